Context: an optimization exercise on an open-source flow, tuned for small area, a short achievable clock period and few clock cycles per item. The choices shown serve that exercise and are no tape-out recipe.
Where RTL was checked, it was by simulation tests only, not by an equivalence proof against the original.
The runs stand in the order in which they began. Some may have run side by side, so a run need not build on the results above it, and the first need not be the original design.
The series may have gaps, and a smaller design here may also do less where the tests do not look.
Function not checked in runs 9, 10, 13 to 18, 24, 25, 31, 33 to 35, 40 to 43, 45, 48, 56 and 57: the RTL went through the layout flow alone.

`design/flow/design.v`:
```
module Convolution_without_pipeline(
    clk, rst_n, in_valid,
    In_IFM_1, In_IFM_2, In_IFM_3, In_IFM_4, In_IFM_5, In_IFM_6, In_IFM_7, In_IFM_8, In_IFM_9,
    In_Weight_1, In_Weight_2, In_Weight_3, In_Weight_4, In_Weight_5, In_Weight_6, In_Weight_7, In_Weight_8, In_Weight_9,
    out_valid, Out_OFM
    );
input clk, rst_n;
input in_valid;
input [7:0] In_IFM_1, In_IFM_2, In_IFM_3, In_IFM_4, In_IFM_5, In_IFM_6, In_IFM_7, In_IFM_8, In_IFM_9;
input [7:0] In_Weight_1, In_Weight_2, In_Weight_3, In_Weight_4, In_Weight_5, In_Weight_6, In_Weight_7, In_Weight_8, In_Weight_9;
output reg out_valid;
output reg [20:0] Out_OFM;
wire [20:0] dot = In_IFM_1*In_Weight_1 + In_IFM_2*In_Weight_2 + In_IFM_3*In_Weight_3
                + In_IFM_4*In_Weight_4 + In_IFM_5*In_Weight_5 + In_IFM_6*In_Weight_6
                + In_IFM_7*In_Weight_7 + In_IFM_8*In_Weight_8 + In_IFM_9*In_Weight_9;
always @(posedge clk or negedge rst_n)
    if (!rst_n) out_valid <= 1'b0;
    else        out_valid <= in_valid;
always @(posedge clk)
    Out_OFM <= dot;
endmodule
```
`design/flow/config.mk`:
```
export PLATFORM = sky130hd
export DESIGN_NAME = Convolution_without_pipeline
export DESIGN_NICKNAME = Convolution_without_pipeline
export VERILOG_FILES = /design/flow/design.v
export SDC_FILE = /design/flow/constraint.sdc
export NUM_CORES = 4
export LEC_CHECK = 0
export CAP_MARGIN = 20
export CORE_MARGIN = 2
export CORE_UTILIZATION = 40
export SLEW_MARGIN = 20
```
`design/flow/run.sh`:
```
#!/bin/bash
# synth_recipe.tcl (not shown) runs the flow's synth.tcl, then flattens the netlist and writes it again
# the make line also repeats each setting of config.mk as NAME=value (left out here)
make -C /OpenROAD-flow-scripts/flow DESIGN_CONFIG=/design/flow/config.mk WORK_HOME=/design/flow/orfs CLKGATE_MAP_FILE= SYNTH_SCRIPT=/design/flow/synth_recipe.tcl finish
```
`design/flow/constraint.sdc`:
```
create_clock -name core_clock -period 10.0 [get_ports {clk}]
set_input_delay 2.0000 -clock core_clock [delete_from_list [all_inputs] [get_ports {clk}]]
set_output_delay 2.0000 -clock core_clock [all_outputs]
set_load 0.01 [all_outputs]
```
==> results of run 1 <==
layer usage:
layer  GRT usage (%)  routed length (um)
met1            29.9               25000
met2            37.4               27200
met3            1.51                2030
met4            2.94                 693
met5               0                   0
cell usage after synthesis (3+ instances only):
master    instances  area, um^2
inv_1           702        2640
fa_1            543       10900
and2_1          361        2260
ha_1            258        3230
nand2_1         222         833
dfxtp_1          21         420
a21o_1           12        90.1
a21oi_1          11        55.1
xnor2_1           8        70.1
nor2b_1           5        31.3
nor2_1            4        15.0
nor3_1            4        20.0
o21ai_1           4        20.0
xor2_1            4        35.0
a211oi_1          3        22.5
nand4_1           3        18.8
cell type report:
type | count | area (um^2) | area share (%)
tap | 680 | 851 | 3.57
timing repair buffer | 214 | 2040 | 8.55
antenna | 1 | 2.50 | 0.0105
inverter | 702 | 2640 | 11.1
sequential | 22 | 445 | 1.87
multi-input combinational | 1465 | 17800 | 74.6
clock buffer | 4 | 88.8 | 0.373
through the flow:
step / hold WS (ns) / instance area (um^2) / TNS (ns)
finish: 1.88 / 23800 / 0
global route: 1.89 / 23800 / 0
CTS: 1.88 / 23800 / 0
detailed placement: 2.15 / 23700 / -0.0212
global placement: 2.15 / 23700 / 0
floorplan: 1.70 / 20900 / 0
registers in the layout, summed over array words and instances (netlist names):
| signal | flops |
|---|---|
| out_valid | 1 |
| Out_OFM | 21 |
worst max-delay path, cell delays in order:
cell and delay (ns):
clkdlybuf4s50_1 0.69, nand2_1 0.14, fa_1 0.55, inv_1 0.05
fa_1 0.48, fa_1 0.57, inv_1 0.07, fa_1 0.53
inv_1 0.08, fa_1 0.49, fa_1 0.51, fa_1 0.54
inv_1 0.07, fa_1 0.48, inv_1 0.05, fa_1 0.50
fa_1 0.42, ha_1 0.37, and3_2 0.23, a221oi_4 0.28
nor2b_1 0.10, nand4_1 0.14, o21bai_2 0.10, a311o_1 0.34
what timing repair did:
| action | 4_1_cts | 5_1_grt |
|---|---|---|
| setup endpoints to repair | 0 | 1 |
| buffers inserted | 0 | 0 |
| gates resized for setup | 0 | 5 |
logic make-up after synthesis:
kind of cell               after synthesis  synth area share, %
AOI/OAI and AO/OA                       44                 1.46
xor gates and xnor gates                12                0.504
adders and majority gates              801                 67.6
buffers and inverters                  706                 12.8
DFF                                     22                 2.14
muxes                                    1               0.0480
and+or+nand+nor                        607                 15.5
worst paths after layout:
path                        startpoint           to  slack [ns]  depth (start not counted)
max                        In_IFM_6[3]  Out_OFM[20]        0.37                         24
min in group core_clock       in_valid    out_valid        2.19                          1
max in group asynchronous        rst_n    out_valid        8.02                          1
min                              rst_n    out_valid        1.88                          1
==> summary.txt, run 1 <==
Floorplanning
  • Row count: 83
  • Horiz. Die Dim: roughly 230 um
  • Die area: around 54000 um^2
  • Die Height: ~230 um
  • Starting Density: about two fifths
  • Total core area: a little over 50000 um^2
  • Io pins: 169

Timing
  • Period utilization: ~96%
  • Least-Margin Pin Slew: 0.388 ns
  • Slew headroom: approximately 74%
  • Maximum clock rate: between 100 and 150 MHz
  • Min cycle time layout: 9.63 ns
  • Final Setup Violations: 0
  • Final WS setup: 0.369 ns
  • Hold Fails Final Rpt: 0
  • Unrepaired setup endpoints after global routing: no
  • Slew Viols, Final: 0

Clocking
  • Clock root cell: clkbuf_16
  • CTS tree: built
  • Total CTS buffers: 3
  • Hold buffers post-CTS: 0
  • Clock Sinks: 22
  • Max clock buf depth: 2
  • H-tree depth: 1
  • CTS clk-pin slew, worst paths: roughly 0.06 ns

Detailed routing
  • # DRC: 0
  • Total Routed Length: 54900 um
  • WL/cell: 17.8 um
  • Vias: 14300
  • 1st-iter DRT viols: around 650
  • Routed Antenna Nets: 0
  • Via density: about 4.6
  • Total iterations of the first detailed-routing run: 5

Synthesis
  • Cell count after synthesis: about 2200
  • Synth cell types: 37
  • Sequential share of the synthesized area: about 2.1%
  • Flops & latches, synth: 22
  • Cell area after synthesis: roughly 21000 um^2
  • Syn_nets: between 3000 and 4000
  • Avg Synthesized Cell Area: about 9.5 um^2
  • Number of enable flip-flop cells after synthesis: 0
  • Synth Flop Type: dfxtp_1
  • Post-synth ARST share: under 10%
  • Synth warn: 1

Global route
  • GR Util All Layers: 21.4%
  • Initial antenna violation count: 1
  • Number of global-route vias before repair: about 16000
  • Pin count of the biggest net entering global routing: 13
  • First-pass GRT wire length: roughly 90000 um
  • Total global routing overflow: 0

Setup path
  • Setup CP Type: in -> reg
  • CP startpoint kind: primary input
  • WP data required: approximately 10 ns
  • Crit path DAT: between 9 and 10 ns
  • Crit end category: flip-flop
  • Worst-path fanout max: 8

Place
  • DP Worst Slack: -0.0212 ns
  • Gpl congestion: approximately 0.9
  • IO buf count: 168
  • Cells after DPL: 3083
  • HPWL after DPL: a little over 50000 um

Final layout
  • Post-Layout Cell Count: ~3100
  • Commonest non-fill, non-tap cell in the layout: inv_1
  • Layout Area Growth over Synthesis: 14.2%
  • Most frequent cells in the layout: inv_1, fa_1, and2_1, ha_1, nand2_1
  • Layout cells sized above 1: 2.29%
  • Filler instances: roughly 5000
  • Finished Core Util: a little under half
  • # nets final: ~3400

Hold path
  • Worst min path class: in -> async

Run
  • Max-Cap Viols: 0

Status
  • Status: no timing/DRC/antenna violations
Testbench counts, summed over its fixed seeds: cycles 3,208, items 3,200.
Power of run 1 is left out: the tool's default activity adds up to more than one toggle a clock period on the data nets, which glitch-free logic cannot reach.
--- run 2: outline of the changes from run 1 ---
design/flow/design.v: 21 -> 1217 lines; modules unchanged: 0
  Convolution_without_pipeline: edited, 21 -> 1213 lines, shown in part
  fa3: new, 4 lines
==> module Convolution_without_pipeline as of run 2, first 14 of 1213 lines <==
module Convolution_without_pipeline(
    clk, rst_n, in_valid,
    In_IFM_1, In_IFM_2, In_IFM_3, In_IFM_4, In_IFM_5, In_IFM_6, In_IFM_7, In_IFM_8, In_IFM_9,
    In_Weight_1, In_Weight_2, In_Weight_3, In_Weight_4, In_Weight_5, In_Weight_6, In_Weight_7, In_Weight_8, In_Weight_9,
    out_valid, Out_OFM
    );
input clk, rst_n;
input in_valid;
input [7:0] In_IFM_1, In_IFM_2, In_IFM_3, In_IFM_4, In_IFM_5, In_IFM_6, In_IFM_7, In_IFM_8, In_IFM_9;
input [7:0] In_Weight_1, In_Weight_2, In_Weight_3, In_Weight_4, In_Weight_5, In_Weight_6, In_Weight_7, In_Weight_8, In_Weight_9;
output reg out_valid;
output [20:0] Out_OFM;
always @(posedge clk or negedge rst_n)
    if (!rst_n) out_valid <= 1'b0;
==> module fa3 as of run 2 <==
module fa3(input a, input b, input c, output s, output co);
assign s = a ^ b ^ c;
assign co = (a & b) | (a & c) | (b & c);
endmodule
--- a/design/flow/config.mk
+++ b/design/flow/config.mk
@@ -9,3 +9,5 @@
 export CORE_MARGIN = 2
 export CORE_UTILIZATION = 40
 export SLEW_MARGIN = 20
+export SYNTH_HIERARCHICAL = 1
+export SYNTH_MINIMUM_KEEP_SIZE = 0
==> summary.txt, run 2 <==
Setup path
  • Biggest cell delay along the critical path: ~0.55 ns
  • Crit path DAT: roughly 4.3 ns
  • WP data required: around 8 ns
  • CP max stage cell: clkdlybuf4s50_1
  • Bufs and invs on worst path: 2
  • CP startpoint kind: flip-flop
  • Worst-path fanout max: 4
  • Most used cell, CP: fa_1
  • CP Cell Sequence: fa_1 > fa_1 > fa_1 > fa_1 > inv_1 > ha_1 > nor2b_1 > a31o_1 > o31ai_2 > a21oi_2 > xnor2_1 > clkdlybuf4s50_1
  • Crit end category: output port
  • CP delay by family, top: adder cells
  • Setup CP Type: reg -> out

Global route
  • GR Util All Layers: about a quarter
  • Pin count of the biggest net entering global routing: 12
  • Number of global-route vias before repair: 12000
  • First-pass GRT wire length: between 70000 and 80000 um
  • Initial antenna violation count: 0
  • Total global routing overflow: 0

Timing
  • Slew headroom: about 63%
  • Maximum clock rate: 158 MHz
  • Final Setup Violations: 0
  • Setup TNS: 0 ns
  • Min cycle time layout: around 6.3 ns
  • Least-Margin Pin Slew: approximately 0.55 ns
  • Final WS setup: 3.66 ns
  • Hold Fails Final Rpt: 0
  • Slew Viols, Final: 0
  • Hold Slack: 1.79 ns
  • Period utilization: between 60% and 70%
  • Unrepaired setup endpoints after global routing: no

Synthesis
  • Sequential share of the synthesized area: under 10%
  • Cell area after synthesis: 15700 um^2
  • Synth warn: 7
  • Flops & latches, synth: between 60 and 70
  • Synth Flop Type: dfxtp_1
  • Post-synth ARST share: 1.54%
  • Synth cell types: 37
  • Avg Synthesized Cell Area: about 11 um^2
  • Synth area leader: fa_1
  • Syn_nets: 2135
  • Area fraction of the dominant cell type after synthesis: ~70%
  • Cell count after synthesis: between 1000 and 1500
  • Number of enable flip-flop cells after synthesis: 0
  • Area contributors post-synth: fa_1, nand2_1, dfxtp_1
  • Synth top cells by count: nand2_1, fa_1, clkbuf_1
  • Most numerous cell in the Yosys netlist: nand2_1

Final layout
  • Most frequent cells in the layout: nand2_1, fa_1, clkdlybuf4s50_1, dfxtp_1, inv_1
  • Layout cells sized above 1: 1.43%
  • Multi-input gate area: between 10000 and 15000 um^2
  • Commonest non-fill, non-tap cell in the layout: nand2_1
  • Sequential cell area: approximately 1300 um^2
  • # diodes: 0
  • Final instance area: between 15000 and 20000 um^2
  • Filler instances: about 3600
  • # nets final: 2168
  • Layout Area Growth over Synthesis: 13.3%

Run
  • Max-Cap Viols: 0

Detailed routing
  • Total Routed Length: approximately 51000 um
  • Routed Antenna Nets: 0
  • 1st-iter DRT viols: ~1000
  • Via density: about 5.4
  • WL/cell: 25.9 um
  • # DRC: 0
  • Total iterations of the first detailed-routing run: 5
  • Vias: around 11000

Clocking
  • Max clock buf depth: 2
  • Clock root cell: clkbuf_16
  • CTS resizes: 0
  • Total CTS buffers: 9
  • CTS tree: built
  • H-tree depth: 3
  • CTS clk-pin slew, worst paths: around 0.06 ns
  • Clock Sinks: 65
  • Hold buffers post-CTS: 0
  • Post-CTS Setup Bufs: 0

Floorplanning
  • Starting Density: just over 40%
  • Horiz. Die Dim: approximately 200 um
  • Total core area: approximately 39000 um^2
  • Die area: 40700 um^2
  • Row count: slightly above 70
  • Io pins: 169
  • Die Height: 202 um

Place
  • DP Worst Slack: ~3.8 ns
  • Gpl congestion: around 0.94
  • HPWL after DPL: approximately 47000 um
  • IO buf count: 167
  • DP Area: approximately 17000 um^2

Hold path
  • Worst min path class: in -> async

Status
  • Status: no timing/DRC/antenna violations
==> run 2: changes by cell type in the layout (fill, tap and decap cells not counted), moves of 6 or more <==
cell and change:
a21o_1 -10, and2_1 -361, buf_4 -45, clkbuf_16 +6, dfxtp_1 +43, fa_1 +6
ha_1 -249, inv_1 -682, nand2_1 +358
==> run 2: cell families (layout without fill, tap and decap cells) <==
group           after synthesis  after routing  share of synthesized area, %
compound gates               19             19                         0.879
buf+inv                     166            203                          4.00
fa+ha+maj                   558            558                          70.9
other cells                   1              1                        0.0240
simple gates                606            606                          15.0
xor+xnor                     15             15                         0.839
flops                        65             65                          8.34
==> run 2: modules after synthesis, one instance, submodules excluded <==
module / cells / flip-flops and latches / cell area [um^2] / times used
fa3: 1 / 0 / 20.0 / 549
Convolution_without_pipeline: 881 / 65 / 4670 / 1
==> run 2: layer usage <==
metal  share of wire [%]  track usage, %  routed length [um]
met2                  47            41.4               24100
met4                 4.9            10.8                2530
met5                   0               0                   0
met3                 8.5            4.05                4390
met1                  40            37.5               20400
==> run 2: final timing paths <==
kind	start	endpoint	cells after the start
max in group asynchronous	rst_n	out_valid	1
min in group core_clock	in_valid	out_valid	1
setup / recovery	r_c414	Out_OFM[17]	12
hold / removal	rst_n	out_valid	1
==> run 2: metrics by stage <==
stage / util (%) / cells
CTS: 45.9 / 1985
global placement: 45.1 / 1970
global route: 45.9 / 1985
detailed placement: 45.1 / 1970
floorplan: - / 1430
finish: 45.9 / 1985
==> run 2: final cells by class <==
cell class | instances | area share (%)
Clock buffer | 10 | 1.29
Sequential cell | 65 | 7.36
Multi-Input combinational cell | 1199 | 77.3
Tap cell | 518 | 3.65
Inverter | 20 | 0.423
Timing Repair Buffer | 168 | 9.46
Clock inverter | 5 | 0.458
Testbench counts for the RTL of run 2, summed over its fixed seeds: cycles 3,208, items 3,200.
Power of run 2 is not shown: the default activity estimate is doubtful for this run.
==> run 3: too many edits to list; what changed since run 2 <==
design/flow/design.v: 1217 -> 1206 lines; modules unchanged: 1
  Convolution_without_pipeline: edited, 1213 -> 1202 lines, not shown
==> summary.txt, run 3 <==
Floorplanning
  • Total core area: a little under 40000 um^2
  • Die area: ~40000 um^2
  • Die Height: ~200 um
  • Starting Density: about two fifths
  • Row count: a little over 70
  • Io pins: 169
  • Horiz. Die Dim: between 200 and 250 um

Setup path
  • Crit end category: output port
  • CP delay by family, top: adder cells
  • CP Cell Sequence: fa_1 > fa_1 > fa_1 > inv_1 > ha_1 > and4bb_1 > o211ai_1 > and4_1 > a2111oi_0 > clkdlybuf4s50_1
  • Crit path from: r_c309
  • Worst-path fanout max: 6
  • Bufs and invs on worst path: 2
  • Crit path DAT: 4.24 ns
  • CP max stage cell: clkdlybuf4s50_1
  • Biggest cell delay along the critical path: 0.61 ns
  • Most used cell, CP: fa_1
  • WP data required: about 8.0 ns
  • CP startpoint kind: flip-flop
  • Setup CP Type: reg -> out

Global route
  • First-pass GRT wire length: about 77000 um
  • Pin count of the biggest net entering global routing: 16
  • Number of global-route vias before repair: roughly 12000
  • Total global routing overflow: 0
  • Initial antenna violation count: 0
  • GR Util All Layers: roughly a quarter

Clocking
  • Max clock buf depth: 2
  • CTS resizes: 0
  • Clock Sinks: 54
  • CTS clk-pin slew, worst paths: around 0.070 ns
  • H-tree depth: 2
  • Post-CTS Setup Bufs: 0
  • Total CTS buffers: 5
  • Clock root cell: clkbuf_16
  • CTS tree: built
  • Hold buffers post-CTS: 0

Timing
  • Hold Fails Final Rpt: 0
  • Slew Viols, Final: 0
  • Maximum clock rate: approximately 160 MHz
  • Setup TNS: 0 ns
  • Slew headroom: 33.4%
  • Unrepaired setup endpoints after global routing: no
  • Min cycle time layout: between 6 and 7 ns
  • Final Setup Violations: 0
  • Least-Margin Pin Slew: around 1.0 ns
  • Period utilization: a little over three fifths

Final layout
  • Most frequent cells in the layout: nand2_1, fa_1, clkdlybuf4s50_1, dfxtp_1, inv_1
  • # diodes: 0
  • Commonest non-fill, non-tap cell in the layout: nand2_1
  • Layout cells sized above 1: less than 1%
  • Filler instances: between 3000 and 4000
  • # nets final: about 2200
  • Layout Area Growth over Synthesis: 12.2%
  • Post-Layout Cell Count: around 2000
  • Finished Core Util: a little under half

Place
  • HPWL after DPL: ~46000 um
  • Gpl congestion: a little under 1
  • IO buf count: ~170
  • Cells after DPL: a little under 2000

Detailed routing
  • Via density: roughly 5.4
  • Routed Antenna Nets: 0
  • 1st-iter DRT viols: slightly below 900
  • # DRC: 0
  • WL/cell: between 20 and 25 um
  • Total iterations of the first detailed-routing run: 5
  • Vias: around 11000
  • Total Routed Length: 49500 um

Synthesis
  • Flops & latches, synth: 54
  • Number of enable flip-flop cells after synthesis: 0
  • Area contributors post-synth: fa_1, nand2_1, dfxtp_1
  • Area fraction of the dominant cell type after synthesis: a little over two thirds
  • Post-synth ARST share: 1.85%
  • Most numerous cell in the Yosys netlist: nand2_1
  • Synth warn: 7
  • Cell count after synthesis: around 1400
  • Synth top cells by count: nand2_1, fa_1, clkbuf_1
  • Sequential share of the synthesized area: under 10%
  • Syn_nets: 2141
  • Synth Flop Type: dfxtp_1
  • Avg Synthesized Cell Area: about 11 um^2
  • Synth cell types: 48
  • Cell area after synthesis: approximately 16000 um^2
  • Synth area leader: fa_1

Run
  • Max-Cap Viols: 0

Hold path
  • Worst min path class: in -> async

Status
  • Status: no timing/DRC/antenna violations
[run 3: changes by cell type after synthesis, sizes merged, moves of 3 or more]
cell	change
dfxtp	-11
inv	+3
nand2	+3
o221ai	+3
xor2	-3
[run 3: cell type report]
class / instances / area (um^2) / share of cell area [%]
timing repair buffer: 167 / 1670 / 9.58
inverter: 23 / 86.3 / 0.495
clock buffer: 7 / 143 / 0.818
sequential: 54 / 1090 / 6.22
multi-input combinational: 1212 / 13800 / 79.2
tap: 518 / 648 / 3.71
[run 3: per-layer routing]
layer	GRT usage [%]	part of all wire [%]	vias up
met5	0	0	-
met4	5.05	2.3	0
met3	4.39	9.2	52
met2	43.0	49	622
met1	36.4	40	5789
li1	-	-	4282
[run 3: logic make-up after synthesis]
logic type,Yosys count,synth area share (%)
other cells,1,0.0241
flops,54,6.98
fa+ha+maj,558,71.4
compound gates,25,1.15
xor+xnor,12,0.676
simple gates,616,15.6
buf+inv,170,4.18
[run 3: worst paths after layout]
kind / endpoint / slack [ns] / depth (start not counted)
worst min-delay path: out_valid / 1.83 / 1
min in group core_clock: out_valid / 2.14 / 1
max in group asynchronous: out_valid / 8.08 / 1
worst max-delay path: Out_OFM[12] / 3.76 / 10
[run 3: modules after synthesis, one instance, submodules excluded]
module                        area, um^2  cells  flip-flops and latches  times used
Convolution_without_pipeline        4560    887                      54           1
fa3                                 20.0      1                       0         549
[run 3: metrics by stage]
stage	area, um^2	worst slack [ns]	hold WS (ns)
floorplan	15500	4.24	1.70
global placement	17300	3.46	2.15
detailed placement	17300	3.46	2.15
CTS	17400	3.68	1.82
global route	17400	3.49	1.83
finish	17400	3.76	1.83
Testbench counts for the RTL of run 3, summed over its fixed seeds: cycles 3,208, items 3,200.
Power of run 3 is not shown: the default activity estimate is doubtful for this run.
==> run 4: changes to the inputs <==
--- a/design/flow/config.mk
+++ b/design/flow/config.mk
@@ -8,6 +8,7 @@
 export CAP_MARGIN = 20
 export CORE_MARGIN = 2
 export CORE_UTILIZATION = 40
+export SETUP_SLACK_MARGIN = 4.5
 export SLEW_MARGIN = 20
 export SYNTH_HIERARCHICAL = 1
 export SYNTH_MINIMUM_KEEP_SIZE = 0
==> summary.txt, run 4 <==
Timing
  • Period utilization: 54.8%
  • Hold Fails Final Rpt: 0
  • Slew headroom: 32.6%
  • Final WS setup: roughly 4.5 ns
  • Min cycle time layout: approximately 5.5 ns
  • Least-Margin Pin Slew: between 1 and 1.5 ns
  • Unrepaired setup endpoints after global routing: yes
  • Setup TNS: 0 ns
  • Slew Viols, Final: 0
  • Final Setup Violations: 0
  • Maximum clock rate: ~180 MHz

Final layout
  • Post-Layout Cell Count: about 2000
  • Commonest non-fill, non-tap cell in the layout: nand2_1
  • Filler instances: around 3700
  • Layout cells sized above 1: 19.8%
  • Most frequent cells in the layout: nand2_1, fa_1, fa_2, clkbuf_4, buf_2
  • # diodes: 0
  • # nets final: 2181
  • Layout Area Growth over Synthesis: 12.2%

Place
  • DP Worst Slack: roughly 3.6 ns
  • IO buf count: approximately 170
  • Cells after DPL: 1974
  • HPWL after DPL: around 46000 um
  • Gpl congestion: around 0.97

Detailed routing
  • Total iterations of the first detailed-routing run: 5
  • 1st-iter DRT viols: ~1000
  • Total Routed Length: between 50000 and 60000 um
  • Routed Antenna Nets: 0
  • Via density: approximately 5.5
  • WL/cell: 25.2 um
  • # DRC: 0
  • Vias: roughly 11000

Synthesis
  • Simple logic cell fraction of the synthesized area: ~16%
  • Synth Area in XOR/XNOR: less than 1%
  • Avg Synthesized Cell Area: approximately 11 um^2
  • Largest family of logic cells by synthesized area: adder cells
  • Post-synth ARST share: 1.85%
  • Synth cell types: 48
  • Mux cell area share after synthesis: 0%
  • Synth warn: 7
  • Synth area leader: fa_1
  • Adder-cell share of the synthesized area: 71.4%
  • Most numerous cell in the Yosys netlist: nand2_1
  • Area contributors post-synth: fa_1, nand2_1, dfxtp_1
  • Cell area after synthesis: between 15000 and 20000 um^2
  • Syn_nets: 2141
  • Flops & latches, synth: 54
  • Area fraction of the dominant cell type after synthesis: a little over two thirds
  • Cell count after synthesis: approximately 1400
  • Number of enable flip-flop cells after synthesis: 0
  • Synth top cells by count: nand2_1, fa_1, clkbuf_1
  • Synth Area in Compound Gates: about 1.2%
  • Synth Flop Type: dfxtp_1
  • Sequential share of the synthesized area: 6.98%

Floorplanning
  • Io pins: roughly 170
  • Horiz. Die Dim: a little over 200 um
  • Row count: about 70
  • Total core area: around 38000 um^2
  • Die Height: slightly above 200 um
  • Starting Density: between 40 and 50%
  • Die area: a little over 40000 um^2

Hold path
  • Worst min path class: in -> async

Clocking
  • H-tree depth: 2
  • Clock Sinks: 54
  • Max clock buf depth: 2
  • CTS clk-pin slew, worst paths: 0.08 ns
  • Clock root cell: clkbuf_16
  • CTS tree: built
  • Total CTS buffers: 5

Run
  • Max-Cap Viols: 0

Setup path
  • WP data required: between 10 and 15 ns
  • Crit end category: flip-flop
  • Crit path DAT: 5.66 ns
  • CP startpoint kind: primary input
  • Worst-path fanout max: 8
  • Setup CP Type: in -> reg

Global route
  • Pin count of the biggest net entering global routing: 17
  • Number of global-route vias before repair: around 12000
  • GR Util All Layers: 25.9%
  • Initial antenna violation count: 0
  • Total global routing overflow: 0
  • First-pass GRT wire length: ~76000 um

Status
  • Status: no timing/DRC/antenna violations
[run 4: changes by cell type in the layout (fill, tap and decap cells not counted), sizes merged]
cell	previous run	this run
buf	0	74
clkbuf	7	97
dlygate4sd2	0	2
clkinv	0	1
clkdlybuf4s18	0	1
clkdlybuf4s50	167	13
[run 4: modules after synthesis (local to each module, per instance)]
| module | cells | cell area [um^2] |
|---|---|---|
| Convolution_without_pipeline | 887 | 4560 |
| fa3 | 1 | 20.0 |
[run 4: logic make-up after synthesis]
logic type | after synthesis
XOR/XNOR | 12
AND/OR/NAND/NOR | 616
buffers and inverters | 170
other | 1
flip-flops | 54
adder cells (fa/ha/maj) | 558
AO/OA/AOI/OAI | 25
[run 4: layout make-up]
cell class	instances	area, um^2	area share, %
multi-input cells	1212	14200	81.4
clock inverters	1	8.76	0.0502
repair buffers	180	1250	7.17
well taps	518	648	3.71
clock buffers	7	153	0.875
flip-flops and latches	54	1090	6.25
inverters	23	86.3	0.495
[run 4: timing repair]
item	CTS	global route
buffers inserted	11	2
hold buffers	0	0
endpoints found under the setup margin	56	27
pin swaps	19	16
resized for setup	783	147
[run 4: critical path, stage by stage]
cell     delay (ns)
buf_2          0.21
nand2_1        0.11
fa_1           0.45
fa_1           0.49
fa_2           0.44
fa_1           0.47
fa_1           0.54
fa_1           0.44
fa_1           0.50
[run 4: path summary, 6_finish.rpt]
check / slack [ns] / startpoint / cells after the start / to
setup / recovery: 4.52 / In_IFM_5[6] / 9 / r_s493
hold / removal: 1.83 / rst_n / 1 / out_valid
max in group asynchronous: 8.08 / rst_n / 1 / out_valid
min in group core_clock: 2.13 / in_valid / 1 / out_valid
[run 4: stage by stage]
stage	hold WS [ns]	area [um^2]	utilization [%]
floorplan	1.70	15800	-
global placement	2.15	17400	45.3
detailed placement	2.15	17400	45.3
CTS	1.82	17200	44.7
global route	1.83	17500	45.4
finish	1.83	17500	45.4
[run 4: layer usage]
metal / global-route usage (%) / part of all wire, % / vias to the layer above
li1: - / - / 4307
met1: 36.5 / 40 / 5850
met2: 43.0 / 49 / 659
met3: 3.73 / 8.5 / 65
met4: 5.58 / 2.7 / 0
met5: 0 / 0 / -
Power of run 4 is not shown: the default activity estimate is doubtful for this run.
==> run 5: changes to the inputs <==
--- a/design/flow/config.mk
+++ b/design/flow/config.mk
@@ -7,8 +7,8 @@
 export LEC_CHECK = 0
 export CAP_MARGIN = 20
 export CORE_MARGIN = 2
-export CORE_UTILIZATION = 40
-export SETUP_SLACK_MARGIN = 4.5
+export CORE_UTILIZATION = 60
+export SETUP_SLACK_MARGIN = 5
 export SLEW_MARGIN = 20
 export SYNTH_HIERARCHICAL = 1
 export SYNTH_MINIMUM_KEEP_SIZE = 0
==> summary.txt, run 5 <==
Floorplanning
  • Die area: between 20000 and 30000 um^2
  • Io pins: approximately 170
  • Die Height: around 160 um
  • Starting Density: 61.4%
  • Horiz. Die Dim: between 150 and 200 um
  • Total core area: ~25000 um^2
  • Row count: between 50 and 60

Detailed routing
  • WL/cell: approximately 27 um
  • Total Routed Length: 50000 um
  • # DRC: 0
  • 1st-iter DRT viols: approximately 1000
  • Total iterations of the first detailed-routing run: 5
  • Via density: between 6 and 7
  • Vias: about 11000
  • Routed Antenna Nets: 0

Timing
  • Slew Viols, Final: 0
  • Hold Fails Final Rpt: 0
  • Least-Margin Pin Slew: between 0.8 and 0.9 ns
  • Slew headroom: 43.7%
  • Maximum clock rate: between 150 and 200 MHz
  • Hold Slack: 1.82 ns
  • Min cycle time layout: roughly 5.6 ns
  • Period utilization: around 56%
  • Final Setup Violations: 0
  • Setup TNS: 0 ns
  • Unrepaired setup endpoints after global routing: yes

Clocking
  • Clock Sinks: 54
  • CTS tree: built
  • CTS clk-pin slew, worst paths: ~0.080 ns
  • H-tree depth: 2
  • Max clock buf depth: 2
  • Clock root cell: clkbuf_16
  • Hold buffers post-CTS: 0
  • Total CTS buffers: 5

Final layout
  • Filler instances: approximately 1500
  • Final instance area: 20100 um^2
  • # nets final: around 2200
  • Commonest non-fill, non-tap cell in the layout: fa_2
  • Post-Layout Cell Count: between 1500 and 2000
  • Multi-input gate area: 15700 um^2
  • Layout Area Growth over Synthesis: 29.2%
  • Most frequent cells in the layout: fa_2, nand2_1, nand2_2, fa_1, buf_6
  • # diodes: 0
  • Sequential cell area: 1090 um^2
  • Layout cells sized above 1: ~56%

Synthesis
  • Flops & latches, synth: 54
  • Avg Synthesized Cell Area: approximately 11 um^2
  • Synth Flop Type: dfxtp_1
  • Cell count after synthesis: about 1400
  • Area fraction of the dominant cell type after synthesis: between 70 and 80%
  • Synth warn: 7
  • Number of enable flip-flop cells after synthesis: 0
  • Syn_nets: ~2100
  • Area contributors post-synth: fa_1, nand2_1, dfxtp_1
  • Synth area leader: fa_1
  • Most numerous cell in the Yosys netlist: nand2_1
  • Synth cell types: 48
  • Post-synth ARST share: 1.85%
  • Sequential share of the synthesized area: 6.98%
  • Synth top cells by count: nand2_1, fa_1, clkbuf_1
  • Cell area after synthesis: approximately 16000 um^2

Setup path
  • Crit path DAT: roughly 3.6 ns
  • CP startpoint kind: flip-flop
  • Worst-path fanout max: 4
  • WP data required: roughly 8.0 ns
  • Crit end category: output port
  • Setup CP Type: reg -> out

Global route
  • Total global routing overflow: 0
  • GR Util All Layers: between 30% and 40%
  • Initial antenna violation count: 1
  • First-pass GRT wire length: 74100 um
  • Number of global-route vias before repair: ~13000
  • Pin count of the biggest net entering global routing: 19

Place
  • HPWL after DPL: 42900 um
  • DP Area: around 18000 um^2
  • IO buf count: between 150 and 200
  • Gpl congestion: 0.983
  • Cells after DPL: ~1800

Run
  • Max-Cap Viols: 0

Hold path
  • Worst min path class: in -> async

Status
  • Status: no timing/DRC/antenna violations
-- run 5: kinds of logic (layout without fill, tap and decap cells) --
group,count (synthesis),in the layout,share of synthesized area (%)
and+or+nand+nor,616,616,15.6
AOI/OAI and AO/OA,25,25,1.15
other,1,1,0.0241
xor gates and xnor gates,12,12,0.676
buffers and inverters,170,229,4.18
adders and majority gates,558,558,71.4
DFF,54,54,6.98
-- run 5: Yosys stat by module, one instance, submodules excluded --
module / times used / flip-flops and latches / area, um^2 / cells
Convolution_without_pipeline: 1 / 54 / 4560 / 887
fa3: 549 / 0 / 20.0 / 1
-- run 5: how the worst max path moves through the flow --
stage	from	end	slack, ns	cells past startpoint
2_1_floorplan	In_Weight_2[1]	r_s188	4.58	9
3_3_place_gp	In_IFM_1[0]	r_s188	3.73	9
3_5_place_dp	In_Weight_2[1]	r_s188	3.71	9
4_1_cts	r_c366	Out_OFM[17]	4.53	12
5_1_grt	r_c309	Out_OFM[11]	4.28	11
6_report	r_c309	Out_OFM[11]	4.43	11
-- run 5: final cells by class --
cell class | count | area share, %
multi-input combinational | 1212 | 78.4
timing repair buffer | 198 | 12.8
sequential | 54 | 5.43
tap | 330 | 2.06
clock buffer | 5 | 0.623
inverter | 23 | 0.430
clock inverter | 3 | 0.237
-- run 5: metrics by stage --
stage                     utilization (%)  setup WS, ns
after global placement               71.9          3.73
after CTS                            76.6          4.53
after detailed placement             71.9          3.71
after floorplan                         -          4.58
final                                79.3          4.43
after global routing                 79.3          4.28
-- run 5: metal layers --
layer | part of all wire (%) | wire length, um | track usage [%]
met4 | 8.1 | 4060 | 24.8
met2 | 49 | 24700 | 63.2
met5 | 0.042 | 21 | 0
met1 | 33 | 16700 | 49.7
met3 | 9.1 | 4540 | 6.05
-- run 5: worst max-delay path, stage by stage (launching register included) --
cell and delay (ns):
dfxtp_2 0.33, fa_2 0.38, fa_2 0.42, fa_1 0.51, inv_2 0.05, ha_4 0.29, nand4bb_1 0.18, buf_4 0.19
buf_4 0.12, o31ai_1 0.31, xor2_1 0.18, dlygate4sd2_1 0.28
-- run 5: what timing repair did --
action,in CTS,in global routing
endpoints found under the setup margin,61,34
pin swaps,173,150
buffers inserted,22,9
gates resized for setup,1269,176
Power of run 5 is not shown: the default activity estimate is doubtful for this run.
==> run 6: changes to the inputs <==
--- a/design/flow/config.mk
+++ b/design/flow/config.mk
@@ -7,7 +7,7 @@
 export LEC_CHECK = 0
 export CAP_MARGIN = 20
 export CORE_MARGIN = 2
-export CORE_UTILIZATION = 60
+export CORE_UTILIZATION = 40
 export SETUP_SLACK_MARGIN = 5
 export SLEW_MARGIN = 20
 export SYNTH_HIERARCHICAL = 1
==> summary.txt, run 6 <==
Timing
  • Min cycle time layout: 5.41 ns
  • Setup TNS: 0 ns
  • Hold Fails Final Rpt: 0
  • Unrepaired setup endpoints after global routing: yes
  • Slew headroom: approximately 57%
  • Least-Margin Pin Slew: between 0.6 and 0.7 ns
  • Final Setup Violations: 0
  • Period utilization: a little over half
  • Maximum clock rate: around 180 MHz
  • Slew Viols, Final: 0

Setup path
  • Crit end category: output port
  • Setup CP Type: reg -> out
  • Crit path DAT: around 3.4 ns
  • Worst-path fanout max: 7
  • WP data required: around 8 ns
  • CP startpoint kind: flip-flop

Floorplanning
  • Io pins: about 170
  • Die area: between 40000 and 50000 um^2
  • Starting Density: around two fifths
  • Die Height: between 200 and 250 um
  • Horiz. Die Dim: roughly 200 um
  • Row count: 72
  • Total core area: between 30000 and 40000 um^2

Clocking
  • H-tree depth: 2
  • CTS clk-pin slew, worst paths: around 0.080 ns
  • Clock Sinks: 54
  • Total CTS buffers: 5
  • Clock root cell: clkbuf_16
  • CTS tree: built
  • Max clock buf depth: 2

Detailed routing
  • WL/cell: between 20 and 30 um
  • Vias: around 11000
  • Total iterations of the first detailed-routing run: 5
  • Via density: around 5.4
  • 1st-iter DRT viols: 681
  • Total Routed Length: 51300 um
  • # DRC: 0
  • Routed Antenna Nets: 0

Global route
  • GR Util All Layers: between 20% and 30%
  • Total global routing overflow: 0
  • Initial antenna violation count: 0
  • First-pass GRT wire length: a little under 80000 um
  • Number of global-route vias before repair: roughly 12000
  • Pin count of the biggest net entering global routing: 20

Synthesis
  • Cell count after synthesis: around 1400
  • Avg Synthesized Cell Area: ~11 um^2
  • Synth warn: 7
  • Synth area leader: fa_1
  • Sequential share of the synthesized area: about 7%
  • Area fraction of the dominant cell type after synthesis: approximately 71%
  • Number of enable flip-flop cells after synthesis: 0
  • Cell area after synthesis: approximately 16000 um^2
  • Most numerous cell in the Yosys netlist: nand2_1
  • Post-synth ARST share: between 1.5 and 2%
  • Synth cell types: 48
  • Synth Flop Type: dfxtp_1
  • Syn_nets: around 2100
  • Synth top cells by count: nand2_1, fa_1, clkbuf_1
  • Flops & latches, synth: 54
  • Area contributors post-synth: fa_1, nand2_1, dfxtp_1

Place
  • DP Area: 18400 um^2
  • Gpl congestion: approximately 0.89
  • HPWL after DPL: between 40000 and 50000 um
  • IO buf count: between 150 and 200

Final layout
  • Most frequent cells in the layout: fa_2, nand2_1, nand2_2, fa_1, buf_12
  • # diodes: 0
  • # nets final: roughly 2200
  • Layout cells sized above 1: a little under three fifths
  • Layout Area Growth over Synthesis: 32.0%
  • Final instance area: roughly 20000 um^2
  • Commonest non-fill, non-tap cell in the layout: fa_2

Status
  • Status: no timing/DRC/antenna violations

Run
  • Max-Cap Viols: 0

Hold path
  • Worst min path class: in -> async
==> run 6: logic make-up (layout without fill, tap and decap cells) <==
logic type	Yosys count	after routing	share of synthesized area [%]
AND/OR/NAND/NOR	616	616	15.6
other	1	1	0.0241
adder cells (fa/ha/maj)	558	558	71.4
XOR/XNOR	12	12	0.676
flip-flops	54	54	6.98
AO/OA/AOI/OAI	25	25	1.15
buffers and inverters	170	223	4.18
==> run 6: final timing paths <==
path                               end  slack [ns]  cells past startpoint      from
max                        Out_OFM[17]        4.59                     11    r_c366
min                          out_valid        1.82                      1     rst_n
max in group asynchronous    out_valid        8.09                      1     rst_n
min in group core_clock      out_valid        2.12                      1  in_valid
==> run 6: cell type report <==
cell class,instances,area [um^2]
clock buffers,5,125
flip-flops and latches,54,1090
fillers,3287,17900
repair buffers,192,2720
well taps,518,648
inverters,23,86.3
clock inverters,3,28.8
multi-input cells,1212,15800
==> run 6: routing by layer <==
layer	track usage [%]	part of all wire [%]
met1	35.7	39
met2	44.5	51
met3	3.60	6.8
met4	7.83	3.4
met5	0	0
==> run 6: worst max-delay path, stage by stage, from the launching register on <==
cell	delay, ns
dfxtp_2	0.33
fa_2	0.38
fa_1	0.46
fa_2	0.54
inv_1	0.06
ha_4	0.33
nand4b_1	0.21
nor4_4	0.23
buf_4	0.17
o211ai_1	0.08
nor3b_2	0.17
buf_2	0.14
==> run 6: per-stage QoR <==
stage | setup slack, ns | std cells | util, % | hold WS (ns)
after CTS | 4.52 | 1995 | 51.7 | 1.80
final | 4.59 | 2007 | 53.4 | 1.82
after detailed placement | 3.67 | 1974 | 47.9 | 2.15
after global placement | 3.67 | 1974 | 47.9 | 2.15
after floorplan | 4.58 | 1436 | - | 1.70
after global routing | 4.41 | 2007 | 53.4 | 1.80
==> run 6: what timing repair did <==
action / 4_1_cts / 5_1_grt
pin swaps: 188 / 156
gates resized for setup: 1347 / 166
buffers inserted: 13 / 12
setup endpoints to repair: 63 / 33
gates cloned: 0 / 0
hold buffers: 0 / 0
==> run 6: modules after synthesis, one instance, submodules excluded <==
module,cells inside,cell area [um^2],flip-flops and latches
fa3,1,20.0,0
Convolution_without_pipeline,887,4560,54
Power of run 6 is not shown: the default activity estimate is doubtful for this run.
==> run 7: changes to the inputs <==
--- a/design/flow/config.mk
+++ b/design/flow/config.mk
@@ -7,8 +7,8 @@
 export LEC_CHECK = 0
 export CAP_MARGIN = 20
 export CORE_MARGIN = 2
-export CORE_UTILIZATION = 40
-export SETUP_SLACK_MARGIN = 5
+export CORE_UTILIZATION = 60
+export SETUP_SLACK_MARGIN = 4.5
 export SLEW_MARGIN = 20
 export SYNTH_HIERARCHICAL = 1
 export SYNTH_MINIMUM_KEEP_SIZE = 0
==> summary.txt, run 7 <==
Detailed routing
  • 1st-iter DRT viols: between 1000 and 1500
  • # DRC: 0
  • Total Routed Length: roughly 48000 um
  • WL/cell: about 26 um
  • Vias: between 10000 and 15000
  • Routed Antenna Nets: 0
  • Via density: ~6.1
  • Total iterations of the first detailed-routing run: 7

Synthesis
  • Synth cell types: 48
  • Synth top cells by count: nand2_1, fa_1, clkbuf_1
  • Avg Synthesized Cell Area: roughly 11 um^2
  • Synth area leader: fa_1
  • Flops & latches, synth: 54
  • Cell area after synthesis: about 16000 um^2
  • Area fraction of the dominant cell type after synthesis: approximately 71%
  • Sequential share of the synthesized area: between 6 and 7%
  • Number of enable flip-flop cells after synthesis: 0
  • Post-synth ARST share: around 1.9%
  • Synth Flop Type: dfxtp_1
  • Syn_nets: between 2000 and 2500
  • Synth warn: 7
  • Area contributors post-synth: fa_1, nand2_1, dfxtp_1
  • Cell count after synthesis: around 1400
  • Most numerous cell in the Yosys netlist: nand2_1

Timing
  • Period utilization: a little under three fifths
  • Slew headroom: a little under half
  • Least-Margin Pin Slew: around 0.79 ns
  • Setup TNS: 0 ns
  • Hold Fails Final Rpt: 0
  • Final Setup Violations: 0
  • Slew Viols, Final: 0
  • Min cycle time layout: between 5 and 6 ns
  • Maximum clock rate: 180 MHz
  • Unrepaired setup endpoints after global routing: yes

Clocking
  • Hold buffers post-CTS: 0
  • CTS tree: built
  • Clock root cell: clkbuf_16
  • Clock Sinks: 54
  • Total CTS buffers: 5
  • Max clock buf depth: 2
  • CTS clk-pin slew, worst paths: approximately 0.08 ns
  • H-tree depth: 2

Place
  • Gpl congestion: 0.960
  • HPWL after DPL: between 40000 and 50000 um
  • IO buf count: about 170

Setup path
  • Crit end category: output port
  • Most used cell, CP: fa_2
  • Crit path DAT: between 3 and 4 ns
  • CP startpoint kind: flip-flop
  • Setup CP Type: reg -> out
  • Worst-path fanout max: 4
  • CP max stage cell: fa_2
  • Bufs and invs on worst path: 3
  • CP delay by family, top: adder cells
  • CP Cell Sequence: fa_1 > fa_2 > fa_2 > inv_2 > ha_4 > nand4b_1 > nor4_4 > buf_4 > o211ai_1 > nor3b_2 > buf_2
  • WP data required: approximately 8 ns
  • Biggest cell delay along the critical path: approximately 0.6 ns

Global route
  • First-pass GRT wire length: between 70000 and 80000 um
  • Initial antenna violation count: 0
  • Total global routing overflow: 0
  • Pin count of the biggest net entering global routing: 18
  • Number of global-route vias before repair: between 10000 and 15000
  • GR Util All Layers: about 38%

Final layout
  • Multi-input gate area: between 10000 and 15000 um^2
  • Filler instances: approximately 2000
  • # diodes: 0
  • Most frequent cells in the layout: nand2_1, fa_1, fa_2, buf_2, clkbuf_4
  • Layout cells sized above 1: roughly 21%
  • Commonest non-fill, non-tap cell in the layout: nand2_1
  • Layout Area Growth over Synthesis: 10.4%
  • Sequential cell area: roughly 1100 um^2
  • # nets final: 2184

Floorplanning
  • Die area: 27200 um^2
  • Io pins: 169
  • Total core area: 25300 um^2
  • Row count: 58
  • Starting Density: a little over 60%
  • Die Height: approximately 160 um
  • Horiz. Die Dim: 165 um

Hold path
  • Worst min path class: in -> async

Run
  • Max-Cap Viols: 0

Status
  • Status: no timing/DRC/antenna violations
-- run 7: cell counts after synthesis --
Identical to the previous run, type by type.
-- run 7: worst paths after layout --
| kind | slack [ns] | depth (start not counted) | endpoint | startpoint |
|---|---|---|---|---|
| max | 4.43 | 11 | Out_OFM[17] | r_c458 |
| min | 1.83 | 1 | out_valid | rst_n |
| max in group asynchronous | 8.08 | 1 | out_valid | rst_n |
| min in group core_clock | 2.13 | 1 | out_valid | in_valid |
-- run 7: logic make-up (layout without fill, tap and decap cells) --
group           count (synthesis)  count (layout)  synth area share (%)
buf+inv                       170             214                  4.18
flops                          54              54                  6.98
fa+ha+maj                     558             558                  71.4
xor+xnor                       12              12                 0.676
other cells                     1               1                0.0241
simple gates                  616             616                  15.6
compound gates                 25              25                  1.15
-- run 7: layout make-up --
type                       instances  area share (%)
multi-input combinational       1212            82.8
sequential                        54            6.36
timing repair buffer             183            7.00
clock buffer                       6           0.809
inverter                          23           0.503
tap                              330            2.41
clock inverter                     2          0.0948
-- run 7: modules after synthesis, one instance, submodules excluded --
module | flip-flops and latches | times used | area (um^2)
Convolution_without_pipeline | 54 | 1 | 4560
fa3 | 0 | 549 | 20.0
-- run 7: timing repair --
| item | in CTS | in global routing |
|---|---|---|
| endpoints found under the setup margin | 57 | 27 |
| hold endpoints to repair | 0 | 0 |
| pin swaps | 23 | 25 |
| gates resized for setup | 718 | 168 |
| setup buffers | 9 | 7 |
-- run 7: per-layer routing --
layer  vias up  global-route usage [%]  share of wire [%]
met5         -                       0                  0
met4         0                    20.2                6.6
met3       125                    6.38                9.6
met2       757                    59.1                 48
met1      5819                    51.0                 36
li1       4317                       -                  -
-- run 7: per-stage QoR --
stage          worst slack (ns)  util, %  cells  hold WS (ns)  area (um^2)
3_3_place_gp               3.61     67.8   1786          2.15        17200
6_report                   4.43     67.8   1810          1.83        17200
2_1_floorplan              4.46        -   1436          1.70        15800
3_5_place_dp               3.59     67.8   1786          2.16        17200
4_1_cts                    4.37     67.9   1803          1.83        17200
5_1_grt                    4.33     67.8   1810          1.83        17200
Power of run 7 is not shown: the default activity estimate is doubtful for this run.
==> run 8: changes to the inputs <==
--- a/design/flow/config.mk
+++ b/design/flow/config.mk
@@ -7,8 +7,8 @@
 export LEC_CHECK = 0
 export CAP_MARGIN = 20
 export CORE_MARGIN = 2
-export CORE_UTILIZATION = 60
-export SETUP_SLACK_MARGIN = 4.5
+export CORE_UTILIZATION = 40
+export SETUP_SLACK_MARGIN = 4.7
 export SLEW_MARGIN = 20
 export SYNTH_HIERARCHICAL = 1
 export SYNTH_MINIMUM_KEEP_SIZE = 0
==> summary.txt, run 8 <==
Clocking
  • Max clock buf depth: 2
  • Hold buffers post-CTS: 0
  • H-tree depth: 2
  • Total CTS buffers: 5
  • Clock Sinks: 54
  • Clock root cell: clkbuf_16
  • CTS tree: built
  • CTS clk-pin slew, worst paths: roughly 0.08 ns

Place
  • DP Area: 17900 um^2
  • IO buf count: 167
  • HPWL after DPL: between 40000 and 50000 um
  • Gpl congestion: around 0.95

Floorplanning
  • Io pins: ~170
  • Die area: 40500 um^2
  • Starting Density: approximately two fifths
  • Die Height: 201 um
  • Horiz. Die Dim: 201 um
  • Total core area: ~38000 um^2
  • Row count: slightly above 70

Final layout
  • Finished Core Util: 47.8%
  • Layout Area Growth over Synthesis: 18.2%
  • Filler instances: about 3600
  • Final instance area: 18400 um^2
  • # nets final: approximately 2200
  • Most frequent cells in the layout: nand2_1, fa_2, fa_1, buf_4, buf_6
  • Commonest non-fill, non-tap cell in the layout: nand2_1
  • Layout cells sized above 1: approximately 36%

Setup path
  • CP startpoint kind: flip-flop
  • Crit path from: r_c366
  • Setup crit end: Out_OFM[17]
  • Worst-path fanout max: 4
  • WP data required: 8.00 ns
  • Crit end category: output port
  • Crit path DAT: about 3.5 ns
  • Setup CP Type: reg -> out

Timing
  • Period utilization: between 50% and 60%
  • Maximum clock rate: roughly 180 MHz
  • Min cycle time layout: between 5 and 6 ns
  • Final Setup Violations: 0
  • Slew headroom: between 20 and 30%
  • Unrepaired setup endpoints after global routing: yes
  • Hold Fails Final Rpt: 0
  • Hold Slack: ~1.8 ns
  • Setup TNS: 0 ns
  • Slew Viols, Final: 0
  • Least-Margin Pin Slew: between 1 and 1.5 ns

Synthesis
  • Most numerous cell in the Yosys netlist: nand2_1
  • Cell area after synthesis: roughly 16000 um^2
  • Sequential share of the synthesized area: roughly 7.0%
  • Syn_nets: 2141
  • Flops & latches, synth: 54
  • Synth area leader: fa_1
  • Synth Flop Type: dfxtp_1
  • Area contributors post-synth: fa_1, nand2_1, dfxtp_1
  • Cell count after synthesis: approximately 1400
  • Area fraction of the dominant cell type after synthesis: 70.7%
  • Synth cell types: 48
  • Synth warn: 7
  • Synth top cells by count: nand2_1, fa_1, clkbuf_1
  • Number of enable flip-flop cells after synthesis: 0
  • Avg Synthesized Cell Area: approximately 11 um^2
  • Post-synth ARST share: roughly 1.9%

Global route
  • Total global routing overflow: 0
  • Number of global-route vias before repair: about 12000
  • First-pass GRT wire length: about 77000 um
  • Pin count of the biggest net entering global routing: 20
  • Initial antenna violation count: 0
  • GR Util All Layers: 26.3%

Detailed routing
  • Total Routed Length: approximately 51000 um
  • WL/cell: 25.5 um
  • 1st-iter DRT viols: 934
  • Routed Antenna Nets: 0
  • Total iterations of the first detailed-routing run: 5
  • Vias: 10800
  • Via density: approximately 5.4
  • # DRC: 0

Hold path
  • Worst min path class: in -> async

Status
  • Status: no timing/DRC/antenna violations

Run
  • Max-Cap Viols: 0
-- run 8: cell counts after synthesis --
No cell type changed its count.
-- run 8: metal layers --
metal	up-vias	GRT usage, %	part of all wire (%)
met2	700	43.1	49
li1	4307	-	-
met5	-	0	0
met1	5751	35.1	37
met4	0	8.41	3.9
met3	74	5.86	10
-- run 8: kinds of logic after synthesis --
group                    share of synthesized area, %
AND/OR/NAND/NOR                                  15.6
adder cells (fa/ha/maj)                          71.4
buffers and inverters                            4.18
flip-flops                                       6.98
AO/OA/AOI/OAI                                    1.15
XOR/XNOR                                        0.676
other                                          0.0241
-- run 8: worst min-delay path by stage --
stage,endpoint,slack [ns],cells after the start,from
CTS,out_valid,1.80,1,rst_n
global route,out_valid,1.81,1,rst_n
floorplan,out_valid,1.70,0,rst_n
finish,out_valid,1.82,1,rst_n
detailed placement,out_valid,2.15,1,rst_n
global placement,out_valid,2.15,1,rst_n
-- run 8: final cells by class --
type,count,area [um^2],share of cell area [%]
antenna,1,2.50,0.0136
clock buffer,5,125,0.681
clock inverter,3,28.8,0.157
inverter,23,86.3,0.470
multi-input combinational,1212,14900,80.9
sequential,54,1090,5.94
tap,518,648,3.53
timing repair buffer,176,1530,8.33
-- run 8: modules after synthesis, one instance, submodules excluded --
module | copies in the design | area (um^2)
Convolution_without_pipeline | 1 | 4560
fa3 | 549 | 20.0
-- run 8: worst max-delay path, cell delays in order (launching register included) --
cell,delay [ns]
dfxtp_2,0.33
fa_2,0.39
fa_1,0.46
fa_2,0.36
fa_2,0.37
inv_2,0.09
ha_4,0.16
nand4b_1,0.20
nor4_4,0.25
buf_4,0.18
o211ai_1,0.08
nor3b_2,0.16
buf_2,0.14
-- run 8: metrics by stage --
stage	cells	setup slack, ns
detailed placement	1974	3.63
global route	1991	4.36
CTS	1991	4.52
floorplan	1436	4.58
finish	1992	4.52
global placement	1974	3.72
-- run 8: timing repair --
item                       4_1_cts  5_1_grt
hold endpoints to repair         0        0
setup endpoints to repair       57       24
pin swaps                       24       64
setup buffers                    9        0
resized for setup              901      201
Power of run 8 is not shown: the default activity estimate is doubtful for this run.
## Run 9: large edit since run 8, in outline
design/flow/design.v: 1206 -> 1213 lines; modules unchanged: 1
  Convolution_without_pipeline: edited, 1202 -> 1209 lines, not shown
--- a/design/flow/config.mk
+++ b/design/flow/config.mk
@@ -8,7 +8,7 @@
 export CAP_MARGIN = 20
 export CORE_MARGIN = 2
 export CORE_UTILIZATION = 40
-export SETUP_SLACK_MARGIN = 4.7
+export SETUP_SLACK_MARGIN = 4.5
 export SLEW_MARGIN = 20
 export SYNTH_HIERARCHICAL = 1
 export SYNTH_MINIMUM_KEEP_SIZE = 0
==> summary.txt, run 9 <==
Status
  • Status: no timing/DRC/antenna violations

Synthesis
  • Post-synth ARST share: around 1.6%
  • Cell area after synthesis: 15700 um^2
  • Avg Synthesized Cell Area: around 11 um^2
  • Syn_nets: 2148
  • Synth top cells by count: nand2_1, fa_1, clkbuf_1
  • Synth warn: 7
  • Cell count after synthesis: roughly 1400
  • Most numerous cell in the Yosys netlist: nand2_1
  • Synth area leader: fa_1
  • Number of enable flip-flop cells after synthesis: 0
  • Area contributors post-synth: fa_1, nand2_1, dfxtp_1
  • Synth Flop Type: dfxtp_1
  • Area fraction of the dominant cell type after synthesis: 70.1%
  • Flops & latches, synth: 61
  • Synth cell types: 48
  • Sequential share of the synthesized area: between 7 and 8%

Final layout
  • Layout cells sized above 1: between 10% and 20%
  • Layout Area Growth over Synthesis: 11.3%
  • # diodes: 0
  • Finished Core Util: around 45%
  • Most frequent cells in the layout: nand2_1, fa_1, buf_2, dfxtp_1, clkbuf_2
  • Post-Layout Cell Count: 2005
  • # nets final: 2187
  • Commonest non-fill, non-tap cell in the layout: nand2_1

Timing
  • Period utilization: approximately 60%
  • Min cycle time layout: 5.97 ns
  • Maximum clock rate: approximately 170 MHz
  • Slew headroom: between 40 and 50%
  • Final Setup Violations: 0
  • Setup TNS: 0 ns
  • Unrepaired setup endpoints after global routing: yes
  • Final WS setup: 4.03 ns
  • Slew Viols, Final: 0
  • Hold Fails Final Rpt: 0
  • Least-Margin Pin Slew: a little over 0.8 ns

Floorplanning
  • Horiz. Die Dim: 202 um
  • Io pins: between 150 and 200
  • Row count: 72
  • Total core area: just under 40000 um^2
  • Die area: around 41000 um^2
  • Starting Density: 40.6%
  • Die Height: 202 um

Hold path
  • Worst min path class: in -> async

Global route
  • Total global routing overflow: 0
  • Pin count of the biggest net entering global routing: 12
  • Initial antenna violation count: 1
  • Number of global-route vias before repair: around 12000
  • GR Util All Layers: 26.2%
  • First-pass GRT wire length: 77300 um

Detailed routing
  • 1st-iter DRT viols: 972
  • Total Routed Length: just over 50000 um
  • Total iterations of the first detailed-routing run: 5
  • Vias: 10900
  • Via density: ~5.4
  • # DRC: 0
  • WL/cell: 25.2 um
  • Routed Antenna Nets: 0

Place
  • DP Worst Slack: ~3.6 ns
  • Cells after DPL: around 2000
  • HPWL after DPL: 46300 um
  • IO buf count: ~170
  • Gpl congestion: 0.938

Setup path
  • Worst-path fanout max: 4
  • CP startpoint kind: flip-flop
  • Setup CP Type: reg -> out
  • WP data required: around 8 ns
  • Crit end category: output port
  • Crit path DAT: 3.97 ns

Run
  • Max-Cap Viols: 0

Clocking
  • H-tree depth: 3
  • Clock root cell: clkbuf_16
  • CTS tree: built
  • Max clock buf depth: 2
  • Total CTS buffers: 9
  • Clock Sinks: 61
  • CTS clk-pin slew, worst paths: about 0.060 ns
-- run 9: cell count changes after synthesis, sizes merged --
| cell | change |
|---|---|
| dfxtp | +7 |
-- run 9: repair_timing --
item	4_1_cts	5_1_grt
buffers inserted	5	3
setup endpoints to repair	56	22
resized for setup	449	214
pin swaps	23	17
hold buffers	0	0
-- run 9: through the flow --
step / area [um^2] / hold slack (ns)
floorplan: 15800 / 1.70
global placement: 17400 / 2.15
detailed placement: 17400 / 2.15
CTS: 18000 / 1.79
global route: 17500 / 1.79
finish: 17500 / 1.80
-- run 9: kinds of logic (layout without fill, tap and decap cells) --
kind of cell / after synthesis / count (layout) / share of synthesized area, %
compound gates: 25 / 25 / 1.14
xor+xnor: 12 / 12 / 0.670
fa+ha+maj: 558 / 558 / 70.8
buf+inv: 170 / 214 / 4.15
flops: 61 / 61 / 7.82
other cells: 1 / 1 / 0.0239
simple gates: 616 / 616 / 15.4
-- run 9: area by class of cell --
cell class              instances  area (um^2)
repair buffers                175         1210
inverters                      23         86.3
flip-flops and latches         61         1230
fillers                      3640        21200
clock buffers                  10          229
well taps                     518          648
clock inverters                 6         63.8
multi-input cells            1212        14000
-- run 9: critical path: stages (launching register included) --
cell,delay (ns)
dfxtp_2,0.32
fa_2,0.39
fa_1,0.46
fa_2,0.35
fa_2,0.54
inv_2,0.06
ha_4,0.29
nand4b_1,0.20
nor4_4,0.44
buf_4,0.18
o211ai_1,0.07
nor3b_2,0.17
buf_2,0.14
-- run 9: worst max-delay path by stage --
stage	startpoint	to	slack (ns)	depth (start not counted)
detailed placement	In_IFM_1[0]	r_s367	3.65	9
global placement	In_IFM_1[0]	r_s367	3.67	9
finish	r_c415	Out_OFM[17]	4.03	12
CTS	r_c415	Out_OFM[17]	4.05	12
global route	r_c415	Out_OFM[17]	3.90	12
floorplan	In_Weight_7[2]	r_s367	4.49	9
-- run 9: Yosys stat by module (local to each module, per instance) --
module,times used,cells inside,flops+latches
Convolution_without_pipeline,1,894,61
fa3,549,1,0
-- run 9: layer usage --
layer | share of wire, % | track usage [%]
met5 | 0 | 0
met4 | 4.1 | 9.22
met3 | 8.0 | 3.31
met2 | 47 | 40.9
met1 | 41 | 38.0
Power of run 9 is not shown: the default activity estimate is doubtful for this run.
--- run 10: outline of the changes from run 9 ---
design/flow/design.v: 1213 -> 1201 lines; modules unchanged: 1
  Convolution_without_pipeline: edited, 1209 -> 1197 lines, not shown
==> summary.txt, run 10 <==
Detailed routing
  • Met2 Routed Length: ~24000 um
  • 1st-iter DRT viols: 1133
  • Met1 WL: slightly below 20000 um
  • Met3 WL: 4410 um
  • Vias: about 11000
  • WL/cell: 25.3 um
  • Total iterations of the first detailed-routing run: 7
  • # DRC: 0
  • Via density: ~5.5
  • Routed Antenna Nets: 0
  • Total Routed Length: 50100 um
  • Top Layer Used: met4

Setup path
  • Crit end category: output port
  • WP data required: about 8.0 ns
  • Biggest cell delay along the critical path: 0.51 ns
  • CP startpoint kind: flip-flop
  • CP max stage cell: fa_1
  • CP Cell Sequence: fa_1 > fa_2 > fa_1 > inv_1 > ha_4 > nand4b_1 > buf_4 > nor4_4 > buf_4 > o211ai_1 > nor3b_2 > dlygate4sd2_1
  • Bufs and invs on worst path: 4
  • CP delay by family, top: adder cells
  • Setup CP Type: reg -> out
  • Crit path DAT: 3.50 ns
  • Worst-path fanout max: 4

Clocking
  • Clock Sinks: 49
  • H-tree depth: 2
  • CTS clk-pin slew, worst paths: 0.07 ns
  • Max clock buf depth: 2
  • Total CTS buffers: 5
  • CTS tree: built
  • Clock root cell: clkbuf_16

Final layout
  • Commonest non-fill, non-tap cell in the layout: nand2_1
  • Layout cells sized above 1: roughly 24%
  • Layout Area Growth over Synthesis: 14.1%
  • Finished Core Util: between 40 and 50%
  • Final instance area: between 15000 and 20000 um^2
  • Most frequent cells in the layout: nand2_1, fa_1, fa_2, buf_4, clkbuf_4
  • # nets final: roughly 2200
  • Post-Layout Cell Count: 1978

Floorplanning
  • Horiz. Die Dim: 201 um
  • Total core area: ~38000 um^2
  • Starting Density: 40.8%
  • Die Height: 201 um
  • Io pins: between 150 and 200
  • Row count: 71
  • Die area: ~40000 um^2

Place
  • HPWL after DPL: around 46000 um
  • Gpl congestion: between 0.9 and 1
  • IO buf count: ~170
  • DP Worst Slack: ~3.5 ns
  • Cells after DPL: around 2000
  • DP Area: between 15000 and 20000 um^2

Global route
  • First-pass GRT wire length: between 70000 and 80000 um
  • Pin count of the biggest net entering global routing: 16
  • Number of global-route vias before repair: approximately 12000
  • GR Util All Layers: about a quarter
  • Initial antenna violation count: 0
  • Total global routing overflow: 0

Synthesis
  • Synth top cells by count: nand2_1, fa_1, clkbuf_1
  • Cell count after synthesis: 1431
  • Synth area leader: fa_1
  • Synth cell types: 47
  • Number of enable flip-flop cells after synthesis: 0
  • Area contributors post-synth: fa_1, nand2_1, dfxtp_1
  • Cell area after synthesis: about 15000 um^2
  • Sequential share of the synthesized area: ~6.4%
  • Syn_nets: approximately 2100
  • Avg Synthesized Cell Area: around 11 um^2
  • Flops & latches, synth: just under 50
  • Area fraction of the dominant cell type after synthesis: a little under three quarters
  • Synth Flop Type: dfxtp_1
  • Most numerous cell in the Yosys netlist: nand2_1
  • Synth warn: 7
  • Post-synth ARST share: around 2.0%

Timing
  • Hold Fails Final Rpt: 0
  • Setup TNS: 0 ns
  • Period utilization: a little under three fifths
  • Min cycle time layout: roughly 5.5 ns
  • Maximum clock rate: 182 MHz
  • Slew Viols, Final: 0
  • Final WS setup: ~4.5 ns
  • Unrepaired setup endpoints after global routing: yes
  • Final Setup Violations: 0
  • Hold Slack: ~1.8 ns

Run
  • Max-Cap Viols: 0

Hold path
  • Worst min path class: in -> async

Status
  • Status: no timing/DRC/antenna violations
## run 10: changes by cell type after synthesis, sizes merged
cell,previous run,this run
dfxtp,60,48
## run 10: cell type report
class | instances | area [um^2]
Sequential cell | 49 | 986
Timing Repair Buffer | 174 | 1360
Tap cell | 511 | 639
Clock buffer | 6 | 129
Multi-Input combinational cell | 1212 | 14400
Inverter | 23 | 86.3
Antenna cell | 1 | 2.50
Fill cell | 3617 | 20200
Clock inverter | 2 | 38.8
## run 10: layer usage
metal / GRT usage [%] / vias up
li1: - / 4284
met1: 36.3 / 5800
met2: 41.6 / 679
met3: 4.12 / 90
met4: 8.68 / 0
met5: 0 / -
## run 10: cell families after synthesis
| group | after synthesis | share of synthesized area [%] |
|---|---|---|
| AND/OR/NAND/NOR | 616 | 15.7 |
| buffers and inverters | 170 | 4.21 |
| XOR/XNOR | 12 | 0.680 |
| other | 1 | 0.0243 |
| AO/OA/AOI/OAI | 25 | 1.16 |
| adder cells (fa/ha/maj) | 558 | 71.9 |
| flip-flops | 49 | 6.38 |
## run 10: timing repair
| action | in CTS | in global routing |
|---|---|---|
| buffers inserted | 5 | 1 |
| cloned | 0 | 0 |
| hold endpoints to repair | 0 | 0 |
| endpoints found under the setup margin | 49 | 25 |
| hold buffers | 0 | 0 |
| gates resized for setup | 840 | 121 |
| pin swaps | 11 | 38 |
## run 10: worst max path at each step
stage / to / depth (start not counted) / slack (ns) / start
6_report: Out_OFM[17] / 12 / 4.50 / r_c458
5_1_grt: Out_OFM[17] / 12 / 4.38 / r_c458
4_1_cts: Out_OFM[17] / 11 / 4.44 / r_c458
3_5_place_dp: r_s418 / 9 / 3.50 / In_Weight_1[2]
3_3_place_gp: r_s311 / 9 / 3.51 / In_IFM_1[0]
2_1_floorplan: r_s311 / 9 / 4.44 / In_IFM_5[6]
## run 10: modules after synthesis, one instance, submodules excluded
module,flip-flops and latches,times used,cells,area (um^2)
Convolution_without_pipeline,49,1,882,4460
fa3,0,549,1,20.0
Power of run 10 is not shown: the default activity estimate is doubtful for this run.
==> run 11: changes to the inputs <==
==> design/flow/design.v: back to that of run 3 <==
==> design/flow/flow/run.sh (new file) <==
#!/bin/bash
# Own flow: the standard ORFS flow, with the port buffers made from buf_2
# cells (instead of the slow clkdlybuf4s50_1 that buffer_ports picks by default).
set -euo pipefail
bash standard.sh synth > synth.log 2>&1
bash standard.sh "BUFFER_PORTS_ARGS=-buffer_cell sky130_fd_sc_hd__buf_2" finish > layout.log 2>&1
==> design/flow/standard.sh (new file) <==
#!/bin/bash
# synth_recipe.tcl (not shown) runs the flow's synth.tcl, then flattens the netlist and writes it again
# the make line also repeats each setting of config.mk as NAME=value (left out here)
make -C /OpenROAD-flow-scripts/flow DESIGN_CONFIG=/design/flow/config.mk WORK_HOME=/design/flow/orfs CLKGATE_MAP_FILE= SYNTH_SCRIPT=/design/flow/synth_recipe.tcl "${@:-finish}"
removed: design/flow/run.sh
==> summary.txt, run 11 <==
Synthesis
  • Cell area after synthesis: 15500 um^2
  • Cell count after synthesis: roughly 1400
  • Most numerous cell in the Yosys netlist: nand2_1
  • Syn_nets: between 2000 and 2500
  • Area contributors post-synth: fa_1, nand2_1, dfxtp_1
  • Synth top cells by count: nand2_1, fa_1, clkbuf_1
  • Synth warn: 7
  • Avg Synthesized Cell Area: approximately 11 um^2
  • Synth cell types: 48
  • Synth area leader: fa_1
  • Area fraction of the dominant cell type after synthesis: about 71%
  • Number of enable flip-flop cells after synthesis: 0
  • Synth Flop Type: dfxtp_1
  • Flops & latches, synth: 54
  • Sequential share of the synthesized area: 6.98%
  • Post-synth ARST share: under 10%

Detailed routing
  • Vias: approximately 11000
  • WL/cell: approximately 25 um
  • # DRC: 0
  • Total iterations of the first detailed-routing run: 5
  • Routed Antenna Nets: 0
  • Via density: roughly 5.4
  • 1st-iter DRT viols: 964
  • Total Routed Length: 49600 um

Setup path
  • Most used cell, CP: fa_2
  • Critical path depth: 12
  • CP max stage cell: fa_1
  • Worst-path fanout max: 4
  • Biggest cell delay along the critical path: 0.46 ns
  • CP delay by family, top: adder cells
  • CP Cell Sequence: fa_2 > fa_1 > fa_2 > fa_2 > inv_2 > ha_4 > nand4b_1 > nor4_4 > buf_4 > o211ai_1 > nor3b_2 > buf_2
  • Crit path DAT: roughly 3.5 ns
  • Crit end category: output port
  • Setup CP Type: reg -> out
  • CP startpoint kind: flip-flop
  • Bufs and invs on worst path: 3
  • WP data required: 8.00 ns

Timing
  • Unrepaired setup endpoints after global routing: yes
  • Hold Fails Final Rpt: 0
  • Least-Margin Pin Slew: between 1 and 1.5 ns
  • Slew Viols, Final: 0
  • Final Setup Violations: 0
  • Setup TNS: 0 ns
  • Maximum clock rate: 182 MHz
  • Min cycle time layout: 5.49 ns
  • Hold Slack: roughly 1.5 ns
  • Period utilization: between 50 and 60%
  • Slew headroom: 31.5%

Clocking
  • Max clock buf depth: 2
  • Clock root cell: clkbuf_16
  • CTS clk-pin slew, worst paths: about 0.070 ns
  • Hold buffers post-CTS: 0
  • H-tree depth: 2
  • Total CTS buffers: 5
  • CTS tree: built
  • Clock Sinks: between 50 and 60

Place
  • IO buf count: 167
  • HPWL after DPL: roughly 46000 um
  • Gpl congestion: between 0.9 and 1

Global route
  • Total global routing overflow: 0
  • GR Util All Layers: 25.7%
  • Number of global-route vias before repair: approximately 12000
  • First-pass GRT wire length: about 76000 um
  • Pin count of the biggest net entering global routing: 16
  • Initial antenna violation count: 0

Floorplanning
  • Row count: a little over 70
  • Io pins: 169
  • Die Height: 201 um
  • Horiz. Die Dim: between 200 and 250 um
  • Die area: 40500 um^2
  • Starting Density: between 40% and 50%
  • Total core area: between 30000 and 40000 um^2

Final layout
  • Finished Core Util: a little under half
  • # diodes: 0
  • Commonest non-fill, non-tap cell in the layout: nand2_1
  • Layout cells sized above 1: 21.0%
  • Layout Area Growth over Synthesis: 11.8%
  • Most frequent cells in the layout: nand2_1, fa_1, fa_2, clkbuf_4, buf_2
  • # nets final: 2177

Hold path
  • Worst min path class: in -> async

Run
  • Max-Cap Viols: 0

Status
  • Status: no timing/DRC/antenna violations
## run 11: stage by stage
stage / cells / cell area (um^2) / worst slack, ns
6_report: 1990 / 17400 / 4.51
3_3_place_gp: 1974 / 16600 / 4.08
2_1_floorplan: 1436 / 15800 / 4.46
4_1_cts: 1987 / 17000 / 4.45
5_1_grt: 1990 / 17400 / 4.40
3_5_place_dp: 1974 / 16600 / 4.11
## run 11: worst paths after layout
check / end / from / slack [ns]
worst max-delay path: Out_OFM[17] / r_c366 / 4.51
worst min-delay path: out_valid / rst_n / 1.46
max in group asynchronous: out_valid / rst_n / 8.46
min in group core_clock: out_valid / in_valid / 1.81
## run 11: Yosys stat by module (local to each module, per instance)
module | cells | flip-flops and latches | cell area (um^2)
Convolution_without_pipeline | 887 | 54 | 4560
fa3 | 1 | 0 | 20.0
## run 11: cell type report
| class | instances | area, um^2 |
|---|---|---|
| flip-flops and latches | 54 | 1090 |
| fillers | 3651 | 21100 |
| clock buffers | 6 | 129 |
| repair buffers | 176 | 1180 |
| multi-input cells | 1212 | 14200 |
| inverters | 23 | 86.3 |
| clock inverters | 1 | 7.51 |
| well taps | 518 | 648 |
## run 11: routing by layer
metal / share of wire (%) / track usage [%] / routed length [um] / vias up
met5: 0 / 0 / 0 / -
met4: 4.3 / 9.02 / 2120 / 0
met1: 40 / 36.5 / 20000 / 5731
met3: 8.4 / 3.61 / 4180 / 88
met2: 47 / 41.0 / 23300 / 659
li1: - / - / - / 4302
## run 11: repair_timing
| item | 4_1_cts | 5_1_grt |
|---|---|---|
| endpoints found under the setup margin | 15 | 21 |
| gates resized for setup | 54 | 144 |
| buffers inserted | 6 | 3 |
| pin swaps | 18 | 30 |
## run 11: logic make-up after synthesis
logic type      synth area share (%)
fa+ha+maj                       71.4
simple gates                    15.6
compound gates                  1.15
buf+inv                         4.18
xor+xnor                       0.676
other cells                   0.0241
flops                           6.98
Testbench counts for the RTL of run 11, summed over its fixed seeds: cycles 3,208, items 3,200.
Power of run 11 is not shown: the default activity estimate is doubtful for this run.
==> run 12: changes to the inputs <==
==> design/flow/run.sh (new file) <==
#!/bin/bash
# synth_recipe.tcl (not shown) runs the flow's synth.tcl, then flattens the netlist and writes it again
# the make line also repeats each setting of config.mk as NAME=value (left out here)
make -C /OpenROAD-flow-scripts/flow DESIGN_CONFIG=/design/flow/config.mk WORK_HOME=/design/flow/orfs CLKGATE_MAP_FILE= SYNTH_SCRIPT=/design/flow/synth_recipe.tcl finish
--- a/design/flow/config.mk
+++ b/design/flow/config.mk
@@ -8,7 +8,7 @@
 export CAP_MARGIN = 20
 export CORE_MARGIN = 2
 export CORE_UTILIZATION = 40
-export SETUP_SLACK_MARGIN = 4.5
+export SETUP_SLACK_MARGIN = 4.4
 export SLEW_MARGIN = 20
 export SYNTH_HIERARCHICAL = 1
 export SYNTH_MINIMUM_KEEP_SIZE = 0
removed: design/flow/flow/run.sh
removed: design/flow/standard.sh
==> summary.txt, run 12 <==
Place
  • Gpl congestion: 0.932
  • HPWL after DPL: around 47000 um
  • IO buf count: 167

Timing
  • Setup TNS: 0 ns
  • Hold Fails Final Rpt: 0
  • Maximum clock rate: 180 MHz
  • Period utilization: 55.5%
  • Final Setup Violations: 0
  • Min cycle time layout: about 5.5 ns
  • Unrepaired setup endpoints after global routing: yes
  • Slew Viols, Final: 0
  • Slew headroom: a little under a third
  • Least-Margin Pin Slew: 1.03 ns

Detailed routing
  • Met1 WL: 20000 um
  • WL/cell: about 26 um
  • 1st-iter DRT viols: approximately 1000
  • Met2 Routed Length: roughly 25000 um
  • Total Routed Length: slightly above 50000 um
  • Via density: 5.50
  • Total iterations of the first detailed-routing run: 6
  • Top Layer Used: met4
  • Routed Antenna Nets: 0
  • # DRC: 0
  • Met3 WL: 4410 um
  • Vias: between 10000 and 15000

Synthesis
  • Simple logic cell fraction of the synthesized area: between 15 and 20%
  • Cell area after synthesis: roughly 16000 um^2
  • Avg Synthesized Cell Area: 10.8 um^2
  • Synth warn: 7
  • Number of enable flip-flop cells after synthesis: 0
  • Area contributors post-synth: fa_1, nand2_1, dfxtp_1
  • Syn_nets: ~2100
  • Area fraction of the dominant cell type after synthesis: between 70 and 80%
  • Synth Flop Type: dfxtp_1
  • Synth top cells by count: nand2_1, fa_1, clkbuf_1
  • Largest family of logic cells by synthesized area: adder cells
  • Synth area leader: fa_1
  • Synth Area in XOR/XNOR: less than 1%
  • Adder-cell share of the synthesized area: 71.4%
  • Mux cell area share after synthesis: 0%
  • Post-synth ARST share: under 10%
  • Flops & latches, synth: 54
  • Most numerous cell in the Yosys netlist: nand2_1
  • Sequential share of the synthesized area: ~7%
  • Cell count after synthesis: 1436
  • Synth cell types: 48
  • Synth Area in Compound Gates: 1.15%

Final layout
  • # nets final: 2174
  • Most frequent cells in the layout: nand2_1, fa_1, buf_2, dfxtp_1, fa_2
  • Layout Area Growth over Synthesis: 10.5%
  • Filler instances: ~3700
  • Layout cells sized above 1: roughly 16%
  • # diodes: 0
  • Commonest non-fill, non-tap cell in the layout: nand2_1

Setup path
  • WP data required: ~8 ns
  • CP startpoint kind: flip-flop
  • Crit end category: output port
  • Worst-path fanout max: 4
  • Crit path DAT: about 3.6 ns
  • Setup CP Type: reg -> out
  • Crit path from: r_s309

Floorplanning
  • Total core area: just under 40000 um^2
  • Die Height: approximately 200 um
  • Die area: ~40000 um^2
  • Io pins: 169
  • Row count: 72
  • Starting Density: around 40%
  • Horiz. Die Dim: between 200 and 250 um

Status
  • Status: no timing/DRC/antenna violations

Clocking
  • Max clock buf depth: 2
  • CTS tree: built
  • Clock root cell: clkbuf_16
  • CTS clk-pin slew, worst paths: 0.08 ns
  • Total CTS buffers: 5
  • Clock Sinks: between 50 and 60
  • Hold buffers post-CTS: 0
  • H-tree depth: 2

Global route
  • First-pass GRT wire length: between 70000 and 80000 um
  • GR Util All Layers: between 20% and 30%
  • Number of global-route vias before repair: between 10000 and 15000
  • Pin count of the biggest net entering global routing: 19
  • Total global routing overflow: 0
  • Initial antenna violation count: 0

Run
  • Max-Cap Viols: 0

Hold path
  • Worst min path class: in -> async
==> run 12: cell count changes in the layout (fill, tap and decap cells not counted), sizes merged, moves of 3 or more <==
cell           change
clkdlybuf4s50     +13
clkdlybuf4s18      +6
clkbuf            -74
buf               +39
dlygate4sd2        +3
clkdlybuf4s15      +9
==> run 12: cells by family after synthesis <==
family | Yosys count
flip-flops | 54
XOR/XNOR | 12
AND/OR/NAND/NOR | 616
adder cells (fa/ha/maj) | 558
buffers and inverters | 170
other | 1
AO/OA/AOI/OAI | 25
==> run 12: cell type report <==
cell class | instances | area [um^2] | share of cell area [%]
clock buffers | 5 | 125 | 0.728
clock inverters | 3 | 48.8 | 0.284
inverters | 23 | 86.3 | 0.502
multi-input cells | 1212 | 14100 | 82.0
flip-flops and latches | 54 | 1090 | 6.34
well taps | 518 | 648 | 3.77
repair buffers | 173 | 1100 | 6.39
==> run 12: worst max-delay path: stages (launching register included) <==
cell,delay (ns)
dfxtp_2,0.33
fa_2,0.47
fa_2,0.35
fa_1,0.56
inv_2,0.06
ha_4,0.30
and4bb_1,0.19
o211ai_1,0.22
and4_1,0.26
a2111oi_2,0.32
buf_2,0.18
==> run 12: Yosys stat by module (local to each module, per instance) <==
module	flops+latches	cells
Convolution_without_pipeline	54	887
fa3	0	1
==> run 12: path summary, 6_finish.rpt <==
kind,to,slack [ns],depth (start not counted)
setup / recovery,Out_OFM[12],4.45,10
hold / removal,out_valid,1.82,1
max in group asynchronous,out_valid,8.09,1
min in group core_clock,out_valid,2.12,1
==> run 12: through the flow <==
stage,hold WS [ns],area (um^2),setup WS (ns),utilization (%),instances
floorplan,1.70,15700,4.39,-,1436
global placement,2.15,17300,3.55,45.0,1974
detailed placement,2.15,17300,3.51,45.0,1974
CTS,1.81,17600,4.29,45.7,1986
global route,1.81,17200,4.33,44.7,1988
finish,1.82,17200,4.45,44.7,1988
==> run 12: layer usage <==
layer / vias up / global-route usage, %
met5: - / 0
met4: 0 / 8.94
met3: 78 / 3.94
met2: 672 / 42.4
met1: 5892 / 37.0
li1: 4294 / -
==> run 12: timing repair <==
item                       4_1_cts  5_1_grt
buffers inserted                 4        2
resized for setup              590      216
pin swaps                       14        8
setup endpoints to repair       55       22
Power of run 12 is not shown: the default activity estimate is doubtful for this run.
## Run 13: large edit since run 12, in outline
design/flow/design.v: 1206 -> 1348 lines; modules unchanged: 1
  Convolution_without_pipeline: edited, 1202 -> 1340 lines, shown in part
  ha2n: new, 4 lines
==> module Convolution_without_pipeline as of run 13, first 12 of 1340 lines <==
module Convolution_without_pipeline(
    clk, rst_n, in_valid,
    In_IFM_1, In_IFM_2, In_IFM_3, In_IFM_4, In_IFM_5, In_IFM_6, In_IFM_7, In_IFM_8, In_IFM_9,
    In_Weight_1, In_Weight_2, In_Weight_3, In_Weight_4, In_Weight_5, In_Weight_6, In_Weight_7, In_Weight_8, In_Weight_9,
    out_valid, Out_OFM
    );
input clk, rst_n;
input in_valid;
input [7:0] In_IFM_1, In_IFM_2, In_IFM_3, In_IFM_4, In_IFM_5, In_IFM_6, In_IFM_7, In_IFM_8, In_IFM_9;
input [7:0] In_Weight_1, In_Weight_2, In_Weight_3, In_Weight_4, In_Weight_5, In_Weight_6, In_Weight_7, In_Weight_8, In_Weight_9;
output reg out_valid;
output [20:0] Out_OFM;
==> module ha2n as of run 13 <==
module ha2n(input a, input b, output s, output co);
assign s = ~(a ^ b);
assign co = a | b;
endmodule
--- a/design/flow/config.mk
+++ b/design/flow/config.mk
@@ -8,7 +8,7 @@
 export CAP_MARGIN = 20
 export CORE_MARGIN = 2
 export CORE_UTILIZATION = 40
-export SETUP_SLACK_MARGIN = 4.4
+export SETUP_SLACK_MARGIN = 4.5
 export SLEW_MARGIN = 20
 export SYNTH_HIERARCHICAL = 1
 export SYNTH_MINIMUM_KEEP_SIZE = 0
==> summary.txt, run 13 <==
Timing
  • Slew Viols, Final: 0
  • Setup TNS: 0 ns
  • Hold Slack: between 1.5 and 2 ns
  • Maximum clock rate: between 150 and 200 MHz
  • Unrepaired setup endpoints after global routing: yes
  • Final WS setup: about 4.4 ns
  • Period utilization: between 50% and 60%
  • Hold Fails Final Rpt: 0
  • Final Setup Violations: 0
  • Min cycle time layout: roughly 5.6 ns

Floorplanning
  • Die Height: between 200 and 250 um
  • Row count: 74
  • Total core area: a little over 40000 um^2
  • Horiz. Die Dim: approximately 210 um
  • Io pins: between 150 and 200
  • Die area: ~43000 um^2
  • Starting Density: between 40% and 50%

Final layout
  • Layout Area Growth over Synthesis: 11.4%
  • # nets final: roughly 2400
  • Most frequent cells in the layout: nand2_1, fa_1, inv_1, buf_2, dfxtp_1
  • Finished Core Util: between 40% and 50%
  • Layout cells sized above 1: between 10% and 20%
  • Commonest non-fill, non-tap cell in the layout: nand2_1
  • # diodes: 0

Clocking
  • H-tree depth: 3
  • Clock root cell: clkbuf_16
  • Clock Sinks: 68
  • CTS tree: built
  • Total CTS buffers: 9
  • CTS clk-pin slew, worst paths: 0.06 ns
  • Hold buffers post-CTS: 0
  • Max clock buf depth: 2

Detailed routing
  • Met1 WL: between 20000 and 25000 um
  • # DRC: 0
  • WL/cell: about 25 um
  • 1st-iter DRT viols: between 1000 and 1500
  • Met2 Routed Length: about 26000 um
  • Total iterations of the first detailed-routing run: 5
  • Routed Antenna Nets: 0
  • Via density: between 5 and 6
  • Vias: 11800
  • Top Layer Used: met4
  • Met3 WL: about 4300 um
  • Total Routed Length: around 55000 um

Synthesis
  • Post-synth ARST share: under 10%
  • Mux cell area share after synthesis: 0%
  • Flops & latches, synth: 68
  • Synth Flop Type: dfxtp_1
  • Synth Area in Compound Gates: under 10%
  • Syn_nets: approximately 2300
  • Largest family of logic cells by synthesized area: adder cells
  • Synth Area in XOR/XNOR: less than 1%
  • Area fraction of the dominant cell type after synthesis: 65.2%
  • Number of enable flip-flop cells after synthesis: 0
  • Adder-cell share of the synthesized area: between 60% and 70%
  • Cell area after synthesis: roughly 17000 um^2
  • Synth top cells by count: nand2_1, fa_1, clkbuf_1
  • Synth warn: 7
  • Cell count after synthesis: 1620
  • Simple logic cell fraction of the synthesized area: around 14%
  • Most numerous cell in the Yosys netlist: nand2_1
  • Avg Synthesized Cell Area: 10.2 um^2
  • Sequential share of the synthesized area: about 8%
  • Synth area leader: fa_1
  • Area contributors post-synth: fa_1, nand2_1, dfxtp_1
  • Synth cell types: 37

Place
  • HPWL after DPL: between 40000 and 50000 um
  • Gpl congestion: between 0.9 and 1
  • DP Worst Slack: around 3.6 ns
  • IO buf count: approximately 170

Status
  • Status: no timing/DRC/antenna violations

Global route
  • Number of global-route vias before repair: 13300
  • Pin count of the biggest net entering global routing: 15
  • Total global routing overflow: 0
  • Initial antenna violation count: 0
  • GR Util All Layers: 27.0%
  • First-pass GRT wire length: around 84000 um

Setup path
  • Crit path DAT: about 3.6 ns
  • Worst-path fanout max: 6
  • CP startpoint kind: flip-flop
  • WP data required: roughly 8 ns
  • Setup CP Type: reg -> out
  • Crit end category: output port

Run
  • Max-Cap Viols: 0

Hold path
  • Worst min path class: in -> async
==> run 13: repair_timing <==
action                     4_1_cts  5_1_grt
setup endpoints to repair       61       26
pin swaps                       19        7
gates resized for setup        474      186
buffers inserted                 6        3
==> run 13: Yosys stat by module (local to each module, per instance) <==
module	cells inside	flip-flops and latches	times used	area, um^2
Convolution_without_pipeline	966	68	1	5160
ha2n	5	0	23	27.5
fa3	1	0	539	20.0
==> run 13: worst max path at each step <==
stage | from | end | slack (ns) | depth (start not counted)
final | r_s470 | Out_OFM[16] | 4.45 | 12
after global routing | r_s472 | Out_OFM[16] | 4.30 | 12
after CTS | r_s470 | Out_OFM[16] | 4.41 | 12
after detailed placement | In_Weight_2[4] | r_s514 | 3.60 | 9
after global placement | In_Weight_3[5] | r_s514 | 3.65 | 9
after floorplan | In_Weight_2[0] | r_s518 | 4.48 | 9
==> run 13: area by class of cell <==
| class | instances | area, um^2 |
|---|---|---|
| well taps | 532 | 666 |
| multi-input cells | 1271 | 14400 |
| fillers | 3947 | 22400 |
| clock inverters | 7 | 57.6 |
| flip-flops and latches | 68 | 1370 |
| inverters | 132 | 495 |
| repair buffers | 176 | 1310 |
| clock buffers | 9 | 225 |
==> run 13: critical path: stages (launching register included) <==
cell      delay (ns)
dfxtp_2         0.32
fa_2            0.38
fa_2            0.46
fa_1            0.54
inv_2           0.05
ha_4            0.17
a21o_1          0.18
a21o_1          0.22
a21oi_4         0.22
a21oi_4         0.08
or2_4           0.24
o211ai_1        0.16
buf_2           0.17
==> run 13: cell families (layout without fill, tap and decap cells) <==
logic type | Yosys count | after routing
other cells | 1 | 1
fa+ha+maj | 581 | 581
xor+xnor | 13 | 13
compound gates | 53 | 53
flops | 68 | 68
buf+inv | 281 | 324
simple gates | 623 | 623
==> run 13: stage by stage <==
step	area (um^2)	std cells
4_1_cts	18900	2192
3_5_place_dp	18400	2170
5_1_grt	18500	2195
2_1_floorplan	16700	1620
3_3_place_gp	18400	2170
6_report	18500	2195
==> run 13: per-layer routing <==
metal	GRT usage, %	vias to the layer above
li1	-	4793
met1	35.5	6275
met2	43.5	624
met3	4.81	101
met4	13.2	0
met5	0	-
Power of run 13 is not shown: the default activity estimate is doubtful for this run.
==> run 14: changes to the inputs <==
--- a/design/flow/design.v
+++ b/design/flow/design.v
@@ -1223,15 +1223,19 @@
 fa3 u_fa548 (.a(c530), .b(s503), .c(s531), .s(s548), .co(c548));
 fa3 u_fa512 (.a(c471), .b(c472), .c(s474), .s(s512), .co(c512));
 fa3 u_fa514 (.a(c474), .b(s477), .c(c475), .s(s514), .co(c514));
+fa3 u_fa516 (.a(c477), .b(s480), .c(c478), .s(s516), .co(c516));
 fa3 u_fa518 (.a(s483), .b(c480), .c(c481), .s(s518), .co(c518));
 fa3 u_fa525 (.a(c490), .b(s494), .c(c491), .s(s525), .co(c525));
+fa3 u_fa519 (.a(s484), .b(c482), .c(s485), .s(s519), .co(c519));
+fa3 u_fa521 (.a(c484), .b(c485), .c(s488), .s(s521), .co(c521));
 fa3 u_fa523 (.a(c487), .b(s491), .c(c488), .s(s523), .co(c523));
-reg r_s448, r_c467, r_s469, r_s470, r_c470, r_s472, r_s473, r_c473, r_s475, r_s476, r_c476, r_c477;
-reg r_s478, r_c478, r_s479, r_c479, r_s480, r_s481, r_s482, r_c482, r_s484, r_c484, r_s485, r_c485;
-reg r_s488, r_s495, r_c504, r_s505, r_c505, r_s506, r_c506, r_s507, r_c507, r_s508, r_c508, r_s510;
-reg r_c510, r_s512, r_c512, r_s514, r_c514, r_s518, r_c518, r_s520, r_c520, r_s522, r_c522, r_s523;
-reg r_c523, r_s524, r_s525, r_c525, r_c526, r_s527, r_c531, r_s532, r_c532, r_s543, r_c543, r_s545;
-reg r_c545, r_s546, r_c546, r_s547, r_c547, r_s548, r_c548;
+fa3 u_fa542 (.a(s524), .b(c522), .c(s525), .s(s542), .co(c542));
+reg r_s448, r_c467, r_s469, r_s470, r_c470, r_s472, r_s473, r_c473, r_s475, r_s476, r_c476, r_s478;
+reg r_s479, r_c479, r_s481, r_s482, r_s495, r_c504, r_s505, r_c505, r_s506, r_c506, r_s507, r_c507;
+reg r_s508, r_c508, r_s510, r_c510, r_s512, r_c512, r_s514, r_c514, r_s516, r_c516, r_s518, r_c518;
+reg r_s519, r_c519, r_s520, r_c520, r_s521, r_c521, r_s522, r_s523, r_c523, r_c525, r_c526, r_s527;
+reg r_c531, r_s532, r_c532, r_s542, r_c542, r_s543, r_c543, r_s545, r_c545, r_s546, r_c546, r_s547;
+reg r_c547, r_s548, r_c548;
 always @(posedge clk) begin
     r_s448 <= s448;
     r_c467 <= c467;
@@ -1244,20 +1248,11 @@
     r_s475 <= s475;
     r_s476 <= s476;
     r_c476 <= c476;
-    r_c477 <= c477;
     r_s478 <= s478;
-    r_c478 <= c478;
     r_s479 <= s479;
     r_c479 <= c479;
-    r_s480 <= s480;
     r_s481 <= s481;
     r_s482 <= s482;
-    r_c482 <= c482;
-    r_s484 <= s484;
-    r_c484 <= c484;
-    r_s485 <= s485;
-    r_c485 <= c485;
-    r_s488 <= s488;
     r_s495 <= s495;
     r_c504 <= c504;
     r_s505 <= s505;
@@ -1274,22 +1269,27 @@
     r_c512 <= c512;
     r_s514 <= s514;
     r_c514 <= c514;
+    r_s516 <= s516;
+    r_c516 <= c516;
     r_s518 <= s518;
     r_c518 <= c518;
+    r_s519 <= s519;
+    r_c519 <= c519;
     r_s520 <= s520;
     r_c520 <= c520;
+    r_s521 <= s521;
+    r_c521 <= c521;
     r_s522 <= s522;
-    r_c522 <= c522;
     r_s523 <= s523;
     r_c523 <= c523;
-    r_s524 <= s524;
-    r_s525 <= s525;
     r_c525 <= c525;
     r_c526 <= c526;
     r_s527 <= s527;
     r_c531 <= c531;
     r_s532 <= s532;
     r_c532 <= c532;
+    r_s542 <= s542;
+    r_c542 <= c542;
     r_s543 <= s543;
     r_c543 <= c543;
     r_s545 <= s545;
@@ -1308,31 +1308,27 @@
 fa3 u_fa549 (.a(r_c531), .b(r_s532), .c(r_s505), .s(s549), .co(c549));
 fa3 u_fa534 (.a(r_c506), .b(r_s508), .c(r_c507), .s(s534), .co(c534));
 fa3 u_fa513 (.a(r_s475), .b(r_c473), .c(r_s476), .s(s513), .co(c513));
-fa3 u_fa516 (.a(r_c477), .b(r_s480), .c(r_c478), .s(s516), .co(c516));
 fa3 u_fa515 (.a(r_s478), .b(r_c476), .c(r_s479), .s(s515), .co(c515));
 fa3 u_fa517 (.a(r_s481), .b(r_c479), .c(r_s482), .s(s517), .co(c517));
-fa3 u_fa519 (.a(r_s484), .b(r_c482), .c(r_s485), .s(s519), .co(c519));
-fa3 u_fa521 (.a(r_c484), .b(r_c485), .c(r_s488), .s(s521), .co(c521));
 fa3 u_fa550 (.a(r_c532), .b(r_s507), .c(s533), .s(s550), .co(c550));
 ha2n u_ha561 (.a(r_c526), .b(r_c543), .s(s561), .co(c561));
 fa3 u_fa535 (.a(r_c508), .b(r_s510), .c(c509), .s(s535), .co(c535));
 fa3 u_fa536 (.a(r_c510), .b(r_s512), .c(c511), .s(s536), .co(c536));
 fa3 u_fa551 (.a(c533), .b(s509), .c(s534), .s(s551), .co(c551));
 fa3 u_fa537 (.a(r_c512), .b(r_s514), .c(c513), .s(s537), .co(c537));
-fa3 u_fa542 (.a(r_s524), .b(r_c522), .c(r_s525), .s(s542), .co(c542));
-fa3 u_fa538 (.a(r_c514), .b(s516), .c(c515), .s(s538), .co(c538));
-fa3 u_fa539 (.a(c516), .b(r_s518), .c(c517), .s(s539), .co(c539));
-fa3 u_fa540 (.a(r_s520), .b(r_c518), .c(c519), .s(s540), .co(c540));
+fa3 u_fa538 (.a(r_c514), .b(r_s516), .c(c515), .s(s538), .co(c538));
+fa3 u_fa539 (.a(r_c516), .b(r_s518), .c(c517), .s(s539), .co(c539));
+fa3 u_fa540 (.a(r_s520), .b(r_c518), .c(r_c519), .s(s540), .co(c540));
 fa3 u_fa541 (.a(r_s522), .b(r_c520), .c(r_s523), .s(s541), .co(c541));
 fa3 u_fa552 (.a(c534), .b(s511), .c(s535), .s(s552), .co(c552));
 fa3 u_fa553 (.a(s513), .b(c535), .c(s536), .s(s553), .co(c553));
 fa3 u_fa554 (.a(s515), .b(c536), .c(s537), .s(s554), .co(c554));
-fa3 u_fa560 (.a(r_s543), .b(r_c525), .c(c542), .s(s560), .co(c560));
+fa3 u_fa560 (.a(r_s543), .b(r_c525), .c(r_c542), .s(s560), .co(c560));
 fa3 u_fa555 (.a(s517), .b(c537), .c(s538), .s(s555), .co(c555));
-fa3 u_fa556 (.a(s519), .b(c538), .c(s539), .s(s556), .co(c556));
-fa3 u_fa557 (.a(s521), .b(c539), .c(s540), .s(s557), .co(c557));
-fa3 u_fa558 (.a(c521), .b(s541), .c(c540), .s(s558), .co(c558));
-fa3 u_fa559 (.a(r_c523), .b(s542), .c(c541), .s(s559), .co(c559));
+fa3 u_fa556 (.a(r_s519), .b(c538), .c(s539), .s(s556), .co(c556));
+fa3 u_fa557 (.a(r_s521), .b(c539), .c(s540), .s(s557), .co(c557));
+fa3 u_fa558 (.a(r_c521), .b(s541), .c(c540), .s(s558), .co(c558));
+fa3 u_fa559 (.a(r_c523), .b(r_s542), .c(c541), .s(s559), .co(c559));
 wire [19:0] row_a_n = {1'b1, c561, s561, s560, s559, c557, c556, c555, c554, c553, c552, c551, c550, c549, r_c548, r_c547, r_c546, r_c545, c544, r_s448};
 wire [19:0] row_b_n = {1'b1, 1'b1, c560, c559, c558, s558, s557, s556, s555, s554, s553, s552, s551, s550, s549, r_s548, r_s547, r_s546, r_s545, s544};
 wire [19:0] sum = ~row_a_n + ~row_b_n;
==> summary.txt, run 14 <==
Timing
  • Unrepaired setup endpoints after global routing: yes
  • Setup TNS: 0 ns
  • Period utilization: 55.6%
  • Min cycle time layout: approximately 5.6 ns
  • Hold Fails Final Rpt: 0
  • Final Setup Violations: 0
  • Maximum clock rate: around 180 MHz
  • Slew Viols, Final: 0

Detailed routing
  • Met1 WL: about 22000 um
  • Met3 WL: between 4000 and 5000 um
  • # DRC: 0
  • 1st-iter DRT viols: ~1000
  • Met2 Routed Length: ~27000 um
  • Top Layer Used: met4
  • Total iterations of the first detailed-routing run: 5
  • Total Routed Length: roughly 56000 um
  • Via density: around 5.4
  • Routed Antenna Nets: 0
  • WL/cell: roughly 26 um
  • Vias: roughly 12000

Global route
  • M3 GR Usage: under 10%
  • GR Layer Usage met2: ~44%
  • Total global routing overflow: 0
  • Busiest grt layer: met2
  • Pin count of the biggest net entering global routing: 12
  • GR Util All Layers: around 28%
  • First-pass GRT wire length: roughly 86000 um
  • Initial antenna violation count: 0
  • Number of global-route vias before repair: between 10000 and 15000
  • Routing usage on met1: a little under two fifths

Synthesis
  • Synth warn: 7
  • Synth top cells by count: nand2_1, fa_1, clkbuf_1
  • Synth cell types: 37
  • Syn_nets: 2344
  • Number of enable flip-flop cells after synthesis: 0
  • Synth Flop Type: dfxtp_1
  • Most numerous cell in the Yosys netlist: nand2_1
  • Cell count after synthesis: 1616
  • Avg Synthesized Cell Area: 10.2 um^2
  • Cell area after synthesis: 16500 um^2
  • Post-synth ARST share: under 10%
  • Synth area leader: fa_1
  • Sequential share of the synthesized area: a little under 8%
  • Area contributors post-synth: fa_1, nand2_1, dfxtp_1
  • Area fraction of the dominant cell type after synthesis: 65.5%
  • Flops & latches, synth: 64

Setup path
  • CP startpoint kind: flip-flop
  • WP data required: roughly 8 ns
  • Crit path DAT: between 3 and 4 ns
  • Crit path from: r_s473
  • Setup CP Type: reg -> out
  • Worst-path fanout max: 5
  • Crit end category: output port

Status
  • Status: no timing/DRC/antenna violations

Clocking
  • Max clock buf depth: 2
  • H-tree depth: 3
  • Clock root cell: clkbuf_16
  • Clock Sinks: between 60 and 70
  • CTS tree: built
  • CTS clk-pin slew, worst paths: approximately 0.06 ns
  • Total CTS buffers: 9

Place
  • Gpl congestion: between 0.9 and 1
  • IO buf count: about 170
  • HPWL after DPL: roughly 51000 um

Final layout
  • Most frequent cells in the layout: nand2_1, fa_1, inv_1, buf_2, fa_2
  • Layout cells sized above 1: between 10% and 20%
  • Commonest non-fill, non-tap cell in the layout: nand2_1
  • # diodes: 0
  • Finished Core Util: between 40% and 50%
  • # nets final: around 2400
  • Layout Area Growth over Synthesis: 11.3%

Floorplanning
  • Io pins: between 150 and 200
  • Horiz. Die Dim: a little over 200 um
  • Die Height: about 210 um
  • Total core area: just over 40000 um^2
  • Starting Density: 40.5%
  • Die area: between 40000 and 50000 um^2
  • Row count: between 70 and 80

Run
  • Max-Cap Viols: 0

Hold path
  • Worst min path class: in -> async
==> run 14: final timing paths <==
path / to / slack, ns / depth (start not counted)
max in group asynchronous: out_valid / 8.12 / 1
min in group core_clock: out_valid / 2.09 / 1
setup / recovery: Out_OFM[16] / 4.44 / 12
hold / removal: out_valid / 1.78 / 1
==> run 14: critical path, stage by stage, from the launching register on <==
cell and delay (ns):
dfxtp_2 0.32, fa_2 0.38, fa_1 0.47, fa_1 0.52
inv_2 0.05, ha_4 0.25, a21o_1 0.16, a21o_1 0.18
a21oi_4 0.20, a21oi_2 0.09, or2_4 0.24, o211ai_1 0.18
buf_2 0.18
==> run 14: through the flow <==
| stage | cell area, um^2 | hold WS, ns | cells | setup WS (ns) |
|---|---|---|---|---|
| 6_report | 18400 | 1.78 | 2195 | 4.44 |
| 5_1_grt | 18400 | 1.77 | 2195 | 4.32 |
| 4_1_cts | 18800 | 1.77 | 2191 | 4.34 |
| 3_5_place_dp | 18400 | 2.15 | 2166 | 3.48 |
| 3_3_place_gp | 18400 | 2.15 | 2166 | 3.47 |
| 2_1_floorplan | 16900 | 1.70 | 1616 | 4.48 |
==> run 14: kinds of logic (layout without fill, tap and decap cells) <==
logic type               count (synthesis)  after routing  synth area share [%]
AND/OR/NAND/NOR                        623            623                  14.5
adder cells (fa/ha/maj)                581            581                  68.6
buffers and inverters                  281            328                  6.41
flip-flops                              64             64                  7.79
AO/OA/AOI/OAI                           53             53                  1.96
XOR/XNOR                                13             13                 0.690
other                                    1              1                0.0227
==> run 14: repair_timing <==
action                                  in CTS  in global routing
resized for setup                          586                214
endpoints found under the setup margin      57                 28
setup buffers                                9                  4
endpoints found under the hold margin        0                  0
pin swaps                                   15                 11
hold buffers                                 0                  0
==> run 14: final cells by class <==
class / count / area [um^2]
Sequential cell: 64 / 1290
Tap cell: 532 / 666
Inverter: 132 / 495
Multi-Input combinational cell: 1271 / 14500
Clock buffer: 11 / 243
Clock inverter: 5 / 78.8
Timing Repair Buffer: 180 / 1140
Fill cell: 3982 / 22400
==> run 14: per-module statistics from Yosys (local to each module, per instance) <==
| module | flip-flops and latches | cells inside |
|---|---|---|
| Convolution_without_pipeline | 64 | 962 |
| fa3 | 0 | 1 |
| ha2n | 0 | 5 |
Power of run 14 is not shown: the default activity estimate is doubtful for this run.
--- run 15: outline of the changes from run 14 ---
design/flow/design.v: 1344 -> 1570 lines; modules unchanged: 1
  Convolution_without_pipeline: edited, 1336 -> 1542 lines, shown in part
  xnor2m: new, 3 lines
  xor2m: new, 3 lines
  or2m: new, 3 lines
  nor2m: new, 3 lines
  nand2m: new, 3 lines, not shown
  invm: new, 3 lines
  a21oim: new, 3 lines, not shown
  o21aim: new, 3 lines, not shown
  removed: ha2n
==> module Convolution_without_pipeline, changes in run 15, first 6 of 1687 lines <==
@@ -13,113 +13,124 @@
 always @(posedge clk or negedge rst_n)
     if (!rst_n) out_valid <= 1'b0;
     else        out_valid <= in_valid;
-wire c0, c1, c10, c100, c101, c102, c103, c104, c105, c106, c107, c108, c109, c11, c110, c111;
-wire c112, c113, c114, c115, c116, c117, c118, c119, c12, c120, c121, c122, c123, c124, c125, c126;
==> module xnor2m as of run 15 <==
module xnor2m(input a, input b, output y);
assign y = ~(a ^ b);
endmodule
==> module xor2m as of run 15 <==
module xor2m(input a, input b, output y);
assign y = a ^ b;
endmodule
==> module or2m as of run 15 <==
module or2m(input a, input b, output y);
assign y = a | b;
endmodule
==> module nor2m as of run 15 <==
module nor2m(input a, input b, output y);
assign y = ~(a | b);
endmodule
==> module invm as of run 15 <==
module invm(input a, output y);
assign y = ~a;
endmodule
==> summary.txt, run 15 <==
Synthesis
  • Sequential share of the synthesized area: under 10%
  • Largest family of logic cells by synthesized area: adder cells
  • Cell count after synthesis: approximately 1600
  • Syn_nets: 2252
  • Cell area after synthesis: around 17000 um^2
  • Synth Area in XOR/XNOR: 2.96%
  • Mux cell area share after synthesis: 0%
  • Synth warn: 7
  • Synth Flop Type: dfxtp_1
  • Adder-cell share of the synthesized area: about 60%
  • Flops & latches, synth: between 60 and 70
  • Area fraction of the dominant cell type after synthesis: between 60 and 70%
  • Post-synth ARST share: under 10%
  • Most numerous cell in the Yosys netlist: nand2_1
  • Synth cell types: 15
  • Area contributors post-synth: fa_1, nand2_1, buf_6
  • Simple logic cell fraction of the synthesized area: 14.7%
  • Avg Synthesized Cell Area: roughly 11 um^2
  • Synth area leader: fa_1
  • Synth top cells by count: nand2_1, fa_1, buf_6
  • Synth Area in Compound Gates: between 2 and 3%
  • Number of enable flip-flop cells after synthesis: 0

Final layout
  • Layout Area Growth over Synthesis: 4.74%
  • Most frequent cells in the layout: nand2_1, fa_1, buf_2, dfxtp_1, clkbuf_4
  • Layout cells sized above 1: a little under a fifth
  • # diodes: 0
  • # nets final: around 2300
  • Commonest non-fill, non-tap cell in the layout: nand2_1
  • Final instance area: about 18000 um^2
  • Finished Core Util: around 42%

Clocking
  • Clock root cell: clkbuf_16
  • CTS clk-pin slew, worst paths: 0.06 ns
  • Hold buffers post-CTS: 0
  • Clock Sinks: 66
  • H-tree depth: 3
  • Max clock buf depth: 2
  • CTS tree: built
  • Total CTS buffers: 9

Timing
  • Final Setup Violations: 0
  • Slew headroom: approximately 52%
  • Maximum clock rate: approximately 180 MHz
  • Setup TNS: 0 ns
  • Period utilization: 55.6%
  • Hold Fails Final Rpt: 0
  • Min cycle time layout: roughly 5.6 ns
  • Least-Margin Pin Slew: around 0.72 ns
  • Unrepaired setup endpoints after global routing: yes
  • Slew Viols, Final: 0

Floorplanning
  • Starting Density: between 40% and 50%
  • Row count: 76
  • Die Height: 213 um
  • Horiz. Die Dim: between 200 and 250 um
  • Io pins: between 150 and 200
  • Total core area: around 43000 um^2
  • Die area: ~45000 um^2

Hold path
  • Worst min path class: in -> async

Global route
  • Total global routing overflow: 0
  • First-pass GRT wire length: 83000 um
  • Initial antenna violation count: 0
  • Number of global-route vias before repair: 12900
  • GR Util All Layers: around a quarter
  • Pin count of the biggest net entering global routing: 15

Setup path
  • Crit path from: r_s503
  • WP data required: ~8.0 ns
  • Worst-path fanout max: 2
  • Crit end category: output port
  • CP startpoint kind: flip-flop
  • Crit path DAT: roughly 3.6 ns
  • Setup CP Type: reg -> out

Detailed routing
  • # DRC: 0
  • Total iterations of the first detailed-routing run: 5
  • 1st-iter DRT viols: 1053
  • WL/cell: about 26 um
  • Vias: between 10000 and 15000
  • Routed Antenna Nets: 0
  • Total Routed Length: between 50000 and 60000 um
  • Via density: roughly 5.3

Status
  • Status: no timing/DRC/antenna violations

Place
  • Gpl congestion: ~0.96
  • IO buf count: around 170
  • HPWL after DPL: 51200 um
  • DP Area: around 18000 um^2

Run
  • Max-Cap Viols: 0
run 15: changes by cell type in the layout (fill, tap and decap cells not counted), moves of 12 or more:
cell      previous run  this run
buf_2              117        99
fa_1               476       516
ha_1                33         0
xor2_1               5        19
nand2_2              2        14
o21ai_1              2        18
inv_1              128         9
clkbuf_4            13        37
fa_2                64        23
or2_1                0        23
a21oi_2              8        32
xnor2_1              8        26
nor2_1              13        26
a21oi_1             13         0
run 15: cells by family (layout without fill, tap and decap cells):
group | Yosys count | count (layout)
xor+xnor | 59 | 59
fa+ha+maj | 539 | 539
compound gates | 63 | 63
simple gates | 664 | 664
flops | 66 | 66
buf+inv | 174 | 207
other cells | 1 | 1
run 15: final cells by class:
class	instances	area, um^2
Clock inverter	7	105
Inverter	9	33.8
Tap cell	585	732
Sequential cell	66	1330
Timing Repair Buffer	182	1160
Multi-Input combinational cell	1326	14700
Fill cell	4186	24800
Clock buffer	9	225
run 15: timing repair:
item,in CTS,in global routing
setup buffers,11,4
gates resized for setup,585,264
pin swaps,12,14
setup endpoints to repair,60,24
run 15: worst paths after layout:
kind,endpoint,cells after the start
max,Out_OFM[17],11
min,out_valid,1
max in group asynchronous,out_valid,1
min in group core_clock,r_n548_0,3
run 15: worst max-delay path, cell delays in order, from the launching register on:
cell and delay (ns):
dfxtp_1 0.32, fa_2 0.39, fa_1 0.57, fa_2 0.51
nor2_1 0.34, a21oi_2 0.14, o21ai_1 0.25, a21oi_2 0.05
o21ai_1 0.10, a21oi_2 0.06, xnor2_2 0.16, dlygate4sd2_1 0.31
run 15: through the flow:
stage | cells | setup slack [ns] | hold WS [ns]
final | 2184 | 4.44 | 1.79
after global routing | 2184 | 4.31 | 1.78
after CTS | 2180 | 4.28 | 1.77
after detailed placement | 2153 | 3.52 | 2.15
after global placement | 2153 | 3.56 | 2.15
after floorplan | 1566 | 4.51 | 1.70
run 15: routing by layer:
metal,track usage (%),up-vias,share of wire (%)
li1,-,4656,-
met1,36.3,6131,39
met2,40.8,719,46
met3,4.91,97,9.8
met4,10.3,0,4.3
met5,0,-,0
Power of run 15 is not shown: default switching activity piles up to over one toggle a cycle in this logic, so the estimate is an artifact.
==> run 16: changes to the inputs <==
--- a/design/flow/config.mk
+++ b/design/flow/config.mk
@@ -8,7 +8,7 @@
 export CAP_MARGIN = 20
 export CORE_MARGIN = 2
 export CORE_UTILIZATION = 40
-export SETUP_SLACK_MARGIN = 4.5
+export SETUP_SLACK_MARGIN = 4.7
 export SLEW_MARGIN = 20
 export SYNTH_HIERARCHICAL = 1
 export SYNTH_MINIMUM_KEEP_SIZE = 0
==> summary.txt, run 16 <==
Detailed routing
  • Vias: approximately 12000
  • Routed Antenna Nets: 0
  • 1st-iter DRT viols: ~940
  • Total Routed Length: about 56000 um
  • # DRC: 0
  • WL/cell: about 25 um
  • Total iterations of the first detailed-routing run: 5
  • Via density: roughly 5.2

Clocking
  • Max clock buf depth: 2
  • CTS tree: built
  • Clock root cell: clkbuf_16
  • Hold buffers post-CTS: 0
  • H-tree depth: 3
  • Total CTS buffers: 9
  • CTS clk-pin slew, worst paths: about 0.06 ns
  • Clock Sinks: 66

Final layout
  • Layout Area Growth over Synthesis: 9.03%
  • Most frequent cells in the layout: nand2_1, fa_1, fa_2, buf_4, clkbuf_4
  • Commonest non-fill, non-tap cell in the layout: nand2_1
  • Layout cells sized above 1: 27.6%
  • Final instance area: between 15000 and 20000 um^2
  • # diodes: 0
  • # nets final: around 2300

Setup path
  • CP Cell Sequence: fa_2 > fa_1 > fa_2 > xor2_2 > buf_6 > a21oi_4 > o21ai_4 > buf_6 > a21oi_2 > o21ai_2 > xor2_1 > buf_2
  • Setup CP Type: reg -> out
  • Crit end category: output port
  • CP delay by family, top: adder cells
  • Crit path DAT: 3.37 ns
  • WP data required: 8.00 ns
  • Worst-path fanout max: 3
  • Bufs and invs on worst path: 3
  • CP max stage cell: fa_1
  • CP startpoint kind: flip-flop
  • Biggest cell delay along the critical path: roughly 0.57 ns

Place
  • HPWL after DPL: 50700 um
  • DP Area: 18300 um^2
  • DP Worst Slack: 3.65 ns
  • Gpl congestion: ~0.93
  • IO buf count: about 170

Synthesis
  • Sequential share of the synthesized area: between 7 and 8%
  • Synth cell types: 15
  • Syn_nets: 2252
  • Area contributors post-synth: fa_1, nand2_1, buf_6
  • Avg Synthesized Cell Area: between 10 and 15 um^2
  • Synth Flop Type: dfxtp_1
  • Cell count after synthesis: 1566
  • Most numerous cell in the Yosys netlist: nand2_1
  • Flops & latches, synth: 66
  • Post-synth ARST share: between 1.5 and 2%
  • Number of enable flip-flop cells after synthesis: 0
  • Synth area leader: fa_1
  • Synth warn: 7
  • Area fraction of the dominant cell type after synthesis: 61.8%
  • Synth top cells by count: nand2_1, fa_1, buf_6
  • Cell area after synthesis: approximately 17000 um^2

Global route
  • Pin count of the biggest net entering global routing: 13
  • Total global routing overflow: 0
  • Initial antenna violation count: 0
  • Number of global-route vias before repair: around 13000
  • First-pass GRT wire length: approximately 85000 um
  • GR Util All Layers: approximately a quarter

Timing
  • Maximum clock rate: 186 MHz
  • Slew headroom: between 60% and 70%
  • Min cycle time layout: 5.37 ns
  • Least-Margin Pin Slew: 0.575 ns
  • Setup TNS: 0 ns
  • Slew Viols, Final: 0
  • Final Setup Violations: 0
  • Unrepaired setup endpoints after global routing: yes
  • Period utilization: a little over half
  • Hold Fails Final Rpt: 0
  • Final WS setup: 4.63 ns

Floorplanning
  • Die Height: between 200 and 250 um
  • Horiz. Die Dim: 213 um
  • Starting Density: between 40% and 50%
  • Total core area: about 43000 um^2
  • Row count: 76
  • Io pins: 169
  • Die area: approximately 45000 um^2

Run
  • Max-Cap Viols: 0

Hold path
  • Worst min path class: in -> async

Status
  • Status: no timing/DRC/antenna violations
run 16: cell counts after synthesis:
Identical to the previous run, type by type.
run 16: worst paths after layout:
kind | startpoint | endpoint | slack, ns | cells after the start
max in group asynchronous | rst_n | out_valid | 8.09 | 1
worst max-delay path | r_s495 | Out_OFM[15] | 4.63 | 12
worst min-delay path | rst_n | out_valid | 1.81 | 1
min in group core_clock | In_IFM_9[0] | r_n548_0 | 2.08 | 3
run 16: cell families (layout without fill, tap and decap cells):
logic type               count (synthesis)  in the layout  share of synthesized area [%]
adder cells (fa/ha/maj)                539            539                           61.8
AO/OA/AOI/OAI                           63             63                           2.56
flip-flops                              66             66                           7.59
buffers and inverters                  174            228                           10.4
other                                    1              1                         0.0215
AND/OR/NAND/NOR                        664            664                           14.7
XOR/XNOR                                59             59                           2.96
run 16: stage by stage:
| step | instances | hold WS, ns | utilization [%] |
|---|---|---|---|
| after floorplan | 1566 | 1.70 | - |
| after global placement | 2153 | 2.15 | 42.5 |
| after detailed placement | 2153 | 2.16 | 42.5 |
| after CTS | 2198 | 1.80 | 43.3 |
| after global routing | 2205 | 1.80 | 44.2 |
| final | 2205 | 1.81 | 44.2 |
run 16: per-layer routing:
metal	global-route usage, %	up-vias	part of all wire (%)	wire [um]
li1	-	4692	-	-
met1	36.8	6195	40	22700
met2	42.1	591	47	26500
met3	3.96	91	7.6	4260
met4	10.9	0	4.8	2700
met5	0	-	0	0
run 16: area by class of cell:
type                    instances  area, um^2
inverters                       9        33.8
multi-input cells            1326       15100
clock buffers                  10         229
clock inverters                 6         115
repair buffers                203        1500
well taps                     585         732
flip-flops and latches         66        1330
fillers                      4120       24000
run 16: timing repair:
item,in CTS,in global routing
setup buffers,29,7
pin swaps,44,53
hold endpoints to repair,0,0
setup endpoints to repair,67,23
resized for setup,898,140
run 16: per-module statistics from Yosys (local to each module, per instance):
module,area (um^2),times used,cells
Convolution_without_pipeline,5290,1,808
a21oim,8.76,35,1
fa3,20.0,539,1
invm,3.75,9,1
nand2m,3.75,29,1
nor2m,3.75,36,1
o21aim,5.00,28,1
or2m,6.26,23,1
xnor2m,8.76,29,1
xor2m,8.76,30,1
Power of run 16 is left out for the same reason.
==> run 17: changes to the inputs <==
==> design/flow/flow/run.sh (new file) <==
#!/bin/bash
# Own flow: the standard flow (standard.sh) with its synthesis unchanged.
# The layout steps only differ in two ways:
#  * the delay cells (clkdlybuf4s*, dlygate*, dlymetal*) are not used, so the
#    port buffers and the resizer use ordinary buffers instead;
#  * buffer_ports uses buf_2 for the port buffers.
set -euo pipefail
bash standard.sh synth > synth.log 2>&1
PLATFORM_DONT_USE="sky130_fd_sc_hd__probe_p_8 sky130_fd_sc_hd__probec_p_8 sky130_fd_sc_hd__lpflow_bleeder_1 sky130_fd_sc_hd__lpflow_clkbufkapwr_1 sky130_fd_sc_hd__lpflow_clkbufkapwr_16 sky130_fd_sc_hd__lpflow_clkbufkapwr_2 sky130_fd_sc_hd__lpflow_clkbufkapwr_4 sky130_fd_sc_hd__lpflow_clkbufkapwr_8 sky130_fd_sc_hd__lpflow_clkinvkapwr_1 sky130_fd_sc_hd__lpflow_clkinvkapwr_16 sky130_fd_sc_hd__lpflow_clkinvkapwr_2 sky130_fd_sc_hd__lpflow_clkinvkapwr_4 sky130_fd_sc_hd__lpflow_clkinvkapwr_8 sky130_fd_sc_hd__lpflow_decapkapwr_12 sky130_fd_sc_hd__lpflow_decapkapwr_3 sky130_fd_sc_hd__lpflow_decapkapwr_4 sky130_fd_sc_hd__lpflow_decapkapwr_6 sky130_fd_sc_hd__lpflow_decapkapwr_8 sky130_fd_sc_hd__lpflow_inputiso0n_1 sky130_fd_sc_hd__lpflow_inputiso0p_1 sky130_fd_sc_hd__lpflow_inputiso1n_1 sky130_fd_sc_hd__lpflow_inputiso1p_1 sky130_fd_sc_hd__lpflow_inputisolatch_1 sky130_fd_sc_hd__lpflow_isobufsrc_1 sky130_fd_sc_hd__lpflow_isobufsrc_16 sky130_fd_sc_hd__lpflow_isobufsrc_2 sky130_fd_sc_hd__lpflow_isobufsrc_4 sky130_fd_sc_hd__lpflow_isobufsrc_8 sky130_fd_sc_hd__lpflow_isobufsrckapwr_16 sky130_fd_sc_hd__lpflow_lsbuf_lh_hl_isowell_tap_1 sky130_fd_sc_hd__lpflow_lsbuf_lh_hl_isowell_tap_2 sky130_fd_sc_hd__lpflow_lsbuf_lh_hl_isowell_tap_4 sky130_fd_sc_hd__lpflow_lsbuf_lh_isowell_4 sky130_fd_sc_hd__lpflow_lsbuf_lh_isowell_tap_1 sky130_fd_sc_hd__lpflow_lsbuf_lh_isowell_tap_2 sky130_fd_sc_hd__lpflow_lsbuf_lh_isowell_tap_4"
DELAY_CELLS="sky130_fd_sc_hd__clkdlybuf4s15_1 sky130_fd_sc_hd__clkdlybuf4s15_2 sky130_fd_sc_hd__clkdlybuf4s18_1 sky130_fd_sc_hd__clkdlybuf4s18_2 sky130_fd_sc_hd__clkdlybuf4s25_1 sky130_fd_sc_hd__clkdlybuf4s25_2 sky130_fd_sc_hd__clkdlybuf4s50_1 sky130_fd_sc_hd__clkdlybuf4s50_2 sky130_fd_sc_hd__dlygate4sd1_1 sky130_fd_sc_hd__dlygate4sd2_1 sky130_fd_sc_hd__dlygate4sd3_1 sky130_fd_sc_hd__dlymetal6s2s_1 sky130_fd_sc_hd__dlymetal6s4s_1 sky130_fd_sc_hd__dlymetal6s6s_1"
bash standard.sh "DONT_USE_CELLS=$PLATFORM_DONT_USE $DELAY_CELLS" \
  "BUFFER_PORTS_ARGS=-buffer_cell sky130_fd_sc_hd__buf_2" finish > layout.log 2>&1
==> design/flow/standard.sh (new file) <==
#!/bin/bash
# synth_recipe.tcl (not shown) runs the flow's synth.tcl, then flattens the netlist and writes it again
# the make line also repeats each setting of config.mk as NAME=value (left out here)
make -C /OpenROAD-flow-scripts/flow DESIGN_CONFIG=/design/flow/config.mk WORK_HOME=/design/flow/orfs CLKGATE_MAP_FILE= SYNTH_SCRIPT=/design/flow/synth_recipe.tcl "${@:-finish}"
--- a/design/flow/config.mk
+++ b/design/flow/config.mk
@@ -8,7 +8,7 @@
 export CAP_MARGIN = 20
 export CORE_MARGIN = 2
 export CORE_UTILIZATION = 40
-export SETUP_SLACK_MARGIN = 4.7
+export SETUP_SLACK_MARGIN = 4.5
 export SLEW_MARGIN = 20
 export SYNTH_HIERARCHICAL = 1
 export SYNTH_MINIMUM_KEEP_SIZE = 0
removed: design/flow/run.sh
==> summary.txt, run 17 <==
Synthesis
  • Synth warn: 7
  • Synth cell types: 15
  • Cell area after synthesis: 17500 um^2
  • Most numerous cell in the Yosys netlist: nand2_1
  • Syn_nets: 2252
  • Area contributors post-synth: fa_1, nand2_1, buf_6
  • Sequential share of the synthesized area: under 10%
  • Number of enable flip-flop cells after synthesis: 0
  • Avg Synthesized Cell Area: between 10 and 15 um^2
  • Cell count after synthesis: 1566
  • Synth top cells by count: nand2_1, fa_1, buf_6
  • Flops & latches, synth: 66
  • Synth area leader: fa_1
  • Synth Flop Type: dfxtp_1
  • Post-synth ARST share: between 1.5 and 2%
  • Area fraction of the dominant cell type after synthesis: roughly three fifths

Clocking
  • CTS tree: built
  • Clock root cell: clkbuf_16
  • Total CTS buffers: 9
  • H-tree depth: 3
  • CTS clk-pin slew, worst paths: approximately 0.060 ns
  • Hold buffers post-CTS: 0
  • Max clock buf depth: 2
  • Clock Sinks: 66

Floorplanning
  • Starting Density: roughly 41%
  • Horiz. Die Dim: between 200 and 250 um
  • Io pins: 169
  • Row count: 76
  • Die area: 45400 um^2
  • Total core area: roughly 43000 um^2
  • Die Height: 213 um

Timing
  • Hold Fails Final Rpt: 0
  • Period utilization: 54.5%
  • Unrepaired setup endpoints after global routing: yes
  • Final WS setup: approximately 4.5 ns
  • Least-Margin Pin Slew: 0.702 ns
  • Slew Viols, Final: 0
  • Slew headroom: a little over half
  • Final Setup Violations: 0
  • Min cycle time layout: 5.45 ns
  • Maximum clock rate: roughly 180 MHz
  • Setup TNS: 0 ns

Place
  • DP Worst Slack: approximately 4 ns
  • HPWL after DPL: between 50000 and 60000 um
  • IO buf count: around 170
  • Gpl congestion: between 0.9 and 1

Setup path
  • Crit end category: flip-flop
  • CP max stage cell: fa_1
  • Worst-path fanout max: 8
  • Bufs and invs on worst path: 1
  • WP data required: just over 10 ns
  • Crit path DAT: approximately 5.7 ns
  • Most used cell, CP: fa_1
  • CP delay by family, top: adder cells
  • Biggest cell delay along the critical path: roughly 0.55 ns
  • CP Cell Sequence: buf_2 > nand2_1 > fa_1 > fa_1 > fa_1 > fa_1 > fa_1 > fa_1 > fa_1
  • Setup CP Type: in -> reg
  • CP startpoint kind: primary input

Global route
  • Pin count of the biggest net entering global routing: 13
  • GR Util All Layers: between 20% and 30%
  • Initial antenna violation count: 0
  • Number of global-route vias before repair: ~13000
  • First-pass GRT wire length: between 80000 and 90000 um
  • Total global routing overflow: 0

Detailed routing
  • WL/cell: between 20 and 30 um
  • 1st-iter DRT viols: approximately 960
  • Via density: around 5.3
  • Routed Antenna Nets: 0
  • Vias: 11700
  • Total Routed Length: 55500 um
  • # DRC: 0
  • Total iterations of the first detailed-routing run: 5

Final layout
  • # diodes: 0
  • # nets final: between 2000 and 2500
  • Layout Area Growth over Synthesis: 4.00%
  • Commonest non-fill, non-tap cell in the layout: nand2_1
  • Most frequent cells in the layout: nand2_1, fa_1, buf_2, clkbuf_4, dfxtp_1
  • Layout cells sized above 1: about 18%
  • Finished Core Util: 42.2%

Run
  • Max-Cap Viols: 0

Status
  • Status: no timing/DRC/antenna violations

Hold path
  • Worst min path class: in -> async
[run 17: worst max-delay path by stage]
stage                 from           to  slack (ns)  depth (start not counted)
6_report       In_IFM_8[3]       r_s538        4.55                          9
5_1_grt             r_s491  Out_OFM[10]        4.46                         10
4_1_cts             r_s503  Out_OFM[17]        4.49                         11
3_5_place_dp   In_IFM_1[3]       r_s541        4.08                         10
3_3_place_gp   In_IFM_1[3]       r_s541        4.12                         10
2_1_floorplan  In_IFM_1[3]       r_s541        4.51                         10
[run 17: cell type report]
type	count	area, um^2
timing repair buffer	179	1090
sequential	66	1330
tap	585	732
clock inverter	6	88.8
inverter	9	33.8
fill	4141	24900
multi-input combinational	1326	14700
clock buffer	10	239
[run 17: stage by stage]
step,hold slack (ns),std cells,area (um^2)
floorplan,1.70,1566,17500
global placement,1.77,2153,17300
detailed placement,1.78,2153,17300
CTS,1.40,2171,17700
global route,1.40,2181,18200
finish,1.41,2181,18200
[run 17: per-module statistics from Yosys, one instance, submodules excluded]
module / times used / cell area, um^2 / flops+latches
Convolution_without_pipeline: 1 / 5290 / 66
a21oim: 35 / 8.76 / 0
fa3: 539 / 20.0 / 0
invm: 9 / 3.75 / 0
nand2m: 29 / 3.75 / 0
nor2m: 36 / 3.75 / 0
o21aim: 28 / 5.00 / 0
or2m: 23 / 6.26 / 0
xnor2m: 29 / 8.76 / 0
xor2m: 30 / 8.76 / 0
[run 17: timing repair]
item                                    4_1_cts  5_1_grt
endpoints found under the setup margin       11       17
endpoints found under the hold margin         0        0
gates resized for setup                      21      129
pin swaps                                     4       27
buffers inserted                              2       10
[run 17: cells by family after synthesis]
kind of cell | synth area share, %
other | 0.0215
AND/OR/NAND/NOR | 14.7
XOR/XNOR | 2.96
buffers and inverters | 10.4
AO/OA/AOI/OAI | 2.56
flip-flops | 7.59
adder cells (fa/ha/maj) | 61.8
[run 17: layer usage]
metal	part of all wire [%]	vias to the layer above	GRT usage (%)
li1	-	4661	-
met1	41	6239	36.4
met2	46	664	40.1
met3	8.9	87	4.78
met4	4.2	0	10.1
met5	0	-	0
Power of run 17 is left out for the same reason.
==> run 18: changes to the inputs <==
==> design/flow/run.sh (new file) <==
#!/bin/bash
# synth_recipe.tcl (not shown) runs the flow's synth.tcl, then flattens the netlist and writes it again
# the make line also repeats each setting of config.mk as NAME=value (left out here)
make -C /OpenROAD-flow-scripts/flow DESIGN_CONFIG=/design/flow/config.mk WORK_HOME=/design/flow/orfs CLKGATE_MAP_FILE= SYNTH_SCRIPT=/design/flow/synth_recipe.tcl finish
--- a/design/flow/config.mk
+++ b/design/flow/config.mk
@@ -8,6 +8,8 @@
 export CAP_MARGIN = 20
 export CORE_MARGIN = 2
 export CORE_UTILIZATION = 40
+export CTS_BUF_LIST = sky130_fd_sc_hd__clkbuf_4 sky130_fd_sc_hd__clkbuf_8
+export CTS_CLUSTER_SIZE = 40
 export SETUP_SLACK_MARGIN = 4.5
 export SLEW_MARGIN = 20
 export SYNTH_HIERARCHICAL = 1
removed: design/flow/flow/run.sh
removed: design/flow/standard.sh
==> summary.txt, run 18 <==
Status
  • Status: no timing/DRC/antenna violations

Floorplanning
  • Total core area: around 43000 um^2
  • Die Height: approximately 210 um
  • Horiz. Die Dim: 213 um
  • Starting Density: 40.5%
  • N_taps: about 600
  • Die area: 45400 um^2
  • Row count: 76
  • Io pins: about 170

Detailed routing
  • Total iterations of the first detailed-routing run: 5
  • # DRC: 0
  • WL/cell: roughly 26 um
  • Via density: about 5.3
  • Routed Antenna Nets: 0
  • Vias: 11600
  • 1st-iter DRT viols: around 1000
  • Total Routed Length: between 50000 and 60000 um

Synthesis
  • Cell count after synthesis: 1566
  • Synth Flop Type: dfxtp_1
  • Synth top cells by count: nand2_1, fa_1, buf_6
  • Cell area after synthesis: 17500 um^2
  • Most numerous cell in the Yosys netlist: nand2_1
  • Area fraction of the dominant cell type after synthesis: between 60% and 70%
  • Area contributors post-synth: fa_1, nand2_1, buf_6
  • Flops & latches, synth: 66
  • Synth area leader: fa_1
  • Syn_nets: around 2300
  • Synth cell types: 15
  • Sequential share of the synthesized area: about 7.6%
  • Avg Synthesized Cell Area: 11.2 um^2
  • Number of enable flip-flop cells after synthesis: 0
  • Post-synth ARST share: about 1.5%
  • Synth warn: 7

Setup path
  • Crit path DAT: between 3 and 4 ns
  • Worst-path fanout max: 2
  • Setup CP Type: reg -> out
  • WP data required: roughly 8 ns
  • CP startpoint kind: flip-flop
  • Crit end category: output port

Final layout
  • Non-CTS inverters: 9
  • Clk cell area share: under 10%
  • Most frequent cells in the layout: nand2_1, fa_1, buf_2, dfxtp_1, a21oi_2
  • Multi-In Gates: about 1300
  • Post-Layout Cell Count: roughly 2200
  • Non-clk bufs: ~190
  • Filler instances: about 4200
  • Commonest non-fill, non-tap cell in the layout: nand2_1
  • CLK BUF: 9
  • # diodes: 0
  • Multi-input combinational area share: about 80%
  • Seq cells: 66
  • Multi-input gate area: 14700 um^2
  • # nets final: roughly 2300
  • Sequential cell area: about 1300 um^2
  • Signal buf overhead: 6.82%
  • Layout Area Growth over Synthesis: 4.79%
  • Layout cells sized above 1: 19.2%
  • Fraction of area in registers: under 10%
  • Largest class: multi-input gates

Hold path
  • Worst min path class: in -> async

Timing
  • Min cycle time layout: between 5 and 6 ns
  • Final WS setup: between 4 and 5 ns
  • Slew Viols, Final: 0
  • Hold Fails Final Rpt: 0
  • Least-Margin Pin Slew: approximately 0.74 ns
  • Final Setup Violations: 0
  • Setup TNS: 0 ns
  • Maximum clock rate: 184 MHz
  • Unrepaired setup endpoints after global routing: yes
  • Slew headroom: around half
  • Period utilization: a little over half

Place
  • IO buf count: about 170
  • DP Worst Slack: about 3.5 ns
  • Gpl congestion: 0.957
  • HPWL after DPL: between 50000 and 60000 um
  • Cells after DPL: 2153

Clocking
  • Total CTS buffers: 9
  • Hold buffers post-CTS: 0
  • Max clock buf depth: 2
  • CTS tree: built
  • Clock root cell: clkbuf_8
  • H-tree depth: 3
  • CTS clk-pin slew, worst paths: approximately 0.08 ns
  • Clock Sinks: 66

Global route
  • Total global routing overflow: 0
  • Number of global-route vias before repair: between 10000 and 15000
  • Pin count of the biggest net entering global routing: 15
  • GR Util All Layers: a little over a quarter
  • First-pass GRT wire length: 82900 um
  • Initial antenna violation count: 0

Run
  • Max-Cap Viols: 0
run 18: cell counts after synthesis:
Identical to the previous run, type by type.
run 18: cell families (layout without fill, tap and decap cells):
family	Yosys count	count (layout)	synth area share, %
adder cells (fa/ha/maj)	539	539	61.8
AO/OA/AOI/OAI	63	63	2.56
XOR/XNOR	59	59	2.96
AND/OR/NAND/NOR	664	664	14.7
buffers and inverters	174	213	10.4
other	1	1	0.0215
flip-flops	66	66	7.59
run 18: path summary, 6_finish.rpt:
check	cells after the start	slack (ns)	to	startpoint
worst max-delay path	11	4.55	Out_OFM[17]	r_s504
worst min-delay path	1	1.75	out_valid	rst_n
max in group asynchronous	1	8.15	out_valid	rst_n
min in group core_clock	1	2.06	out_valid	in_valid
run 18: per-layer routing:
metal	up-vias	global-route usage (%)	wire, um
li1	4659	-	-
met1	6155	36.3	22400
met2	712	40.8	26300
met3	88	4.84	5370
met4	0	9.93	2320
met5	-	0	0
run 18: per-module statistics from Yosys (local to each module, per instance):
| module | cell area [um^2] | cells | times used |
|---|---|---|---|
| fa3 | 20.0 | 1 | 539 |
| a21oim | 8.76 | 1 | 35 |
| Convolution_without_pipeline | 5290 | 808 | 1 |
| or2m | 6.26 | 1 | 23 |
| o21aim | 5.00 | 1 | 28 |
| xor2m | 8.76 | 1 | 30 |
| nand2m | 3.75 | 1 | 29 |
| xnor2m | 8.76 | 1 | 29 |
| invm | 3.75 | 1 | 9 |
| nor2m | 3.75 | 1 | 36 |
run 18: critical path, cell delays in order (launching register included):
cell and delay [ns]:
dfxtp_2 0.33, fa_2 0.38, fa_1 0.56, fa_2 0.50, nor2_1 0.35, a21oi_2 0.13
o21ai_1 0.26, a21oi_2 0.06, o21ai_1 0.10, a21oi_2 0.06, xnor2_2 0.16, buf_2 0.17
run 18: stage by stage:
stage | utilization, % | area (um^2) | hold slack (ns)
finish | 42.5 | 18300 | 1.75
global route | 42.5 | 18300 | 1.74
CTS | 43.4 | 18700 | 1.73
detailed placement | 42.0 | 18100 | 2.15
global placement | 42.0 | 18100 | 2.15
floorplan | - | 17500 | 1.70
run 18: repair_timing:
action	CTS	global route
resized for setup	526	280
setup endpoints to repair	58	23
buffers inserted	13	8
pin swaps	18	30
Power of run 18 is left out for the same reason.
## Run 19: large edit since run 18, in outline
design/flow/design.v: 1570 -> 1457 lines; modules unchanged: 9
  Convolution_without_pipeline: edited, 1542 -> 1429 lines, shown in part
==> module Convolution_without_pipeline as of run 19, first 15 of 1429 lines <==
module Convolution_without_pipeline(
    clk, rst_n, in_valid,
    In_IFM_1, In_IFM_2, In_IFM_3, In_IFM_4, In_IFM_5, In_IFM_6, In_IFM_7, In_IFM_8, In_IFM_9,
    In_Weight_1, In_Weight_2, In_Weight_3, In_Weight_4, In_Weight_5, In_Weight_6, In_Weight_7, In_Weight_8, In_Weight_9,
    out_valid, Out_OFM
    );
input clk, rst_n;
input in_valid;
input [7:0] In_IFM_1, In_IFM_2, In_IFM_3, In_IFM_4, In_IFM_5, In_IFM_6, In_IFM_7, In_IFM_8, In_IFM_9;
input [7:0] In_Weight_1, In_Weight_2, In_Weight_3, In_Weight_4, In_Weight_5, In_Weight_6, In_Weight_7, In_Weight_8, In_Weight_9;
output reg out_valid;
output [20:0] Out_OFM;
always @(posedge clk or negedge rst_n)
    if (!rst_n) out_valid <= 1'b0;
    else        out_valid <= in_valid;
--- a/design/flow/config.mk
+++ b/design/flow/config.mk
@@ -8,8 +8,6 @@
 export CAP_MARGIN = 20
 export CORE_MARGIN = 2
 export CORE_UTILIZATION = 40
-export CTS_BUF_LIST = sky130_fd_sc_hd__clkbuf_4 sky130_fd_sc_hd__clkbuf_8
-export CTS_CLUSTER_SIZE = 40
 export SETUP_SLACK_MARGIN = 4.5
 export SLEW_MARGIN = 20
 export SYNTH_HIERARCHICAL = 1
==> summary.txt, run 19 <==
Synthesis
  • Post-synth ARST share: roughly 1.9%
  • Synth area leader: fa_1
  • Avg Synthesized Cell Area: about 11 um^2
  • Sequential share of the synthesized area: under 10%
  • Number of enable flip-flop cells after synthesis: 0
  • Cell area after synthesis: approximately 17000 um^2
  • Synth Area in XOR/XNOR: under 10%
  • Area contributors post-synth: fa_1, nand2_1, buf_6
  • Mux cell area share after synthesis: 0%
  • Most numerous cell in the Yosys netlist: nand2_1
  • Adder-cell share of the synthesized area: about 66%
  • Flops & latches, synth: 54
  • Synth cell types: 14
  • Largest family of logic cells by synthesized area: adder cells
  • Simple logic cell fraction of the synthesized area: between 10 and 15%
  • Cell count after synthesis: approximately 1500
  • Area fraction of the dominant cell type after synthesis: 66.0%
  • Synth Flop Type: dfxtp_1
  • Syn_nets: between 2000 and 2500
  • Synth warn: 7
  • Synth top cells by count: nand2_1, fa_1, buf_6
  • Synth Area in Compound Gates: less than 1%

Status
  • Status: no timing/DRC/antenna violations

Floorplanning
  • Row count: 74
  • Total core area: approximately 41000 um^2
  • Die area: ~43000 um^2
  • Io pins: approximately 170
  • Die Height: roughly 210 um
  • Starting Density: 40.7%
  • Horiz. Die Dim: about 210 um

Setup path
  • CP max stage cell: fa_1
  • Most used cell, CP: fa_2
  • Crit end category: output port
  • Setup CP Type: reg -> out
  • CP delay by family, top: adder cells
  • CP startpoint kind: flip-flop
  • Biggest cell delay along the critical path: 0.47 ns
  • Crit path DAT: about 3.5 ns
  • Worst-path fanout max: 3
  • Bufs and invs on worst path: 2
  • CP Cell Sequence: fa_2 > fa_1 > fa_2 > fa_2 > xor2_2 > nand2_2 > nor2_4 > nand2_2 > o21ai_4 > buf_6 > a21oi_2 > xnor2_1 > buf_2
  • WP data required: 8.00 ns

Detailed routing
  • Vias: ~11000
  • Total Routed Length: ~50000 um
  • 1st-iter DRT viols: around 950
  • Total iterations of the first detailed-routing run: 5
  • # DRC: 0
  • Routed Antenna Nets: 0
  • Via density: between 5 and 6
  • WL/cell: roughly 25 um

Final layout
  • Post-Layout Cell Count: slightly above 2000
  • Most frequent cells in the layout: nand2_1, fa_1, clkbuf_4, fa_2, dfxtp_1
  • # nets final: ~2200
  • Layout cells sized above 1: 20.0%
  • Finished Core Util: a little over two fifths
  • Commonest non-fill, non-tap cell in the layout: nand2_1
  • Layout Area Growth over Synthesis: 4.32%
  • Filler instances: 3969

Timing
  • Setup TNS: 0 ns
  • Period utilization: a little under three fifths
  • Min cycle time layout: roughly 5.5 ns
  • Final Setup Violations: 0
  • Maximum clock rate: 181 MHz
  • Least-Margin Pin Slew: ~0.57 ns
  • Slew Viols, Final: 0
  • Final WS setup: about 4.5 ns
  • Unrepaired setup endpoints after global routing: yes
  • Slew headroom: around 62%
  • Hold Fails Final Rpt: 0

Place
  • DP Worst Slack: about 3.5 ns
  • Gpl congestion: ~1
  • IO buf count: roughly 170
  • HPWL after DPL: 47100 um
  • Cells after DPL: 1994

Clocking
  • CTS clk-pin slew, worst paths: 0.08 ns
  • H-tree depth: 2
  • Clock Sinks: 54
  • Hold buffers post-CTS: 0
  • Max clock buf depth: 2
  • Clock root cell: clkbuf_16
  • Total CTS buffers: 5
  • CTS tree: built

Global route
  • First-pass GRT wire length: a little under 80000 um
  • Initial antenna violation count: 1
  • Total global routing overflow: 0
  • GR Util All Layers: 24.5%
  • Pin count of the biggest net entering global routing: 20
  • Number of global-route vias before repair: between 10000 and 15000

Hold path
  • Worst min path class: in -> async

Run
  • Max-Cap Viols: 0
run 19: changes by cell type in the layout (fill, tap and decap cells not counted), moves of 22 or more:
cell	before	now
clkbuf_4	8	82
inv_1	9	31
fa_1	516	475
buf_2	108	41
a21oi_2	31	9
fa_2	23	74
buf_4	14	37
or2_1	23	0
run 19: kinds of logic (layout without fill, tap and decap cells):
| logic type | count (synthesis) | count (layout) |
|---|---|---|
| buf+inv | 197 | 220 |
| xor+xnor | 25 | 25 |
| flops | 54 | 54 |
| other cells | 1 | 2 |
| simple gates | 615 | 615 |
| fa+ha+maj | 549 | 549 |
| compound gates | 19 | 19 |
run 19: path summary, 6_finish.rpt:
kind                          start           to  slack, ns  cells after the start
setup / recovery             r_c367  Out_OFM[15]       4.49                     13
hold / removal                rst_n    out_valid       1.81                      1
max in group asynchronous     rst_n    out_valid       8.09                      1
min in group core_clock    in_valid    out_valid       2.13                      1
run 19: timing repair:
action                                  4_1_cts  5_1_grt
resized for setup                           805      173
buffers inserted                             10        3
pin swaps                                    18       26
endpoints found under the setup margin       56       25
run 19: layer usage:
layer  vias up  GRT usage (%)  wire, um
met5         -              0         0
met4         0           6.73      1780
met3        70           3.35      3960
met2       632           40.0     24900
met1      5783           34.6     20600
li1       4247              -         -
run 19: per-stage QoR:
step	hold WS, ns	area, um^2
3_5_place_dp	2.15	17200
5_1_grt	1.82	17400
4_1_cts	1.81	17100
2_1_floorplan	1.70	16700
3_3_place_gp	2.15	17200
6_report	1.81	17400
run 19: area by class of cell:
cell class | count | area (um^2) | area share [%]
flip-flops and latches | 54 | 1090 | 6.26
repair buffers | 180 | 1290 | 7.43
diodes | 1 | 2.50 | 0.0144
inverters | 32 | 120 | 0.691
clock inverters | 3 | 26.3 | 0.151
clock buffers | 5 | 125 | 0.720
multi-input cells | 1209 | 14100 | 80.9
well taps | 532 | 666 | 3.83
run 19: Yosys stat by module, one instance, submodules excluded, excerpt:
module                        cell area (um^2)  copies in the design  cells inside
fa3                                       20.0                   549             1
nand2m                                    3.75                    22             1
xor2m                                     8.76                    12             1
nor2m                                     3.75                    17             1
a21oim                                    8.76                     9             1
xnor2m                                    8.76                    13             1
Convolution_without_pipeline              5050                     1           796
Testbench counts for the RTL of run 19, summed over its fixed seeds: cycles 3,208, items 3,200.
Power of run 19 is not shown: the default activity estimate is doubtful for this run.
==> run 20: changes to the inputs <==
--- a/design/flow/config.mk
+++ b/design/flow/config.mk
@@ -8,7 +8,7 @@
 export CAP_MARGIN = 20
 export CORE_MARGIN = 2
 export CORE_UTILIZATION = 40
-export SETUP_SLACK_MARGIN = 4.5
+export SETUP_SLACK_MARGIN = 4.7
 export SLEW_MARGIN = 20
 export SYNTH_HIERARCHICAL = 1
 export SYNTH_MINIMUM_KEEP_SIZE = 0
==> summary.txt, run 20 <==
Synthesis
  • Area contributors post-synth: fa_1, nand2_1, buf_6
  • Flops & latches, synth: between 50 and 60
  • Number of enable flip-flop cells after synthesis: 0
  • Mux cell area share after synthesis: 0%
  • Cell area after synthesis: approximately 17000 um^2
  • Synth top cells by count: nand2_1, fa_1, buf_6
  • Synth Area in Compound Gates: less than 1%
  • Most numerous cell in the Yosys netlist: nand2_1
  • Synth cell types: 14
  • Synth Area in XOR/XNOR: 1.31%
  • Largest family of logic cells by synthesized area: adder cells
  • Avg Synthesized Cell Area: around 11 um^2
  • Adder-cell share of the synthesized area: between 60% and 70%
  • Simple logic cell fraction of the synthesized area: roughly 14%
  • Cell count after synthesis: 1460
  • Synth area leader: fa_1
  • Post-synth ARST share: under 10%
  • Synth Flop Type: dfxtp_1
  • Syn_nets: around 2200
  • Sequential share of the synthesized area: 6.52%
  • Synth warn: 7
  • Area fraction of the dominant cell type after synthesis: between 60 and 70%

Setup path
  • Crit end category: output port
  • Worst-path fanout max: 3
  • Crit path DAT: roughly 3.4 ns
  • WP data required: roughly 8 ns
  • Setup CP Type: reg -> out
  • CP startpoint kind: flip-flop

Final layout
  • # diodes: 0
  • Commonest non-fill, non-tap cell in the layout: nand2_1
  • Most frequent cells in the layout: nand2_1, fa_1, fa_2, buf_4, dfxtp_1
  • # nets final: 2176
  • Layout cells sized above 1: between 30% and 40%
  • Layout Area Growth over Synthesis: 8.41%
  • Final instance area: about 18000 um^2

Timing
  • Hold Fails Final Rpt: 0
  • Least-Margin Pin Slew: roughly 0.63 ns
  • Final WS setup: 4.58 ns
  • Period utilization: between 50% and 60%
  • Slew headroom: approximately 58%
  • Setup TNS: 0 ns
  • Slew Viols, Final: 0
  • Final Setup Violations: 0
  • Maximum clock rate: ~180 MHz
  • Hold Slack: ~1.8 ns
  • Min cycle time layout: between 5 and 6 ns
  • Unrepaired setup endpoints after global routing: yes

Clocking
  • CTS clk-pin slew, worst paths: 0.08 ns
  • Clock root cell: clkbuf_16
  • H-tree depth: 2
  • Max clock buf depth: 2
  • CTS tree: built
  • Clock Sinks: 54
  • Total CTS buffers: 5

Floorplanning
  • Starting Density: between 40% and 50%
  • Total core area: approximately 41000 um^2
  • Io pins: between 150 and 200
  • Horiz. Die Dim: 208 um
  • Row count: 74
  • Die Height: roughly 210 um
  • Die area: 43300 um^2

Run
  • Max-Cap Viols: 0

Hold path
  • Worst min path class: in -> async

Global route
  • GR Util All Layers: between 20 and 25%
  • First-pass GRT wire length: 75900 um
  • Total global routing overflow: 0
  • Initial antenna violation count: 0
  • Pin count of the biggest net entering global routing: 20
  • Number of global-route vias before repair: 12000

Detailed routing
  • # DRC: 0
  • Via density: 5.34
  • Total Routed Length: between 50000 and 60000 um
  • Vias: around 11000
  • 1st-iter DRT viols: 1022
  • Routed Antenna Nets: 0
  • Total iterations of the first detailed-routing run: 5
  • WL/cell: ~25 um

Place
  • Gpl congestion: 0.953
  • HPWL after DPL: roughly 46000 um
  • IO buf count: approximately 170
  • DP Area: between 15000 and 20000 um^2
  • DP Worst Slack: about 3.7 ns

Status
  • Status: no timing/DRC/antenna violations
## run 20: cell counts after synthesis
Identical to the previous run, type by type.
## run 20: area by class of cell
type                            count  area [um^2]
Multi-Input combinational cell   1209        14600
Sequential cell                    54         1090
Tap cell                          532          666
Fill cell                        3815        22900
Clock inverter                      3         28.8
Clock buffer                        5          125
Inverter                           32          120
Timing Repair Buffer              178         1470
## run 20: logic make-up (layout without fill, tap and decap cells)
| family | Yosys count | count (layout) |
|---|---|---|
| DFF | 54 | 54 |
| other | 1 | 1 |
| adders and majority gates | 549 | 549 |
| xor gates and xnor gates | 25 | 25 |
| buffers and inverters | 197 | 218 |
| AOI/OAI and AO/OA | 19 | 19 |
| and+or+nand+nor | 615 | 615 |
## run 20: critical path, stage by stage, from the launching register on
cell and delay, ns:
dfxtp_2 0.33, fa_2 0.38, fa_1 0.47, fa_2 0.35
fa_2 0.57, inv_1 0.08, nand2_4 0.11, nor2_4 0.06
a21oi_2 0.18, o21ai_4 0.11, a21oi_2 0.17, xnor2_2 0.14
buf_4 0.16
## run 20: per-module statistics from Yosys (local to each module, per instance)
module / cells / cell area (um^2)
Convolution_without_pipeline: 796 / 5050
a21oim: 1 / 8.76
fa3: 1 / 20.0
invm: 1 / 3.75
nand2m: 1 / 3.75
nor2m: 1 / 3.75
o21aim: 1 / 5.00
xnor2m: 1 / 8.76
xor2m: 1 / 8.76
## run 20: timing repair
action | CTS | global route
hold buffers | 0 | 0
resized for setup | 915 | 201
setup endpoints to repair | 57 | 27
setup buffers | 7 | 4
pin swaps | 27 | 78
## run 20: worst paths after layout
check | from | slack (ns) | end | cells past startpoint
max | r_c367 | 4.58 | Out_OFM[15] | 12
min | rst_n | 1.81 | out_valid | 1
max in group asynchronous | rst_n | 8.09 | out_valid | 1
min in group core_clock | in_valid | 2.12 | out_valid | 1
## run 20: per-layer routing
layer  routed length (um)  global-route usage, %
met4                 1850                   7.09
met3                 4420                   3.49
met2                25400                   40.8
met1                19300                   33.0
met5                    0                      0
## run 20: metrics by stage
stage / cells / utilization [%]
6_report: 2013 / 44.1
2_1_floorplan: 1460 / -
5_1_grt: 2013 / 44.1
3_3_place_gp: 1994 / 43.1
4_1_cts: 2009 / 42.8
3_5_place_dp: 1994 / 43.1
Power of run 20 is not shown: the default activity estimate is doubtful for this run.
==> run 21: changes to the inputs <==
==> design/flow/design.v: back to that of run 3 <==
==> design/flow/flow/run.sh (new file) <==
#!/bin/bash
# Own flow: the standard flow (standard.sh) with its synthesis unchanged.
# The layout steps only differ in two ways:
#  * the delay cells (clkdlybuf4s*, dlygate*, dlymetal*) are not used, so the
#    port buffers and the resizer use ordinary buffers instead;
#  * buffer_ports uses buf_2 for the port buffers.
set -euo pipefail
bash standard.sh synth > synth.log 2>&1
PLATFORM_DONT_USE="sky130_fd_sc_hd__probe_p_8 sky130_fd_sc_hd__probec_p_8 sky130_fd_sc_hd__lpflow_bleeder_1 sky130_fd_sc_hd__lpflow_clkbufkapwr_1 sky130_fd_sc_hd__lpflow_clkbufkapwr_16 sky130_fd_sc_hd__lpflow_clkbufkapwr_2 sky130_fd_sc_hd__lpflow_clkbufkapwr_4 sky130_fd_sc_hd__lpflow_clkbufkapwr_8 sky130_fd_sc_hd__lpflow_clkinvkapwr_1 sky130_fd_sc_hd__lpflow_clkinvkapwr_16 sky130_fd_sc_hd__lpflow_clkinvkapwr_2 sky130_fd_sc_hd__lpflow_clkinvkapwr_4 sky130_fd_sc_hd__lpflow_clkinvkapwr_8 sky130_fd_sc_hd__lpflow_decapkapwr_12 sky130_fd_sc_hd__lpflow_decapkapwr_3 sky130_fd_sc_hd__lpflow_decapkapwr_4 sky130_fd_sc_hd__lpflow_decapkapwr_6 sky130_fd_sc_hd__lpflow_decapkapwr_8 sky130_fd_sc_hd__lpflow_inputiso0n_1 sky130_fd_sc_hd__lpflow_inputiso0p_1 sky130_fd_sc_hd__lpflow_inputiso1n_1 sky130_fd_sc_hd__lpflow_inputiso1p_1 sky130_fd_sc_hd__lpflow_inputisolatch_1 sky130_fd_sc_hd__lpflow_isobufsrc_1 sky130_fd_sc_hd__lpflow_isobufsrc_16 sky130_fd_sc_hd__lpflow_isobufsrc_2 sky130_fd_sc_hd__lpflow_isobufsrc_4 sky130_fd_sc_hd__lpflow_isobufsrc_8 sky130_fd_sc_hd__lpflow_isobufsrckapwr_16 sky130_fd_sc_hd__lpflow_lsbuf_lh_hl_isowell_tap_1 sky130_fd_sc_hd__lpflow_lsbuf_lh_hl_isowell_tap_2 sky130_fd_sc_hd__lpflow_lsbuf_lh_hl_isowell_tap_4 sky130_fd_sc_hd__lpflow_lsbuf_lh_isowell_4 sky130_fd_sc_hd__lpflow_lsbuf_lh_isowell_tap_1 sky130_fd_sc_hd__lpflow_lsbuf_lh_isowell_tap_2 sky130_fd_sc_hd__lpflow_lsbuf_lh_isowell_tap_4"
DELAY_CELLS="sky130_fd_sc_hd__clkdlybuf4s15_1 sky130_fd_sc_hd__clkdlybuf4s15_2 sky130_fd_sc_hd__clkdlybuf4s18_1 sky130_fd_sc_hd__clkdlybuf4s18_2 sky130_fd_sc_hd__clkdlybuf4s25_1 sky130_fd_sc_hd__clkdlybuf4s25_2 sky130_fd_sc_hd__clkdlybuf4s50_1 sky130_fd_sc_hd__clkdlybuf4s50_2 sky130_fd_sc_hd__dlygate4sd1_1 sky130_fd_sc_hd__dlygate4sd2_1 sky130_fd_sc_hd__dlygate4sd3_1 sky130_fd_sc_hd__dlymetal6s2s_1 sky130_fd_sc_hd__dlymetal6s4s_1 sky130_fd_sc_hd__dlymetal6s6s_1"
bash standard.sh "DONT_USE_CELLS=$PLATFORM_DONT_USE $DELAY_CELLS" \
  "BUFFER_PORTS_ARGS=-buffer_cell sky130_fd_sc_hd__buf_2" finish > layout.log 2>&1
==> design/flow/standard.sh (new file) <==
#!/bin/bash
# synth_recipe.tcl (not shown) runs the flow's synth.tcl, then flattens the netlist and writes it again
# the make line also repeats each setting of config.mk as NAME=value (left out here)
make -C /OpenROAD-flow-scripts/flow DESIGN_CONFIG=/design/flow/config.mk WORK_HOME=/design/flow/orfs CLKGATE_MAP_FILE= SYNTH_SCRIPT=/design/flow/synth_recipe.tcl "${@:-finish}"
--- a/design/flow/config.mk
+++ b/design/flow/config.mk
@@ -8,7 +8,7 @@
 export CAP_MARGIN = 20
 export CORE_MARGIN = 2
 export CORE_UTILIZATION = 40
-export SETUP_SLACK_MARGIN = 4.7
+export SETUP_SLACK_MARGIN = 4.5
 export SLEW_MARGIN = 20
 export SYNTH_HIERARCHICAL = 1
 export SYNTH_MINIMUM_KEEP_SIZE = 0
removed: design/flow/run.sh
==> summary.txt, run 21 <==
Place
  • Gpl congestion: around 0.95
  • DP Worst Slack: between 4 and 5 ns
  • Cells after DPL: 1974
  • IO buf count: ~170
  • HPWL after DPL: 45700 um

Final layout
  • Layout Area Growth over Synthesis: 11.3%
  • # diodes: 0
  • Filler instances: 3664
  • Most frequent cells in the layout: nand2_1, fa_1, fa_2, clkbuf_4, buf_2
  • Layout cells sized above 1: 20.4%
  • Post-Layout Cell Count: 1990
  • Commonest non-fill, non-tap cell in the layout: nand2_1
  • # nets final: 2177

Detailed routing
  • Via density: 5.43
  • Total iterations of the first detailed-routing run: 5
  • # DRC: 0
  • WL/cell: ~25 um
  • Total Routed Length: between 40000 and 50000 um
  • Routed Antenna Nets: 0
  • Vias: between 10000 and 15000
  • 1st-iter DRT viols: between 900 and 1000

Status
  • Status: no timing/DRC/antenna violations

Synthesis
  • Sequential share of the synthesized area: roughly 7%
  • Area fraction of the dominant cell type after synthesis: 70.7%
  • Number of enable flip-flop cells after synthesis: 0
  • Synth Flop Type: dfxtp_1
  • Syn_nets: 2141
  • Flops & latches, synth: between 50 and 60
  • Area contributors post-synth: fa_1, nand2_1, dfxtp_1
  • Synth area leader: fa_1
  • Cell count after synthesis: about 1400
  • Synth top cells by count: nand2_1, fa_1, clkbuf_1
  • Avg Synthesized Cell Area: roughly 11 um^2
  • Post-synth ARST share: ~1.9%
  • Most numerous cell in the Yosys netlist: nand2_1
  • Cell area after synthesis: 15500 um^2
  • Synth cell types: between 40 and 50
  • Synth warn: 7

Timing
  • Slew headroom: around 37%
  • Slew Viols, Final: 0
  • Maximum clock rate: roughly 180 MHz
  • Unrepaired setup endpoints after global routing: yes
  • Hold Fails Final Rpt: 0
  • Hold Slack: roughly 1.5 ns
  • Setup TNS: 0 ns
  • Final WS setup: about 4.5 ns
  • Min cycle time layout: roughly 5.5 ns
  • Least-Margin Pin Slew: 0.946 ns
  • Period utilization: about 55%
  • Final Setup Violations: 0

Run
  • Max-Cap Viols: 0

Global route
  • First-pass GRT wire length: between 70000 and 80000 um
  • Total global routing overflow: 0
  • Initial antenna violation count: 0
  • Number of global-route vias before repair: around 12000
  • GR Util All Layers: between 20% and 30%
  • Pin count of the biggest net entering global routing: 16

Clocking
  • Clock root cell: clkbuf_16
  • Hold buffers post-CTS: 0
  • CTS tree: built
  • Total CTS buffers: 5
  • H-tree depth: 2
  • Clock Sinks: 54
  • Max clock buf depth: 2
  • CTS clk-pin slew, worst paths: about 0.070 ns

Floorplanning
  • Die Height: a little over 200 um
  • Die area: roughly 40000 um^2
  • Horiz. Die Dim: between 200 and 250 um
  • Total core area: between 30000 and 40000 um^2
  • Starting Density: 40.4%
  • Io pins: between 150 and 200
  • Row count: 72

Setup path
  • Crit path DAT: 5.66 ns
  • Crit path from: In_IFM_8[3]
  • Worst-path fanout max: 8
  • Crit end category: flip-flop
  • Setup crit end: r_s367
  • Setup CP Type: in -> reg
  • WP data required: 10.16 ns
  • CP startpoint kind: primary input

Hold path
  • Worst min path class: in -> async
## run 21: final cells by class
class	instances	area (um^2)	area share [%]
repair buffers	176	1160	6.72
flip-flops and latches	54	1090	6.30
inverters	23	86.3	0.499
clock buffers	6	129	0.745
well taps	518	648	3.75
clock inverters	1	7.51	0.0434
multi-input cells	1212	14200	82.0
## run 21: modules after synthesis (local to each module, per instance)
module	cells	times used	cell area, um^2
Convolution_without_pipeline	887	1	4560
fa3	1	549	20.0
## run 21: timing repair
item                       4_1_cts  5_1_grt
setup buffers                    5        4
setup endpoints to repair       15       21
gates resized for setup         47      142
pin swaps                       15       30
## run 21: worst min path at each step
stage               start         to  slack [ns]  depth (start not counted)
detailed placement  rst_n  out_valid        1.78                          1
CTS                 rst_n  out_valid        1.45                          1
floorplan           rst_n  out_valid        1.70                          0
global placement    rst_n  out_valid        1.77                          1
finish              rst_n  out_valid        1.45                          1
global route        rst_n  out_valid        1.45                          1
## run 21: critical path, stage by stage
cell and delay, ns:
buf_2 0.21, nand2_1 0.12, fa_1 0.52, fa_1 0.52, fa_1 0.44, fa_1 0.42, fa_1 0.40, fa_1 0.49
fa_1 0.53
## run 21: stage by stage
stage | area, um^2 | util [%]
3_3_place_gp | 16600 | 43.1
4_1_cts | 16900 | 44.0
5_1_grt | 17300 | 45.0
6_report | 17300 | 45.0
3_5_place_dp | 16600 | 43.1
2_1_floorplan | 15800 | -
## run 21: metal layers
layer	vias up	share of wire, %	GRT usage [%]
li1	4302	-	-
met1	5756	40	36.5
met2	662	47	40.8
met3	90	8.8	3.61
met4	0	4.3	9.02
met5	-	0	0
## run 21: kinds of logic (layout without fill, tap and decap cells)
| kind of cell | count (synthesis) | count (layout) | share of synthesized area [%] |
|---|---|---|---|
| and+or+nand+nor | 616 | 616 | 15.6 |
| xor gates and xnor gates | 12 | 12 | 0.676 |
| adders and majority gates | 558 | 558 | 71.4 |
| other | 1 | 1 | 0.0241 |
| DFF | 54 | 54 | 6.98 |
| buffers and inverters | 170 | 206 | 4.18 |
| AOI/OAI and AO/OA | 25 | 25 | 1.15 |
Testbench counts for the RTL of run 21, summed over its fixed seeds: cycles 3,208, items 3,200.
Power of run 21 is not shown: the default activity estimate is doubtful for this run.
==> run 22: changes to the inputs <==
--- a/design/flow/config.mk
+++ b/design/flow/config.mk
@@ -8,7 +8,7 @@
 export CAP_MARGIN = 20
 export CORE_MARGIN = 2
 export CORE_UTILIZATION = 40
-export SETUP_SLACK_MARGIN = 4.5
+export SETUP_SLACK_MARGIN = 4.6
 export SLEW_MARGIN = 20
 export SYNTH_HIERARCHICAL = 1
 export SYNTH_MINIMUM_KEEP_SIZE = 0
==> summary.txt, run 22 <==
Synthesis
  • Avg Synthesized Cell Area: 10.8 um^2
  • Synth top cells by count: nand2_1, fa_1, clkbuf_1
  • Post-synth ARST share: approximately 1.9%
  • Synth cell types: 48
  • Number of enable flip-flop cells after synthesis: 0
  • Synth Flop Type: dfxtp_1
  • Most numerous cell in the Yosys netlist: nand2_1
  • Cell count after synthesis: ~1400
  • Sequential share of the synthesized area: ~7.0%
  • Cell area after synthesis: 15500 um^2
  • Flops & latches, synth: 54
  • Synth area leader: fa_1
  • Syn_nets: around 2100
  • Synth warn: 7
  • Area fraction of the dominant cell type after synthesis: a little over two thirds
  • Area contributors post-synth: fa_1, nand2_1, dfxtp_1

Setup path
  • Crit path DAT: approximately 3.5 ns
  • WP data required: around 8 ns
  • CP startpoint kind: flip-flop
  • Worst-path fanout max: 4
  • Setup CP Type: reg -> out
  • Crit end category: output port

Final layout
  • Filler instances: 3648
  • Commonest non-fill, non-tap cell in the layout: nand2_1
  • Layout cells sized above 1: between 20 and 30%
  • Finished Core Util: 45.7%
  • Post-Layout Cell Count: 1993
  • Multi-input gate area: about 15000 um^2
  • # nets final: 2179
  • Most frequent cells in the layout: nand2_1, fa_1, fa_2, buf_2, clkbuf_4
  • Layout Area Growth over Synthesis: 13.1%
  • Sequential cell area: roughly 1100 um^2
  • # diodes: 0
  • Final instance area: 17600 um^2

Clocking
  • Clock root cell: clkbuf_16
  • CTS tree: built
  • Clock Sinks: 54
  • H-tree depth: 2
  • Total CTS buffers: 5
  • CTS clk-pin slew, worst paths: 0.09 ns
  • Max clock buf depth: 2

Timing
  • Final WS setup: 4.50 ns
  • Min cycle time layout: approximately 5.5 ns
  • Hold Slack: between 1 and 1.5 ns
  • Setup TNS: 0 ns
  • Slew Viols, Final: 0
  • Slew headroom: about 52%
  • Final Setup Violations: 0
  • Least-Margin Pin Slew: ~0.72 ns
  • Maximum clock rate: roughly 180 MHz
  • Unrepaired setup endpoints after global routing: yes
  • Period utilization: between 50% and 60%
  • Hold Fails Final Rpt: 0

Detailed routing
  • # DRC: 0
  • Total iterations of the first detailed-routing run: 5
  • Via density: approximately 5.4
  • Total Routed Length: approximately 51000 um
  • Routed Antenna Nets: 0
  • 1st-iter DRT viols: 882
  • WL/cell: roughly 25 um
  • Vias: between 10000 and 15000

Global route
  • GR Util All Layers: 26.2%
  • Initial antenna violation count: 0
  • Pin count of the biggest net entering global routing: 20
  • M3 GR Usage: under 10%
  • Busiest grt layer: met2
  • First-pass GRT wire length: 76400 um
  • Number of global-route vias before repair: about 12000
  • Routing usage on met1: 35.5%
  • GR Layer Usage met2: between 40% and 50%
  • Total global routing overflow: 0

Floorplanning
  • Starting Density: roughly two fifths
  • Io pins: 169
  • Horiz. Die Dim: around 200 um
  • Die area: around 40000 um^2
  • Total core area: ~38000 um^2
  • Row count: a little over 70
  • Die Height: between 200 and 250 um

Run
  • Max-Cap Viols: 0

Place
  • DP Area: 16900 um^2
  • HPWL after DPL: about 46000 um
  • DP Worst Slack: approximately 4.2 ns
  • Cells after DPL: 1974
  • IO buf count: around 170
  • Gpl congestion: 0.952

Hold path
  • Worst min path class: in -> async

Status
  • Status: no timing/DRC/antenna violations
==> run 22: cell types whose count changed in the layout (fill, tap and decap cells not counted), moves of 3 or more <==
cell      change
nand2_1       -3
fa_1         -95
buf_2        +26
buf_4        -12
fa_2         +95
clkbuf_4     -13
inv_6         +3
==> run 22: layout make-up <==
| type | count | share of cell area [%] |
|---|---|---|
| multi-input combinational | 1212 | 82.5 |
| sequential | 54 | 6.20 |
| timing repair buffer | 178 | 6.30 |
| inverter | 23 | 0.491 |
| tap | 518 | 3.68 |
| clock inverter | 3 | 0.149 |
| clock buffer | 5 | 0.711 |
==> run 22: critical path, cell delays in order (launching register included) <==
cell,delay (ns)
dfxtp_2,0.33
fa_2,0.38
fa_1,0.46
fa_2,0.35
fa_2,0.38
inv_2,0.08
ha_4,0.16
and4b_1,0.24
and3_4,0.21
o31ai_2,0.07
nor4b_2,0.32
buf_2,0.18
==> run 22: cell families after synthesis <==
logic type / count (synthesis) / share of synthesized area [%]
compound gates: 25 / 1.15
xor+xnor: 12 / 0.676
fa+ha+maj: 558 / 71.4
buf+inv: 170 / 4.18
flops: 54 / 6.98
other cells: 1 / 0.0241
simple gates: 616 / 15.6
==> run 22: timing repair <==
item	4_1_cts	5_1_grt
setup buffers	8	3
gates resized for setup	46	113
cloned	0	0
pin swaps	15	12
endpoints found under the setup margin	13	19
hold buffers	0	0
==> run 22: path summary, 6_finish.rpt <==
check	startpoint	to	slack, ns	depth (start not counted)
max	r_c366	Out_OFM[18]	4.50	11
min	rst_n	out_valid	1.43	1
max in group asynchronous	rst_n	out_valid	8.49	1
min in group core_clock	in_valid	out_valid	1.78	1
==> run 22: Yosys stat by module, one instance, submodules excluded <==
module	times used	cells	cell area (um^2)	flip-flops and latches
Convolution_without_pipeline	1	887	4560	54
fa3	549	1	20.0	0
==> run 22: layer usage <==
metal,up-vias,wire (um)
met2,577,25200
li1,4302,-
met3,59,3790
met1,5781,19800
met5,-,0
met4,0,1710
Power of run 22 is not shown: the default activity estimate is doubtful for this run.
==> run 23: changes to the inputs <==
==> design/flow/design.v: back to that of run 19 <==
==> summary.txt, run 23 <==
Status
  • Status: no timing/DRC/antenna violations

Detailed routing
  • Via density: ~5.3
  • WL/cell: 25.1 um
  • Met2 Routed Length: about 25000 um
  • # DRC: 0
  • 1st-iter DRT viols: just under 800
  • Total Routed Length: between 50000 and 60000 um
  • Vias: around 11000
  • Total iterations of the first detailed-routing run: 7
  • Met3 WL: 3430 um
  • Top Layer Used: met4
  • Routed Antenna Nets: 0
  • Met1 WL: between 15000 and 20000 um

Synthesis
  • Avg Synthesized Cell Area: about 11 um^2
  • Synth Flop Type: dfxtp_1
  • Most numerous cell in the Yosys netlist: nand2_1
  • Number of enable flip-flop cells after synthesis: 0
  • Cell area after synthesis: between 15000 and 20000 um^2
  • Synth cell types: 14
  • Synth warn: 7
  • Area fraction of the dominant cell type after synthesis: between 60% and 70%
  • Synth top cells by count: nand2_1, fa_1, buf_6
  • Synth area leader: fa_1
  • Post-synth ARST share: 1.85%
  • Sequential share of the synthesized area: 6.52%
  • Flops & latches, synth: 54
  • Cell count after synthesis: 1460
  • Area contributors post-synth: fa_1, nand2_1, buf_6
  • Syn_nets: roughly 2200

Clocking
  • Post-CTS Setup Bufs: 7
  • Total CTS buffers: 5
  • CTS clk-pin slew, worst paths: approximately 0.08 ns
  • Clock root cell: clkbuf_16
  • H-tree depth: 2
  • CTS resizes: 69
  • CTS tree: built
  • Clock Sinks: 54
  • Max clock buf depth: 2
  • Hold buffers post-CTS: 0

Global route
  • Initial antenna violation count: 1
  • GR Util All Layers: between 20% and 30%
  • Pin count of the biggest net entering global routing: 19
  • Busiest grt layer: met2
  • Total global routing overflow: 0
  • First-pass GRT wire length: roughly 77000 um
  • M3 GR Usage: 2.81%
  • Routing usage on met1: between 30% and 40%
  • GR Layer Usage met2: between 40% and 50%
  • Number of global-route vias before repair: approximately 12000

Timing
  • Final WS setup: around 4.6 ns
  • Period utilization: a little over half
  • Hold Slack: 1.45 ns
  • Least-Margin Pin Slew: 0.643 ns
  • Slew Viols, Final: 0
  • Unrepaired setup endpoints after global routing: yes
  • Final Setup Violations: 0
  • Min cycle time layout: around 5.4 ns
  • Maximum clock rate: ~180 MHz
  • Setup TNS: 0 ns
  • Hold Fails Final Rpt: 0
  • Slew headroom: a little under three fifths

Place
  • IO buf count: about 170
  • DP Worst Slack: 4.17 ns
  • Gpl congestion: between 0.9 and 1
  • HPWL after DPL: ~47000 um

Setup path
  • Crit path DAT: about 3.4 ns
  • Biggest cell delay along the critical path: ~0.47 ns
  • CP startpoint kind: flip-flop
  • Most used cell, CP: fa_2
  • WP data required: 8.00 ns
  • CP Cell Sequence: fa_2 > fa_1 > fa_2 > fa_2 > xor2_2 > nand2_4 > nor2_4 > nand2_1 > o21ai_4 > a21oi_2 > xnor2_2 > buf_2
  • Setup CP Type: reg -> out
  • Worst-path fanout max: 3
  • Bufs and invs on worst path: 1
  • Crit end category: output port
  • CP delay by family, top: adder cells
  • CP max stage cell: fa_1

Floorplanning
  • Die Height: 208 um
  • Die area: 43300 um^2
  • Io pins: between 150 and 200
  • Starting Density: between 40% and 50%
  • Total core area: ~41000 um^2
  • Row count: 74
  • Horiz. Die Dim: 208 um

Final layout
  • Layout Area Growth over Synthesis: 5.29%
  • Sequential cell area: approximately 1100 um^2
  • # nets final: about 2200
  • Multi-input gate area: between 10000 and 15000 um^2
  • Filler instances: a little under 4000
  • Finished Core Util: between 40 and 50%
  • Layout cells sized above 1: between 20 and 30%
  • Most frequent cells in the layout: nand2_1, fa_1, fa_2, clkbuf_4, dfxtp_1
  • Commonest non-fill, non-tap cell in the layout: nand2_1

Run
  • Max-Cap Viols: 0

Hold path
  • Worst min path class: in -> async
## run 23: cell count changes after synthesis, sizes merged, moves of 3 or more
cell    previous run  this run
nand2            583       598
or3                4         0
nor3               4         0
o221ai             3         0
ha                 9         0
xnor2              7        13
nor2               7        17
buf                3       165
inv               23        32
xor2               5        12
o21ai              3        10
clkbuf           144         0
## run 23: metrics by stage
| stage | std cells | area [um^2] |
|---|---|---|
| 4_1_cts | 2009 | 17000 |
| 6_report | 2014 | 17500 |
| 5_1_grt | 2014 | 17500 |
| 2_1_floorplan | 1460 | 16900 |
| 3_3_place_gp | 1994 | 16600 |
| 3_5_place_dp | 1994 | 16600 |
## run 23: worst max-delay path by stage
stage	start	to	slack (ns)	cells past startpoint
floorplan	In_IFM_2[7]	r_s520	4.59	9
global placement	In_Weight_7[0]	r_s250	4.25	9
detailed placement	In_Weight_7[0]	r_s250	4.17	9
CTS	r_c367	Out_OFM[15]	4.50	12
global route	r_c367	Out_OFM[15]	4.45	12
finish	r_c367	Out_OFM[15]	4.56	12
## run 23: per-module statistics from Yosys, one instance, submodules excluded
module | copies in the design | flops+latches | area (um^2)
a21oim | 9 | 0 | 8.76
Convolution_without_pipeline | 1 | 54 | 5050
invm | 32 | 0 | 3.75
xor2m | 12 | 0 | 8.76
nor2m | 17 | 0 | 3.75
xnor2m | 13 | 0 | 8.76
nand2m | 22 | 0 | 3.75
fa3 | 549 | 0 | 20.0
o21aim | 10 | 0 | 5.00
## run 23: area by class of cell
cell class	instances	area share, %
multi-input cells	1209	81.3
repair buffers	178	7.01
flip-flops and latches	54	6.20
well taps	532	3.80
clock buffers	5	0.713
inverters	32	0.685
clock inverters	3	0.278
diodes	1	0.0143
## run 23: cell families (layout without fill, tap and decap cells)
| family | after synthesis | count (layout) | share of synthesized area (%) |
|---|---|---|---|
| buffers and inverters | 197 | 218 | 11.4 |
| other | 1 | 2 | 0.0225 |
| and+or+nand+nor | 615 | 615 | 14.0 |
| adders and majority gates | 549 | 549 | 66.0 |
| AOI/OAI and AO/OA | 19 | 19 | 0.774 |
| DFF | 54 | 54 | 6.52 |
| xor gates and xnor gates | 25 | 25 | 1.31 |
Testbench counts for the RTL of run 23, summed over its fixed seeds: cycles 3,208, items 3,200.
Power of run 23 is not shown: the default activity estimate is doubtful for this run.
==> run 24: changes to the inputs <==
--- a/design/flow/design.v
+++ b/design/flow/design.v
@@ -1213,22 +1213,26 @@
 fa3 u_fa542 (.a(s541), .b(c533), .c(s542), .s(s543), .co(c543));
 fa3 u_fa492 (.a(c456), .b(s490), .c(c457), .s(s493), .co(c493));
 fa3 u_fa309 (.a(c246), .b(s306), .c(c247), .s(s310), .co(c310));
+fa3 u_fa136 (.a(s135), .b(c93), .c(s136), .s(s137), .co(c137));
 fa3 u_fa188 (.a(c135), .b(s187), .c(c136), .s(s189), .co(c189));
 fa3 u_fa249 (.a(c187), .b(s247), .c(s248), .s(s250), .co(c250));
 fa3 u_fa310 (.a(s307), .b(s308), .c(c248), .s(s311), .co(c311));
 fa3 u_fa367 (.a(s364), .b(c309), .c(s365), .s(s368), .co(c368));
 fa3 u_fa417 (.a(c365), .b(s415), .c(c366), .s(s418), .co(c418));
 fa3 u_fa459 (.a(c415), .b(s457), .c(c416), .s(s460), .co(c460));
+fa3 u_fa418 (.a(c367), .b(s416), .c(s417), .s(s419), .co(c419));
+fa3 u_fa460 (.a(s458), .b(c417), .c(s459), .s(s461), .co(c461));
 fa3 u_fa493 (.a(s491), .b(c458), .c(s492), .s(s494), .co(c494));
 fa3 u_fa535 (.a(c517), .b(s534), .c(c518), .s(s536), .co(c536));
 fa3 u_fa543 (.a(c534), .b(c535), .c(s543), .s(s544), .co(c544));
 fa3 u_fa546 (.a(c542), .b(s546), .c(c543), .s(s547), .co(c547));
 fa3 u_fa519 (.a(c492), .b(s518), .c(c493), .s(s520), .co(c520));
-reg r_s4, r_s13, r_s14, r_s32, r_c32, r_s58, r_s93, r_c93, r_s135, r_s136, r_s188, r_c188;
-reg r_s189, r_c189, r_s249, r_c249, r_s250, r_c250, r_s309, r_s310, r_c310, r_s311, r_c311, r_s366;
-reg r_s367, r_c367, r_s368, r_c368, r_s416, r_s417, r_c417, r_s418, r_c418, r_s458, r_s459, r_c459;
-reg r_s460, r_c460, r_s493, r_s494, r_c494, r_s519, r_c519, r_s520, r_c520, r_s535, r_s536, r_c536;
-reg r_s544, r_c544, r_c546, r_s547, r_c547;
+fa3 u_fa311 (.a(s309), .b(c249), .c(s310), .s(s312), .co(c312));
+fa3 u_fa368 (.a(c310), .b(s366), .c(s367), .s(s369), .co(c369));
+reg r_s4, r_s13, r_s14, r_s32, r_c32, r_s58, r_s93, r_s137, r_c137, r_s188, r_c188, r_s189;
+reg r_c189, r_s249, r_s250, r_c250, r_s311, r_c311, r_s312, r_c312, r_s368, r_c368, r_s369, r_c369;
+reg r_s418, r_c418, r_s419, r_c419, r_c459, r_s460, r_c460, r_s461, r_c461, r_s493, r_s494, r_c494;
+reg r_s519, r_c519, r_s520, r_c520, r_s535, r_s536, r_c536, r_s544, r_c544, r_c546, r_s547, r_c547;
 always @(posedge clk) begin
     r_s4 <= s4;
     r_s13 <= s13;
@@ -1237,37 +1241,32 @@
     r_c32 <= c32;
     r_s58 <= s58;
     r_s93 <= s93;
-    r_c93 <= c93;
-    r_s135 <= s135;
-    r_s136 <= s136;
+    r_s137 <= s137;
+    r_c137 <= c137;
     r_s188 <= s188;
     r_c188 <= c188;
     r_s189 <= s189;
     r_c189 <= c189;
     r_s249 <= s249;
-    r_c249 <= c249;
     r_s250 <= s250;
     r_c250 <= c250;
-    r_s309 <= s309;
-    r_s310 <= s310;
-    r_c310 <= c310;
     r_s311 <= s311;
     r_c311 <= c311;
-    r_s366 <= s366;
-    r_s367 <= s367;
-    r_c367 <= c367;
+    r_s312 <= s312;
+    r_c312 <= c312;
     r_s368 <= s368;
     r_c368 <= c368;
-    r_s416 <= s416;
-    r_s417 <= s417;
-    r_c417 <= c417;
+    r_s369 <= s369;
+    r_c369 <= c369;
     r_s418 <= s418;
     r_c418 <= c418;
-    r_s458 <= s458;
-    r_s459 <= s459;
+    r_s419 <= s419;
+    r_c419 <= c419;
     r_c459 <= c459;
     r_s460 <= s460;
     r_c460 <= c460;
+    r_s461 <= s461;
+    r_c461 <= c461;
     r_s493 <= s493;
     r_s494 <= s494;
     r_c494 <= c494;
@@ -1296,35 +1295,30 @@
 nor2m u_no552 (.a(r_c32), .b(r_s58), .y(n553_0));
 nand2m u_na568 (.a(n568_0), .b(n551_0), .y(n569_0));
 nand2m u_na571 (.a(n552_0), .b(n571_0), .y(n572_0));
-fa3 u_fa136 (.a(r_s135), .b(r_c93), .c(r_s136), .s(s137), .co(c137));
-fa3 u_fa418 (.a(r_c367), .b(r_s416), .c(r_s417), .s(s419), .co(c419));
-fa3 u_fa460 (.a(r_s458), .b(r_c417), .c(r_s459), .s(s461), .co(c461));
 xnor2m u_xn569 (.a(n552_0), .b(n569_0), .y(n570_0));
-fa3 u_fa311 (.a(r_s309), .b(r_c249), .c(r_s310), .s(s312), .co(c312));
-fa3 u_fa368 (.a(r_c310), .b(r_s366), .c(r_s367), .s(s369), .co(c369));
 invm u_in572 (.a(n572_0), .y(n573_0));
 invm u_in579 (.a(n572_0), .y(n580_0));
-nor2m u_no577 (.a(s137), .b(r_s93), .y(n578_0));
-fa3 u_fa189 (.a(r_s188), .b(r_s189), .c(c137), .s(s190), .co(c190));
+nor2m u_no577 (.a(r_s137), .b(r_s93), .y(n578_0));
+fa3 u_fa189 (.a(r_s188), .b(r_s189), .c(r_c137), .s(s190), .co(c190));
 fa3 u_fa250 (.a(r_c188), .b(r_s249), .c(r_c189), .s(s251), .co(c251));
 fa3 u_fa494 (.a(r_c459), .b(r_s493), .c(r_c460), .s(s495), .co(c495));
-fa3 u_fa461 (.a(r_c418), .b(r_s460), .c(c419), .s(s462), .co(c462));
+fa3 u_fa461 (.a(r_c418), .b(r_s460), .c(r_c419), .s(s462), .co(c462));
 fa3 u_fa536 (.a(r_s535), .b(r_c519), .c(r_s536), .s(s537), .co(c537));
 fa3 u_fa520 (.a(r_s519), .b(r_c494), .c(r_s520), .s(s521), .co(c521));
-fa3 u_fa312 (.a(r_c250), .b(r_s311), .c(s312), .s(s313), .co(c313));
-fa3 u_fa369 (.a(r_c311), .b(r_s368), .c(c312), .s(s370), .co(c370));
-fa3 u_fa419 (.a(r_c368), .b(r_s418), .c(c369), .s(s420), .co(c420));
+fa3 u_fa312 (.a(r_c250), .b(r_s311), .c(r_s312), .s(s313), .co(c313));
+fa3 u_fa369 (.a(r_c311), .b(r_s368), .c(r_c312), .s(s370), .co(c370));
+fa3 u_fa419 (.a(r_c368), .b(r_s418), .c(r_c369), .s(s420), .co(c420));
 a21oim u_a2573 (.a(n553_0), .b(n573_0), .c(n551_0), .y(n574_0));
 nand2m u_na578 (.a(n578_0), .b(n553_0), .y(n579_0));
 nand2m u_na580 (.a(n578_0), .b(n580_0), .y(n581_0));
 invm u_in584 (.a(s190), .y(n585_0));
 fa3 u_fa251 (.a(r_s250), .b(s251), .c(c190), .s(s252), .co(c252));
-fa3 u_fa495 (.a(r_s494), .b(c461), .c(s495), .s(s496), .co(c496));
+fa3 u_fa495 (.a(r_s494), .b(r_c461), .c(s495), .s(s496), .co(c496));
 fa3 u_fa544 (.a(r_c536), .b(r_s544), .c(c537), .s(s545), .co(c545));
 fa3 u_fa537 (.a(r_c520), .b(s537), .c(c521), .s(s538), .co(c538));
-fa3 u_fa370 (.a(s369), .b(c313), .c(s370), .s(s371), .co(c371));
-fa3 u_fa420 (.a(s419), .b(c370), .c(s420), .s(s421), .co(c421));
-fa3 u_fa462 (.a(s461), .b(c420), .c(s462), .s(s463), .co(c463));
+fa3 u_fa370 (.a(r_s369), .b(c313), .c(s370), .s(s371), .co(c371));
+fa3 u_fa420 (.a(r_s419), .b(c370), .c(s420), .s(s421), .co(c421));
+fa3 u_fa462 (.a(r_s461), .b(c420), .c(s462), .s(s463), .co(c463));
 xor2m u_xo574 (.a(r_s93), .b(n574_0), .y(n575_0));
 nor2m u_no575 (.a(r_s93), .b(n574_0), .y(n576_0));
 o21aim u_o2582 (.a(n579_0), .b(n581_0), .c(n582_0), .y(n583_0));
@@ -1339,7 +1333,7 @@
 xor2m u_xo557 (.a(c421), .b(s463), .y(n558_0));
 nor2m u_no558 (.a(c421), .b(s463), .y(n559_0));
 fa3 u_fa496 (.a(c462), .b(s496), .c(c463), .s(s497), .co(c497));
-xnor2m u_xn576 (.a(s137), .b(n576_0), .y(n577_0));
+xnor2m u_xn576 (.a(r_s137), .b(n576_0), .y(n577_0));
 xnor2m u_xn583 (.a(s190), .b(n583_0), .y(n584_0));
 nand2m u_na585 (.a(n585_0), .b(n583_0), .y(n586_0));
 invm u_in627 (.a(n583_0), .y(n628_0));
--- a/design/flow/config.mk
+++ b/design/flow/config.mk
@@ -8,7 +8,7 @@
 export CAP_MARGIN = 20
 export CORE_MARGIN = 2
 export CORE_UTILIZATION = 40
-export SETUP_SLACK_MARGIN = 4.6
+export SETUP_SLACK_MARGIN = 4.5
 export SLEW_MARGIN = 20
 export SYNTH_HIERARCHICAL = 1
 export SYNTH_MINIMUM_KEEP_SIZE = 0
==> summary.txt, run 24 <==
Final layout
  • Layout cells sized above 1: 27.5%
  • Most frequent cells in the layout: nand2_1, fa_1, fa_2, clkbuf_4, buf_4
  • Commonest non-fill, non-tap cell in the layout: nand2_1
  • Layout Area Growth over Synthesis: 6.30%
  • # diodes: 0
  • # nets final: between 2000 and 2500
  • Post-Layout Cell Count: 2000
  • Finished Core Util: a little over two fifths

Synthesis
  • Sequential share of the synthesized area: approximately 6.0%
  • Largest family of logic cells by synthesized area: adder cells
  • Synth Area in XOR/XNOR: ~1.3%
  • Area contributors post-synth: fa_1, nand2_1, buf_6
  • Post-synth ARST share: a little over 2%
  • Synth warn: 7
  • Flops & latches, synth: between 40 and 50
  • Mux cell area share after synthesis: 0%
  • Syn_nets: around 2200
  • Avg Synthesized Cell Area: about 11 um^2
  • Synth top cells by count: nand2_1, fa_1, buf_6
  • Synth cell types: 14
  • Number of enable flip-flop cells after synthesis: 0
  • Adder-cell share of the synthesized area: about two thirds
  • Synth area leader: fa_1
  • Synth Area in Compound Gates: less than 1%
  • Area fraction of the dominant cell type after synthesis: 66.4%
  • Most numerous cell in the Yosys netlist: nand2_1
  • Cell count after synthesis: around 1500
  • Cell area after synthesis: between 15000 and 20000 um^2
  • Simple logic cell fraction of the synthesized area: roughly 14%
  • Synth Flop Type: dfxtp_1

Setup path
  • Worst-path fanout max: 3
  • WP data required: roughly 8.0 ns
  • Biggest cell delay along the critical path: around 0.61 ns
  • CP Cell Sequence: fa_1 > fa_2 > fa_2 > inv_1 > nand2_2 > nor2_4 > a21oi_2 > o21ai_4 > buf_8 > a21oi_2 > xnor2_2 > buf_2
  • Crit path DAT: 3.46 ns
  • CP startpoint kind: flip-flop
  • Setup CP Type: reg -> out
  • CP delay by family, top: adder cells
  • Bufs and invs on worst path: 3
  • CP max stage cell: fa_2
  • Crit path from: r_c459
  • Crit end category: output port

Detailed routing
  • Routed Antenna Nets: 0
  • 1st-iter DRT viols: slightly below 1000
  • Total iterations of the first detailed-routing run: 7
  • Vias: around 11000
  • Via density: roughly 5.3
  • # DRC: 0
  • Total Routed Length: around 51000 um
  • WL/cell: around 25 um

Timing
  • Setup TNS: 0 ns
  • Maximum clock rate: between 150 and 200 MHz
  • Min cycle time layout: approximately 5.5 ns
  • Slew Viols, Final: 0
  • Period utilization: about 55%
  • Slew headroom: between 60 and 70%
  • Hold Slack: 1.45 ns
  • Unrepaired setup endpoints after global routing: yes
  • Final Setup Violations: 0
  • Hold Fails Final Rpt: 0
  • Least-Margin Pin Slew: around 0.51 ns

Place
  • Gpl congestion: roughly 0.95
  • HPWL after DPL: approximately 47000 um
  • IO buf count: between 150 and 200
  • Cells after DPL: 1989

Status
  • Status: no timing/DRC/antenna violations

Global route
  • Initial antenna violation count: 0
  • Pin count of the biggest net entering global routing: 17
  • GR Util All Layers: between 20% and 30%
  • Number of global-route vias before repair: 11800
  • Total global routing overflow: 0
  • First-pass GRT wire length: between 70000 and 80000 um

Floorplanning
  • Horiz. Die Dim: between 200 and 250 um
  • Io pins: between 150 and 200
  • Starting Density: 40.5%
  • Die area: around 43000 um^2
  • Die Height: about 210 um
  • Total core area: just over 40000 um^2
  • Row count: 74

Clocking
  • Clock Sinks: 49
  • CTS clk-pin slew, worst paths: around 0.070 ns
  • Hold buffers post-CTS: 0
  • CTS tree: built
  • H-tree depth: 2
  • Total CTS buffers: 5
  • Clock root cell: clkbuf_16
  • Max clock buf depth: 2

Run
  • Max-Cap Viols: 0

Hold path
  • Worst min path class: in -> async
-- run 24: cell count changes in the layout (fill, tap and decap cells not counted), moves of 7 or more --
cell / delta
clkbuf_4: -52
buf_8: +7
buf_2: -12
nand2_1: -15
nand2_2: +13
buf_4: +21
buf_6: +33
-- run 24: per-module statistics from Yosys, one instance, submodules excluded --
module	cells	copies in the design
xnor2m	1	13
invm	1	32
o21aim	1	10
xor2m	1	12
nor2m	1	17
fa3	1	549
nand2m	1	22
Convolution_without_pipeline	791	1
a21oim	1	9
-- run 24: area by class of cell --
cell class                      count  area (um^2)
Fill cell                        3907        23200
Multi-Input combinational cell   1209        14300
Timing Repair Buffer              170         1390
Sequential cell                    49          986
Tap cell                          532          666
Clock buffer                        5          125
Inverter                           32          120
Clock inverter                      3         43.8
-- run 24: final timing paths --
path	end	slack, ns	depth (start not counted)
worst max-delay path	Out_OFM[15]	4.54	12
worst min-delay path	out_valid	1.45	1
max in group asynchronous	out_valid	8.47	1
min in group core_clock	out_valid	1.79	1
-- run 24: repair_timing --
item	CTS	global route
gates cloned	0	0
gates resized for setup	88	245
pin swaps	13	83
setup endpoints to repair	18	20
buffers inserted	2	1
-- run 24: logic make-up (layout without fill, tap and decap cells) --
| family | count (synthesis) | count (layout) |
|---|---|---|
| AND/OR/NAND/NOR | 615 | 615 |
| buffers and inverters | 197 | 210 |
| other | 1 | 1 |
| adder cells (fa/ha/maj) | 549 | 549 |
| flip-flops | 49 | 49 |
| AO/OA/AOI/OAI | 19 | 19 |
| XOR/XNOR | 25 | 25 |
-- run 24: per-layer routing --
layer	global-route usage (%)	vias to the layer above	share of wire, %
met5	0	-	0
met4	7.88	0	3.9
met3	4.11	64	8.2
met2	40.5	567	49
met1	33.6	5687	39
li1	-	4213	-
-- run 24: metrics by stage --
stage                     cell area [um^2]  setup WS [ns]
after floorplan                      16800           4.46
after global placement               16500           4.05
after detailed placement             16500           4.05
after CTS                            17000           4.41
after global routing                 17600           4.42
final                                17600           4.54
Power of run 24 is not shown: the default activity estimate is doubtful for this run.
==> run 25: changes to the inputs <==
--- a/design/flow/design.v
+++ b/design/flow/design.v
@@ -1213,26 +1213,20 @@
 fa3 u_fa542 (.a(s541), .b(c533), .c(s542), .s(s543), .co(c543));
 fa3 u_fa492 (.a(c456), .b(s490), .c(c457), .s(s493), .co(c493));
 fa3 u_fa309 (.a(c246), .b(s306), .c(c247), .s(s310), .co(c310));
-fa3 u_fa136 (.a(s135), .b(c93), .c(s136), .s(s137), .co(c137));
-fa3 u_fa188 (.a(c135), .b(s187), .c(c136), .s(s189), .co(c189));
 fa3 u_fa249 (.a(c187), .b(s247), .c(s248), .s(s250), .co(c250));
 fa3 u_fa310 (.a(s307), .b(s308), .c(c248), .s(s311), .co(c311));
 fa3 u_fa367 (.a(s364), .b(c309), .c(s365), .s(s368), .co(c368));
 fa3 u_fa417 (.a(c365), .b(s415), .c(c366), .s(s418), .co(c418));
 fa3 u_fa459 (.a(c415), .b(s457), .c(c416), .s(s460), .co(c460));
-fa3 u_fa418 (.a(c367), .b(s416), .c(s417), .s(s419), .co(c419));
-fa3 u_fa460 (.a(s458), .b(c417), .c(s459), .s(s461), .co(c461));
 fa3 u_fa493 (.a(s491), .b(c458), .c(s492), .s(s494), .co(c494));
 fa3 u_fa535 (.a(c517), .b(s534), .c(c518), .s(s536), .co(c536));
 fa3 u_fa543 (.a(c534), .b(c535), .c(s543), .s(s544), .co(c544));
 fa3 u_fa546 (.a(c542), .b(s546), .c(c543), .s(s547), .co(c547));
-fa3 u_fa519 (.a(c492), .b(s518), .c(c493), .s(s520), .co(c520));
-fa3 u_fa311 (.a(s309), .b(c249), .c(s310), .s(s312), .co(c312));
-fa3 u_fa368 (.a(c310), .b(s366), .c(s367), .s(s369), .co(c369));
-reg r_s4, r_s13, r_s14, r_s32, r_c32, r_s58, r_s93, r_s137, r_c137, r_s188, r_c188, r_s189;
-reg r_c189, r_s249, r_s250, r_c250, r_s311, r_c311, r_s312, r_c312, r_s368, r_c368, r_s369, r_c369;
-reg r_s418, r_c418, r_s419, r_c419, r_c459, r_s460, r_c460, r_s461, r_c461, r_s493, r_s494, r_c494;
-reg r_s519, r_c519, r_s520, r_c520, r_s535, r_s536, r_c536, r_s544, r_c544, r_c546, r_s547, r_c547;
+reg r_s4, r_s13, r_s14, r_s32, r_c32, r_s58, r_s93, r_c93, r_s135, r_c135, r_s136, r_c136;
+reg r_s187, r_s188, r_c188, r_s249, r_c249, r_s250, r_c250, r_s309, r_s310, r_c310, r_s311, r_c311;
+reg r_s366, r_s367, r_c367, r_s368, r_c368, r_s416, r_s417, r_c417, r_s418, r_c418, r_s458, r_s459;
+reg r_c459, r_s460, r_c460, r_c492, r_s493, r_c493, r_s494, r_c494, r_s518, r_s519, r_c519, r_s535;
+reg r_s536, r_c536, r_s544, r_c544, r_c546, r_s547, r_c547;
 always @(posedge clk) begin
     r_s4 <= s4;
     r_s13 <= s13;
@@ -1241,39 +1235,46 @@
     r_c32 <= c32;
     r_s58 <= s58;
     r_s93 <= s93;
-    r_s137 <= s137;
-    r_c137 <= c137;
+    r_c93 <= c93;
+    r_s135 <= s135;
+    r_c135 <= c135;
+    r_s136 <= s136;
+    r_c136 <= c136;
+    r_s187 <= s187;
     r_s188 <= s188;
     r_c188 <= c188;
-    r_s189 <= s189;
-    r_c189 <= c189;
     r_s249 <= s249;
+    r_c249 <= c249;
     r_s250 <= s250;
     r_c250 <= c250;
+    r_s309 <= s309;
+    r_s310 <= s310;
+    r_c310 <= c310;
     r_s311 <= s311;
     r_c311 <= c311;
-    r_s312 <= s312;
-    r_c312 <= c312;
+    r_s366 <= s366;
+    r_s367 <= s367;
+    r_c367 <= c367;
     r_s368 <= s368;
     r_c368 <= c368;
-    r_s369 <= s369;
-    r_c369 <= c369;
+    r_s416 <= s416;
+    r_s417 <= s417;
+    r_c417 <= c417;
     r_s418 <= s418;
     r_c418 <= c418;
-    r_s419 <= s419;
-    r_c419 <= c419;
+    r_s458 <= s458;
+    r_s459 <= s459;
     r_c459 <= c459;
     r_s460 <= s460;
     r_c460 <= c460;
-    r_s461 <= s461;
-    r_c461 <= c461;
+    r_c492 <= c492;
     r_s493 <= s493;
+    r_c493 <= c493;
     r_s494 <= s494;
     r_c494 <= c494;
+    r_s518 <= s518;
     r_s519 <= s519;
     r_c519 <= c519;
-    r_s520 <= s520;
-    r_c520 <= c520;
     r_s535 <= s535;
     r_s536 <= s536;
     r_c536 <= c536;
@@ -1295,30 +1296,37 @@
 nor2m u_no552 (.a(r_c32), .b(r_s58), .y(n553_0));
 nand2m u_na568 (.a(n568_0), .b(n551_0), .y(n569_0));
 nand2m u_na571 (.a(n552_0), .b(n571_0), .y(n572_0));
+fa3 u_fa136 (.a(r_s135), .b(r_c93), .c(r_s136), .s(s137), .co(c137));
+fa3 u_fa188 (.a(r_c135), .b(r_s187), .c(r_c136), .s(s189), .co(c189));
+fa3 u_fa418 (.a(r_c367), .b(r_s416), .c(r_s417), .s(s419), .co(c419));
+fa3 u_fa460 (.a(r_s458), .b(r_c417), .c(r_s459), .s(s461), .co(c461));
+fa3 u_fa519 (.a(r_c492), .b(r_s518), .c(r_c493), .s(s520), .co(c520));
 xnor2m u_xn569 (.a(n552_0), .b(n569_0), .y(n570_0));
+fa3 u_fa311 (.a(r_s309), .b(r_c249), .c(r_s310), .s(s312), .co(c312));
+fa3 u_fa368 (.a(r_c310), .b(r_s366), .c(r_s367), .s(s369), .co(c369));
 invm u_in572 (.a(n572_0), .y(n573_0));
 invm u_in579 (.a(n572_0), .y(n580_0));
-nor2m u_no577 (.a(r_s137), .b(r_s93), .y(n578_0));
-fa3 u_fa189 (.a(r_s188), .b(r_s189), .c(r_c137), .s(s190), .co(c190));
-fa3 u_fa250 (.a(r_c188), .b(r_s249), .c(r_c189), .s(s251), .co(c251));
+nor2m u_no577 (.a(s137), .b(r_s93), .y(n578_0));
+fa3 u_fa189 (.a(r_s188), .b(s189), .c(c137), .s(s190), .co(c190));
+fa3 u_fa250 (.a(r_c188), .b(r_s249), .c(c189), .s(s251), .co(c251));
 fa3 u_fa494 (.a(r_c459), .b(r_s493), .c(r_c460), .s(s495), .co(c495));
-fa3 u_fa461 (.a(r_c418), .b(r_s460), .c(r_c419), .s(s462), .co(c462));
+fa3 u_fa461 (.a(r_c418), .b(r_s460), .c(c419), .s(s462), .co(c462));
 fa3 u_fa536 (.a(r_s535), .b(r_c519), .c(r_s536), .s(s537), .co(c537));
-fa3 u_fa520 (.a(r_s519), .b(r_c494), .c(r_s520), .s(s521), .co(c521));
-fa3 u_fa312 (.a(r_c250), .b(r_s311), .c(r_s312), .s(s313), .co(c313));
-fa3 u_fa369 (.a(r_c311), .b(r_s368), .c(r_c312), .s(s370), .co(c370));
-fa3 u_fa419 (.a(r_c368), .b(r_s418), .c(r_c369), .s(s420), .co(c420));
+fa3 u_fa520 (.a(r_s519), .b(r_c494), .c(s520), .s(s521), .co(c521));
+fa3 u_fa312 (.a(r_c250), .b(r_s311), .c(s312), .s(s313), .co(c313));
+fa3 u_fa369 (.a(r_c311), .b(r_s368), .c(c312), .s(s370), .co(c370));
+fa3 u_fa419 (.a(r_c368), .b(r_s418), .c(c369), .s(s420), .co(c420));
 a21oim u_a2573 (.a(n553_0), .b(n573_0), .c(n551_0), .y(n574_0));
 nand2m u_na578 (.a(n578_0), .b(n553_0), .y(n579_0));
 nand2m u_na580 (.a(n578_0), .b(n580_0), .y(n581_0));
 invm u_in584 (.a(s190), .y(n585_0));
 fa3 u_fa251 (.a(r_s250), .b(s251), .c(c190), .s(s252), .co(c252));
-fa3 u_fa495 (.a(r_s494), .b(r_c461), .c(s495), .s(s496), .co(c496));
+fa3 u_fa495 (.a(r_s494), .b(c461), .c(s495), .s(s496), .co(c496));
 fa3 u_fa544 (.a(r_c536), .b(r_s544), .c(c537), .s(s545), .co(c545));
-fa3 u_fa537 (.a(r_c520), .b(s537), .c(c521), .s(s538), .co(c538));
-fa3 u_fa370 (.a(r_s369), .b(c313), .c(s370), .s(s371), .co(c371));
-fa3 u_fa420 (.a(r_s419), .b(c370), .c(s420), .s(s421), .co(c421));
-fa3 u_fa462 (.a(r_s461), .b(c420), .c(s462), .s(s463), .co(c463));
+fa3 u_fa537 (.a(c520), .b(s537), .c(c521), .s(s538), .co(c538));
+fa3 u_fa370 (.a(s369), .b(c313), .c(s370), .s(s371), .co(c371));
+fa3 u_fa420 (.a(s419), .b(c370), .c(s420), .s(s421), .co(c421));
+fa3 u_fa462 (.a(s461), .b(c420), .c(s462), .s(s463), .co(c463));
 xor2m u_xo574 (.a(r_s93), .b(n574_0), .y(n575_0));
 nor2m u_no575 (.a(r_s93), .b(n574_0), .y(n576_0));
 o21aim u_o2582 (.a(n579_0), .b(n581_0), .c(n582_0), .y(n583_0));
@@ -1333,7 +1341,7 @@
 xor2m u_xo557 (.a(c421), .b(s463), .y(n558_0));
 nor2m u_no558 (.a(c421), .b(s463), .y(n559_0));
 fa3 u_fa496 (.a(c462), .b(s496), .c(c463), .s(s497), .co(c497));
-xnor2m u_xn576 (.a(r_s137), .b(n576_0), .y(n577_0));
+xnor2m u_xn576 (.a(s137), .b(n576_0), .y(n577_0));
 xnor2m u_xn583 (.a(s190), .b(n583_0), .y(n584_0));
 nand2m u_na585 (.a(n585_0), .b(n583_0), .y(n586_0));
 invm u_in627 (.a(n583_0), .y(n628_0));
==> summary.txt, run 25 <==
Status
  • Status: no timing/DRC/antenna violations

Final layout
  • # diodes: 0
  • Sequential cell area: 1130 um^2
  • # nets final: 2181
  • Most frequent cells in the layout: nand2_1, fa_1, clkbuf_4, buf_2, dfxtp_1
  • Final instance area: between 15000 and 20000 um^2
  • Multi-input gate area: approximately 14000 um^2
  • Commonest non-fill, non-tap cell in the layout: nand2_1
  • Layout cells sized above 1: a little under a fifth
  • Layout Area Growth over Synthesis: 2.87%
  • Filler instances: approximately 3900

Setup path
  • Setup CP Type: reg -> out
  • Biggest cell delay along the critical path: ~0.66 ns
  • CP max stage cell: fa_2
  • CP startpoint kind: flip-flop
  • WP data required: roughly 8.0 ns
  • Crit path DAT: between 3 and 4 ns
  • CP delay by family, top: adder cells
  • CP Cell Sequence: fa_1 > fa_2 > fa_2 > xor2_4 > nand2_4 > buf_1 > o21ai_2 > inv_1 > o21ai_2 > a21oi_2 > o21ai_2 > xnor2_1 > buf_2
  • Crit end category: output port
  • Worst-path fanout max: 3
  • Most used cell, CP: o21ai_2
  • Bufs and invs on worst path: 3

Global route
  • Total global routing overflow: 0
  • First-pass GRT wire length: between 70000 and 80000 um
  • Pin count of the biggest net entering global routing: 20
  • GR Util All Layers: between 20% and 30%
  • Initial antenna violation count: 0
  • Number of global-route vias before repair: approximately 12000

Synthesis
  • Area contributors post-synth: fa_1, nand2_1, buf_6
  • Avg Synthesized Cell Area: 11.4 um^2
  • Synth warn: 7
  • Sequential share of the synthesized area: between 6 and 7%
  • Area fraction of the dominant cell type after synthesis: approximately 66%
  • Syn_nets: between 2000 and 2500
  • Synth area leader: fa_1
  • Synth cell types: 14
  • Flops & latches, synth: between 50 and 60
  • Most numerous cell in the Yosys netlist: nand2_1
  • Synth top cells by count: nand2_1, fa_1, buf_6
  • Post-synth ARST share: 1.79%
  • Number of enable flip-flop cells after synthesis: 0
  • Synth Flop Type: dfxtp_1
  • Cell area after synthesis: 16700 um^2
  • Cell count after synthesis: 1462

Timing
  • Hold Slack: 1.43 ns
  • Unrepaired setup endpoints after global routing: yes
  • Least-Margin Pin Slew: 0.590 ns
  • Setup TNS: 0 ns
  • Slew Viols, Final: 0
  • Final Setup Violations: 0
  • Maximum clock rate: roughly 180 MHz
  • Slew headroom: between 60% and 70%
  • Period utilization: between 50 and 60%
  • Final WS setup: between 4 and 5 ns
  • Min cycle time layout: approximately 5.6 ns
  • Hold Fails Final Rpt: 0

Place
  • DP Worst Slack: 4.13 ns
  • IO buf count: 167
  • DP Area: 16400 um^2
  • HPWL after DPL: around 47000 um
  • Gpl congestion: 0.952

Run
  • Max-Cap Viols: 0

Detailed routing
  • # DRC: 0
  • Total iterations of the first detailed-routing run: 6
  • 1st-iter DRT viols: around 1100
  • Routed Antenna Nets: 0
  • WL/cell: roughly 25 um
  • Vias: 10800
  • Via density: about 5.4
  • Total Routed Length: approximately 51000 um

Clocking
  • Max clock buf depth: 2
  • Clock root cell: clkbuf_16
  • Total CTS buffers: 5
  • CTS clk-pin slew, worst paths: around 0.09 ns
  • CTS tree: built
  • H-tree depth: 2
  • Hold buffers post-CTS: 0
  • Clock Sinks: 56

Floorplanning
  • Die area: 43400 um^2
  • Die Height: 208 um
  • Horiz. Die Dim: approximately 210 um
  • Total core area: ~41000 um^2
  • Io pins: ~170
  • Row count: between 70 and 80
  • Starting Density: between 40 and 50%

Hold path
  • Worst min path class: in -> async
[run 25: cell count changes after synthesis]
cell	delta
dfxtp_1	+7
[run 25: final timing paths]
path	end	start	slack, ns	depth (start not counted)
setup / recovery	Out_OFM[18]	r_c492	4.44	13
hold / removal	out_valid	rst_n	1.43	1
max in group asynchronous	out_valid	rst_n	8.49	1
min in group core_clock	out_valid	in_valid	1.78	1
[run 25: per-module statistics from Yosys (local to each module, per instance), excerpt]
module                        cells  flip-flops and latches  area, um^2  times used
a21oim                            1                       0        8.76           9
Convolution_without_pipeline    798                      56        5090           1
nor2m                             1                       0        3.75          17
invm                              1                       0        3.75          32
o21aim                            1                       0        5.00          10
xnor2m                            1                       0        8.76          13
[run 25: metal layers]
layer  global-route usage (%)  up-vias  wire, um
met5                        0        -         0
met4                     5.33        0      1220
met3                     4.17       51      5260
met2                     40.0      706     24900
met1                     35.0     5790     19700
li1                         -     4257         -
[run 25: cells by family (layout without fill, tap and decap cells)]
kind of cell | Yosys count | in the layout | synth area share (%)
adders and majority gates | 549 | 549 | 65.8
and+or+nand+nor | 615 | 615 | 13.9
AOI/OAI and AO/OA | 19 | 19 | 0.772
DFF | 56 | 56 | 6.74
xor gates and xnor gates | 25 | 25 | 1.31
other | 1 | 1 | 0.0225
buffers and inverters | 197 | 221 | 11.4
[run 25: repair_timing]
| item | 4_1_cts | 5_1_grt |
|---|---|---|
| cloned | 0 | 0 |
| endpoints found under the hold margin | 0 | 0 |
| endpoints found under the setup margin | 11 | 19 |
| pin swaps | 9 | 26 |
| setup buffers | 7 | 7 |
| resized for setup | 34 | 160 |
[run 25: stage by stage]
stage	instances	util, %
global route	2018	41.9
CTS	2011	40.8
global placement	1996	40.0
detailed placement	1996	40.0
finish	2018	41.9
floorplan	1462	-
[run 25: area by class of cell]
cell class                 instances  share of cell area [%]
multi-input combinational       1209                    81.2
timing repair buffer             181                    6.72
clock buffer                       5                   0.728
clock inverter                     3                   0.160
inverter                          32                   0.699
sequential                        56                    6.58
tap                              532                    3.88
Power of run 25 is not shown: the default activity estimate is doubtful for this run.
==> run 26: changes to the inputs <==
==> design/flow/design.v: back to that of run 19 <==
==> summary.txt, run 26 <==
Status
  • Status: no timing/DRC/antenna violations

Global route
  • First-pass GRT wire length: 77900 um
  • Number of global-route vias before repair: approximately 12000
  • Total global routing overflow: 0
  • Pin count of the biggest net entering global routing: 19
  • Initial antenna violation count: 2
  • GR Util All Layers: between 20% and 30%

Synthesis
  • Sequential share of the synthesized area: between 6 and 7%
  • Synth top cells by count: nand2_1, fa_1, buf_6
  • Area contributors post-synth: fa_1, nand2_1, buf_6
  • Cell count after synthesis: 1460
  • Simple logic cell fraction of the synthesized area: 14.0%
  • Mux cell area share after synthesis: 0%
  • Synth cell types: 14
  • Synth warn: 7
  • Area fraction of the dominant cell type after synthesis: 66.0%
  • Synth area leader: fa_1
  • Post-synth ARST share: 1.85%
  • Syn_nets: between 2000 and 2500
  • Number of enable flip-flop cells after synthesis: 0
  • Largest family of logic cells by synthesized area: adder cells
  • Synth Area in Compound Gates: 0.774%
  • Avg Synthesized Cell Area: ~11 um^2
  • Most numerous cell in the Yosys netlist: nand2_1
  • Synth Flop Type: dfxtp_1
  • Flops & latches, synth: 54
  • Synth Area in XOR/XNOR: roughly 1.3%
  • Cell area after synthesis: ~17000 um^2
  • Adder-cell share of the synthesized area: between 60 and 70%

Setup path
  • Worst-path fanout max: 3
  • CP startpoint kind: flip-flop
  • Setup CP Type: reg -> out
  • Crit end category: output port
  • WP data required: roughly 8.0 ns
  • Crit path DAT: approximately 3.5 ns
  • Crit path from: r_c367

Clocking
  • Max clock buf depth: 2
  • H-tree depth: 2
  • Clock root cell: clkbuf_16
  • CTS clk-pin slew, worst paths: 0.08 ns
  • CTS tree: built
  • Clock Sinks: 54
  • Hold buffers post-CTS: 0
  • Total CTS buffers: 5

Floorplanning
  • Total core area: 40900 um^2
  • Io pins: ~170
  • Die area: 43300 um^2
  • Starting Density: between 40% and 50%
  • Horiz. Die Dim: around 210 um
  • Row count: 74
  • Die Height: 208 um

Timing
  • Final WS setup: 4.53 ns
  • Slew Viols, Final: 0
  • Setup TNS: 0 ns
  • Unrepaired setup endpoints after global routing: yes
  • Hold Fails Final Rpt: 0
  • Slew headroom: approximately two thirds
  • Min cycle time layout: around 5.5 ns
  • Least-Margin Pin Slew: around 0.5 ns
  • Maximum clock rate: around 180 MHz
  • Period utilization: 54.7%
  • Final Setup Violations: 0

Detailed routing
  • Vias: 10700
  • # DRC: 0
  • 1st-iter DRT viols: 938
  • Routed Antenna Nets: 0
  • WL/cell: about 25 um
  • Total iterations of the first detailed-routing run: 6
  • Total Routed Length: roughly 50000 um
  • Via density: around 5.3

Place
  • DP Worst Slack: between 4 and 5 ns
  • Gpl congestion: roughly 0.97
  • IO buf count: approximately 170
  • HPWL after DPL: 46900 um

Final layout
  • Commonest non-fill, non-tap cell in the layout: nand2_1
  • Finished Core Util: about two fifths
  • Sequential cell area: between 1000 and 1500 um^2
  • # nets final: about 2200
  • Layout Area Growth over Synthesis: 2.97%
  • Multi-input gate area: around 14000 um^2
  • Filler instances: 3969
  • Most frequent cells in the layout: nand2_1, fa_1, clkbuf_4, fa_2, buf_2
  • Layout cells sized above 1: 19.6%

Hold path
  • Worst min path class: in -> async

Run
  • Max-Cap Viols: 0
[run 26: layer usage]
metal | GRT usage (%) | up-vias | part of all wire [%]
li1 | - | 4240 | -
met1 | 34.3 | 5810 | 39
met2 | 40.7 | 637 | 49
met3 | 4.24 | 50 | 9.2
met4 | 4.87 | 0 | 2.5
met5 | 0 | - | 0
[run 26: how the worst max path moves through the flow]
stage          cells after the start  slack, ns     endpoint
2_1_floorplan                     10       4.49       r_s520
3_3_place_gp                       9       4.11       r_s189
3_5_place_dp                       9       4.07       r_s189
4_1_cts                           12       4.45  Out_OFM[15]
5_1_grt                           14       4.39  Out_OFM[18]
6_report                          12       4.53  Out_OFM[14]
[run 26: metrics by stage]
step           instances  area (um^2)  hold WS [ns]
2_1_floorplan       1460        16700          1.70
3_3_place_gp        1994        16400          1.77
3_5_place_dp        1994        16400          1.78
4_1_cts             2009        16800          1.44
5_1_grt             2012        17200          1.44
6_report            2012        17200          1.45
[run 26: kinds of logic after synthesis]
kind of cell / after synthesis
buffers and inverters: 197
AO/OA/AOI/OAI: 19
flip-flops: 54
other: 1
AND/OR/NAND/NOR: 615
XOR/XNOR: 25
adder cells (fa/ha/maj): 549
[run 26: final cells by class]
cell class              count  area share, %
well taps                 532           3.88
diodes                      1         0.0146
clock inverters             3          0.146
multi-input cells        1209           81.6
repair buffers            176           6.61
flip-flops and latches     54           6.34
clock buffers               5          0.730
inverters                  32          0.700
[run 26: critical path, cell delays in order (launching register included)]
cell and delay, ns:
dfxtp_2 0.33, fa_2 0.38, fa_1 0.48, fa_2 0.37
fa_2 0.41, xor2_4 0.19, nand2_4 0.10, nor2_4 0.13
nand2_2 0.07, o21ai_4 0.24, buf_2 0.17, xor2_1 0.13
buf_4 0.15
[run 26: modules after synthesis (local to each module, per instance), a selection]
module                        times used  cells inside  area [um^2]
Convolution_without_pipeline           1           796         5050
xnor2m                                13             1         8.76
invm                                  32             1         3.75
nand2m                                22             1         3.75
xor2m                                 12             1         8.76
o21aim                                10             1         5.00
fa3                                  549             1         20.0
[run 26: what timing repair did]
action,CTS,global route
setup endpoints to repair,19,25
pin swaps,12,23
endpoints found under the hold margin,0,0
buffers inserted,7,2
cloned,0,0
resized for setup,55,144
Testbench counts for the RTL of run 26, summed over its fixed seeds: cycles 3,208, items 3,200.
Power of run 26 is not shown: the default activity estimate is doubtful for this run.
==> run 27: changes to the inputs <==
--- a/design/flow/config.mk
+++ b/design/flow/config.mk
@@ -8,6 +8,7 @@
 export CAP_MARGIN = 20
 export CORE_MARGIN = 2
 export CORE_UTILIZATION = 40
+export PLACE_DENSITY = 0.75
 export SETUP_SLACK_MARGIN = 4.5
 export SLEW_MARGIN = 20
 export SYNTH_HIERARCHICAL = 1
==> summary.txt, run 27 <==
Status
  • Status: no timing/DRC/antenna violations

Final layout
  • Layout Area Growth over Synthesis: 3.50%
  • Filler instances: ~4000
  • Post-Layout Cell Count: around 2000
  • Layout cells sized above 1: a little under a fifth
  • # diodes: 0
  • Most frequent cells in the layout: nand2_1, fa_1, buf_2, clkbuf_4, fa_2
  • Commonest non-fill, non-tap cell in the layout: nand2_1
  • # nets final: between 2000 and 2500

Synthesis
  • Avg Synthesized Cell Area: between 10 and 15 um^2
  • Sequential share of the synthesized area: under 10%
  • Cell count after synthesis: ~1500
  • Flops & latches, synth: 54
  • Synth top cells by count: nand2_1, fa_1, buf_6
  • Syn_nets: 2156
  • Area contributors post-synth: fa_1, nand2_1, buf_6
  • Synth cell types: 14
  • Most numerous cell in the Yosys netlist: nand2_1
  • Synth area leader: fa_1
  • Number of enable flip-flop cells after synthesis: 0
  • Post-synth ARST share: ~1.9%
  • Cell area after synthesis: roughly 17000 um^2
  • Synth Flop Type: dfxtp_1
  • Area fraction of the dominant cell type after synthesis: between 60% and 70%
  • Synth warn: 7

Global route
  • GR Util All Layers: a little under a quarter
  • Initial antenna violation count: 0
  • Pin count of the biggest net entering global routing: 20
  • Total global routing overflow: 0
  • First-pass GRT wire length: between 70000 and 80000 um
  • Number of global-route vias before repair: 12400

Setup path
  • CP delay by family, top: adder cells
  • Biggest cell delay along the critical path: between 0.5 and 0.6 ns
  • Bufs and invs on worst path: 5
  • Most used cell, CP: fa_2
  • Crit path DAT: about 3.6 ns
  • Setup CP Type: reg -> out
  • Crit end category: output port
  • CP Cell Sequence: fa_2 > fa_1 > fa_2 > fa_2 > inv_1 > nand2_2 > buf_2 > nor2_4 > a21oi_2 > o21ai_4 > buf_8 > buf_6 > xnor2_2 > buf_2
  • WP data required: approximately 8 ns
  • CP startpoint kind: flip-flop
  • CP max stage cell: fa_2
  • Worst-path fanout max: 3

Clocking
  • CTS clk-pin slew, worst paths: approximately 0.08 ns
  • Total CTS buffers: 5
  • CTS tree: built
  • Max clock buf depth: 2
  • Hold buffers post-CTS: 0
  • Clock root cell: clkbuf_16
  • Clock Sinks: 54
  • H-tree depth: 2

Detailed routing
  • Total Routed Length: between 50000 and 60000 um
  • # DRC: 0
  • WL/cell: between 20 and 25 um
  • 1st-iter DRT viols: 1091
  • Routed Antenna Nets: 0
  • Vias: 11100
  • Total iterations of the first detailed-routing run: 7
  • Via density: roughly 5.5

Timing
  • Period utilization: between 50% and 60%
  • Slew Viols, Final: 0
  • Hold Fails Final Rpt: 0
  • Setup TNS: 0 ns
  • Maximum clock rate: between 150 and 200 MHz
  • Final Setup Violations: 0
  • Unrepaired setup endpoints after global routing: yes
  • Hold Slack: between 1 and 1.5 ns
  • Least-Margin Pin Slew: around 0.53 ns
  • Slew headroom: approximately 65%
  • Min cycle time layout: 5.59 ns

Hold path
  • Worst min path class: in -> async

Floorplanning
  • Die Height: 208 um
  • Total core area: roughly 41000 um^2
  • Row count: between 70 and 80
  • Die area: 43300 um^2
  • Starting Density: roughly two fifths
  • Horiz. Die Dim: approximately 210 um
  • Io pins: 169

Place
  • Gpl congestion: 1.01
  • IO buf count: around 170
  • HPWL after DPL: between 40000 and 50000 um
  • Cells after DPL: 1994

Run
  • Max-Cap Viols: 0
-- run 27: changes by cell type in the layout (fill, tap and decap cells not counted), moves of 2 or more --
cell	previous run	this run
clkbuf_4	86	72
xor2_1	8	6
nand2_2	14	16
xnor2_2	1	4
xnor2_1	12	8
buf_1	5	16
buf_6	1	4
buf_2	69	83
fa_2	71	52
xor2_2	2	4
fa_1	478	497
-- run 27: logic make-up (layout without fill, tap and decap cells) --
logic type	Yosys count	count (layout)	share of synthesized area [%]
compound gates	19	19	0.774
xor+xnor	25	25	1.31
fa+ha+maj	549	549	66.0
buf+inv	197	233	11.4
flops	54	54	6.52
other cells	1	1	0.0225
simple gates	615	615	14.0
-- run 27: worst max-delay path by stage --
stage | from | to | depth (start not counted) | slack, ns
2_1_floorplan | In_IFM_4[6] | r_s520 | 10 | 4.49
3_3_place_gp | In_Weight_1[2] | r_s189 | 9 | 4.18
3_5_place_dp | In_IFM_1[3] | r_s520 | 9 | 4.12
4_1_cts | r_c367 | Out_OFM[17] | 13 | 4.41
5_1_grt | r_c459 | Out_OFM[18] | 14 | 4.28
6_report | r_c367 | Out_OFM[16] | 14 | 4.41
-- run 27: layer usage --
layer | wire, um | GRT usage, % | share of wire [%] | vias up
met5 | 0 | 0 | 0 | -
met4 | 2290 | 8.31 | 4.6 | 0
met3 | 5770 | 5.54 | 11 | 109
met2 | 23600 | 37.9 | 47 | 853
met1 | 18500 | 32.7 | 37 | 5913
li1 | - | - | - | 4274
-- run 27: metrics by stage --
step           setup slack, ns  util, %  cell area (um^2)
4_1_cts                   4.41     41.2             16900
5_1_grt                   4.28     42.1             17200
6_report                  4.41     42.1             17200
3_5_place_dp              4.12     40.1             16400
2_1_floorplan             4.49        -             16700
3_3_place_gp              4.18     40.1             16400
-- run 27: cell type report --
cell class,instances,area [um^2],share of cell area [%]
clock buffer,5,125,0.726
timing repair buffer,193,1200,6.97
multi-input combinational,1209,14000,81.3
tap,532,666,3.86
sequential,54,1090,6.31
inverter,32,120,0.697
clock inverter,3,28.8,0.167
-- run 27: what timing repair did --
item,4_1_cts,5_1_grt
cloned,0,0
setup buffers,18,8
endpoints found under the setup margin,14,26
gates resized for setup,58,125
pin swaps,17,28
Power of run 27 is not shown: the default activity estimate is doubtful for this run.
==> run 28: changes to the inputs <==
--- a/design/flow/config.mk
+++ b/design/flow/config.mk
@@ -8,8 +8,7 @@
 export CAP_MARGIN = 20
 export CORE_MARGIN = 2
 export CORE_UTILIZATION = 40
-export PLACE_DENSITY = 0.75
-export SETUP_SLACK_MARGIN = 4.5
+export SETUP_SLACK_MARGIN = 4.3
 export SLEW_MARGIN = 20
 export SYNTH_HIERARCHICAL = 1
 export SYNTH_MINIMUM_KEEP_SIZE = 0
==> summary.txt, run 28 <==
Global route
  • Initial antenna violation count: 1
  • GR Util All Layers: a little under a quarter
  • Pin count of the biggest net entering global routing: 18
  • Number of global-route vias before repair: ~12000
  • First-pass GRT wire length: 75100 um
  • Total global routing overflow: 0

Place
  • Gpl congestion: between 0.9 and 1
  • Cells after DPL: 1994
  • IO buf count: roughly 170
  • HPWL after DPL: 46600 um
  • DP Worst Slack: about 4.1 ns
  • DP Area: 16400 um^2

Final layout
  • Most frequent cells in the layout: nand2_1, fa_1, buf_2, dfxtp_1, inv_1
  • Final instance area: about 17000 um^2
  • Commonest non-fill, non-tap cell in the layout: nand2_1
  • # nets final: between 2000 and 2500
  • Finished Core Util: between 40% and 50%
  • Layout Area Growth over Synthesis: 0.668%
  • Filler instances: 4010
  • Post-Layout Cell Count: 2007
  • Sequential cell area: around 1100 um^2
  • # diodes: 0
  • Multi-input gate area: ~14000 um^2
  • Layout cells sized above 1: about 15%

Timing
  • Maximum clock rate: roughly 180 MHz
  • Least-Margin Pin Slew: between 0.5 and 0.6 ns
  • Final Setup Violations: 0
  • Unrepaired setup endpoints after global routing: yes
  • Period utilization: ~56%
  • Slew Viols, Final: 0
  • Hold Slack: around 1.5 ns
  • Slew headroom: between 60 and 70%
  • Min cycle time layout: 5.62 ns
  • Setup TNS: 0 ns
  • Final WS setup: 4.38 ns
  • Hold Fails Final Rpt: 0

Synthesis
  • Post-synth ARST share: ~1.9%
  • Synth top cells by count: nand2_1, fa_1, buf_6
  • Area fraction of the dominant cell type after synthesis: 66.0%
  • Synth Flop Type: dfxtp_1
  • Cell area after synthesis: 16700 um^2
  • Number of enable flip-flop cells after synthesis: 0
  • Flops & latches, synth: 54
  • Synth area leader: fa_1
  • Cell count after synthesis: around 1500
  • Syn_nets: between 2000 and 2500
  • Avg Synthesized Cell Area: approximately 11 um^2
  • Most numerous cell in the Yosys netlist: nand2_1
  • Synth warn: 7
  • Synth cell types: 14
  • Sequential share of the synthesized area: under 10%
  • Area contributors post-synth: fa_1, nand2_1, buf_6

Setup path
  • Bufs and invs on worst path: 2
  • CP Cell Sequence: fa_1 > fa_1 > fa_2 > fa_2 > xor2_2 > nand2_2 > o21ai_1 > inv_1 > o21ai_1 > a21oi_2 > o21ai_2 > xnor2_1 > buf_2
  • Crit end category: output port
  • Setup CP Type: reg -> out
  • Biggest cell delay along the critical path: 0.48 ns
  • Crit path DAT: ~3.6 ns
  • Worst-path fanout max: 3
  • CP delay by family, top: adder cells
  • WP data required: approximately 8.0 ns
  • CP startpoint kind: flip-flop
  • CP max stage cell: fa_1

Floorplanning
  • Starting Density: about two fifths
  • Io pins: ~170
  • Horiz. Die Dim: roughly 210 um
  • Die Height: about 210 um
  • Die area: approximately 43000 um^2
  • Row count: 74
  • Total core area: 40900 um^2

Clocking
  • Total CTS buffers: 5
  • H-tree depth: 2
  • Hold buffers post-CTS: 0
  • Clock root cell: clkbuf_16
  • Clock Sinks: 54
  • CTS clk-pin slew, worst paths: 0.07 ns
  • Max clock buf depth: 2
  • CTS tree: built

Run
  • Max-Cap Viols: 0

Detailed routing
  • Total iterations of the first detailed-routing run: 5
  • Routed Antenna Nets: 0
  • # DRC: 0
  • 1st-iter DRT viols: around 1100
  • Total Routed Length: around 50000 um
  • Via density: roughly 5.3
  • WL/cell: roughly 25 um
  • Vias: approximately 11000

Hold path
  • Worst min path class: in -> async

Status
  • Status: no timing/DRC/antenna violations
-- run 28: cell counts after synthesis --
No cell type changed its count.
-- run 28: how the worst max path moves through the flow --
| stage | from | endpoint | cells past startpoint | slack [ns] |
|---|---|---|---|---|
| 6_report | r_c367 | Out_OFM[18] | 13 | 4.38 |
| 5_1_grt | r_c367 | Out_OFM[16] | 13 | 4.25 |
| 4_1_cts | r_c367 | Out_OFM[15] | 12 | 4.28 |
| 3_5_place_dp | In_Weight_1[6] | r_s520 | 10 | 4.05 |
| 3_3_place_gp | In_Weight_1[6] | r_s520 | 10 | 4.05 |
| 2_1_floorplan | In_Weight_1[6] | r_s520 | 10 | 4.40 |
-- run 28: timing repair --
item                       CTS  global route
resized for setup           10            41
setup endpoints to repair    7             9
setup buffers                1             4
pin swaps                    3             5
-- run 28: cell type report --
class,count,area share (%)
multi-input combinational,1209,82.3
sequential,54,6.48
timing repair buffer,172,5.51
tap,532,3.97
clock buffer,5,0.746
inverter,32,0.716
clock inverter,3,0.261
-- run 28: metal layers --
layer / GRT usage (%) / share of wire [%] / vias to the layer above
met4: 6.43 / 3.2 / 0
met2: 38.2 / 48 / 630
met5: 0 / 0 / -
met3: 3.88 / 9.5 / 58
met1: 34.0 / 39 / 5710
li1: - / - / 4227
-- run 28: Yosys stat by module, one instance, submodules excluded --
| module | copies in the design | cell area (um^2) | cells |
|---|---|---|---|
| Convolution_without_pipeline | 1 | 5050 | 796 |
| a21oim | 9 | 8.76 | 1 |
| fa3 | 549 | 20.0 | 1 |
| invm | 32 | 3.75 | 1 |
| nand2m | 22 | 3.75 | 1 |
| nor2m | 17 | 3.75 | 1 |
| o21aim | 10 | 5.00 | 1 |
| xnor2m | 13 | 8.76 | 1 |
| xor2m | 12 | 8.76 | 1 |
-- run 28: cell families (layout without fill, tap and decap cells) --
group,Yosys count,count (layout),share of synthesized area [%]
compound gates,19,19,0.774
xor+xnor,25,25,1.31
fa+ha+maj,549,549,66.0
buf+inv,197,212,11.4
flops,54,54,6.52
other cells,1,1,0.0225
simple gates,615,615,14.0
Power of run 28 is not shown: the default activity estimate is doubtful for this run.
==> run 29: changes to the inputs <==
--- a/design/flow/config.mk
+++ b/design/flow/config.mk
@@ -8,7 +8,7 @@
 export CAP_MARGIN = 20
 export CORE_MARGIN = 2
 export CORE_UTILIZATION = 40
-export SETUP_SLACK_MARGIN = 4.3
+export SETUP_SLACK_MARGIN = 4.2
 export SLEW_MARGIN = 20
 export SYNTH_HIERARCHICAL = 1
 export SYNTH_MINIMUM_KEEP_SIZE = 0
==> summary.txt, run 29 <==
Place
  • Gpl congestion: a little under 1
  • IO buf count: 167
  • HPWL after DPL: approximately 47000 um
  • DP Area: approximately 16000 um^2
  • DP Worst Slack: roughly 4.1 ns

Synthesis
  • Post-synth ARST share: roughly 1.9%
  • Syn_nets: about 2200
  • Number of enable flip-flop cells after synthesis: 0
  • Cell area after synthesis: 16700 um^2
  • Sequential share of the synthesized area: 6.52%
  • Synth cell types: 14
  • Most numerous cell in the Yosys netlist: nand2_1
  • Synth warn: 7
  • Area fraction of the dominant cell type after synthesis: between 60 and 70%
  • Area contributors post-synth: fa_1, nand2_1, buf_6
  • Avg Synthesized Cell Area: 11.4 um^2
  • Cell count after synthesis: 1460
  • Synth top cells by count: nand2_1, fa_1, buf_6
  • Synth Flop Type: dfxtp_1
  • Synth area leader: fa_1
  • Flops & latches, synth: 54

Hold path
  • Worst min path class: in -> async

Detailed routing
  • Vias: roughly 11000
  • Routed Antenna Nets: 0
  • Total iterations of the first detailed-routing run: 5
  • Total Routed Length: 50000 um
  • 1st-iter DRT viols: 970
  • Via density: around 5.3
  • WL/cell: roughly 25 um
  • # DRC: 0

Setup path
  • Bufs and invs on worst path: 2
  • Biggest cell delay along the critical path: 0.48 ns
  • Critical path depth: 12
  • CP max stage cell: fa_1
  • WP data required: roughly 8 ns
  • Setup crit end: Out_OFM[16]
  • Setup CP Type: reg -> out
  • Crit path from: r_c367
  • CP startpoint kind: flip-flop
  • CP delay by family, top: adder cells
  • Crit path DAT: 3.66 ns
  • Crit end category: output port
  • CP Cell Sequence: fa_1 > fa_1 > fa_2 > fa_2 > xor2_2 > nand2_2 > nor2_2 > nand2_1 > o21ai_4 > buf_1 > xnor2_1 > buf_2
  • Worst-path fanout max: 3

Clocking
  • Total CTS buffers: 5
  • CTS tree: built
  • H-tree depth: 2
  • CTS clk-pin slew, worst paths: ~0.070 ns
  • Max clock buf depth: 2
  • Clock root cell: clkbuf_16
  • Clock Sinks: 54

Floorplanning
  • Io pins: 169
  • Row count: 74
  • Total core area: 40900 um^2
  • Die area: ~43000 um^2
  • Horiz. Die Dim: ~210 um
  • Starting Density: 40.7%
  • Die Height: approximately 210 um

Final layout
  • Layout Area Growth over Synthesis: -0.218%
  • Most frequent cells in the layout: nand2_1, fa_1, buf_2, dfxtp_1, inv_1
  • Filler instances: 4019
  • Commonest non-fill, non-tap cell in the layout: nand2_1
  • Final instance area: 16600 um^2
  • # nets final: ~2200
  • # diodes: 0
  • Layout cells sized above 1: 13.8%

Timing
  • Final WS setup: ~4.3 ns
  • Min cycle time layout: roughly 5.7 ns
  • Period utilization: roughly 57%
  • Setup TNS: 0 ns
  • Slew Viols, Final: 0
  • Slew headroom: 65.3%
  • Unrepaired setup endpoints after global routing: no
  • Final Setup Violations: 0
  • Least-Margin Pin Slew: a little over 0.5 ns
  • Maximum clock rate: about 180 MHz
  • Hold Fails Final Rpt: 0
  • Hold Slack: between 1 and 1.5 ns

Run
  • Max-Cap Viols: 0

Status
  • Status: no timing/DRC/antenna violations

Global route
  • Pin count of the biggest net entering global routing: 18
  • GR Util All Layers: 23.9%
  • First-pass GRT wire length: 75100 um
  • Number of global-route vias before repair: 11700
  • Total global routing overflow: 0
  • Initial antenna violation count: 1
-- run 29: cell types whose count changed in the layout (fill, tap and decap cells not counted), moves of 4 or more --
| cell | change |
|---|---|
| fa_2 | -4 |
| fa_1 | +4 |
| buf_2 | +20 |
| clkbuf_4 | -20 |
-- run 29: repair_timing --
item / 4_1_cts / 5_1_grt
endpoints found under the setup margin: 5 / 7
buffers inserted: 0 / 2
endpoints found under the hold margin: 0 / 0
pin swaps: 1 / 3
resized for setup: 6 / 8
hold buffers: 0 / 0
-- run 29: per-layer routing --
metal / vias to the layer above / GRT usage [%] / routed length [um]
met2: 643 / 38.2 / 24000
met4: 0 / 6.43 / 1670
met3: 60 / 3.85 / 4750
met1: 5725 / 34.0 / 19600
li1: 4222 / - / -
met5: - / 0 / 0
-- run 29: how the worst min path moves through the flow --
| stage | cells after the start | slack (ns) | from | endpoint |
|---|---|---|---|---|
| after floorplan | 0 | 1.70 | rst_n | out_valid |
| after global placement | 1 | 1.77 | rst_n | out_valid |
| after detailed placement | 1 | 1.77 | rst_n | out_valid |
| after CTS | 1 | 1.44 | rst_n | out_valid |
| after global routing | 1 | 1.43 | rst_n | out_valid |
| final | 1 | 1.46 | rst_n | out_valid |
-- run 29: layout make-up --
type                            instances  area (um^2)  area share, %
Timing Repair Buffer                  169          843           5.07
Inverter                               32          120          0.723
Clock inverter                          3         43.8          0.263
Tap cell                              532          666           4.01
Sequential cell                        54         1090           6.53
Clock buffer                            5          125          0.753
Multi-Input combinational cell       1209        13700           82.6
-- run 29: through the flow --
stage	cells	utilization, %
6_report	2004	40.6
3_5_place_dp	1994	40.0
2_1_floorplan	1460	-
4_1_cts	2002	40.5
5_1_grt	2004	40.6
3_3_place_gp	1994	40.0
-- run 29: kinds of logic (layout without fill, tap and decap cells) --
kind of cell    after synthesis  in the layout  share of synthesized area, %
xor+xnor                     25             25                          1.31
fa+ha+maj                   549            549                          66.0
buf+inv                     197            209                          11.4
flops                        54             54                          6.52
simple gates                615            615                          14.0
other cells                   1              1                        0.0225
compound gates               19             19                         0.774
Power of run 29 is not shown: the default activity estimate is doubtful for this run.
==> run 30: changes to the inputs <==
==> design/flow/flow/run.sh (replaced) <==
#!/bin/bash
# Own flow: the standard flow (standard.sh) with its synthesis unchanged.
# The layout steps only differ in two ways:
#  * the delay cells (clkdlybuf4s*, dlygate*, dlymetal*) are not used, so the
#    port buffers and the resizer use ordinary buffers instead;
#  * buffer_ports uses buf_2 for the port buffers;
#  * the resizer may swap a cell for one of another footprint.
set -euo pipefail
bash standard.sh synth > synth.log 2>&1
PLATFORM_DONT_USE="sky130_fd_sc_hd__probe_p_8 sky130_fd_sc_hd__probec_p_8 sky130_fd_sc_hd__lpflow_bleeder_1 sky130_fd_sc_hd__lpflow_clkbufkapwr_1 sky130_fd_sc_hd__lpflow_clkbufkapwr_16 sky130_fd_sc_hd__lpflow_clkbufkapwr_2 sky130_fd_sc_hd__lpflow_clkbufkapwr_4 sky130_fd_sc_hd__lpflow_clkbufkapwr_8 sky130_fd_sc_hd__lpflow_clkinvkapwr_1 sky130_fd_sc_hd__lpflow_clkinvkapwr_16 sky130_fd_sc_hd__lpflow_clkinvkapwr_2 sky130_fd_sc_hd__lpflow_clkinvkapwr_4 sky130_fd_sc_hd__lpflow_clkinvkapwr_8 sky130_fd_sc_hd__lpflow_decapkapwr_12 sky130_fd_sc_hd__lpflow_decapkapwr_3 sky130_fd_sc_hd__lpflow_decapkapwr_4 sky130_fd_sc_hd__lpflow_decapkapwr_6 sky130_fd_sc_hd__lpflow_decapkapwr_8 sky130_fd_sc_hd__lpflow_inputiso0n_1 sky130_fd_sc_hd__lpflow_inputiso0p_1 sky130_fd_sc_hd__lpflow_inputiso1n_1 sky130_fd_sc_hd__lpflow_inputiso1p_1 sky130_fd_sc_hd__lpflow_inputisolatch_1 sky130_fd_sc_hd__lpflow_isobufsrc_1 sky130_fd_sc_hd__lpflow_isobufsrc_16 sky130_fd_sc_hd__lpflow_isobufsrc_2 sky130_fd_sc_hd__lpflow_isobufsrc_4 sky130_fd_sc_hd__lpflow_isobufsrc_8 sky130_fd_sc_hd__lpflow_isobufsrckapwr_16 sky130_fd_sc_hd__lpflow_lsbuf_lh_hl_isowell_tap_1 sky130_fd_sc_hd__lpflow_lsbuf_lh_hl_isowell_tap_2 sky130_fd_sc_hd__lpflow_lsbuf_lh_hl_isowell_tap_4 sky130_fd_sc_hd__lpflow_lsbuf_lh_isowell_4 sky130_fd_sc_hd__lpflow_lsbuf_lh_isowell_tap_1 sky130_fd_sc_hd__lpflow_lsbuf_lh_isowell_tap_2 sky130_fd_sc_hd__lpflow_lsbuf_lh_isowell_tap_4"
DELAY_CELLS="sky130_fd_sc_hd__clkdlybuf4s15_1 sky130_fd_sc_hd__clkdlybuf4s15_2 sky130_fd_sc_hd__clkdlybuf4s18_1 sky130_fd_sc_hd__clkdlybuf4s18_2 sky130_fd_sc_hd__clkdlybuf4s25_1 sky130_fd_sc_hd__clkdlybuf4s25_2 sky130_fd_sc_hd__clkdlybuf4s50_1 sky130_fd_sc_hd__clkdlybuf4s50_2 sky130_fd_sc_hd__dlygate4sd1_1 sky130_fd_sc_hd__dlygate4sd2_1 sky130_fd_sc_hd__dlygate4sd3_1 sky130_fd_sc_hd__dlymetal6s2s_1 sky130_fd_sc_hd__dlymetal6s4s_1 sky130_fd_sc_hd__dlymetal6s6s_1"
bash standard.sh "DONT_USE_CELLS=$PLATFORM_DONT_USE $DELAY_CELLS" \
  "BUFFER_PORTS_ARGS=-buffer_cell sky130_fd_sc_hd__buf_2" MATCH_CELL_FOOTPRINT=0 finish > layout.log 2>&1
--- a/design/flow/config.mk
+++ b/design/flow/config.mk
@@ -8,7 +8,7 @@
 export CAP_MARGIN = 20
 export CORE_MARGIN = 2
 export CORE_UTILIZATION = 40
-export SETUP_SLACK_MARGIN = 4.2
+export SETUP_SLACK_MARGIN = 4.4
 export SLEW_MARGIN = 20
 export SYNTH_HIERARCHICAL = 1
 export SYNTH_MINIMUM_KEEP_SIZE = 0
==> summary.txt, run 30 <==
Global route
  • First-pass GRT wire length: 75100 um
  • Pin count of the biggest net entering global routing: 18
  • Total global routing overflow: 0
  • Initial antenna violation count: 1
  • Number of global-route vias before repair: about 12000
  • GR Util All Layers: between 20% and 30%

Clocking
  • CTS tree: built
  • Hold buffers post-CTS: 0
  • Total CTS buffers: 5
  • Max clock buf depth: 2
  • CTS clk-pin slew, worst paths: roughly 0.070 ns
  • H-tree depth: 2
  • Clock root cell: clkbuf_16
  • Clock Sinks: 54

Detailed routing
  • 1st-iter DRT viols: 1043
  • # DRC: 0
  • Total Routed Length: 50300 um
  • Routed Antenna Nets: 0
  • WL/cell: between 20 and 25 um
  • Total iterations of the first detailed-routing run: 5
  • Vias: between 10000 and 15000
  • Via density: 5.30

Timing
  • Hold Fails Final Rpt: 0
  • Min cycle time layout: roughly 5.5 ns
  • Setup TNS: 0 ns
  • Unrepaired setup endpoints after global routing: yes
  • Slew headroom: between 60 and 70%
  • Least-Margin Pin Slew: 0.535 ns
  • Slew Viols, Final: 0
  • Maximum clock rate: 181 MHz
  • Final Setup Violations: 0
  • Period utilization: a little under three fifths

Setup path
  • CP Cell Sequence: fa_2 > fa_1 > fa_2 > fa_2 > xor2_2 > nand2_4 > nor2_4 > nand2_1 > o21ai_4 > buf_8 > buf_6 > xnor2_2 > buf_2
  • Crit path DAT: roughly 3.5 ns
  • CP startpoint kind: flip-flop
  • CP delay by family, top: adder cells
  • Worst-path fanout max: 3
  • Biggest cell delay along the critical path: about 0.47 ns
  • Most used cell, CP: fa_2
  • WP data required: roughly 8.0 ns
  • Setup CP Type: reg -> out
  • Crit end category: output port
  • CP max stage cell: fa_1
  • Bufs and invs on worst path: 3

Synthesis
  • Mux cell area share after synthesis: 0%
  • Synth Area in Compound Gates: less than 1%
  • Avg Synthesized Cell Area: approximately 11 um^2
  • Synth Area in XOR/XNOR: about 1.3%
  • Simple logic cell fraction of the synthesized area: between 10% and 20%
  • Post-synth ARST share: ~1.9%
  • Cell count after synthesis: 1460
  • Synth Flop Type: dfxtp_1
  • Synth warn: 7
  • Flops & latches, synth: between 50 and 60
  • Area fraction of the dominant cell type after synthesis: about two thirds
  • Cell area after synthesis: 16700 um^2
  • Area contributors post-synth: fa_1, nand2_1, buf_6
  • Synth cell types: 14
  • Syn_nets: ~2200
  • Most numerous cell in the Yosys netlist: nand2_1
  • Sequential share of the synthesized area: about 6.5%
  • Largest family of logic cells by synthesized area: adder cells
  • Synth top cells by count: nand2_1, fa_1, buf_6
  • Synth area leader: fa_1
  • Number of enable flip-flop cells after synthesis: 0
  • Adder-cell share of the synthesized area: around 66%

Final layout
  • # nets final: 2174
  • # diodes: 0
  • Layout cells sized above 1: 16.3%
  • Filler instances: 3986
  • Layout Area Growth over Synthesis: 1.42%
  • Commonest non-fill, non-tap cell in the layout: nand2_1
  • Most frequent cells in the layout: nand2_1, fa_1, buf_2, dfxtp_1, clkbuf_4

Run
  • Max-Cap Viols: 0

Place
  • Gpl congestion: 0.965
  • HPWL after DPL: about 47000 um
  • IO buf count: around 170

Floorplanning
  • Horiz. Die Dim: 208 um
  • Io pins: 169
  • Total core area: 40900 um^2
  • Die Height: between 200 and 250 um
  • Die area: 43300 um^2
  • Row count: 74
  • Starting Density: 40.7%

Status
  • Status: no timing/DRC/antenna violations

Hold path
  • Worst min path class: in -> async
-- run 30: worst max path at each step --
stage | startpoint | endpoint | cells after the start
final | r_c367 | Out_OFM[16] | 13
after global routing | r_c367 | Out_OFM[16] | 13
after CTS | r_c367 | Out_OFM[15] | 12
after detailed placement | In_Weight_1[6] | r_s520 | 10
after global placement | In_Weight_1[6] | r_s520 | 10
after floorplan | In_Weight_1[6] | r_s520 | 10
-- run 30: Yosys stat by module, one instance, submodules excluded --
module | times used | cell area (um^2)
o21aim | 10 | 5.00
nor2m | 17 | 3.75
fa3 | 549 | 20.0
Convolution_without_pipeline | 1 | 5050
a21oim | 9 | 8.76
xor2m | 12 | 8.76
nand2m | 22 | 3.75
xnor2m | 13 | 8.76
invm | 32 | 3.75
-- run 30: area by class of cell --
type | count | area [um^2] | area share, %
inverter | 32 | 120 | 0.711
clock inverter | 3 | 43.8 | 0.259
sequential | 54 | 1090 | 6.44
tap | 532 | 666 | 3.94
timing repair buffer | 176 | 971 | 5.75
multi-input combinational | 1209 | 13900 | 82.2
clock buffer | 5 | 125 | 0.741
-- run 30: per-layer routing --
metal | GRT usage (%) | up-vias | wire length, um
met1 | 34.0 | 5713 | 19600
li1 | - | 4237 | -
met3 | 3.89 | 64 | 4820
met5 | 0 | - | 0
met2 | 38.2 | 649 | 24100
met4 | 6.43 | 0 | 1730
-- run 30: kinds of logic after synthesis --
kind of cell             Yosys count
AND/OR/NAND/NOR                  615
adder cells (fa/ha/maj)          549
buffers and inverters            197
flip-flops                        54
XOR/XNOR                          25
AO/OA/AOI/OAI                     19
other                              1
-- run 30: timing repair --
action | in CTS | in global routing
endpoints found under the hold margin | 0 | 0
buffers inserted | 2 | 7
endpoints found under the setup margin | 8 | 19
resized for setup | 22 | 68
pin swaps | 3 | 12
-- run 30: metrics by stage --
step,instance area [um^2],setup WS (ns),cells,utilization [%],hold slack [ns]
2_1_floorplan,16700,4.40,1460,-,1.70
3_3_place_gp,16400,4.05,1994,40.0,1.77
3_5_place_dp,16400,4.05,1994,40.0,1.77
4_1_cts,16700,4.38,2004,40.7,1.44
5_1_grt,16900,4.36,2011,41.3,1.43
6_report,16900,4.46,2011,41.3,1.45
Power of run 30 is not shown: the default activity estimate is doubtful for this run.
## Run 31: large edit since run 30, in outline
design/flow/design.v: 1457 -> 1512 lines; modules unchanged: 9
  Convolution_without_pipeline: edited, 1429 -> 1484 lines, shown in part
==> module Convolution_without_pipeline as of run 31, first 18 of 1484 lines <==
module Convolution_without_pipeline(
    clk, rst_n, in_valid,
    In_IFM_1, In_IFM_2, In_IFM_3, In_IFM_4, In_IFM_5, In_IFM_6, In_IFM_7, In_IFM_8, In_IFM_9,
    In_Weight_1, In_Weight_2, In_Weight_3, In_Weight_4, In_Weight_5, In_Weight_6, In_Weight_7, In_Weight_8, In_Weight_9,
    out_valid, Out_OFM
    );
input clk, rst_n;
input in_valid;
input [7:0] In_IFM_1, In_IFM_2, In_IFM_3, In_IFM_4, In_IFM_5, In_IFM_6, In_IFM_7, In_IFM_8, In_IFM_9;
input [7:0] In_Weight_1, In_Weight_2, In_Weight_3, In_Weight_4, In_Weight_5, In_Weight_6, In_Weight_7, In_Weight_8, In_Weight_9;
output reg out_valid;
output [20:0] Out_OFM;
always @(posedge clk or negedge rst_n)
    if (!rst_n) out_valid <= 1'b0;
    else        out_valid <= in_valid;
wire c1, c100, c101, c102, c103, c106, c107, c11, c110, c111, c112, c113, c114, c115, c116, c117;
wire c118, c119, c120, c121, c122, c123, c124, c125, c126, c127, c128, c129, c130, c131, c132, c133;
wire c136, c137, c138, c139, c14, c140, c141, c142, c143, c144, c145, c146, c147, c148, c149, c15;
changed, not shown: design/flow/flow/run.sh
==> summary.txt, run 31 <==
Clocking
  • Max clock buf depth: 2
  • CTS tree: built
  • Total CTS buffers: 9
  • H-tree depth: 3
  • CTS clk-pin slew, worst paths: about 0.060 ns
  • Hold buffers post-CTS: 0
  • Clock root cell: clkbuf_16
  • Clock Sinks: 65

Floorplanning
  • Horiz. Die Dim: between 200 and 250 um
  • Row count: 75
  • Total core area: between 40000 and 50000 um^2
  • Die Height: between 200 and 250 um
  • Die area: 44600 um^2
  • Io pins: ~170
  • Starting Density: between 40 and 50%

Global route
  • Total global routing overflow: 0
  • Number of global-route vias before repair: around 12000
  • Pin count of the biggest net entering global routing: 13
  • First-pass GRT wire length: 79900 um
  • Initial antenna violation count: 1
  • GR Util All Layers: approximately 25%

Final layout
  • Layout cells sized above 1: around 16%
  • Final instance area: 17400 um^2
  • # diodes: 0
  • Most frequent cells in the layout: nand2_1, fa_1, buf_2, dfxtp_1, xnor2_1
  • Layout Area Growth over Synthesis: 1.35%
  • Finished Core Util: just over 40%
  • Commonest non-fill, non-tap cell in the layout: nand2_1
  • # nets final: roughly 2200
  • Post-Layout Cell Count: about 2100

Run
  • Max-Cap Viols: 0

Timing
  • Hold Fails Final Rpt: 0
  • Period utilization: 55.0%
  • Slew Viols, Final: 0
  • Setup TNS: 0 ns
  • Final WS setup: ~4.5 ns
  • Min cycle time layout: between 5 and 6 ns
  • Unrepaired setup endpoints after global routing: yes
  • Maximum clock rate: 182 MHz
  • Final Setup Violations: 0
  • Hold Slack: ~1.4 ns

Synthesis
  • Synth warn: 7
  • Post-synth ARST share: approximately 1.5%
  • Area contributors post-synth: fa_1, nand2_1, buf_6
  • Syn_nets: about 2200
  • Sequential share of the synthesized area: under 10%
  • Synth Flop Type: dfxtp_1
  • Synth top cells by count: nand2_1, fa_1, buf_6
  • Area fraction of the dominant cell type after synthesis: 62.8%
  • Number of enable flip-flop cells after synthesis: 0
  • Synth cell types: 15
  • Synth area leader: fa_1
  • Cell count after synthesis: roughly 1500
  • Most numerous cell in the Yosys netlist: nand2_1
  • Flops & latches, synth: 65
  • Cell area after synthesis: roughly 17000 um^2
  • Avg Synthesized Cell Area: roughly 11 um^2

Detailed routing
  • Total Routed Length: 53900 um
  • Routed Antenna Nets: 0
  • WL/cell: around 26 um
  • Total iterations of the first detailed-routing run: 5
  • Via density: 5.43
  • Vias: ~11000
  • # DRC: 0
  • 1st-iter DRT viols: between 900 and 1000

Setup path
  • CP Cell Sequence: buf_2 > nand2_1 > fa_1 > or2_1 > fa_1 > fa_1 > fa_1 > fa_1 > fa_1 > fa_1
  • Biggest cell delay along the critical path: ~0.47 ns
  • Crit path DAT: between 5 and 6 ns
  • CP max stage cell: fa_1
  • CP startpoint kind: primary input
  • Worst-path fanout max: 8
  • Most used cell, CP: fa_1
  • Crit end category: flip-flop
  • WP data required: between 10 and 15 ns
  • Setup CP Type: in -> reg

Place
  • Gpl congestion: 0.964
  • HPWL after DPL: ~49000 um
  • DP Worst Slack: approximately 4 ns
  • DP Area: roughly 17000 um^2
  • Cells after DPL: slightly above 2000
  • IO buf count: between 150 and 200

Status
  • Status: no timing/DRC/antenna violations

Hold path
  • Worst min path class: in -> async
==> run 31: cell types whose count changed after synthesis, sizes merged, moves of 10 or more <==
cell	change
nor2	+10
or2	+23
inv	-26
xor2	+13
xnor2	+21
a21oi	+16
fa	-10
dfxtp	+11
==> run 31: metal layers <==
metal	share of wire (%)	up-vias	global-route usage, %
met2	48	712	40.3
met4	3.9	2	9.01
li1	-	4444	-
met5	0.015	-	0
met1	39	6031	34.9
met3	9.5	79	4.45
==> run 31: cells by family (layout without fill, tap and decap cells) <==
family                     count (synthesis)  after routing  share of synthesized area [%]
AOI/OAI and AO/OA                         38             38                           1.65
and+or+nand+nor                          639            639                           14.4
adders and majority gates                539            539                           62.8
other                                      1              1                         0.0218
xor gates and xnor gates                  59             59                           3.01
buffers and inverters                    171            195                           10.5
DFF                                       65             65                           7.60
==> run 31: how the worst max path moves through the flow <==
stage,start,endpoint,slack (ns),depth (start not counted)
2_1_floorplan,In_IFM_1[3],r_s541,4.50,10
4_1_cts,r_s488,Out_OFM[11],4.40,11
5_1_grt,r_s503,Out_OFM[18],4.37,11
3_5_place_dp,In_Weight_1[4],r_s541,4.12,10
6_report,In_Weight_1[6],r_s541,4.50,10
3_3_place_gp,In_Weight_1[7],r_s541,4.14,10
==> run 31: layout make-up <==
type	count	area, um^2
Clock buffer	9	225
Clock inverter	7	70.1
Fill cell	4068	24700
Inverter	6	22.5
Multi-Input combinational cell	1276	14200
Sequential cell	65	1310
Tap cell	539	674
Timing Repair Buffer	173	887
==> run 31: repair_timing <==
item                                    in CTS  in global routing
gates resized for setup                     11                 30
pin swaps                                    0                 13
cloned                                       0                  0
endpoints found under the setup margin       7                 11
buffers inserted                             0                  6
==> run 31: modules after synthesis (local to each module, per instance) <==
module                        flops+latches  cells
Convolution_without_pipeline             65    807
fa3                                       0      1
a21oim                                    0      1
xnor2m                                    0      1
xor2m                                     0      1
or2m                                      0      1
o21aim                                    0      1
invm                                      0      1
nand2m                                    0      1
nor2m                                     0      1
==> run 31: worst max-delay path: cells and delay by family <==
family | cells | cell delay (ns)
adders and majority gates | 7 | 3.13
buffers and inverters | 1 | 0.22
and+or+nand+nor | 2 | 0.37
Power of run 31 is not shown: the default activity estimate is doubtful for this run.
==> run 32: changes to the inputs <==
==> design/flow/design.v: back to that of run 19 <==
==> summary.txt, run 32 <==
Clocking
  • Post-CTS Setup Bufs: 2
  • CTS tree: built
  • Max clock buf depth: 2
  • CTS resizes: 22
  • CTS clk-pin slew, worst paths: roughly 0.07 ns
  • Clock Sinks: 54
  • Total CTS buffers: 5
  • H-tree depth: 2
  • Hold buffers post-CTS: 0
  • Clock root cell: clkbuf_16

Detailed routing
  • Total Routed Length: 50300 um
  • Vias: between 10000 and 15000
  • 1st-iter DRT viols: ~1000
  • Via density: 5.30
  • Total iterations of the first detailed-routing run: 5
  • # DRC: 0
  • Routed Antenna Nets: 0
  • WL/cell: ~25 um

Global route
  • GR Util All Layers: roughly a quarter
  • Initial antenna violation count: 1
  • First-pass GRT wire length: between 70000 and 80000 um
  • Pin count of the biggest net entering global routing: 18
  • Routing usage on met1: approximately 34%
  • Busiest grt layer: met2
  • GR Layer Usage met2: approximately two fifths
  • M3 GR Usage: 3.88%
  • Total global routing overflow: 0
  • Number of global-route vias before repair: 11700

Timing
  • Unrepaired setup endpoints after global routing: yes
  • Slew headroom: between 60% and 70%
  • Slew Viols, Final: 0
  • Setup TNS: 0 ns
  • Least-Margin Pin Slew: about 0.53 ns
  • Maximum clock rate: approximately 180 MHz
  • Hold Fails Final Rpt: 0
  • Min cycle time layout: about 5.5 ns
  • Period utilization: 55.4%
  • Final Setup Violations: 0

Synthesis
  • Sequential share of the synthesized area: ~6.5%
  • Avg Synthesized Cell Area: about 11 um^2
  • Synth cell types: 14
  • Cell area after synthesis: ~17000 um^2
  • Area fraction of the dominant cell type after synthesis: 66.0%
  • Synth warn: 7
  • Syn_nets: 2156
  • Most numerous cell in the Yosys netlist: nand2_1
  • Synth Flop Type: dfxtp_1
  • Synth area leader: fa_1
  • Synth top cells by count: nand2_1, fa_1, buf_6
  • Number of enable flip-flop cells after synthesis: 0
  • Flops & latches, synth: between 50 and 60
  • Post-synth ARST share: 1.85%
  • Area contributors post-synth: fa_1, nand2_1, buf_6
  • Cell count after synthesis: between 1000 and 1500

Floorplanning
  • Die Height: 208 um
  • Total core area: between 40000 and 50000 um^2
  • Horiz. Die Dim: 208 um
  • Starting Density: between 40% and 50%
  • Io pins: 169
  • Row count: between 70 and 80
  • Die area: 43300 um^2

Final layout
  • # nets final: roughly 2200
  • Most frequent cells in the layout: nand2_1, fa_1, buf_2, dfxtp_1, inv_1
  • Layout Area Growth over Synthesis: 1.42%
  • # diodes: 0
  • Commonest non-fill, non-tap cell in the layout: nand2_1
  • Layout cells sized above 1: roughly 16%

Hold path
  • Worst min path class: in -> async

Setup path
  • Worst-path fanout max: 3
  • Setup CP Type: reg -> out
  • Crit path DAT: 3.54 ns
  • WP data required: roughly 8.0 ns
  • CP startpoint kind: flip-flop
  • Crit end category: output port

Place
  • HPWL after DPL: 46600 um
  • Gpl congestion: between 0.9 and 1
  • IO buf count: 167

Status
  • Status: no timing/DRC/antenna violations

Run
  • Max-Cap Viols: 0
run 32: cell types whose count changed after synthesis, sizes merged:
cell / before / now
nand2: 589 / 598
or2: 23 / 0
xor2: 25 / 12
fa: 539 / 549
dfxtp: 64 / 53
xnor2: 34 / 13
a21oi: 25 / 9
inv: 6 / 32
nor2: 27 / 17
o21ai: 13 / 10
run 32: kinds of logic (layout without fill, tap and decap cells):
| logic type | count (synthesis) | after routing | share of synthesized area [%] |
|---|---|---|---|
| other | 1 | 1 | 0.0225 |
| AO/OA/AOI/OAI | 19 | 19 | 0.774 |
| flip-flops | 54 | 54 | 6.52 |
| buffers and inverters | 197 | 216 | 11.4 |
| XOR/XNOR | 25 | 25 | 1.31 |
| adder cells (fa/ha/maj) | 549 | 549 | 66.0 |
| AND/OR/NAND/NOR | 615 | 615 | 14.0 |
run 32: stage by stage:
stage          util (%)  worst slack (ns)  cells  hold WS [ns]  instance area, um^2
4_1_cts            40.7              4.38   2004          1.44                16700
5_1_grt            41.3              4.36   2011          1.43                16900
3_3_place_gp       40.0              4.05   1994          1.77                16400
6_report           41.3              4.46   2011          1.45                16900
2_1_floorplan         -              4.40   1460          1.70                16700
3_5_place_dp       40.0              4.05   1994          1.77                16400
run 32: routing by layer:
metal,up-vias,share of wire [%]
li1,4238,-
met1,5720,39
met2,628,48
met3,68,9.3
met4,0,3.4
met5,-,0
run 32: worst paths after layout:
path,end,depth (start not counted),slack [ns],from
setup / recovery,Out_OFM[16],13,4.46,r_c367
hold / removal,out_valid,1,1.45,rst_n
max in group asynchronous,out_valid,1,8.46,rst_n
min in group core_clock,out_valid,1,1.80,in_valid
run 32: cell type report:
cell class                 count  area [um^2]
clock buffer                   5          125
clock inverter                 3         43.8
fill                        3986        24000
inverter                      32          120
multi-input combinational   1209        13900
sequential                    54         1090
tap                          532          666
timing repair buffer         176          971
run 32: worst max-delay path: stages, from the launching register on:
cell     delay (ns)
dfxtp_2        0.33
fa_2           0.39
fa_1           0.47
fa_2           0.37
fa_2           0.44
xor2_2         0.22
nand2_4        0.11
nor2_4         0.13
nand2_1        0.11
o21ai_4        0.15
buf_8          0.14
buf_6          0.10
xnor2_2        0.11
buf_2          0.16
Testbench counts for the RTL of run 32, summed over its fixed seeds: cycles 3,208, items 3,200.
Power of run 32 is not shown: the default activity estimate is doubtful for this run.
## Run 33: large edit since run 32, in outline
design/flow/design.v: 1457 -> 1444 lines; modules unchanged: 9
  Convolution_without_pipeline: edited, 1429 -> 1407 lines, not shown
  a21boim: new, 3 lines
  o21baim: new, 3 lines
  nand2bm: new, 3 lines
==> module a21boim as of run 33 <==
module a21boim(input a, input b, input c, output y);
assign y = ~(~a | (b & c));
endmodule
==> module o21baim as of run 33 <==
module o21baim(input a, input b, input c, output y);
assign y = ~(~a & (b | c));
endmodule
==> module nand2bm as of run 33 <==
module nand2bm(input a, input b, output y);
assign y = ~(~a & b);
endmodule
==> summary.txt, run 33 <==
Synthesis
  • Number of enable flip-flop cells after synthesis: 0
  • Most numerous cell in the Yosys netlist: nand2_1
  • Post-synth ARST share: 1.85%
  • Synth area leader: fa_1
  • Synth warn: 7
  • Synth top cells by count: nand2_1, fa_1, buf_6
  • Area contributors post-synth: fa_1, nand2_1, buf_6
  • Area fraction of the dominant cell type after synthesis: between 60% and 70%
  • Syn_nets: around 2100
  • Cell area after synthesis: between 15000 and 20000 um^2
  • Sequential share of the synthesized area: 6.53%
  • Cell count after synthesis: about 1400
  • Synth Flop Type: dfxtp_1
  • Avg Synthesized Cell Area: between 10 and 15 um^2
  • Synth cell types: 16
  • Flops & latches, synth: 54

Setup path
  • Biggest cell delay along the critical path: between 0.5 and 0.6 ns
  • Most used cell, CP: fa_2
  • Setup CP Type: reg -> out
  • Crit path from: r_c367
  • Critical path depth: 13
  • Crit path DAT: between 3 and 4 ns
  • CP Cell Sequence: fa_2 > fa_1 > fa_2 > fa_2 > nand2b_4 > nor2_2 > buf_1 > a21oi_2 > o21ai_4 > buf_8 > a21oi_4 > xnor2_2 > buf_2
  • Setup crit end: Out_OFM[15]
  • WP data required: 8.00 ns
  • CP delay by family, top: adder cells
  • CP startpoint kind: flip-flop
  • CP max stage cell: fa_2
  • Worst-path fanout max: 3
  • Crit end category: output port
  • Bufs and invs on worst path: 3

Place
  • Cells after DPL: ~2000
  • HPWL after DPL: ~46000 um
  • DP Area: between 15000 and 20000 um^2
  • IO buf count: approximately 170
  • Gpl congestion: slightly below 1

Floorplanning
  • Total core area: around 41000 um^2
  • Io pins: about 170
  • Starting Density: about two fifths
  • Row count: between 70 and 80
  • Die Height: slightly above 200 um
  • Horiz. Die Dim: 208 um
  • Die area: 43200 um^2

Detailed routing
  • # DRC: 0
  • Vias: ~11000
  • WL/cell: roughly 25 um
  • Via density: between 5 and 6
  • Routed Antenna Nets: 0
  • Total iterations of the first detailed-routing run: 7
  • 1st-iter DRT viols: 1139
  • Total Routed Length: 49700 um

Timing
  • Unrepaired setup endpoints after global routing: yes
  • Final Setup Violations: 0
  • Slew Viols, Final: 0
  • Setup TNS: 0 ns
  • Hold Fails Final Rpt: 0
  • Maximum clock rate: 179 MHz
  • Min cycle time layout: roughly 5.6 ns
  • Period utilization: 55.9%
  • Hold Slack: around 1.4 ns

Clocking
  • Clock root cell: clkbuf_16
  • Total CTS buffers: 5
  • CTS clk-pin slew, worst paths: 0.09 ns
  • Max clock buf depth: 2
  • H-tree depth: 2
  • Clock Sinks: 54
  • CTS tree: built

Global route
  • Pin count of the biggest net entering global routing: 20
  • First-pass GRT wire length: 74700 um
  • GR Util All Layers: about a quarter
  • Initial antenna violation count: 2
  • Total global routing overflow: 0
  • Number of global-route vias before repair: 11700

Hold path
  • Worst min path class: in -> async

Run
  • Max-Cap Viols: 0

Status
  • Status: no timing/DRC/antenna violations

Final layout
  • Post-Layout Cell Count: about 2000
  • Layout Area Growth over Synthesis: 1.22%
  • Final instance area: approximately 17000 um^2
  • Most frequent cells in the layout: nand2_1, fa_1, buf_2, dfxtp_1, fa_2
  • Layout cells sized above 1: between 10% and 20%
  • # nets final: 2153
  • Commonest non-fill, non-tap cell in the layout: nand2_1
==> run 33: cell count changes after synthesis <==
cell	previous run	this run
o21ai_1	10	7
o21bai_1	0	3
nand2_1	590	574
nand2b_1	0	16
inv_1	32	11
==> run 33: worst min-delay path by stage <==
stage,start,end,cells past startpoint
2_1_floorplan,rst_n,out_valid,0
3_3_place_gp,rst_n,out_valid,1
3_5_place_dp,rst_n,out_valid,1
4_1_cts,rst_n,out_valid,1
5_1_grt,rst_n,out_valid,1
6_report,rst_n,out_valid,1
==> run 33: per-stage QoR <==
| step | worst slack (ns) | utilization [%] |
|---|---|---|
| floorplan | 4.40 | - |
| global placement | 4.07 | 39.9 |
| detailed placement | 4.02 | 39.9 |
| CTS | 4.36 | 40.6 |
| global route | 4.35 | 41.1 |
| finish | 4.41 | 41.1 |
==> run 33: cell type report <==
type,instances,area (um^2)
clock inverter,3,28.8
fill,3992,24100
antenna,3,7.51
tap,532,666
inverter,11,41.3
timing repair buffer,176,927
multi-input combinational,1209,13900
sequential,54,1090
clock buffer,5,125
==> run 33: layer usage <==
layer | track usage [%] | vias to the layer above | part of all wire [%]
met5 | 0 | - | 0
met4 | 7.21 | 0 | 3.8
met3 | 4.45 | 69 | 9.3
met2 | 37.6 | 660 | 47
met1 | 33.6 | 5693 | 39
li1 | - | 4207 | -
==> run 33: cell families (layout without fill, tap and decap cells) <==
group | Yosys count | count (layout) | synth area share, %
flops | 54 | 54 | 6.53
xor+xnor | 25 | 25 | 1.32
buf+inv | 176 | 195 | 11.0
other cells | 1 | 4 | 0.0226
simple gates | 615 | 615 | 14.2
compound gates | 19 | 19 | 0.820
fa+ha+maj | 549 | 549 | 66.1
==> run 33: Yosys stat by module (local to each module, per instance) <==
module / cells inside / flip-flops and latches
Convolution_without_pipeline: 796 / 54
fa3: 1 / 0
a21oim: 1 / 0
xnor2m: 1 / 0
xor2m: 1 / 0
o21baim: 1 / 0
nand2bm: 1 / 0
o21aim: 1 / 0
invm: 1 / 0
nand2m: 1 / 0
nor2m: 1 / 0
==> run 33: what timing repair did <==
action	4_1_cts	5_1_grt
gates cloned	0	0
pin swaps	6	9
resized for setup	20	51
setup buffers	4	5
hold buffers	0	0
endpoints found under the hold margin	0	0
setup endpoints to repair	11	16
Power of run 33 is not shown: the default activity estimate is doubtful for this run.
==> run 34: too many edits to list; what changed since run 33 <==
design/flow/design.v: 1444 -> 1548 lines; modules unchanged: 9
  Convolution_without_pipeline: edited, 1407 -> 1517 lines, not shown
  maj3m: new, 3 lines
  removed: a21boim, o21baim, nand2bm
==> module maj3m as of run 34 <==
module maj3m(input a, input b, input c, output y);
assign y = (a & b) | (a & c) | (b & c);
endmodule
==> summary.txt, run 34 <==
Setup path
  • Crit path DAT: roughly 5.7 ns
  • CP startpoint kind: primary input
  • Crit end category: flip-flop
  • WP data required: between 10 and 15 ns
  • Worst-path fanout max: 8
  • Bufs and invs on worst path: 1
  • Critical path depth: 9
  • Most used cell, CP: fa_1
  • Setup CP Type: in -> reg
  • Crit path from: In_IFM_7[2]
  • Biggest cell delay along the critical path: 0.54 ns
  • Setup crit end: r_s494
  • CP max stage cell: fa_1
  • CP Cell Sequence: buf_2 > nand2_1 > fa_1 > fa_1 > fa_1 > fa_1 > fa_1 > fa_1 > fa_1
  • CP delay by family, top: adder cells

Clocking
  • Total CTS buffers: 5
  • Hold buffers post-CTS: 0
  • CTS clk-pin slew, worst paths: ~0.08 ns
  • Clock root cell: clkbuf_16
  • H-tree depth: 2
  • Max clock buf depth: 2
  • CTS tree: built
  • Clock Sinks: between 50 and 60

Synthesis
  • Cell area after synthesis: between 15000 and 20000 um^2
  • Synth area leader: fa_1
  • Cell count after synthesis: between 1500 and 2000
  • Adder-cell share of the synthesized area: a little under two thirds
  • Area contributors post-synth: fa_1, nand2_1, buf_6
  • Synth Flop Type: dfxtp_1
  • Syn_nets: between 2000 and 2500
  • Synth Area in Compound Gates: less than 1%
  • Number of enable flip-flop cells after synthesis: 0
  • Sequential share of the synthesized area: just over 6%
  • Synth cell types: 15
  • Most numerous cell in the Yosys netlist: nand2_1
  • Synth warn: 7
  • Largest family of logic cells by synthesized area: adder cells
  • Mux cell area share after synthesis: 0%
  • Area fraction of the dominant cell type after synthesis: about 62%
  • Simple logic cell fraction of the synthesized area: between 10% and 20%
  • Post-synth ARST share: under 10%
  • Synth Area in XOR/XNOR: under 10%
  • Flops & latches, synth: 52
  • Synth top cells by count: nand2_1, fa_1, buf_6
  • Avg Synthesized Cell Area: between 10 and 15 um^2

Floorplanning
  • Starting Density: between 40% and 50%
  • Die Height: approximately 210 um
  • Total core area: between 40000 and 50000 um^2
  • Die area: approximately 44000 um^2
  • Horiz. Die Dim: 209 um
  • Row count: between 70 and 80
  • Io pins: ~170

Final layout
  • Filler instances: between 4000 and 5000
  • Layout cells sized above 1: about 17%
  • Most frequent cells in the layout: nand2_1, fa_1, buf_2, xor2_1, dfxtp_1
  • Commonest non-fill, non-tap cell in the layout: nand2_1
  • # nets final: ~2200
  • # diodes: 0
  • Layout Area Growth over Synthesis: 0.956%
  • Multi-input gate area: approximately 14000 um^2
  • Sequential cell area: ~1000 um^2

Place
  • DP Worst Slack: between 4 and 5 ns
  • IO buf count: ~170
  • HPWL after DPL: around 48000 um
  • Gpl congestion: about 0.97

Timing
  • Maximum clock rate: about 180 MHz
  • Period utilization: 55.1%
  • Final WS setup: approximately 4.5 ns
  • Slew headroom: approximately 43%
  • Slew Viols, Final: 0
  • Hold Fails Final Rpt: 0
  • Setup TNS: 0 ns
  • Least-Margin Pin Slew: roughly 0.86 ns
  • Min cycle time layout: between 5 and 6 ns
  • Final Setup Violations: 0
  • Unrepaired setup endpoints after global routing: yes

Global route
  • Total global routing overflow: 0
  • Pin count of the biggest net entering global routing: 19
  • First-pass GRT wire length: roughly 79000 um
  • GR Util All Layers: 25.1%
  • Initial antenna violation count: 0
  • Number of global-route vias before repair: between 10000 and 15000

Detailed routing
  • Vias: about 11000
  • 1st-iter DRT viols: roughly 950
  • Total iterations of the first detailed-routing run: 5
  • Routed Antenna Nets: 0
  • Total Routed Length: a little over 50000 um
  • WL/cell: approximately 25 um
  • # DRC: 0
  • Via density: 5.30

Status
  • Status: no timing/DRC/antenna violations

Run
  • Max-Cap Viols: 0

Hold path
  • Worst min path class: in -> async
==> run 34: cell type report <==
class                      count  share of cell area, %
clock buffer                   5                  0.734
clock inverter                 3                  0.154
inverter                      32                  0.705
multi-input combinational   1269                   82.8
sequential                    52                   6.15
tap                          539                   3.96
timing repair buffer         172                   5.51
==> run 34: what timing repair did <==
item	CTS	global route
endpoints found under the setup margin	2	14
gates resized for setup	6	68
setup buffers	0	5
pin swaps	0	15
==> run 34: how the worst min path moves through the flow <==
stage	end	slack (ns)
after floorplan	out_valid	1.70
after global placement	out_valid	1.77
after detailed placement	out_valid	1.78
after CTS	out_valid	1.43
after global routing	out_valid	1.42
final	out_valid	1.44
==> run 34: kinds of logic (layout without fill, tap and decap cells) <==
family	Yosys count	in the layout
AOI/OAI and AO/OA	19	19
xor gates and xnor gates	85	85
adders and majority gates	549	549
buffers and inverters	197	212
DFF	52	52
other	1	1
and+or+nand+nor	615	615
==> run 34: per-module statistics from Yosys, one instance, submodules excluded, a selection <==
module	cells	cell area (um^2)
o21aim	1	5.00
xnor2m	1	8.76
fa3	1	20.0
a21oim	1	8.76
Convolution_without_pipeline	794	5010
invm	1	3.75
==> run 34: layer usage <==
metal	global-route usage (%)	vias to the layer above	routed length (um)
li1	-	4439	-
met1	34.3	5871	20200
met2	40.9	600	25300
met3	3.94	71	4340
met4	8.89	0	2140
met5	0	-	0
==> run 34: stage by stage <==
step | util (%) | cell area, um^2 | hold WS (ns) | std cells
2_1_floorplan | - | 16900 | 1.70 | 1518
6_report | 40.8 | 17000 | 1.44 | 2072
4_1_cts | 40.2 | 16800 | 1.43 | 2067
5_1_grt | 40.8 | 17000 | 1.42 | 2072
3_5_place_dp | 39.8 | 16600 | 1.78 | 2059
3_3_place_gp | 39.8 | 16600 | 1.77 | 2059
Power of run 34 is not shown: the default activity estimate is doubtful for this run.
==> run 35: changes to the inputs <==
--- a/design/flow/config.mk
+++ b/design/flow/config.mk
@@ -8,7 +8,7 @@
 export CAP_MARGIN = 20
 export CORE_MARGIN = 2
 export CORE_UTILIZATION = 40
-export SETUP_SLACK_MARGIN = 4.4
+export SETUP_SLACK_MARGIN = 4.6
 export SLEW_MARGIN = 20
 export SYNTH_HIERARCHICAL = 1
 export SYNTH_MINIMUM_KEEP_SIZE = 0
==> summary.txt, run 35 <==
Status
  • Status: no timing/DRC/antenna violations

Final layout
  • Final instance area: about 18000 um^2
  • Post-Layout Cell Count: roughly 2100
  • Most frequent cells in the layout: nand2_1, fa_1, fa_2, clkbuf_4, xor2_1
  • Layout Area Growth over Synthesis: 5.13%
  • Layout cells sized above 1: between 20% and 30%
  • Commonest non-fill, non-tap cell in the layout: nand2_1
  • # nets final: approximately 2200

Detailed routing
  • Total iterations of the first detailed-routing run: 6
  • Routed Antenna Nets: 0
  • WL/cell: 24.8 um
  • Total Routed Length: 51500 um
  • Vias: approximately 11000
  • 1st-iter DRT viols: 1009
  • # DRC: 0
  • Via density: around 5.2

Setup path
  • Worst-path fanout max: 3
  • CP startpoint kind: flip-flop
  • CP max stage cell: fa_2
  • CP Cell Sequence: fa_1 > fa_2 > xor2_2 > xor2_2 > buf_6 > xor2_4 > nand2_4 > nor2_4 > buf_6 > nand2_1 > inv_1 > nand2_1 > o21ai_1 > xnor2_1 > buf_2
  • Crit path DAT: roughly 3.4 ns
  • Biggest cell delay along the critical path: roughly 0.58 ns
  • Bufs and invs on worst path: 4
  • WP data required: about 8 ns
  • CP delay by family, top: adder cells
  • Setup CP Type: reg -> out
  • Crit end category: output port

Synthesis
  • Area contributors post-synth: fa_1, nand2_1, buf_6
  • Sequential share of the synthesized area: roughly 6.2%
  • Synth area leader: fa_1
  • Most numerous cell in the Yosys netlist: nand2_1
  • Post-synth ARST share: around 1.9%
  • Cell count after synthesis: about 1500
  • Flops & latches, synth: 52
  • Syn_nets: ~2200
  • Synth top cells by count: nand2_1, fa_1, buf_6
  • Synth Flop Type: dfxtp_1
  • Cell area after synthesis: 16900 um^2
  • Number of enable flip-flop cells after synthesis: 0
  • Synth warn: 7
  • Synth cell types: 15
  • Avg Synthesized Cell Area: approximately 11 um^2
  • Area fraction of the dominant cell type after synthesis: 61.6%

Global route
  • M3 GR Usage: 3.74%
  • Busiest grt layer: met2
  • Initial antenna violation count: 2
  • Routing usage on met1: between 30% and 40%
  • Total global routing overflow: 0
  • GR Layer Usage met2: roughly two fifths
  • GR Util All Layers: between 20% and 30%
  • First-pass GRT wire length: just under 80000 um
  • Number of global-route vias before repair: around 12000
  • Pin count of the biggest net entering global routing: 20

Clocking
  • CTS clk-pin slew, worst paths: roughly 0.08 ns
  • CTS tree: built
  • Clock Sinks: 52
  • Clock root cell: clkbuf_16
  • Max clock buf depth: 2
  • Total CTS buffers: 5
  • H-tree depth: 2

Timing
  • Period utilization: 54.4%
  • Setup TNS: 0 ns
  • Maximum clock rate: 184 MHz
  • Final Setup Violations: 0
  • Slew Viols, Final: 0
  • Slew headroom: between 40% and 50%
  • Hold Fails Final Rpt: 0
  • Min cycle time layout: 5.44 ns
  • Least-Margin Pin Slew: between 0.8 and 0.9 ns
  • Unrepaired setup endpoints after global routing: yes

Place
  • IO buf count: between 150 and 200
  • HPWL after DPL: between 40000 and 50000 um
  • DP Area: about 17000 um^2
  • Gpl congestion: 0.968
  • Cells after DPL: 2059

Floorplanning
  • Total core area: around 42000 um^2
  • Row count: 75
  • Io pins: 169
  • Die Height: ~210 um
  • Die area: ~44000 um^2
  • Starting Density: about two fifths
  • Horiz. Die Dim: about 210 um

Hold path
  • Worst min path class: in -> async

Run
  • Max-Cap Viols: 0
[run 35: area by class of cell]
cell class	count	area, um^2
inverter	32	120
clock inverter	3	28.8
tap	539	674
sequential	52	1050
antenna	2	5.00
multi-input combinational	1269	14500
fill	3995	24000
timing repair buffer	176	1220
clock buffer	5	125
[run 35: per-layer routing]
layer  share of wire, %  vias up
met1                 40     5754
met4                3.6        0
met3                8.0       63
met5                  0        -
met2                 49      551
li1                   -     4444
[run 35: worst max path at each step]
stage | startpoint | endpoint | cells past startpoint
finish | r_c493 | Out_OFM[18] | 15
global route | r_s310 | Out_OFM[18] | 13
CTS | r_c492 | Out_OFM[15] | 15
detailed placement | In_IFM_1[0] | r_s369 | 10
global placement | In_IFM_1[0] | r_s369 | 10
floorplan | In_IFM_6[5] | r_s494 | 9
[run 35: per-module statistics from Yosys, one instance, submodules excluded, a selection]
module	cell area, um^2	cells
invm	3.75	1
xnor2m	8.76	1
xor2m	8.76	1
nor2m	3.75	1
maj3m	11.3	1
nand2m	3.75	1
[run 35: metrics by stage]
step	hold slack (ns)	worst slack, ns	util, %
after CTS	1.42	4.54	41.1
after floorplan	1.70	4.59	-
after global placement	1.77	4.12	40.1
after detailed placement	1.78	4.13	40.1
after global routing	1.42	4.40	42.5
final	1.44	4.56	42.5
[run 35: cell families after synthesis]
kind of cell             synth area share, %
AND/OR/NAND/NOR                         13.8
adder cells (fa/ha/maj)                 63.6
buffers and inverters                   11.3
XOR/XNOR                                4.41
flip-flops                              6.20
AO/OA/AOI/OAI                          0.764
other                                 0.0222
[run 35: timing repair]
item                       in CTS  in global routing
setup endpoints to repair      19                 27
buffers inserted                5                  4
gates resized for setup        60                197
hold buffers                    0                  0
pin swaps                      12                 46
gates cloned                    0                  0
Power of run 35 is not shown: the default activity estimate is doubtful for this run.
==> run 36: changes to the inputs <==
==> design/flow/design.v: back to that of run 19 <==
==> design/flow/flow/run.sh (replaced) <==
#!/bin/bash
# Own flow: the standard flow (standard.sh) with its synthesis unchanged.
# The layout steps only differ in two ways:
#  * the delay cells (clkdlybuf4s*, dlygate*, dlymetal*) are not used, so the
#    port buffers and the resizer use ordinary buffers instead;
#  * buffer_ports uses buf_1 for the port buffers (the resizer upsizes those that need it).
set -euo pipefail
bash standard.sh synth > synth.log 2>&1
PLATFORM_DONT_USE="sky130_fd_sc_hd__probe_p_8 sky130_fd_sc_hd__probec_p_8 sky130_fd_sc_hd__lpflow_bleeder_1 sky130_fd_sc_hd__lpflow_clkbufkapwr_1 sky130_fd_sc_hd__lpflow_clkbufkapwr_16 sky130_fd_sc_hd__lpflow_clkbufkapwr_2 sky130_fd_sc_hd__lpflow_clkbufkapwr_4 sky130_fd_sc_hd__lpflow_clkbufkapwr_8 sky130_fd_sc_hd__lpflow_clkinvkapwr_1 sky130_fd_sc_hd__lpflow_clkinvkapwr_16 sky130_fd_sc_hd__lpflow_clkinvkapwr_2 sky130_fd_sc_hd__lpflow_clkinvkapwr_4 sky130_fd_sc_hd__lpflow_clkinvkapwr_8 sky130_fd_sc_hd__lpflow_decapkapwr_12 sky130_fd_sc_hd__lpflow_decapkapwr_3 sky130_fd_sc_hd__lpflow_decapkapwr_4 sky130_fd_sc_hd__lpflow_decapkapwr_6 sky130_fd_sc_hd__lpflow_decapkapwr_8 sky130_fd_sc_hd__lpflow_inputiso0n_1 sky130_fd_sc_hd__lpflow_inputiso0p_1 sky130_fd_sc_hd__lpflow_inputiso1n_1 sky130_fd_sc_hd__lpflow_inputiso1p_1 sky130_fd_sc_hd__lpflow_inputisolatch_1 sky130_fd_sc_hd__lpflow_isobufsrc_1 sky130_fd_sc_hd__lpflow_isobufsrc_16 sky130_fd_sc_hd__lpflow_isobufsrc_2 sky130_fd_sc_hd__lpflow_isobufsrc_4 sky130_fd_sc_hd__lpflow_isobufsrc_8 sky130_fd_sc_hd__lpflow_isobufsrckapwr_16 sky130_fd_sc_hd__lpflow_lsbuf_lh_hl_isowell_tap_1 sky130_fd_sc_hd__lpflow_lsbuf_lh_hl_isowell_tap_2 sky130_fd_sc_hd__lpflow_lsbuf_lh_hl_isowell_tap_4 sky130_fd_sc_hd__lpflow_lsbuf_lh_isowell_4 sky130_fd_sc_hd__lpflow_lsbuf_lh_isowell_tap_1 sky130_fd_sc_hd__lpflow_lsbuf_lh_isowell_tap_2 sky130_fd_sc_hd__lpflow_lsbuf_lh_isowell_tap_4"
DELAY_CELLS="sky130_fd_sc_hd__clkdlybuf4s15_1 sky130_fd_sc_hd__clkdlybuf4s15_2 sky130_fd_sc_hd__clkdlybuf4s18_1 sky130_fd_sc_hd__clkdlybuf4s18_2 sky130_fd_sc_hd__clkdlybuf4s25_1 sky130_fd_sc_hd__clkdlybuf4s25_2 sky130_fd_sc_hd__clkdlybuf4s50_1 sky130_fd_sc_hd__clkdlybuf4s50_2 sky130_fd_sc_hd__dlygate4sd1_1 sky130_fd_sc_hd__dlygate4sd2_1 sky130_fd_sc_hd__dlygate4sd3_1 sky130_fd_sc_hd__dlymetal6s2s_1 sky130_fd_sc_hd__dlymetal6s4s_1 sky130_fd_sc_hd__dlymetal6s6s_1"
bash standard.sh "DONT_USE_CELLS=$PLATFORM_DONT_USE $DELAY_CELLS" \
  "BUFFER_PORTS_ARGS=-buffer_cell sky130_fd_sc_hd__buf_1" finish > layout.log 2>&1
--- a/design/flow/config.mk
+++ b/design/flow/config.mk
@@ -8,7 +8,7 @@
 export CAP_MARGIN = 20
 export CORE_MARGIN = 2
 export CORE_UTILIZATION = 40
-export SETUP_SLACK_MARGIN = 4.6
+export SETUP_SLACK_MARGIN = 4.4
 export SLEW_MARGIN = 20
 export SYNTH_HIERARCHICAL = 1
 export SYNTH_MINIMUM_KEEP_SIZE = 0
==> summary.txt, run 36 <==
Final layout
  • Layout cells sized above 1: 15.3%
  • Layout Area Growth over Synthesis: 2.07%
  • Final instance area: 17000 um^2
  • # diodes: 0
  • Commonest non-fill, non-tap cell in the layout: nand2_1
  • Post-Layout Cell Count: 2011
  • Most frequent cells in the layout: nand2_1, fa_1, buf_2, clkbuf_4, dfxtp_1
  • # nets final: 2174

Timing
  • Unrepaired setup endpoints after global routing: yes
  • Slew headroom: 64.9%
  • Least-Margin Pin Slew: between 0.5 and 0.6 ns
  • Setup TNS: 0 ns
  • Final Setup Violations: 0
  • Hold Fails Final Rpt: 0
  • Period utilization: between 50% and 60%
  • Maximum clock rate: about 180 MHz
  • Min cycle time layout: about 5.5 ns
  • Slew Viols, Final: 0

Synthesis
  • Synth cell types: 14
  • Sequential share of the synthesized area: 6.52%
  • Area fraction of the dominant cell type after synthesis: about two thirds
  • Cell count after synthesis: 1460
  • Post-synth ARST share: between 1.5 and 2%
  • Synth warn: 7
  • Cell area after synthesis: 16700 um^2
  • Area contributors post-synth: fa_1, nand2_1, buf_6
  • Syn_nets: about 2200
  • Avg Synthesized Cell Area: about 11 um^2
  • Most numerous cell in the Yosys netlist: nand2_1
  • Synth area leader: fa_1
  • Synth top cells by count: nand2_1, fa_1, buf_6
  • Flops & latches, synth: 54
  • Synth Flop Type: dfxtp_1
  • Number of enable flip-flop cells after synthesis: 0

Global route
  • Routing usage on met1: between 30% and 40%
  • GR Layer Usage met2: 39.0%
  • First-pass GRT wire length: approximately 76000 um
  • GR Util All Layers: approximately a quarter
  • Busiest grt layer: met2
  • Number of global-route vias before repair: 11800
  • M3 GR Usage: about 3.8%
  • Total global routing overflow: 0
  • Initial antenna violation count: 1
  • Pin count of the biggest net entering global routing: 20

Floorplanning
  • Horiz. Die Dim: 208 um
  • Die area: roughly 43000 um^2
  • Io pins: ~170
  • Die Height: ~210 um
  • Starting Density: between 40% and 50%
  • Row count: 74
  • Total core area: between 40000 and 50000 um^2

Detailed routing
  • Total Routed Length: between 50000 and 60000 um
  • WL/cell: ~25 um
  • # DRC: 0
  • Routed Antenna Nets: 0
  • 1st-iter DRT viols: 876
  • Total iterations of the first detailed-routing run: 5
  • Vias: 10600
  • Via density: roughly 5.3

Place
  • HPWL after DPL: roughly 47000 um
  • IO buf count: ~170
  • Gpl congestion: ~0.97
  • Cells after DPL: around 2000
  • DP Area: 16200 um^2

Clocking
  • Total CTS buffers: 5
  • Clock Sinks: 54
  • CTS clk-pin slew, worst paths: 0.08 ns
  • Hold buffers post-CTS: 0
  • Clock root cell: clkbuf_16
  • Max clock buf depth: 2
  • CTS tree: built
  • H-tree depth: 2

Setup path
  • Bufs and invs on worst path: 1
  • Crit end category: flip-flop
  • CP max stage cell: fa_1
  • Worst-path fanout max: 8
  • CP Cell Sequence: buf_2 > nand2_1 > fa_1 > fa_1 > fa_1 > fa_1 > fa_1 > fa_1 > fa_1
  • Most used cell, CP: fa_1
  • CP delay by family, top: adder cells
  • Setup CP Type: in -> reg
  • CP startpoint kind: primary input
  • Biggest cell delay along the critical path: ~0.57 ns
  • Crit path DAT: ~5.7 ns
  • WP data required: 10.19 ns

Status
  • Status: no timing/DRC/antenna violations

Run
  • Max-Cap Viols: 0

Hold path
  • Worst min path class: in -> async
## run 36: cell count changes after synthesis
cell / previous run / this run
xor2_1: 72 / 12
fa_1: 519 / 549
maj3_2: 30 / 0
dfxtp_1: 51 / 53
## run 36: final timing paths
path | startpoint | end | slack, ns | cells past startpoint
worst max-delay path | In_Weight_2[2] | r_s189 | 4.49 | 9
worst min-delay path | rst_n | out_valid | 1.43 | 1
min in group core_clock | in_valid | out_valid | 1.78 | 1
max in group asynchronous | rst_n | out_valid | 8.47 | 1
## run 36: repair_timing
item / 4_1_cts / 5_1_grt
buffers inserted: 1 / 8
endpoints found under the setup margin: 31 / 19
pin swaps: 3 / 12
resized for setup: 168 / 108
## run 36: cells by family (layout without fill, tap and decap cells)
logic type               Yosys count  after routing  share of synthesized area [%]
flip-flops                        54             54                           6.52
buffers and inverters            197            216                           11.4
adder cells (fa/ha/maj)          549            549                           66.0
AND/OR/NAND/NOR                  615            615                           14.0
other                              1              1                         0.0225
AO/OA/AOI/OAI                     19             19                          0.774
XOR/XNOR                          25             25                           1.31
## run 36: routing by layer
layer | share of wire [%] | wire [um] | vias to the layer above
met4 | 3.8 | 1940 | 2
met1 | 39 | 19900 | 5668
met5 | 0.014 | 7 | -
li1 | - | - | 4238
met2 | 48 | 24000 | 643
met3 | 9.2 | 4660 | 78
## run 36: metrics by stage
step	hold slack, ns	setup slack (ns)	utilization [%]
final	1.43	4.49	41.5
after global routing	1.42	4.39	41.5
after CTS	1.43	4.35	40.6
after detailed placement	1.76	3.74	39.5
after global placement	1.76	3.80	39.5
after floorplan	1.70	4.40	-
## run 36: layout make-up
cell class,instances,area [um^2]
inverter,32,120
fill,3938,23900
multi-input combinational,1209,13900
tap,532,666
sequential,54,1090
clock inverter,3,28.8
timing repair buffer,176,1030
clock buffer,5,125
## run 36: Yosys stat by module (local to each module, per instance), excerpt
module                        copies in the design  flip-flops and latches
Convolution_without_pipeline                     1                      54
a21oim                                           9                       0
fa3                                            549                       0
invm                                            32                       0
nor2m                                           17                       0
o21aim                                          10                       0
xnor2m                                          13                       0
xor2m                                           12                       0
Testbench counts for the RTL of run 36, summed over its fixed seeds: cycles 3,208, items 3,200.
Power of run 36 is not shown: the default activity estimate is doubtful for this run.
==> run 37: changes to the inputs <==
==> design/flow/flow/run.sh (replaced) <==
#!/bin/bash
# Own flow: the standard flow (standard.sh) with its synthesis unchanged.
# The layout steps only differ in two ways:
#  * the delay cells (clkdlybuf4s*, dlygate*, dlymetal*) are not used, so the
#    port buffers and the resizer use ordinary buffers instead;
#  * buffer_ports uses buf_2 for the port buffers.
set -euo pipefail
bash standard.sh synth > synth.log 2>&1
PLATFORM_DONT_USE="sky130_fd_sc_hd__probe_p_8 sky130_fd_sc_hd__probec_p_8 sky130_fd_sc_hd__lpflow_bleeder_1 sky130_fd_sc_hd__lpflow_clkbufkapwr_1 sky130_fd_sc_hd__lpflow_clkbufkapwr_16 sky130_fd_sc_hd__lpflow_clkbufkapwr_2 sky130_fd_sc_hd__lpflow_clkbufkapwr_4 sky130_fd_sc_hd__lpflow_clkbufkapwr_8 sky130_fd_sc_hd__lpflow_clkinvkapwr_1 sky130_fd_sc_hd__lpflow_clkinvkapwr_16 sky130_fd_sc_hd__lpflow_clkinvkapwr_2 sky130_fd_sc_hd__lpflow_clkinvkapwr_4 sky130_fd_sc_hd__lpflow_clkinvkapwr_8 sky130_fd_sc_hd__lpflow_decapkapwr_12 sky130_fd_sc_hd__lpflow_decapkapwr_3 sky130_fd_sc_hd__lpflow_decapkapwr_4 sky130_fd_sc_hd__lpflow_decapkapwr_6 sky130_fd_sc_hd__lpflow_decapkapwr_8 sky130_fd_sc_hd__lpflow_inputiso0n_1 sky130_fd_sc_hd__lpflow_inputiso0p_1 sky130_fd_sc_hd__lpflow_inputiso1n_1 sky130_fd_sc_hd__lpflow_inputiso1p_1 sky130_fd_sc_hd__lpflow_inputisolatch_1 sky130_fd_sc_hd__lpflow_isobufsrc_1 sky130_fd_sc_hd__lpflow_isobufsrc_16 sky130_fd_sc_hd__lpflow_isobufsrc_2 sky130_fd_sc_hd__lpflow_isobufsrc_4 sky130_fd_sc_hd__lpflow_isobufsrc_8 sky130_fd_sc_hd__lpflow_isobufsrckapwr_16 sky130_fd_sc_hd__lpflow_lsbuf_lh_hl_isowell_tap_1 sky130_fd_sc_hd__lpflow_lsbuf_lh_hl_isowell_tap_2 sky130_fd_sc_hd__lpflow_lsbuf_lh_hl_isowell_tap_4 sky130_fd_sc_hd__lpflow_lsbuf_lh_isowell_4 sky130_fd_sc_hd__lpflow_lsbuf_lh_isowell_tap_1 sky130_fd_sc_hd__lpflow_lsbuf_lh_isowell_tap_2 sky130_fd_sc_hd__lpflow_lsbuf_lh_isowell_tap_4"
DELAY_CELLS="sky130_fd_sc_hd__clkdlybuf4s15_1 sky130_fd_sc_hd__clkdlybuf4s15_2 sky130_fd_sc_hd__clkdlybuf4s18_1 sky130_fd_sc_hd__clkdlybuf4s18_2 sky130_fd_sc_hd__clkdlybuf4s25_1 sky130_fd_sc_hd__clkdlybuf4s25_2 sky130_fd_sc_hd__clkdlybuf4s50_1 sky130_fd_sc_hd__clkdlybuf4s50_2 sky130_fd_sc_hd__dlygate4sd1_1 sky130_fd_sc_hd__dlygate4sd2_1 sky130_fd_sc_hd__dlygate4sd3_1 sky130_fd_sc_hd__dlymetal6s2s_1 sky130_fd_sc_hd__dlymetal6s4s_1 sky130_fd_sc_hd__dlymetal6s6s_1"
bash standard.sh "DONT_USE_CELLS=$PLATFORM_DONT_USE $DELAY_CELLS" \
  "BUFFER_PORTS_ARGS=-buffer_cell sky130_fd_sc_hd__buf_2" finish > layout.log 2>&1
--- a/design/flow/config.mk
+++ b/design/flow/config.mk
@@ -12,3 +12,4 @@
 export SLEW_MARGIN = 20
 export SYNTH_HIERARCHICAL = 1
 export SYNTH_MINIMUM_KEEP_SIZE = 0
+export TNS_END_PERCENT = 0
==> summary.txt, run 37 <==
Final layout
  • Sequential cell area: ~1100 um^2
  • Commonest non-fill, non-tap cell in the layout: nand2_1
  • Multi-input gate area: roughly 14000 um^2
  • Layout cells sized above 1: 14.4%
  • Most frequent cells in the layout: nand2_1, fa_1, buf_2, dfxtp_1, inv_1
  • Layout Area Growth over Synthesis: 0.420%
  • Post-Layout Cell Count: ~2000
  • Finished Core Util: approximately two fifths
  • # diodes: 0
  • Final instance area: between 15000 and 20000 um^2
  • # nets final: ~2200
  • Filler instances: about 4000

Synthesis
  • Number of enable flip-flop cells after synthesis: 0
  • Cell area after synthesis: 16700 um^2
  • Area fraction of the dominant cell type after synthesis: around two thirds
  • Synth Area in Compound Gates: less than 1%
  • Synth Flop Type: dfxtp_1
  • Syn_nets: around 2200
  • Sequential share of the synthesized area: around 6.5%
  • Largest family of logic cells by synthesized area: adder cells
  • Synth top cells by count: nand2_1, fa_1, buf_6
  • Post-synth ARST share: under 10%
  • Cell count after synthesis: 1460
  • Synth cell types: 14
  • Synth warn: 7
  • Most numerous cell in the Yosys netlist: nand2_1
  • Adder-cell share of the synthesized area: roughly two thirds
  • Synth area leader: fa_1
  • Simple logic cell fraction of the synthesized area: approximately 14%
  • Area contributors post-synth: fa_1, nand2_1, buf_6
  • Flops & latches, synth: 54
  • Mux cell area share after synthesis: 0%
  • Synth Area in XOR/XNOR: under 10%
  • Avg Synthesized Cell Area: around 11 um^2

Detailed routing
  • 1st-iter DRT viols: around 1100
  • Via density: 5.30
  • Vias: roughly 11000
  • Routed Antenna Nets: 0
  • Met1 WL: between 15000 and 20000 um
  • Met3 WL: 4960 um
  • WL/cell: about 25 um
  • # DRC: 0
  • Total iterations of the first detailed-routing run: 7
  • Top Layer Used: met4
  • Met2 Routed Length: around 24000 um
  • Total Routed Length: 50100 um

Setup path
  • CP max stage cell: fa_1
  • CP startpoint kind: flip-flop
  • Crit path DAT: between 3 and 4 ns
  • CP delay by family, top: adder cells
  • Setup crit end: Out_OFM[18]
  • CP Cell Sequence: fa_1 > fa_1 > fa_2 > fa_2 > xor2_2 > nand2_2 > o21ai_1 > inv_1 > o21ai_1 > a21oi_2 > o21ai_2 > xnor2_1 > buf_2
  • Crit end category: output port
  • WP data required: ~8 ns
  • Bufs and invs on worst path: 2
  • Crit path from: r_c367
  • Worst-path fanout max: 3
  • Critical path depth: 13
  • Setup CP Type: reg -> out
  • Biggest cell delay along the critical path: 0.48 ns

Status
  • Status: no timing/DRC/antenna violations

Global route
  • First-pass GRT wire length: around 75000 um
  • Total global routing overflow: 0
  • Initial antenna violation count: 1
  • Pin count of the biggest net entering global routing: 18
  • Number of global-route vias before repair: around 12000
  • GR Util All Layers: between 20% and 30%

Clocking
  • Max clock buf depth: 2
  • H-tree depth: 2
  • Hold buffers post-CTS: 0
  • Clock root cell: clkbuf_16
  • CTS clk-pin slew, worst paths: 0.07 ns
  • Total CTS buffers: 5
  • CTS tree: built
  • Clock Sinks: 54

Place
  • Cells after DPL: around 2000
  • DP Area: 16400 um^2
  • HPWL after DPL: between 40000 and 50000 um
  • DP Worst Slack: around 4.1 ns
  • IO buf count: 167
  • Gpl congestion: between 0.9 and 1

Floorplanning
  • Total core area: 40900 um^2
  • Starting Density: between 40% and 50%
  • Horiz. Die Dim: 208 um
  • Die Height: approximately 210 um
  • Io pins: between 150 and 200
  • Die area: between 40000 and 50000 um^2
  • Row count: 74

Run
  • Max-Cap Viols: 0

Timing
  • Final Setup Violations: 0
  • Hold Fails Final Rpt: 0
  • Hold Slack: about 1.5 ns
  • Unrepaired setup endpoints after global routing: yes
  • Setup TNS: 0 ns
  • Slew Viols, Final: 0
  • Slew headroom: 64.2%
  • Maximum clock rate: 178 MHz
  • Min cycle time layout: roughly 5.6 ns
  • Final WS setup: between 4 and 5 ns
  • Period utilization: between 50% and 60%
  • Least-Margin Pin Slew: approximately 0.53 ns

Hold path
  • Worst min path class: in -> async
[run 37: area by class of cell]
type / instances / area share [%]
multi-input cells: 1209 / 82.5
flip-flops and latches: 54 / 6.49
repair buffers: 170 / 5.27
well taps: 532 / 3.98
clock buffers: 5 / 0.748
inverters: 32 / 0.718
clock inverters: 3 / 0.262
[run 37: repair_timing]
| action | 4_1_cts | 5_1_grt |
|---|---|---|
| gates resized for setup | 13 | 26 |
| buffers inserted | 1 | 2 |
| setup endpoints to repair | 8 | 20 |
| pin swaps | 3 | 5 |
[run 37: how the worst min path moves through the flow]
stage | cells past startpoint | slack (ns) | from | to
5_1_grt | 1 | 1.43 | rst_n | out_valid
3_5_place_dp | 1 | 1.77 | rst_n | out_valid
2_1_floorplan | 0 | 1.70 | rst_n | out_valid
4_1_cts | 1 | 1.44 | rst_n | out_valid
6_report | 1 | 1.45 | rst_n | out_valid
3_3_place_gp | 1 | 1.77 | rst_n | out_valid
[run 37: kinds of logic (layout without fill, tap and decap cells)]
| group | after synthesis | after routing |
|---|---|---|
| other | 1 | 1 |
| buffers and inverters | 197 | 210 |
| XOR/XNOR | 25 | 25 |
| AND/OR/NAND/NOR | 615 | 615 |
| AO/OA/AOI/OAI | 19 | 19 |
| flip-flops | 54 | 54 |
| adder cells (fa/ha/maj) | 549 | 549 |
[run 37: layer usage]
metal | vias to the layer above | GRT usage [%]
met2 | 644 | 38.2
li1 | 4223 | -
met3 | 66 | 3.88
met1 | 5689 | 34.0
met5 | - | 0
met4 | 0 | 6.43
[run 37: modules after synthesis, one instance, submodules excluded]
module / times used / cell area [um^2] / cells
a21oim: 9 / 8.76 / 1
Convolution_without_pipeline: 1 / 5050 / 796
fa3: 549 / 20.0 / 1
o21aim: 10 / 5.00 / 1
nor2m: 17 / 3.75 / 1
xor2m: 12 / 8.76 / 1
xnor2m: 13 / 8.76 / 1
invm: 32 / 3.75 / 1
nand2m: 22 / 3.75 / 1
Power of run 37 is not shown: the default activity estimate is doubtful for this run.
==> run 38: changes to the inputs <==
--- a/design/flow/config.mk
+++ b/design/flow/config.mk
@@ -8,8 +8,8 @@
 export CAP_MARGIN = 20
 export CORE_MARGIN = 2
 export CORE_UTILIZATION = 40
-export SETUP_SLACK_MARGIN = 4.4
+export GPL_ROUTABILITY_DRIVEN = 0
+export SETUP_SLACK_MARGIN = 4.5
 export SLEW_MARGIN = 20
 export SYNTH_HIERARCHICAL = 1
 export SYNTH_MINIMUM_KEEP_SIZE = 0
-export TNS_END_PERCENT = 0
==> summary.txt, run 38 <==
Final layout
  • # diodes: 0
  • Multi-input gate area: 14000 um^2
  • Layout Area Growth over Synthesis: 3.65%
  • Filler instances: about 3900
  • Layout cells sized above 1: ~20%
  • # nets final: ~2200
  • Post-Layout Cell Count: approximately 2000
  • Finished Core Util: 42.2%
  • Commonest non-fill, non-tap cell in the layout: nand2_1
  • Sequential cell area: around 1100 um^2
  • Most frequent cells in the layout: nand2_1, fa_1, clkbuf_4, buf_2, fa_2

Floorplanning
  • Starting Density: about two fifths
  • Horiz. Die Dim: between 200 and 250 um
  • Die Height: approximately 210 um
  • Die area: approximately 43000 um^2
  • Total core area: about 41000 um^2
  • Io pins: around 170
  • Row count: 74

Setup path
  • Setup CP Type: reg -> out
  • CP startpoint kind: flip-flop
  • Worst-path fanout max: 3
  • WP data required: approximately 8 ns
  • Crit end category: output port
  • Crit path DAT: around 3.5 ns
  • Crit path from: r_c367

Clocking
  • Clock root cell: clkbuf_16
  • CTS tree: built
  • Hold buffers post-CTS: 0
  • CTS resizes: 44
  • CTS clk-pin slew, worst paths: about 0.070 ns
  • Max clock buf depth: 2
  • H-tree depth: 2
  • Total CTS buffers: 5
  • Post-CTS Setup Bufs: 4
  • Clock Sinks: 54

Timing
  • Slew Viols, Final: 0
  • Final Setup Violations: 0
  • Period utilization: 54.8%
  • Maximum clock rate: roughly 180 MHz
  • Hold Fails Final Rpt: 0
  • Least-Margin Pin Slew: just over 0.5 ns
  • Min cycle time layout: between 5 and 6 ns
  • Setup TNS: 0 ns
  • Slew headroom: 65.8%
  • Unrepaired setup endpoints after global routing: yes
  • Final WS setup: around 4.5 ns

Global route
  • Pin count of the biggest net entering global routing: 18
  • Routing usage on met1: around 34%
  • Busiest grt layer: met2
  • GR Layer Usage met2: approximately two fifths
  • First-pass GRT wire length: 77100 um
  • M3 GR Usage: under 10%
  • Total global routing overflow: 0
  • Initial antenna violation count: 0
  • Number of global-route vias before repair: between 10000 and 15000
  • GR Util All Layers: around 24%

Synthesis
  • Cell area after synthesis: around 17000 um^2
  • Avg Synthesized Cell Area: approximately 11 um^2
  • Post-synth ARST share: under 10%
  • Sequential share of the synthesized area: under 10%
  • Cell count after synthesis: approximately 1500
  • Synth cell types: 14
  • Synth Flop Type: dfxtp_1
  • Flops & latches, synth: 54
  • Area fraction of the dominant cell type after synthesis: ~66%
  • Synth area leader: fa_1
  • Syn_nets: 2156
  • Area contributors post-synth: fa_1, nand2_1, buf_6
  • Synth warn: 7
  • Number of enable flip-flop cells after synthesis: 0
  • Most numerous cell in the Yosys netlist: nand2_1
  • Synth top cells by count: nand2_1, fa_1, buf_6

Status
  • Status: no timing/DRC/antenna violations

Place
  • IO buf count: between 150 and 200
  • HPWL after DPL: between 40000 and 50000 um
  • DP Worst Slack: between 4 and 5 ns
  • Cells after DPL: 1994

Detailed routing
  • WL/cell: around 25 um
  • Routed Antenna Nets: 0
  • 1st-iter DRT viols: around 1000
  • Met2 Routed Length: between 20000 and 25000 um
  • Met1 WL: ~20000 um
  • Met3 WL: roughly 4700 um
  • # DRC: 0
  • Total iterations of the first detailed-routing run: 6
  • Vias: roughly 11000
  • Total Routed Length: about 50000 um
  • Top Layer Used: met4
  • Via density: about 5.4

Run
  • Max-Cap Viols: 0

Hold path
  • Worst min path class: in -> async
==> run 38: changes by cell type in the layout (fill, tap and decap cells not counted), moves of 4 or more <==
cell      delta
nand2_1      -7
fa_1        -57
nand2_2      +6
buf_4       +12
fa_2        +57
clkbuf_4    +78
buf_2       -88
nor2_2       +4
nor2_1       -4
==> run 38: kinds of logic (layout without fill, tap and decap cells) <==
kind of cell | Yosys count | count (layout) | synth area share [%]
other cells | 1 | 1 | 0.0225
xor+xnor | 25 | 25 | 1.31
fa+ha+maj | 549 | 549 | 66.0
simple gates | 615 | 615 | 14.0
buf+inv | 197 | 217 | 11.4
flops | 54 | 54 | 6.52
compound gates | 19 | 19 | 0.774
==> run 38: cell type report <==
cell class | instances | area share (%)
Multi-Input combinational cell | 1209 | 81.3
Timing Repair Buffer | 177 | 6.73
Sequential cell | 54 | 6.30
Tap cell | 532 | 3.86
Clock buffer | 5 | 0.725
Inverter | 32 | 0.696
Clock inverter | 3 | 0.399
==> run 38: path summary, 6_finish.rpt <==
path                               end  slack [ns]  cells past startpoint
setup / recovery           Out_OFM[15]        4.52                     12
hold / removal               out_valid        1.45                      1
max in group asynchronous    out_valid        8.47                      1
min in group core_clock      out_valid        1.79                      1
==> run 38: modules after synthesis, one instance, submodules excluded <==
module                        flip-flops and latches  cell area, um^2  copies in the design
invm                                               0             3.75                    32
nor2m                                              0             3.75                    17
a21oim                                             0             8.76                     9
nand2m                                             0             3.75                    22
fa3                                                0             20.0                   549
Convolution_without_pipeline                      54             5050                     1
xor2m                                              0             8.76                    12
o21aim                                             0             5.00                    10
xnor2m                                             0             8.76                    13
==> run 38: worst max-delay path, stage by stage, from the launching register on <==
cell and delay (ns):
dfxtp_2 0.33, fa_2 0.39, fa_1 0.46, fa_2 0.36, fa_2 0.41, xor2_4 0.19, nand2_4 0.09, nor2_4 0.17
nand2_2 0.09, o21ai_4 0.26, a21oi_2 0.11, xnor2_2 0.16, buf_2 0.16
==> run 38: stage by stage <==
| step | cell area, um^2 | hold WS (ns) |
|---|---|---|
| finish | 17300 | 1.45 |
| global route | 17300 | 1.43 |
| CTS | 16800 | 1.44 |
| detailed placement | 16400 | 1.78 |
| global placement | 16400 | 1.77 |
| floorplan | 16700 | 1.70 |
Power of run 38 is not shown: the default activity estimate is doubtful for this run.
==> run 39: changes to the inputs <==
--- a/design/flow/config.mk
+++ b/design/flow/config.mk
@@ -9,7 +9,7 @@
 export CORE_MARGIN = 2
 export CORE_UTILIZATION = 40
 export GPL_ROUTABILITY_DRIVEN = 0
-export SETUP_SLACK_MARGIN = 4.5
+export SETUP_SLACK_MARGIN = 4.3
 export SLEW_MARGIN = 20
 export SYNTH_HIERARCHICAL = 1
 export SYNTH_MINIMUM_KEEP_SIZE = 0
==> summary.txt, run 39 <==
Synthesis
  • Area contributors post-synth: fa_1, nand2_1, buf_6
  • Number of enable flip-flop cells after synthesis: 0
  • Simple logic cell fraction of the synthesized area: between 10% and 20%
  • Most numerous cell in the Yosys netlist: nand2_1
  • Synth area leader: fa_1
  • Mux cell area share after synthesis: 0%
  • Cell count after synthesis: about 1500
  • Synth top cells by count: nand2_1, fa_1, buf_6
  • Adder-cell share of the synthesized area: 66.0%
  • Synth warn: 7
  • Area fraction of the dominant cell type after synthesis: around 66%
  • Flops & latches, synth: between 50 and 60
  • Synth Area in Compound Gates: less than 1%
  • Synth Flop Type: dfxtp_1
  • Synth cell types: 14
  • Avg Synthesized Cell Area: around 11 um^2
  • Post-synth ARST share: 1.85%
  • Syn_nets: ~2200
  • Cell area after synthesis: 16700 um^2
  • Largest family of logic cells by synthesized area: adder cells
  • Sequential share of the synthesized area: under 10%
  • Synth Area in XOR/XNOR: between 1 and 1.5%

Floorplanning
  • Starting Density: 40.7%
  • Total core area: ~40000 um^2
  • Io pins: about 170
  • Die Height: around 210 um
  • Horiz. Die Dim: about 210 um
  • Die area: 43300 um^2
  • Row count: between 70 and 80

Setup path
  • Worst-path fanout max: 3
  • WP data required: roughly 8.0 ns
  • Crit path from: r_s417
  • Crit end category: output port
  • CP Cell Sequence: fa_2 > fa_1 > fa_2 > fa_2 > xor2_4 > nand2_4 > nor2_4 > nand2_1 > o21ai_4 > a21oi_2 > xnor2_2 > buf_2
  • Bufs and invs on worst path: 1
  • Setup CP Type: reg -> out
  • CP startpoint kind: flip-flop
  • Biggest cell delay along the critical path: roughly 0.52 ns
  • Crit path DAT: 3.62 ns
  • CP delay by family, top: adder cells
  • CP max stage cell: fa_1
  • Most used cell, CP: fa_2

Clocking
  • Total CTS buffers: 5
  • Max clock buf depth: 2
  • Clock root cell: clkbuf_16
  • H-tree depth: 2
  • CTS tree: built
  • CTS clk-pin slew, worst paths: 0.07 ns
  • Clock Sinks: 54

Timing
  • Min cycle time layout: 5.62 ns
  • Slew headroom: approximately 64%
  • Hold Fails Final Rpt: 0
  • Final Setup Violations: 0
  • Unrepaired setup endpoints after global routing: yes
  • Maximum clock rate: between 150 and 200 MHz
  • Setup TNS: 0 ns
  • Least-Margin Pin Slew: around 0.54 ns
  • Slew Viols, Final: 0
  • Period utilization: 56.2%

Status
  • Status: no timing/DRC/antenna violations

Detailed routing
  • Total iterations of the first detailed-routing run: 5
  • Total Routed Length: between 40000 and 50000 um
  • 1st-iter DRT viols: approximately 980
  • Via density: about 5.3
  • Vias: 10600
  • # DRC: 0
  • Routed Antenna Nets: 0
  • WL/cell: ~25 um

Final layout
  • Layout cells sized above 1: between 10 and 15%
  • Commonest non-fill, non-tap cell in the layout: nand2_1
  • Finished Core Util: between 40 and 50%
  • # diodes: 0
  • # nets final: between 2000 and 2500
  • Most frequent cells in the layout: nand2_1, fa_1, buf_2, dfxtp_1, inv_1
  • Layout Area Growth over Synthesis: 0.578%

Place
  • IO buf count: 167
  • HPWL after DPL: around 46000 um

Global route
  • Initial antenna violation count: 0
  • Pin count of the biggest net entering global routing: 18
  • First-pass GRT wire length: around 75000 um
  • Number of global-route vias before repair: approximately 12000
  • GR Util All Layers: 23.9%
  • Total global routing overflow: 0

Run
  • Max-Cap Viols: 0

Hold path
  • Worst min path class: in -> async
==> run 39: cell counts after synthesis <==
No cell type changed its count.
==> run 39: logic make-up after synthesis <==
kind of cell	Yosys count
AND/OR/NAND/NOR	615
adder cells (fa/ha/maj)	549
buffers and inverters	197
flip-flops	54
XOR/XNOR	25
AO/OA/AOI/OAI	19
other	1
==> run 39: worst paths after layout <==
kind                                to  cells past startpoint  slack (ns)
min                          out_valid                      1        1.45
max in group asynchronous    out_valid                      1        8.47
min in group core_clock      out_valid                      1        1.79
max                        Out_OFM[15]                     12        4.38
==> run 39: final cells by class <==
cell class	instances	area [um^2]
clock buffers	5	125
inverters	32	120
multi-input cells	1209	13800
well taps	532	666
clock inverters	3	18.8
repair buffers	172	908
fillers	3996	24200
flip-flops and latches	54	1090
==> run 39: Yosys stat by module (local to each module, per instance) <==
module                        flip-flops and latches  cell area (um^2)  cells  times used
nor2m                                              0              3.75      1          17
a21oim                                             0              8.76      1           9
o21aim                                             0              5.00      1          10
xnor2m                                             0              8.76      1          13
xor2m                                              0              8.76      1          12
nand2m                                             0              3.75      1          22
invm                                               0              3.75      1          32
fa3                                                0              20.0      1         549
Convolution_without_pipeline                      54              5050    796           1
==> run 39: stage by stage <==
step,instance area [um^2],hold WS [ns],setup slack [ns],cells
3_3_place_gp,16400,1.77,4.05,1994
3_5_place_dp,16400,1.78,4.07,1994
2_1_floorplan,16700,1.70,4.40,1460
5_1_grt,16800,1.43,4.22,2007
6_report,16800,1.45,4.38,2007
4_1_cts,16600,1.44,4.29,2003
==> run 39: timing repair <==
item | CTS | global route
buffers inserted | 1 | 4
pin swaps | 1 | 10
endpoints found under the setup margin | 7 | 9
gates resized for setup | 11 | 36
hold buffers | 0 | 0
==> run 39: metal layers <==
metal,vias to the layer above,track usage [%],share of wire [%]
li1,4232,-,-
met1,5724,33.6,39
met2,638,38.7,49
met3,50,4.45,9.3
met4,0,5.62,2.7
met5,-,0,0
Power of run 39 is not shown: the default activity estimate is doubtful for this run.
==> run 40: changes to the inputs <==
==> design/flow/design.v: back to that of run 31 <==
--- a/design/flow/config.mk
+++ b/design/flow/config.mk
@@ -8,8 +8,7 @@
 export CAP_MARGIN = 20
 export CORE_MARGIN = 2
 export CORE_UTILIZATION = 40
-export GPL_ROUTABILITY_DRIVEN = 0
-export SETUP_SLACK_MARGIN = 4.3
+export SETUP_SLACK_MARGIN = 4.6
 export SLEW_MARGIN = 20
 export SYNTH_HIERARCHICAL = 1
 export SYNTH_MINIMUM_KEEP_SIZE = 0
==> summary.txt, run 40 <==
Status
  • Status: no timing/DRC/antenna violations

Timing
  • Slew Viols, Final: 0
  • Min cycle time layout: ~5.4 ns
  • Setup TNS: 0 ns
  • Period utilization: between 50% and 60%
  • Unrepaired setup endpoints after global routing: yes
  • Maximum clock rate: between 150 and 200 MHz
  • Hold Fails Final Rpt: 0
  • Final WS setup: between 4 and 5 ns
  • Final Setup Violations: 0
  • Hold Slack: about 1.4 ns

Clocking
  • Max clock buf depth: 2
  • H-tree depth: 3
  • Clock Sinks: between 60 and 70
  • Clock root cell: clkbuf_16
  • Hold buffers post-CTS: 0
  • Total CTS buffers: 9
  • CTS tree: built
  • CTS clk-pin slew, worst paths: roughly 0.060 ns

Global route
  • Total global routing overflow: 0
  • GR Util All Layers: 25.7%
  • Pin count of the biggest net entering global routing: 12
  • Initial antenna violation count: 0
  • Number of global-route vias before repair: 12900
  • First-pass GRT wire length: between 80000 and 90000 um

Run
  • Max-Cap Viols: 0

Final layout
  • Most frequent cells in the layout: nand2_1, fa_1, clkbuf_4, buf_2, dfxtp_1
  • Finished Core Util: 42.8%
  • Commonest non-fill, non-tap cell in the layout: nand2_1
  • # diodes: 0
  • Layout Area Growth over Synthesis: 4.90%
  • # nets final: between 2000 and 2500
  • Layout cells sized above 1: 20.9%

Hold path
  • Worst min path class: in -> async

Synthesis
  • Number of enable flip-flop cells after synthesis: 0
  • Post-synth ARST share: approximately 1.5%
  • Synth area leader: fa_1
  • Synth Flop Type: dfxtp_1
  • Cell count after synthesis: approximately 1500
  • Synth warn: 7
  • Syn_nets: approximately 2200
  • Flops & latches, synth: 65
  • Synth cell types: 15
  • Synth top cells by count: nand2_1, fa_1, buf_6
  • Area contributors post-synth: fa_1, nand2_1, buf_6
  • Avg Synthesized Cell Area: about 11 um^2
  • Area fraction of the dominant cell type after synthesis: 62.8%
  • Cell area after synthesis: 17200 um^2
  • Sequential share of the synthesized area: 7.60%
  • Most numerous cell in the Yosys netlist: nand2_1

Detailed routing
  • Vias: 11300
  • WL/cell: between 20 and 30 um
  • # DRC: 0
  • Via density: about 5.4
  • Routed Antenna Nets: 0
  • 1st-iter DRT viols: 1081
  • Total Routed Length: about 54000 um
  • Total iterations of the first detailed-routing run: 5

Floorplanning
  • Row count: between 70 and 80
  • Die Height: about 210 um
  • Starting Density: roughly two fifths
  • Horiz. Die Dim: ~210 um
  • Io pins: between 150 and 200
  • Total core area: approximately 42000 um^2
  • Die area: ~45000 um^2

Setup path
  • CP max stage cell: fa_1
  • Setup CP Type: reg -> out
  • Biggest cell delay along the critical path: between 0.5 and 0.6 ns
  • CP startpoint kind: flip-flop
  • Worst-path fanout max: 3
  • CP Cell Sequence: fa_2 > fa_1 > fa_2 > xor2_4 > a21oi_4 > o21ai_1 > a21oi_2 > o21ai_4 > a21oi_2 > xnor2_2 > buf_2
  • Bufs and invs on worst path: 1
  • Critical path depth: 11
  • CP delay by family, top: adder cells
  • Crit path DAT: roughly 3.4 ns
  • WP data required: about 8.0 ns
  • Crit end category: output port

Place
  • DP Worst Slack: 4.07 ns
  • HPWL after DPL: 49300 um
  • IO buf count: around 170
  • Gpl congestion: between 0.9 and 1
## run 40: timing repair
| item | CTS | global route |
|---|---|---|
| resized for setup | 83 | 132 |
| pin swaps | 29 | 31 |
| buffers inserted | 8 | 4 |
| setup endpoints to repair | 17 | 21 |
## run 40: area by class of cell
| type | instances | area, um^2 |
|---|---|---|
| multi-input cells | 1276 | 14500 |
| inverters | 6 | 22.5 |
| clock inverters | 2 | 37.5 |
| flip-flops and latches | 65 | 1310 |
| well taps | 539 | 674 |
| clock buffers | 14 | 264 |
| fillers | 4033 | 24100 |
| repair buffers | 179 | 1180 |
## run 40: per-stage QoR
stage	cell area [um^2]	cells
finish	18000	2081
global route	18000	2081
CTS	17600	2077
detailed placement	17000	2053
global placement	17000	2053
floorplan	17200	1512
## run 40: Yosys stat by module, one instance, submodules excluded
module,flip-flops and latches,times used,cells inside,cell area [um^2]
or2m,0,23,1,6.26
xor2m,0,25,1,8.76
nor2m,0,27,1,3.75
o21aim,0,13,1,5.00
Convolution_without_pipeline,65,1,807,5270
nand2m,0,13,1,3.75
xnor2m,0,34,1,8.76
a21oim,0,25,1,8.76
fa3,0,539,1,20.0
invm,0,6,1,3.75
## run 40: kinds of logic (layout without fill, tap and decap cells)
group	after synthesis	after routing	share of synthesized area [%]
AND/OR/NAND/NOR	639	639	14.4
adder cells (fa/ha/maj)	539	539	62.8
buffers and inverters	171	201	10.5
flip-flops	65	65	7.60
XOR/XNOR	59	59	3.01
AO/OA/AOI/OAI	38	38	1.65
other	1	1	0.0218
## run 40: final timing paths
path | start | endpoint
worst max-delay path | r_s504 | Out_OFM[17]
max in group asynchronous | rst_n | out_valid
min in group core_clock | in_valid | out_valid
worst min-delay path | rst_n | out_valid
## run 40: layer usage
| layer | vias to the layer above | share of wire, % | global-route usage [%] |
|---|---|---|---|
| li1 | 4460 | - | - |
| met1 | 6060 | 39 | 35.2 |
| met2 | 686 | 47 | 40.4 |
| met3 | 104 | 9.0 | 4.55 |
| met4 | 0 | 5.2 | 11.3 |
| met5 | - | 0 | 0 |
Power of run 40 is not shown: the default activity estimate is doubtful for this run.
==> run 41: changes to the inputs <==
==> design/flow/design.v: back to that of run 34 <==
--- a/design/flow/config.mk
+++ b/design/flow/config.mk
@@ -8,7 +8,7 @@
 export CAP_MARGIN = 20
 export CORE_MARGIN = 2
 export CORE_UTILIZATION = 40
-export SETUP_SLACK_MARGIN = 4.6
+export SETUP_SLACK_MARGIN = 4.2
 export SLEW_MARGIN = 20
 export SYNTH_HIERARCHICAL = 1
 export SYNTH_MINIMUM_KEEP_SIZE = 0
==> summary.txt, run 41 <==
Synthesis
  • Synth Flop Type: dfxtp_1
  • Most numerous cell in the Yosys netlist: nand2_1
  • Cell count after synthesis: about 1500
  • Syn_nets: 2184
  • Post-synth ARST share: 1.92%
  • Synth cell types: 15
  • Avg Synthesized Cell Area: about 11 um^2
  • Synth top cells by count: nand2_1, fa_1, buf_6
  • Simple logic cell fraction of the synthesized area: 13.8%
  • Number of enable flip-flop cells after synthesis: 0
  • Synth warn: 7
  • Mux cell area share after synthesis: 0%
  • Synth area leader: fa_1
  • Cell area after synthesis: 16900 um^2
  • Adder-cell share of the synthesized area: 63.6%
  • Area fraction of the dominant cell type after synthesis: 61.6%
  • Sequential share of the synthesized area: under 10%
  • Flops & latches, synth: 52
  • Area contributors post-synth: fa_1, nand2_1, buf_6
  • Synth Area in Compound Gates: 0.764%
  • Largest family of logic cells by synthesized area: adder cells
  • Synth Area in XOR/XNOR: roughly 4.4%

Timing
  • Hold Fails Final Rpt: 0
  • Least-Margin Pin Slew: 0.876 ns
  • Maximum clock rate: 179 MHz
  • Min cycle time layout: roughly 5.6 ns
  • Period utilization: ~56%
  • Slew headroom: 41.4%
  • Setup TNS: 0 ns
  • Final Setup Violations: 0
  • Slew Viols, Final: 0
  • Unrepaired setup endpoints after global routing: yes

Place
  • IO buf count: roughly 170
  • DP Area: between 15000 and 20000 um^2
  • HPWL after DPL: ~48000 um
  • Cells after DPL: between 2000 and 2500
  • Gpl congestion: approximately 0.97

Detailed routing
  • Vias: 11000
  • Total iterations of the first detailed-routing run: 5
  • # DRC: 0
  • Routed Antenna Nets: 0
  • 1st-iter DRT viols: ~1000
  • Total Routed Length: slightly above 50000 um
  • Via density: between 5 and 6
  • WL/cell: roughly 25 um

Final layout
  • Layout Area Growth over Synthesis: -0.437%
  • # nets final: 2193
  • Largest class: multi-input gates
  • Finished Core Util: ~40%
  • # diodes: 0
  • Seq cells: between 50 and 60
  • Signal buf overhead: around 5.0%
  • Multi-input combinational area share: between 80% and 90%
  • Filler instances: 4057
  • Non-CTS inverters: 32
  • Clk cell area share: less than 1%
  • Layout cells sized above 1: 14.9%
  • CLK BUF: 5
  • Fraction of area in registers: just over 6%
  • Final instance area: roughly 17000 um^2
  • Multi-input gate area: approximately 14000 um^2
  • Post-Layout Cell Count: between 2000 and 2500
  • Non-clk bufs: roughly 170
  • Multi-In Gates: between 1000 and 1500
  • Sequential cell area: between 1000 and 1500 um^2
  • Most frequent cells in the layout: nand2_1, fa_1, buf_2, xor2_1, dfxtp_1
  • Commonest non-fill, non-tap cell in the layout: nand2_1

Clocking
  • H-tree depth: 2
  • Clock Sinks: 52
  • Total CTS buffers: 5
  • CTS clk-pin slew, worst paths: about 0.080 ns
  • Max clock buf depth: 2
  • CTS tree: built
  • Clock root cell: clkbuf_16

Global route
  • First-pass GRT wire length: 79100 um
  • GR Util All Layers: 25.1%
  • Initial antenna violation count: 0
  • Number of global-route vias before repair: about 12000
  • Total global routing overflow: 0
  • Pin count of the biggest net entering global routing: 19

Floorplanning
  • Die area: 43900 um^2
  • Row count: 75
  • Io pins: about 170
  • N_taps: between 500 and 600
  • Die Height: between 200 and 250 um
  • Horiz. Die Dim: between 200 and 250 um
  • Starting Density: 40.4%
  • Total core area: between 40000 and 50000 um^2

Setup path
  • WP data required: just over 10 ns
  • CP startpoint kind: primary input
  • Worst-path fanout max: 8
  • Crit end category: flip-flop
  • Setup CP Type: in -> reg
  • Crit path DAT: just under 6 ns

Hold path
  • Worst min path class: in -> async

Status
  • Status: no timing/DRC/antenna violations

Run
  • Max-Cap Viols: 0
## run 41: cell count changes in the layout (fill, tap and decap cells not counted), sizes merged, moves of 3 or more
cell / before / now
inv: 6 / 34
dfxtp: 64 / 51
buf: 97 / 167
maj3: 0 / 30
xor2: 25 / 72
a21oi: 25 / 9
xnor2: 34 / 13
clkbuf: 96 / 5
nor2: 27 / 17
nand2: 589 / 598
o21ai: 13 / 10
or2: 23 / 0
fa: 539 / 519
## run 41: layer usage
layer,share of wire [%],track usage [%]
met5,0,0
met4,4.1,9.04
met3,7.9,3.92
met2,49,40.8
met1,39,34.3
## run 41: kinds of logic (layout without fill, tap and decap cells)
family | after synthesis | after routing
simple gates | 615 | 615
fa+ha+maj | 549 | 549
buf+inv | 197 | 207
xor+xnor | 85 | 85
flops | 52 | 52
compound gates | 19 | 19
other cells | 1 | 1
## run 41: modules after synthesis, one instance, submodules excluded, a selection
module / cells inside / flip-flops and latches / times used
maj3m: 1 / 0 / 30
o21aim: 1 / 0 / 10
nand2m: 1 / 0 / 22
xor2m: 1 / 0 / 72
Convolution_without_pipeline: 794 / 52 / 1
xnor2m: 1 / 0 / 13
## run 41: worst max-delay path by stage
stage                 from  depth (start not counted)          end
4_1_cts             r_c492                         12  Out_OFM[15]
3_3_place_gp   In_IFM_1[2]                          9       r_s494
5_1_grt             r_c492                         11  Out_OFM[17]
6_report       In_IFM_1[0]                         10       r_s419
2_1_floorplan  In_IFM_2[3]                          9       r_s494
3_5_place_dp   In_IFM_1[0]                         10       r_s419
## run 41: critical path: stages
cell and delay [ns]:
buf_2 0.20, nand2_1 0.12, fa_1 0.48, fa_1 0.49
fa_1 0.54, fa_1 0.52, fa_1 0.47, fa_1 0.60
xor2_1 0.17, xor2_1 0.21
## run 41: stage by stage
stage	hold slack [ns]	worst slack, ns
after global placement	1.77	4.15
after floorplan	1.70	4.48
final	1.44	4.43
after detailed placement	1.78	4.11
after CTS	1.43	4.20
after global routing	1.42	4.19
## run 41: timing repair
item	CTS	global route
buffers inserted	0	0
gates cloned	0	0
endpoints found under the hold margin	0	0
resized for setup	1	6
hold buffers	0	0
endpoints found under the setup margin	1	6
Power of run 41 is not shown: the default activity estimate is doubtful for this run.
==> run 42: too many edits to list; what changed since run 41 <==
design/flow/design.v: 1548 -> 1481 lines; modules unchanged: 10
  Convolution_without_pipeline: edited, 1517 -> 1450 lines, shown in part
==> module Convolution_without_pipeline as of run 42, first 15 of 1450 lines <==
module Convolution_without_pipeline(
    clk, rst_n, in_valid,
    In_IFM_1, In_IFM_2, In_IFM_3, In_IFM_4, In_IFM_5, In_IFM_6, In_IFM_7, In_IFM_8, In_IFM_9,
    In_Weight_1, In_Weight_2, In_Weight_3, In_Weight_4, In_Weight_5, In_Weight_6, In_Weight_7, In_Weight_8, In_Weight_9,
    out_valid, Out_OFM
    );
input clk, rst_n;
input in_valid;
input [7:0] In_IFM_1, In_IFM_2, In_IFM_3, In_IFM_4, In_IFM_5, In_IFM_6, In_IFM_7, In_IFM_8, In_IFM_9;
input [7:0] In_Weight_1, In_Weight_2, In_Weight_3, In_Weight_4, In_Weight_5, In_Weight_6, In_Weight_7, In_Weight_8, In_Weight_9;
output reg out_valid;
output [20:0] Out_OFM;
always @(posedge clk or negedge rst_n)
    if (!rst_n) out_valid <= 1'b0;
    else        out_valid <= in_valid;
--- a/design/flow/config.mk
+++ b/design/flow/config.mk
@@ -8,7 +8,8 @@
 export CAP_MARGIN = 20
 export CORE_MARGIN = 2
 export CORE_UTILIZATION = 40
-export SETUP_SLACK_MARGIN = 4.2
+export GPL_ROUTABILITY_DRIVEN = 0
+export SETUP_SLACK_MARGIN = 4.4
 export SLEW_MARGIN = 20
 export SYNTH_HIERARCHICAL = 1
 export SYNTH_MINIMUM_KEEP_SIZE = 0
==> summary.txt, run 42 <==
Place
  • IO buf count: around 170
  • HPWL after DPL: approximately 47000 um
  • DP Worst Slack: just over 4 ns
  • DP Area: approximately 17000 um^2

Clocking
  • Clock Sinks: between 60 and 70
  • Max clock buf depth: 2
  • CTS clk-pin slew, worst paths: 0.07 ns
  • H-tree depth: 3
  • Total CTS buffers: 9
  • CTS tree: built
  • Clock root cell: clkbuf_16

Timing
  • Slew headroom: 66.6%
  • Min cycle time layout: 5.54 ns
  • Final Setup Violations: 0
  • Maximum clock rate: ~180 MHz
  • Unrepaired setup endpoints after global routing: yes
  • Least-Margin Pin Slew: between 0.5 and 0.6 ns
  • Period utilization: 55.4%
  • Final WS setup: 4.46 ns
  • Setup TNS: 0 ns
  • Slew Viols, Final: 0
  • Hold Fails Final Rpt: 0
  • Hold Slack: approximately 1.4 ns

Final layout
  • Most frequent cells in the layout: nand2_1, fa_1, buf_2, dfxtp_1, a21oi_2
  • Final instance area: roughly 17000 um^2
  • Layout Area Growth over Synthesis: 1.71%
  • # nets final: 2184
  • Commonest non-fill, non-tap cell in the layout: nand2_1
  • Layout cells sized above 1: between 10% and 20%

Setup path
  • CP Cell Sequence: buf_2 > nand2_1 > fa_1 > fa_1 > fa_1 > fa_1 > fa_1 > fa_1 > fa_1
  • CP delay by family, top: adder cells
  • Setup CP Type: in -> reg
  • Crit path DAT: 5.77 ns
  • Crit end category: flip-flop
  • Biggest cell delay along the critical path: about 0.6 ns
  • CP max stage cell: fa_1
  • Most used cell, CP: fa_1
  • Worst-path fanout max: 8
  • CP startpoint kind: primary input
  • Bufs and invs on worst path: 1
  • WP data required: about 10 ns

Global route
  • GR Util All Layers: 24.9%
  • Total global routing overflow: 0
  • Pin count of the biggest net entering global routing: 12
  • Number of global-route vias before repair: around 12000
  • Initial antenna violation count: 1
  • First-pass GRT wire length: just under 80000 um

Floorplanning
  • Die area: about 44000 um^2
  • Horiz. Die Dim: roughly 210 um
  • Row count: 75
  • Starting Density: around two fifths
  • Die Height: about 210 um
  • Io pins: about 170
  • Total core area: ~42000 um^2

Synthesis
  • Largest family of logic cells by synthesized area: adder cells
  • Synth warn: 7
  • Flops & latches, synth: 64
  • Avg Synthesized Cell Area: between 10 and 15 um^2
  • Synth Area in XOR/XNOR: around 2.2%
  • Syn_nets: between 2000 and 2500
  • Mux cell area share after synthesis: 0%
  • Sequential share of the synthesized area: 7.59%
  • Cell count after synthesis: approximately 1500
  • Synth top cells by count: nand2_1, fa_1, buf_6
  • Area fraction of the dominant cell type after synthesis: a little under two thirds
  • Area contributors post-synth: fa_1, nand2_1, buf_6
  • Synth cell types: 15
  • Number of enable flip-flop cells after synthesis: 0
  • Synth Flop Type: dfxtp_1
  • Synth Area in Compound Gates: between 1.5 and 2%
  • Post-synth ARST share: roughly 1.6%
  • Adder-cell share of the synthesized area: between 60 and 70%
  • Simple logic cell fraction of the synthesized area: between 10% and 20%
  • Most numerous cell in the Yosys netlist: nand2_1
  • Synth area leader: fa_1
  • Cell area after synthesis: 16900 um^2

Detailed routing
  • Total Routed Length: 52400 um
  • WL/cell: roughly 26 um
  • Total iterations of the first detailed-routing run: 5
  • Routed Antenna Nets: 0
  • Vias: approximately 11000
  • # DRC: 0
  • 1st-iter DRT viols: ~1000
  • Via density: 5.51

Run
  • Max-Cap Viols: 0

Hold path
  • Worst min path class: in -> async

Status
  • Status: no timing/DRC/antenna violations
## run 42: cell types whose count changed in the layout (fill, tap and decap cells not counted), sizes merged, moves of 6 or more
cell,change
inv,-28
xnor2,+6
or2,+9
clkbuf,+9
nor2,+9
nand2,-9
a21oi,+15
dfxtp,+12
xor2,-48
fa,+21
maj3,-30
## run 42: logic make-up (layout without fill, tap and decap cells)
logic type               after synthesis  after routing
AO/OA/AOI/OAI                         37             37
XOR/XNOR                              43             43
adder cells (fa/ha/maj)              540            540
buffers and inverters                171            193
flip-flops                            64             64
other                                  1              2
AND/OR/NAND/NOR                      624            624
## run 42: Yosys stat by module, one instance, submodules excluded
module                        copies in the design  cells  flops+latches
fa3                                            540      1              0
Convolution_without_pipeline                     1    806             64
nand2m                                          13      1              0
or2m                                             9      1              0
xnor2m                                          19      1              0
a21oim                                          24      1              0
invm                                             6      1              0
nor2m                                           26      1              0
o21aim                                          13      1              0
xor2m                                           24      1              0
## run 42: final timing paths
path,slack [ns],from,endpoint,cells past startpoint
worst max-delay path,4.46,In_IFM_8[4],r_s512,9
worst min-delay path,1.40,rst_n,out_valid,1
max in group asynchronous,8.52,rst_n,out_valid,1
min in group core_clock,1.74,in_valid,out_valid,1
## run 42: metal layers
layer	track usage [%]	part of all wire, %
met3	6.03	10
met1	34.4	40
met4	6.19	2.9
met2	39.7	48
met5	0.445	0
## run 42: area by class of cell
class	instances	area (um^2)
clock buffer	10	239
multi-input combinational	1245	14100
inverter	6	22.5
sequential	64	1290
clock inverter	6	82.6
timing repair buffer	171	863
antenna	1	2.50
fill	4048	24600
tap	539	674
## run 42: what timing repair did
action | 4_1_cts | 5_1_grt
setup buffers | 0 | 3
endpoints found under the setup margin | 9 | 11
hold buffers | 0 | 0
pin swaps | 0 | 18
resized for setup | 19 | 27
## run 42: metrics by stage
step | util (%) | std cells
finish | 41.2 | 2042
global route | 41.2 | 2042
CTS | 40.9 | 2038
detailed placement | 39.8 | 2022
global placement | 39.8 | 2022
floorplan | - | 1480
Power of run 42 is not shown: the default activity estimate is doubtful for this run.
==> run 43: changes to the inputs <==
--- a/design/flow/config.mk
+++ b/design/flow/config.mk
@@ -9,7 +9,7 @@
 export CORE_MARGIN = 2
 export CORE_UTILIZATION = 40
 export GPL_ROUTABILITY_DRIVEN = 0
-export SETUP_SLACK_MARGIN = 4.4
+export SETUP_SLACK_MARGIN = 4.6
 export SLEW_MARGIN = 20
 export SYNTH_HIERARCHICAL = 1
 export SYNTH_MINIMUM_KEEP_SIZE = 0
==> summary.txt, run 43 <==
Status
  • Status: no timing/DRC/antenna violations

Global route
  • Initial antenna violation count: 2
  • GR Util All Layers: approximately 26%
  • First-pass GRT wire length: just over 80000 um
  • Total global routing overflow: 0
  • Pin count of the biggest net entering global routing: 13
  • Number of global-route vias before repair: 12600

Synthesis
  • Number of enable flip-flop cells after synthesis: 0
  • Cell area after synthesis: roughly 17000 um^2
  • Area contributors post-synth: fa_1, nand2_1, buf_6
  • Simple logic cell fraction of the synthesized area: between 10% and 20%
  • Largest family of logic cells by synthesized area: adder cells
  • Cell count after synthesis: approximately 1500
  • Mux cell area share after synthesis: 0%
  • Synth cell types: 15
  • Synth Area in Compound Gates: around 1.6%
  • Adder-cell share of the synthesized area: between 60% and 70%
  • Flops & latches, synth: 64
  • Synth Flop Type: dfxtp_1
  • Most numerous cell in the Yosys netlist: nand2_1
  • Post-synth ARST share: 1.56%
  • Area fraction of the dominant cell type after synthesis: roughly 64%
  • Sequential share of the synthesized area: about 7.6%
  • Syn_nets: between 2000 and 2500
  • Synth warn: 7
  • Synth top cells by count: nand2_1, fa_1, buf_6
  • Avg Synthesized Cell Area: about 11 um^2
  • Synth area leader: fa_1
  • Synth Area in XOR/XNOR: 2.22%

Final layout
  • Filler instances: 4012
  • Most frequent cells in the layout: nand2_1, fa_1, buf_2, clkbuf_4, dfxtp_1
  • Commonest non-fill, non-tap cell in the layout: nand2_1
  • Layout cells sized above 1: 21.4%
  • # nets final: ~2200
  • Final instance area: ~18000 um^2
  • Finished Core Util: around 42%
  • Post-Layout Cell Count: a little over 2000
  • Layout Area Growth over Synthesis: 4.84%

Timing
  • Slew Viols, Final: 0
  • Min cycle time layout: between 5 and 6 ns
  • Final WS setup: approximately 4.5 ns
  • Maximum clock rate: 183 MHz
  • Period utilization: between 50 and 60%
  • Unrepaired setup endpoints after global routing: yes
  • Hold Fails Final Rpt: 0
  • Final Setup Violations: 0
  • Hold Slack: between 1 and 1.5 ns
  • Setup TNS: 0 ns

Setup path
  • Biggest cell delay along the critical path: 0.52 ns
  • WP data required: roughly 8.0 ns
  • CP startpoint kind: flip-flop
  • CP max stage cell: fa_2
  • Crit path DAT: around 3.5 ns
  • Crit end category: output port
  • Setup CP Type: reg -> out
  • Worst-path fanout max: 2
  • CP Cell Sequence: fa_2 > fa_1 > fa_2 > xor2_4 > buf_6 > a21oi_4 > o21ai_2 > clkbuf_2 > a21oi_2 > o21ai_2 > a21oi_2 > xor2_1 > buf_2
  • CP delay by family, top: adder cells
  • Bufs and invs on worst path: 3

Place
  • DP Area: 16800 um^2
  • HPWL after DPL: a little under 50000 um
  • Cells after DPL: approximately 2000
  • DP Worst Slack: roughly 4.1 ns
  • IO buf count: roughly 170

Clocking
  • H-tree depth: 3
  • CTS tree: built
  • Max clock buf depth: 2
  • Clock Sinks: 64
  • Hold buffers post-CTS: 0
  • Clock root cell: clkbuf_16
  • Total CTS buffers: 9
  • CTS clk-pin slew, worst paths: about 0.060 ns

Detailed routing
  • 1st-iter DRT viols: approximately 1200
  • Via density: between 5 and 6
  • WL/cell: approximately 26 um
  • Total Routed Length: roughly 53000 um
  • # DRC: 0
  • Routed Antenna Nets: 0
  • Vias: 11200
  • Total iterations of the first detailed-routing run: 6

Floorplanning
  • Starting Density: between 40% and 50%
  • Die area: between 40000 and 50000 um^2
  • Die Height: 210 um
  • Row count: between 70 and 80
  • Total core area: between 40000 and 50000 um^2
  • Io pins: 169
  • Horiz. Die Dim: 210 um

Hold path
  • Worst min path class: in -> async

Run
  • Max-Cap Viols: 0
-- run 43: cell count changes in the layout (fill, tap and decap cells not counted), sizes merged --
cell	previous run	this run
clkbuf	14	96
buf	167	102
bufinv	2	1
clkinv	3	4
clkinvlp	1	2
diode	1	2
-- run 43: final timing paths --
kind                       slack (ns)  cells after the start  startpoint           to
max in group asynchronous        8.51                      1       rst_n    out_valid
min                              1.41                      1       rst_n    out_valid
min in group core_clock          1.75                      1    in_valid    out_valid
max                              4.53                     13      r_c475  Out_OFM[18]
-- run 43: layer usage --
metal	vias up	GRT usage [%]	share of wire [%]
met5	-	0	0
met4	0	10.7	4.8
met3	110	5.84	9.8
met2	751	41.5	48
met1	5951	33.8	38
li1	4380	-	-
-- run 43: per-module statistics from Yosys (local to each module, per instance) --
| module | cells inside | cell area, um^2 | flip-flops and latches |
|---|---|---|---|
| xor2m | 1 | 8.76 | 0 |
| nor2m | 1 | 3.75 | 0 |
| invm | 1 | 3.75 | 0 |
| or2m | 1 | 6.26 | 0 |
| fa3 | 1 | 20.0 | 0 |
| o21aim | 1 | 5.00 | 0 |
| xnor2m | 1 | 8.76 | 0 |
| a21oim | 1 | 8.76 | 0 |
| Convolution_without_pipeline | 806 | 5250 | 64 |
| nand2m | 1 | 3.75 | 0 |
-- run 43: area by class of cell --
type | instances | area [um^2] | area share [%]
Antenna cell | 2 | 5.00 | 0.0282
Clock buffer | 9 | 225 | 1.27
Clock inverter | 7 | 72.6 | 0.409
Inverter | 6 | 22.5 | 0.127
Multi-Input combinational cell | 1245 | 14300 | 80.5
Sequential cell | 64 | 1290 | 7.26
Tap cell | 539 | 674 | 3.80
Timing Repair Buffer | 189 | 1170 | 6.59
-- run 43: kinds of logic (layout without fill, tap and decap cells) --
kind of cell               after synthesis  count (layout)
other                                    1               3
xor gates and xnor gates                43              43
buffers and inverters                  171             211
DFF                                     64              64
AOI/OAI and AO/OA                       37              37
adders and majority gates              540             540
and+or+nand+nor                        624             624
-- run 43: repair_timing --
action                                  CTS  global route
buffers inserted                         15             6
endpoints found under the setup margin   14            25
pin swaps                                29            17
gates resized for setup                  54           123
Power of run 43 is not shown: the default activity estimate is doubtful for this run.
==> run 44: changes to the inputs <==
==> design/flow/design.v: back to that of run 19 <==
--- a/design/flow/config.mk
+++ b/design/flow/config.mk
@@ -9,7 +9,7 @@
 export CORE_MARGIN = 2
 export CORE_UTILIZATION = 40
 export GPL_ROUTABILITY_DRIVEN = 0
-export SETUP_SLACK_MARGIN = 4.6
+export SETUP_SLACK_MARGIN = 4.4
 export SLEW_MARGIN = 20
 export SYNTH_HIERARCHICAL = 1
 export SYNTH_MINIMUM_KEEP_SIZE = 0
==> summary.txt, run 44 <==
Status
  • Status: no timing/DRC/antenna violations

Global route
  • Total global routing overflow: 0
  • Number of global-route vias before repair: roughly 12000
  • Initial antenna violation count: 0
  • Pin count of the biggest net entering global routing: 18
  • GR Layer Usage met2: about two fifths
  • GR Util All Layers: 23.9%
  • First-pass GRT wire length: 75200 um
  • M3 GR Usage: under 10%
  • Busiest grt layer: met2
  • Routing usage on met1: approximately 34%

Floorplanning
  • Row count: 74
  • Die Height: about 210 um
  • Horiz. Die Dim: around 210 um
  • Total core area: ~41000 um^2
  • Starting Density: 40.7%
  • Die area: 43300 um^2
  • Io pins: between 150 and 200

Synthesis
  • Area fraction of the dominant cell type after synthesis: between 60% and 70%
  • Most numerous cell in the Yosys netlist: nand2_1
  • Synth top cells by count: nand2_1, fa_1, buf_6
  • Flops & latches, synth: 54
  • Avg Synthesized Cell Area: 11.4 um^2
  • Number of enable flip-flop cells after synthesis: 0
  • Synth cell types: 14
  • Area contributors post-synth: fa_1, nand2_1, buf_6
  • Cell count after synthesis: around 1500
  • Sequential share of the synthesized area: ~6.5%
  • Synth warn: 7
  • Synth area leader: fa_1
  • Synth Flop Type: dfxtp_1
  • Syn_nets: 2156
  • Post-synth ARST share: between 1.5 and 2%
  • Cell area after synthesis: 16700 um^2

Timing
  • Hold Fails Final Rpt: 0
  • Period utilization: a little under three fifths
  • Final Setup Violations: 0
  • Final WS setup: roughly 4.5 ns
  • Setup TNS: 0 ns
  • Slew headroom: 65.0%
  • Unrepaired setup endpoints after global routing: yes
  • Slew Viols, Final: 0
  • Least-Margin Pin Slew: roughly 0.52 ns
  • Min cycle time layout: 5.51 ns
  • Maximum clock rate: around 180 MHz
  • Hold Slack: between 1 and 1.5 ns

Final layout
  • Most frequent cells in the layout: nand2_1, fa_1, buf_2, dfxtp_1, clkbuf_4
  • Final instance area: 16900 um^2
  • Post-Layout Cell Count: around 2000
  • # diodes: 0
  • Layout cells sized above 1: 15.9%
  • Commonest non-fill, non-tap cell in the layout: nand2_1
  • Multi-input gate area: roughly 14000 um^2
  • Layout Area Growth over Synthesis: 1.21%
  • Finished Core Util: between 40% and 50%
  • # nets final: approximately 2200
  • Filler instances: 3998
  • Sequential cell area: between 1000 and 1500 um^2

Detailed routing
  • # DRC: 0
  • 1st-iter DRT viols: roughly 950
  • Vias: approximately 11000
  • WL/cell: 24.8 um
  • Met3 WL: 4740 um
  • Total Routed Length: 49800 um
  • Routed Antenna Nets: 0
  • Total iterations of the first detailed-routing run: 5
  • Met2 Routed Length: between 20000 and 25000 um
  • Top Layer Used: met4
  • Met1 WL: just under 20000 um
  • Via density: between 5 and 6

Place
  • IO buf count: between 150 and 200
  • DP Worst Slack: between 4 and 5 ns
  • HPWL after DPL: approximately 46000 um
  • DP Area: 16400 um^2
  • Cells after DPL: between 1500 and 2000

Setup path
  • CP max stage cell: fa_1
  • Biggest cell delay along the critical path: 0.53 ns
  • Crit end category: flip-flop
  • Worst-path fanout max: 8
  • Most used cell, CP: fa_1
  • Setup crit end: r_s494
  • WP data required: slightly above 10 ns
  • CP startpoint kind: primary input
  • Crit path DAT: about 5.7 ns
  • Crit path from: In_IFM_6[2]
  • Setup CP Type: in -> reg
  • CP Cell Sequence: buf_2 > nand2_1 > fa_1 > fa_1 > fa_1 > fa_1 > fa_1 > fa_1 > fa_1

Clocking
  • Hold buffers post-CTS: 0
  • Clock Sinks: between 50 and 60
  • Total CTS buffers: 5
  • Clock root cell: clkbuf_16
  • Max clock buf depth: 2
  • CTS clk-pin slew, worst paths: approximately 0.070 ns
  • CTS tree: built
  • H-tree depth: 2

Run
  • Max-Cap Viols: 0

Hold path
  • Worst min path class: in -> async
## run 44: cell types whose count changed after synthesis, sizes merged
| cell | change |
|---|---|
| nand2 | +9 |
| xnor2 | -6 |
| fa | +9 |
| o21ai | -3 |
| a21oi | -15 |
| nor2 | -9 |
| inv | +26 |
| dfxtp | -10 |
| or2 | -9 |
| xor2 | -12 |
## run 44: worst min-delay path by stage
stage                     startpoint  depth (start not counted)  slack (ns)        end
final                          rst_n                          1        1.45  out_valid
after global routing           rst_n                          1        1.43  out_valid
after CTS                      rst_n                          1        1.44  out_valid
after detailed placement       rst_n                          1        1.78  out_valid
after global placement         rst_n                          1        1.77  out_valid
after floorplan                rst_n                          0        1.70  out_valid
## run 44: layout make-up
| cell class | instances | share of cell area (%) |
|---|---|---|
| clock buffers | 5 | 0.742 |
| clock inverters | 3 | 0.111 |
| inverters | 32 | 0.713 |
| multi-input cells | 1209 | 82.2 |
| flip-flops and latches | 54 | 6.45 |
| well taps | 532 | 3.95 |
| repair buffers | 175 | 5.86 |
## run 44: cell families (layout without fill, tap and decap cells)
family                     after synthesis  in the layout  synth area share, %
other                                    1              1               0.0225
buffers and inverters                  197            215                 11.4
adders and majority gates              549            549                 66.0
DFF                                     54             54                 6.52
xor gates and xnor gates                25             25                 1.31
and+or+nand+nor                        615            615                 14.0
AOI/OAI and AO/OA                       19             19                0.774
## run 44: timing repair
action,CTS,global route
hold endpoints to repair,0,0
cloned,0,0
pin swaps,2,11
setup buffers,2,6
gates resized for setup,16,79
setup endpoints to repair,8,20
## run 44: Yosys stat by module (local to each module, per instance)
module | cells inside | area (um^2) | flops+latches
fa3 | 1 | 20.0 | 0
nand2m | 1 | 3.75 | 0
o21aim | 1 | 5.00 | 0
xor2m | 1 | 8.76 | 0
xnor2m | 1 | 8.76 | 0
invm | 1 | 3.75 | 0
a21oim | 1 | 8.76 | 0
nor2m | 1 | 3.75 | 0
Convolution_without_pipeline | 796 | 5050 | 54
## run 44: critical path, delay by kind of cell
kind	cells	cell delay, ns
simple gates	1	0.12
buf+inv	1	0.22
fa+ha+maj	7	3.34
Testbench counts for the RTL of run 44, summed over its fixed seeds: cycles 3,208, items 3,200.
Power of run 44 is not shown: the default activity estimate is doubtful for this run.
--- run 45: outline of the changes from run 44 ---
design/flow/design.v: 1457 -> 1452 lines; modules unchanged: 9
  Convolution_without_pipeline: edited, 1429 -> 1421 lines, shown in part
  maj3m: new, 3 lines
==> module Convolution_without_pipeline, changes in run 45, first 7 of 436 lines <==
@@ -54,77 +54,77 @@
 wire n609_0, n610_0, n611_0, n612_0, n613_0, n614_0, n615_0, n616_0, n617_0, n618_0, n619_0, n620_0, n621_0, n622_0, n623_0, n624_0;
 wire n625_0, n626_0, n627_0, n628_0, n629_0, n630_0, n631_0, n632_0, n633_0, n634_0, n635_0, n636_0, n637_0, n638_0, n639_0, n640_0;
 wire n641_0, n642_0, n643_0, n644_0, n645_0, n646_0, n647_0, n648_0, n649_0, n650_0, n651_0, n652_0, n653_0, n654_0, n655_0, n656_0;
-wire n657_0, n658_0, n659_0, n660_0, n661_0, n662_0, n663_0, n664_0, p1_0_0, p1_0_1, p1_0_2, p1_0_3, p1_0_4, p1_0_5, p1_0_6, p1_0_7;
-wire p1_1_0, p1_1_1, p1_1_2, p1_1_3, p1_1_4, p1_1_5, p1_1_6, p1_1_7, p1_2_0, p1_2_1, p1_2_2, p1_2_3, p1_2_4, p1_2_5, p1_2_6, p1_2_7;
-wire p1_3_0, p1_3_1, p1_3_2, p1_3_3, p1_3_4, p1_3_5, p1_3_6, p1_3_7, p1_4_0, p1_4_1, p1_4_2, p1_4_3, p1_4_4, p1_4_5, p1_4_6, p1_4_7;
==> module maj3m as of run 45 <==
module maj3m(input a, input b, input c, output y);
assign y = (a & b) | (a & c) | (b & c);
endmodule
==> summary.txt, run 45 <==
Synthesis
  • Flops & latches, synth: 53
  • Synth cell types: 14
  • Sequential share of the synthesized area: 6.42%
  • Synth top cells by count: nand2_1, fa_1, buf_6
  • Largest family of logic cells by synthesized area: adder cells
  • Synth area leader: fa_1
  • Number of enable flip-flop cells after synthesis: 0
  • Most numerous cell in the Yosys netlist: nand2_1
  • Post-synth ARST share: between 1.5 and 2%
  • Synth Area in XOR/XNOR: 1.32%
  • Synth warn: 7
  • Avg Synthesized Cell Area: about 11 um^2
  • Synth Flop Type: dfxtp_1
  • Simple logic cell fraction of the synthesized area: between 10 and 15%
  • Adder-cell share of the synthesized area: between 60% and 70%
  • Cell count after synthesis: 1452
  • Area fraction of the dominant cell type after synthesis: around two thirds
  • Mux cell area share after synthesis: 0%
  • Syn_nets: ~2100
  • Cell area after synthesis: roughly 17000 um^2
  • Area contributors post-synth: fa_1, nand2_1, buf_6
  • Synth Area in Compound Gates: less than 1%

Detailed routing
  • Routed Antenna Nets: 0
  • Vias: 10600
  • Via density: around 5.3
  • WL/cell: roughly 24 um
  • 1st-iter DRT viols: 1073
  • Total iterations of the first detailed-routing run: 5
  • # DRC: 0
  • Total Routed Length: just under 50000 um

Final layout
  • # nets final: about 2200
  • Final instance area: between 15000 and 20000 um^2
  • Filler instances: 4010
  • Layout Area Growth over Synthesis: 1.18%
  • Commonest non-fill, non-tap cell in the layout: nand2_1
  • Most frequent cells in the layout: nand2_1, fa_1, buf_2, dfxtp_1, clkbuf_4
  • Post-Layout Cell Count: about 2000
  • Layout cells sized above 1: 16.2%
  • # diodes: 0

Setup path
  • Crit path DAT: 5.73 ns
  • WP data required: between 10 and 15 ns
  • CP Cell Sequence: buf_2 > nand2_1 > fa_1 > fa_1 > fa_2 > fa_1 > fa_1 > fa_1 > fa_1 > fa_1
  • Most used cell, CP: fa_1
  • CP startpoint kind: primary input
  • CP max stage cell: fa_1
  • Worst-path fanout max: 8
  • Crit path from: In_IFM_5[3]
  • Crit end category: flip-flop
  • Setup crit end: r_s520
  • Setup CP Type: in -> reg
  • Biggest cell delay along the critical path: roughly 0.45 ns

Floorplanning
  • Die area: roughly 43000 um^2
  • Starting Density: between 40% and 50%
  • Row count: 74
  • Total core area: 40900 um^2
  • Io pins: around 170
  • Horiz. Die Dim: roughly 210 um
  • Die Height: 208 um

Timing
  • Final Setup Violations: 0
  • Unrepaired setup endpoints after global routing: no
  • Slew Viols, Final: 0
  • Period utilization: 55.5%
  • Final WS setup: between 4 and 5 ns
  • Maximum clock rate: 180 MHz
  • Setup TNS: 0 ns
  • Min cycle time layout: between 5 and 6 ns
  • Hold Fails Final Rpt: 0

Status
  • Status: no timing/DRC/antenna violations

Place
  • HPWL after DPL: roughly 45000 um
  • DP Worst Slack: a little over 4 ns
  • IO buf count: around 170
  • Cells after DPL: between 1500 and 2000
  • DP Area: 16300 um^2

Clocking
  • Total CTS buffers: 5
  • Clock root cell: clkbuf_16
  • Max clock buf depth: 2
  • Clock Sinks: 53
  • CTS tree: built
  • CTS clk-pin slew, worst paths: about 0.07 ns
  • H-tree depth: 2
  • Hold buffers post-CTS: 0

Global route
  • Pin count of the biggest net entering global routing: 16
  • GR Util All Layers: 23.7%
  • Total global routing overflow: 0
  • Number of global-route vias before repair: ~12000
  • Initial antenna violation count: 0
  • First-pass GRT wire length: approximately 75000 um

Run
  • Max-Cap Viols: 0

Hold path
  • Worst min path class: in -> async
[run 45: changes by cell type after synthesis, sizes merged]
cell,change
xnor2,-4
xor2,+4
inv,-3
o21ai,-3
a21oi,+1
dfxtp,-1
nand2,-1
nor2,-1
[run 45: worst min path at each step]
| stage | start | end | cells after the start |
|---|---|---|---|
| 2_1_floorplan | rst_n | out_valid | 0 |
| 3_5_place_dp | rst_n | out_valid | 1 |
| 3_3_place_gp | rst_n | out_valid | 1 |
| 6_report | rst_n | out_valid | 1 |
| 5_1_grt | rst_n | out_valid | 1 |
| 4_1_cts | rst_n | out_valid | 1 |
[run 45: cell families after synthesis]
family          count (synthesis)
simple gates                  613
fa+ha+maj                     549
buf+inv                       194
flops                          53
xor+xnor                       25
compound gates                 17
other cells                     1
[run 45: what timing repair did]
| item | CTS | global route |
|---|---|---|
| resized for setup | 22 | 63 |
| pin swaps | 0 | 14 |
| setup endpoints to repair | 12 | 15 |
| hold endpoints to repair | 0 | 0 |
| buffers inserted | 0 | 9 |
[run 45: critical path: cells and delay by family]
family | cells | cell delay [ns]
AND/OR/NAND/NOR | 1 | 0.13
adder cells (fa/ha/maj) | 8 | 3.35
buffers and inverters | 1 | 0.25
[run 45: area by class of cell]
| class | instances | area, um^2 | share of cell area (%) |
|---|---|---|---|
| clock buffer | 7 | 143 | 0.849 |
| sequential | 53 | 1070 | 6.35 |
| timing repair buffer | 177 | 972 | 5.78 |
| inverter | 29 | 109 | 0.648 |
| tap | 532 | 666 | 3.96 |
| clock inverter | 1 | 30.0 | 0.179 |
| multi-input combinational | 1205 | 13800 | 82.2 |
[run 45: per-stage QoR]
stage | utilization [%] | hold WS [ns]
floorplan | - | 1.70
detailed placement | 39.9 | 1.78
global route | 41.1 | 1.43
CTS | 40.5 | 1.43
finish | 41.1 | 1.44
global placement | 39.9 | 1.77
[run 45: layer usage]
| layer | global-route usage (%) | part of all wire (%) | up-vias | wire (um) |
|---|---|---|---|---|
| li1 | - | - | 4214 | - |
| met1 | 33.6 | 39 | 5665 | 18700 |
| met2 | 38.6 | 49 | 654 | 23600 |
| met3 | 3.78 | 10 | 52 | 4960 |
| met4 | 5.55 | 2.7 | 0 | 1320 |
| met5 | 0 | 0 | - | 0 |
Power of run 45 is not shown: the default activity estimate is doubtful for this run.
==> run 46: changes to the inputs <==
--- a/design/flow/design.v
+++ b/design/flow/design.v
@@ -1222,7 +1222,6 @@
 nand2m u_na568 (.a(n568_0), .b(n551_0), .y(n569_0));
 fa3 u_fa309 (.a(c246), .b(s306), .c(c247), .s(s310), .co(c310));
 nand2m u_na571 (.a(n552_0), .b(n571_0), .y(n572_0));
-fa3 u_fa188 (.a(c135), .b(s187), .c(c136), .s(s189), .co(c189));
 fa3 u_fa249 (.a(c187), .b(s247), .c(s248), .s(s250), .co(c250));
 fa3 u_fa310 (.a(s307), .b(s308), .c(c248), .s(s311), .co(c311));
 fa3 u_fa367 (.a(s364), .b(c309), .c(s365), .s(s368), .co(c368));
@@ -1232,25 +1231,25 @@
 fa3 u_fa535 (.a(c517), .b(s534), .c(c518), .s(s536), .co(c536));
 fa3 u_fa543 (.a(c534), .b(c535), .c(s543), .s(s544), .co(c544));
 fa3 u_fa546 (.a(c542), .b(s546), .c(c543), .s(s547), .co(c547));
-fa3 u_fa519 (.a(c492), .b(s518), .c(c493), .s(s520), .co(c520));
 xnor2m u_xn569 (.a(n552_0), .b(n569_0), .y(n570_0));
 invm u_in572 (.a(n572_0), .y(n573_0));
 a21oim u_a2573 (.a(n553_0), .b(n573_0), .c(n551_0), .y(n574_0));
-reg r_s4, r_s93, r_c93, r_s135, r_s136, r_s188, r_c188, r_s189, r_c189, r_s249, r_c249, r_s250;
-reg r_c250, r_s309, r_s310, r_c310, r_s311, r_c311, r_s366, r_s367, r_c367, r_s368, r_c368, r_s416;
-reg r_s417, r_c417, r_s418, r_c418, r_s458, r_s459, r_c459, r_s460, r_c460, r_s493, r_s494, r_c494;
-reg r_s519, r_c519, r_s520, r_c520, r_s535, r_s536, r_c536, r_s544, r_c544, r_c546, r_s547, r_c547;
-reg r_n550_0, r_n567_0, r_n570_0, r_n574_0;
+reg r_s4, r_s93, r_c93, r_s135, r_c135, r_s136, r_c136, r_s187, r_s188, r_c188, r_s249, r_c249;
+reg r_s250, r_c250, r_s309, r_s310, r_c310, r_s311, r_c311, r_s366, r_s367, r_c367, r_s368, r_c368;
+reg r_s416, r_s417, r_c417, r_s418, r_c418, r_s458, r_s459, r_c459, r_s460, r_c460, r_c492, r_s493;
+reg r_c493, r_s494, r_c494, r_s518, r_s519, r_c519, r_s535, r_s536, r_c536, r_s544, r_c544, r_c546;
+reg r_s547, r_c547, r_n550_0, r_n567_0, r_n570_0, r_n574_0;
 always @(posedge clk) begin
     r_s4 <= s4;
     r_s93 <= s93;
     r_c93 <= c93;
     r_s135 <= s135;
+    r_c135 <= c135;
     r_s136 <= s136;
+    r_c136 <= c136;
+    r_s187 <= s187;
     r_s188 <= s188;
     r_c188 <= c188;
-    r_s189 <= s189;
-    r_c189 <= c189;
     r_s249 <= s249;
     r_c249 <= c249;
     r_s250 <= s250;
@@ -1275,13 +1274,14 @@
     r_c459 <= c459;
     r_s460 <= s460;
     r_c460 <= c460;
+    r_c492 <= c492;
     r_s493 <= s493;
+    r_c493 <= c493;
     r_s494 <= s494;
     r_c494 <= c494;
+    r_s518 <= s518;
     r_s519 <= s519;
     r_c519 <= c519;
-    r_s520 <= s520;
-    r_c520 <= c520;
     r_s535 <= s535;
     r_s536 <= s536;
     r_c536 <= c536;
@@ -1297,17 +1297,19 @@
 end
 invm u_in565 (.a(r_s4), .y(n566_0));
 fa3 u_fa136 (.a(r_s135), .b(r_c93), .c(r_s136), .s(s137), .co(c137));
+fa3 u_fa188 (.a(r_c135), .b(r_s187), .c(r_c136), .s(s189), .co(c189));
 fa3 u_fa418 (.a(r_c367), .b(r_s416), .c(r_s417), .s(s419), .co(c419));
 fa3 u_fa460 (.a(r_s458), .b(r_c417), .c(r_s459), .s(s461), .co(c461));
+fa3 u_fa519 (.a(r_c492), .b(r_s518), .c(r_c493), .s(s520), .co(c520));
 fa3 u_fa311 (.a(r_s309), .b(r_c249), .c(r_s310), .s(s312), .co(c312));
 fa3 u_fa368 (.a(r_c310), .b(r_s366), .c(r_s367), .s(s369), .co(c369));
 nor2m u_no577 (.a(s137), .b(r_s93), .y(n578_0));
-fa3 u_fa189 (.a(r_s188), .b(r_s189), .c(c137), .s(s190), .co(c190));
-fa3 u_fa250 (.a(r_c188), .b(r_s249), .c(r_c189), .s(s251), .co(c251));
+fa3 u_fa189 (.a(r_s188), .b(s189), .c(c137), .s(s190), .co(c190));
+fa3 u_fa250 (.a(r_c188), .b(r_s249), .c(c189), .s(s251), .co(c251));
 fa3 u_fa494 (.a(r_c459), .b(r_s493), .c(r_c460), .s(s495), .co(c495));
 fa3 u_fa461 (.a(r_c418), .b(r_s460), .c(c419), .s(s462), .co(c462));
 fa3 u_fa536 (.a(r_s535), .b(r_c519), .c(r_s536), .s(s537), .co(c537));
-fa3 u_fa520 (.a(r_s519), .b(r_c494), .c(r_s520), .s(s521), .co(c521));
+fa3 u_fa520 (.a(r_s519), .b(r_c494), .c(s520), .s(s521), .co(c521));
 fa3 u_fa312 (.a(r_c250), .b(r_s311), .c(s312), .s(s313), .co(c313));
 fa3 u_fa369 (.a(r_c311), .b(r_s368), .c(c312), .s(s370), .co(c370));
 fa3 u_fa419 (.a(r_c368), .b(r_s418), .c(c369), .s(s420), .co(c420));
@@ -1315,7 +1317,7 @@
 fa3 u_fa251 (.a(r_s250), .b(s251), .c(c190), .s(s252), .co(c252));
 fa3 u_fa495 (.a(r_s494), .b(c461), .c(s495), .s(s496), .co(c496));
 fa3 u_fa544 (.a(r_c536), .b(r_s544), .c(c537), .s(s545), .co(c545));
-fa3 u_fa537 (.a(r_c520), .b(s537), .c(c521), .s(s538), .co(c538));
+fa3 u_fa537 (.a(c520), .b(s537), .c(c521), .s(s538), .co(c538));
 fa3 u_fa370 (.a(s369), .b(c313), .c(s370), .s(s371), .co(c371));
 fa3 u_fa420 (.a(s419), .b(c370), .c(s420), .s(s421), .co(c421));
 fa3 u_fa462 (.a(s461), .b(c420), .c(s462), .s(s463), .co(c463));
--- a/design/flow/config.mk
+++ b/design/flow/config.mk
@@ -9,7 +9,7 @@
 export CORE_MARGIN = 2
 export CORE_UTILIZATION = 40
 export GPL_ROUTABILITY_DRIVEN = 0
-export SETUP_SLACK_MARGIN = 4.4
+export SETUP_SLACK_MARGIN = 4.5
 export SLEW_MARGIN = 20
 export SYNTH_HIERARCHICAL = 1
 export SYNTH_MINIMUM_KEEP_SIZE = 0
==> summary.txt, run 46 <==
Status
  • Status: no timing/DRC/antenna violations

Synthesis
  • Number of enable flip-flop cells after synthesis: 0
  • Synth area leader: fa_1
  • Area contributors post-synth: fa_1, nand2_1, buf_6
  • Avg Synthesized Cell Area: 11.5 um^2
  • Cell area after synthesis: between 15000 and 20000 um^2
  • Synth warn: 7
  • Post-synth ARST share: 1.82%
  • Flops & latches, synth: between 50 and 60
  • Cell count after synthesis: around 1500
  • Synth Flop Type: dfxtp_1
  • Syn_nets: about 2200
  • Synth top cells by count: nand2_1, fa_1, buf_6
  • Synth cell types: 14
  • Most numerous cell in the Yosys netlist: nand2_1
  • Sequential share of the synthesized area: around 6.6%
  • Area fraction of the dominant cell type after synthesis: 66.0%

Final layout
  • Layout cells sized above 1: between 15 and 20%
  • Layout Area Growth over Synthesis: 2.96%
  • Filler instances: ~3900
  • Most frequent cells in the layout: nand2_1, fa_1, buf_2, clkbuf_4, dfxtp_1
  • # nets final: 2182
  • Final instance area: ~17000 um^2
  • Commonest non-fill, non-tap cell in the layout: nand2_1
  • # diodes: 0

Detailed routing
  • Via density: 5.35
  • WL/cell: about 25 um
  • 1st-iter DRT viols: 1141
  • Total iterations of the first detailed-routing run: 5
  • Routed Antenna Nets: 0
  • Vias: approximately 11000
  • Total Routed Length: a little under 50000 um
  • # DRC: 0

Timing
  • Min cycle time layout: between 5 and 6 ns
  • Period utilization: around 55%
  • Hold Fails Final Rpt: 0
  • Setup TNS: 0 ns
  • Unrepaired setup endpoints after global routing: yes
  • Maximum clock rate: about 180 MHz
  • Final Setup Violations: 0
  • Slew Viols, Final: 0

Floorplanning
  • Io pins: about 170
  • Die area: 43300 um^2
  • Row count: 74
  • Total core area: around 41000 um^2
  • Die Height: 208 um
  • Horiz. Die Dim: ~210 um
  • Starting Density: ~40%

Clocking
  • Max clock buf depth: 2
  • Total CTS buffers: 5
  • CTS clk-pin slew, worst paths: roughly 0.080 ns
  • Clock root cell: clkbuf_16
  • Hold buffers post-CTS: 0
  • CTS tree: built
  • H-tree depth: 2
  • Clock Sinks: 55
  • CTS resizes: 40
  • Post-CTS Setup Bufs: 13

Global route
  • Pin count of the biggest net entering global routing: 19
  • Total global routing overflow: 0
  • Number of global-route vias before repair: approximately 12000
  • First-pass GRT wire length: about 76000 um
  • GR Util All Layers: 24.0%
  • Initial antenna violation count: 0

Setup path
  • CP startpoint kind: flip-flop
  • Setup crit end: Out_OFM[17]
  • Crit path from: r_s417
  • Crit end category: output port
  • Worst-path fanout max: 4
  • Setup CP Type: reg -> out
  • WP data required: about 8.0 ns
  • Crit path DAT: 3.51 ns

Place
  • DP Area: between 15000 and 20000 um^2
  • IO buf count: around 170
  • HPWL after DPL: ~46000 um

Run
  • Max-Cap Viols: 0

Hold path
  • Worst min path class: in -> async
## run 46: layout make-up
type	instances	area, um^2	area share, %
repair buffers	190	1170	6.83
well taps	532	666	3.88
clock buffers	5	125	0.730
clock inverters	3	46.3	0.270
inverters	29	109	0.635
flip-flops and latches	55	1110	6.48
multi-input cells	1205	13900	81.2
## run 46: critical path, stage by stage (launching register included)
cell	delay (ns)
dfxtp_2	0.32
fa_2	0.38
fa_1	0.50
fa_2	0.51
xor2_4	0.19
buf_6	0.13
a21oi_4	0.13
o21ai_4	0.08
buf_8	0.14
buf_6	0.12
a21oi_4	0.17
o21ai_4	0.11
nand2_1	0.10
xor2_1	0.16
buf_2	0.15
## run 46: per-stage QoR
| stage | utilization, % | hold WS (ns) | cells | setup slack (ns) |
|---|---|---|---|---|
| 2_1_floorplan | - | 1.70 | 1454 | 4.52 |
| 3_3_place_gp | 40.0 | 1.77 | 1989 | 4.19 |
| 4_1_cts | 41.0 | 1.43 | 2010 | 4.49 |
| 6_report | 41.9 | 1.44 | 2019 | 4.49 |
| 5_1_grt | 41.9 | 1.42 | 2019 | 4.38 |
| 3_5_place_dp | 40.0 | 1.78 | 1989 | 4.16 |
## run 46: layer usage
| layer | vias up | part of all wire [%] | track usage, % | wire length (um) |
|---|---|---|---|---|
| li1 | 4247 | - | - | - |
| met1 | 5799 | 39 | 33.8 | 19500 |
| met2 | 679 | 48 | 38.4 | 23700 |
| met3 | 72 | 9.1 | 4.02 | 4500 |
| met4 | 0 | 3.7 | 7.43 | 1810 |
| met5 | - | 0 | 0 | 0 |
## run 46: Yosys stat by module, one instance, submodules excluded
module	flops+latches	cells	times used	cell area (um^2)
invm	0	1	29	3.75
xnor2m	0	1	9	8.76
o21aim	0	1	7	5.00
Convolution_without_pipeline	55	797	1	5070
nor2m	0	1	16	3.75
a21oim	0	1	10	8.76
xor2m	0	1	16	8.76
nand2m	0	1	21	3.75
fa3	0	1	549	20.0
## run 46: cell families (layout without fill, tap and decap cells)
logic type | after synthesis | after routing | share of synthesized area (%)
simple gates | 613 | 613 | 13.9
fa+ha+maj | 549 | 549 | 66.0
buf+inv | 194 | 227 | 11.3
flops | 55 | 55 | 6.64
xor+xnor | 25 | 25 | 1.31
compound gates | 17 | 17 | 0.736
other cells | 1 | 1 | 0.0225
Testbench counts for the RTL of run 46, summed over its fixed seeds: cycles 3,208, items 3,200.
Power of run 46 is not shown: the default activity estimate is doubtful for this run.
==> run 47: changes to the inputs <==
--- a/design/flow/config.mk
+++ b/design/flow/config.mk
@@ -9,7 +9,7 @@
 export CORE_MARGIN = 2
 export CORE_UTILIZATION = 40
 export GPL_ROUTABILITY_DRIVEN = 0
-export SETUP_SLACK_MARGIN = 4.5
+export SETUP_SLACK_MARGIN = 4.3
 export SLEW_MARGIN = 20
 export SYNTH_HIERARCHICAL = 1
 export SYNTH_MINIMUM_KEEP_SIZE = 0
==> summary.txt, run 47 <==
Setup path
  • WP data required: about 8.0 ns
  • CP startpoint kind: flip-flop
  • Crit end category: output port
  • Setup CP Type: reg -> out
  • Worst-path fanout max: 4
  • Crit path DAT: 3.59 ns

Hold path
  • Worst min path class: in -> async

Global route
  • Total global routing overflow: 0
  • GR Layer Usage met2: ~39%
  • M3 GR Usage: between 3 and 4%
  • First-pass GRT wire length: 75900 um
  • Number of global-route vias before repair: roughly 12000
  • Busiest grt layer: met2
  • Pin count of the biggest net entering global routing: 19
  • Routing usage on met1: approximately 34%
  • Initial antenna violation count: 0
  • GR Util All Layers: a little under a quarter

Clocking
  • CTS clk-pin slew, worst paths: 0.08 ns
  • CTS tree: built
  • Max clock buf depth: 2
  • H-tree depth: 2
  • Clock root cell: clkbuf_16
  • Total CTS buffers: 5
  • Clock Sinks: between 50 and 60

Final layout
  • Layout cells sized above 1: between 10% and 20%
  • Layout Area Growth over Synthesis: 0.300%
  • # nets final: between 2000 and 2500
  • Most frequent cells in the layout: nand2_1, fa_1, buf_2, dfxtp_1, inv_1
  • # diodes: 0
  • Finished Core Util: ~40%
  • Commonest non-fill, non-tap cell in the layout: nand2_1

Synthesis
  • Post-synth ARST share: 1.82%
  • Syn_nets: ~2200
  • Synth Flop Type: dfxtp_1
  • Cell count after synthesis: approximately 1500
  • Cell area after synthesis: 16700 um^2
  • Area fraction of the dominant cell type after synthesis: 66.0%
  • Synth area leader: fa_1
  • Synth warn: 7
  • Most numerous cell in the Yosys netlist: nand2_1
  • Area contributors post-synth: fa_1, nand2_1, buf_6
  • Avg Synthesized Cell Area: ~11 um^2
  • Flops & latches, synth: 55
  • Synth cell types: 14
  • Sequential share of the synthesized area: under 10%
  • Synth top cells by count: nand2_1, fa_1, buf_6
  • Number of enable flip-flop cells after synthesis: 0

Timing
  • Maximum clock rate: 179 MHz
  • Unrepaired setup endpoints after global routing: no
  • Final Setup Violations: 0
  • Slew Viols, Final: 0
  • Min cycle time layout: 5.59 ns
  • Hold Slack: ~1.4 ns
  • Hold Fails Final Rpt: 0
  • Final WS setup: approximately 4.4 ns
  • Setup TNS: 0 ns
  • Period utilization: a little under three fifths

Detailed routing
  • Routed Antenna Nets: 0
  • WL/cell: between 20 and 25 um
  • 1st-iter DRT viols: 1111
  • # DRC: 0
  • Met3 WL: roughly 4300 um
  • Total Routed Length: between 40000 and 50000 um
  • Via density: between 5 and 6
  • Total iterations of the first detailed-routing run: 5
  • Vias: approximately 11000
  • Met2 Routed Length: between 20000 and 25000 um
  • Top Layer Used: met4
  • Met1 WL: slightly below 20000 um

Floorplanning
  • Die area: 43300 um^2
  • Die Height: 208 um
  • Row count: between 70 and 80
  • Starting Density: between 40% and 50%
  • Io pins: roughly 170
  • Horiz. Die Dim: about 210 um
  • Total core area: about 40000 um^2

Run
  • Max-Cap Viols: 0

Place
  • IO buf count: 167
  • DP Worst Slack: approximately 4.1 ns
  • HPWL after DPL: between 40000 and 50000 um

Status
  • Status: no timing/DRC/antenna violations
[run 47: cells by family after synthesis]
kind of cell	after synthesis	synth area share [%]
other	1	0.0225
AOI/OAI and AO/OA	17	0.736
adders and majority gates	549	66.0
and+or+nand+nor	613	13.9
DFF	55	6.64
xor gates and xnor gates	25	1.31
buffers and inverters	194	11.3
[run 47: critical path, cell delays in order (launching register included)]
cell and delay (ns):
dfxtp_1 0.35, fa_2 0.45, fa_2 0.36, fa_2 0.38
fa_2 0.45, xor2_4 0.17, nand2_2 0.11, nor2_4 0.24
nand2_2 0.11, o21ai_4 0.24, nand2_1 0.10, xor2_1 0.17
buf_2 0.14
[run 47: worst max path at each step]
stage / cells after the start / end / start / slack, ns
after detailed placement: 9 / r_s494 / In_IFM_2[3] / 4.13
after global routing: 13 / Out_OFM[15] / r_s135 / 4.25
after global placement: 12 / Out_OFM[17] / r_c135 / 4.19
final: 12 / Out_OFM[18] / r_s187 / 4.41
after floorplan: 9 / r_s494 / In_IFM_2[3] / 4.48
after CTS: 11 / Out_OFM[15] / r_c310 / 4.31
[run 47: cell type report]
class                           count  area, um^2
Sequential cell                    55        1110
Multi-Input combinational cell   1205       13800
Timing Repair Buffer              176         885
Tap cell                          532         666
Fill cell                        3986       24200
Clock inverter                      3        46.3
Clock buffer                        5         125
Inverter                           29         109
[run 47: modules after synthesis, one instance, submodules excluded]
| module | copies in the design | cell area, um^2 |
|---|---|---|
| nor2m | 16 | 3.75 |
| xnor2m | 9 | 8.76 |
| a21oim | 10 | 8.76 |
| fa3 | 549 | 20.0 |
| xor2m | 16 | 8.76 |
| o21aim | 7 | 5.00 |
| nand2m | 21 | 3.75 |
| Convolution_without_pipeline | 1 | 5070 |
| invm | 29 | 3.75 |
[run 47: through the flow]
step | cell area [um^2] | std cells
6_report | 16700 | 2005
3_3_place_gp | 16400 | 1989
5_1_grt | 16700 | 2005
3_5_place_dp | 16400 | 1989
4_1_cts | 16600 | 1998
2_1_floorplan | 16700 | 1454
[run 47: repair_timing]
item	4_1_cts	5_1_grt
hold buffers	0	0
endpoints found under the setup margin	8	8
pin swaps	2	12
setup buffers	1	7
resized for setup	12	12
Power of run 47 is not shown: the default activity estimate is doubtful for this run.
==> run 48: changes to the inputs <==
--- a/design/flow/design.v
+++ b/design/flow/design.v
@@ -1222,23 +1222,19 @@
 nand2m u_na568 (.a(n568_0), .b(n551_0), .y(n569_0));
 fa3 u_fa309 (.a(c246), .b(s306), .c(c247), .s(s310), .co(c310));
 nand2m u_na571 (.a(n552_0), .b(n571_0), .y(n572_0));
-fa3 u_fa249 (.a(c187), .b(s247), .c(s248), .s(s250), .co(c250));
 fa3 u_fa310 (.a(s307), .b(s308), .c(c248), .s(s311), .co(c311));
 fa3 u_fa367 (.a(s364), .b(c309), .c(s365), .s(s368), .co(c368));
 fa3 u_fa417 (.a(c365), .b(s415), .c(c366), .s(s418), .co(c418));
-fa3 u_fa459 (.a(c415), .b(s457), .c(c416), .s(s460), .co(c460));
-fa3 u_fa493 (.a(s491), .b(c458), .c(s492), .s(s494), .co(c494));
 fa3 u_fa535 (.a(c517), .b(s534), .c(c518), .s(s536), .co(c536));
-fa3 u_fa543 (.a(c534), .b(c535), .c(s543), .s(s544), .co(c544));
 fa3 u_fa546 (.a(c542), .b(s546), .c(c543), .s(s547), .co(c547));
 xnor2m u_xn569 (.a(n552_0), .b(n569_0), .y(n570_0));
 invm u_in572 (.a(n572_0), .y(n573_0));
 a21oim u_a2573 (.a(n553_0), .b(n573_0), .c(n551_0), .y(n574_0));
-reg r_s4, r_s93, r_c93, r_s135, r_c135, r_s136, r_c136, r_s187, r_s188, r_c188, r_s249, r_c249;
-reg r_s250, r_c250, r_s309, r_s310, r_c310, r_s311, r_c311, r_s366, r_s367, r_c367, r_s368, r_c368;
-reg r_s416, r_s417, r_c417, r_s418, r_c418, r_s458, r_s459, r_c459, r_s460, r_c460, r_c492, r_s493;
-reg r_c493, r_s494, r_c494, r_s518, r_s519, r_c519, r_s535, r_s536, r_c536, r_s544, r_c544, r_c546;
-reg r_s547, r_c547, r_n550_0, r_n567_0, r_n570_0, r_n574_0;
+reg r_s4, r_s93, r_c93, r_s135, r_c135, r_s136, r_c136, r_s187, r_c187, r_s188, r_c188, r_s247;
+reg r_s248, r_s249, r_c249, r_s309, r_s310, r_c310, r_s311, r_c311, r_s366, r_s367, r_c367, r_s368;
+reg r_c368, r_c415, r_s416, r_c416, r_s417, r_c417, r_s418, r_c418, r_s457, r_s458, r_c458, r_s459;
+reg r_c459, r_s491, r_s492, r_c492, r_s493, r_c493, r_s518, r_s519, r_c519, r_c534, r_s535, r_c535;
+reg r_s536, r_c536, r_s543, r_c546, r_s547, r_c547, r_n550_0, r_n567_0, r_n570_0, r_n574_0;
 always @(posedge clk) begin
     r_s4 <= s4;
     r_s93 <= s93;
@@ -1248,12 +1244,13 @@
     r_s136 <= s136;
     r_c136 <= c136;
     r_s187 <= s187;
+    r_c187 <= c187;
     r_s188 <= s188;
     r_c188 <= c188;
+    r_s247 <= s247;
+    r_s248 <= s248;
     r_s249 <= s249;
     r_c249 <= c249;
-    r_s250 <= s250;
-    r_c250 <= c250;
     r_s309 <= s309;
     r_s310 <= s310;
     r_c310 <= c310;
@@ -1264,29 +1261,32 @@
     r_c367 <= c367;
     r_s368 <= s368;
     r_c368 <= c368;
+    r_c415 <= c415;
     r_s416 <= s416;
+    r_c416 <= c416;
     r_s417 <= s417;
     r_c417 <= c417;
     r_s418 <= s418;
     r_c418 <= c418;
+    r_s457 <= s457;
     r_s458 <= s458;
+    r_c458 <= c458;
     r_s459 <= s459;
     r_c459 <= c459;
-    r_s460 <= s460;
-    r_c460 <= c460;
+    r_s491 <= s491;
+    r_s492 <= s492;
     r_c492 <= c492;
     r_s493 <= s493;
     r_c493 <= c493;
-    r_s494 <= s494;
-    r_c494 <= c494;
     r_s518 <= s518;
     r_s519 <= s519;
     r_c519 <= c519;
+    r_c534 <= c534;
     r_s535 <= s535;
+    r_c535 <= c535;
     r_s536 <= s536;
     r_c536 <= c536;
-    r_s544 <= s544;
-    r_c544 <= c544;
+    r_s543 <= s543;
     r_c546 <= c546;
     r_s547 <= s547;
     r_c547 <= c547;
@@ -1298,25 +1298,29 @@
 invm u_in565 (.a(r_s4), .y(n566_0));
 fa3 u_fa136 (.a(r_s135), .b(r_c93), .c(r_s136), .s(s137), .co(c137));
 fa3 u_fa188 (.a(r_c135), .b(r_s187), .c(r_c136), .s(s189), .co(c189));
+fa3 u_fa249 (.a(r_c187), .b(r_s247), .c(r_s248), .s(s250), .co(c250));
+fa3 u_fa459 (.a(r_c415), .b(r_s457), .c(r_c416), .s(s460), .co(c460));
 fa3 u_fa418 (.a(r_c367), .b(r_s416), .c(r_s417), .s(s419), .co(c419));
 fa3 u_fa460 (.a(r_s458), .b(r_c417), .c(r_s459), .s(s461), .co(c461));
+fa3 u_fa493 (.a(r_s491), .b(r_c458), .c(r_s492), .s(s494), .co(c494));
+fa3 u_fa543 (.a(r_c534), .b(r_c535), .c(r_s543), .s(s544), .co(c544));
 fa3 u_fa519 (.a(r_c492), .b(r_s518), .c(r_c493), .s(s520), .co(c520));
 fa3 u_fa311 (.a(r_s309), .b(r_c249), .c(r_s310), .s(s312), .co(c312));
 fa3 u_fa368 (.a(r_c310), .b(r_s366), .c(r_s367), .s(s369), .co(c369));
 nor2m u_no577 (.a(s137), .b(r_s93), .y(n578_0));
 fa3 u_fa189 (.a(r_s188), .b(s189), .c(c137), .s(s190), .co(c190));
 fa3 u_fa250 (.a(r_c188), .b(r_s249), .c(c189), .s(s251), .co(c251));
-fa3 u_fa494 (.a(r_c459), .b(r_s493), .c(r_c460), .s(s495), .co(c495));
-fa3 u_fa461 (.a(r_c418), .b(r_s460), .c(c419), .s(s462), .co(c462));
+fa3 u_fa494 (.a(r_c459), .b(r_s493), .c(c460), .s(s495), .co(c495));
+fa3 u_fa461 (.a(r_c418), .b(s460), .c(c419), .s(s462), .co(c462));
 fa3 u_fa536 (.a(r_s535), .b(r_c519), .c(r_s536), .s(s537), .co(c537));
-fa3 u_fa520 (.a(r_s519), .b(r_c494), .c(s520), .s(s521), .co(c521));
-fa3 u_fa312 (.a(r_c250), .b(r_s311), .c(s312), .s(s313), .co(c313));
+fa3 u_fa520 (.a(r_s519), .b(c494), .c(s520), .s(s521), .co(c521));
+fa3 u_fa312 (.a(c250), .b(r_s311), .c(s312), .s(s313), .co(c313));
 fa3 u_fa369 (.a(r_c311), .b(r_s368), .c(c312), .s(s370), .co(c370));
 fa3 u_fa419 (.a(r_c368), .b(r_s418), .c(c369), .s(s420), .co(c420));
 invm u_in581 (.a(s190), .y(n582_0));
-fa3 u_fa251 (.a(r_s250), .b(s251), .c(c190), .s(s252), .co(c252));
-fa3 u_fa495 (.a(r_s494), .b(c461), .c(s495), .s(s496), .co(c496));
-fa3 u_fa544 (.a(r_c536), .b(r_s544), .c(c537), .s(s545), .co(c545));
+fa3 u_fa251 (.a(s250), .b(s251), .c(c190), .s(s252), .co(c252));
+fa3 u_fa495 (.a(s494), .b(c461), .c(s495), .s(s496), .co(c496));
+fa3 u_fa544 (.a(r_c536), .b(s544), .c(c537), .s(s545), .co(c545));
 fa3 u_fa537 (.a(c520), .b(s537), .c(c521), .s(s538), .co(c538));
 fa3 u_fa370 (.a(s369), .b(c313), .c(s370), .s(s371), .co(c371));
 fa3 u_fa420 (.a(s419), .b(c370), .c(s420), .s(s421), .co(c421));
@@ -1328,7 +1332,7 @@
 nor2m u_no585 (.a(s252), .b(s190), .y(n586_0));
 fa3 u_fa313 (.a(c251), .b(s313), .c(c252), .s(s314), .co(c314));
 fa3 u_fa521 (.a(c495), .b(s521), .c(c496), .s(s522), .co(c522));
-fa3 u_fa547 (.a(r_c544), .b(r_s547), .c(c545), .s(s548), .co(c548));
+fa3 u_fa547 (.a(c544), .b(r_s547), .c(c545), .s(s548), .co(c548));
 xor2m u_xo563 (.a(c538), .b(s545), .y(n564_0));
 nor2m u_no564 (.a(c538), .b(s545), .y(n565_0));
 xor2m u_xo555 (.a(c371), .b(s421), .y(n556_0));
--- a/design/flow/config.mk
+++ b/design/flow/config.mk
@@ -9,7 +9,7 @@
 export CORE_MARGIN = 2
 export CORE_UTILIZATION = 40
 export GPL_ROUTABILITY_DRIVEN = 0
-export SETUP_SLACK_MARGIN = 4.3
+export SETUP_SLACK_MARGIN = 4.4
 export SLEW_MARGIN = 20
 export SYNTH_HIERARCHICAL = 1
 export SYNTH_MINIMUM_KEEP_SIZE = 0
==> summary.txt, run 48 <==
Clocking
  • H-tree depth: 3
  • Hold buffers post-CTS: 0
  • Total CTS buffers: 9
  • Clock root cell: clkbuf_16
  • CTS tree: built
  • CTS clk-pin slew, worst paths: 0.06 ns
  • Max clock buf depth: 2
  • Clock Sinks: between 50 and 60

Timing
  • Final Setup Violations: 0
  • Final WS setup: 4.44 ns
  • Hold Slack: between 1 and 1.5 ns
  • Unrepaired setup endpoints after global routing: yes
  • Setup TNS: 0 ns
  • Period utilization: around 56%
  • Maximum clock rate: ~180 MHz
  • Hold Fails Final Rpt: 0
  • Slew Viols, Final: 0
  • Min cycle time layout: 5.56 ns

Setup path
  • CP startpoint kind: flip-flop
  • Setup CP Type: reg -> out
  • Crit path DAT: ~3.6 ns
  • CP max stage cell: fa_2
  • Bufs and invs on worst path: 4
  • CP Cell Sequence: fa_2 > fa_2 > fa_2 > fa_2 > buf_1 > nor2_4 > inv_1 > o21ai_4 > a21oi_2 > o21ai_4 > buf_2 > xnor2_2 > buf_2
  • Biggest cell delay along the critical path: roughly 0.47 ns
  • CP delay by family, top: adder cells
  • Crit end category: output port
  • Worst-path fanout max: 5
  • WP data required: roughly 8.0 ns
  • Most used cell, CP: fa_2

Floorplanning
  • Die area: between 40000 and 50000 um^2
  • Row count: 74
  • Horiz. Die Dim: around 210 um
  • Total core area: 41000 um^2
  • Starting Density: 40.8%
  • Die Height: between 200 and 250 um
  • Io pins: 169

Global route
  • Pin count of the biggest net entering global routing: 11
  • Initial antenna violation count: 0
  • GR Util All Layers: 23.9%
  • First-pass GRT wire length: ~75000 um
  • Total global routing overflow: 0
  • Number of global-route vias before repair: around 12000

Detailed routing
  • Total Routed Length: 49300 um
  • Vias: about 11000
  • Via density: around 5.4
  • Total iterations of the first detailed-routing run: 8
  • 1st-iter DRT viols: ~1200
  • WL/cell: 24.3 um
  • # DRC: 0
  • Routed Antenna Nets: 0

Final layout
  • Filler instances: just under 4000
  • Post-Layout Cell Count: between 2000 and 2500
  • # nets final: 2182
  • # diodes: 0
  • Most frequent cells in the layout: nand2_1, fa_1, buf_2, dfxtp_1, inv_1
  • Finished Core Util: slightly above 40%
  • Commonest non-fill, non-tap cell in the layout: nand2_1
  • Layout cells sized above 1: between 10% and 20%
  • Layout Area Growth over Synthesis: 1.56%
  • Final instance area: 17000 um^2

Synthesis
  • Number of enable flip-flop cells after synthesis: 0
  • Synth area leader: fa_1
  • Area contributors post-synth: fa_1, nand2_1, buf_6
  • Sequential share of the synthesized area: 7.09%
  • Flops & latches, synth: between 50 and 60
  • Most numerous cell in the Yosys netlist: nand2_1
  • Avg Synthesized Cell Area: around 11 um^2
  • Cell count after synthesis: roughly 1500
  • Synth top cells by count: nand2_1, fa_1, buf_6
  • Synth warn: 7
  • Synth cell types: 14
  • Cell area after synthesis: around 17000 um^2
  • Area fraction of the dominant cell type after synthesis: about two thirds
  • Post-synth ARST share: between 1.5 and 2%
  • Synth Flop Type: dfxtp_1
  • Syn_nets: around 2200

Place
  • DP Worst Slack: about 4.2 ns
  • Cells after DPL: about 2000
  • IO buf count: 167
  • HPWL after DPL: 45200 um
  • DP Area: roughly 16000 um^2

Run
  • Max-Cap Viols: 0

Hold path
  • Worst min path class: in -> async

Status
  • Status: no timing/DRC/antenna violations
[run 48: changes by cell type in the layout (fill, tap and decap cells not counted), sizes merged]
cell | before | now
buf | 176 | 182
bufinv | 1 | 2
clkbuf | 5 | 11
clkinv | 0 | 2
dfxtp | 54 | 58
inv | 30 | 29
[run 48: routing by layer]
layer | up-vias | part of all wire (%) | track usage [%]
met4 | 0 | 2.0 | 4.12
met2 | 717 | 49 | 38.7
li1 | 4251 | - | -
met3 | 54 | 10 | 3.92
met1 | 5859 | 39 | 34.6
met5 | - | 0 | 0
[run 48: repair_timing]
action	4_1_cts	5_1_grt
hold endpoints to repair	0	0
gates resized for setup	30	10
buffers inserted	6	8
endpoints found under the setup margin	11	10
pin swaps	17	13
[run 48: modules after synthesis, one instance, submodules excluded, excerpt]
| module | times used | cells | cell area [um^2] |
|---|---|---|---|
| xor2m | 16 | 1 | 8.76 |
| nor2m | 16 | 1 | 3.75 |
| a21oim | 10 | 1 | 8.76 |
| xnor2m | 9 | 1 | 8.76 |
| o21aim | 7 | 1 | 5.00 |
| Convolution_without_pipeline | 1 | 801 | 5150 |
| invm | 29 | 1 | 3.75 |
[run 48: layout make-up]
class	count	area, um^2	share of cell area (%)
well taps	532	666	3.92
repair buffers	182	901	5.30
clock inverters	5	77.6	0.457
flip-flops and latches	59	1190	7.00
inverters	29	109	0.641
clock buffers	11	233	1.37
multi-input cells	1205	13800	81.3
[run 48: cell families after synthesis]
logic type,count (synthesis),share of synthesized area (%)
AND/OR/NAND/NOR,613,13.9
other,1,0.0224
buffers and inverters,194,11.3
XOR/XNOR,25,1.31
AO/OA/AOI/OAI,17,0.733
adder cells (fa/ha/maj),549,65.7
flip-flops,59,7.09
[run 48: how the worst max path moves through the flow]
| stage | from | end | slack, ns | depth (start not counted) |
|---|---|---|---|---|
| after floorplan | In_Weight_1[4] | r_s368 | 4.57 | 9 |
| after global placement | r_c135 | Out_OFM[17] | 4.24 | 12 |
| after detailed placement | r_c135 | Out_OFM[18] | 4.20 | 12 |
| after CTS | r_c416 | Out_OFM[16] | 4.38 | 12 |
| after global routing | r_c136 | Out_OFM[18] | 4.31 | 13 |
| final | r_c136 | Out_OFM[16] | 4.44 | 13 |
Power of run 48 is not shown: the default activity estimate is doubtful for this run.
==> run 49: changes to the inputs <==
==> design/flow/design.v: back to that of run 46 <==
==> summary.txt, run 49 <==
Status
  • Status: no timing/DRC/antenna violations

Global route
  • GR Util All Layers: 23.9%
  • Initial antenna violation count: 0
  • Total global routing overflow: 0
  • Pin count of the biggest net entering global routing: 19
  • Number of global-route vias before repair: around 12000
  • First-pass GRT wire length: 76000 um

Setup path
  • Setup CP Type: reg -> out
  • CP delay by family, top: adder cells
  • Bufs and invs on worst path: 2
  • Crit path DAT: 3.53 ns
  • CP Cell Sequence: fa_2 > fa_1 > fa_2 > fa_2 > xor2_2 > nand2_2 > nor2_4 > buf_2 > nand2_2 > o21ai_2 > xor2_1 > buf_2
  • Biggest cell delay along the critical path: ~0.48 ns
  • Most used cell, CP: fa_2
  • Worst-path fanout max: 4
  • Crit end category: output port
  • WP data required: 8.00 ns
  • CP startpoint kind: flip-flop
  • CP max stage cell: fa_1

Synthesis
  • Mux cell area share after synthesis: 0%
  • Sequential share of the synthesized area: under 10%
  • Simple logic cell fraction of the synthesized area: between 10% and 20%
  • Synth Area in XOR/XNOR: 1.31%
  • Area contributors post-synth: fa_1, nand2_1, buf_6
  • Synth cell types: 14
  • Number of enable flip-flop cells after synthesis: 0
  • Flops & latches, synth: 55
  • Synth area leader: fa_1
  • Synth Flop Type: dfxtp_1
  • Most numerous cell in the Yosys netlist: nand2_1
  • Syn_nets: between 2000 and 2500
  • Synth top cells by count: nand2_1, fa_1, buf_6
  • Cell area after synthesis: around 17000 um^2
  • Area fraction of the dominant cell type after synthesis: around 66%
  • Largest family of logic cells by synthesized area: adder cells
  • Synth Area in Compound Gates: less than 1%
  • Cell count after synthesis: roughly 1500
  • Avg Synthesized Cell Area: about 11 um^2
  • Adder-cell share of the synthesized area: about two thirds
  • Post-synth ARST share: under 10%
  • Synth warn: 7

Place
  • IO buf count: around 170
  • HPWL after DPL: 45500 um
  • DP Worst Slack: approximately 4.1 ns

Clocking
  • CTS tree: built
  • Clock Sinks: 55
  • H-tree depth: 2
  • Total CTS buffers: 5
  • CTS clk-pin slew, worst paths: about 0.080 ns
  • Clock root cell: clkbuf_16
  • Max clock buf depth: 2

Timing
  • Period utilization: around 55%
  • Maximum clock rate: around 180 MHz
  • Hold Fails Final Rpt: 0
  • Unrepaired setup endpoints after global routing: yes
  • Final WS setup: between 4 and 5 ns
  • Setup TNS: 0 ns
  • Slew Viols, Final: 0
  • Min cycle time layout: about 5.5 ns
  • Final Setup Violations: 0

Final layout
  • # nets final: 2171
  • Filler instances: ~4000
  • Commonest non-fill, non-tap cell in the layout: nand2_1
  • Layout Area Growth over Synthesis: 0.579%
  • # diodes: 0
  • Most frequent cells in the layout: nand2_1, fa_1, buf_2, dfxtp_1, inv_1
  • Layout cells sized above 1: around 15%

Detailed routing
  • WL/cell: 24.5 um
  • Total Routed Length: 49200 um
  • Vias: ~11000
  • 1st-iter DRT viols: around 1200
  • Total iterations of the first detailed-routing run: 5
  • Via density: 5.30
  • Routed Antenna Nets: 0
  • # DRC: 0

Floorplanning
  • Starting Density: between 40% and 50%
  • Die Height: 208 um
  • Die area: between 40000 and 50000 um^2
  • Row count: 74
  • Io pins: 169
  • Total core area: 40900 um^2
  • Horiz. Die Dim: around 210 um

Hold path
  • Worst min path class: in -> async

Run
  • Max-Cap Viols: 0
==> run 49: stage by stage <==
step	util, %	cell area (um^2)	hold slack (ns)	instances
after floorplan	-	16700	1.70	1454
after global placement	40.0	16400	1.77	1989
after detailed placement	40.0	16400	1.78	1989
after CTS	40.7	16700	1.42	2004
after global routing	40.9	16700	1.42	2008
final	40.9	16700	1.43	2008
==> run 49: layout make-up <==
cell class	count	area, um^2	area share [%]
Multi-Input combinational cell	1205	13800	82.3
Sequential cell	55	1110	6.62
Timing Repair Buffer	179	908	5.42
Tap cell	532	666	3.97
Clock buffer	5	125	0.747
Inverter	29	109	0.650
Clock inverter	3	46.3	0.276
==> run 49: worst max path at each step <==
stage	from	endpoint	slack, ns	cells past startpoint
final	r_c136	Out_OFM[13]	4.47	12
after global routing	r_c136	Out_OFM[13]	4.28	12
after CTS	r_c135	Out_OFM[18]	4.40	12
after detailed placement	In_IFM_2[3]	r_s494	4.13	9
after global placement	r_c135	Out_OFM[17]	4.19	12
after floorplan	In_IFM_2[3]	r_s494	4.48	9
==> run 49: timing repair <==
action,4_1_cts,5_1_grt
pin swaps,4,17
endpoints found under the setup margin,9,10
gates resized for setup,18,22
cloned,0,0
hold buffers,0,0
buffers inserted,7,4
==> run 49: kinds of logic after synthesis <==
group | count (synthesis)
fa+ha+maj | 549
compound gates | 17
xor+xnor | 25
simple gates | 613
buf+inv | 194
other cells | 1
flops | 55
==> run 49: metal layers <==
| metal | share of wire (%) | vias to the layer above | wire (um) | track usage (%) |
|---|---|---|---|---|
| met5 | 0 | - | 0 | 0 |
| met4 | 2.8 | 0 | 1390 | 5.36 |
| met3 | 9.3 | 62 | 4600 | 3.41 |
| met2 | 49 | 616 | 23900 | 39.4 |
| met1 | 39 | 5737 | 19200 | 33.8 |
| li1 | - | 4222 | - | - |
Testbench counts for the RTL of run 49, summed over its fixed seeds: cycles 3,208, items 3,200.
Power of run 49 is not shown: the default activity estimate is doubtful for this run.
==> run 50: changes to the inputs <==
--- a/design/flow/config.mk
+++ b/design/flow/config.mk
@@ -7,7 +7,7 @@
 export LEC_CHECK = 0
 export CAP_MARGIN = 20
 export CORE_MARGIN = 2
-export CORE_UTILIZATION = 40
+export CORE_UTILIZATION = 65
 export GPL_ROUTABILITY_DRIVEN = 0
 export SETUP_SLACK_MARGIN = 4.4
 export SLEW_MARGIN = 20
==> summary.txt, run 50 <==
Synthesis
  • Post-synth ARST share: 1.82%
  • Synth Flop Type: dfxtp_1
  • Avg Synthesized Cell Area: approximately 11 um^2
  • Cell count after synthesis: around 1500
  • Area contributors post-synth: fa_1, nand2_1, buf_6
  • Flops & latches, synth: 55
  • Synth area leader: fa_1
  • Sequential share of the synthesized area: under 10%
  • Synth top cells by count: nand2_1, fa_1, buf_6
  • Synth cell types: 14
  • Syn_nets: ~2200
  • Synth warn: 7
  • Area fraction of the dominant cell type after synthesis: about 66%
  • Cell area after synthesis: roughly 17000 um^2
  • Number of enable flip-flop cells after synthesis: 0
  • Most numerous cell in the Yosys netlist: nand2_1

Global route
  • M3 GR Usage: roughly 5%
  • Initial antenna violation count: 0
  • Total global routing overflow: 0
  • Routing usage on met1: about half
  • Busiest grt layer: met2
  • GR Layer Usage met2: between 50 and 60%
  • First-pass GRT wire length: about 68000 um
  • Number of global-route vias before repair: approximately 11000
  • Pin count of the biggest net entering global routing: 19
  • GR Util All Layers: 36.3%

Setup path
  • CP Cell Sequence: fa_2 > fa_2 > fa_2 > fa_2 > xor2_2 > nand2_2 > nor2_4 > buf_4 > nand2_1 > o21ai_1 > xor2_1 > buf_2
  • Crit path DAT: about 3.5 ns
  • Crit path from: r_s187
  • Bufs and invs on worst path: 2
  • Setup CP Type: reg -> out
  • WP data required: 8.00 ns
  • Most used cell, CP: fa_2
  • CP startpoint kind: flip-flop
  • CP max stage cell: fa_2
  • Worst-path fanout max: 4
  • Critical path depth: 12
  • Biggest cell delay along the critical path: between 0.4 and 0.5 ns
  • CP delay by family, top: adder cells
  • Crit end category: output port

Detailed routing
  • Total iterations of the first detailed-routing run: 6
  • Via density: 5.89
  • WL/cell: ~25 um
  • 1st-iter DRT viols: ~1100
  • Total Routed Length: about 46000 um
  • # DRC: 0
  • Vias: roughly 11000
  • Routed Antenna Nets: 0

Place
  • Cells after DPL: approximately 1800
  • HPWL after DPL: 41500 um
  • IO buf count: 167

Floorplanning
  • Die area: roughly 27000 um^2
  • Horiz. Die Dim: 164 um
  • Total core area: between 20000 and 30000 um^2
  • Row count: 58
  • Die Height: about 160 um
  • Starting Density: 66.1%
  • Io pins: between 150 and 200

Final layout
  • # diodes: 0
  • Commonest non-fill, non-tap cell in the layout: nand2_1
  • # nets final: approximately 2200
  • Layout Area Growth over Synthesis: -0.857%
  • Post-Layout Cell Count: roughly 1800
  • Layout cells sized above 1: between 10% and 20%
  • Finished Core Util: between 60% and 70%
  • Most frequent cells in the layout: nand2_1, fa_1, buf_2, dfxtp_1, inv_1

Clocking
  • H-tree depth: 2
  • Max clock buf depth: 2
  • Clock Sinks: 55
  • Hold buffers post-CTS: 0
  • CTS clk-pin slew, worst paths: around 0.09 ns
  • Total CTS buffers: 5
  • CTS tree: built
  • Clock root cell: clkbuf_16

Timing
  • Setup TNS: 0 ns
  • Unrepaired setup endpoints after global routing: yes
  • Min cycle time layout: 5.51 ns
  • Maximum clock rate: 182 MHz
  • Period utilization: a little under three fifths
  • Final Setup Violations: 0
  • Hold Fails Final Rpt: 0
  • Slew Viols, Final: 0

Status
  • Status: no timing/DRC/antenna violations

Run
  • Max-Cap Viols: 0

Hold path
  • Worst min path class: in -> async
-- run 50: cell type report --
type                       count  area [um^2]
fill                        2039         8670
clock buffer                   5          125
tap                          330          413
sequential                    55         1110
clock inverter                 3         22.5
multi-input combinational   1205        13800
timing repair buffer         180          916
inverter                      29          109
-- run 50: repair_timing --
| action | CTS | global route |
|---|---|---|
| pin swaps | 5 | 22 |
| cloned | 0 | 0 |
| setup buffers | 5 | 7 |
| gates resized for setup | 13 | 30 |
| setup endpoints to repair | 11 | 10 |
-- run 50: final timing paths --
kind                                to
max                        Out_OFM[13]
min                          out_valid
max in group asynchronous    out_valid
min in group core_clock      out_valid
-- run 50: modules after synthesis (local to each module, per instance) --
| module | times used | flops+latches |
|---|---|---|
| xnor2m | 9 | 0 |
| nand2m | 21 | 0 |
| fa3 | 549 | 0 |
| nor2m | 16 | 0 |
| Convolution_without_pipeline | 1 | 55 |
| invm | 29 | 0 |
| xor2m | 16 | 0 |
| o21aim | 7 | 0 |
| a21oim | 10 | 0 |
-- run 50: cells by family (layout without fill, tap and decap cells) --
kind of cell / after synthesis / after routing / share of synthesized area, %
simple gates: 613 / 613 / 13.9
fa+ha+maj: 549 / 549 / 66.0
buf+inv: 194 / 217 / 11.3
flops: 55 / 55 / 6.64
xor+xnor: 25 / 25 / 1.31
compound gates: 17 / 17 / 0.736
other cells: 1 / 1 / 0.0225
-- run 50: per-layer routing --
layer / routed length, um / vias to the layer above
met1: 16700 / 5654
met4: 1850 / 0
met5: 0 / -
li1: - / 4234
met3: 4380 / 73
met2: 22600 / 678
-- run 50: metrics by stage --
step,setup WS [ns],instance area (um^2),hold slack [ns]
2_1_floorplan,4.48,16700,1.70
3_3_place_gp,4.17,16100,1.77
3_5_place_dp,4.16,16100,1.78
4_1_cts,4.42,16400,1.43
5_1_grt,4.36,16500,1.43
6_report,4.49,16500,1.44
Power of run 50 is not shown: the default activity estimate is doubtful for this run.
==> run 51: changes to the inputs <==
--- a/design/flow/config.mk
+++ b/design/flow/config.mk
@@ -7,7 +7,7 @@
 export LEC_CHECK = 0
 export CAP_MARGIN = 20
 export CORE_MARGIN = 2
-export CORE_UTILIZATION = 65
+export CORE_UTILIZATION = 75
 export GPL_ROUTABILITY_DRIVEN = 0
 export SETUP_SLACK_MARGIN = 4.4
 export SLEW_MARGIN = 20
==> summary.txt, run 51 <==
Place
  • HPWL after DPL: roughly 40000 um
  • IO buf count: ~170
  • DP Worst Slack: 4.17 ns
  • DP Area: 16100 um^2

Final layout
  • Filler instances: roughly 1500
  • Layout Area Growth over Synthesis: -1.40%
  • # diodes: 0
  • Layout cells sized above 1: between 15 and 20%
  • Final instance area: 16400 um^2
  • Most frequent cells in the layout: nand2_1, fa_1, buf_2, dfxtp_1, inv_1
  • Multi-input gate area: about 14000 um^2
  • Sequential cell area: about 1100 um^2
  • # nets final: about 2200
  • Commonest non-fill, non-tap cell in the layout: nand2_1

Timing
  • Min cycle time layout: between 5 and 6 ns
  • Setup TNS: 0 ns
  • Slew Viols, Final: 0
  • Hold Fails Final Rpt: 0
  • Maximum clock rate: between 150 and 200 MHz
  • Unrepaired setup endpoints after global routing: yes
  • Period utilization: 55.4%
  • Final WS setup: roughly 4.5 ns
  • Final Setup Violations: 0

Synthesis
  • Simple logic cell fraction of the synthesized area: between 10% and 20%
  • Avg Synthesized Cell Area: about 11 um^2
  • Largest family of logic cells by synthesized area: adder cells
  • Synth area leader: fa_1
  • Sequential share of the synthesized area: roughly 6.6%
  • Flops & latches, synth: 55
  • Synth Area in XOR/XNOR: under 10%
  • Synth cell types: 14
  • Synth top cells by count: nand2_1, fa_1, buf_6
  • Syn_nets: 2150
  • Mux cell area share after synthesis: 0%
  • Synth Area in Compound Gates: less than 1%
  • Synth Flop Type: dfxtp_1
  • Area contributors post-synth: fa_1, nand2_1, buf_6
  • Cell area after synthesis: ~17000 um^2
  • Cell count after synthesis: between 1000 and 1500
  • Most numerous cell in the Yosys netlist: nand2_1
  • Adder-cell share of the synthesized area: between 60% and 70%
  • Synth warn: 7
  • Number of enable flip-flop cells after synthesis: 0
  • Area fraction of the dominant cell type after synthesis: roughly two thirds
  • Post-synth ARST share: about 1.8%

Setup path
  • Bufs and invs on worst path: 2
  • Setup CP Type: reg -> out
  • CP delay by family, top: adder cells
  • WP data required: ~8 ns
  • Crit end category: output port
  • Biggest cell delay along the critical path: around 0.64 ns
  • CP Cell Sequence: fa_2 > fa_1 > fa_2 > xor2_2 > nand2_2 > o21ai_4 > buf_2 > a21oi_2 > o21ai_1 > xor2_1 > buf_2
  • Crit path from: r_s417
  • CP startpoint kind: flip-flop
  • CP max stage cell: fa_2
  • Critical path depth: 11
  • Crit path DAT: 3.54 ns
  • Setup crit end: Out_OFM[14]
  • Worst-path fanout max: 5

Detailed routing
  • # DRC: 0
  • Routed Antenna Nets: 0
  • 1st-iter DRT viols: 1139
  • Total iterations of the first detailed-routing run: 5
  • Vias: between 10000 and 15000
  • WL/cell: between 20 and 30 um
  • Via density: 6.23
  • Total Routed Length: about 44000 um

Clocking
  • Total CTS buffers: 5
  • H-tree depth: 2
  • Clock Sinks: 55
  • CTS tree: built
  • Max clock buf depth: 2
  • Clock root cell: clkbuf_16
  • CTS clk-pin slew, worst paths: about 0.08 ns

Floorplanning
  • Row count: 54
  • Horiz. Die Dim: between 150 and 200 um
  • Die Height: between 150 and 200 um
  • Total core area: around 22000 um^2
  • Starting Density: ~76%
  • Die area: around 23000 um^2
  • Io pins: about 170

Global route
  • Initial antenna violation count: 0
  • First-pass GRT wire length: 68600 um
  • Total global routing overflow: 0
  • Number of global-route vias before repair: between 10000 and 15000
  • GR Util All Layers: 40.7%
  • Pin count of the biggest net entering global routing: 19

Run
  • Max-Cap Viols: 0

Hold path
  • Worst min path class: in -> async

Status
  • Status: no timing/DRC/antenna violations
run 51: cell types whose count changed in the layout (fill, tap and decap cells not counted), moves of 2 or more:
| cell | previous run | this run |
|---|---|---|
| buf_2 | 171 | 176 |
| clkbuf_4 | 3 | 1 |
| fa_1 | 540 | 538 |
| fa_2 | 9 | 11 |
| nor2_2 | 1 | 3 |
| xor2_2 | 3 | 5 |
| xor2_4 | 2 | 0 |
run 51: modules after synthesis (local to each module, per instance):
module	flip-flops and latches	cells inside
invm	0	1
xor2m	0	1
Convolution_without_pipeline	55	797
fa3	0	1
nand2m	0	1
xnor2m	0	1
a21oim	0	1
nor2m	0	1
o21aim	0	1
run 51: through the flow:
step | std cells | hold slack, ns | utilization, %
5_1_grt | 1759 | 1.44 | 75.2
6_report | 1759 | 1.45 | 75.2
3_5_place_dp | 1737 | 1.78 | 73.6
3_3_place_gp | 1737 | 1.77 | 73.6
2_1_floorplan | 1454 | 1.70 | -
4_1_cts | 1747 | 1.44 | 74.6
run 51: what timing repair did:
| item | CTS | global route |
|---|---|---|
| cloned | 0 | 0 |
| buffers inserted | 2 | 12 |
| endpoints found under the setup margin | 9 | 13 |
| gates resized for setup | 14 | 24 |
| hold buffers | 0 | 0 |
| pin swaps | 2 | 17 |
run 51: final cells by class:
| type | instances | area share [%] |
|---|---|---|
| multi-input combinational | 1205 | 84.0 |
| sequential | 55 | 6.75 |
| timing repair buffer | 182 | 5.59 |
| tap | 280 | 2.13 |
| clock buffer | 5 | 0.762 |
| inverter | 29 | 0.663 |
| clock inverter | 3 | 0.137 |
run 51: logic make-up after synthesis:
| group | count (synthesis) |
|---|---|
| other | 1 |
| XOR/XNOR | 25 |
| flip-flops | 55 |
| AO/OA/AOI/OAI | 17 |
| adder cells (fa/ha/maj) | 549 |
| AND/OR/NAND/NOR | 613 |
| buffers and inverters | 194 |
run 51: per-layer routing:
layer	vias up	share of wire, %	global-route usage (%)
met4	0	7.7	23.9
met1	5720	34	55.6
li1	4234	-	-
met2	854	47	61.5
met3	145	11	9.27
met5	-	0	0
Power of run 51 is not shown: the default activity estimate is doubtful for this run.
==> run 52: changes to the inputs <==
--- a/design/flow/config.mk
+++ b/design/flow/config.mk
@@ -7,7 +7,7 @@
 export LEC_CHECK = 0
 export CAP_MARGIN = 20
 export CORE_MARGIN = 2
-export CORE_UTILIZATION = 75
+export CORE_UTILIZATION = 55
 export GPL_ROUTABILITY_DRIVEN = 0
 export SETUP_SLACK_MARGIN = 4.4
 export SLEW_MARGIN = 20
==> summary.txt, run 52 <==
Detailed routing
  • WL/cell: approximately 25 um
  • Via density: between 5 and 6
  • # DRC: 0
  • 1st-iter DRT viols: 931
  • Routed Antenna Nets: 0
  • Total Routed Length: approximately 46000 um
  • Total iterations of the first detailed-routing run: 5
  • Vias: between 10000 and 15000

Status
  • Status: no timing/DRC/antenna violations

Timing
  • Final WS setup: roughly 4.5 ns
  • Slew Viols, Final: 0
  • Final Setup Violations: 0
  • Min cycle time layout: around 5.5 ns
  • Setup TNS: 0 ns
  • Hold Slack: between 1 and 1.5 ns
  • Maximum clock rate: 182 MHz
  • Period utilization: 55.1%
  • Hold Fails Final Rpt: 0
  • Unrepaired setup endpoints after global routing: no

Global route
  • Total global routing overflow: 0
  • Number of global-route vias before repair: roughly 12000
  • Initial antenna violation count: 0
  • GR Util All Layers: between 30% and 40%
  • Pin count of the biggest net entering global routing: 17
  • First-pass GRT wire length: 70300 um

Synthesis
  • Synth warn: 7
  • Area fraction of the dominant cell type after synthesis: about 66%
  • Number of enable flip-flop cells after synthesis: 0
  • Sequential share of the synthesized area: 6.64%
  • Synth Flop Type: dfxtp_1
  • Flops & latches, synth: 55
  • Synth top cells by count: nand2_1, fa_1, buf_6
  • Area contributors post-synth: fa_1, nand2_1, buf_6
  • Synth cell types: 14
  • Syn_nets: approximately 2200
  • Most numerous cell in the Yosys netlist: nand2_1
  • Cell area after synthesis: around 17000 um^2
  • Cell count after synthesis: between 1000 and 1500
  • Avg Synthesized Cell Area: ~11 um^2
  • Post-synth ARST share: 1.82%
  • Synth area leader: fa_1

Setup path
  • Crit path DAT: between 5 and 6 ns
  • CP startpoint kind: primary input
  • WP data required: 10.18 ns
  • Setup CP Type: in -> reg
  • Crit end category: flip-flop
  • Worst-path fanout max: 8

Final layout
  • # diodes: 0
  • Final instance area: roughly 17000 um^2
  • # nets final: between 2000 and 2500
  • Commonest non-fill, non-tap cell in the layout: nand2_1
  • Filler instances: 2618
  • Layout Area Growth over Synthesis: -0.797%
  • Finished Core Util: between 50% and 60%
  • Layout cells sized above 1: roughly 15%
  • Post-Layout Cell Count: 1865
  • Most frequent cells in the layout: nand2_1, fa_1, buf_2, dfxtp_1, inv_1

Place
  • DP Worst Slack: approximately 4.2 ns
  • DP Area: 16200 um^2
  • HPWL after DPL: approximately 43000 um
  • Cells after DPL: about 1800
  • IO buf count: 167

Clocking
  • Clock Sinks: 55
  • Max clock buf depth: 2
  • CTS clk-pin slew, worst paths: ~0.07 ns
  • CTS tree: built
  • Total CTS buffers: 5
  • H-tree depth: 2
  • Clock root cell: clkbuf_16
  • Hold buffers post-CTS: 0

Floorplanning
  • Die Height: 178 um
  • Row count: 63
  • Starting Density: 56.0%
  • Die area: around 32000 um^2
  • Io pins: 169
  • Horiz. Die Dim: ~180 um
  • Total core area: 29700 um^2

Hold path
  • Worst min path class: in -> async

Run
  • Max-Cap Viols: 0
==> run 52: Yosys stat by module, one instance, submodules excluded <==
module	copies in the design	cells	area (um^2)	flops+latches
Convolution_without_pipeline	1	797	5070	55
fa3	549	1	20.0	0
a21oim	10	1	8.76	0
xnor2m	9	1	8.76	0
xor2m	16	1	8.76	0
o21aim	7	1	5.00	0
invm	29	1	3.75	0
nand2m	21	1	3.75	0
nor2m	16	1	3.75	0
==> run 52: layout make-up <==
type | count | area, um^2 | share of cell area, %
Multi-Input combinational cell | 1205 | 13800 | 83.4
Sequential cell | 55 | 1110 | 6.70
Timing Repair Buffer | 178 | 903 | 5.47
Tap cell | 390 | 488 | 2.95
Clock buffer | 6 | 129 | 0.780
Inverter | 29 | 109 | 0.659
Clock inverter | 2 | 12.5 | 0.0757
==> run 52: worst paths after layout <==
check / from / endpoint / slack, ns / cells past startpoint
max: In_IFM_3[4] / r_s460 / 4.49 / 9
min in group core_clock: in_valid / out_valid / 1.79 / 1
max in group asynchronous: rst_n / out_valid / 8.47 / 1
min: rst_n / out_valid / 1.45 / 1
==> run 52: cells by family after synthesis <==
logic type	Yosys count	synth area share, %
adders and majority gates	549	66.0
buffers and inverters	194	11.3
DFF	55	6.64
other	1	0.0225
AOI/OAI and AO/OA	17	0.736
and+or+nand+nor	613	13.9
xor gates and xnor gates	25	1.31
==> run 52: routing by layer <==
| metal | track usage, % | share of wire (%) |
|---|---|---|
| met1 | 43.5 | 38 |
| met5 | 0 | 0 |
| met2 | 51.5 | 50 |
| met4 | 11.6 | 4.4 |
| met3 | 4.18 | 8.0 |
==> run 52: critical path, stage by stage <==
cell	delay, ns
buf_2	0.23
nand2_1	0.12
fa_1	0.50
fa_1	0.50
fa_1	0.53
fa_1	0.48
fa_1	0.42
fa_1	0.45
fa_1	0.45
==> run 52: what timing repair did <==
action / in CTS / in global routing
pin swaps: 2 / 12
endpoints found under the setup margin: 8 / 10
setup buffers: 3 / 7
gates resized for setup: 15 / 17
Power of run 52 is not shown: the default activity estimate is doubtful for this run.
==> run 53: changes to the inputs <==
--- a/design/flow/config.mk
+++ b/design/flow/config.mk
@@ -9,7 +9,7 @@
 export CORE_MARGIN = 2
 export CORE_UTILIZATION = 55
 export GPL_ROUTABILITY_DRIVEN = 0
-export SETUP_SLACK_MARGIN = 4.4
+export SETUP_SLACK_MARGIN = 4.3
 export SLEW_MARGIN = 20
 export SYNTH_HIERARCHICAL = 1
 export SYNTH_MINIMUM_KEEP_SIZE = 0
==> summary.txt, run 53 <==
Synthesis
  • Synth area leader: fa_1
  • Cell area after synthesis: 16700 um^2
  • Area fraction of the dominant cell type after synthesis: 66.0%
  • Synth top cells by count: nand2_1, fa_1, buf_6
  • Syn_nets: roughly 2200
  • Post-synth ARST share: 1.82%
  • Synth warn: 7
  • Synth Flop Type: dfxtp_1
  • Avg Synthesized Cell Area: around 11 um^2
  • Sequential share of the synthesized area: 6.64%
  • Synth cell types: 14
  • Area contributors post-synth: fa_1, nand2_1, buf_6
  • Cell count after synthesis: around 1500
  • Flops & latches, synth: between 50 and 60
  • Number of enable flip-flop cells after synthesis: 0
  • Most numerous cell in the Yosys netlist: nand2_1

Global route
  • First-pass GRT wire length: between 70000 and 80000 um
  • M3 GR Usage: roughly 4.2%
  • Total global routing overflow: 0
  • Pin count of the biggest net entering global routing: 17
  • Initial antenna violation count: 0
  • GR Layer Usage met2: between 50% and 60%
  • Routing usage on met1: a little over two fifths
  • Number of global-route vias before repair: approximately 12000
  • Busiest grt layer: met2
  • GR Util All Layers: between 30% and 40%

Detailed routing
  • Via density: around 5.7
  • Met2 Routed Length: around 23000 um
  • Top Layer Used: met4
  • Total iterations of the first detailed-routing run: 6
  • Met1 WL: roughly 18000 um
  • Vias: around 11000
  • Routed Antenna Nets: 0
  • WL/cell: 24.9 um
  • # DRC: 0
  • Met3 WL: 3670 um
  • 1st-iter DRT viols: 905
  • Total Routed Length: 46400 um

Final layout
  • Layout Area Growth over Synthesis: -0.917%
  • Most frequent cells in the layout: nand2_1, fa_1, buf_2, dfxtp_1, inv_1
  • Filler instances: 2620
  • # nets final: about 2200
  • Post-Layout Cell Count: roughly 1900
  • Layout cells sized above 1: 14.8%
  • Commonest non-fill, non-tap cell in the layout: nand2_1
  • # diodes: 0

Setup path
  • Worst-path fanout max: 4
  • Crit end category: output port
  • Crit path DAT: around 3.5 ns
  • CP startpoint kind: flip-flop
  • WP data required: roughly 8 ns
  • Setup CP Type: reg -> out

Place
  • IO buf count: ~170
  • HPWL after DPL: about 43000 um
  • Cells after DPL: about 1800

Clocking
  • CTS tree: built
  • H-tree depth: 2
  • Max clock buf depth: 2
  • Clock root cell: clkbuf_16
  • Clock Sinks: 55
  • Total CTS buffers: 5
  • CTS clk-pin slew, worst paths: roughly 0.07 ns

Floorplanning
  • Starting Density: a little under three fifths
  • Horiz. Die Dim: roughly 180 um
  • Die area: approximately 32000 um^2
  • Row count: between 60 and 70
  • Io pins: 169
  • Total core area: slightly below 30000 um^2
  • Die Height: 178 um

Timing
  • Maximum clock rate: ~180 MHz
  • Unrepaired setup endpoints after global routing: no
  • Setup TNS: 0 ns
  • Min cycle time layout: about 5.5 ns
  • Final Setup Violations: 0
  • Hold Fails Final Rpt: 0
  • Period utilization: between 50 and 60%
  • Slew Viols, Final: 0

Status
  • Status: no timing/DRC/antenna violations

Run
  • Max-Cap Viols: 0

Hold path
  • Worst min path class: in -> async
-- run 53: cell counts after synthesis --
No cell type changed its count.
-- run 53: critical path, stage by stage, from the launching register on --
cell and delay, ns:
dfxtp_1 0.32, fa_1 0.44, fa_1 0.46, fa_2 0.36, fa_2 0.42, xor2_2 0.20, nand2_2 0.11, nor2_4 0.21
buf_4 0.17, nand2_1 0.05, o21ai_1 0.15, xor2_1 0.19, buf_2 0.16
-- run 53: cell families (layout without fill, tap and decap cells) --
| family | after synthesis | after routing | synth area share [%] |
|---|---|---|---|
| fa+ha+maj | 549 | 549 | 66.0 |
| buf+inv | 194 | 216 | 11.3 |
| flops | 55 | 55 | 6.64 |
| compound gates | 17 | 17 | 0.736 |
| xor+xnor | 25 | 25 | 1.31 |
| simple gates | 613 | 613 | 13.9 |
| other cells | 1 | 1 | 0.0225 |
-- run 53: what timing repair did --
action                                  4_1_cts  5_1_grt
gates resized for setup                       8       14
hold buffers                                  0        0
pin swaps                                     1       10
setup buffers                                 2        9
endpoints found under the setup margin        8        8
endpoints found under the hold margin         0        0
-- run 53: path summary, 6_finish.rpt --
| path | slack (ns) | cells past startpoint | to | start |
|---|---|---|---|---|
| setup / recovery | 4.47 | 12 | Out_OFM[14] | r_c135 |
| hold / removal | 1.44 | 1 | out_valid | rst_n |
| max in group asynchronous | 8.47 | 1 | out_valid | rst_n |
| min in group core_clock | 1.79 | 1 | out_valid | in_valid |
-- run 53: through the flow --
stage,area [um^2],hold WS (ns),util (%),setup WS [ns]
floorplan,16700,1.70,-,4.48
global placement,16200,1.77,54.5,4.19
detailed placement,16200,1.78,54.5,4.17
CTS,16400,1.44,55.2,4.29
global route,16500,1.44,55.5,4.27
finish,16500,1.44,55.5,4.47
-- run 53: final cells by class --
| cell class | instances | area, um^2 | share of cell area, % |
|---|---|---|---|
| Timing Repair Buffer | 179 | 898 | 5.45 |
| Sequential cell | 55 | 1110 | 6.70 |
| Clock inverter | 2 | 12.5 | 0.0758 |
| Clock buffer | 6 | 129 | 0.781 |
| Tap cell | 390 | 488 | 2.96 |
| Inverter | 29 | 109 | 0.660 |
| Multi-Input combinational cell | 1205 | 13800 | 83.4 |
Power of run 53 is not shown: the default activity estimate is doubtful for this run.
==> run 54: changes to the inputs <==
--- a/design/flow/config.mk
+++ b/design/flow/config.mk
@@ -9,7 +9,7 @@
 export CORE_MARGIN = 2
 export CORE_UTILIZATION = 55
 export GPL_ROUTABILITY_DRIVEN = 0
-export SETUP_SLACK_MARGIN = 4.3
+export SETUP_SLACK_MARGIN = 4.5
 export SLEW_MARGIN = 20
 export SYNTH_HIERARCHICAL = 1
 export SYNTH_MINIMUM_KEEP_SIZE = 0
==> summary.txt, run 54 <==
Setup path
  • Bufs and invs on worst path: 1
  • CP Cell Sequence: buf_2 > nand2_1 > fa_1 > fa_1 > fa_1 > fa_1 > fa_1 > fa_1 > fa_1
  • Worst-path fanout max: 8
  • CP max stage cell: fa_1
  • Most used cell, CP: fa_1
  • Crit end category: flip-flop
  • Setup CP Type: in -> reg
  • CP startpoint kind: primary input
  • Crit path DAT: between 5 and 6 ns
  • WP data required: 10.19 ns
  • Crit path from: In_Weight_1[7]
  • CP delay by family, top: adder cells
  • Biggest cell delay along the critical path: 0.59 ns
  • Critical path depth: 9

Global route
  • Initial antenna violation count: 0
  • Pin count of the biggest net entering global routing: 17
  • Total global routing overflow: 0
  • GR Util All Layers: between 30% and 40%
  • Number of global-route vias before repair: 11500
  • First-pass GRT wire length: a little over 70000 um

Synthesis
  • Avg Synthesized Cell Area: 11.5 um^2
  • Synth Area in XOR/XNOR: between 1 and 1.5%
  • Synth top cells by count: nand2_1, fa_1, buf_6
  • Mux cell area share after synthesis: 0%
  • Synth warn: 7
  • Cell count after synthesis: 1454
  • Largest family of logic cells by synthesized area: adder cells
  • Adder-cell share of the synthesized area: roughly 66%
  • Area contributors post-synth: fa_1, nand2_1, buf_6
  • Synth Flop Type: dfxtp_1
  • Simple logic cell fraction of the synthesized area: around 14%
  • Most numerous cell in the Yosys netlist: nand2_1
  • Synth Area in Compound Gates: less than 1%
  • Synth area leader: fa_1
  • Area fraction of the dominant cell type after synthesis: about two thirds
  • Cell area after synthesis: around 17000 um^2
  • Flops & latches, synth: 55
  • Number of enable flip-flop cells after synthesis: 0
  • Sequential share of the synthesized area: 6.64%
  • Post-synth ARST share: ~1.8%
  • Synth cell types: 14
  • Syn_nets: 2150

Detailed routing
  • Total Routed Length: between 40000 and 50000 um
  • Via density: between 5 and 6
  • # DRC: 0
  • Total iterations of the first detailed-routing run: 5
  • Vias: 10500
  • WL/cell: around 25 um
  • Routed Antenna Nets: 0
  • 1st-iter DRT viols: around 830

Final layout
  • Commonest non-fill, non-tap cell in the layout: nand2_1
  • # diodes: 0
  • Final instance area: around 17000 um^2
  • # nets final: ~2200
  • Most frequent cells in the layout: nand2_1, fa_1, buf_2, dfxtp_1, fa_2
  • Layout cells sized above 1: between 10% and 20%
  • Layout Area Growth over Synthesis: 1.00%
  • Filler instances: roughly 2600

Floorplanning
  • Starting Density: 56.0%
  • Horiz. Die Dim: 178 um
  • Die Height: 178 um
  • Row count: 63
  • Total core area: ~30000 um^2
  • Io pins: ~170
  • Die area: between 30000 and 40000 um^2

Clocking
  • H-tree depth: 2
  • Clock Sinks: 55
  • Total CTS buffers: 5
  • CTS clk-pin slew, worst paths: about 0.08 ns
  • Clock root cell: clkbuf_16
  • CTS tree: built
  • Max clock buf depth: 2
  • Hold buffers post-CTS: 0

Timing
  • Period utilization: 54.4%
  • Min cycle time layout: approximately 5.4 ns
  • Setup TNS: 0 ns
  • Unrepaired setup endpoints after global routing: yes
  • Slew Viols, Final: 0
  • Hold Fails Final Rpt: 0
  • Maximum clock rate: about 180 MHz
  • Final Setup Violations: 0

Place
  • DP Area: 16200 um^2
  • IO buf count: about 170
  • HPWL after DPL: 42400 um

Hold path
  • Worst min path class: in -> async

Status
  • Status: no timing/DRC/antenna violations

Run
  • Max-Cap Viols: 0
## run 54: kinds of logic after synthesis
family,Yosys count
AND/OR/NAND/NOR,613
adder cells (fa/ha/maj),549
buffers and inverters,194
flip-flops,55
XOR/XNOR,25
AO/OA/AOI/OAI,17
other,1
## run 54: metal layers
| layer | routed length, um | GRT usage (%) | vias up |
|---|---|---|---|
| li1 | - | - | 4223 |
| met1 | 17300 | 44.0 | 5590 |
| met2 | 22900 | 51.2 | 589 |
| met3 | 3930 | 5.01 | 76 |
| met4 | 2010 | 10.7 | 0 |
| met5 | 0 | 0 | - |
## run 54: worst paths after layout
path | end | slack (ns)
worst max-delay path | r_s494 | 4.56
worst min-delay path | out_valid | 1.44
max in group asynchronous | out_valid | 8.47
min in group core_clock | out_valid | 1.79
## run 54: repair_timing
action / CTS / global route
buffers inserted: 6 / 7
pin swaps: 8 / 27
setup endpoints to repair: 9 / 19
resized for setup: 26 / 103
## run 54: per-module statistics from Yosys (local to each module, per instance)
module | times used | cells inside
Convolution_without_pipeline | 1 | 797
nor2m | 16 | 1
o21aim | 7 | 1
xnor2m | 9 | 1
nand2m | 21 | 1
fa3 | 549 | 1
a21oim | 10 | 1
xor2m | 16 | 1
invm | 29 | 1
## run 54: layout make-up
cell class | instances | area [um^2] | area share (%)
timing repair buffer | 181 | 1020 | 6.04
sequential | 55 | 1110 | 6.60
inverter | 29 | 109 | 0.647
multi-input combinational | 1205 | 13900 | 82.8
clock buffer | 5 | 125 | 0.744
clock inverter | 2 | 37.5 | 0.223
tap | 390 | 488 | 2.90
## run 54: stage by stage
stage	hold WS, ns	instances	utilization (%)	setup slack [ns]
3_5_place_dp	1.78	1847	54.5	4.13
6_report	1.44	1867	56.6	4.56
2_1_floorplan	1.70	1454	-	4.52
3_3_place_gp	1.77	1847	54.5	4.15
5_1_grt	1.43	1867	56.6	4.43
4_1_cts	1.43	1860	55.5	4.50
Power of run 54 is not shown: the default activity estimate is doubtful for this run.
==> run 55: changes to the inputs <==
--- a/design/flow/config.mk
+++ b/design/flow/config.mk
@@ -7,9 +7,9 @@
 export LEC_CHECK = 0
 export CAP_MARGIN = 20
 export CORE_MARGIN = 2
-export CORE_UTILIZATION = 55
+export CORE_UTILIZATION = 50
 export GPL_ROUTABILITY_DRIVEN = 0
-export SETUP_SLACK_MARGIN = 4.5
+export SETUP_SLACK_MARGIN = 4.4
 export SLEW_MARGIN = 20
 export SYNTH_HIERARCHICAL = 1
 export SYNTH_MINIMUM_KEEP_SIZE = 0
==> summary.txt, run 55 <==
Final layout
  • Post-Layout Cell Count: roughly 1900
  • Finished Core Util: between 50% and 60%
  • # diodes: 0
  • Most frequent cells in the layout: nand2_1, fa_1, buf_2, dfxtp_1, inv_1
  • Layout cells sized above 1: about 16%
  • Commonest non-fill, non-tap cell in the layout: nand2_1
  • Layout Area Growth over Synthesis: -0.286%
  • Final instance area: 16600 um^2
  • # nets final: 2168

Global route
  • GR Util All Layers: ~28%
  • Total global routing overflow: 0
  • First-pass GRT wire length: ~70000 um
  • Initial antenna violation count: 0
  • Number of global-route vias before repair: 11500
  • Pin count of the biggest net entering global routing: 18

Setup path
  • WP data required: about 10 ns
  • Setup CP Type: in -> reg
  • Crit end category: flip-flop
  • CP startpoint kind: primary input
  • Worst-path fanout max: 8
  • Crit path DAT: 5.71 ns

Floorplanning
  • Total core area: roughly 33000 um^2
  • Io pins: 169
  • Horiz. Die Dim: roughly 190 um
  • Die Height: between 150 and 200 um
  • Starting Density: between 50% and 60%
  • Die area: roughly 35000 um^2
  • Row count: 66

Detailed routing
  • 1st-iter DRT viols: roughly 900
  • WL/cell: between 20 and 25 um
  • Routed Antenna Nets: 0
  • Total Routed Length: 46400 um
  • Vias: between 10000 and 15000
  • Via density: 5.51
  • # DRC: 0
  • Total iterations of the first detailed-routing run: 5

Synthesis
  • Cell count after synthesis: around 1500
  • Synth area leader: fa_1
  • Most numerous cell in the Yosys netlist: nand2_1
  • Area fraction of the dominant cell type after synthesis: 66.0%
  • Avg Synthesized Cell Area: about 11 um^2
  • Flops & latches, synth: 55
  • Number of enable flip-flop cells after synthesis: 0
  • Sequential share of the synthesized area: approximately 6.6%
  • Post-synth ARST share: roughly 1.8%
  • Synth top cells by count: nand2_1, fa_1, buf_6
  • Synth cell types: 14
  • Area contributors post-synth: fa_1, nand2_1, buf_6
  • Synth warn: 7
  • Cell area after synthesis: ~17000 um^2
  • Syn_nets: 2150
  • Synth Flop Type: dfxtp_1

Timing
  • Final Setup Violations: 0
  • Unrepaired setup endpoints after global routing: yes
  • Period utilization: 55.3%
  • Slew Viols, Final: 0
  • Maximum clock rate: roughly 180 MHz
  • Hold Fails Final Rpt: 0
  • Min cycle time layout: around 5.5 ns
  • Setup TNS: 0 ns

Run
  • Max-Cap Viols: 0

Clocking
  • Clock Sinks: between 50 and 60
  • CTS tree: built
  • H-tree depth: 2
  • CTS clk-pin slew, worst paths: about 0.090 ns
  • Total CTS buffers: 5
  • Clock root cell: clkbuf_16
  • Max clock buf depth: 2
  • Hold buffers post-CTS: 0

Hold path
  • Worst min path class: in -> async

Place
  • HPWL after DPL: 43000 um
  • Cells after DPL: approximately 1900
  • IO buf count: 167
  • DP Area: 16300 um^2

Status
  • Status: no timing/DRC/antenna violations
[run 55: critical path, stage by stage]
cell,delay [ns]
buf_2,0.23
nand2_1,0.14
fa_1,0.52
fa_1,0.43
fa_1,0.50
fa_1,0.44
fa_1,0.47
fa_1,0.55
fa_1,0.42
[run 55: how the worst max path moves through the flow]
stage	from	endpoint	slack (ns)	cells past startpoint
after floorplan	In_IFM_2[3]	r_s494	4.48	9
after global placement	In_IFM_2[3]	r_s494	4.18	9
after detailed placement	In_Weight_1[7]	r_s494	4.11	9
after CTS	r_c367	Out_OFM[17]	4.40	11
after global routing	r_c135	Out_OFM[17]	4.37	12
final	In_Weight_6[3]	r_s494	4.47	9
[run 55: cells by family (layout without fill, tap and decap cells)]
| kind of cell | Yosys count | in the layout | share of synthesized area, % |
|---|---|---|---|
| AND/OR/NAND/NOR | 613 | 613 | 13.9 |
| XOR/XNOR | 25 | 25 | 1.31 |
| flip-flops | 55 | 55 | 6.64 |
| other | 1 | 1 | 0.0225 |
| buffers and inverters | 194 | 213 | 11.3 |
| adder cells (fa/ha/maj) | 549 | 549 | 66.0 |
| AO/OA/AOI/OAI | 17 | 17 | 0.736 |
[run 55: layout make-up]
type	count	area (um^2)
Fill cell	3044	16100
Multi-Input combinational cell	1205	13800
Sequential cell	55	1110
Timing Repair Buffer	176	901
Tap cell	442	553
Clock buffer	5	125
Inverter	29	109
Clock inverter	3	18.8
[run 55: what timing repair did]
item | CTS | global route
endpoints found under the setup margin | 9 | 9
gates resized for setup | 18 | 25
pin swaps | 5 | 12
setup buffers | 3 | 5
[run 55: metrics by stage]
step	setup slack (ns)	hold slack, ns
2_1_floorplan	4.48	1.70
3_3_place_gp	4.18	1.77
3_5_place_dp	4.11	1.78
4_1_cts	4.40	1.42
5_1_grt	4.37	1.42
6_report	4.47	1.44
[run 55: per-layer routing]
| layer | track usage [%] | wire [um] |
|---|---|---|
| met1 | 39.3 | 17800 |
| met4 | 7.39 | 1450 |
| met5 | 0 | 0 |
| met2 | 46.2 | 22800 |
| met3 | 4.85 | 4340 |
Power of run 55 is not shown: the default activity estimate is doubtful for this run.
==> run 56: changes to the inputs <==
--- a/design/flow/design.v
+++ b/design/flow/design.v
@@ -1227,7 +1227,6 @@
 fa3 u_fa367 (.a(s364), .b(c309), .c(s365), .s(s368), .co(c368));
 fa3 u_fa417 (.a(c365), .b(s415), .c(c366), .s(s418), .co(c418));
 fa3 u_fa459 (.a(c415), .b(s457), .c(c416), .s(s460), .co(c460));
-fa3 u_fa493 (.a(s491), .b(c458), .c(s492), .s(s494), .co(c494));
 fa3 u_fa535 (.a(c517), .b(s534), .c(c518), .s(s536), .co(c536));
 fa3 u_fa543 (.a(c534), .b(c535), .c(s543), .s(s544), .co(c544));
 fa3 u_fa546 (.a(c542), .b(s546), .c(c543), .s(s547), .co(c547));
@@ -1236,9 +1235,9 @@
 a21oim u_a2573 (.a(n553_0), .b(n573_0), .c(n551_0), .y(n574_0));
 reg r_s4, r_s93, r_c93, r_s135, r_c135, r_s136, r_c136, r_s187, r_s188, r_c188, r_s249, r_c249;
 reg r_s250, r_c250, r_s309, r_s310, r_c310, r_s311, r_c311, r_s366, r_s367, r_c367, r_s368, r_c368;
-reg r_s416, r_s417, r_c417, r_s418, r_c418, r_s458, r_s459, r_c459, r_s460, r_c460, r_c492, r_s493;
-reg r_c493, r_s494, r_c494, r_s518, r_s519, r_c519, r_s535, r_s536, r_c536, r_s544, r_c544, r_c546;
-reg r_s547, r_c547, r_n550_0, r_n567_0, r_n570_0, r_n574_0;
+reg r_s416, r_s417, r_c417, r_s418, r_c418, r_s458, r_c458, r_s459, r_c459, r_s460, r_c460, r_s491;
+reg r_s492, r_c492, r_s493, r_c493, r_s518, r_s519, r_c519, r_s535, r_s536, r_c536, r_s544, r_c544;
+reg r_c546, r_s547, r_c547, r_n550_0, r_n567_0, r_n570_0, r_n574_0;
 always @(posedge clk) begin
     r_s4 <= s4;
     r_s93 <= s93;
@@ -1270,15 +1269,16 @@
     r_s418 <= s418;
     r_c418 <= c418;
     r_s458 <= s458;
+    r_c458 <= c458;
     r_s459 <= s459;
     r_c459 <= c459;
     r_s460 <= s460;
     r_c460 <= c460;
+    r_s491 <= s491;
+    r_s492 <= s492;
     r_c492 <= c492;
     r_s493 <= s493;
     r_c493 <= c493;
-    r_s494 <= s494;
-    r_c494 <= c494;
     r_s518 <= s518;
     r_s519 <= s519;
     r_c519 <= c519;
@@ -1300,6 +1300,7 @@
 fa3 u_fa188 (.a(r_c135), .b(r_s187), .c(r_c136), .s(s189), .co(c189));
 fa3 u_fa418 (.a(r_c367), .b(r_s416), .c(r_s417), .s(s419), .co(c419));
 fa3 u_fa460 (.a(r_s458), .b(r_c417), .c(r_s459), .s(s461), .co(c461));
+fa3 u_fa493 (.a(r_s491), .b(r_c458), .c(r_s492), .s(s494), .co(c494));
 fa3 u_fa519 (.a(r_c492), .b(r_s518), .c(r_c493), .s(s520), .co(c520));
 fa3 u_fa311 (.a(r_s309), .b(r_c249), .c(r_s310), .s(s312), .co(c312));
 fa3 u_fa368 (.a(r_c310), .b(r_s366), .c(r_s367), .s(s369), .co(c369));
@@ -1309,13 +1310,13 @@
 fa3 u_fa494 (.a(r_c459), .b(r_s493), .c(r_c460), .s(s495), .co(c495));
 fa3 u_fa461 (.a(r_c418), .b(r_s460), .c(c419), .s(s462), .co(c462));
 fa3 u_fa536 (.a(r_s535), .b(r_c519), .c(r_s536), .s(s537), .co(c537));
-fa3 u_fa520 (.a(r_s519), .b(r_c494), .c(s520), .s(s521), .co(c521));
+fa3 u_fa520 (.a(r_s519), .b(c494), .c(s520), .s(s521), .co(c521));
 fa3 u_fa312 (.a(r_c250), .b(r_s311), .c(s312), .s(s313), .co(c313));
 fa3 u_fa369 (.a(r_c311), .b(r_s368), .c(c312), .s(s370), .co(c370));
 fa3 u_fa419 (.a(r_c368), .b(r_s418), .c(c369), .s(s420), .co(c420));
 invm u_in581 (.a(s190), .y(n582_0));
 fa3 u_fa251 (.a(r_s250), .b(s251), .c(c190), .s(s252), .co(c252));
-fa3 u_fa495 (.a(r_s494), .b(c461), .c(s495), .s(s496), .co(c496));
+fa3 u_fa495 (.a(s494), .b(c461), .c(s495), .s(s496), .co(c496));
 fa3 u_fa544 (.a(r_c536), .b(r_s544), .c(c537), .s(s545), .co(c545));
 fa3 u_fa537 (.a(c520), .b(s537), .c(c521), .s(s538), .co(c538));
 fa3 u_fa370 (.a(s369), .b(c313), .c(s370), .s(s371), .co(c371));
--- a/design/flow/config.mk
+++ b/design/flow/config.mk
@@ -7,7 +7,7 @@
 export LEC_CHECK = 0
 export CAP_MARGIN = 20
 export CORE_MARGIN = 2
-export CORE_UTILIZATION = 50
+export CORE_UTILIZATION = 55
 export GPL_ROUTABILITY_DRIVEN = 0
 export SETUP_SLACK_MARGIN = 4.4
 export SLEW_MARGIN = 20
==> summary.txt, run 56 <==
Synthesis
  • Number of enable flip-flop cells after synthesis: 0
  • Avg Synthesized Cell Area: 11.5 um^2
  • Cell count after synthesis: about 1500
  • Flops & latches, synth: 56
  • Synth Flop Type: dfxtp_1
  • Synth warn: 7
  • Synth top cells by count: nand2_1, fa_1, buf_6
  • Synth area leader: fa_1
  • Area contributors post-synth: fa_1, nand2_1, buf_6
  • Cell area after synthesis: 16700 um^2
  • Most numerous cell in the Yosys netlist: nand2_1
  • Sequential share of the synthesized area: under 10%
  • Syn_nets: 2151
  • Area fraction of the dominant cell type after synthesis: about two thirds
  • Post-synth ARST share: about 1.8%
  • Synth cell types: 14

Timing
  • Setup TNS: 0 ns
  • Min cycle time layout: approximately 5.5 ns
  • Unrepaired setup endpoints after global routing: yes
  • Period utilization: 55.0%
  • Slew Viols, Final: 0
  • Hold Fails Final Rpt: 0
  • Maximum clock rate: 182 MHz
  • Final Setup Violations: 0

Detailed routing
  • Via density: around 5.6
  • Vias: 10500
  • Met3 WL: about 3700 um
  • Routed Antenna Nets: 0
  • WL/cell: between 20 and 25 um
  • Met1 WL: between 15000 and 20000 um
  • Total iterations of the first detailed-routing run: 6
  • 1st-iter DRT viols: between 800 and 900
  • # DRC: 0
  • Met2 Routed Length: between 20000 and 25000 um
  • Total Routed Length: approximately 46000 um
  • Top Layer Used: met4

Final layout
  • Layout cells sized above 1: between 10% and 20%
  • # diodes: 0
  • # nets final: 2170
  • Commonest non-fill, non-tap cell in the layout: nand2_1
  • Filler instances: 2622
  • Most frequent cells in the layout: nand2_1, fa_1, buf_2, dfxtp_1, inv_1
  • Layout Area Growth over Synthesis: -0.833%

Clocking
  • Total CTS buffers: 5
  • CTS tree: built
  • Clock Sinks: 56
  • Max clock buf depth: 2
  • CTS clk-pin slew, worst paths: 0.07 ns
  • Hold buffers post-CTS: 0
  • H-tree depth: 2
  • Clock root cell: clkbuf_16

Setup path
  • Worst-path fanout max: 5
  • Bufs and invs on worst path: 1
  • CP Cell Sequence: fa_2 > fa_1 > fa_2 > fa_2 > xor2_2 > nand2_2 > nor2_4 > nand2_2 > o21ai_4 > nand2_1 > xor2_1 > buf_2
  • WP data required: 8.00 ns
  • CP max stage cell: fa_1
  • Crit end category: output port
  • Crit path DAT: roughly 3.5 ns
  • CP startpoint kind: flip-flop
  • Biggest cell delay along the critical path: about 0.49 ns
  • Setup CP Type: reg -> out
  • CP delay by family, top: adder cells
  • Most used cell, CP: fa_2
  • Crit path from: r_c136

Global route
  • Initial antenna violation count: 0
  • Total global routing overflow: 0
  • First-pass GRT wire length: about 70000 um
  • Number of global-route vias before repair: between 10000 and 15000
  • Pin count of the biggest net entering global routing: 16
  • GR Util All Layers: 31.3%

Status
  • Status: no timing/DRC/antenna violations

Floorplanning
  • Row count: 63
  • Io pins: roughly 170
  • Die area: 31700 um^2
  • Starting Density: approximately 56%
  • Die Height: between 150 and 200 um
  • Horiz. Die Dim: between 150 and 200 um
  • Total core area: between 20000 and 30000 um^2

Run
  • Max-Cap Viols: 0

Place
  • HPWL after DPL: ~43000 um
  • IO buf count: 167

Hold path
  • Worst min path class: in -> async
[run 56: cell count changes in the layout (fill, tap and decap cells not counted), sizes merged]
cell | before | now
inv | 30 | 29
clkinv | 2 | 0
buf | 172 | 177
clkbuf | 9 | 8
dfxtp | 54 | 55
[run 56: worst max-delay path by stage]
stage                              to  cells after the start
after floorplan                r_s250                      9
after global placement         r_s418                      9
after detailed placement       r_s418                      9
after CTS                 Out_OFM[18]                     12
after global routing      Out_OFM[18]                     12
final                     Out_OFM[17]                     12
[run 56: kinds of logic (layout without fill, tap and decap cells)]
logic type	after synthesis	count (layout)	share of synthesized area [%]
simple gates	613	613	13.9
fa+ha+maj	549	549	65.9
flops	56	56	6.75
other cells	1	1	0.0225
compound gates	17	17	0.735
buf+inv	194	214	11.3
xor+xnor	25	25	1.31
[run 56: final cells by class]
type / count / area (um^2) / share of cell area (%)
repair buffers: 177 / 891 / 5.39
clock buffers: 8 / 146 / 0.885
multi-input cells: 1205 / 13800 / 83.3
well taps: 390 / 488 / 2.95
inverters: 29 / 109 / 0.658
flip-flops and latches: 56 / 1130 / 6.82
[run 56: modules after synthesis, one instance, submodules excluded]
module / cells / area (um^2) / times used
nand2m: 1 / 3.75 / 21
fa3: 1 / 20.0 / 549
xor2m: 1 / 8.76 / 16
o21aim: 1 / 5.00 / 7
Convolution_without_pipeline: 798 / 5090 / 1
nor2m: 1 / 3.75 / 16
xnor2m: 1 / 8.76 / 9
invm: 1 / 3.75 / 29
a21oim: 1 / 8.76 / 10
[run 56: repair_timing]
action / in CTS / in global routing
pin swaps: 2 / 17
setup endpoints to repair: 8 / 9
buffers inserted: 5 / 4
gates resized for setup: 16 / 16
[run 56: through the flow]
stage	worst slack [ns]	hold slack, ns	std cells	util [%]	instance area, um^2
floorplan	4.52	1.70	1455	-	16700
global placement	4.19	1.77	1848	54.6	16200
detailed placement	4.18	1.78	1848	54.6	16200
CTS	4.44	1.43	1861	55.4	16500
global route	4.37	1.43	1865	55.6	16500
finish	4.50	1.45	1865	55.6	16500
[run 56: routing by layer]
metal | global-route usage [%] | vias up
li1 | - | 4220
met1 | 43.4 | 5660
met2 | 51.2 | 567
met3 | 4.82 | 72
met4 | 10.1 | 0
met5 | 0 | -
Power of run 56 is not shown: the default activity estimate is doubtful for this run.
## Run 57: large edit since run 56, in outline
design/flow/design.v: 1455 -> 1473 lines; modules unchanged: 10
  Convolution_without_pipeline: edited, 1424 -> 1442 lines, shown in part
==> module Convolution_without_pipeline, changes in run 57, first 12 of 1466 lines <==
@@ -43,88 +43,89 @@
 wire c489, c49, c490, c491, c492, c493, c494, c495, c496, c497, c498, c499, c5, c50, c500, c501;
 wire c502, c503, c504, c505, c506, c507, c508, c509, c51, c510, c511, c512, c513, c514, c515, c516;
 wire c517, c518, c519, c52, c520, c521, c522, c523, c524, c525, c526, c527, c528, c529, c53, c530;
-wire c531, c532, c533, c534, c535, c536, c537, c538, c539, c54, c540, c541, c542, c543, c544, c545;
-wire c546, c547, c548, c549, c55, c56, c57, c58, c59, c6, c60, c61, c62, c63, c64, c65;
-wire c66, c67, c68, c69, c7, c70, c71, c72, c73, c74, c75, c76, c77, c78, c79, c8;
-wire c80, c81, c82, c83, c84, c85, c86, c87, c88, c89, c9, c90, c91, c92, c93, c94;
-wire c95, c96, c97, c98, c99, n550_0, n551_0, n552_0, n553_0, n554_0, n555_0, n556_0, n557_0, n558_0, n559_0, n560_0;
+wire c531, c532, c533, c534, c535, c536, c537, c54, c544, c545, c546, c549, c55, c550, c551, c56;
+wire c57, c58, c59, c6, c60, c61, c62, c63, c64, c65, c66, c67, c68, c69, c7, c70;
+wire c71, c72, c73, c74, c75, c76, c77, c78, c79, c8, c80, c81, c82, c83, c84, c85;
==> summary.txt, run 57 <==
Final layout
  • # nets final: 2181
  • Layout cells sized above 1: between 10% and 20%
  • Most frequent cells in the layout: nand2_1, fa_1, buf_2, dfxtp_1, inv_1
  • Commonest non-fill, non-tap cell in the layout: nand2_1
  • Sequential cell area: approximately 1100 um^2
  • # diodes: 0
  • Layout Area Growth over Synthesis: -0.911%
  • Multi-input gate area: around 14000 um^2
  • Filler instances: ~2600

Setup path
  • Setup CP Type: in -> reg
  • CP startpoint kind: primary input
  • WP data required: between 10 and 15 ns
  • Crit end category: flip-flop
  • Crit path DAT: roughly 5.7 ns
  • Worst-path fanout max: 8

Synthesis
  • Largest family of logic cells by synthesized area: adder cells
  • Synth top cells by count: nand2_1, fa_1, buf_6
  • Post-synth ARST share: 1.79%
  • Number of enable flip-flop cells after synthesis: 0
  • Synth cell types: 15
  • Synth Area in XOR/XNOR: between 1.5 and 2%
  • Synth Flop Type: dfxtp_1
  • Synth area leader: fa_1
  • Cell area after synthesis: ~17000 um^2
  • Cell count after synthesis: roughly 1500
  • Most numerous cell in the Yosys netlist: nand2_1
  • Avg Synthesized Cell Area: ~11 um^2
  • Area fraction of the dominant cell type after synthesis: 64.9%
  • Flops & latches, synth: 56
  • Adder-cell share of the synthesized area: about 65%
  • Synth Area in Compound Gates: between 1 and 1.5%
  • Sequential share of the synthesized area: between 6 and 7%
  • Simple logic cell fraction of the synthesized area: about 14%
  • Area contributors post-synth: fa_1, nand2_1, buf_6
  • Mux cell area share after synthesis: 0%
  • Synth warn: 7
  • Syn_nets: between 2000 and 2500

Floorplanning
  • Die area: 31900 um^2
  • Starting Density: 56.2%
  • Horiz. Die Dim: between 150 and 200 um
  • Die Height: ~180 um
  • Total core area: 29800 um^2
  • Io pins: roughly 170
  • Row count: 63

Clocking
  • Clock Sinks: 56
  • Max clock buf depth: 2
  • Total CTS buffers: 5
  • Hold buffers post-CTS: 0
  • H-tree depth: 2
  • CTS clk-pin slew, worst paths: ~0.080 ns
  • Clock root cell: clkbuf_16
  • CTS tree: built

Place
  • HPWL after DPL: around 43000 um
  • IO buf count: between 150 and 200

Detailed routing
  • Total Routed Length: ~47000 um
  • Vias: 10700
  • 1st-iter DRT viols: 800
  • # DRC: 0
  • Via density: roughly 5.7
  • WL/cell: between 20 and 25 um
  • Total iterations of the first detailed-routing run: 5
  • Routed Antenna Nets: 0

Global route
  • GR Util All Layers: a little under a third
  • Initial antenna violation count: 0
  • Pin count of the biggest net entering global routing: 17
  • First-pass GRT wire length: around 70000 um
  • Number of global-route vias before repair: about 12000
  • Total global routing overflow: 0

Timing
  • Setup TNS: 0 ns
  • Hold Fails Final Rpt: 0
  • Final Setup Violations: 0
  • Min cycle time layout: between 5 and 6 ns
  • Period utilization: ~55%
  • Maximum clock rate: 181 MHz
  • Slew Viols, Final: 0
  • Unrepaired setup endpoints after global routing: yes

Hold path
  • Worst min path class: in -> async

Status
  • Status: no timing/DRC/antenna violations

Run
  • Max-Cap Viols: 0
-- run 57: layer usage --
| metal | global-route usage (%) | wire length, um | vias to the layer above |
|---|---|---|---|
| met4 | 15.1 | 2690 | 0 |
| met3 | 4.26 | 3850 | 92 |
| met5 | 0 | 0 | - |
| met1 | 43.4 | 17600 | 5696 |
| met2 | 51.2 | 22600 | 613 |
| li1 | - | - | 4292 |
-- run 57: worst max-delay path, cell delays in order --
cell and delay (ns):
buf_2 0.21, nand2_1 0.11, fa_1 0.53, fa_1 0.49
fa_1 0.51, fa_1 0.47, fa_1 0.45, fa_1 0.53
fa_1 0.41
-- run 57: cell type report --
| class | count | share of cell area, % |
|---|---|---|
| clock inverters | 2 | 0.0603 |
| multi-input cells | 1228 | 83.5 |
| flip-flops and latches | 56 | 6.78 |
| clock buffers | 6 | 0.837 |
| well taps | 390 | 2.94 |
| inverters | 23 | 0.520 |
| repair buffers | 177 | 5.37 |
-- run 57: per-stage QoR --
step,hold WS [ns],utilization (%),setup slack (ns),instance area (um^2),cells
global placement,1.77,54.7,4.16,16300,1865
global route,1.43,55.7,4.35,16600,1882
detailed placement,1.78,54.7,4.14,16300,1865
CTS,1.43,55.4,4.40,16500,1874
floorplan,1.70,-,4.48,16800,1472
finish,1.43,55.7,4.49,16600,1882
-- run 57: timing repair --
item                                    CTS  global route
gates resized for setup                  10            10
endpoints found under the setup margin    7             8
gates cloned                              0             0
buffers inserted                          1             8
pin swaps                                 1             8
-- run 57: logic make-up after synthesis --
family	count (synthesis)
AOI/OAI and AO/OA	28
xor gates and xnor gates	37
adders and majority gates	543
buffers and inverters	188
DFF	56
other	1
and+or+nand+nor	619
-- run 57: final timing paths --
check,cells past startpoint,slack [ns],to,start
max in group asynchronous,1,8.48,out_valid,rst_n
min,1,1.43,out_valid,rst_n
max,9,4.49,r_s477,In_Weight_2[5]
min in group core_clock,1,1.78,out_valid,in_valid
Power of run 57 is not shown: the default activity estimate is doubtful for this run.

afterwards: timing with drivers on the ports:
The flow's constraints put no driver on any port. The routed layouts listed below were extracted and timed again, unchanged, in two steps.
Step 1 (the two cells are an assumption about what drives the block):
set clk [get_ports {clk}]
set_driving_cell -lib_cell sky130_fd_sc_hd__clkbuf_16 $clk
set_driving_cell -lib_cell sky130_fd_sc_hd__buf_2 [delete_from_list [all_inputs] $clk]
Step 2, shift: input delay + t, output delay - t, t = (earliest + latest rising clock arrival at the registers) / 2. This alone moves slack from input paths to output paths.
Three values: ideal ports, drivers, drivers and shift; two values: the first two.
| run | t (ns) | setup WS [ns] | hold WS [ns] | worst data-port slew with drivers (ns) |
|---|---|---|---|---|
| run 1 | 0.281 | 0.369 / 0.365 / 0.084 | 1.882 / 1.884 / 2.165 | 0.06 |
| run 2 | 0.391 | 3.656 / 3.610 / 3.788 | 1.787 / 1.766 / 2.156 | 0.06 |
| run 3 | 0.349 | 3.760 / 3.711 / 3.448 | 1.828 / 1.808 / 2.157 | 0.06 |
| run 4 | 0.352 | 4.516 / 4.475 / 4.187 | 1.826 / 1.807 / 2.159 | 0.08 |
| run 5 | 0.361 | 4.428 / 4.373 / 4.362 | 1.820 / 1.794 / 2.155 | 0.07 |
| run 6 | 0.354 | 4.586 / 4.537 / 4.442 | 1.816 / 1.792 / 2.146 | 0.09 |
| run 7 | 0.360 | 4.434 / 4.384 / 4.208 | 1.826 / 1.802 / 2.162 | 0.04 |
| run 8 | 0.350 | 4.520 / 4.477 / 4.342 | 1.818 / 1.805 / 2.155 | 0.07 |
| run 9 | 0.392 | 4.033 / 3.983 / 4.189 | 1.797 / 1.778 / 2.169 | 0.06 |
| run 10 | 0.347 | 4.499 / 4.452 / 4.135 | 1.837 / 1.818 / 2.165 | 0.07 |
| run 11 | 0.350 | 4.509 / 4.462 / 4.187 | 1.456 / 1.434 / 1.783 | 0.07 |
| run 12 | 0.353 | 4.452 / 4.405 / 4.128 | 1.819 / 1.799 / 2.152 | 0.05 |
| run 13 | 0.411 | 4.447 / 4.395 / 4.172 | 1.774 / 1.748 / 2.159 | 0.05 |
| run 14 | 0.400 | 4.439 / 4.393 / 4.113 | 1.784 / 1.761 / 2.161 | 0.05 |
| run 15 | 0.405 | 4.442 / 4.390 / 4.188 | 1.786 / 1.765 / 2.170 | 0.06 |
| run 16 | 0.390 | 4.627 / 4.572 / 4.359 | 1.807 / 1.778 / 2.167 | 0.07 |
| run 17 | 0.393 | 4.546 / 4.530 / 4.172 | 1.414 / 1.391 / 1.784 | 0.07 |
| run 18 | 0.421 | 4.554 / 4.510 / 4.160 | 1.754 / 1.741 / 2.163 | 0.06 |
| run 19 | 0.358 | 4.489 / 4.439 / 4.211 | 1.814 / 1.793 / 2.152 | 0.07 |
| run 20 | 0.355 | 4.583 / 4.537 / 4.382 | 1.813 / 1.794 / 2.149 | 0.07 |
| run 21 | 0.351 | 4.509 / 4.495 / 4.174 | 1.454 / 1.431 / 1.782 | 0.07 |
| run 22 | 0.364 | 4.501 / 4.453 / 4.283 | 1.429 / 1.400 / 1.764 | 0.06 |
| run 23 | 0.345 | 4.561 / 4.517 / 4.301 | 1.451 / 1.429 / 1.773 | 0.07 |
| run 24 | 0.352 | 4.537 / 4.488 / 4.190 | 1.450 / 1.424 / 1.776 | 0.07 |
| run 25 | 0.363 | 4.440 / 4.392 / 4.194 | 1.433 / 1.409 / 1.772 | 0.07 |
| run 26 | 0.351 | 4.528 / 4.478 / 4.227 | 1.448 / 1.420 / 1.771 | 0.07 |
| run 27 | 0.361 | 4.414 / 4.366 / 4.183 | 1.432 / 1.409 / 1.770 | 0.08 |
| run 28 | 0.345 | 4.383 / 4.336 / 4.085 | 1.455 / 1.430 / 1.775 | 0.06 |
| run 29 | 0.345 | 4.342 / 4.293 / 4.040 | 1.456 / 1.430 / 1.775 | 0.06 |
| run 30 | 0.345 | 4.464 / 4.416 / 4.131 | 1.454 / 1.429 / 1.774 | 0.06 |
| run 31 | 0.401 | 4.499 / 4.484 / 4.118 | 1.407 / 1.375 / 1.776 | 0.08 |
| run 32 | 0.345 | 4.463 / 4.416 / 4.129 | 1.454 / 1.429 / 1.774 | 0.06 |
| run 33 | 0.363 | 4.414 / 4.364 / 4.113 | 1.431 / 1.401 / 1.765 | 0.08 |
| run 34 | 0.351 | 4.488 / 4.480 / 4.145 | 1.441 / 1.420 / 1.771 | 0.06 |
| run 35 | 0.359 | 4.559 / 4.511 / 4.272 | 1.438 / 1.411 / 1.770 | 0.08 |
| run 36 | 0.347 | 4.486 / 4.452 / 4.137 | 1.434 / 1.412 / 1.759 | 0.06 |
| run 37 | 0.345 | 4.386 / 4.339 / 4.051 | 1.455 / 1.430 / 1.775 | 0.06 |
| run 38 | 0.350 | 4.520 / 4.476 / 4.211 | 1.450 / 1.428 / 1.779 | 0.07 |
| run 39 | 0.348 | 4.384 / 4.335 / 4.096 | 1.452 / 1.424 / 1.772 | 0.06 |
| run 40 | 0.380 | 4.558 / 4.519 / 4.252 | 1.414 / 1.394 / 1.774 | 0.08 |
| run 41 | 0.352 | 4.425 / 4.385 / 4.093 | 1.441 / 1.419 / 1.771 | 0.06 |
| run 42 | 0.399 | 4.461 / 4.418 / 4.075 | 1.396 / 1.372 / 1.772 | 0.06 |
| run 43 | 0.401 | 4.532 / 4.485 / 4.275 | 1.407 / 1.381 / 1.782 | 0.07 |
| run 44 | 0.348 | 4.486 / 4.494 / 4.156 | 1.451 / 1.423 / 1.771 | 0.06 |
| run 45 | 0.351 | 4.454 / 4.450 / 4.099 | 1.444 / 1.420 / 1.771 | 0.06 |
| run 46 | 0.355 | 4.494 / 4.445 / 4.228 | 1.442 / 1.413 / 1.768 | 0.07 |
| run 47 | 0.365 | 4.413 / 4.362 / 4.118 | 1.433 / 1.402 / 1.767 | 0.07 |
| run 48 | 0.388 | 4.445 / 4.396 / 4.199 | 1.410 / 1.382 / 1.769 | 0.05 |
| run 49 | 0.364 | 4.469 / 4.419 / 4.154 | 1.433 / 1.403 / 1.767 | 0.07 |
| run 50 | 0.360 | 4.494 / 4.446 / 4.158 | 1.435 / 1.409 / 1.769 | 0.05 |
| run 51 | 0.353 | 4.458 / 4.409 / 4.134 | 1.450 / 1.421 / 1.774 | 0.05 |
| run 52 | 0.349 | 4.491 / 4.474 / 4.163 | 1.445 / 1.431 / 1.780 | 0.07 |
| run 53 | 0.350 | 4.466 / 4.423 / 4.141 | 1.445 / 1.430 / 1.781 | 0.07 |
| run 54 | 0.352 | 4.559 / 4.547 / 4.214 | 1.443 / 1.422 / 1.775 | 0.05 |
| run 55 | 0.353 | 4.473 / 4.478 / 4.133 | 1.435 / 1.414 / 1.768 | 0.04 |
| run 56 | 0.351 | 4.498 / 4.452 / 4.197 | 1.446 / 1.425 / 1.777 | 0.05 |
| run 57 | 0.364 | 4.487 / 4.472 / 4.150 | 1.434 / 1.408 / 1.772 | 0.05 |
After both steps setup and hold are still met in every run listed. For run 18, which loses most, drivers alone change the setup slack by -0.044 ns; drivers and shift together by -0.394 ns.
